Source: an optimization exercise on an open RTL-to-GDS flow (aim: small area). Production flows keep margins and buffers that such runs may drop. Function was checked by simulation only, so behaviour that the tests miss may differ from the original. Order is by start time. A run may have started before the one above it ended, and the first run may already hold edits. Not every run is shown, and edits may drop behaviour that the tests do not exercise. The flow treats the clock pin as an ideal source, which a real chip does not have. Power is estimated from default activity; no workload was simulated.

==> design.v <==
module gf1
	(
	input MCLK,
	input CLK,  
	input IOW,
	input IOR,
	input CS1,  
	input CS2,  
	input DACK1,  
	input DACK2,  
	input RESET,
	output WAIT,
	output DRQ1,
	output DRQ2,
	output IRQ1,
	output IRQ2,
	output IRQ3,
	input DMA_TC,
	input [15:0] DATA_i,
	output [15:0] DATA_o,
	input IO16,
	input [3:0] ADDRESS,
	output BUSA_LOW,
	output BUSA_HIGH,
	input [7:0] DRAM_DATA_i,
	output [7:0] DRAM_DATA_o,
	output reg DRAM_WE,
	output reg DRAM_RAS,
	output [8:0] DRAM_ADDR,
	output DRAM_CAS0,
	output DRAM_CAS1,
	output DRAM_CAS2,
	output DRAM_CAS3,
	output DAC_DATA,
	output reg DAC_CLK,
	output reg DAC_LR,
	output reg DAC_LR2
	);
	reg clk_sel[0:16];
	reg clk1, clk2, clk3, clk4;
	reg chan_sel_i;
	reg [5:0] chan_cnt[0:1];
	reg chan_cnt_res_l;
	reg chan_c0_l;
	reg [4:0] chan_latch1[0:3];
	reg [4:0] chan_latch2;
	reg [4:0] chan_active_cnt;
	reg [4:0] chan_active_cnt_l;
	reg [4:0] chan_irq;
	reg [4:0] chan_irq_l;
	reg [4:0] chan_cmp_l;
	reg [4:0] chan_cmp_l2;
	reg [4:0] ram_addr_l;
	reg chan_cnt_res;
	reg clk4_chc0;
	reg clk4_chc0n;
	reg voice_ram_update_pipeline;
	reg voice_ram_update;
	reg [4:0] chan_sel;
	reg [15:0] glob_data_bus;
	wire chan_c0 = chan_cnt[1][0];
	wire chan_active_match = chan_cmp_l == chan_active_cnt_l;
	wire chan_irq_match = chan_cmp_l2 == chan_irq_l;
	reg [147:0] voice_ram[0:31];
	reg [147:0] ram_right_bus;
	reg [147:0] ram_left_bus;
	reg [147:0] ram_output_latch;
	reg [147:0] ram_input_latch;
	wire [7:0] wave_params = ram_output_latch[147:140];
	reg [5:0] wave_params_l1[0:2];
	reg [2:0] wave_params_l2[0:2];
	reg wave_roll[0:2];
	reg wave_end_reach;
	wire wave_end_cond = wave_end_reach & (wave_params_l1[2][1] | ~wave_roll[2]);
	wire wave_irq_pend_next = wave_params_l1[2][3] & (wave_params_l1[2][5] | wave_end_reach);
	wire wave_status_next = wave_params_l1[2][0] | (~wave_params_l1[2][0] & (wave_end_cond & ~wave_params_l1[2][1]));
	wire wave_dir_next = wave_params_l1[2][4] ^ (wave_end_cond & (wave_params_l1[2][1] & wave_params_l1[2][2]));
	wire wave_is_stopped = wave_params[1] | wave_params[0];
	reg w1811;
	reg w1856;
	reg w1813;
	reg w1853;
	reg wave_phase1;
	reg wave_phase2;
	reg wave_phase3;
	reg wave_phase4;
	reg wave_of_check_l;
	reg [28:0] wave_mux_lo;
	reg [28:0] wave_mux_hi;
	reg [28:0] wave_inc2;
	reg wave_sel1;  
	reg wave_sel2;  
	reg wave_sel3;  
	wire [28:0] wave_add1 = (wave_sel2 ? wave_inc2 : (wave_sel1 ? wave_mux_lo : wave_mux_hi)) ^ {29{wave_sel3}};
	wire [28:0] wave_add2 = wave_sel1 ? wave_mux_hi : wave_mux_lo;
	wire [29:0] wave_sum = { 1'h0, wave_add1 } + { 1'h0, wave_add2 } + { 29'h0, wave_sel3 };
	reg [28:0] wave_sum_mem;
	reg [28:0] wave_next_l[0:5];
	reg [28:0] wave_addr_l[0:2];
	reg wave_irq_set;
	reg wave_irq_set_l;
	reg wave_irq_clear;
	reg wave_irq_clear_l1;
	reg wave_irq_clear_l2;
	reg wave_irq_clear_l3;
	reg wave_irq_clear_l4;
	reg wave_irq_clear_l5;
	reg wave_irq_set_cond;
	wire [28:0] wave_cur = {
			ram_output_latch[139],
			ram_output_latch[136],
			ram_output_latch[133],
			ram_output_latch[130],
			ram_output_latch[127],
			ram_output_latch[124],
			ram_output_latch[121],
			ram_output_latch[118],
			ram_output_latch[115],
			ram_output_latch[112],
			ram_output_latch[109],
			ram_output_latch[106],
			ram_output_latch[103],
			ram_output_latch[100],
			ram_output_latch[97],
			ram_output_latch[93],
			ram_output_latch[89],
			ram_output_latch[85],
			ram_output_latch[81],
			ram_output_latch[77],
			ram_output_latch[73],
			ram_output_latch[69],
			ram_output_latch[65],
			ram_output_latch[61],
			ram_output_latch[57],
			ram_output_latch[55],
			ram_output_latch[53],
			ram_output_latch[51],
			ram_output_latch[49]
		};
	wire [28:0] wave_start = {
			ram_output_latch[138],
			ram_output_latch[135],
			ram_output_latch[132],
			ram_output_latch[129],
			ram_output_latch[126],
			ram_output_latch[123],
			ram_output_latch[120],
			ram_output_latch[117],
			ram_output_latch[114],
			ram_output_latch[111],
			ram_output_latch[108],
			ram_output_latch[105],
			ram_output_latch[102],
			ram_output_latch[99],
			ram_output_latch[96],
			ram_output_latch[92],
			ram_output_latch[88],
			ram_output_latch[84],
			ram_output_latch[80],
			ram_output_latch[76],
			ram_output_latch[72],
			ram_output_latch[68],
			ram_output_latch[64],
			ram_output_latch[60],
			5'h0
		};
	wire [28:0] wave_end = {
			ram_output_latch[137],
			ram_output_latch[134],
			ram_output_latch[131],
			ram_output_latch[128],
			ram_output_latch[125],
			ram_output_latch[122],
			ram_output_latch[119],
			ram_output_latch[116],
			ram_output_latch[113],
			ram_output_latch[110],
			ram_output_latch[107],
			ram_output_latch[104],
			ram_output_latch[101],
			ram_output_latch[98],
			ram_output_latch[95],
			ram_output_latch[91],
			ram_output_latch[87],
			ram_output_latch[83],
			ram_output_latch[79],
			ram_output_latch[75],
			ram_output_latch[71],
			ram_output_latch[67],
			ram_output_latch[63],
			ram_output_latch[59],
			5'h0
		};
	wire [28:0] wave_inc = {
			14'h0,
			ram_output_latch[94],
			ram_output_latch[90],
			ram_output_latch[86],
			ram_output_latch[82],
			ram_output_latch[78],
			ram_output_latch[74],
			ram_output_latch[70],
			ram_output_latch[66],
			ram_output_latch[62],
			ram_output_latch[58],
			ram_output_latch[56],
			ram_output_latch[54],
			ram_output_latch[52],
			ram_output_latch[50],
			ram_output_latch[48]
		};
	wire [7:0] ramp_params = ram_output_latch[41:34];
	reg [5:0] ramp_params_l1[0:2];
	reg [2:0] ramp_params_l2[0:2];
	reg ramp_end_reach;
	wire ramp_end_cond = ramp_end_reach;
	wire ramp_irq_pend_next = ramp_params_l1[2][3] & (ramp_params_l1[2][5] | ramp_end_reach);
	wire ramp_status_next = ramp_params_l1[2][0] | (~ramp_params_l1[2][0] & (ramp_end_cond & ~ramp_params_l1[2][1]));
	wire ramp_dir_next = ramp_params_l1[2][4] ^ (ramp_end_cond & (ramp_params_l1[2][1] & ramp_params_l1[2][2]));
	wire ramp_is_stopped = ramp_params[1] | ramp_params[0];
	reg w1935;
	reg w1987;
	reg w1989;
	reg w1932;
	reg ramp_phase1;
	reg ramp_phase2;
	reg ramp_phase3;
	reg ramp_phase4;
	reg ramp_of_check_l;
	reg [11:0] ramp_mux_lo;
	reg [11:0] ramp_mux_hi;
	reg ramp_sel1;
	reg ramp_sel2;
	reg ramp_sel3;
	wire [11:0] ramp_add1 = (ramp_sel2 ? 12'h0 : (ramp_sel1 ? ramp_mux_lo : ramp_mux_hi)) ^ {12{ramp_sel3}};
	wire [11:0] ramp_add2 = ramp_sel1 ? ramp_mux_hi : ramp_mux_lo;
	wire [12:0] ramp_sum = { 1'h0, ramp_add1 } + { 1'h0, ramp_add2 } + { 12'h0, ramp_sel3 };
	reg [11:0] ramp_sum_mem;
	reg [11:0] ramp_next_l[0:5];
	reg [11:0] ramp_addr_l[0:2];
	reg [8:0] ramp_cnt[0:1];
	reg [4:0] ramp_ch_l;
	reg w368;
	reg ramp_irq_set;
	reg ramp_irq_set_l;
	reg ramp_irq_clear;
	reg ramp_irq_clear_l1;
	reg ramp_irq_clear_l2;
	reg ramp_irq_clear_l3;
	reg ramp_irq_clear_l4;
	reg ramp_irq_clear_l5;
	reg ramp_irq_set_cond;
	wire [11:0] ramp_cur = {
			ram_output_latch[33],
			ram_output_latch[30],
			ram_output_latch[27],
			ram_output_latch[24],
			ram_output_latch[21],
			ram_output_latch[18],
			ram_output_latch[15],
			ram_output_latch[11],
			ram_output_latch[7],
			ram_output_latch[5],
			ram_output_latch[3],
			ram_output_latch[1]
		};
	wire [11:0] ramp_start = {
			ram_output_latch[32],
			ram_output_latch[29],
			ram_output_latch[26],
			ram_output_latch[23],
			ram_output_latch[20],
			ram_output_latch[17],
			ram_output_latch[14],
			ram_output_latch[10],
			4'h0
		};
	wire [11:0] ramp_end = {
			ram_output_latch[31],
			ram_output_latch[28],
			ram_output_latch[25],
			ram_output_latch[22],
			ram_output_latch[19],
			ram_output_latch[16],
			ram_output_latch[13],
			ram_output_latch[9],
			4'h0
		};
	wire [11:0] ramp_inc = {
			6'h0,
			ram_output_latch[12] & w368,
			ram_output_latch[8] & w368,
			ram_output_latch[6] & w368,
			ram_output_latch[4] & w368,
			ram_output_latch[2] & w368,
			ram_output_latch[0] & w368
		};
	reg voice_irq_read_l;
	reg voice_irq_read_l2;
	reg [15:0] cpu_bus;
	wire rec_dma_chan_width = 0;  
	wire midi_rx_irq = 0;
	wire midi_tx_irq = 0;
	assign DRQ2 = 0;
	assign IRQ3 = 0;
	wire dack_comb = DACK1 | DACK2;
	wire cpu_write = IOW & ~dack_comb;
	wire cpu_read = IOR & ~dack_comb;
	wire cpu_addr_0 = ADDRESS == 4'h0;
	wire cpu_addr_1 = ADDRESS == 4'h1;
	wire cpu_addr_2 = ADDRESS == 4'h2;
	wire cpu_addr_3 = ADDRESS == 4'h3;
	wire cpu_addr_4 = ADDRESS == 4'h4;
	wire cpu_addr_5 = ADDRESS == 4'h5;
	wire cpu_addr_6 = ADDRESS == 4'h6;
	wire cpu_addr_7 = ADDRESS == 4'h7;
	wire cpu_addr_8 = ADDRESS == 4'h8;
	wire cpu_addr_9 = ADDRESS == 4'h9;
	wire cpu_addr_A = ADDRESS == 4'hA;
	wire cpu_addr_C = ADDRESS == 4'hC;
	wire cpu_addr_D = ADDRESS == 4'hD;
	wire cpu_addr_E = ADDRESS == 4'hE;
	wire cpu_input = IOW & (dack_comb |
		(CS1 & (cpu_addr_1 | cpu_addr_2 | cpu_addr_3 | cpu_addr_4 | cpu_addr_5 | cpu_addr_6 | cpu_addr_7
			| cpu_addr_8 | cpu_addr_9 | cpu_addr_A | cpu_addr_C | cpu_addr_D | cpu_addr_E)) |
			(CS2 & (cpu_addr_0 | cpu_addr_1)));
	wire cpu_output = IOR & (dack_comb |
		(CS1 & (cpu_addr_1 | cpu_addr_2 | cpu_addr_3 | cpu_addr_4 | cpu_addr_5 | cpu_addr_6 | cpu_addr_7
			| cpu_addr_8 | cpu_addr_9 | cpu_addr_A | cpu_addr_C | cpu_addr_E)) |
			(CS2 & (cpu_addr_0 | cpu_addr_1)));
	assign DATA_o = cpu_bus;
	reg [7:0] glob_reg;
	reg [7:0] glob_reg_l2;
	reg [15:0] glob_data_read;
	reg [7:0] glob_data_l1;
	reg [15:0] glob_data_l2;
	wire glob_data_exec = cpu_write & CS1 & ((cpu_addr_4 & IO16) | cpu_addr_5);
	reg glob_data_wr1;
	reg glob_data_wr2;
	reg glob_data_rd1;
	reg glob_data_rd2;
	reg glob_data_rd3;
	wire cpu_write_4 = cpu_write & CS1 & cpu_addr_4;
	wire cpu_write_5 = cpu_write & CS1 & cpu_addr_5;
	wire glob_addr_41 = glob_reg_l2[6:0] == 7'h41;
	wire glob_addr_42 = glob_reg_l2[6:0] == 7'h42;
	wire glob_addr_43 = glob_reg_l2[6:0] == 7'h43;
	wire glob_addr_44 = glob_reg_l2[6:0] == 7'h44;
	wire glob_addr_45 = glob_reg_l2[6:0] == 7'h45;
	wire glob_addr_46 = glob_reg_l2[6:0] == 7'h46;
	wire glob_addr_47 = glob_reg_l2[6:0] == 7'h47;
	wire glob_addr_48 = glob_reg_l2[6:0] == 7'h48;
	wire glob_addr_49 = glob_reg_l2[6:0] == 7'h49;
	wire glob_addr_4b = glob_reg_l2[6:0] == 7'h4b;
	wire glob_addr_4c = glob_reg_l2[6:0] == 7'h4c;
	reg [7:0] glob_read_mux;
	reg dram_dma_invert_msb;
	reg dram_dma_data_size;
	reg dram_dma_irq_en_l;
	reg dram_dma_irq_en;
	reg dram_dma_rate1;
	reg dram_dma_rate0;
	reg dram_dma_chan_width;
	reg dram_dma_dir;
	reg dram_dma_en_l;
	reg dram_dma_en;
	reg [19:0] dram_dma_address[0:1];
	reg [19:0] dram_peek_address;
	reg timer_ctrl_b5_l;
	reg timer_ctrl_b5;
	reg timer_ctrl_b4_l;
	reg timer_ctrl_b4;
	reg timer2_irq_en_l;
	reg timer2_irq_en;
	reg timer1_irq_en_l;
	reg timer1_irq_en;
	reg timer_ctrl_b1_l;
	reg timer_ctrl_b1;
	reg timer_ctrl_b0_l;
	reg timer_ctrl_b0;
	reg [7:0] timer1_reg_l;
	reg [7:0] timer1_reg;
	reg [7:0] timer2_reg_l;
	reg [7:0] timer2_reg;
	reg clk_div_reset[0:1];
	reg [3:0] clk_div_cnt[0:1];
	reg clk_div_reset2[0:1];
	reg [6:0] clk_div_cnt2[0:1];
	reg [1:0] clk_div_cnt3[0:1];
	reg clk_div_timer;
	reg clk_div_timer2;
	reg [7:0] timer1_cnt[0:1];
	wire [8:0] timer1_cnt_add = { 1'h0, timer1_cnt[1] } + 9'h1;
	wire timer1_of = timer1_cnt_add[8];
	reg timer1_irq_l;
	reg timer1_irq;
	reg timer1_expire_l;
	reg timer1_expire;
	reg timer1_start_l;
	reg timer1_start;
	reg timer1_mask_l;
	reg timer1_mask;
	reg [7:0] timer2_cnt[0:1];
	wire [8:0] timer2_cnt_add = { 1'h0, timer2_cnt[1] } + 9'h1;
	wire timer2_of = timer2_cnt_add[8];
	reg timer2_irq_l;
	reg timer2_irq;
	reg timer2_expire_l;
	reg timer2_expire;
	reg timer2_start_l;
	reg timer2_start;
	reg timer2_mask_l;
	reg timer2_mask;
	reg timer_irq_res_l;
	reg timer_irq_res;
	reg adlib_io_req_l;
	reg adlib_io_req;
	reg blaster_io_dsp_req_l;
	reg blaster_io_dsp_req;
	reg blaster_io_dsp_reset_req_l;
	reg blaster_io_dsp_reset_req;
	reg voice_write_pending[0:1];
	reg voice_read_pending[0:1];
	wire voice_rw_pending = voice_write_pending[1] | voice_read_pending[1];
	wire cpu_write3 = cpu_write & CS1 & cpu_addr_3;
	reg gf1_irq_enable_l;
	reg gf1_irq_enable;
	reg dac_enable_l;
	reg dac_enable;
	reg reset_reg_not_l;
	reg reset_reg_not;
	wire wave_irq = gf1_irq_enable & wave_irq_set;
	wire ramp_irq = gf1_irq_enable & ramp_irq_set;
	wire reset_reg = ~reset_reg_not;
	reg [7:0] peek_reg;
	reg [7:0] reg_2XA;
	reg [7:0] reg_2XC;
	reg [7:0] reg_2XE;
	reg [7:0] adlib_reg;
	reg [7:0] adlib_data;
	reg adlib_reg_sel_4[0:1];
	reg dram_dma_tc_l;
	reg dram_dma_tc;
	reg dram_dma_irq_pending;
	reg dram_dma_req_wr1;
	reg dram_dma_req_wr2;
	reg dram_dma_req_rd;
	reg cls9_dma_write;
	reg cls9_dma_read;
	reg dram_refresh_slot;
	reg [2:0] dram_dma_clk_cnt[0:1];
	wire dram_dma_rate00 = ~dram_dma_rate0 & ~dram_dma_rate1;
	wire dram_dma_rate01 = ~dram_dma_rate0 & dram_dma_rate1;
	wire dram_dma_rate10 = dram_dma_rate0 & ~dram_dma_rate1;
	wire dram_dma_rate11 = dram_dma_rate0 & dram_dma_rate1;
	wire [3:0] dram_dma_clk_cntc = { dram_dma_clk_cnt[1], ~dram_refresh_slot };
	wire dram_dma_tick = dram_dma_en & (
		(dram_dma_rate00 & 1'h1) |
		(dram_dma_rate01 & dram_dma_clk_cntc[1:0] == 2'h0) |
		(dram_dma_rate10 & dram_dma_clk_cntc[2:0] == 3'h0) |
		(dram_dma_rate11 & dram_dma_clk_cntc[3:0] == 4'h0));
	assign DRQ1 = (~dram_dma_tc & dram_dma_req_wr2) | dram_dma_req_rd;
	reg [15:0] dram_dma_in_data;
	wire [15:0] dram_dma_in_data_sign;
	reg dram_dma_hi_lo_byte_sel[0:1];
	assign dram_dma_in_data_sign = { dram_dma_in_data[15] ^ (dram_dma_chan_width & dram_dma_invert_msb),
		dram_dma_in_data[14:8], 
		dram_dma_in_data[7] ^ (dram_dma_invert_msb &
		(~dram_dma_data_size | (~dram_dma_hi_lo_byte_sel[1] & dram_dma_data_size & ~dram_dma_chan_width))),
		dram_dma_in_data[6:0] };
	reg dram_dma_write_state1;
	reg dram_dma_write_state2;
	wire dram_dma_irq_ack = cpu_read & CS1 & cpu_addr_5 & glob_addr_41;
	reg dram_io_wr_dma_l;
	reg dram_io_wr_dma;
	reg dram_io_rd_dma_l;
	reg dram_io_rd_dma;
	reg dram_io_pp_l;
	reg dram_io_pp;
	wire dram_dma_access = dram_io_wr_dma | dram_io_rd_dma;
	reg [15:0] dram_dma_rd_latch;
	reg dram_dma_read_state1;
	reg dram_dma_read_state2;
	reg dram_dma_read_state3;
	wire dram_cpu_poke = cpu_write & CS1 & cpu_addr_7;
	wire dram_cpu_peek = cpu_read & CS1 & cpu_addr_7;
	wire dram_cpu_pp = dram_cpu_poke | dram_cpu_peek;
	wire dram_pp_enable = dram_io_pp & ~dram_io_wr_dma & (~dram_io_rd_dma | dram_io_wr_dma);
	reg dram_pp_state;
	wire dram_pp_wait = ~reset_reg & (dram_cpu_pp & ~dram_pp_state);
	wire cpu_dram_access = dram_io_pp | dram_io_wr_dma | dram_io_rd_dma;
	wire dram_io_dir = dram_io_wr_dma | (dram_pp_enable & ~dram_cpu_peek);
	wire dram_cpu_access_16 = dram_dma_chan_width & (dram_io_rd_dma | dram_io_wr_dma);
	reg dram_voice_access_16;
	reg dram_access_16;
	reg dram_in_16;
	reg [15:0] dram_bus;
	reg [15:0] dram_in;
	reg dram_subaddr;
	reg dram_hi_sel;
	assign DRAM_DATA_o = ((dram_access_16 & ~dram_subaddr) | ~dram_access_16) ? dram_bus[7:0] : dram_bus[15:8];
	reg dram_addr_cw_sel;
	wire [19:0] dram_cpu_addr = dram_dma_access ? dram_dma_address[1] : dram_peek_address;
	wire [19:0] dram_addr_linear = dram_addr_cw_sel ? dram_cpu_addr : wave_addr_l[2][28:9];
	wire [10:0] dram_addr1 = dram_hi_sel ?
		{ dram_addr_linear[16], dram_addr_linear[15], dram_addr_linear[15], dram_addr_linear[14:7] } :
		{ dram_addr_linear[17], dram_addr_linear[16], dram_addr_linear[7:0], dram_subaddr };
	assign DRAM_ADDR = dram_access_16 ?
		{ dram_addr1[9], dram_addr1[7:0] } :
		{ dram_addr1[10], dram_addr1[8:1] };
	reg dram_cas;
	reg dram_cas_refresh;
	assign DRAM_CAS0 = dram_cas & (dram_addr_linear[19:18] == 2'h0 | dram_cas_refresh);
	assign DRAM_CAS1 = dram_cas & (dram_addr_linear[19:18] == 2'h1 | dram_cas_refresh);
	assign DRAM_CAS2 = dram_cas & (dram_addr_linear[19:18] == 2'h2 | dram_cas_refresh);
	assign DRAM_CAS3 = dram_cas & (dram_addr_linear[19:18] == 2'h3 | dram_cas_refresh);
	reg dram_latch_hi;
	reg dram_latch_lo;
	wire dma_tc_irq = dram_dma_irq_en & dram_dma_tc;  
	reg [4:0] dest_channel;
	reg [4:0] dest_channel_l2;
	reg [5:0] voice_reg_sel;
	wire voice_reg_0 = voice_reg_sel[4:0] == 5'h0;
	wire voice_reg_1 = voice_reg_sel[4:0] == 5'h1;
	wire voice_reg_2 = voice_reg_sel[4:0] == 5'h2;
	wire voice_reg_3 = voice_reg_sel[4:0] == 5'h3;
	wire voice_reg_4 = voice_reg_sel[4:0] == 5'h4;
	wire voice_reg_5 = voice_reg_sel[4:0] == 5'h5;
	wire voice_reg_6 = voice_reg_sel[4:0] == 5'h6;
	wire voice_reg_7 = voice_reg_sel[4:0] == 5'h7;
	wire voice_reg_8 = voice_reg_sel[4:0] == 5'h8;
	wire voice_reg_9 = voice_reg_sel[4:0] == 5'h9;
	wire voice_reg_A = voice_reg_sel[4:0] == 5'ha;
	wire voice_reg_B = voice_reg_sel[4:0] == 5'hb;
	wire voice_reg_C = voice_reg_sel[4:0] == 5'hc;
	wire voice_reg_D = voice_reg_sel[4:0] == 5'hd;
	wire voice_reg_E = voice_reg_sel[3:0] == 4'he;
	wire voice_reg_F = voice_reg_sel[3:0] == 4'hf;
	wire blaster_io_irq = blaster_io_dsp_req | blaster_io_dsp_reset_req | adlib_io_req;
	wire adlib_irq = timer1_expire | timer2_expire;
	wire wait_voice_write = glob_data_exec & glob_data_wr2;
	wire wait_voice_read = (glob_data_rd3 & cpu_read & CS1 & (cpu_addr_4 | cpu_addr_5)) | (glob_data_wr2 & cpu_write3);
	assign WAIT = dram_pp_wait | wait_voice_read | wait_voice_write;
	reg ram_strobe;
	reg ram_wr_strobe;
	reg w1816;
	reg w1822;
	reg w1848;
	reg w1885;
	reg w1823;
	reg w1845;
	reg w192;
	reg w100;
	reg w134;
	reg w1863;
	reg w1982;
	reg w1800;
	reg w1801;
	reg w1944;
	reg w434;
	reg wave_is_stopped_l[0:4];
	reg ramp_is_stopped_l[0:4];
	reg voice_ram_read;
	reg [15:0] mul_val_a_l;
	reg [15:0] mul_val_a;
	reg [8:0] mul_val_b;
	reg [7:0] interp_in;
	reg [8:0] interp_in_mul;
	wire signed [15:0] mul_val_a_s = mul_val_a;
	wire signed [9:0] mul_val_b_s = { 1'h0, mul_val_b };
	reg signed [24:0] mul_result;
	reg [15:0] mul_mem[0:1];
	reg [15:0] mul_interp;
	reg [11:0] atten_l[0:1];
	reg [3:0] pan_l[0:1];
	reg w2048;
	wire [3:0] pan = w2048 ? pan_l[1] : ~pan_l[1];
	reg [8:0] pan_atten;
	wire [12:0] atten1 = { 1'h0, atten_l[1] } + { pan_atten, 4'h0 };
	wire [11:0] atten = ((pan == 4'hf) | atten1[12]) ? 12'h000 : atten1[11:0];
	reg [15:0] val_shifted;
	reg [20:0] accum_l[0:1];
	reg [20:0] accum_add;
	wire [20:0] accum_sum = accum_add + { {5{val_shifted[15]}}, val_shifted }; 
	wire accum_clip1 = ~accum_sum[20] & (accum_sum[19:15] != 5'h0);
	wire accum_clip2 = accum_sum[20] & (accum_sum[19:15] != 5'h1f);
	wire [15:0] accum_clip = accum_clip2 ? 16'h8000 : (accum_clip1 ? 16'h7fff : accum_sum[15:0]);
	reg [15:0] accum_mem;
	reg [15:0] accum_shifter[0:1];
	reg [5:0] dac_counter[0:1];
	reg w2008[0:1];
	reg w2007;
	reg w2003;
	reg w2042;
	reg w2045;
	reg w2043;
	reg w2044;
	reg w2020;
	reg w2029;
	reg w2022;
	reg w2021;
	reg w1999;
	reg w1998;
	reg w2059;
	reg w2031;
	reg w2038;
	reg w2055;
	reg w2040;
	assign DAC_DATA = accum_shifter[1][15];
	assign IRQ1 = dma_tc_irq | ramp_irq | wave_irq;
	assign IRQ2 = blaster_io_irq | timer2_irq | timer1_irq;
	assign BUSA_LOW = cpu_input | cpu_output;
	assign BUSA_HIGH = (cpu_input | cpu_output) & (IO16 | (DACK1 & dram_dma_chan_width) | (DACK2 & rec_dma_chan_width));
	reg w2056;
	reg w33;
	reg w2036;
	reg w2035;
	reg w2415;
	reg w2416;
	reg w1924;
	reg w1923;
	reg w2360;
	reg w2360_l[0:3];
	reg dac_clk1_l[0:1];
	reg dac_clk2_l[0:1];
	reg dac_clk3_l[0:1];
	reg dac_clk4_l[0:1];
	reg w262;
	reg w262_l[0:2];
	always @(posedge MCLK)
	begin
		if (!CLK)
		begin
        clk_sel[1] = clk_sel[0];
        clk_sel[3] = clk_sel[2];
        clk_sel[5] = clk_sel[4];
        clk_sel[7] = clk_sel[6];
        clk_sel[9] = clk_sel[8];
        clk_sel[11] = clk_sel[10];
        clk_sel[13] = clk_sel[12];
        clk_sel[15] = clk_sel[14];
		end
		else
		begin
        clk_sel[2] = clk_sel[1];
        clk_sel[4] = clk_sel[3];
        clk_sel[6] = clk_sel[5];
        clk_sel[8] = clk_sel[7];
        clk_sel[10] = clk_sel[9];
        clk_sel[12] = clk_sel[11];
        clk_sel[14] = clk_sel[13];
        clk_sel[16] = clk_sel[15];
        clk_sel[0] = ~(clk_sel[1] | clk_sel[3] | clk_sel[5] |
            clk_sel[7] | clk_sel[9] | clk_sel[11] | clk_sel[13]);
		end
		if (RESET)
		begin
			clk_sel[0] = 0;
			clk_sel[1] = 0;
			clk_sel[2] = 0;
			clk_sel[3] = 0;
			clk_sel[4] = 0;
			clk_sel[5] = 0;
			clk_sel[6] = 0;
			clk_sel[7] = 0;
			clk_sel[8] = 0;
			clk_sel[9] = 0;
			clk_sel[10] = 0;
			clk_sel[11] = 0;
			clk_sel[12] = 0;
			clk_sel[13] = 0;
			clk_sel[14] = 0;
			clk_sel[15] = 0;
			clk_sel[16] = 0;
		end
		if (clk_sel[13])
			clk1 = 1;
		else if (clk_sel[1])
			clk1 = 0;
		if (clk_sel[1])
			clk2 = 1;
		else if (clk_sel[5])
			clk2 = 0;
		if (clk_sel[5])
			clk3 = 1;
		else if (clk_sel[9])
			clk3 = 0;
		if (clk_sel[9])
			clk4 = 1;
		else if (clk_sel[13])
			clk4 = 0;
		if (RESET)
		begin
			clk1 = 0;
			clk2 = 0;
			clk3 = 0;
			clk4 = 0;
		end
		chan_cnt_res = clk2 & chan_cnt_res_l & chan_c0;
		clk4_chc0 = chan_c0 & clk4;
		clk4_chc0n = ~chan_c0 & clk4;
		if (clk4)
			chan_sel_i <= 1;
		else if (clk2)
			chan_sel_i <= 0;
		if (clk1)
			chan_cnt[0] <= chan_cnt[1] + 6'h1;
		else if (chan_cnt_res)
			chan_cnt[0] <= 0;
		if (clk3)
			chan_cnt[1] <= chan_cnt[0];
		if (clk1)
			chan_c0_l <= chan_c0;
		if (clk3)
		begin
			if (~chan_c0_l)
			begin
				chan_latch1[0] <= chan_cnt[1][5:1];
				chan_latch1[2] <= chan_latch1[1];
				chan_latch2 <= chan_latch1[3];
			end
			else
			begin
				chan_latch1[1] <= chan_latch1[0];
				chan_latch1[3] <= chan_latch1[2];
				chan_latch2 <= chan_cnt[1][5:1];
			end
		end
		if (chan_sel_i)
			chan_sel <= chan_latch2;
		else
			chan_sel <= dest_channel_l2;
		if (clk2)
			chan_active_cnt_l <= chan_active_cnt;
		if (clk4_chc0n)
			chan_cmp_l <= chan_sel;
		if (clk4_chc0)
			chan_cnt_res_l <= chan_active_match | reset_reg;
		if (clk4_chc0)
			chan_cmp_l2 <= chan_cmp_l;
		if (wave_irq_set_cond | ramp_irq_set_cond)
			chan_irq <= chan_cmp_l2;
		if (clk1)
			chan_irq_l <= chan_irq;
		if (RESET)
		begin
			chan_cnt[0] <= 0;
			chan_cnt[1] <= 0;
			chan_cnt_res_l <= 0;
			chan_active_cnt <= 0;
		end
		if (glob_reg_l2[7:6] != 2'h0 | reset_reg | glob_data_wr2)
			glob_data_wr1 <= 0;
		else if (glob_data_exec)
			glob_data_wr1 <= 1;
		if (reset_reg | (clk_sel[9] & voice_rw_pending))
			glob_data_wr2 <= 0;
		else if (~glob_data_exec & glob_data_wr1)
			glob_data_wr2 <= 1;
		if (~glob_data_wr2)
		begin
			dest_channel_l2 <= dest_channel;
			glob_reg_l2 <= glob_reg;
			glob_data_l2[7:0] <= glob_data_l1;
			if (glob_data_exec)
				glob_data_l2[15:8] <= IO16 ? DATA_i[15:8] : DATA_i[7:0];
		end
		w434 = clk3 & voice_read_pending[1] & ~voice_write_pending[1];
		if (glob_reg_l2[7:6] != 2'h2 | reset_reg | glob_data_rd2)
			glob_data_rd1 <= 0;
		else if (cpu_write3)
			glob_data_rd1 <= 1;
		if (reset_reg | w434)
			glob_data_rd2 <= 0;
		else if (~cpu_write3 & glob_data_rd1)
			glob_data_rd2 <= 1;
		if (reset_reg | (~w434 & ~glob_data_rd2))
			glob_data_rd3 <= 0;
		else if (glob_data_rd2)
			glob_data_rd3 <= 1;
		if (clk_sel[14] | reset_reg)
		begin
			voice_write_pending[0] <= 1'h0;
			voice_write_pending[1] <= 1'h0;
			voice_read_pending[0] <= 1'h0;
			voice_read_pending[1] <= 1'h0;
		end
		else if (clk_sel[1])
		begin
			voice_write_pending[1] <= voice_write_pending[0];
			voice_read_pending[1] <= voice_read_pending[0];
		end
		else
		begin
			voice_write_pending[0] <= glob_data_wr2;
			voice_read_pending[0] <= glob_data_rd2;
		end
		ram_strobe = clk_sel[3] | clk_sel[11];
		if (voice_write_pending[1] & clk3)
			ram_wr_strobe = 1'h1;
		else if (clk4)
			ram_wr_strobe = 1'h0;
		if (clk3)
			voice_irq_read_l <= 1'h0;
		if (ram_strobe & clk2 & voice_rw_pending)
		begin
			glob_data_bus <= 16'hffff;  
		end
		else if (ram_wr_strobe)
		begin
			glob_data_bus <= glob_data_bus & ~glob_data_l2;
		end
		else if (w434)
		begin
			if (voice_reg_E)
				glob_data_bus[12:8] <= glob_data_bus[12:8] & chan_active_cnt;
			else if (voice_reg_F)
			begin
				glob_data_bus[15:8] <= glob_data_bus[15:8] & { ~wave_irq_set_l, ~ramp_irq_set_l, 1'h1, chan_irq };
				voice_irq_read_l <= 1'h1;
			end
			else if (voice_reg_0)
				glob_data_bus[15:8] <= glob_data_bus[15:8] & ram_right_bus[147:140];
			else if (voice_reg_1)
			begin
				glob_data_bus[15:1] <= glob_data_bus[15:1] & {
					ram_right_bus[94],
					ram_right_bus[90],
					ram_right_bus[86],
					ram_right_bus[82],
					ram_right_bus[78],
					ram_right_bus[74],
					ram_right_bus[70],
					ram_right_bus[66],
					ram_right_bus[62],
					ram_right_bus[58],
					ram_right_bus[56],
					ram_right_bus[54],
					ram_right_bus[52],
					ram_right_bus[50],
					ram_right_bus[48] };
			end
			else if (voice_reg_2)
			begin
				glob_data_bus[12:0] <= glob_data_bus[12:0] & {
					ram_right_bus[138],
					ram_right_bus[135],
					ram_right_bus[132],
					ram_right_bus[129],
					ram_right_bus[126],
					ram_right_bus[123],
					ram_right_bus[120],
					ram_right_bus[117],
					ram_right_bus[114],
					ram_right_bus[111],
					ram_right_bus[108],
					ram_right_bus[105],
					ram_right_bus[102] };
			end
			else if (voice_reg_3)
			begin
				glob_data_bus[15:5] <= glob_data_bus[15:5] & {
					ram_right_bus[99],
					ram_right_bus[96],
					ram_right_bus[92],
					ram_right_bus[88],
					ram_right_bus[84],
					ram_right_bus[80],
					ram_right_bus[76],
					ram_right_bus[72],
					ram_right_bus[68],
					ram_right_bus[64],
					ram_right_bus[60] };
			end
			else if (voice_reg_4)
			begin
				glob_data_bus[12:0] <= glob_data_bus[12:0] & {
					ram_right_bus[137],
					ram_right_bus[134],
					ram_right_bus[131],
					ram_right_bus[128],
					ram_right_bus[125],
					ram_right_bus[122],
					ram_right_bus[119],
					ram_right_bus[116],
					ram_right_bus[113],
					ram_right_bus[110],
					ram_right_bus[107],
					ram_right_bus[104],
					ram_right_bus[101] };
			end
			else if (voice_reg_5)
			begin
				glob_data_bus[15:5] <= glob_data_bus[15:5] & {
					ram_right_bus[98],
					ram_right_bus[95],
					ram_right_bus[91],
					ram_right_bus[87],
					ram_right_bus[83],
					ram_right_bus[79],
					ram_right_bus[75],
					ram_right_bus[71],
					ram_right_bus[67],
					ram_right_bus[63],
					ram_right_bus[59] };
			end
			else if (voice_reg_6)
			begin
				glob_data_bus[15:8] <= glob_data_bus[15:8] & {
					ram_right_bus[43],
					ram_right_bus[42],
					ram_right_bus[12],
					ram_right_bus[8],
					ram_right_bus[6],
					ram_right_bus[4],
					ram_right_bus[2],
					ram_right_bus[0] };
			end
			else if (voice_reg_7)
			begin
				glob_data_bus[15:8] <= glob_data_bus[15:8] & {
					ram_right_bus[32],
					ram_right_bus[29],
					ram_right_bus[26],
					ram_right_bus[23],
					ram_right_bus[20],
					ram_right_bus[17],
					ram_right_bus[14],
					ram_right_bus[10] };
			end
			else if (voice_reg_8)
			begin
				glob_data_bus[15:8] <= glob_data_bus[15:8] & {
					ram_right_bus[31],
					ram_right_bus[28],
					ram_right_bus[25],
					ram_right_bus[22],
					ram_right_bus[19],
					ram_right_bus[16],
					ram_right_bus[13],
					ram_right_bus[9] };
			end
			else if (voice_reg_9)
			begin
				glob_data_bus[15:4] <= glob_data_bus[15:4] & {
					ram_right_bus[33],
					ram_right_bus[30],
					ram_right_bus[27],
					ram_right_bus[24],
					ram_right_bus[21],
					ram_right_bus[18],
					ram_right_bus[15],
					ram_right_bus[11],
					ram_right_bus[7],
					ram_right_bus[5],
					ram_right_bus[3],
					ram_right_bus[1] };
			end
			else if (voice_reg_A)
			begin
				glob_data_bus[12:0] <= glob_data_bus[12:0] & {
					ram_right_bus[139],
					ram_right_bus[136],
					ram_right_bus[133],
					ram_right_bus[130],
					ram_right_bus[127],
					ram_right_bus[124],
					ram_right_bus[121],
					ram_right_bus[118],
					ram_right_bus[115],
					ram_right_bus[112],
					ram_right_bus[109],
					ram_right_bus[106],
					ram_right_bus[103] };
			end
			else if (voice_reg_B)
			begin
				glob_data_bus <= glob_data_bus & {
					ram_right_bus[100],
					ram_right_bus[97],
					ram_right_bus[93],
					ram_right_bus[89],
					ram_right_bus[85],
					ram_right_bus[81],
					ram_right_bus[77],
					ram_right_bus[73],
					ram_right_bus[69],
					ram_right_bus[65],
					ram_right_bus[61],
					ram_right_bus[57],
					ram_right_bus[55],
					ram_right_bus[53],
					ram_right_bus[51],
					ram_right_bus[49] };
			end
			else if (voice_reg_C)
			begin
				glob_data_bus[11:8] <= glob_data_bus[11:8] & {
					ram_right_bus[47],
					ram_right_bus[46],
					ram_right_bus[45],
					ram_right_bus[44] };
			end
			else if (voice_reg_D)
			begin
				glob_data_bus[15:8] <= glob_data_bus[15:8] & {
					ram_right_bus[41],
					ram_right_bus[40],
					ram_right_bus[39],
					ram_right_bus[38],
					ram_right_bus[37],
					ram_right_bus[36],
					ram_right_bus[35],
					ram_right_bus[34] };
			end
		end
		if (clk_sel[4])
			voice_reg_sel <= glob_reg_l2[5:0];
		voice_ram_update_pipeline = chan_c0 & clk2;
		w1816 = voice_write_pending[1] & clk4;
		voice_ram_update = voice_ram_update_pipeline | w1816;
		w1848 = voice_rw_pending & clk3;
		voice_ram_read = clk1 | w1848;
		if (voice_ram_read)
			ram_addr_l = chan_sel;
		if (voice_ram_read)
			ram_right_bus <= voice_ram[ram_addr_l];
		else if ((clk_sel[4] & ~clk1) | clk_sel[12])
			ram_right_bus <= ~148'h0;
		if (voice_ram_update)
			voice_ram[ram_addr_l] <= ram_left_bus;
		w1823 = voice_rw_pending & clk3;
		w1845 = chan_c0 & clk1;
		w100 = clk4 & voice_write_pending[1];
		if (w100)
		begin
			if (voice_reg_E)
				chan_active_cnt <= ~glob_data_bus[12:8];
			else if (voice_reg_0)
				ram_input_latch[147:140] <= glob_data_bus[15:8];
			else if (voice_reg_1)
			begin
				ram_input_latch[94] <= glob_data_bus[15];
				ram_input_latch[90] <= glob_data_bus[14];
				ram_input_latch[86] <= glob_data_bus[13];
				ram_input_latch[82] <= glob_data_bus[12];
				ram_input_latch[78] <= glob_data_bus[11];
				ram_input_latch[74] <= glob_data_bus[10];
				ram_input_latch[70] <= glob_data_bus[9];
				ram_input_latch[66] <= glob_data_bus[8];
				ram_input_latch[62] <= glob_data_bus[7];
				ram_input_latch[58] <= glob_data_bus[6];
				ram_input_latch[56] <= glob_data_bus[5];
				ram_input_latch[54] <= glob_data_bus[4];
				ram_input_latch[52] <= glob_data_bus[3];
				ram_input_latch[50] <= glob_data_bus[2];
				ram_input_latch[48] <= glob_data_bus[1];
			end
			else if (voice_reg_2)
			begin
				ram_input_latch[138] <= glob_data_bus[12];
				ram_input_latch[135] <= glob_data_bus[11];
				ram_input_latch[132] <= glob_data_bus[10];
				ram_input_latch[129] <= glob_data_bus[9];
				ram_input_latch[126] <= glob_data_bus[8];
				ram_input_latch[123] <= glob_data_bus[7];
				ram_input_latch[120] <= glob_data_bus[6];
				ram_input_latch[117] <= glob_data_bus[5];
				ram_input_latch[114] <= glob_data_bus[4];
				ram_input_latch[111] <= glob_data_bus[3];
				ram_input_latch[108] <= glob_data_bus[2];
				ram_input_latch[105] <= glob_data_bus[1];
				ram_input_latch[102] <= glob_data_bus[0];
			end
			else if (voice_reg_3)
			begin
				ram_input_latch[99] <= glob_data_bus[15];
				ram_input_latch[96] <= glob_data_bus[14];
				ram_input_latch[92] <= glob_data_bus[13];
				ram_input_latch[88] <= glob_data_bus[12];
				ram_input_latch[84] <= glob_data_bus[11];
				ram_input_latch[80] <= glob_data_bus[10];
				ram_input_latch[76] <= glob_data_bus[9];
				ram_input_latch[72] <= glob_data_bus[8];
				ram_input_latch[68] <= glob_data_bus[7];
				ram_input_latch[64] <= glob_data_bus[6];
				ram_input_latch[60] <= glob_data_bus[5];
			end
			else if (voice_reg_4)
			begin
				ram_input_latch[137] <= glob_data_bus[12];
				ram_input_latch[134] <= glob_data_bus[11];
				ram_input_latch[131] <= glob_data_bus[10];
				ram_input_latch[128] <= glob_data_bus[9];
				ram_input_latch[125] <= glob_data_bus[8];
				ram_input_latch[122] <= glob_data_bus[7];
				ram_input_latch[119] <= glob_data_bus[6];
				ram_input_latch[116] <= glob_data_bus[5];
				ram_input_latch[113] <= glob_data_bus[4];
				ram_input_latch[110] <= glob_data_bus[3];
				ram_input_latch[107] <= glob_data_bus[2];
				ram_input_latch[104] <= glob_data_bus[1];
				ram_input_latch[101] <= glob_data_bus[0];
			end
			else if (voice_reg_5)
			begin
				ram_input_latch[98] <= glob_data_bus[15];
				ram_input_latch[95] <= glob_data_bus[14];
				ram_input_latch[91] <= glob_data_bus[13];
				ram_input_latch[87] <= glob_data_bus[12];
				ram_input_latch[83] <= glob_data_bus[11];
				ram_input_latch[79] <= glob_data_bus[10];
				ram_input_latch[75] <= glob_data_bus[9];
				ram_input_latch[71] <= glob_data_bus[8];
				ram_input_latch[67] <= glob_data_bus[7];
				ram_input_latch[63] <= glob_data_bus[6];
				ram_input_latch[59] <= glob_data_bus[5];
			end
			else if (voice_reg_6)
			begin
				ram_input_latch[43] <= glob_data_bus[15];
				ram_input_latch[42] <= glob_data_bus[14];
				ram_input_latch[12] <= glob_data_bus[13];
				ram_input_latch[8] <= glob_data_bus[12];
				ram_input_latch[6] <= glob_data_bus[11];
				ram_input_latch[4] <= glob_data_bus[10];
				ram_input_latch[2] <= glob_data_bus[9];
				ram_input_latch[0] <= glob_data_bus[8];
			end
			else if (voice_reg_7)
			begin
				ram_input_latch[32] <= glob_data_bus[15];
				ram_input_latch[29] <= glob_data_bus[14];
				ram_input_latch[26] <= glob_data_bus[13];
				ram_input_latch[23] <= glob_data_bus[12];
				ram_input_latch[20] <= glob_data_bus[11];
				ram_input_latch[17] <= glob_data_bus[10];
				ram_input_latch[14] <= glob_data_bus[9];
				ram_input_latch[10] <= glob_data_bus[8];
			end
			else if (voice_reg_8)
			begin
				ram_input_latch[31] <= glob_data_bus[15];
				ram_input_latch[28] <= glob_data_bus[14];
				ram_input_latch[25] <= glob_data_bus[13];
				ram_input_latch[22] <= glob_data_bus[12];
				ram_input_latch[19] <= glob_data_bus[11];
				ram_input_latch[16] <= glob_data_bus[10];
				ram_input_latch[13] <= glob_data_bus[9];
				ram_input_latch[9] <= glob_data_bus[8];
			end
			else if (voice_reg_9)
			begin
				ram_input_latch[33] <= glob_data_bus[15];
				ram_input_latch[30] <= glob_data_bus[14];
				ram_input_latch[27] <= glob_data_bus[13];
				ram_input_latch[24] <= glob_data_bus[12];
				ram_input_latch[21] <= glob_data_bus[11];
				ram_input_latch[18] <= glob_data_bus[10];
				ram_input_latch[15] <= glob_data_bus[9];
				ram_input_latch[11] <= glob_data_bus[8];
				ram_input_latch[7] <= glob_data_bus[7];
				ram_input_latch[5] <= glob_data_bus[6];
				ram_input_latch[3] <= glob_data_bus[5];
				ram_input_latch[1] <= glob_data_bus[4];
			end
			else if (voice_reg_A)
			begin
				ram_input_latch[139] <= glob_data_bus[12];
				ram_input_latch[136] <= glob_data_bus[11];
				ram_input_latch[133] <= glob_data_bus[10];
				ram_input_latch[130] <= glob_data_bus[9];
				ram_input_latch[127] <= glob_data_bus[8];
				ram_input_latch[124] <= glob_data_bus[7];
				ram_input_latch[121] <= glob_data_bus[6];
				ram_input_latch[118] <= glob_data_bus[5];
				ram_input_latch[115] <= glob_data_bus[4];
				ram_input_latch[112] <= glob_data_bus[3];
				ram_input_latch[109] <= glob_data_bus[2];
				ram_input_latch[106] <= glob_data_bus[1];
				ram_input_latch[103] <= glob_data_bus[0];
			end
			else if (voice_reg_B)
			begin
				ram_input_latch[100] <= glob_data_bus[15];
				ram_input_latch[97] <= glob_data_bus[14];
				ram_input_latch[93] <= glob_data_bus[13];
				ram_input_latch[89] <= glob_data_bus[12];
				ram_input_latch[85] <= glob_data_bus[11];
				ram_input_latch[81] <= glob_data_bus[10];
				ram_input_latch[77] <= glob_data_bus[9];
				ram_input_latch[73] <= glob_data_bus[8];
				ram_input_latch[69] <= glob_data_bus[7];
				ram_input_latch[65] <= glob_data_bus[6];
				ram_input_latch[61] <= glob_data_bus[5];
				ram_input_latch[57] <= glob_data_bus[4];
				ram_input_latch[55] <= glob_data_bus[3];
				ram_input_latch[53] <= glob_data_bus[2];
				ram_input_latch[51] <= glob_data_bus[1];
				ram_input_latch[49] <= glob_data_bus[0];
			end
			else if (voice_reg_C)
			begin
				ram_input_latch[47] <= glob_data_bus[11];
				ram_input_latch[46] <= glob_data_bus[10];
				ram_input_latch[45] <= glob_data_bus[9];
				ram_input_latch[44] <= glob_data_bus[8];
			end
			else if (voice_reg_D)
			begin
				ram_input_latch[41] <= glob_data_bus[15];
				ram_input_latch[40] <= glob_data_bus[14];
				ram_input_latch[39] <= glob_data_bus[13];
				ram_input_latch[38] <= glob_data_bus[12];
				ram_input_latch[37] <= glob_data_bus[11];
				ram_input_latch[36] <= glob_data_bus[10];
				ram_input_latch[35] <= glob_data_bus[9];
				ram_input_latch[34] <= glob_data_bus[8];
			end
		end
		else if (w1823 | w1845)
		begin
			ram_input_latch <= ~ram_right_bus; 
		end
		w1885 = ~chan_c0 & clk1;
		if (w1885)
			ram_output_latch <= ram_right_bus;
		w134 = chan_c0 & clk2;
		if (clk4)
		begin
			if (chan_c0)
			begin
				wave_is_stopped_l[0] <= wave_is_stopped;
				wave_is_stopped_l[2] <= wave_is_stopped_l[1];
				wave_is_stopped_l[4] <= wave_is_stopped_l[3];
				ramp_is_stopped_l[0] <= ramp_is_stopped;
				ramp_is_stopped_l[2] <= ramp_is_stopped_l[1];
				ramp_is_stopped_l[4] <= ramp_is_stopped_l[3];
			end
			else
			begin
				wave_is_stopped_l[1] <= wave_is_stopped_l[0];
				wave_is_stopped_l[3] <= wave_is_stopped_l[2];
				ramp_is_stopped_l[1] <= ramp_is_stopped_l[0];
				ramp_is_stopped_l[3] <= ramp_is_stopped_l[2];
			end
		end
		w1863 = (chan_c0 & ~wave_is_stopped_l[4]) & clk2;
		w1982 = (chan_c0 & ~ramp_is_stopped_l[4]) & clk2;
		if (w134)
		begin
			ram_left_bus[147] <= wave_params_l2[2][2] & ~wave_irq_clear_l5;
			ram_left_bus[41] <= ramp_params_l2[2][2] & ~ramp_irq_clear_l5;
		end
		if (w1863)
		begin
			ram_left_bus[146] <= wave_params_l2[2][1];
			ram_left_bus[140] <= wave_params_l2[2][0];
			ram_left_bus[139] <= wave_next_l[5][28];
			ram_left_bus[136] <= wave_next_l[5][27];
			ram_left_bus[133] <= wave_next_l[5][26];
			ram_left_bus[130] <= wave_next_l[5][25];
			ram_left_bus[127] <= wave_next_l[5][24];
			ram_left_bus[124] <= wave_next_l[5][23];
			ram_left_bus[121] <= wave_next_l[5][22];
			ram_left_bus[118] <= wave_next_l[5][21];
			ram_left_bus[115] <= wave_next_l[5][20];
			ram_left_bus[112] <= wave_next_l[5][19];
			ram_left_bus[109] <= wave_next_l[5][18];
			ram_left_bus[106] <= wave_next_l[5][17];
			ram_left_bus[103] <= wave_next_l[5][16];
			ram_left_bus[100] <= wave_next_l[5][15];
			ram_left_bus[97] <= wave_next_l[5][14];
			ram_left_bus[93] <= wave_next_l[5][13];
			ram_left_bus[89] <= wave_next_l[5][12];
			ram_left_bus[85] <= wave_next_l[5][11];
			ram_left_bus[81] <= wave_next_l[5][10];
			ram_left_bus[77] <= wave_next_l[5][9];
			ram_left_bus[73] <= wave_next_l[5][8];
			ram_left_bus[69] <= wave_next_l[5][7];
			ram_left_bus[65] <= wave_next_l[5][6];
			ram_left_bus[61] <= wave_next_l[5][5];
			ram_left_bus[57] <= wave_next_l[5][4];
			ram_left_bus[55] <= wave_next_l[5][3];
			ram_left_bus[53] <= wave_next_l[5][2];
			ram_left_bus[51] <= wave_next_l[5][1];
			ram_left_bus[49] <= wave_next_l[5][0];
		end
		if (w1982)
		begin
			ram_left_bus[40] <= ramp_params_l2[2][1];
			ram_left_bus[34] <= ramp_params_l2[2][0];
			ram_left_bus[33] <= ramp_next_l[5][11];
			ram_left_bus[30] <= ramp_next_l[5][10];
			ram_left_bus[27] <= ramp_next_l[5][9];
			ram_left_bus[24] <= ramp_next_l[5][8];
			ram_left_bus[21] <= ramp_next_l[5][7];
			ram_left_bus[18] <= ramp_next_l[5][6];
			ram_left_bus[15] <= ramp_next_l[5][5];
			ram_left_bus[11] <= ramp_next_l[5][4];
			ram_left_bus[7] <= ramp_next_l[5][3];
			ram_left_bus[5] <= ramp_next_l[5][2];
			ram_left_bus[3] <= ramp_next_l[5][1];
			ram_left_bus[1] <= ramp_next_l[5][0];
		end
		w1800 = ram_strobe & w134;
		w1801 = ram_strobe & (w100 | (w134 & ~w1863));
		w1944 = ram_strobe & (w100 | (w134 & ~w1982));
		if (w1800 | w1801)
		begin
			ram_left_bus[145] <= ~ram_input_latch[145];
			ram_left_bus[144] <= ~ram_input_latch[144];
			ram_left_bus[143] <= ~ram_input_latch[143];
			ram_left_bus[142] <= ~ram_input_latch[142];
			ram_left_bus[141] <= ~ram_input_latch[141];
			ram_left_bus[138] <= ~ram_input_latch[138];
			ram_left_bus[137] <= ~ram_input_latch[137];
			ram_left_bus[135] <= ~ram_input_latch[135];
			ram_left_bus[134] <= ~ram_input_latch[134];
			ram_left_bus[132] <= ~ram_input_latch[132];
			ram_left_bus[131] <= ~ram_input_latch[131];
			ram_left_bus[129] <= ~ram_input_latch[129];
			ram_left_bus[128] <= ~ram_input_latch[128];
			ram_left_bus[126] <= ~ram_input_latch[126];
			ram_left_bus[125] <= ~ram_input_latch[125];
			ram_left_bus[123] <= ~ram_input_latch[123];
			ram_left_bus[122] <= ~ram_input_latch[122];
			ram_left_bus[120] <= ~ram_input_latch[120];
			ram_left_bus[119] <= ~ram_input_latch[119];
			ram_left_bus[117] <= ~ram_input_latch[117];
			ram_left_bus[116] <= ~ram_input_latch[116];
			ram_left_bus[114] <= ~ram_input_latch[114];
			ram_left_bus[113] <= ~ram_input_latch[113];
			ram_left_bus[111] <= ~ram_input_latch[111];
			ram_left_bus[110] <= ~ram_input_latch[110];
			ram_left_bus[108] <= ~ram_input_latch[108];
			ram_left_bus[107] <= ~ram_input_latch[107];
			ram_left_bus[105] <= ~ram_input_latch[105];
			ram_left_bus[104] <= ~ram_input_latch[104];
			ram_left_bus[102] <= ~ram_input_latch[102];
			ram_left_bus[101] <= ~ram_input_latch[101];
			ram_left_bus[99] <= ~ram_input_latch[99];
			ram_left_bus[98] <= ~ram_input_latch[98];
			ram_left_bus[96] <= ~ram_input_latch[96];
			ram_left_bus[95] <= ~ram_input_latch[95];
			ram_left_bus[94] <= ~ram_input_latch[94];
			ram_left_bus[92] <= ~ram_input_latch[92];
			ram_left_bus[91] <= ~ram_input_latch[91];
			ram_left_bus[90] <= ~ram_input_latch[90];
			ram_left_bus[88] <= ~ram_input_latch[88];
			ram_left_bus[87] <= ~ram_input_latch[87];
			ram_left_bus[86] <= ~ram_input_latch[86];
			ram_left_bus[84] <= ~ram_input_latch[84];
			ram_left_bus[83] <= ~ram_input_latch[83];
			ram_left_bus[82] <= ~ram_input_latch[82];
			ram_left_bus[80] <= ~ram_input_latch[80];
			ram_left_bus[79] <= ~ram_input_latch[79];
			ram_left_bus[78] <= ~ram_input_latch[78];
			ram_left_bus[76] <= ~ram_input_latch[76];
			ram_left_bus[75] <= ~ram_input_latch[75];
			ram_left_bus[74] <= ~ram_input_latch[74];
			ram_left_bus[72] <= ~ram_input_latch[72];
			ram_left_bus[71] <= ~ram_input_latch[71];
			ram_left_bus[70] <= ~ram_input_latch[70];
			ram_left_bus[68] <= ~ram_input_latch[68];
			ram_left_bus[67] <= ~ram_input_latch[67];
			ram_left_bus[66] <= ~ram_input_latch[66];
			ram_left_bus[64] <= ~ram_input_latch[64];
			ram_left_bus[63] <= ~ram_input_latch[63];
			ram_left_bus[62] <= ~ram_input_latch[62];
			ram_left_bus[60] <= ~ram_input_latch[60];
			ram_left_bus[59] <= ~ram_input_latch[59];
			ram_left_bus[58] <= ~ram_input_latch[58];
			ram_left_bus[56] <= ~ram_input_latch[56];
			ram_left_bus[54] <= ~ram_input_latch[54];
			ram_left_bus[52] <= ~ram_input_latch[52];
			ram_left_bus[50] <= ~ram_input_latch[50];
			ram_left_bus[48] <= ~ram_input_latch[48];
			ram_left_bus[47] <= ~ram_input_latch[47];
			ram_left_bus[46] <= ~ram_input_latch[46];
			ram_left_bus[45] <= ~ram_input_latch[45];
			ram_left_bus[44] <= ~ram_input_latch[44];
			ram_left_bus[43] <= ~ram_input_latch[43];
			ram_left_bus[42] <= ~ram_input_latch[42];
			ram_left_bus[39] <= ~ram_input_latch[39];
			ram_left_bus[38] <= ~ram_input_latch[38];
			ram_left_bus[37] <= ~ram_input_latch[37];
			ram_left_bus[36] <= ~ram_input_latch[36];
			ram_left_bus[35] <= ~ram_input_latch[35];
			ram_left_bus[32] <= ~ram_input_latch[32];
			ram_left_bus[31] <= ~ram_input_latch[31];
			ram_left_bus[29] <= ~ram_input_latch[29];
			ram_left_bus[28] <= ~ram_input_latch[28];
			ram_left_bus[26] <= ~ram_input_latch[26];
			ram_left_bus[25] <= ~ram_input_latch[25];
			ram_left_bus[23] <= ~ram_input_latch[23];
			ram_left_bus[22] <= ~ram_input_latch[22];
			ram_left_bus[20] <= ~ram_input_latch[20];
			ram_left_bus[19] <= ~ram_input_latch[19];
			ram_left_bus[17] <= ~ram_input_latch[17];
			ram_left_bus[16] <= ~ram_input_latch[16];
			ram_left_bus[14] <= ~ram_input_latch[14];
			ram_left_bus[13] <= ~ram_input_latch[13];
			ram_left_bus[12] <= ~ram_input_latch[12];
			ram_left_bus[10] <= ~ram_input_latch[10];
			ram_left_bus[9] <= ~ram_input_latch[9];
			ram_left_bus[8] <= ~ram_input_latch[8];
			ram_left_bus[6] <= ~ram_input_latch[6];
			ram_left_bus[4] <= ~ram_input_latch[4];
			ram_left_bus[2] <= ~ram_input_latch[2];
			ram_left_bus[0] <= ~ram_input_latch[0];
		end
		if (w1801)
		begin
			ram_left_bus[147] <= ~ram_input_latch[147];
			ram_left_bus[146] <= ~ram_input_latch[146];
			ram_left_bus[140] <= ~ram_input_latch[140];
			ram_left_bus[139] <= ~ram_input_latch[139];
			ram_left_bus[136] <= ~ram_input_latch[136];
			ram_left_bus[133] <= ~ram_input_latch[133];
			ram_left_bus[130] <= ~ram_input_latch[130];
			ram_left_bus[127] <= ~ram_input_latch[127];
			ram_left_bus[124] <= ~ram_input_latch[124];
			ram_left_bus[121] <= ~ram_input_latch[121];
			ram_left_bus[118] <= ~ram_input_latch[118];
			ram_left_bus[115] <= ~ram_input_latch[115];
			ram_left_bus[112] <= ~ram_input_latch[112];
			ram_left_bus[109] <= ~ram_input_latch[109];
			ram_left_bus[106] <= ~ram_input_latch[106];
			ram_left_bus[103] <= ~ram_input_latch[103];
			ram_left_bus[100] <= ~ram_input_latch[100];
			ram_left_bus[97] <= ~ram_input_latch[97];
			ram_left_bus[93] <= ~ram_input_latch[93];
			ram_left_bus[89] <= ~ram_input_latch[89];
			ram_left_bus[85] <= ~ram_input_latch[85];
			ram_left_bus[81] <= ~ram_input_latch[81];
			ram_left_bus[77] <= ~ram_input_latch[77];
			ram_left_bus[73] <= ~ram_input_latch[73];
			ram_left_bus[69] <= ~ram_input_latch[69];
			ram_left_bus[65] <= ~ram_input_latch[65];
			ram_left_bus[61] <= ~ram_input_latch[61];
			ram_left_bus[57] <= ~ram_input_latch[57];
			ram_left_bus[55] <= ~ram_input_latch[55];
			ram_left_bus[53] <= ~ram_input_latch[53];
			ram_left_bus[51] <= ~ram_input_latch[51];
			ram_left_bus[49] <= ~ram_input_latch[49];
		end
		if (w1944)
		begin
			ram_left_bus[41] <= ~ram_input_latch[41];
			ram_left_bus[40] <= ~ram_input_latch[40];
			ram_left_bus[34] <= ~ram_input_latch[34];
			ram_left_bus[33] <= ~ram_input_latch[33];
			ram_left_bus[30] <= ~ram_input_latch[30];
			ram_left_bus[27] <= ~ram_input_latch[27];
			ram_left_bus[24] <= ~ram_input_latch[24];
			ram_left_bus[21] <= ~ram_input_latch[21];
			ram_left_bus[18] <= ~ram_input_latch[18];
			ram_left_bus[15] <= ~ram_input_latch[15];
			ram_left_bus[11] <= ~ram_input_latch[11];
			ram_left_bus[7] <= ~ram_input_latch[7];
			ram_left_bus[5] <= ~ram_input_latch[5];
			ram_left_bus[3] <= ~ram_input_latch[3];
			ram_left_bus[1] <= ~ram_input_latch[1];
		end
		if (clk_sel[8] | clk_sel[16])
			ram_left_bus <= 148'h0;
		if (clk3)
		begin
			wave_params_l1[0] <= { wave_params[7], wave_params[6], wave_params[5], wave_params[4], wave_params[3], wave_params[0] };
			wave_roll[0] <= ramp_params[2];
		end
		if (clk1)
		begin
			wave_params_l1[1] <= wave_params_l1[0];
			wave_roll[1] <= wave_roll[0];
		end
		if (clk3)
		begin
			wave_params_l1[2] <= wave_params_l1[1];
			wave_roll[2] <= wave_roll[1];
		end
		if (clk4_chc0)
			wave_params_l2[0] <= { wave_irq_pend_next, wave_dir_next, wave_status_next };
		if (clk3)
			wave_params_l2[1] <= wave_params_l2[0];
		if (clk4_chc0)
			wave_params_l2[2] <= wave_params_l2[1];
		if (clk4)
			w1811 <= chan_c0;
		if (clk2)
			w1856 <= w1811;
		if (clk3)
			w1813 = 1'h1;
		if (clk1)
			w1813 = 1'h0;
		if (clk1)
			w1853 = 1'h1;
		if (clk3)
			w1853 = 1'h0;
		wave_phase1 = w1813 & w1856;
		wave_phase2 = w1813 & ~w1856;
		wave_phase3 = w1853 & w1811;
		wave_phase4 = w1853 & ~w1811;
		if (clk2 | clk4)
		begin
			wave_inc2 <= 29'h0;
			wave_inc2[9] <= wave_phase4;
			wave_sel1 <= 1'h1;
			wave_sel2 <= 1'h0;
			wave_sel3 <= 1'h0;
			if (wave_phase4)
			begin
				wave_sel2 <= 1'h1;
				wave_mux_hi <= wave_cur;
			end
			if (wave_phase2)
			begin
				if (wave_params[6])  
					wave_sel3 <= 1'h1;
				wave_mux_lo <= wave_inc;
				wave_mux_hi <= wave_cur;
			end
			if (wave_phase3)
			begin
				wave_sel3 <= 1'h1;
				if (wave_params[6])  
					wave_mux_lo <= wave_start;
				else
				begin
					wave_sel1 <= 1'h0;
					wave_mux_lo <= wave_end;
				end
				wave_mux_hi <= wave_sum_mem;
			end
			if (wave_phase1)
			begin
				if (~wave_is_stopped)
				begin
					if (wave_end_cond)
					begin
						if (wave_params[3])  
						begin
							if (wave_params[6] ^ wave_params[4])
								wave_mux_lo <= wave_end;
							else
							begin
								wave_mux_lo <= wave_start;
								wave_sel3 <= 1'h1;
							end
							wave_sel1 <= 1'h0;
							wave_mux_hi <= wave_sum_mem;
						end
						else
						begin
							wave_sel2 <= 1'h1;
							wave_mux_hi <= wave_cur;
						end
					end
					else
					begin
						if (wave_params[6])  
							wave_sel3 <= 1'h1;
						wave_mux_lo <= wave_inc;
						wave_mux_hi <= wave_cur;
					end
				end
				else
				begin
					wave_sel2 <= 1'h1;
					wave_mux_hi <= wave_cur;
				end
			end
		end
		if (clk2)
			wave_of_check_l <= chan_c0;
		if (wave_of_check_l & clk3)
			wave_end_reach <= ~wave_sum[29];
		if (clk1 | clk3)
			wave_sum_mem <= wave_sum[28:0];
		if (clk1)
		begin
			wave_next_l[0] <= wave_sum[28:0];
			wave_next_l[2] <= wave_next_l[1];
			wave_next_l[4] <= wave_next_l[3];
		end
		if (clk3)
		begin
			wave_next_l[1] <= wave_next_l[0];
			wave_next_l[3] <= wave_next_l[2];
			wave_next_l[5] <= wave_next_l[4];
		end
		if (clk3)
		begin
			wave_addr_l[0] <= wave_sum[28:0];
			wave_addr_l[2] <= wave_addr_l[1];
		end
		if (clk1 & chan_c0)
			wave_addr_l[1] <= wave_addr_l[0];
		else if (clk2 & ~chan_c0)
			wave_addr_l[1] <= wave_cur;
		if (clk3)
		begin
			ramp_params_l1[0] <= { ramp_params[7], ramp_params[6], ramp_params[5], ramp_params[4], ramp_params[3], ramp_params[0] };
		end
		if (clk1)
		begin
			ramp_params_l1[1] <= ramp_params_l1[0];
		end
		if (clk3)
		begin
			ramp_params_l1[2] <= ramp_params_l1[1];
		end
		if (clk4_chc0)
			ramp_params_l2[0] <= { ramp_irq_pend_next, ramp_dir_next, ramp_status_next };
		if (clk3)
			ramp_params_l2[1] <= ramp_params_l2[0];
		if (clk4_chc0)
			ramp_params_l2[2] <= ramp_params_l2[1];
		if (clk4)
			w1935 <= chan_c0;
		if (clk2)
			w1987 <= w1935;
		if (clk3)
			w1989 = 1'h1;
		if (clk1)
			w1989 = 1'h0;
		if (clk1)
			w1932 = 1'h1;
		if (clk3)
			w1932 = 1'h0;
		ramp_phase1 = w1989 & w1987;
		ramp_phase2 = w1989 & ~w1987;
		ramp_phase3 = w1932 & w1935;
		ramp_phase4 = w1932 & ~w1935;
		if (clk2 | clk4)
		begin
			ramp_sel1 <= 1'h1;
			ramp_sel2 <= 1'h0;
			ramp_sel3 <= 1'h0;
			if (ramp_phase4)
			begin
				ramp_sel2 <= 1'h1;
				ramp_mux_hi <= ramp_cur;
			end
			if (ramp_phase2)
			begin
				if (ramp_params[6])  
					ramp_sel3 <= 1'h1;
				ramp_mux_lo <= ramp_inc;
				ramp_mux_hi <= ramp_cur;
			end
			if (ramp_phase3)
			begin
				ramp_sel3 <= 1'h1;
				if (ramp_params[6])  
					ramp_mux_lo <= ramp_start;
				else
				begin
					ramp_sel1 <= 1'h0;
					ramp_mux_lo <= ramp_end;
				end
				ramp_mux_hi <= ramp_sum_mem;
			end
			if (ramp_phase1)
			begin
				if (~ramp_is_stopped)
				begin
					if (ramp_end_cond)
					begin
						if (ramp_params[3])  
						begin
							if (ramp_params[6] ^ ramp_params[4])
								ramp_mux_lo <= ramp_end;
							else
							begin
								ramp_mux_lo <= ramp_start;
								ramp_sel3 <= 1'h1;
							end
							ramp_sel1 <= 1'h0;
							ramp_mux_hi <= ramp_sum_mem;
						end
						else
						begin
							ramp_sel2 <= 1'h1;
							ramp_mux_hi <= ramp_cur;
						end
					end
					else
					begin
						if (ramp_params[6])  
							ramp_sel3 <= 1'h1;
						ramp_mux_lo <= ramp_inc;
						ramp_mux_hi <= ramp_cur;
					end
				end
				else
				begin
					ramp_sel2 <= 1'h1;
					ramp_mux_hi <= ramp_cur;
				end
			end
		end
		if (clk2)
			ramp_of_check_l <= chan_c0;
		if (ramp_of_check_l & clk3)
			ramp_end_reach <= ~ramp_sum[12];
		if (clk1 | clk3)
			ramp_sum_mem <= ramp_sum[11:0];
		if (clk1)
		begin
			ramp_next_l[0] <= ramp_sum[11:0];
			ramp_next_l[2] <= ramp_next_l[1];
			ramp_next_l[4] <= ramp_next_l[3];
		end
		if (clk3)
		begin
			ramp_next_l[1] <= ramp_next_l[0];
			ramp_next_l[3] <= ramp_next_l[2];
			ramp_next_l[5] <= ramp_next_l[4];
		end
		if (clk3)
		begin
			ramp_addr_l[0] <= ramp_sum[11:0];
			ramp_addr_l[2] <= ramp_addr_l[1];
		end
		if (clk1 & chan_c0)
			ramp_addr_l[1] <= ramp_addr_l[0];
		else if (clk2 & ~chan_c0)
			ramp_addr_l[1] <= ramp_cur;
		if (reset_reg)
		begin
			ramp_cnt[0] <= 9'h0;
			ramp_cnt[1] <= 9'h0;
		end
		else if (~chan_cnt_res)
			ramp_cnt[0] <= ramp_cnt[1] + 9'h1;
		else
			ramp_cnt[1] <= ramp_cnt[0];
		if (w1885)
			ramp_ch_l <= ~chan_sel;
		if (clk3)
		begin
			case ({ram_output_latch[43], ram_output_latch[42]})
				2'h0: w368 <= 1'h1;
				2'h1: w368 <= ramp_ch_l[2:0] == ramp_cnt[1][2:0];
				2'h2: w368 <= ramp_ch_l == ramp_cnt[1][4:0] & ramp_cnt[1][5];
				2'h3: w368 <= ramp_ch_l == ramp_cnt[1][4:0] & ramp_cnt[1][8:5] == 4'hf;
				default: w368 <= 1'h1;
			endcase
		end
		voice_irq_read_l2 = clk4 & voice_irq_read_l;
		wave_irq_set_cond = clk2 & ~chan_c0 & ~wave_irq_clear_l1 & ~wave_irq_set_l & ~ramp_irq_set_l & wave_irq_pend_next;
		if (reset_reg | voice_irq_read_l2)
			wave_irq_set <= 1'h0;
		else if (wave_irq_set_cond)
			wave_irq_set <= 1'h1;
		if (reset_reg | wave_irq_clear_l4)
			wave_irq_clear <= 1'h0;
		else if (voice_irq_read_l2 & wave_irq_set_l)
			wave_irq_clear <= 1'h1;
		if (clk3)
		begin
			wave_irq_set_l <= wave_irq_set;
			wave_irq_clear_l2 <= wave_irq_clear_l1;
			wave_irq_clear_l4 <= wave_irq_clear_l3;
		end
		if (clk4 & chan_c0)
		begin
			wave_irq_clear_l1 <= wave_irq_clear;
			wave_irq_clear_l3 <= wave_irq_clear_l2 & ~wave_irq_set & chan_irq_match;
			wave_irq_clear_l5 <= wave_irq_clear_l4;
		end
		ramp_irq_set_cond = clk2 & ~chan_c0 & ~ramp_irq_clear_l1 & ~wave_irq_set_l & ~ramp_irq_set_l & ramp_irq_pend_next;
		if (reset_reg | voice_irq_read_l2)
			ramp_irq_set <= 1'h0;
		else if (ramp_irq_set_cond)
			ramp_irq_set <= 1'h1;
		if (reset_reg | ramp_irq_clear_l4)
			ramp_irq_clear <= 1'h0;
		else if (voice_irq_read_l2 & ramp_irq_set_l)
			ramp_irq_clear <= 1'h1;
		if (clk3)
		begin
			ramp_irq_set_l <= ramp_irq_set;
			ramp_irq_clear_l2 <= ramp_irq_clear_l1;
			ramp_irq_clear_l4 <= ramp_irq_clear_l3;
		end
		if (clk4 & chan_c0)
		begin
			ramp_irq_clear_l1 <= ramp_irq_clear;
			ramp_irq_clear_l3 <= ramp_irq_clear_l2 & ~ramp_irq_set & chan_irq_match;
			ramp_irq_clear_l5 <= ramp_irq_clear_l4;
		end
		if (cpu_write_5 & glob_addr_41)
		begin
			dram_dma_invert_msb <= glob_data_l2[15];
			dram_dma_data_size <= glob_data_l2[14];
			dram_dma_irq_en_l <= glob_data_l2[13];
			dram_dma_rate1 <= glob_data_l2[12];
			dram_dma_rate0 <= glob_data_l2[11];
			dram_dma_chan_width <= glob_data_l2[10];
			dram_dma_dir <= glob_data_l2[9];
			dram_dma_en_l <= glob_data_l2[8];
		end
		else
		begin
			dram_dma_irq_en <= dram_dma_irq_en_l;
			dram_dma_en <= dram_dma_en_l;
		end
		if (cpu_write_5 & glob_addr_45)
		begin
			timer_ctrl_b5_l <= glob_data_l2[13];
			timer_ctrl_b4_l <= glob_data_l2[12];
			timer2_irq_en_l <= glob_data_l2[11];
			timer1_irq_en_l <= glob_data_l2[10];
			timer_ctrl_b1_l <= glob_data_l2[9];
			timer_ctrl_b0_l <= glob_data_l2[8];
		end
		else
		begin
			timer_ctrl_b5 <= timer_ctrl_b5_l;
			timer_ctrl_b4 <= timer_ctrl_b4_l;
			timer2_irq_en <= timer2_irq_en_l;
			timer1_irq_en <= timer1_irq_en_l;
			timer_ctrl_b1 <= timer_ctrl_b1_l;
			timer_ctrl_b0 <= timer_ctrl_b0_l;
		end
		if (cpu_write_5 & glob_addr_46)
		begin
			timer1_reg_l <= glob_data_l2[15:8];
		end
		else
		begin
			timer1_reg <= timer1_reg_l;
		end
		if (cpu_write_5 & glob_addr_47)
		begin
			timer2_reg_l <= glob_data_l2[15:8];
		end
		else
		begin
			timer2_reg <= timer2_reg_l;
		end
		if (cpu_write_5 & glob_addr_4c)
		begin
			gf1_irq_enable_l <= glob_data_l2[10];
			dac_enable_l <= glob_data_l2[9];
			reset_reg_not_l <= glob_data_l2[8];
		end
		else
		begin
			gf1_irq_enable <= gf1_irq_enable_l;
			dac_enable <= dac_enable_l;
			reset_reg_not <= reset_reg_not_l;
		end
		if (reset_reg)
		begin
			dram_dma_invert_msb <= 1'h0;
			dram_dma_data_size <= 1'h0;
			dram_dma_irq_en_l <= 1'h0;
			dram_dma_irq_en <= 1'h0;
			dram_dma_rate1 <= 1'h0;
			dram_dma_rate0 <= 1'h0;
			dram_dma_chan_width <= 1'h0;
			dram_dma_dir <= 1'h0;
			timer_ctrl_b5_l <= 1'h0;
			timer_ctrl_b5 <= 1'h0;
			timer_ctrl_b4_l <= 1'h0;
			timer_ctrl_b4 <= 1'h0;
			timer2_irq_en_l <= 1'h0;
			timer2_irq_en <= 1'h0;
			timer1_irq_en_l <= 1'h0;
			timer1_irq_en <= 1'h0;
			timer_ctrl_b1_l <= 1'h0;
			timer_ctrl_b1 <= 1'h0;
			timer_ctrl_b0_l <= 1'h0;
			timer_ctrl_b0 <= 1'h0;
			gf1_irq_enable_l <= 1'h0;
			gf1_irq_enable <= 1'h0;
			dac_enable_l <= 1'h0;
			dac_enable <= 1'h0;
		end
		if (reset_reg | (dram_dma_tc & (dram_dma_dir | cls9_dma_write)))
		begin
			dram_dma_en_l <= 1'h0;
			dram_dma_en <= 1'h0;
		end
		if (RESET)
		begin
			reset_reg_not_l <= 1'h0;
			reset_reg_not <= 1'h0;
		end
		if (((cpu_write_4 & IO16) | cpu_write_5) & glob_addr_43)
			dram_peek_address[15:0] <= glob_data_l2;
		if (cpu_write_5 & glob_addr_44)
			dram_peek_address[19:16] <= glob_data_l2[11:8];
		if (glob_addr_41)
		begin
			glob_read_mux = { 
				dram_dma_invert_msb,
				dram_dma_irq_pending,
				dram_dma_irq_en_l,
				dram_dma_rate1,
				dram_dma_rate0,
				dram_dma_chan_width,
				dram_dma_dir,
				dram_dma_en_l
				};
		end
		else if (glob_addr_45)
		begin
			glob_read_mux = { 
				2'h0,
				timer_ctrl_b5,
				timer_ctrl_b4,
				timer2_irq_en,
				timer1_irq_en,
				timer_ctrl_b1,
				timer_ctrl_b0
				};
		end
		else if (glob_addr_49)
		begin
			glob_read_mux = 8'h0;  
		end
		else if (glob_addr_4c)
		begin
			glob_read_mux = { 
				5'h0,
				gf1_irq_enable,
				dac_enable,
				reset_reg_not
				};
		end
		if (w434)
			glob_data_read <= glob_data_bus;
		if (cpu_input)
			cpu_bus <= DATA_i;
		if (cpu_read)
		begin
			if (CS1)  
			begin
				if (cpu_addr_1)  
					cpu_bus[7:0] <= 8'h0;  
				if (glob_reg_l2[7:6] == 2'h2)  
				begin
					if (cpu_addr_4 | cpu_addr_5)
						cpu_bus[15:8] <= glob_data_read[15:8];
					if (cpu_addr_5 & ~IO16)
						cpu_bus[7:0] <= glob_data_read[15:8];
					if (cpu_addr_4 | (cpu_addr_5 & IO16))
						cpu_bus[7:0] <= glob_data_read[7:0];
				end
				if (glob_reg_l2[6] & (cpu_addr_4 | cpu_addr_5))
					cpu_bus <= glob_read_mux;
				if (cpu_addr_6)  
					cpu_bus[7:0] <= { dma_tc_irq, ramp_irq, wave_irq, blaster_io_irq, timer2_irq, timer1_irq, midi_rx_irq, midi_tx_irq };
				if (cpu_addr_7)  
					cpu_bus[7:0] <= peek_reg;
				if (cpu_addr_8)  
				begin
					if (~timer_ctrl_b0)
						cpu_bus[7:0] <= { adlib_irq, timer1_expire, timer2_expire, blaster_io_dsp_req, blaster_io_dsp_reset_req, timer1_irq, timer2_irq, adlib_io_req };
					else
						cpu_bus[7:0] <= reg_2XA;
				end
				if (cpu_addr_9)  
					cpu_bus[7:0] <= adlib_data;
				if (cpu_addr_A)  
					cpu_bus[7:0] <= adlib_reg;
				if (cpu_addr_C)  
					cpu_bus[7:0] <= reg_2XC;
				if (cpu_addr_E)  
					cpu_bus[7:0] <= reg_2XE;
			end
			if (CS2)  
			begin
				if (cpu_addr_0)
					cpu_bus[7:0] <= 8'h0;  
				if (cpu_addr_1)
					cpu_bus[7:0] <= 8'h0;  
			end
		end
		if (cpu_write)
		begin
			if (CS1)
			begin
				if (cpu_addr_2)
					dest_channel <= DATA_i[4:0];
				if (cpu_addr_3)
					glob_reg <= DATA_i[7:0];
				if (cpu_addr_4 | (cpu_addr_5 & IO16))
					glob_data_l1 <= DATA_i[7:0];
				if (cpu_addr_A)
					reg_2XA <= DATA_i[7:0];
				if (cpu_addr_C | cpu_addr_D)
					reg_2XC <= DATA_i[7:0];
				if (cpu_addr_E)
					reg_2XE <= DATA_i[7:0];
			end
			if (CS2)
			begin
			end
		end
		if (cpu_write & CS1 & cpu_addr_8)
		begin
			adlib_reg <= DATA_i[7:0];
			adlib_reg_sel_4[0] <= DATA_i[7:0] == 8'h4;
		end
		else
			adlib_reg_sel_4[1] <= adlib_reg_sel_4[0];
		if (cpu_write & CS1 & cpu_addr_9 & (~adlib_reg_sel_4[1] | timer_ctrl_b0))
		begin
			adlib_data <= DATA_i[7:0];
			adlib_io_req_l <= timer_ctrl_b1;
		end
		else
			adlib_io_req <= adlib_io_req_l;
		if ((cpu_read & CS1 & cpu_addr_9) | reset_reg)
		begin
			adlib_io_req_l <= 1'h0;
			adlib_io_req <= 1'h0;
		end
		if (cpu_write & CS1 & cpu_addr_9 & adlib_reg_sel_4[1] & ~timer_ctrl_b0)
		begin
			timer_irq_res_l <= DATA_i[7];
			timer1_mask_l <= DATA_i[7] ? timer1_mask : DATA_i[6];
			timer2_mask_l <= DATA_i[7] ? timer2_mask : DATA_i[5];
			timer2_start_l <= DATA_i[7] ? timer2_start : DATA_i[1];
			timer1_start_l <= DATA_i[7] ? timer1_start : DATA_i[0];
		end
		else
		begin
			timer_irq_res <= timer_irq_res_l;
			timer1_mask <= timer1_mask_l;
			timer2_mask <= timer2_mask_l;
			timer2_start <= timer2_start_l;
			timer1_start <= timer1_start_l;
		end
		if (reset_reg)
		begin
			timer1_mask_l <= 1'h0;
			timer1_mask <= 1'h0;
			timer2_mask_l <= 1'h0;
			timer2_mask <= 1'h0;
			timer2_start_l <= 1'h0;
			timer2_start <= 1'h0;
			timer1_start_l <= 1'h0;
			timer1_start <= 1'h0;
		end
		if (~adlib_irq)
		begin
			timer_irq_res_l <= 1'h0;
			timer_irq_res <= 1'h0;
		end
		if (cpu_read & CS1 & cpu_addr_C)
			blaster_io_dsp_req_l <= timer_ctrl_b5;
		else
			blaster_io_dsp_req <= blaster_io_dsp_req_l;
		if (cpu_read & CS1 & cpu_addr_6)
			blaster_io_dsp_reset_req_l <= timer_ctrl_b5;
		else
			blaster_io_dsp_reset_req <= blaster_io_dsp_reset_req_l;
		if (reset_reg | ~timer_ctrl_b5)
		begin
			blaster_io_dsp_req_l <= 1'h0;
			blaster_io_dsp_req <= 1'h0;
			blaster_io_dsp_reset_req_l <= 1'h0;
			blaster_io_dsp_reset_req <= 1'h0;
		end
		if (~CLK)
		begin
			clk_div_cnt[0] = clk_div_cnt[1] + 4'h1;
			clk_div_reset[1] = clk_div_reset[0];
		end
		else
		begin
			clk_div_cnt[1] = clk_div_cnt[0];
			clk_div_reset[0] = clk_div_cnt[1][3] & clk_div_cnt[1][1];
		end
		if (RESET | clk_div_reset[1])
		begin
			clk_div_cnt[0] = 4'h0;
			clk_div_cnt[1] = 4'h0;
		end
		if (RESET)
		begin
			clk_div_reset[0] = 1'h0;
			clk_div_reset[1] = 1'h0;
		end
		if (~clk_div_cnt[1][2])
		begin
			clk_div_cnt2[0] = clk_div_cnt2[1] + 7'h1;
			clk_div_reset2[1] = clk_div_reset2[0];
		end
		else
		begin
			clk_div_cnt2[1] = clk_div_cnt2[0];
			clk_div_reset2[0] = clk_div_cnt2[1][6] & clk_div_cnt2[1][3] & clk_div_cnt2[1][2] & clk_div_cnt2[1][1];
		end
		if (reset_reg | clk_div_reset2[1])
		begin
			clk_div_cnt2[0] = 7'h0;
			clk_div_cnt2[1] = 7'h0;
		end
		if (reset_reg)
		begin
			clk_div_reset2[0] = 1'h0;
			clk_div_reset2[1] = 1'h0;
		end
		clk_div_timer = ~((~clk_div_cnt2[1][6] & clk_div_cnt[1][2]) | (~clk_div_cnt2[1][6] & ~timer_ctrl_b4) | (clk_div_cnt[1][2] & timer_ctrl_b4));
		if (~clk_div_timer)
			clk_div_cnt3[0] = clk_div_cnt3[1] + 2'h1;
		else
			clk_div_cnt3[1] = clk_div_cnt3[0];
		if (reset_reg)
		begin
			clk_div_cnt3[0] = 1'h0;
			clk_div_cnt3[1] = 1'h0;
		end
		clk_div_timer2 = clk_div_cnt3[1][1];
		if (~clk_div_timer)
		begin
			if (timer1_start & ~timer1_of)
				timer1_cnt[0] <= timer1_cnt_add[7:0];
			else
				timer1_cnt[0] <= timer1_reg;
			timer1_irq_l <= timer1_irq | (timer1_start & timer1_of);
			timer1_expire_l <= timer1_expire | (~timer1_mask & timer1_start & timer1_of);
		end
		else
		begin
			timer1_cnt[1] <= timer1_cnt[0];
			timer1_irq <= timer1_irq_l;
			timer1_expire <= timer1_expire_l;
		end
		if (~timer1_irq_en)
		begin
			timer1_irq_l <= 1'h0;
			timer1_irq <= 1'h0;
		end
		if (~clk_div_timer2)
		begin
			if (timer2_start & ~timer2_of)
				timer2_cnt[0] <= timer2_cnt_add[7:0];
			else
				timer2_cnt[0] <= timer2_reg;
			timer2_irq_l <= timer2_irq | (timer2_start & timer2_of);
			timer2_expire_l <= timer2_expire | (~timer2_mask & timer2_start & timer2_of);
		end
		else
		begin
			timer2_cnt[1] <= timer2_cnt[0];
			timer2_irq <= timer2_irq_l;
			timer2_expire <= timer2_expire_l;
		end
		if (~timer2_irq_en)
		begin
			timer2_irq_l <= 1'h0;
			timer2_irq <= 1'h0;
		end
		if (reset_reg | timer_irq_res)
		begin
			timer1_expire_l <= 1'h0;
			timer1_expire <= 1'h0;
			timer2_expire_l <= 1'h0;
			timer2_expire <= 1'h0;
		end
		if (clk_sel[1] & chan_c0)
			dram_refresh_slot = 1'h1;
		else if (clk_sel[9])
			dram_refresh_slot = 1'h0;
		if ((IOR | IOW) & DACK1 & dram_dma_en)
			dram_dma_tc_l <= DMA_TC;
		else
			dram_dma_tc <= dram_dma_tc_l;
		if (reset_reg | dram_dma_irq_ack)
		begin
			dram_dma_tc_l <= 1'h0;
			dram_dma_tc <= 1'h0;
		end
		if (dram_dma_tc)
			dram_dma_irq_pending <= 1'h1;
		else if (~dram_dma_tc & ~dram_dma_irq_ack)
			dram_dma_irq_pending <= 1'h0;
		cls9_dma_write = clk_sel[9] & ~dram_dma_dir & dram_dma_access;
		cls9_dma_read = clk_sel[9] & dram_dma_dir & dram_dma_access;
		if (cls9_dma_read)
			dram_dma_req_rd <= 1'h1;
		else if (DACK1 | ~dram_dma_en)
			dram_dma_req_rd <= 1'h0;
		if (~dram_dma_en | cls9_dma_write)
			dram_dma_req_wr1 <= 1'h1;
		else if (dram_dma_req_wr2)
			dram_dma_req_wr1 <= 1'h0;
		if (dram_dma_tick & ~dram_dma_dir & dram_dma_req_wr1)
			dram_dma_req_wr2 <= 1'h1;
		else if (DACK1 | ~dram_dma_en)
			dram_dma_req_wr2 <= 1'h0;
		if (dram_refresh_slot)
			dram_dma_clk_cnt[0] <= dram_dma_clk_cnt[1] + 3'h1;
		else
			dram_dma_clk_cnt[1] <= dram_dma_clk_cnt[0];
		if (reset_reg)
		begin
			dram_dma_clk_cnt[0] <= 0;
			dram_dma_clk_cnt[1] <= 0;
		end
		if (DACK1 & IOW)
			dram_dma_in_data <= DATA_i;
		if (~dram_dma_write_state1)
			dram_dma_hi_lo_byte_sel[0] <= ~dram_dma_hi_lo_byte_sel[1];
		else
			dram_dma_hi_lo_byte_sel[1] <= dram_dma_hi_lo_byte_sel[0];
		if (~dram_dma_en)
		begin
			dram_dma_hi_lo_byte_sel[0] <= 1'h0;
			dram_dma_hi_lo_byte_sel[1] <= 1'h0;
		end
		if (IOW & DACK1)
			dram_dma_write_state1 <= 1'h1;
		else if (dram_dma_dir | ~dram_dma_en | dram_dma_write_state2)
			dram_dma_write_state1 <= 1'h0;
		if (dram_dma_write_state1 & ~IOW)
			dram_dma_write_state2 <= 1'h1;
		else if (cls9_dma_write | ~dram_dma_en)
			dram_dma_write_state2 <= 1'h0;
		if (IOR & DACK1 & dram_dma_en & dram_dma_dir)
			cpu_bus <= dram_dma_rd_latch;
		if (IOR & DACK1)
			dram_dma_read_state1 <= 1'h1;
		else if (~dram_dma_en | dram_dma_read_state2)
			dram_dma_read_state1 <= 1'h0;
		if (dram_dma_en | (IOR & ~dram_dma_read_state1))
			dram_dma_read_state2 <= 1'h1;
		else if (cls9_dma_read)
			dram_dma_read_state2 <= 1'h0;
		if (dram_dma_read_state2 & dram_dma_dir & dram_dma_tick)
			dram_dma_read_state3 <= 1'h1;
		else if (cls9_dma_read | ~dram_dma_en)
			dram_dma_read_state3 <= 1'h0;
		if (((cpu_write_4 & IO16) | cpu_write_5) & glob_addr_42)
		begin
			dram_dma_address[0] <= { glob_data_l2, 4'h0 };
			dram_dma_address[1] <= { glob_data_l2, 4'h0 };
		end
		else if (cls9_dma_read | dram_dma_write_state2)
			dram_dma_address[0] <= dram_dma_address[1] + 20'h1;
		else
			dram_dma_address[1] <= dram_dma_address[0];
		if (~clk_sel[1])
			dram_io_wr_dma_l = dram_dma_write_state2;
		else
			dram_io_wr_dma = dram_io_wr_dma_l;
		if (~clk_sel[1])
			dram_io_rd_dma_l = dram_dma_read_state3;
		else
			dram_io_rd_dma = dram_io_rd_dma_l;
		if (~clk_sel[1])
			dram_io_pp_l = dram_cpu_pp;
		else
			dram_io_pp = dram_io_pp_l;
		if (dram_refresh_slot | clk_sel[14] | reset_reg)
		begin
			dram_io_wr_dma_l = 1'h0;
			dram_io_wr_dma = 1'h0;
			dram_io_rd_dma_l = 1'h0;
			dram_io_rd_dma = 1'h0;
			dram_io_pp_l = 1'h0;
			dram_io_pp = 1'h0;
		end
		if (reset_reg | ~dram_cpu_pp)
			dram_pp_state <= 1'h0;
		else if (clk_sel[9] & dram_pp_enable)
			dram_pp_state <= 1'h1;
		if (dram_cpu_pp & ~dram_pp_state)
			peek_reg <= dram_bus[7:0];
		if (clk3)
			dram_voice_access_16 <= wave_params[2];
		if (dram_cpu_access_16 & clk_sel[1])
			dram_access_16 <= 1'h1;
		if (~dram_cpu_access_16 & clk_sel[1])
			dram_access_16 <= 1'h0;
		if (dram_voice_access_16 & clk_sel[9])
			dram_access_16 <= 1'h1;
		if (~dram_voice_access_16 & clk_sel[9])
			dram_access_16 <= 1'h0;
		if (clk_sel[2] | clk_sel[10])
			dram_in_16 <= dram_access_16;
		if (clk_sel[2] & dram_io_dir)
			DRAM_WE <= 1'h1;
		if (clk_sel[9])
			DRAM_WE <= 1'h0;
		if (clk_sel[6] | clk_sel[14])
			dram_subaddr <= 1'h1;
		if (clk_sel[9] | clk_sel[1])
			dram_subaddr <= 1'h0;
		if (clk_sel[1])
			dram_addr_cw_sel <= 1'h1;
		else if (clk_sel[9])
			dram_addr_cw_sel <= 1'h0;
		if (clk_sel[8] & clk_sel[9])
			dram_hi_sel <= 1'h1;
		if (clk_sel[11])
			dram_hi_sel <= 1'h0;
		if (clk_sel[16] & clk_sel[1])
			dram_hi_sel <= 1'h1;
		if (clk_sel[3])
			dram_hi_sel <= 1'h0;
		if (~dram_io_dir)
		begin
			dram_bus[15:8] <= dram_in[15:8];
			if (dram_in_16)
				dram_bus[7:0] <= dram_in[7:0];
			else
				dram_bus[7:0] <= dram_in[15:8];
		end
		if (dram_io_dir & dram_pp_enable & dram_cpu_poke)
			dram_bus[7:0] <= cpu_bus[7:0];
		if (dram_io_dir & dram_dma_access & ~dram_dma_dir)
			dram_bus <= dram_dma_in_data_sign;
		if (dram_dma_read_state3)
			dram_dma_rd_latch <= dram_bus;
		if (clk_sel[10])
			DRAM_RAS <= 1'h1;
		if (clk_sel[16])
			DRAM_RAS <= 1'h0;
		if (clk_sel[2] & cpu_dram_access)
			DRAM_RAS <= 1'h1;
		if (clk_sel[5] & dram_refresh_slot)
			DRAM_RAS <= 1'h1;
		if (clk_sel[7] & clk_sel[8])
			DRAM_RAS <= 1'h0;
		if (clk_sel[11] & clk_sel[12])
			dram_cas <= 1'h1;
		if (clk_sel[13] & clk_sel[14] & dram_voice_access_16)
			dram_cas <= 1'h0;
		else if (clk_sel[15])
			dram_cas <= 1'h1;
		if (clk_sel[1])
			dram_cas <= 1'h0;
		if (clk_sel[4] & (cpu_dram_access | dram_refresh_slot))
			dram_cas <= 1'h1;
		if (clk_sel[5] & clk_sel[6] & dram_cpu_access_16)
			dram_cas <= 1'h0;
		else if (clk_sel[7])
			dram_cas <= 1'h1;
		if (clk_sel[9])
			dram_cas <= 1'h0;
		if (clk_sel[2] & chan_c0)
			dram_cas_refresh <= 1'h1;
		if (clk_sel[9])
			dram_cas_refresh <= 1'h0;
		if (clk_sel[1] | clk_sel[9])
			dram_latch_hi <= 1'h1;
		if (clk_sel[6] | clk_sel[14])
			dram_latch_hi <= 1'h0;
		if (clk_sel[6] | clk_sel[14])
			dram_latch_lo <= 1'h1;
		if (clk_sel[4] | clk_sel[12])
			dram_latch_lo <= 1'h0;
		if (dram_latch_hi)
			dram_in[15:8] <= DRAM_DATA_i;
		if (dram_latch_lo)
			dram_in[7:0] <= DRAM_DATA_i;
		if (~dram_in_16)
			dram_in[7:0] <= 8'h0;
		if (clk1)
			mul_val_a_l <= dram_in;
		if (clk3)
			mul_val_a <= mul_val_a_l;
		else if (clk1)
			mul_val_a <= mul_interp;
		w2056 = clk2 & chan_c0_l;
		w33 = ~chan_c0_l & clk2;
		w2036 = chan_c0 & clk1;
		w2035 = ~chan_c0 & clk1;
		w2415 = ~chan_c0_l & clk4;
		w2416 = chan_c0_l & clk4;
		w1924 = chan_c0_l & clk3;
		w1923 = ~chan_c0_l & clk3;
		if (w1924)
		begin
			atten_l[0] <= ramp_cur;
			pan_l[0] <= ram_output_latch[47:44];
		end
		if (w1923)
		begin
			atten_l[1] <= atten_l[0];
			pan_l[1] <= pan_l[0];
		end
		if (w33)
			interp_in <= wave_cur[8:1];
		if (w2036)
			interp_in_mul <= 9'h100 - { 1'h0, interp_in };
		if (w2035)
			interp_in_mul <= { 1'h0, interp_in };
		if (clk3)
			mul_val_b <= interp_in_mul;
		else if (clk1)
			mul_val_b <= { 1'h1, atten[7:0] };
		mul_result <= mul_val_a_s * mul_val_b_s;
		if (w2415)
			mul_mem[0] <= mul_result[23:8];
		if (w2416)
			mul_mem[1] <= mul_result[23:8];
		if (w2036)
			mul_interp <= mul_mem[0] + mul_mem[1];
		if (w2415)
			w2048 <= 1'h1;
		else if (w2416)
			w2048 <= 1'h0;
		case (pan)
			4'h0: pan_atten = 9'h000;
			4'h1: pan_atten = 9'h1fe;
			4'h2: pan_atten = 9'h1fc;
			4'h3: pan_atten = 9'h1fa;
			4'h4: pan_atten = 9'h1f8;
			4'h5: pan_atten = 9'h1f7;
			4'h6: pan_atten = 9'h1f4;
			4'h7: pan_atten = 9'h1f2;
			4'h8: pan_atten = 9'h1f0;
			4'h9: pan_atten = 9'h1eb;
			4'ha: pan_atten = 9'h1e7;
			4'hb: pan_atten = 9'h1e2;
			4'hc: pan_atten = 9'h1da;
			4'hd: pan_atten = 9'h1d2;
			4'he: pan_atten = 9'h1c0;
			default: pan_atten = 9'h0;
		endcase
		if (clk2)
		begin
			val_shifted <= {{15{mul_result[24]}}, mul_result[24:9]} >> (~atten[11:8]);
		end
		if (w2416)
			accum_l[0] <= accum_sum;
		if (w2415)
			accum_l[1] <= accum_sum;
		if (w33)
			w2360 <= 1'h0;
		else if (chan_cnt_res)
			w2360 <= 1'h1;
		if (w2416)
		begin
			w2360_l[0] <= w2360;
			w2360_l[2] <= w2360_l[1];
		end
		else if (w2056)
		begin
			w2360_l[1] <= w2360_l[0];
			w2360_l[3] <= w2360_l[2];
		end
		if (w2360_l[3])
			accum_add <= 21'h0;
		else if (w2056)
			accum_add <= accum_l[0];
		else if (w33)
			accum_add <= accum_l[1];
		if (w2360_l[1] & w2415)
			accum_mem <= accum_clip;
		if (CLK)
		begin
			dac_clk1_l[0] = clk1;
			dac_clk2_l[0] = clk2;
			dac_clk3_l[0] = clk3;
			dac_clk4_l[0] = clk4;
		end
		else
		begin
			dac_clk1_l[1] = dac_clk1_l[0];
			dac_clk2_l[1] = dac_clk2_l[0];
			dac_clk3_l[1] = dac_clk3_l[0];
			dac_clk4_l[1] = dac_clk4_l[0];
		end
		w2003 = (clk1 & dac_clk1_l[1])
			| (clk2 & dac_clk2_l[1])
			| (clk3 & dac_clk3_l[1])
			| (clk4 & dac_clk4_l[1]);
		if (clk1)
			w262 = 1'h1;
		else if (chan_cnt_res)
			w262 = 1'h0;
		if (clk3)
		begin
			w262_l[0] <= w262;
			w262_l[2] <= w262_l[1];
		end
		if (clk1)
			w262_l[1] <= w262_l[0];
		if (~w2003)
		begin
			dac_counter[0] = dac_counter[1] + 6'h1;
			w2008[0] = dac_counter[1][5] & dac_counter[1][4] & dac_counter[1][2];
		end
		else
		begin
			dac_counter[1] = dac_counter[0];
			w2008[1] = w2008[0];
		end
		if (~dac_enable | w2008[1])
			w2007 = 1'h1;
		else if (~w262_l[2])
			w2007 = 1'h0;
		if (w2007)
		begin
			dac_counter[0] = 0;
			dac_counter[1] = 0;
		end
		w2042 = ~(dac_counter[1][1] & dac_counter[1][2]);
		w2045 = ~(~dac_counter[1][0] & ~dac_counter[1][1]);
		w2043 = ~(w2042 & dac_counter[1][5] & ~dac_counter[1][4] & ~dac_counter[1][3]);
		w2044 = ~(w2045 & dac_counter[1][4] & dac_counter[1][3] & dac_counter[1][2]);
		w2020 = ~(w2043 & w2044);
		w2029 = ~(~dac_counter[1][3] & dac_counter[1][2] & ~dac_counter[1][1] & dac_counter[1][0]);
		w2022 = ~(~dac_counter[1][4] & ~dac_counter[1][5]);
		w2021 = ~w2022;
		w1999 = ~(w2029 | w2022);
		w1998 = ~(w2020 | w1999);
		w2059 = ~(~dac_counter[1][5] & ~(dac_counter[1][4] & dac_counter[1][3] & dac_counter[1][2]));
		w2031 = ~(~dac_counter[1][3] | ~dac_counter[1][2] | ~dac_counter[1][1]);
		w2038 = ~(~w2003 & (w1999 | w2022 | w2031));
		w2055 = ~(~dac_counter[1][5] | dac_counter[1][4] | ~dac_counter[1][3] | ~dac_counter[1][0]);
		w2040 = ~(dac_counter[1][5] | ~dac_counter[1][4] | dac_counter[1][3] | ~dac_counter[1][0]);
		if (w2038)
			accum_shifter[0] <= w1998 ? { accum_shifter[1][14:0], 1'h0 } : (w2059 ? accum_mem : accum_clip);
		else
			accum_shifter[1] <= accum_shifter[0];
		DAC_CLK <= w2003;
		if (w2021 & ~w2003)
			DAC_LR <= 1'h1;
		if (~dac_enable | (w2020 & ~w2003))
			DAC_LR <= 1'h0;
		if ((w2020 | w2021) & ~w2003)
			DAC_LR2 <= 1'h1;
		if (~dac_enable | ((w2055 | w2040) & ~w2003))
			DAC_LR2 <= 1'h0;
	end
endmodule
==> run.sh <==
#!/bin/bash
# synth_recipe.tcl (not shown) runs the flow's synth.tcl, then flattens the netlist and writes it again
# the make line also repeats each setting of config.mk as NAME=value (left out here)
make -C /OpenROAD-flow-scripts/flow DESIGN_CONFIG=/design/flow/config.mk WORK_HOME=/design/flow/orfs CLKGATE_MAP_FILE= SYNTH_SCRIPT=/design/flow/synth_recipe.tcl finish
==> config.mk <==
export PLATFORM = sky130hd
export DESIGN_NAME = gf1
export DESIGN_NICKNAME = gf1
export VERILOG_FILES = /design/flow/design.v
export SDC_FILE = /design/flow/constraint.sdc
export NUM_CORES = 8
export LEC_CHECK = 0
export CAP_MARGIN = 20
export CORE_MARGIN = 2
export CORE_UTILIZATION = 45
export SLEW_MARGIN = 20
export SYNTH_MEMORY_MAX_BITS = 16384
==> constraint.sdc <==
create_clock -name core_clock -period 15.0 [get_ports {MCLK}]
set_input_delay 3.0000 -clock core_clock [delete_from_list [all_inputs] [get_ports {MCLK}]]
set_output_delay 3.0000 -clock core_clock [all_outputs]
set_load 0.01 [all_outputs]
==> notes.md, run 1 <==
Worst setup path:
- Walking the worst path, the cells encountered are clkdlybuf4s50_1 -> nor2_1 -> nand3_1 -> nor4_4 -> o21ai_0 -> o211ai_1 -> clkdlybuf4s50_1.
- The arrival time at the worst endpoint is 6.87 ns.
- The cell type with the highest occurrence count on the critical path is sky130_fd_sc_hd__clkdlybuf4s50_1.
- STA classifies the critical path startpoint as an input pin.
- The critical path in this run is classified as input pin to output pin.
- The critical-path cell with the highest stage delay is sky130_fd_sc_hd__nor4_4.
- The largest fanout on the critical path is 12.
- The data required time of the critical path is 12.00 ns.
- Counting both buffers and inverters, the worst setup path holds a total of 2.
- STA classifies the critical path endpoint as an output pin.
- The critical path's top delay family is simple AND/OR/NAND/NOR gates.
- The critical path's largest stage delay is 0.93 ns.

Global routing:
- The number of antenna violations at the first check in global routing is 41.
- The global-route wire length before repair is 1130 mm.
- The final global-route overflow total is 0.
- The aggregate global-route resource usage is 25.5%.
- The via count of the first global-routing pass is 151441.
- The largest net degree at the start of global routing is 168.

Run:
- The total of max-cap violations is 0.

Finish:
- With fillers left out, the area of the finished cells amounts to 304000 um2.
- The area added between synthesis and finish is 12.3%.
- At the end of the flow the core is filled with cells to 50.8%.
- The flip-flop count of the largest register after layout is 4736.
- The largest register by flop count is voice_ram.
- The total number of nets in the final design is 18136.
- The combined flip-flop and latch cell area is 199000 um2.
- In the final layout, the registers with the most flip-flops are voice_ram (4736), wave_next_l (174).
- The count of cells in the finished layout, fillers not included, comes to 26426.
- The multi-input combinational cells in the finished layout cover a total of 67200 um2.
- Cells with a size suffix above 1 make up 13.0% of the layout.
- The filler cell count is 49348.

Place:
- The congestion estimate from routability-driven global placement came to 0.893.
- The count of input and output buffers is 87.
- The half-perimeter wire length after detailed placement is 438 mm.
- Timing analysis after detailed placement gives a worst setup slack of 4.37 ns.
- Counting tap cells, the placed design contains a total of 25151 instances.
- Once placement finished, the instance area stood at 282000 um2.

Yosys:
- The library cell occupying the most area in the post-synthesis netlist is sky130_fd_sc_hd__edfxtp_1.
- The cell area after technology mapping is 271000 um2.
- The post-synthesis average cell area is 15.3 um2.
- The top cell type by area accounts for 70.0% of the synthesized area.
- The share of synthesized registers carrying an async set or reset is 0%.
- Yosys attributes the largest share of cell area to sky130_fd_sc_hd__edfxtp_1 (70%), sky130_fd_sc_hd__mux4_2 (4.5%), sky130_fd_sc_hd__nand2_1 (4.0%), sky130_fd_sc_hd__dfxtp_1 (3.6%), sky130_fd_sc_hd__mux2i_1 (2.5%).
- Synthesis handed over a netlist of 17678 instances.
- The prevailing post-synth register cell is sky130_fd_sc_hd__edfxtp_1.
- The synthesized design contains 6307 enable-type register cells.
- For this run, the register share of the synthesized area comes to 73.6%.
- In this run, synthesis produced a sequential element count of 6790.
- The netlist uses 105 different library cells.
- The Yosys step of the flow raised 42 warnings.

Timing:
- The shortest clock period the worst path allows after layout is 9.87 ns.
- Headroom to the max-slew limit came out at 13.5%.
- Timing would allow up to 101 MHz.
- For the final database, setup skew stands at 0.0707 ns.
- The worst path meets setup with 5.13 ns of slack.
- Setup violations remaining at the end of the flow were counted as 0.
- Setup repair after global routing left no endpoint under its margin.
- After layout, the worst path uses 65.8% of the clock period.
- The count of endpoints failing hold in the final timing report is 0.
- The transition time at the pin with the least slew margin is 1.30 ns.
- The tightest hold path in the finished design has a slack of 0.373 ns.
- The sum of negative setup slack is 0 ns.
- The max-slew violation count was 0.

Route:
- The number of vias per cell is 6.04.
- The count of TritonRoute iterations in the first routing pass is 8.
- The routed wire length per instance is 30.1 um.
- The detailed-route DRC error count is 0.
- The number of violations reported at the end of detailed-routing iteration 0 is 22023.
- The number of antenna-violating nets in the routed design is 0.
- The routed layout has 159605 vias.
- For this block, the routed nets add up to 796 mm of wire.

Clock network:
- Clock tree synthesis inserted a total of 673 buffers.
- The number of setup buffers added after CTS is 0.
- The CTS tree is built.
- The tree built by TritonCTS fans out to 6790 sinks.
- The H-tree was split into 6 levels.
- For this design, the CTS-stage hold fixing added 0 buffers.
- Clock tree synthesis selected as its root buffer the cell sky130_fd_sc_hd__clkbuf_16.
- The clock latency on the worst-skew pair is 1.16 ns.
- The clock-pin slew on the worst setup and hold paths is 0.06 ns.
- In this run the deepest clock path goes through 4 buffers.
- Once the clock tree was built, the resizer swapped 0 gates to a different size.

Floorplan:
- The die is 779 um tall.
- The floorplan step defined a die boundary enclosing 607000 um2.
- The effective utilization at floorplan is 45.2%.
- In this run the standard cell core region covers 598000 um2.
- The overall die width is 779 um.
- The I/O pin total is 90.
- After floorplanning, the core was divided into 284 placement rows.

Status:
- The run finished with no timing, DRC or antenna violations.

Hold path:
- The kind of path behind the tightest hold check is register to register.

Pwr:
- Total power for the finished layout comes to 42.0 mW.
- VDD sags by at most 0.144 mV.
- Power spread over the standard cell area amounts to 138 nW/um2.
- The static leakage is 94.3 nW.
[cell families after synthesis]
logic type                 count (synthesis)  share of synthesized area [%]
buffers and inverters                   1276                           1.88
and+or+nand+nor                         5335                           8.61
AOI/OAI and AO/OA                       2374                           5.82
DFF                                     6790                           73.6
xor gates and xnor gates                 215                          0.696
muxes                                   1414                           7.81
adders and majority gates                273                           1.60
other                                      1                        0.00139
[placed cells by master (no fill, tap or decap), types with 226 or more instances in the layout]
cell                        instances
sky130_fd_sc_hd__mux2i_1          672
sky130_fd_sc_hd__a211oi_1         226
sky130_fd_sc_hd__a22oi_1          247
sky130_fd_sc_hd__dfxtp_1          403
sky130_fd_sc_hd__buf_4            364
sky130_fd_sc_hd__clkbuf_16        681
sky130_fd_sc_hd__edfxtp_1        6307
sky130_fd_sc_hd__nand3_1          970
sky130_fd_sc_hd__inv_1            233
sky130_fd_sc_hd__and3_1           254
sky130_fd_sc_hd__o21ai_0          335
sky130_fd_sc_hd__a21oi_1          715
sky130_fd_sc_hd__mux4_2           536
sky130_fd_sc_hd__nand2_1         2840
sky130_fd_sc_hd__nor2_1           691
[worst register-to-register path, cell delays in order, from the launching register on]
cell                      delay [ns]
sky130_fd_sc_hd__dfxtp_1        0.61
sky130_fd_sc_hd__nor2_1         0.26
sky130_fd_sc_hd__o32ai_4        0.16
sky130_fd_sc_hd__buf_4          0.53
sky130_fd_sc_hd__buf_12         0.64
sky130_fd_sc_hd__mux2i_4        0.59
sky130_fd_sc_hd__buf_4          0.58
sky130_fd_sc_hd__buf_12         0.52
sky130_fd_sc_hd__nand2_1        0.67
sky130_fd_sc_hd__nor2_4         0.87
sky130_fd_sc_hd__buf_4          0.75
sky130_fd_sc_hd__buf_4          0.84
[layer usage]
layer  GRT usage, %  up-vias  wire [um]
li1               -    67650          -
met1           36.2    82453     321000
met2           40.5     8073     371000
met3           4.69     1415      77700
met4           7.67       14      26300
met5              0        -        104
[layout make-up]
type / count / share of cell area (%)
Clock inverter: 362 / 1.24
Antenna cell: 24 / 0.0198
Clock buffer: 883 / 6.00
Sequential cell: 6790 / 65.5
Multi-Input combinational cell: 9613 / 22.1
Timing Repair Buffer: 499 / 1.49
Inverter: 247 / 0.320
Tap cell: 8008 / 3.30
[worst paths after layout]
| path | slack [ns] | start | end | depth (start not counted) |
|---|---|---|---|---|
| hold reg to reg | 0.37 | w262_l[0] | w262_l[1] | 0 |
| setup / recovery | 5.13 | DACK1 | WAIT | 7 |
| hold / removal | 0.37 | w262_l[0] | w262_l[1] | 0 |
| setup reg to reg | 7.50 | voice_write_pending[1] | voice_ram[0][130] | 11 |
[where the power goes]
group | internal, mW | leakage (nW) | total [mW] | switching, mW
logic | 1.45 | 32.6 | 4.30 | 2.86
clock network | 9.51 | 10.7 | 16.9 | 7.36
registers | 20.7 | 51.0 | 20.9 | 0.173
total | 31.6 | 94.3 | 42.0 | 10.4
[synth_stat cells, drive strengths merged, types with 23 or more instances]
master	number
o2111ai	62
buf	293
o21a	46
xor2	104
and2	132
edfxtp	6307
a211oi	227
a21o	37
or4	76
mux2i	678
dfxtp	483
a21boi	56
ha	150
nor3	69
fa	123
nor2	748
o22ai	53
a31oi	76
mux4	536
xnor2	111
nand3	971
a22oi	248
mux2	200
a221oi	29
clkbuf	736
and3	254
a21oi	725
nand2b	44
nand2	2848
a311oi	223
o211ai	50
o21bai	23
inv	246
o21ai	345
nand4	24
nor2b	65
==> inputs of run 2 (changes only) <==
--- a/design.v
+++ b/design.v
@@ -61,11 +61,27 @@
 	wire chan_c0 = chan_cnt[1][0];
 	wire chan_active_match = chan_cmp_l == chan_active_cnt_l;
 	wire chan_irq_match = chan_cmp_l2 == chan_irq_l;
-	reg [147:0] voice_ram[0:31];
-	reg [147:0] ram_right_bus;
-	reg [147:0] ram_left_bus;
+	reg [1:0] vr_rot;
 	reg [147:0] ram_output_latch;
-	reg [147:0] ram_input_latch;
+	reg vr_ones;             
+	reg [4:0] vr_raddr;      
+	reg [4:0] vr_waddr;      
+	reg vr_pend;             
+	reg vr_host;             
+	reg [1:0] cl147, clW, cl41, clR, clU;
+	reg [1:0] pc147, pcW, pc41, pcR, pcU;
+	reg vr_phost;
+	reg [4735:0] vr_ring;    
+	reg [4:0] vr_ca;
+	reg vr_slot;
+	reg vr_commit;
+	integer vr_i;
+	wire [1:0] vr_rpos = vr_raddr[1:0] + vr_rot;
+	wire [147:0] vr_ring_rd = vr_ring[{vr_raddr[4:2], vr_rpos} * 148 +: 148];
+	wire [147:0] vr_we;
+	wire [147:0] vr_wd;
+	wire vr_byp = vr_pend & (vr_waddr == vr_raddr);
+	wire [147:0] ram_right_bus = vr_ones ? {148{1'b1}} : vr_byp ? ((vr_ring_rd & ~vr_we) | (vr_wd & vr_we)) : vr_ring_rd;
 	wire [7:0] wave_params = ram_output_latch[147:140];
 	reg [5:0] wave_params_l1[0:2];
 	reg [2:0] wave_params_l2[0:2];
@@ -1023,12 +1039,6 @@
 		voice_ram_read = clk1 | w1848;
 		if (voice_ram_read)
 			ram_addr_l = chan_sel;
-		if (voice_ram_read)
-			ram_right_bus <= voice_ram[ram_addr_l];
-		else if ((clk_sel[4] & ~clk1) | clk_sel[12])
-			ram_right_bus <= ~148'h0;
-		if (voice_ram_update)
-			voice_ram[ram_addr_l] <= ram_left_bus;
 		w1823 = voice_rw_pending & clk3;
 		w1845 = chan_c0 & clk1;
 		w100 = clk4 & voice_write_pending[1];
@@ -1036,191 +1046,6 @@
 		begin
 			if (voice_reg_E)
 				chan_active_cnt <= ~glob_data_bus[12:8];
-			else if (voice_reg_0)
-				ram_input_latch[147:140] <= glob_data_bus[15:8];
-			else if (voice_reg_1)
-			begin
-				ram_input_latch[94] <= glob_data_bus[15];
-				ram_input_latch[90] <= glob_data_bus[14];
-				ram_input_latch[86] <= glob_data_bus[13];
-				ram_input_latch[82] <= glob_data_bus[12];
-				ram_input_latch[78] <= glob_data_bus[11];
-				ram_input_latch[74] <= glob_data_bus[10];
-				ram_input_latch[70] <= glob_data_bus[9];
-				ram_input_latch[66] <= glob_data_bus[8];
-				ram_input_latch[62] <= glob_data_bus[7];
-				ram_input_latch[58] <= glob_data_bus[6];
-				ram_input_latch[56] <= glob_data_bus[5];
-				ram_input_latch[54] <= glob_data_bus[4];
-				ram_input_latch[52] <= glob_data_bus[3];
-				ram_input_latch[50] <= glob_data_bus[2];
-				ram_input_latch[48] <= glob_data_bus[1];
-			end
-			else if (voice_reg_2)
-			begin
-				ram_input_latch[138] <= glob_data_bus[12];
-				ram_input_latch[135] <= glob_data_bus[11];
-				ram_input_latch[132] <= glob_data_bus[10];
-				ram_input_latch[129] <= glob_data_bus[9];
-				ram_input_latch[126] <= glob_data_bus[8];
-				ram_input_latch[123] <= glob_data_bus[7];
-				ram_input_latch[120] <= glob_data_bus[6];
-				ram_input_latch[117] <= glob_data_bus[5];
-				ram_input_latch[114] <= glob_data_bus[4];
-				ram_input_latch[111] <= glob_data_bus[3];
-				ram_input_latch[108] <= glob_data_bus[2];
-				ram_input_latch[105] <= glob_data_bus[1];
-				ram_input_latch[102] <= glob_data_bus[0];
-			end
-			else if (voice_reg_3)
-			begin
-				ram_input_latch[99] <= glob_data_bus[15];
-				ram_input_latch[96] <= glob_data_bus[14];
-				ram_input_latch[92] <= glob_data_bus[13];
-				ram_input_latch[88] <= glob_data_bus[12];
-				ram_input_latch[84] <= glob_data_bus[11];
-				ram_input_latch[80] <= glob_data_bus[10];
-				ram_input_latch[76] <= glob_data_bus[9];
-				ram_input_latch[72] <= glob_data_bus[8];
-				ram_input_latch[68] <= glob_data_bus[7];
-				ram_input_latch[64] <= glob_data_bus[6];
-				ram_input_latch[60] <= glob_data_bus[5];
-			end
-			else if (voice_reg_4)
-			begin
-				ram_input_latch[137] <= glob_data_bus[12];
-				ram_input_latch[134] <= glob_data_bus[11];
-				ram_input_latch[131] <= glob_data_bus[10];
-				ram_input_latch[128] <= glob_data_bus[9];
-				ram_input_latch[125] <= glob_data_bus[8];
-				ram_input_latch[122] <= glob_data_bus[7];
-				ram_input_latch[119] <= glob_data_bus[6];
-				ram_input_latch[116] <= glob_data_bus[5];
-				ram_input_latch[113] <= glob_data_bus[4];
-				ram_input_latch[110] <= glob_data_bus[3];
-				ram_input_latch[107] <= glob_data_bus[2];
-				ram_input_latch[104] <= glob_data_bus[1];
-				ram_input_latch[101] <= glob_data_bus[0];
-			end
-			else if (voice_reg_5)
-			begin
-				ram_input_latch[98] <= glob_data_bus[15];
-				ram_input_latch[95] <= glob_data_bus[14];
-				ram_input_latch[91] <= glob_data_bus[13];
-				ram_input_latch[87] <= glob_data_bus[12];
-				ram_input_latch[83] <= glob_data_bus[11];
-				ram_input_latch[79] <= glob_data_bus[10];
-				ram_input_latch[75] <= glob_data_bus[9];
-				ram_input_latch[71] <= glob_data_bus[8];
-				ram_input_latch[67] <= glob_data_bus[7];
-				ram_input_latch[63] <= glob_data_bus[6];
-				ram_input_latch[59] <= glob_data_bus[5];
-			end
-			else if (voice_reg_6)
-			begin
-				ram_input_latch[43] <= glob_data_bus[15];
-				ram_input_latch[42] <= glob_data_bus[14];
-				ram_input_latch[12] <= glob_data_bus[13];
-				ram_input_latch[8] <= glob_data_bus[12];
-				ram_input_latch[6] <= glob_data_bus[11];
-				ram_input_latch[4] <= glob_data_bus[10];
-				ram_input_latch[2] <= glob_data_bus[9];
-				ram_input_latch[0] <= glob_data_bus[8];
-			end
-			else if (voice_reg_7)
-			begin
-				ram_input_latch[32] <= glob_data_bus[15];
-				ram_input_latch[29] <= glob_data_bus[14];
-				ram_input_latch[26] <= glob_data_bus[13];
-				ram_input_latch[23] <= glob_data_bus[12];
-				ram_input_latch[20] <= glob_data_bus[11];
-				ram_input_latch[17] <= glob_data_bus[10];
-				ram_input_latch[14] <= glob_data_bus[9];
-				ram_input_latch[10] <= glob_data_bus[8];
-			end
-			else if (voice_reg_8)
-			begin
-				ram_input_latch[31] <= glob_data_bus[15];
-				ram_input_latch[28] <= glob_data_bus[14];
-				ram_input_latch[25] <= glob_data_bus[13];
-				ram_input_latch[22] <= glob_data_bus[12];
-				ram_input_latch[19] <= glob_data_bus[11];
-				ram_input_latch[16] <= glob_data_bus[10];
-				ram_input_latch[13] <= glob_data_bus[9];
-				ram_input_latch[9] <= glob_data_bus[8];
-			end
-			else if (voice_reg_9)
-			begin
-				ram_input_latch[33] <= glob_data_bus[15];
-				ram_input_latch[30] <= glob_data_bus[14];
-				ram_input_latch[27] <= glob_data_bus[13];
-				ram_input_latch[24] <= glob_data_bus[12];
-				ram_input_latch[21] <= glob_data_bus[11];
-				ram_input_latch[18] <= glob_data_bus[10];
-				ram_input_latch[15] <= glob_data_bus[9];
-				ram_input_latch[11] <= glob_data_bus[8];
-				ram_input_latch[7] <= glob_data_bus[7];
-				ram_input_latch[5] <= glob_data_bus[6];
-				ram_input_latch[3] <= glob_data_bus[5];
-				ram_input_latch[1] <= glob_data_bus[4];
-			end
-			else if (voice_reg_A)
-			begin
-				ram_input_latch[139] <= glob_data_bus[12];
-				ram_input_latch[136] <= glob_data_bus[11];
-				ram_input_latch[133] <= glob_data_bus[10];
-				ram_input_latch[130] <= glob_data_bus[9];
-				ram_input_latch[127] <= glob_data_bus[8];
-				ram_input_latch[124] <= glob_data_bus[7];
-				ram_input_latch[121] <= glob_data_bus[6];
-				ram_input_latch[118] <= glob_data_bus[5];
-				ram_input_latch[115] <= glob_data_bus[4];
-				ram_input_latch[112] <= glob_data_bus[3];
-				ram_input_latch[109] <= glob_data_bus[2];
-				ram_input_latch[106] <= glob_data_bus[1];
-				ram_input_latch[103] <= glob_data_bus[0];
-			end
-			else if (voice_reg_B)
-			begin
-				ram_input_latch[100] <= glob_data_bus[15];
-				ram_input_latch[97] <= glob_data_bus[14];
-				ram_input_latch[93] <= glob_data_bus[13];
-				ram_input_latch[89] <= glob_data_bus[12];
-				ram_input_latch[85] <= glob_data_bus[11];
-				ram_input_latch[81] <= glob_data_bus[10];
-				ram_input_latch[77] <= glob_data_bus[9];
-				ram_input_latch[73] <= glob_data_bus[8];
-				ram_input_latch[69] <= glob_data_bus[7];
-				ram_input_latch[65] <= glob_data_bus[6];
-				ram_input_latch[61] <= glob_data_bus[5];
-				ram_input_latch[57] <= glob_data_bus[4];
-				ram_input_latch[55] <= glob_data_bus[3];
-				ram_input_latch[53] <= glob_data_bus[2];
-				ram_input_latch[51] <= glob_data_bus[1];
-				ram_input_latch[49] <= glob_data_bus[0];
-			end
-			else if (voice_reg_C)
-			begin
-				ram_input_latch[47] <= glob_data_bus[11];
-				ram_input_latch[46] <= glob_data_bus[10];
-				ram_input_latch[45] <= glob_data_bus[9];
-				ram_input_latch[44] <= glob_data_bus[8];
-			end
-			else if (voice_reg_D)
-			begin
-				ram_input_latch[41] <= glob_data_bus[15];
-				ram_input_latch[40] <= glob_data_bus[14];
-				ram_input_latch[39] <= glob_data_bus[13];
-				ram_input_latch[38] <= glob_data_bus[12];
-				ram_input_latch[37] <= glob_data_bus[11];
-				ram_input_latch[36] <= glob_data_bus[10];
-				ram_input_latch[35] <= glob_data_bus[9];
-				ram_input_latch[34] <= glob_data_bus[8];
-			end
-		end
-		else if (w1823 | w1845)
-		begin
-			ram_input_latch <= ~ram_right_bus; 
 		end
 		w1885 = ~chan_c0 & clk1;
 		if (w1885)
@@ -1247,224 +1072,46 @@
 		end
 		w1863 = (chan_c0 & ~wave_is_stopped_l[4]) & clk2;
 		w1982 = (chan_c0 & ~ramp_is_stopped_l[4]) & clk2;
-		if (w134)
-		begin
-			ram_left_bus[147] <= wave_params_l2[2][2] & ~wave_irq_clear_l5;
-			ram_left_bus[41] <= ramp_params_l2[2][2] & ~ramp_irq_clear_l5;
-		end
-		if (w1863)
-		begin
-			ram_left_bus[146] <= wave_params_l2[2][1];
-			ram_left_bus[140] <= wave_params_l2[2][0];
-			ram_left_bus[139] <= wave_next_l[5][28];
-			ram_left_bus[136] <= wave_next_l[5][27];
-			ram_left_bus[133] <= wave_next_l[5][26];
-			ram_left_bus[130] <= wave_next_l[5][25];
-			ram_left_bus[127] <= wave_next_l[5][24];
-			ram_left_bus[124] <= wave_next_l[5][23];
-			ram_left_bus[121] <= wave_next_l[5][22];
-			ram_left_bus[118] <= wave_next_l[5][21];
-			ram_left_bus[115] <= wave_next_l[5][20];
-			ram_left_bus[112] <= wave_next_l[5][19];
-			ram_left_bus[109] <= wave_next_l[5][18];
-			ram_left_bus[106] <= wave_next_l[5][17];
-			ram_left_bus[103] <= wave_next_l[5][16];
-			ram_left_bus[100] <= wave_next_l[5][15];
-			ram_left_bus[97] <= wave_next_l[5][14];
-			ram_left_bus[93] <= wave_next_l[5][13];
-			ram_left_bus[89] <= wave_next_l[5][12];
-			ram_left_bus[85] <= wave_next_l[5][11];
-			ram_left_bus[81] <= wave_next_l[5][10];
-			ram_left_bus[77] <= wave_next_l[5][9];
-			ram_left_bus[73] <= wave_next_l[5][8];
-			ram_left_bus[69] <= wave_next_l[5][7];
-			ram_left_bus[65] <= wave_next_l[5][6];
-			ram_left_bus[61] <= wave_next_l[5][5];
-			ram_left_bus[57] <= wave_next_l[5][4];
-			ram_left_bus[55] <= wave_next_l[5][3];
-			ram_left_bus[53] <= wave_next_l[5][2];
-			ram_left_bus[51] <= wave_next_l[5][1];
-			ram_left_bus[49] <= wave_next_l[5][0];
-		end
-		if (w1982)
-		begin
-			ram_left_bus[40] <= ramp_params_l2[2][1];
-			ram_left_bus[34] <= ramp_params_l2[2][0];
-			ram_left_bus[33] <= ramp_next_l[5][11];
-			ram_left_bus[30] <= ramp_next_l[5][10];
-			ram_left_bus[27] <= ramp_next_l[5][9];
-			ram_left_bus[24] <= ramp_next_l[5][8];
-			ram_left_bus[21] <= ramp_next_l[5][7];
-			ram_left_bus[18] <= ramp_next_l[5][6];
-			ram_left_bus[15] <= ramp_next_l[5][5];
-			ram_left_bus[11] <= ramp_next_l[5][4];
-			ram_left_bus[7] <= ramp_next_l[5][3];
-			ram_left_bus[5] <= ramp_next_l[5][2];
-			ram_left_bus[3] <= ramp_next_l[5][1];
-			ram_left_bus[1] <= ramp_next_l[5][0];
-		end
 		w1800 = ram_strobe & w134;
 		w1801 = ram_strobe & (w100 | (w134 & ~w1863));
 		w1944 = ram_strobe & (w100 | (w134 & ~w1982));
-		if (w1800 | w1801)
+		if (w134) begin cl147 <= 2'd1; cl41 <= 2'd1; end
+		if (w1863) clW <= 2'd1;
+		if (w1982) clR <= 2'd1;
+		if (w1800 | w1801) clU <= 2'd2;
+		if (w1801) begin cl147 <= 2'd2; clW <= 2'd2; end
+		if (w1944) begin cl41 <= 2'd2; clR <= 2'd2; end
+		if (clk_sel[8] | clk_sel[16]) begin cl147 <= 2'd0; clW <= 2'd0; cl41 <= 2'd0; clR <= 2'd0; clU <= 2'd0; end
+		if (w100) vr_host <= 1'b1;
+		else if (w134) vr_host <= 1'b0;
+		if (voice_ram_read)
 		begin
-			ram_left_bus[145] <= ~ram_input_latch[145];
-			ram_left_bus[144] <= ~ram_input_latch[144];
-			ram_left_bus[143] <= ~ram_input_latch[143];
-			ram_left_bus[142] <= ~ram_input_latch[142];
-			ram_left_bus[141] <= ~ram_input_latch[141];
-			ram_left_bus[138] <= ~ram_input_latch[138];
-			ram_left_bus[137] <= ~ram_input_latch[137];
-			ram_left_bus[135] <= ~ram_input_latch[135];
-			ram_left_bus[134] <= ~ram_input_latch[134];
-			ram_left_bus[132] <= ~ram_input_latch[132];
-			ram_left_bus[131] <= ~ram_input_latch[131];
-			ram_left_bus[129] <= ~ram_input_latch[129];
-			ram_left_bus[128] <= ~ram_input_latch[128];
-			ram_left_bus[126] <= ~ram_input_latch[126];
-			ram_left_bus[125] <= ~ram_input_latch[125];
-			ram_left_bus[123] <= ~ram_input_latch[123];
-			ram_left_bus[122] <= ~ram_input_latch[122];
-			ram_left_bus[120] <= ~ram_input_latch[120];
-			ram_left_bus[119] <= ~ram_input_latch[119];
-			ram_left_bus[117] <= ~ram_input_latch[117];
-			ram_left_bus[116] <= ~ram_input_latch[116];
-			ram_left_bus[114] <= ~ram_input_latch[114];
-			ram_left_bus[113] <= ~ram_input_latch[113];
-			ram_left_bus[111] <= ~ram_input_latch[111];
-			ram_left_bus[110] <= ~ram_input_latch[110];
-			ram_left_bus[108] <= ~ram_input_latch[108];
-			ram_left_bus[107] <= ~ram_input_latch[107];
-			ram_left_bus[105] <= ~ram_input_latch[105];
-			ram_left_bus[104] <= ~ram_input_latch[104];
-			ram_left_bus[102] <= ~ram_input_latch[102];
-			ram_left_bus[101] <= ~ram_input_latch[101];
-			ram_left_bus[99] <= ~ram_input_latch[99];
-			ram_left_bus[98] <= ~ram_input_latch[98];
-			ram_left_bus[96] <= ~ram_input_latch[96];
-			ram_left_bus[95] <= ~ram_input_latch[95];
-			ram_left_bus[94] <= ~ram_input_latch[94];
-			ram_left_bus[92] <= ~ram_input_latch[92];
-			ram_left_bus[91] <= ~ram_input_latch[91];
-			ram_left_bus[90] <= ~ram_input_latch[90];
-			ram_left_bus[88] <= ~ram_input_latch[88];
-			ram_left_bus[87] <= ~ram_input_latch[87];
-			ram_left_bus[86] <= ~ram_input_latch[86];
-			ram_left_bus[84] <= ~ram_input_latch[84];
-			ram_left_bus[83] <= ~ram_input_latch[83];
-			ram_left_bus[82] <= ~ram_input_latch[82];
-			ram_left_bus[80] <= ~ram_input_latch[80];
-			ram_left_bus[79] <= ~ram_input_latch[79];
-			ram_left_bus[78] <= ~ram_input_latch[78];
-			ram_left_bus[76] <= ~ram_input_latch[76];
-			ram_left_bus[75] <= ~ram_input_latch[75];
-			ram_left_bus[74] <= ~ram_input_latch[74];
-			ram_left_bus[72] <= ~ram_input_latch[72];
-			ram_left_bus[71] <= ~ram_input_latch[71];
-			ram_left_bus[70] <= ~ram_input_latch[70];
-			ram_left_bus[68] <= ~ram_input_latch[68];
-			ram_left_bus[67] <= ~ram_input_latch[67];
-			ram_left_bus[66] <= ~ram_input_latch[66];
-			ram_left_bus[64] <= ~ram_input_latch[64];
-			ram_left_bus[63] <= ~ram_input_latch[63];
-			ram_left_bus[62] <= ~ram_input_latch[62];
-			ram_left_bus[60] <= ~ram_input_latch[60];
-			ram_left_bus[59] <= ~ram_input_latch[59];
-			ram_left_bus[58] <= ~ram_input_latch[58];
-			ram_left_bus[56] <= ~ram_input_latch[56];
-			ram_left_bus[54] <= ~ram_input_latch[54];
-			ram_left_bus[52] <= ~ram_input_latch[52];
-			ram_left_bus[50] <= ~ram_input_latch[50];
-			ram_left_bus[48] <= ~ram_input_latch[48];
-			ram_left_bus[47] <= ~ram_input_latch[47];
-			ram_left_bus[46] <= ~ram_input_latch[46];
-			ram_left_bus[45] <= ~ram_input_latch[45];
-			ram_left_bus[44] <= ~ram_input_latch[44];
-			ram_left_bus[43] <= ~ram_input_latch[43];
-			ram_left_bus[42] <= ~ram_input_latch[42];
-			ram_left_bus[39] <= ~ram_input_latch[39];
-			ram_left_bus[38] <= ~ram_input_latch[38];
-			ram_left_bus[37] <= ~ram_input_latch[37];
-			ram_left_bus[36] <= ~ram_input_latch[36];
-			ram_left_bus[35] <= ~ram_input_latch[35];
-			ram_left_bus[32] <= ~ram_input_latch[32];
-			ram_left_bus[31] <= ~ram_input_latch[31];
-			ram_left_bus[29] <= ~ram_input_latch[29];
-			ram_left_bus[28] <= ~ram_input_latch[28];
-			ram_left_bus[26] <= ~ram_input_latch[26];
-			ram_left_bus[25] <= ~ram_input_latch[25];
-			ram_left_bus[23] <= ~ram_input_latch[23];
-			ram_left_bus[22] <= ~ram_input_latch[22];
-			ram_left_bus[20] <= ~ram_input_latch[20];
-			ram_left_bus[19] <= ~ram_input_latch[19];
-			ram_left_bus[17] <= ~ram_input_latch[17];
-			ram_left_bus[16] <= ~ram_input_latch[16];
-			ram_left_bus[14] <= ~ram_input_latch[14];
-			ram_left_bus[13] <= ~ram_input_latch[13];
-			ram_left_bus[12] <= ~ram_input_latch[12];
-			ram_left_bus[10] <= ~ram_input_latch[10];
-			ram_left_bus[9] <= ~ram_input_latch[9];
-			ram_left_bus[8] <= ~ram_input_latch[8];
-			ram_left_bus[6] <= ~ram_input_latch[6];
-			ram_left_bus[4] <= ~ram_input_latch[4];
-			ram_left_bus[2] <= ~ram_input_latch[2];
-			ram_left_bus[0] <= ~ram_input_latch[0];
-		end
-		if (w1801)
-		begin
-			ram_left_bus[147] <= ~ram_input_latch[147];
-			ram_left_bus[146] <= ~ram_input_latch[146];
-			ram_left_bus[140] <= ~ram_input_latch[140];
-			ram_left_bus[139] <= ~ram_input_latch[139];
-			ram_left_bus[136] <= ~ram_input_latch[136];
-			ram_left_bus[133] <= ~ram_input_latch[133];
-			ram_left_bus[130] <= ~ram_input_latch[130];
-			ram_left_bus[127] <= ~ram_input_latch[127];
-			ram_left_bus[124] <= ~ram_input_latch[124];
-			ram_left_bus[121] <= ~ram_input_latch[121];
-			ram_left_bus[118] <= ~ram_input_latch[118];
-			ram_left_bus[115] <= ~ram_input_latch[115];
-			ram_left_bus[112] <= ~ram_input_latch[112];
-			ram_left_bus[109] <= ~ram_input_latch[109];
-			ram_left_bus[106] <= ~ram_input_latch[106];
-			ram_left_bus[103] <= ~ram_input_latch[103];
-			ram_left_bus[100] <= ~ram_input_latch[100];
-			ram_left_bus[97] <= ~ram_input_latch[97];
-			ram_left_bus[93] <= ~ram_input_latch[93];
-			ram_left_bus[89] <= ~ram_input_latch[89];
-			ram_left_bus[85] <= ~ram_input_latch[85];
-			ram_left_bus[81] <= ~ram_input_latch[81];
-			ram_left_bus[77] <= ~ram_input_latch[77];
-			ram_left_bus[73] <= ~ram_input_latch[73];
-			ram_left_bus[69] <= ~ram_input_latch[69];
-			ram_left_bus[65] <= ~ram_input_latch[65];
-			ram_left_bus[61] <= ~ram_input_latch[61];
-			ram_left_bus[57] <= ~ram_input_latch[57];
-			ram_left_bus[55] <= ~ram_input_latch[55];
-			ram_left_bus[53] <= ~ram_input_latch[53];
-			ram_left_bus[51] <= ~ram_input_latch[51];
-			ram_left_bus[49] <= ~ram_input_latch[49];
-		end
-		if (w1944)
-		begin
-			ram_left_bus[41] <= ~ram_input_latch[41];
-			ram_left_bus[40] <= ~ram_input_latch[40];
-			ram_left_bus[34] <= ~ram_input_latch[34];
-			ram_left_bus[33] <= ~ram_input_latch[33];
-			ram_left_bus[30] <= ~ram_input_latch[30];
-			ram_left_bus[27] <= ~ram_input_latch[27];
-			ram_left_bus[24] <= ~ram_input_latch[24];
-			ram_left_bus[21] <= ~ram_input_latch[21];
-			ram_left_bus[18] <= ~ram_input_latch[18];
-			ram_left_bus[15] <= ~ram_input_latch[15];
-			ram_left_bus[11] <= ~ram_input_latch[11];
-			ram_left_bus[7] <= ~ram_input_latch[7];
-			ram_left_bus[5] <= ~ram_input_latch[5];
-			ram_left_bus[3] <= ~ram_input_latch[3];
-			ram_left_bus[1] <= ~ram_input_latch[1];
+			vr_ones <= 1'b0;
+			vr_raddr <= chan_sel;
+		end
+		else if ((clk_sel[4] & ~clk1) | clk_sel[12])
+			vr_ones <= 1'b1;
+		vr_ca = vr_waddr;
+		vr_slot = (vr_ca[1:0] + vr_rot) == 2'd3;
+		vr_commit = vr_pend & ~voice_ram_update & vr_slot;
+		vr_rot <= vr_rot + 2'd1;
+		if (voice_ram_update)
+		begin
+			vr_waddr <= ram_addr_l;
+			pc147 <= cl147; pcW <= clW; pc41 <= cl41; pcR <= clR; pcU <= clU;
+			vr_phost <= vr_host;
+		end
+		vr_pend <= voice_ram_update | (vr_pend & ~vr_commit);
+		for (vr_i = 0; vr_i < 8; vr_i = vr_i + 1)
+		begin
+			vr_ring[(vr_i*4+1)*148 +: 148] <= vr_ring[(vr_i*4+0)*148 +: 148];
+			vr_ring[(vr_i*4+2)*148 +: 148] <= vr_ring[(vr_i*4+1)*148 +: 148];
+			vr_ring[(vr_i*4+3)*148 +: 148] <= vr_ring[(vr_i*4+2)*148 +: 148];
+			if (vr_commit & (vr_ca[4:2] == vr_i))
+				vr_ring[(vr_i*4)*148 +: 148] <= (vr_ring[(vr_i*4+3)*148 +: 148] & ~vr_we) | (vr_wd & vr_we);
+			else
+				vr_ring[(vr_i*4)*148 +: 148] <= vr_ring[(vr_i*4+3)*148 +: 148];
 		end
-		if (clk_sel[8] | clk_sel[16])
-			ram_left_bus <= 148'h0;
 		if (clk3)
 		begin
 			wave_params_l1[0] <= { wave_params[7], wave_params[6], wave_params[5], wave_params[4], wave_params[3], wave_params[0] };
@@ -1588,7 +1235,8 @@
 		begin
 			wave_next_l[1] <= wave_next_l[0];
 			wave_next_l[3] <= wave_next_l[2];
-			wave_next_l[5] <= wave_next_l[4];
+			if (~chan_c0_l)
+				wave_next_l[5] <= wave_next_l[4];
 		end
 		if (clk3)
 		begin
@@ -1717,7 +1365,8 @@
 		begin
 			ramp_next_l[1] <= ramp_next_l[0];
 			ramp_next_l[3] <= ramp_next_l[2];
-			ramp_next_l[5] <= ramp_next_l[4];
+			if (~chan_c0_l)
+				ramp_next_l[5] <= ramp_next_l[4];
 		end
 		if (clk3)
 		begin
@@ -2536,4 +2185,27 @@
 		if (~dac_enable | ((w2055 | w2040) & ~w2003))
 			DAC_LR2 <= 1'h0;
 	end
+	wire [147:0] vr_hd = {~glob_data_bus[15], ~glob_data_bus[14], ~glob_data_bus[13], ~glob_data_bus[12], ~glob_data_bus[11], ~glob_data_bus[10], ~glob_data_bus[9], ~glob_data_bus[8], ~glob_data_bus[12], ~glob_data_bus[12], ~glob_data_bus[12], ~glob_data_bus[11], ~glob_data_bus[11], ~glob_data_bus[11], ~glob_data_bus[10], ~glob_data_bus[10], ~glob_data_bus[10], ~glob_data_bus[9], ~glob_data_bus[9], ~glob_data_bus[9], ~glob_data_bus[8], ~glob_data_bus[8], ~glob_data_bus[8], ~glob_data_bus[7], ~glob_data_bus[7], ~glob_data_bus[7], ~glob_data_bus[6], ~glob_data_bus[6], ~glob_data_bus[6], ~glob_data_bus[5], ~glob_data_bus[5], ~glob_data_bus[5], ~glob_data_bus[4], ~glob_data_bus[4], ~glob_data_bus[4], ~glob_data_bus[3], ~glob_data_bus[3], ~glob_data_bus[3], ~glob_data_bus[2], ~glob_data_bus[2], ~glob_data_bus[2], ~glob_data_bus[1], ~glob_data_bus[1], ~glob_data_bus[1], ~glob_data_bus[0], ~glob_data_bus[0], ~glob_data_bus[0], ~glob_data_bus[15], ~glob_data_bus[15], ~glob_data_bus[15], ~glob_data_bus[14], ~glob_data_bus[14], ~glob_data_bus[14], ~glob_data_bus[15], ~glob_data_bus[13], ~glob_data_bus[13], ~glob_data_bus[13], ~glob_data_bus[14], ~glob_data_bus[12], ~glob_data_bus[12], ~glob_data_bus[12], ~glob_data_bus[13], ~glob_data_bus[11], ~glob_data_bus[11], ~glob_data_bus[11], ~glob_data_bus[12], ~glob_data_bus[10], ~glob_data_bus[10], ~glob_data_bus[10], ~glob_data_bus[11], ~glob_data_bus[9], ~glob_data_bus[9], ~glob_data_bus[9], ~glob_data_bus[10], ~glob_data_bus[8], ~glob_data_bus[8], ~glob_data_bus[8], ~glob_data_bus[9], ~glob_data_bus[7], ~glob_data_bus[7], ~glob_data_bus[7], ~glob_data_bus[8], ~glob_data_bus[6], ~glob_data_bus[6], ~glob_data_bus[6], ~glob_data_bus[7], ~glob_data_bus[5], ~glob_data_bus[5], ~glob_data_bus[5], ~glob_data_bus[6], ~glob_data_bus[4], ~glob_data_bus[5], ~glob_data_bus[3], ~glob_data_bus[4], ~glob_data_bus[2], ~glob_data_bus[3], ~glob_data_bus[1], ~glob_data_bus[2], ~glob_data_bus[0], ~glob_data_bus[1], ~glob_data_bus[11], ~glob_data_bus[10], ~glob_data_bus[9], ~glob_data_bus[8], ~glob_data_bus[15], ~glob_data_bus[14], ~glob_data_bus[15], ~glob_data_bus[14], ~glob_data_bus[13], ~glob_data_bus[12], ~glob_data_bus[11], ~glob_data_bus[10], ~glob_data_bus[9], ~glob_data_bus[8], ~glob_data_bus[15], ~glob_data_bus[15], ~glob_data_bus[15], ~glob_data_bus[14], ~glob_data_bus[14], ~glob_data_bus[14], ~glob_data_bus[13], ~glob_data_bus[13], ~glob_data_bus[13], ~glob_data_bus[12], ~glob_data_bus[12], ~glob_data_bus[12], ~glob_data_bus[11], ~glob_data_bus[11], ~glob_data_bus[11], ~glob_data_bus[10], ~glob_data_bus[10], ~glob_data_bus[10], ~glob_data_bus[9], ~glob_data_bus[9], ~glob_data_bus[9], ~glob_data_bus[13], ~glob_data_bus[8], ~glob_data_bus[8], ~glob_data_bus[8], ~glob_data_bus[12], ~glob_data_bus[7], ~glob_data_bus[11], ~glob_data_bus[6], ~glob_data_bus[10], ~glob_data_bus[5], ~glob_data_bus[9], ~glob_data_bus[4], ~glob_data_bus[8]};
+	wire [147:0] vr_hf = ~vr_phost | voice_reg_E ? 148'h0 :
+		voice_reg_0 ? 148'hff00000000000000000000000000000000000 :
+		voice_reg_1 ? 148'h0000000000000444444444555000000000000 :
+		voice_reg_2 ? 148'h0049249249240000000000000000000000000 :
+		voice_reg_3 ? 148'h0000000000009111111111000000000000000 :
+		voice_reg_4 ? 148'h0024924924920000000000000000000000000 :
+		voice_reg_5 ? 148'h0000000000004888888888800000000000000 :
+		voice_reg_6 ? 148'h00000000000000000000000000c0000001155 :
+		voice_reg_7 ? 148'h0000000000000000000000000000124924400 :
+		voice_reg_8 ? 148'h0000000000000000000000000000092492200 :
+		voice_reg_9 ? 148'h00000000000000000000000000002492488aa :
+		voice_reg_A ? 148'h0092492492480000000000000000000000000 :
+		voice_reg_B ? 148'h00000000000122222222222aa000000000000 :
+		voice_reg_C ? 148'h0000000000000000000000000f00000000000 :
+		voice_reg_D ? 148'h000000000000000000000000003fc00000000 :
+		148'h0;
+	wire [147:0] vr_nd = {wave_params_l2[2][2] & ~wave_irq_clear_l5, wave_params_l2[2][1], 1'b0, 1'b0, 1'b0, 1'b0, 1'b0, wave_params_l2[2][0], wave_next_l[5][28], 1'b0, 1'b0, wave_next_l[5][27], 1'b0, 1'b0, wave_next_l[5][26], 1'b0, 1'b0, wave_next_l[5][25], 1'b0, 1'b0, wave_next_l[5][24], 1'b0, 1'b0, wave_next_l[5][23], 1'b0, 1'b0, wave_next_l[5][22], 1'b0, 1'b0, wave_next_l[5][21], 1'b0, 1'b0, wave_next_l[5][20], 1'b0, 1'b0, wave_next_l[5][19], 1'b0, 1'b0, wave_next_l[5][18], 1'b0, 1'b0, wave_next_l[5][17], 1'b0, 1'b0, wave_next_l[5][16], 1'b0, 1'b0, wave_next_l[5][15], 1'b0, 1'b0, wave_next_l[5][14], 1'b0, 1'b0, 1'b0, wave_next_l[5][13], 1'b0, 1'b0, 1'b0, wave_next_l[5][12], 1'b0, 1'b0, 1'b0, wave_next_l[5][11], 1'b0, 1'b0, 1'b0, wave_next_l[5][10], 1'b0, 1'b0, 1'b0, wave_next_l[5][9], 1'b0, 1'b0, 1'b0, wave_next_l[5][8], 1'b0, 1'b0, 1'b0, wave_next_l[5][7], 1'b0, 1'b0, 1'b0, wave_next_l[5][6], 1'b0, 1'b0, 1'b0, wave_next_l[5][5], 1'b0, 1'b0, 1'b0, wave_next_l[5][4], 1'b0, wave_next_l[5][3], 1'b0, wave_next_l[5][2], 1'b0, wave_next_l[5][1], 1'b0, wave_next_l[5][0], 1'b0, 1'b0, 1'b0, 1'b0, 1'b0, 1'b0, 1'b0, ramp_params_l2[2][2] & ~ramp_irq_clear_l5, ramp_params_l2[2][1], 1'b0, 1'b0, 1'b0, 1'b0, 1'b0, ramp_params_l2[2][0], ramp_next_l[5][11], 1'b0, 1'b0, ramp_next_l[5][10], 1'b0, 1'b0, ramp_next_l[5][9], 1'b0, 1'b0, ramp_next_l[5][8], 1'b0, 1'b0, ramp_next_l[5][7], 1'b0, 1'b0, ramp_next_l[5][6], 1'b0, 1'b0, ramp_next_l[5][5], 1'b0, 1'b0, 1'b0, ramp_next_l[5][4], 1'b0, 1'b0, 1'b0, ramp_next_l[5][3], 1'b0, ramp_next_l[5][2], 1'b0, ramp_next_l[5][1], 1'b0, ramp_next_l[5][0], 1'b0};
+	wire [147:0] vr_mz = (pc147 == 2'd0 ? 148'h8000000000000000000000000000000000000 : 148'h0) | (pcW == 2'd0 ? 148'h41924924924922222222222aa000000000000 : 148'h0) | (pc41 == 2'd0 ? 148'h0000000000000000000000000020000000000 : 148'h0) | (pcR == 2'd0 ? 148'h00000000000000000000000000106492488aa : 148'h0) | (pcU == 2'd0 ? 148'h3e6db6db6db6ddddddddddd55fcf9b6db7755 : 148'h0);
+	wire [147:0] vr_mn = (pc147 == 2'd1 ? 148'h8000000000000000000000000000000000000 : 148'h0) | (pcW == 2'd1 ? 148'h41924924924922222222222aa000000000000 : 148'h0) | (pc41 == 2'd1 ? 148'h0000000000000000000000000020000000000 : 148'h0) | (pcR == 2'd1 ? 148'h00000000000000000000000000106492488aa : 148'h0) | (pcU == 2'd1 ? 148'h3e6db6db6db6ddddddddddd55fcf9b6db7755 : 148'h0);
+	wire [147:0] vr_mo = (pc147 == 2'd2 ? 148'h8000000000000000000000000000000000000 : 148'h0) | (pcW == 2'd2 ? 148'h41924924924922222222222aa000000000000 : 148'h0) | (pc41 == 2'd2 ? 148'h0000000000000000000000000020000000000 : 148'h0) | (pcR == 2'd2 ? 148'h00000000000000000000000000106492488aa : 148'h0) | (pcU == 2'd2 ? 148'h3e6db6db6db6ddddddddddd55fcf9b6db7755 : 148'h0);
+	assign vr_we = vr_mz | vr_mn | (vr_mo & vr_hf);
+	assign vr_wd = (vr_mn & vr_nd) | (vr_mo & vr_hf & vr_hd);
 endmodule
==> run 2 against run 1 <==
Compared with the run above:
- final cell count down 6.8%
- first-iteration DRC count shrank 22%
- worst setup slack improved by 0.64 ns
- core utilization grew 0.28 points
- flip-flop and latch count is 410 lower
- synthesized cell count shrank 0.84%
- combinational power is 42% lower
- register-to-register slack improved by 0.41 ns
- critical path depth is the same
- power is 13% lower
- via count is 9.2% lower
- largest power group unchanged
==> notes.md, run 2 <==
Worst setup path:
- For this run, the slowest stage of the critical path takes 0.61 ns.
- STA classifies the critical path startpoint as an input pin.
- The cell type with the highest occurrence count on the critical path is sky130_fd_sc_hd__clkdlybuf4s50_1.
- By startpoint and endpoint, the worst setup path is classified as input pin to output pin.
- The critical path's top delay family is buffers and inverters.
- The critical-path cell with the highest stage delay is sky130_fd_sc_hd__a211oi_1.
- The element type at the critical path end is an output pin.
- Counting both buffers and inverters, the worst setup path holds a total of 2.
- Data arrives at the worst endpoint at 6.22 ns.
- Along the worst path, the maximum fanout reaches 12.
- The signal on the critical path passes through clkdlybuf4s50_1 -> nor2_1 -> nand3_1 -> a211oi_1 -> nand2_1 -> o211ai_1 -> clkdlybuf4s50_1.
- The data required time of the critical path is 12.00 ns.

Route:
- In this run the remaining antenna-violating nets after routing total 0.
- The via count is 144857.
- The first detailed-routing pass ran for 9 iterations.
- The routed wire length per instance is 27.8 um.
- The wire length reported by the detailed router is 685 mm.
- After detailed routing, the number of remaining DRC violations is 0.
- The number of vias per cell is 5.88.
- The number of violations reported at the end of detailed-routing iteration 0 is 17071.

Clock network:
- The CTS buffer count is 633.
- The sink count of the clock tree is 6380.
- Clock tree synthesis selected as its root buffer the cell sky130_fd_sc_hd__clkbuf_16.
- The number of instances resized during post-cts repair is 0.
- The clock-pin slew on the worst setup and hold paths is 0.06 ns.
- The number of setup buffers added after CTS is 0.
- The quantity of hold-fixing buffers added after cts is 0.
- The longest clock path from root to sink contains 4 buffers.
- The H-tree was split into 6 levels.
- Clock latency on the worst-skew pair, taken at its later pin, is 1.13 ns.
- The CTS tree is built.

Finish:
- The ratio of cells with drive above 1 in the final layout is 15.2%.
- The filler cell count is 42034.
- In the layout the commonest cells are sky130_fd_sc_hd__dfxtp_1 (5074), sky130_fd_sc_hd__nand2_1 (2745), sky130_fd_sc_hd__edfxtp_1 (1295).
- The most common cell after layout, fill and taps aside is sky130_fd_sc_hd__dfxtp_1.
- The register with the most flip-flops in the final layout is vr_ring.
- Relative to the synthesized area, the layout overhead comes to 13.3%.
- The largest registers in the layout are vr_ring (4736), wave_next_l (174), ram_output_latch (148).
- The final cell utilization of the core is 51.1%.
- In the final design database the tool counted 17900 nets.
- The flip-flop count of the largest register after layout is 4736.

Global routing:
- Global routing used 26.7% of the available tracks across all layers.
- Summed over all layers, the global routing overflow is 0.
- The first global-routing pass estimated 987 mm of wire.
- The via count of the first global-routing pass was 139396.
- The number of antenna violations at the first check in global routing came to 56.
- Entering global routing, the biggest net connects 156 pins.

Status:
- The run finished with no timing, DRC or antenna violations.

Timing:
- The shortest clock period the worst path allows after layout is 9.22 ns.
- Timing would allow up to 108 MHz.
- The worst max-slew margin expressed relative to the limit is 11.2%.
- Setup violations remaining at the end of the flow were counted as 0.
- The final critical-path share of the clock period is 61.5%.
- On the final layout, the worst clock skew is 0.0974 ns.
- The count of endpoints failing hold in the final timing report is 0.
- The max-slew violation count was 0.
- Setup repair after global routing left no endpoint under its margin.
- The sum of negative setup slack is 0 ns.
- The transition time at the pin with the least slew margin is 1.33 ns.

Floorplan:
- The total area inside the core boundary comes to 493000 um2.
- In this run the count of I/O pins placed on the die edge is 90.
- The effective utilization at floorplan is 45.1%.
- Row generation in the floorplan step produced 258 rows.
- The overall die width is 707 um.
- The die covers 499000 um2.
- The vertical die dimension is 707 um.

Pwr:
- In this run the power density over the cells is 146 nW/um2.
- The static leakage is 91.6 nW.
- The design draws 36.8 mW.
- The maximum vdd drop is 0.119 mV.

Yosys:
- The post-synthesis cell type count is 110.
- For this run, the register share of the synthesized area comes to 63.3%.
- The register bit count reported by yosys is 6380.
- The synthesized design devotes to its leading area cell type 45.8% of total area.
- For this run, asynchronously set or reset flops after synthesis account for 0%.
- Summed over all instances, the cell type with the most area after synthesis is sky130_fd_sc_hd__dfxtp_1.
- A synthesized cell averages 12.7 um2.
- The commonest cells after synthesis are sky130_fd_sc_hd__dfxtp_1 (5085), sky130_fd_sc_hd__nand2_1 (2748), sky130_fd_sc_hd__edfxtp_1 (1295).
- The cell with the most instances after synthesis is sky130_fd_sc_hd__dfxtp_1.
- In this run the cell area of the synthesized design comes to 222000 um2.
- Sorting the synthesized cells by area gives the leading types as sky130_fd_sc_hd__dfxtp_1 (46%), sky130_fd_sc_hd__edfxtp_1 (18%), sky130_fd_sc_hd__mux4_2 (10%), sky130_fd_sc_hd__nand2_1 (4.6%), sky130_fd_sc_hd__o21ai_0 (2.5%).
- During synthesis, Yosys emitted a total of 42 warnings.
- Yosys mapped a number of flops with a built-in enable equal to 1295.
- Among all flip-flop cells after synthesis, the most frequent one is sky130_fd_sc_hd__dfxtp_1.
- The cell count after synthesis came out at 17530.

Place:
- The last weighted congestion value of the routability-driven placer is 0.986.
- During placement, the flow inserted port buffers numbering 87.
- The half-perimeter wire length after detailed placement is 445 mm.

Hold path:
- The worst hold path belongs to the class register to register.

Run:
- The total of max-cap violations is 0.
==> run 2: logic make-up after synthesis <==
kind of cell	count (synthesis)	share of synthesized area (%)
compound gates	3025	8.96
fa+ha+maj	275	1.96
other cells	1	0.00169
simple gates	4632	8.92
mux	1672	13.3
xor+xnor	226	0.905
flops	6380	63.3
buf+inv	1319	2.65
==> run 2: path summary, 6_finish.rpt <==
check	endpoint	depth (start not counted)	slack, ns	startpoint
min reg2reg	vr_ring[432]	0	0.28	vr_ring[284]
min	vr_ring[432]	0	0.28	vr_ring[284]
max	WAIT	7	5.78	DACK1
max reg2reg	glob_data_bus[11]	18	7.91	vr_raddr[4]
==> run 2: cell type report <==
cell class / instances / area (um2) / share of cell area [%]
antenna: 34 / 85.1 / 0.0338
clock buffer: 929 / 18500 / 7.36
timing repair buffer: 483 / 4080 / 1.62
multi-input combinational: 9832 / 76100 / 30.2
sequential: 6380 / 141000 / 55.9
tap: 6500 / 8130 / 3.23
clock inverter: 225 / 3020 / 1.20
inverter: 256 / 1010 / 0.400
==> run 2: metal layers <==
layer | vias to the layer above | global-route usage [%] | part of all wire [%]
met2 | 6984 | 40.3 | 44
met3 | 1602 | 5.87 | 9.5
li1 | 63525 | - | -
met5 | - | 0 | 0.023
met4 | 24 | 12.3 | 5.3
met1 | 72722 | 36.7 | 41
==> run 2: where the power goes <==
| part | total [mW] | switching, mW | internal [mW] |
|---|---|---|---|
| registers | 18.0 | 0.198 | 17.8 |
| logic | 2.48 | 1.52 | 0.966 |
| clock network | 16.2 | 6.91 | 9.34 |
| total | 36.8 | 8.63 | 28.1 |
==> run 2: per-stage QoR <==
stage	setup slack, ns	cells	hold WS (ns)	area, um2
floorplan	3.44	17531	0.323	222000
global placement	5.78	23443	0.327	230000
detailed placement	5.60	23447	0.330	230000
CTS	5.90	24601	0.290	251000
global route	5.66	24608	0.300	252000
finish	5.78	24639	0.276	252000
==> inputs of run 3 (changes only) <==
--- a/design.v
+++ b/design.v
@@ -38,6 +38,7 @@
 	);
 	reg clk_sel[0:16];
 	reg clk1, clk2, clk3, clk4;
+	reg clk1_q, clk4_q;
 	reg chan_sel_i;
 	reg [5:0] chan_cnt[0:1];
 	reg chan_cnt_res_l;
@@ -61,27 +62,54 @@
 	wire chan_c0 = chan_cnt[1][0];
 	wire chan_active_match = chan_cmp_l == chan_active_cnt_l;
 	wire chan_irq_match = chan_cmp_l2 == chan_irq_l;
-	reg [1:0] vr_rot;
+	reg [2:0] vr_rot;
 	reg [147:0] ram_output_latch;
 	reg vr_ones;             
 	reg [4:0] vr_raddr;      
-	reg [4:0] vr_waddr;      
-	reg vr_pend;             
 	reg vr_host;             
 	reg [1:0] cl147, clW, cl41, clR, clU;
+	reg [4:0] vr_waddr;
 	reg [1:0] pc147, pcW, pc41, pcR, pcU;
 	reg vr_phost;
-	reg [4735:0] vr_ring;    
-	reg [4:0] vr_ca;
+	reg [4:0] vr_psel;
+	reg [15:0] vr_pbus;
+	reg [5:0] vr_pnew;
+	reg vr_win;              
+	reg vr_pend;             
+	reg vr_rdy;
 	reg vr_slot;
 	reg vr_commit;
 	integer vr_i;
-	wire [1:0] vr_rpos = vr_raddr[1:0] + vr_rot;
-	wire [147:0] vr_ring_rd = vr_ring[{vr_raddr[4:2], vr_rpos} * 148 +: 148];
+	reg [4735:0] vr_ring;    
+	reg [31:0] vr_oh;        
+	reg [4:0] vr_raddr_n;
+	reg [147:0] vr_ring_rd;
+	integer vr_j;
+	always @*
+	begin
+		vr_ring_rd = 148'h0;
+		for (vr_j = 0; vr_j < 32; vr_j = vr_j + 1)
+			vr_ring_rd = vr_ring_rd | (vr_ring[vr_j*148 +: 148] & {148{vr_oh[vr_j]}});
+	end
 	wire [147:0] vr_we;
 	wire [147:0] vr_wd;
-	wire vr_byp = vr_pend & (vr_waddr == vr_raddr);
+	wire vr_byp = (vr_pend | vr_win) & (vr_waddr == vr_raddr);
 	wire [147:0] ram_right_bus = vr_ones ? {148{1'b1}} : vr_byp ? ((vr_ring_rd & ~vr_we) | (vr_wd & vr_we)) : vr_ring_rd;
+	wire pv_reg_0 = vr_psel[4:0] == 5'h0;
+	wire pv_reg_1 = vr_psel[4:0] == 5'h1;
+	wire pv_reg_2 = vr_psel[4:0] == 5'h2;
+	wire pv_reg_3 = vr_psel[4:0] == 5'h3;
+	wire pv_reg_4 = vr_psel[4:0] == 5'h4;
+	wire pv_reg_5 = vr_psel[4:0] == 5'h5;
+	wire pv_reg_6 = vr_psel[4:0] == 5'h6;
+	wire pv_reg_7 = vr_psel[4:0] == 5'h7;
+	wire pv_reg_8 = vr_psel[4:0] == 5'h8;
+	wire pv_reg_9 = vr_psel[4:0] == 5'h9;
+	wire pv_reg_A = vr_psel[4:0] == 5'ha;
+	wire pv_reg_B = vr_psel[4:0] == 5'hb;
+	wire pv_reg_C = vr_psel[4:0] == 5'hc;
+	wire pv_reg_D = vr_psel[4:0] == 5'hd;
+	wire pv_reg_E = vr_psel[3:0] == 4'he;
 	wire [7:0] wave_params = ram_output_latch[147:140];
 	reg [5:0] wave_params_l1[0:2];
 	reg [2:0] wave_params_l2[0:2];
@@ -111,8 +139,8 @@
 	wire [28:0] wave_add2 = wave_sel1 ? wave_mux_hi : wave_mux_lo;
 	wire [29:0] wave_sum = { 1'h0, wave_add1 } + { 1'h0, wave_add2 } + { 29'h0, wave_sel3 };
 	reg [28:0] wave_sum_mem;
-	reg [28:0] wave_next_l[0:5];
-	reg [28:0] wave_addr_l[0:2];
+	reg [28:0] wave_next_l[0:3];
+	reg [28:0] wave_addr_l[1:2];
 	reg wave_irq_set;
 	reg wave_irq_set_l;
 	reg wave_irq_clear;
@@ -252,8 +280,7 @@
 	wire [11:0] ramp_add2 = ramp_sel1 ? ramp_mux_hi : ramp_mux_lo;
 	wire [12:0] ramp_sum = { 1'h0, ramp_add1 } + { 1'h0, ramp_add2 } + { 12'h0, ramp_sel3 };
 	reg [11:0] ramp_sum_mem;
-	reg [11:0] ramp_next_l[0:5];
-	reg [11:0] ramp_addr_l[0:2];
+	reg [11:0] ramp_next_l[0:3];
 	reg [8:0] ramp_cnt[0:1];
 	reg [4:0] ramp_ch_l;
 	reg w368;
@@ -689,6 +716,8 @@
 			clk_sel[15] = 0;
 			clk_sel[16] = 0;
 		end
+		clk1_q = clk1;
+		clk4_q = clk4;
 		if (clk_sel[13])
 			clk1 = 1;
 		else if (clk_sel[1])
@@ -1084,6 +1113,8 @@
 		if (clk_sel[8] | clk_sel[16]) begin cl147 <= 2'd0; clW <= 2'd0; cl41 <= 2'd0; clR <= 2'd0; clU <= 2'd0; end
 		if (w100) vr_host <= 1'b1;
 		else if (w134) vr_host <= 1'b0;
+		vr_raddr_n = voice_ram_read ? chan_sel : vr_raddr;
+		vr_oh <= 32'd1 << {vr_raddr_n[4:3], vr_raddr_n[2:0] + vr_rot + 3'd1};
 		if (voice_ram_read)
 		begin
 			vr_ones <= 1'b0;
@@ -1091,26 +1122,29 @@
 		end
 		else if ((clk_sel[4] & ~clk1) | clk_sel[12])
 			vr_ones <= 1'b1;
-		vr_ca = vr_waddr;
-		vr_slot = (vr_ca[1:0] + vr_rot) == 2'd3;
-		vr_commit = vr_pend & ~voice_ram_update & vr_slot;
-		vr_rot <= vr_rot + 2'd1;
-		if (voice_ram_update)
+		vr_rdy = vr_pend | (vr_win & ~voice_ram_update);
+		vr_slot = (vr_waddr[2:0] + vr_rot) == 3'd7;
+		vr_commit = vr_rdy & vr_slot;
+		vr_rot <= vr_rot + 3'd1;
+		vr_win <= voice_ram_update;
+		vr_pend <= vr_rdy & ~vr_commit;
+		if (voice_ram_update & (~vr_rdy | vr_commit))
 		begin
 			vr_waddr <= ram_addr_l;
 			pc147 <= cl147; pcW <= clW; pc41 <= cl41; pcR <= clR; pcU <= clU;
 			vr_phost <= vr_host;
-		end
-		vr_pend <= voice_ram_update | (vr_pend & ~vr_commit);
-		for (vr_i = 0; vr_i < 8; vr_i = vr_i + 1)
-		begin
-			vr_ring[(vr_i*4+1)*148 +: 148] <= vr_ring[(vr_i*4+0)*148 +: 148];
-			vr_ring[(vr_i*4+2)*148 +: 148] <= vr_ring[(vr_i*4+1)*148 +: 148];
-			vr_ring[(vr_i*4+3)*148 +: 148] <= vr_ring[(vr_i*4+2)*148 +: 148];
-			if (vr_commit & (vr_ca[4:2] == vr_i))
-				vr_ring[(vr_i*4)*148 +: 148] <= (vr_ring[(vr_i*4+3)*148 +: 148] & ~vr_we) | (vr_wd & vr_we);
+			vr_psel <= voice_reg_sel[4:0];
+			vr_pbus <= glob_data_bus;
+			vr_pnew <= { wave_params_l2[2][2] & ~wave_irq_clear_l5, wave_params_l2[2][1], wave_params_l2[2][0],
+				ramp_params_l2[2][2] & ~ramp_irq_clear_l5, ramp_params_l2[2][1], ramp_params_l2[2][0] };
+		end
+		for (vr_i = 0; vr_i < 4; vr_i = vr_i + 1)
+		begin
+			vr_ring[(vr_i*8+1)*148 +: 148*7] <= vr_ring[(vr_i*8+0)*148 +: 148*7];
+			if (vr_commit & (vr_waddr[4:3] == vr_i))
+				vr_ring[(vr_i*8)*148 +: 148] <= (vr_ring[(vr_i*8+7)*148 +: 148] & ~vr_we) | (vr_wd & vr_we);
 			else
-				vr_ring[(vr_i*4)*148 +: 148] <= vr_ring[(vr_i*4+3)*148 +: 148];
+				vr_ring[(vr_i*8)*148 +: 148] <= vr_ring[(vr_i*8+7)*148 +: 148];
 		end
 		if (clk3)
 		begin
@@ -1226,25 +1260,17 @@
 		if (clk1 | clk3)
 			wave_sum_mem <= wave_sum[28:0];
 		if (clk1)
-		begin
 			wave_next_l[0] <= wave_sum[28:0];
-			wave_next_l[2] <= wave_next_l[1];
-			wave_next_l[4] <= wave_next_l[3];
-		end
-		if (clk3)
+		if (clk1 & ~clk1_q)
 		begin
 			wave_next_l[1] <= wave_next_l[0];
+			wave_next_l[2] <= wave_next_l[1];
 			wave_next_l[3] <= wave_next_l[2];
-			if (~chan_c0_l)
-				wave_next_l[5] <= wave_next_l[4];
 		end
 		if (clk3)
-		begin
-			wave_addr_l[0] <= wave_sum[28:0];
 			wave_addr_l[2] <= wave_addr_l[1];
-		end
-		if (clk1 & chan_c0)
-			wave_addr_l[1] <= wave_addr_l[0];
+		if (clk4 & ~clk4_q & chan_c0)
+			wave_addr_l[1] <= wave_sum[28:0];
 		else if (clk2 & ~chan_c0)
 			wave_addr_l[1] <= wave_cur;
 		if (clk3)
@@ -1356,27 +1382,13 @@
 		if (clk1 | clk3)
 			ramp_sum_mem <= ramp_sum[11:0];
 		if (clk1)
-		begin
 			ramp_next_l[0] <= ramp_sum[11:0];
-			ramp_next_l[2] <= ramp_next_l[1];
-			ramp_next_l[4] <= ramp_next_l[3];
-		end
-		if (clk3)
+		if (clk1 & ~clk1_q)
 		begin
 			ramp_next_l[1] <= ramp_next_l[0];
+			ramp_next_l[2] <= ramp_next_l[1];
 			ramp_next_l[3] <= ramp_next_l[2];
-			if (~chan_c0_l)
-				ramp_next_l[5] <= ramp_next_l[4];
-		end
-		if (clk3)
-		begin
-			ramp_addr_l[0] <= ramp_sum[11:0];
-			ramp_addr_l[2] <= ramp_addr_l[1];
 		end
-		if (clk1 & chan_c0)
-			ramp_addr_l[1] <= ramp_addr_l[0];
-		else if (clk2 & ~chan_c0)
-			ramp_addr_l[1] <= ramp_cur;
 		if (reset_reg)
 		begin
 			ramp_cnt[0] <= 9'h0;
@@ -2185,24 +2197,24 @@
 		if (~dac_enable | ((w2055 | w2040) & ~w2003))
 			DAC_LR2 <= 1'h0;
 	end
-	wire [147:0] vr_hd = {~glob_data_bus[15], ~glob_data_bus[14], ~glob_data_bus[13], ~glob_data_bus[12], ~glob_data_bus[11], ~glob_data_bus[10], ~glob_data_bus[9], ~glob_data_bus[8], ~glob_data_bus[12], ~glob_data_bus[12], ~glob_data_bus[12], ~glob_data_bus[11], ~glob_data_bus[11], ~glob_data_bus[11], ~glob_data_bus[10], ~glob_data_bus[10], ~glob_data_bus[10], ~glob_data_bus[9], ~glob_data_bus[9], ~glob_data_bus[9], ~glob_data_bus[8], ~glob_data_bus[8], ~glob_data_bus[8], ~glob_data_bus[7], ~glob_data_bus[7], ~glob_data_bus[7], ~glob_data_bus[6], ~glob_data_bus[6], ~glob_data_bus[6], ~glob_data_bus[5], ~glob_data_bus[5], ~glob_data_bus[5], ~glob_data_bus[4], ~glob_data_bus[4], ~glob_data_bus[4], ~glob_data_bus[3], ~glob_data_bus[3], ~glob_data_bus[3], ~glob_data_bus[2], ~glob_data_bus[2], ~glob_data_bus[2], ~glob_data_bus[1], ~glob_data_bus[1], ~glob_data_bus[1], ~glob_data_bus[0], ~glob_data_bus[0], ~glob_data_bus[0], ~glob_data_bus[15], ~glob_data_bus[15], ~glob_data_bus[15], ~glob_data_bus[14], ~glob_data_bus[14], ~glob_data_bus[14], ~glob_data_bus[15], ~glob_data_bus[13], ~glob_data_bus[13], ~glob_data_bus[13], ~glob_data_bus[14], ~glob_data_bus[12], ~glob_data_bus[12], ~glob_data_bus[12], ~glob_data_bus[13], ~glob_data_bus[11], ~glob_data_bus[11], ~glob_data_bus[11], ~glob_data_bus[12], ~glob_data_bus[10], ~glob_data_bus[10], ~glob_data_bus[10], ~glob_data_bus[11], ~glob_data_bus[9], ~glob_data_bus[9], ~glob_data_bus[9], ~glob_data_bus[10], ~glob_data_bus[8], ~glob_data_bus[8], ~glob_data_bus[8], ~glob_data_bus[9], ~glob_data_bus[7], ~glob_data_bus[7], ~glob_data_bus[7], ~glob_data_bus[8], ~glob_data_bus[6], ~glob_data_bus[6], ~glob_data_bus[6], ~glob_data_bus[7], ~glob_data_bus[5], ~glob_data_bus[5], ~glob_data_bus[5], ~glob_data_bus[6], ~glob_data_bus[4], ~glob_data_bus[5], ~glob_data_bus[3], ~glob_data_bus[4], ~glob_data_bus[2], ~glob_data_bus[3], ~glob_data_bus[1], ~glob_data_bus[2], ~glob_data_bus[0], ~glob_data_bus[1], ~glob_data_bus[11], ~glob_data_bus[10], ~glob_data_bus[9], ~glob_data_bus[8], ~glob_data_bus[15], ~glob_data_bus[14], ~glob_data_bus[15], ~glob_data_bus[14], ~glob_data_bus[13], ~glob_data_bus[12], ~glob_data_bus[11], ~glob_data_bus[10], ~glob_data_bus[9], ~glob_data_bus[8], ~glob_data_bus[15], ~glob_data_bus[15], ~glob_data_bus[15], ~glob_data_bus[14], ~glob_data_bus[14], ~glob_data_bus[14], ~glob_data_bus[13], ~glob_data_bus[13], ~glob_data_bus[13], ~glob_data_bus[12], ~glob_data_bus[12], ~glob_data_bus[12], ~glob_data_bus[11], ~glob_data_bus[11], ~glob_data_bus[11], ~glob_data_bus[10], ~glob_data_bus[10], ~glob_data_bus[10], ~glob_data_bus[9], ~glob_data_bus[9], ~glob_data_bus[9], ~glob_data_bus[13], ~glob_data_bus[8], ~glob_data_bus[8], ~glob_data_bus[8], ~glob_data_bus[12], ~glob_data_bus[7], ~glob_data_bus[11], ~glob_data_bus[6], ~glob_data_bus[10], ~glob_data_bus[5], ~glob_data_bus[9], ~glob_data_bus[4], ~glob_data_bus[8]};
-	wire [147:0] vr_hf = ~vr_phost | voice_reg_E ? 148'h0 :
-		voice_reg_0 ? 148'hff00000000000000000000000000000000000 :
-		voice_reg_1 ? 148'h0000000000000444444444555000000000000 :
-		voice_reg_2 ? 148'h0049249249240000000000000000000000000 :
-		voice_reg_3 ? 148'h0000000000009111111111000000000000000 :
-		voice_reg_4 ? 148'h0024924924920000000000000000000000000 :
-		voice_reg_5 ? 148'h0000000000004888888888800000000000000 :
-		voice_reg_6 ? 148'h00000000000000000000000000c0000001155 :
-		voice_reg_7 ? 148'h0000000000000000000000000000124924400 :
-		voice_reg_8 ? 148'h0000000000000000000000000000092492200 :
-		voice_reg_9 ? 148'h00000000000000000000000000002492488aa :
-		voice_reg_A ? 148'h0092492492480000000000000000000000000 :
-		voice_reg_B ? 148'h00000000000122222222222aa000000000000 :
-		voice_reg_C ? 148'h0000000000000000000000000f00000000000 :
-		voice_reg_D ? 148'h000000000000000000000000003fc00000000 :
+	wire [147:0] vr_hd = {~vr_pbus[15], ~vr_pbus[14], ~vr_pbus[13], ~vr_pbus[12], ~vr_pbus[11], ~vr_pbus[10], ~vr_pbus[9], ~vr_pbus[8], ~vr_pbus[12], ~vr_pbus[12], ~vr_pbus[12], ~vr_pbus[11], ~vr_pbus[11], ~vr_pbus[11], ~vr_pbus[10], ~vr_pbus[10], ~vr_pbus[10], ~vr_pbus[9], ~vr_pbus[9], ~vr_pbus[9], ~vr_pbus[8], ~vr_pbus[8], ~vr_pbus[8], ~vr_pbus[7], ~vr_pbus[7], ~vr_pbus[7], ~vr_pbus[6], ~vr_pbus[6], ~vr_pbus[6], ~vr_pbus[5], ~vr_pbus[5], ~vr_pbus[5], ~vr_pbus[4], ~vr_pbus[4], ~vr_pbus[4], ~vr_pbus[3], ~vr_pbus[3], ~vr_pbus[3], ~vr_pbus[2], ~vr_pbus[2], ~vr_pbus[2], ~vr_pbus[1], ~vr_pbus[1], ~vr_pbus[1], ~vr_pbus[0], ~vr_pbus[0], ~vr_pbus[0], ~vr_pbus[15], ~vr_pbus[15], ~vr_pbus[15], ~vr_pbus[14], ~vr_pbus[14], ~vr_pbus[14], ~vr_pbus[15], ~vr_pbus[13], ~vr_pbus[13], ~vr_pbus[13], ~vr_pbus[14], ~vr_pbus[12], ~vr_pbus[12], ~vr_pbus[12], ~vr_pbus[13], ~vr_pbus[11], ~vr_pbus[11], ~vr_pbus[11], ~vr_pbus[12], ~vr_pbus[10], ~vr_pbus[10], ~vr_pbus[10], ~vr_pbus[11], ~vr_pbus[9], ~vr_pbus[9], ~vr_pbus[9], ~vr_pbus[10], ~vr_pbus[8], ~vr_pbus[8], ~vr_pbus[8], ~vr_pbus[9], ~vr_pbus[7], ~vr_pbus[7], ~vr_pbus[7], ~vr_pbus[8], ~vr_pbus[6], ~vr_pbus[6], ~vr_pbus[6], ~vr_pbus[7], ~vr_pbus[5], ~vr_pbus[5], ~vr_pbus[5], ~vr_pbus[6], ~vr_pbus[4], ~vr_pbus[5], ~vr_pbus[3], ~vr_pbus[4], ~vr_pbus[2], ~vr_pbus[3], ~vr_pbus[1], ~vr_pbus[2], ~vr_pbus[0], ~vr_pbus[1], ~vr_pbus[11], ~vr_pbus[10], ~vr_pbus[9], ~vr_pbus[8], ~vr_pbus[15], ~vr_pbus[14], ~vr_pbus[15], ~vr_pbus[14], ~vr_pbus[13], ~vr_pbus[12], ~vr_pbus[11], ~vr_pbus[10], ~vr_pbus[9], ~vr_pbus[8], ~vr_pbus[15], ~vr_pbus[15], ~vr_pbus[15], ~vr_pbus[14], ~vr_pbus[14], ~vr_pbus[14], ~vr_pbus[13], ~vr_pbus[13], ~vr_pbus[13], ~vr_pbus[12], ~vr_pbus[12], ~vr_pbus[12], ~vr_pbus[11], ~vr_pbus[11], ~vr_pbus[11], ~vr_pbus[10], ~vr_pbus[10], ~vr_pbus[10], ~vr_pbus[9], ~vr_pbus[9], ~vr_pbus[9], ~vr_pbus[13], ~vr_pbus[8], ~vr_pbus[8], ~vr_pbus[8], ~vr_pbus[12], ~vr_pbus[7], ~vr_pbus[11], ~vr_pbus[6], ~vr_pbus[10], ~vr_pbus[5], ~vr_pbus[9], ~vr_pbus[4], ~vr_pbus[8]};
+	wire [147:0] vr_hf = ~vr_phost | pv_reg_E ? 148'h0 :
+		pv_reg_0 ? 148'hff00000000000000000000000000000000000 :
+		pv_reg_1 ? 148'h0000000000000444444444555000000000000 :
+		pv_reg_2 ? 148'h0049249249240000000000000000000000000 :
+		pv_reg_3 ? 148'h0000000000009111111111000000000000000 :
+		pv_reg_4 ? 148'h0024924924920000000000000000000000000 :
+		pv_reg_5 ? 148'h0000000000004888888888800000000000000 :
+		pv_reg_6 ? 148'h00000000000000000000000000c0000001155 :
+		pv_reg_7 ? 148'h0000000000000000000000000000124924400 :
+		pv_reg_8 ? 148'h0000000000000000000000000000092492200 :
+		pv_reg_9 ? 148'h00000000000000000000000000002492488aa :
+		pv_reg_A ? 148'h0092492492480000000000000000000000000 :
+		pv_reg_B ? 148'h00000000000122222222222aa000000000000 :
+		pv_reg_C ? 148'h0000000000000000000000000f00000000000 :
+		pv_reg_D ? 148'h000000000000000000000000003fc00000000 :
 		148'h0;
-	wire [147:0] vr_nd = {wave_params_l2[2][2] & ~wave_irq_clear_l5, wave_params_l2[2][1], 1'b0, 1'b0, 1'b0, 1'b0, 1'b0, wave_params_l2[2][0], wave_next_l[5][28], 1'b0, 1'b0, wave_next_l[5][27], 1'b0, 1'b0, wave_next_l[5][26], 1'b0, 1'b0, wave_next_l[5][25], 1'b0, 1'b0, wave_next_l[5][24], 1'b0, 1'b0, wave_next_l[5][23], 1'b0, 1'b0, wave_next_l[5][22], 1'b0, 1'b0, wave_next_l[5][21], 1'b0, 1'b0, wave_next_l[5][20], 1'b0, 1'b0, wave_next_l[5][19], 1'b0, 1'b0, wave_next_l[5][18], 1'b0, 1'b0, wave_next_l[5][17], 1'b0, 1'b0, wave_next_l[5][16], 1'b0, 1'b0, wave_next_l[5][15], 1'b0, 1'b0, wave_next_l[5][14], 1'b0, 1'b0, 1'b0, wave_next_l[5][13], 1'b0, 1'b0, 1'b0, wave_next_l[5][12], 1'b0, 1'b0, 1'b0, wave_next_l[5][11], 1'b0, 1'b0, 1'b0, wave_next_l[5][10], 1'b0, 1'b0, 1'b0, wave_next_l[5][9], 1'b0, 1'b0, 1'b0, wave_next_l[5][8], 1'b0, 1'b0, 1'b0, wave_next_l[5][7], 1'b0, 1'b0, 1'b0, wave_next_l[5][6], 1'b0, 1'b0, 1'b0, wave_next_l[5][5], 1'b0, 1'b0, 1'b0, wave_next_l[5][4], 1'b0, wave_next_l[5][3], 1'b0, wave_next_l[5][2], 1'b0, wave_next_l[5][1], 1'b0, wave_next_l[5][0], 1'b0, 1'b0, 1'b0, 1'b0, 1'b0, 1'b0, 1'b0, ramp_params_l2[2][2] & ~ramp_irq_clear_l5, ramp_params_l2[2][1], 1'b0, 1'b0, 1'b0, 1'b0, 1'b0, ramp_params_l2[2][0], ramp_next_l[5][11], 1'b0, 1'b0, ramp_next_l[5][10], 1'b0, 1'b0, ramp_next_l[5][9], 1'b0, 1'b0, ramp_next_l[5][8], 1'b0, 1'b0, ramp_next_l[5][7], 1'b0, 1'b0, ramp_next_l[5][6], 1'b0, 1'b0, ramp_next_l[5][5], 1'b0, 1'b0, 1'b0, ramp_next_l[5][4], 1'b0, 1'b0, 1'b0, ramp_next_l[5][3], 1'b0, ramp_next_l[5][2], 1'b0, ramp_next_l[5][1], 1'b0, ramp_next_l[5][0], 1'b0};
+	wire [147:0] vr_nd = {vr_pnew[5], vr_pnew[4], 1'b0, 1'b0, 1'b0, 1'b0, 1'b0, vr_pnew[3], wave_next_l[3][28], 1'b0, 1'b0, wave_next_l[3][27], 1'b0, 1'b0, wave_next_l[3][26], 1'b0, 1'b0, wave_next_l[3][25], 1'b0, 1'b0, wave_next_l[3][24], 1'b0, 1'b0, wave_next_l[3][23], 1'b0, 1'b0, wave_next_l[3][22], 1'b0, 1'b0, wave_next_l[3][21], 1'b0, 1'b0, wave_next_l[3][20], 1'b0, 1'b0, wave_next_l[3][19], 1'b0, 1'b0, wave_next_l[3][18], 1'b0, 1'b0, wave_next_l[3][17], 1'b0, 1'b0, wave_next_l[3][16], 1'b0, 1'b0, wave_next_l[3][15], 1'b0, 1'b0, wave_next_l[3][14], 1'b0, 1'b0, 1'b0, wave_next_l[3][13], 1'b0, 1'b0, 1'b0, wave_next_l[3][12], 1'b0, 1'b0, 1'b0, wave_next_l[3][11], 1'b0, 1'b0, 1'b0, wave_next_l[3][10], 1'b0, 1'b0, 1'b0, wave_next_l[3][9], 1'b0, 1'b0, 1'b0, wave_next_l[3][8], 1'b0, 1'b0, 1'b0, wave_next_l[3][7], 1'b0, 1'b0, 1'b0, wave_next_l[3][6], 1'b0, 1'b0, 1'b0, wave_next_l[3][5], 1'b0, 1'b0, 1'b0, wave_next_l[3][4], 1'b0, wave_next_l[3][3], 1'b0, wave_next_l[3][2], 1'b0, wave_next_l[3][1], 1'b0, wave_next_l[3][0], 1'b0, 1'b0, 1'b0, 1'b0, 1'b0, 1'b0, 1'b0, vr_pnew[2], vr_pnew[1], 1'b0, 1'b0, 1'b0, 1'b0, 1'b0, vr_pnew[0], ramp_next_l[3][11], 1'b0, 1'b0, ramp_next_l[3][10], 1'b0, 1'b0, ramp_next_l[3][9], 1'b0, 1'b0, ramp_next_l[3][8], 1'b0, 1'b0, ramp_next_l[3][7], 1'b0, 1'b0, ramp_next_l[3][6], 1'b0, 1'b0, ramp_next_l[3][5], 1'b0, 1'b0, 1'b0, ramp_next_l[3][4], 1'b0, 1'b0, 1'b0, ramp_next_l[3][3], 1'b0, ramp_next_l[3][2], 1'b0, ramp_next_l[3][1], 1'b0, ramp_next_l[3][0], 1'b0};
 	wire [147:0] vr_mz = (pc147 == 2'd0 ? 148'h8000000000000000000000000000000000000 : 148'h0) | (pcW == 2'd0 ? 148'h41924924924922222222222aa000000000000 : 148'h0) | (pc41 == 2'd0 ? 148'h0000000000000000000000000020000000000 : 148'h0) | (pcR == 2'd0 ? 148'h00000000000000000000000000106492488aa : 148'h0) | (pcU == 2'd0 ? 148'h3e6db6db6db6ddddddddddd55fcf9b6db7755 : 148'h0);
 	wire [147:0] vr_mn = (pc147 == 2'd1 ? 148'h8000000000000000000000000000000000000 : 148'h0) | (pcW == 2'd1 ? 148'h41924924924922222222222aa000000000000 : 148'h0) | (pc41 == 2'd1 ? 148'h0000000000000000000000000020000000000 : 148'h0) | (pcR == 2'd1 ? 148'h00000000000000000000000000106492488aa : 148'h0) | (pcU == 2'd1 ? 148'h3e6db6db6db6ddddddddddd55fcf9b6db7755 : 148'h0);
 	wire [147:0] vr_mo = (pc147 == 2'd2 ? 148'h8000000000000000000000000000000000000 : 148'h0) | (pcW == 2'd2 ? 148'h41924924924922222222222aa000000000000 : 148'h0) | (pc41 == 2'd2 ? 148'h0000000000000000000000000020000000000 : 148'h0) | (pcR == 2'd2 ? 148'h00000000000000000000000000106492488aa : 148'h0) | (pcU == 2'd2 ? 148'h3e6db6db6db6ddddddddddd55fcf9b6db7755 : 148'h0);
--- a/config.mk
+++ b/config.mk
@@ -8,5 +8,7 @@
 export CAP_MARGIN = 20
 export CORE_MARGIN = 2
 export CORE_UTILIZATION = 45
+export CTS_CLUSTER_DIAMETER = 100
+export CTS_CLUSTER_SIZE = 24
 export SLEW_MARGIN = 20
 export SYNTH_MEMORY_MAX_BITS = 16384
==> run 3 against run 2 <==
Compared with the run above:
- worst hold slack improved by 0.047 ns
- critical path depth grew 1
- worst setup slack worse by 0.43 ns
- die area is 8.7% lower
- fmax is 4.4% lower
- flip-flop and latch count is 41 lower
- critical endpoint unchanged
- largest cell class unchanged
==> notes.md, run 3 <==
Worst setup path:
- The combined buffer and inverter count along the critical path is 2.
- The element type at the critical path end is an output pin.
- The setup path with the least slack is of type input pin to output pin.
- The largest individual stage delay along the critical path comes from the cell sky130_fd_sc_hd__clkdlybuf4s50_1.
- STA classifies the critical path startpoint as an input pin.
- Along the worst path, the maximum fanout reaches 12.
- Grouping stages by cell kind, the critical path spends the most delay in simple AND/OR/NAND/NOR gates.
- Tracing the worst setup path back leads to its startpoint at ADDRESS[2].
- For the worst setup path, the data arrival time is 6.65 ns.
- The critical path's largest stage delay is 0.73 ns.
- The critical path goes through clkdlybuf4s50_1 -> nor2b_1 -> and2_1 -> nand2_1 -> a21oi_1 -> nor2b_1 -> a221o_1 -> clkdlybuf4s50_1.
- The startpoint identified for the worst register-to-register timing path is mul_val_b[1].
- The data required time of the critical path is 12.00 ns.

Clock network:
- The clock latency on the worst-skew pair is 1.05 ns.
- The number of setup buffers added after CTS is 0.
- In this run the number of H-tree levels came out at 5.
- The number of hold buffers added after CTS was 0.
- The number of gates resized after CTS was 0.
- The cell chosen for the clock root is sky130_fd_sc_hd__clkbuf_16.
- Buffers inserted during clock tree synthesis total 307.
- The clock net in this run drives a total of 6339 sinks.
- In this run the deepest clock path goes through 4 buffers.
- Clock-pin slew was measured on the worst setup and hold paths at 0.10 ns.
- The CTS tree is built.

Global routing:
- For met2 alone, demand over resource in global routing was 45.8%.
- Global routing used 41.0% of the available met1 tracks.
- The final global-route overflow total is 0.
- The largest net degree at the start of global routing is 80.
- The aggregate global-route resource usage is 29.6%.
- For this run, global-route usage on met3 was measured as 5.36%.
- The via count of the first global-routing pass is 131499.
- The global-route wire length before repair is 979 mm.
- The most utilized layer in the global route result is met2.
- The number of antenna violations at the first check in global routing came to 41.

Route:
- After detailed routing, the total wire length is 698 mm.
- The detail route stage leaves a number of antenna-violating nets equal to 0.
- The first detailed-routing pass took 8 iterations.
- In the final routed layout, each cell accounts on average for 31.8 um.
- The routed layout has 137744 vias.
- Using the TritonRoute via totals, the vias-per-cell ratio works out to 6.27.
- The number of violations reported at the end of detailed-routing iteration 0 is 18453.
- After detailed routing, the number of remaining DRC violations is 0.

Hold path:
- The startpoint identified for the worst hold timing path is vr_ring[4581].
- The path class of the tightest hold or removal check is register to register.

Finish:
- Compared with the post-synthesis result, the final layout area differs by 8.10%.
- The total number of nets in the final design is 16219.
- In the layout the commonest cells are sky130_fd_sc_hd__dfxtp_1 (5090), sky130_fd_sc_hd__a22oi_1 (1506), sky130_fd_sc_hd__nand2_1 (1243).
- The final cell utilization of the core is 48.8%.
- The filler cell count is 39393.
- In the final layout, the multi-input gates occupy 59100 um2.
- The most common cell after layout, fill and taps aside is sky130_fd_sc_hd__dfxtp_1.
- The largest registers in the layout are vr_ring (4736), ram_output_latch (148), wave_next_l (116).
- The post-route netlist has 6.48% of its cells at a drive strength greater than 1.
- The post-layout instance count excluding filler cells is 21983.
- The largest register by flop count is vr_ring.
- Across the whole layout, storage elements account for 139000 um2.
- Summing all non-filler instances in the final layout gives an area of 219000 um2.
- The flip-flop count of the largest register after layout is 4736.

Status:
- The run finished with no timing, DRC or antenna violations.

Floorplan:
- The core region is 449000 um2.
- The effective utilization at floorplan is 45.2%.
- The overall die width is 675 um.
- The floorplan step defined a die boundary enclosing 456000 um2.
- The vertical die dimension is 675 um.
- After floorplanning, the core was divided into 246 placement rows.
- The I/O pin total is 90.

Place:
- The placement-stage worst setup slack is 5.36 ns.
- The half-perimeter wire length after detailed placement is 430 mm.
- After detailed placement, the total cell area comes to 210000 um2.
- The number of placed instances, taps included, is 21544.
- The count of buffers added on input and output ports is 87.
- The last weighted congestion value of the routability-driven placer is 0.974.

Timing:
- Setup slack on the critical path of the routed design comes to 5.35 ns.
- The sum of negative setup slack is 0 ns.
- Setup violations remaining at the end of the flow were counted as 0.
- Setup repair after global routing left no endpoint under its margin.
- Final hold analysis gives a worst-case slack of 0.324 ns.
- The worst max-slew margin expressed relative to the limit is 13.8%.
- Static timing analysis puts the maximum clock frequency at 104 MHz.
- The max-slew violation count is 0.
- Subtracting the final worst setup slack from the clock period gives 9.65 ns.
- The count of endpoints failing hold in the final timing report is 0.
- For the final database, setup skew stands at 0.0705 ns.
- Dividing the final minimum period by the clock period gives 64.3%.
- At the pin with the least slew margin, the transition time is 1.28 ns.

Yosys:
- The number of warnings issued by yosys is 41.
- The library cell occupying the most area in the post-synthesis netlist is sky130_fd_sc_hd__dfxtp_1.
- The post-synthesis cell type count is 112.
- Among all flip-flop cells after synthesis, the most frequent one is sky130_fd_sc_hd__dfxtp_1.
- The fraction of synthesized cell area taken by the top area cell type is 50.6%.
- The register area share after synthesis is 68.6%.
- After synthesis, the mean cell area works out to 12.6 um2.
- The cell with the most instances after synthesis is sky130_fd_sc_hd__dfxtp_1.
- After synthesis the cells add up to 203000 um2.
- The cell count after synthesis is 16147.
- The number of synthesized flops with an enable pin is 1215.
- Ranked by total cell area, the synthesized netlist is headed by sky130_fd_sc_hd__dfxtp_1 (51%), sky130_fd_sc_hd__edfxtp_1 (18%), sky130_fd_sc_hd__a22oi_1 (5.6%), sky130_fd_sc_hd__a22o_1 (2.9%), sky130_fd_sc_hd__nand2_1 (2.3%).
- After synthesis, the most frequently instantiated cells are sky130_fd_sc_hd__dfxtp_1 (5124), sky130_fd_sc_hd__a22oi_1 (1506), sky130_fd_sc_hd__nand2_1 (1252).
- The share of synthesized registers carrying an async set or reset is 0%.
- After synthesis the netlist holds a flip-flop and latch count of 6339.

Pwr:
- For this design the static power due to leakage is 79.3 nW.
- The maximum vdd drop is 0.0991 mV.
- The total power per unit cell area is 136 nW/um2.
- The overall power consumption is 29.8 mW.

Run:
- Across the run, the number of max-cap violations was 0.
## run 3: kinds of logic (layout without fill, tap and decap cells)
| logic type | count (synthesis) | after routing | share of synthesized area [%] |
|---|---|---|---|
| fa+ha+maj | 278 | 278 | 2.18 |
| other cells | 1 | 21 | 0.00185 |
| compound gates | 4545 | 4545 | 16.5 |
| flops | 6339 | 6339 | 68.6 |
| simple gates | 3099 | 3099 | 7.20 |
| xor+xnor | 226 | 226 | 0.977 |
| mux | 416 | 416 | 2.21 |
| buf+inv | 1243 | 1107 | 2.38 |
## run 3: layer usage
metal	wire, um	up-vias
met1	288000	69451
met2	308000	7669
met4	32700	14
li1	-	59145
met3	70100	1465
met5	97	-
## run 3: power breakdown
group          switching [mW]  leakage [nW]  internal (mW)
Sequential              0.253          52.6           17.6
Combinational            1.70          22.6          0.886
Clock                    5.46          4.16           3.88
## run 3: final timing paths
path / to / slack [ns] / cells past startpoint
worst max-delay path: WAIT / 5.35 / 8
worst min register to register: vr_ring[4729] / 0.32 / 0
worst min-delay path: vr_ring[4729] / 0.32 / 0
worst max register to register: mul_result[24] / 8.59 / 20
## run 3: final cells by class
class / instances / share of cell area, %
Sequential cell: 6339 / 63.5
Multi-Input combinational cell: 8566 / 27.0
Clock buffer: 387 / 3.69
Tap cell: 5952 / 3.40
Timing Repair Buffer: 424 / 1.73
Inverter: 264 / 0.459
Clock inverter: 32 / 0.219
Antenna cell: 19 / 0.0217
## run 3: worst register-to-register path: stages, from the launching register on
cell                       delay, ns
sky130_fd_sc_hd__edfxtp_1       0.85
sky130_fd_sc_hd__nand2_1        0.18
sky130_fd_sc_hd__fa_1           0.56
sky130_fd_sc_hd__inv_1          0.05
sky130_fd_sc_hd__fa_1           0.50
sky130_fd_sc_hd__inv_1          0.06
sky130_fd_sc_hd__fa_1           0.54
sky130_fd_sc_hd__inv_1          0.06
sky130_fd_sc_hd__fa_1           0.50
sky130_fd_sc_hd__fa_1           0.42
sky130_fd_sc_hd__ha_1           0.35
sky130_fd_sc_hd__a21o_1         0.19
sky130_fd_sc_hd__a21o_1         0.18
sky130_fd_sc_hd__o21ai_0        0.22
sky130_fd_sc_hd__o211ai_1       0.21
sky130_fd_sc_hd__a21o_1         0.25
sky130_fd_sc_hd__a21oi_1        0.29
sky130_fd_sc_hd__o21ai_1        0.18
sky130_fd_sc_hd__a211o_1        0.33
sky130_fd_sc_hd__a31o_2         0.27
sky130_fd_sc_hd__xnor2_1        0.12
==> inputs of run 4 (changes only) <==
==> flow/run.sh (new file) <==
#!/bin/bash
# Own layout flow: the standard synthesis, its combinational logic re-mapped
# for area (registers untouched), then the standard layout with its own
# clock tree settings. Each tool's output goes to a log file here.
set -euo pipefail
HERE=$(pwd)
RES=$HERE/orfs/results/$FLOW_PLATFORM/gf1/base
LIB=$FLOW_HOME/platforms/$FLOW_PLATFORM/lib/sky130_fd_sc_hd__tt_025C_1v80.lib
CFG=$FLOW_HOME/platforms/$FLOW_PLATFORM/config.mk

# 1. standard synthesis
bash standard.sh "$RES/1_2_yosys.v" > "$HERE/log_1_synth.txt" 2>&1
cp "$RES/1_2_yosys.v" "$HERE/synth_standard.v"

# 2. re-map the combinational logic
SEQ=$(grep -oE 'sky130_fd_sc_hd__[a-z0-9_]+' "$RES/1_2_yosys.v" | sort -u | grep -E '__(e|s|se)?df|__dl' | tr '\n' ' ')
DU=$(sed -n '/DONT_USE_CELLS += /,/^#/p' "$CFG" | grep -oE 'sky130_fd_sc_hd__[a-z0-9_]+' | sed 's/^/-dont_use /' | tr '\n' ' ')
sed -e "s#{LIB}#$LIB#g" -e "s#{NETLIST}#$RES/1_2_yosys.v#g" -e "s#{TOP}#$FLOW_TOP#g" \
    -e "s#{SEQ}#$SEQ#g" -e "s#{DONTUSE}#$DU#g" -e "s#{ABCSCRIPT}#$HERE/flow/area.abc#g" \
    flow/remap.ys > "$HERE/remap_run.ys"
yosys -l "$HERE/log_2_remap.txt" -q "$HERE/remap_run.ys" > /dev/null 2>&1

# 3. the rest of the standard layout, with the clock tree settings below
CTS="-sink_clustering_enable -repair_clock_nets -dont_use_dummy_load -sink_clustering_size ${CTS_SIZE:-24} -sink_clustering_max_diameter ${CTS_DIAM:-100}"
bash standard.sh "CTS_ARGS=$CTS" finish > "$HERE/log_3_layout.txt" 2>&1
==> flow/area.abc (new file) <==
&get -n
&st
&dc2
&dch -f
&nf -R 1000
&st
&dc2
&dch -f
&nf -R 1000
&put
==> flow/remap.ys (new file) <==
# Re-maps the combinational logic of the standard synthesis netlist for area.
# The flip-flops (dfxtp/edfxtp and any other sequential cell) are kept as they are.
read_liberty -ignore_miss_func {LIB}
read_verilog {NETLIST}
hierarchy -top {TOP}
blackbox {SEQ}
flatten
opt_clean
abc -liberty {LIB} {DONTUSE} -script {ABCSCRIPT}
opt_clean -purge
hilomap -singleton -hicell sky130_fd_sc_hd__conb_1 HI -locell sky130_fd_sc_hd__conb_1 LO
insbuf -buf sky130_fd_sc_hd__buf_4 A X
splitnets
opt_clean -purge
stat -liberty {LIB}
write_verilog -noattr -noexpr -nohex -nodec {NETLIST}
==> standard.sh (new file) <==
#!/bin/bash
# synth_recipe.tcl (not shown) runs the flow's synth.tcl, then flattens the netlist and writes it again
# the make line also repeats each setting of config.mk as NAME=value (left out here)
make -C /OpenROAD-flow-scripts/flow DESIGN_CONFIG=/design/flow/config.mk WORK_HOME=/design/flow/orfs CLKGATE_MAP_FILE= SYNTH_SCRIPT=/design/flow/synth_recipe.tcl "${@:-finish}"
--- a/config.mk
+++ b/config.mk
@@ -8,7 +8,5 @@
 export CAP_MARGIN = 20
 export CORE_MARGIN = 2
 export CORE_UTILIZATION = 45
-export CTS_CLUSTER_DIAMETER = 100
-export CTS_CLUSTER_SIZE = 24
 export SLEW_MARGIN = 20
 export SYNTH_MEMORY_MAX_BITS = 16384
removed: run.sh
==> run 4 against run 3 <==
Compared with the run above:
- area after synthesis is 5.2% lower
- synthesized cell count is 9.1% lower
- final cell count is 4.0% lower
- core utilization is 0.97 points higher
- die area is 5.2% lower
- non-clock buffer count is 46 higher
- power is 1.9% lower
- clock power is 5.1% lower
- register-to-register slack worse by 1.4 ns
- first-iteration DRC count is 11% higher
- count of clock-buffer cells in the layout is 82 lower
- sequential power hardly changed
- largest power group unchanged
- highest routed layer unchanged
==> notes.md, run 4 <==
Run:
- Max-cap violations in this run came to 0.

Global routing:
- Entering global routing, the biggest net connects 155 pins.
- The met3 demand-to-capacity share in global routing is 5.98%.
- The via count of the first global-routing pass is 127336.
- In the global route stage, overall resource usage came out at 30.0%.
- The met1 routing resource usage after global routing is 41.1%.
- The final global-route overflow total is 0.
- The met2 demand-to-capacity share in global routing is 46.2%.
- met2 is the most crowded layer.
- The first global-routing pass estimated 948 mm of wire.
- The number of antenna violations at the first check in global routing came to 39.

Route:
- The number of vias per cell is 6.29.
- In this run, the number of DRC markers left after iteration 0 of detailed routing was 20472.
- The detailed-route DRC error count is 0.
- The via count is 132765.
- The routed wire length per instance is 31.9 um.
- The count of TritonRoute iterations in the first routing pass is 15.
- In this run the remaining antenna-violating nets after routing total 0.
- The wire length reported by the detailed router is 673 mm.

Timing:
- Setup violations remaining at the end of the flow were counted as 0.
- The highest clock frequency the design can meet is 103 MHz.
- Dividing the final minimum period by the clock period gives 64.7%.
- The transition time at the pin with the least slew margin is 1.37 ns.
- The max-slew violation count came to 0.
- The final worst-path setup slack is 5.30 ns.
- The sum of negative setup slack is 0 ns.
- The worst clock skew is 0.103 ns.
- Setup repair after global routing left no endpoint under its margin.
- The count of endpoints failing hold in the final timing report is 0.
- The clock period could shrink to 9.70 ns.
- The worst max-slew margin expressed relative to the limit is 8.37%.

Clock network:
- The CTS tree is built.
- TritonCTS created 305 clock buffers.
- The quantity of hold-fixing buffers added after cts is 0.
- For the worst-skew pair, the clock arrives at the later sink with an insertion delay of 1.03 ns.
- Once the clock tree was built, the setup fixing pass inserted 0 buffers.
- The clock net in this run drives a total of 6339 sinks.
- The largest buffer count on any clock path is 4.
- The level count of the clock H-tree is 5.
- The cell sitting at the root of the clock tree is a sky130_fd_sc_hd__clkbuf_16.
- The number of instances resized during post-cts repair is 0.
- The clock-pin slew on the worst setup and hold paths is 0.10 ns.

Floorplan:
- The die covers 432000 um2.
- After floorplanning, the core was divided into 239 placement rows.
- Pin placement for this block handled 90 I/O pins.
- Measured along the x axis, the die boundary spans 657 um.
- The vertical die dimension is 657 um.
- The region available for standard cell placement spans 424000 um2.
- The effective utilization at floorplan is 45.3%.

Finish:
- Leaving out fill and tap cells, the most frequent cell in the layout is sky130_fd_sc_hd__dfxtp_1.
- The filler cell count is 36946.
- The largest registers in the layout are vr_ring (4736), ram_output_latch (148), wave_next_l (116).
- The flip-flop count of the largest register after layout is 4736.
- The post-route netlist has 5.20% of its cells at a drive strength greater than 1.
- In the layout the commonest cells are sky130_fd_sc_hd__dfxtp_1 (5091), sky130_fd_sc_hd__nand2_1 (1642), sky130_fd_sc_hd__edfxtp_1 (1215).
- The register with the most flip-flops in the final layout is vr_ring.
- The area added between synthesis and finish is 9.99%.
- The post-route cell area is 211000 um2.
- For this run, the post-layout net count is 15474.
- Excluding fillers, the count of instances in the completed layout stands at 21112.

Place:
- Summing all placed instances gives a cell area of 204000 um2.
- The cell count after placement is 20788.
- The half-perimeter wire length after detailed placement is 427 mm.
- Input and output buffers added on the ports amount to 87.
- The placement-stage worst setup slack is 4.47 ns.
- The congestion estimate from routability-driven global placement came to 0.936.

Yosys:
- The cell count after synthesis came out at 14675.
- The Yosys step of the flow raised 41 warnings.
- The post-synthesis average cell area is 13.1 um2.
- The cell area that synthesis handed to floorplanning was 192000 um2.

Worst setup path:
- The worst setup path is captured at an output pin.
- The largest fanout on the critical path is 11.
- In this run the critical register-to-register path is launched from wave_sel1.
- At the worst endpoint, the required time is 12.00 ns.
- The setup path with the least slack is of type input pin to output pin.
- The depth of the worst register-to-register path is 28.
- The worst setup path is launched from an input pin.
- The reg-to-reg critical path endpoint is wave_addr_l[1][28].
- For flop-to-flop paths, the worst setup slack is 7.18 ns.
- The arrival time at the worst endpoint is 6.70 ns.

Hold path:
- For hold timing, the worst endpoint is vr_ring[2651].
- The worst hold path begins at vr_ring[2503].
- The kind of path behind the tightest hold check is register to register.
- The count of cells along the worst hold path is 0.

Status:
- The run finished with no timing, DRC or antenna violations.

Pwr:
- The maximum vdd drop is 0.113 mV.
- Power spread over the standard cell area amounts to 138 nW/um2.
- In this run the static leakage power is 75.4 nW.
run 4: routing by layer:
| metal | wire (um) | part of all wire (%) | vias to the layer above |
|---|---|---|---|
| met5 | 105 | 0.016 | - |
| met2 | 293000 | 44 | 7844 |
| met3 | 73100 | 11 | 1494 |
| met4 | 34600 | 5.1 | 18 |
| li1 | - | - | 57520 |
| met1 | 272000 | 40 | 65889 |
run 4: final cells by class:
type | instances | area (um2) | area share (%)
sequential | 6339 | 139000 | 65.9
multi-input combinational | 8148 | 52700 | 24.9
clock buffer | 305 | 7630 | 3.61
tap | 5663 | 7090 | 3.35
timing repair buffer | 470 | 4010 | 1.90
inverter | 171 | 649 | 0.307
antenna | 16 | 40.0 | 0.0189
run 4: worst max-delay path by stage:
stage,start,to,slack [ns],depth (start not counted)
after global placement,CLK,accum_shifter[0][11],4.75,17
after floorplan,CLK,ramp_next_l[1][0],2.58,3
after detailed placement,CLK,accum_shifter[0][12],4.47,17
final,ADDRESS[3],WAIT,5.30,9
after CTS,ADDRESS[3],WAIT,5.36,9
after global routing,CLK,accum_shifter[0][2],4.75,17
run 4: critical path: stages:
cell	delay, ns
sky130_fd_sc_hd__clkdlybuf4s50_1	0.69
sky130_fd_sc_hd__nor2b_1	0.37
sky130_fd_sc_hd__nand2_1	0.23
sky130_fd_sc_hd__nor2_1	0.44
sky130_fd_sc_hd__o21ai_0	0.24
sky130_fd_sc_hd__nor2_1	0.62
sky130_fd_sc_hd__a32oi_1	0.12
sky130_fd_sc_hd__nand2_1	0.32
sky130_fd_sc_hd__clkdlybuf4s50_1	0.66
run 4: stage by stage:
| stage | power [mW] | hold slack (ns) | utilization, % |
|---|---|---|---|
| 6_report | 29.2 | 0.267 | 49.8 |
| 5_1_grt | 30.0 | 0.283 | 49.8 |
| 4_1_cts | 29.2 | 0.272 | 49.8 |
| 3_5_place_dp | 20.7 | 0.335 | 48.0 |
| 3_3_place_gp | 20.7 | 0.332 | 48.0 |
| 2_1_floorplan | 19.7 | 0.330 | - |
run 4: power by group:
group	leakage [nW]	internal [mW]	total (mW)	switching (mW)
Combinational	19.2	0.857	2.54	1.68
Sequential	52.5	17.6	17.8	0.247
Clock	3.76	3.65	8.86	5.21
==> inputs of run 5 (changes only) <==
--- a/design.v
+++ b/design.v
@@ -40,10 +40,12 @@
 	reg clk1, clk2, clk3, clk4;
 	reg clk1_q, clk4_q;
 	reg chan_sel_i;
-	reg [5:0] chan_cnt[0:1];
+	reg [5:0] chan_cnt[1:1];
+	reg chan_cnt_inc, chan_cnt_zero;   
 	reg chan_cnt_res_l;
 	reg chan_c0_l;
 	reg [4:0] chan_latch1[0:3];
+	reg chan_f1_seen;         
 	reg [4:0] chan_latch2;
 	reg [4:0] chan_active_cnt;
 	reg [4:0] chan_active_cnt_l;
@@ -71,8 +73,6 @@
 	reg [4:0] vr_waddr;
 	reg [1:0] pc147, pcW, pc41, pcR, pcU;
 	reg vr_phost;
-	reg [4:0] vr_psel;
-	reg [15:0] vr_pbus;
 	reg [5:0] vr_pnew;
 	reg vr_win;              
 	reg vr_pend;             
@@ -95,25 +95,26 @@
 	wire [147:0] vr_wd;
 	wire vr_byp = (vr_pend | vr_win) & (vr_waddr == vr_raddr);
 	wire [147:0] ram_right_bus = vr_ones ? {148{1'b1}} : vr_byp ? ((vr_ring_rd & ~vr_we) | (vr_wd & vr_we)) : vr_ring_rd;
-	wire pv_reg_0 = vr_psel[4:0] == 5'h0;
-	wire pv_reg_1 = vr_psel[4:0] == 5'h1;
-	wire pv_reg_2 = vr_psel[4:0] == 5'h2;
-	wire pv_reg_3 = vr_psel[4:0] == 5'h3;
-	wire pv_reg_4 = vr_psel[4:0] == 5'h4;
-	wire pv_reg_5 = vr_psel[4:0] == 5'h5;
-	wire pv_reg_6 = vr_psel[4:0] == 5'h6;
-	wire pv_reg_7 = vr_psel[4:0] == 5'h7;
-	wire pv_reg_8 = vr_psel[4:0] == 5'h8;
-	wire pv_reg_9 = vr_psel[4:0] == 5'h9;
-	wire pv_reg_A = vr_psel[4:0] == 5'ha;
-	wire pv_reg_B = vr_psel[4:0] == 5'hb;
-	wire pv_reg_C = vr_psel[4:0] == 5'hc;
-	wire pv_reg_D = vr_psel[4:0] == 5'hd;
-	wire pv_reg_E = vr_psel[3:0] == 4'he;
+	wire pv_reg_0 = voice_reg_sel[4:0] == 5'h0;
+	wire pv_reg_1 = voice_reg_sel[4:0] == 5'h1;
+	wire pv_reg_2 = voice_reg_sel[4:0] == 5'h2;
+	wire pv_reg_3 = voice_reg_sel[4:0] == 5'h3;
+	wire pv_reg_4 = voice_reg_sel[4:0] == 5'h4;
+	wire pv_reg_5 = voice_reg_sel[4:0] == 5'h5;
+	wire pv_reg_6 = voice_reg_sel[4:0] == 5'h6;
+	wire pv_reg_7 = voice_reg_sel[4:0] == 5'h7;
+	wire pv_reg_8 = voice_reg_sel[4:0] == 5'h8;
+	wire pv_reg_9 = voice_reg_sel[4:0] == 5'h9;
+	wire pv_reg_A = voice_reg_sel[4:0] == 5'ha;
+	wire pv_reg_B = voice_reg_sel[4:0] == 5'hb;
+	wire pv_reg_C = voice_reg_sel[4:0] == 5'hc;
+	wire pv_reg_D = voice_reg_sel[4:0] == 5'hd;
+	wire pv_reg_E = voice_reg_sel[3:0] == 4'he;
 	wire [7:0] wave_params = ram_output_latch[147:140];
 	reg [5:0] wave_params_l1[0:2];
 	reg [2:0] wave_params_l2[0:2];
 	reg wave_roll[0:2];
+	reg clk1_seen;            
 	reg wave_end_reach;
 	wire wave_end_cond = wave_end_reach & (wave_params_l1[2][1] | ~wave_roll[2]);
 	wire wave_irq_pend_next = wave_params_l1[2][3] & (wave_params_l1[2][5] | wave_end_reach);
@@ -281,7 +282,8 @@
 	wire [12:0] ramp_sum = { 1'h0, ramp_add1 } + { 1'h0, ramp_add2 } + { 12'h0, ramp_sel3 };
 	reg [11:0] ramp_sum_mem;
 	reg [11:0] ramp_next_l[0:3];
-	reg [8:0] ramp_cnt[0:1];
+	reg [8:0] ramp_cnt[1:1];
+	reg ramp_cnt_inc;         
 	reg [4:0] ramp_ch_l;
 	reg w368;
 	reg ramp_irq_set;
@@ -407,7 +409,8 @@
 	reg dram_dma_dir;
 	reg dram_dma_en_l;
 	reg dram_dma_en;
-	reg [19:0] dram_dma_address[0:1];
+	reg [19:0] dram_dma_address[1:1];
+	reg dram_dma_addr_inc;    
 	reg [19:0] dram_peek_address;
 	reg timer_ctrl_b5_l;
 	reg timer_ctrl_b5;
@@ -426,10 +429,13 @@
 	reg [7:0] timer2_reg_l;
 	reg [7:0] timer2_reg;
 	reg clk_div_reset[0:1];
-	reg [3:0] clk_div_cnt[0:1];
+	reg [3:0] clk_div_cnt[1:1];
+	reg clk_div_inc;
 	reg clk_div_reset2[0:1];
-	reg [6:0] clk_div_cnt2[0:1];
-	reg [1:0] clk_div_cnt3[0:1];
+	reg [6:0] clk_div_cnt2[1:1];
+	reg clk_div_inc2;
+	reg [1:0] clk_div_cnt3[1:1];
+	reg clk_div_inc3;
 	reg clk_div_timer;
 	reg clk_div_timer2;
 	reg [7:0] timer1_cnt[0:1];
@@ -491,7 +497,8 @@
 	reg cls9_dma_write;
 	reg cls9_dma_read;
 	reg dram_refresh_slot;
-	reg [2:0] dram_dma_clk_cnt[0:1];
+	reg [2:0] dram_dma_clk_cnt[1:1];
+	reg dram_dma_clk_inc;
 	wire dram_dma_rate00 = ~dram_dma_rate0 & ~dram_dma_rate1;
 	wire dram_dma_rate01 = ~dram_dma_rate0 & dram_dma_rate1;
 	wire dram_dma_rate10 = dram_dma_rate0 & ~dram_dma_rate1;
@@ -630,7 +637,8 @@
 	wire [15:0] accum_clip = accum_clip2 ? 16'h8000 : (accum_clip1 ? 16'h7fff : accum_sum[15:0]);
 	reg [15:0] accum_mem;
 	reg [15:0] accum_shifter[0:1];
-	reg [5:0] dac_counter[0:1];
+	reg [5:0] dac_counter[1:1];
+	reg dac_counter_inc;
 	reg w2008[0:1];
 	reg w2007;
 	reg w2003;
@@ -749,11 +757,21 @@
 		else if (clk2)
 			chan_sel_i <= 0;
 		if (clk1)
-			chan_cnt[0] <= chan_cnt[1] + 6'h1;
+		begin
+			chan_cnt_inc <= 1'b1;
+			chan_cnt_zero <= 1'b0;
+		end
 		else if (chan_cnt_res)
-			chan_cnt[0] <= 0;
+		begin
+			chan_cnt_inc <= 1'b0;
+			chan_cnt_zero <= 1'b1;
+		end
 		if (clk3)
-			chan_cnt[1] <= chan_cnt[0];
+		begin
+			chan_cnt[1] <= chan_cnt_zero ? 6'h0 : chan_cnt[1] + {5'h0, chan_cnt_inc};
+			chan_cnt_inc <= 1'b0;
+			chan_cnt_zero <= 1'b0;
+		end
 		if (clk1)
 			chan_c0_l <= chan_c0;
 		if (clk3)
@@ -761,14 +779,17 @@
 			if (~chan_c0_l)
 			begin
 				chan_latch1[0] <= chan_cnt[1][5:1];
-				chan_latch1[2] <= chan_latch1[1];
-				chan_latch2 <= chan_latch1[3];
+				if (chan_f1_seen)
+				begin
+					chan_latch1[2] <= chan_latch1[0];
+					chan_latch2 <= chan_latch1[2];
+				end
+				chan_f1_seen <= 1'b0;
 			end
 			else
 			begin
-				chan_latch1[1] <= chan_latch1[0];
-				chan_latch1[3] <= chan_latch1[2];
 				chan_latch2 <= chan_cnt[1][5:1];
+				chan_f1_seen <= 1'b1;
 			end
 		end
 		if (chan_sel_i)
@@ -789,7 +810,8 @@
 			chan_irq_l <= chan_irq;
 		if (RESET)
 		begin
-			chan_cnt[0] <= 0;
+			chan_cnt_inc <= 1'b0;
+			chan_cnt_zero <= 1'b0;
 			chan_cnt[1] <= 0;
 			chan_cnt_res_l <= 0;
 			chan_active_cnt <= 0;
@@ -847,7 +869,7 @@
 			ram_wr_strobe = 1'h0;
 		if (clk3)
 			voice_irq_read_l <= 1'h0;
-		if (ram_strobe & clk2 & voice_rw_pending)
+		if (clk_sel[4] & clk2 & voice_rw_pending)
 		begin
 			glob_data_bus <= 16'hffff;  
 		end
@@ -1085,18 +1107,14 @@
 			if (chan_c0)
 			begin
 				wave_is_stopped_l[0] <= wave_is_stopped;
-				wave_is_stopped_l[2] <= wave_is_stopped_l[1];
-				wave_is_stopped_l[4] <= wave_is_stopped_l[3];
 				ramp_is_stopped_l[0] <= ramp_is_stopped;
-				ramp_is_stopped_l[2] <= ramp_is_stopped_l[1];
-				ramp_is_stopped_l[4] <= ramp_is_stopped_l[3];
-			end
-			else
-			begin
-				wave_is_stopped_l[1] <= wave_is_stopped_l[0];
-				wave_is_stopped_l[3] <= wave_is_stopped_l[2];
-				ramp_is_stopped_l[1] <= ramp_is_stopped_l[0];
-				ramp_is_stopped_l[3] <= ramp_is_stopped_l[2];
+				if (~clk4_q)
+				begin
+					wave_is_stopped_l[2] <= wave_is_stopped_l[0];
+					wave_is_stopped_l[4] <= wave_is_stopped_l[2];
+					ramp_is_stopped_l[2] <= ramp_is_stopped_l[0];
+					ramp_is_stopped_l[4] <= ramp_is_stopped_l[2];
+				end
 			end
 		end
 		w1863 = (chan_c0 & ~wave_is_stopped_l[4]) & clk2;
@@ -1133,8 +1151,6 @@
 			vr_waddr <= ram_addr_l;
 			pc147 <= cl147; pcW <= clW; pc41 <= cl41; pcR <= clR; pcU <= clU;
 			vr_phost <= vr_host;
-			vr_psel <= voice_reg_sel[4:0];
-			vr_pbus <= glob_data_bus;
 			vr_pnew <= { wave_params_l2[2][2] & ~wave_irq_clear_l5, wave_params_l2[2][1], wave_params_l2[2][0],
 				ramp_params_l2[2][2] & ~ramp_irq_clear_l5, ramp_params_l2[2][1], ramp_params_l2[2][0] };
 		end
@@ -1150,23 +1166,27 @@
 		begin
 			wave_params_l1[0] <= { wave_params[7], wave_params[6], wave_params[5], wave_params[4], wave_params[3], wave_params[0] };
 			wave_roll[0] <= ramp_params[2];
+			ramp_params_l1[0] <= { ramp_params[7], ramp_params[6], ramp_params[5], ramp_params[4], ramp_params[3], ramp_params[0] };
+			if (clk1_seen)
+			begin
+				wave_params_l1[2] <= wave_params_l1[0];
+				wave_roll[2] <= wave_roll[0];
+				ramp_params_l1[2] <= ramp_params_l1[0];
+			end
+			clk1_seen <= 1'b0;
 		end
 		if (clk1)
-		begin
-			wave_params_l1[1] <= wave_params_l1[0];
-			wave_roll[1] <= wave_roll[0];
-		end
-		if (clk3)
-		begin
-			wave_params_l1[2] <= wave_params_l1[1];
-			wave_roll[2] <= wave_roll[1];
-		end
+			clk1_seen <= 1'b1;
 		if (clk4_chc0)
+		begin
 			wave_params_l2[0] <= { wave_irq_pend_next, wave_dir_next, wave_status_next };
-		if (clk3)
-			wave_params_l2[1] <= wave_params_l2[0];
-		if (clk4_chc0)
-			wave_params_l2[2] <= wave_params_l2[1];
+			ramp_params_l2[0] <= { ramp_irq_pend_next, ramp_dir_next, ramp_status_next };
+			if (~clk4_q)
+			begin
+				wave_params_l2[2] <= wave_params_l2[0];
+				ramp_params_l2[2] <= ramp_params_l2[0];
+			end
+		end
 		if (clk4)
 			w1811 <= chan_c0;
 		if (clk2)
@@ -1273,24 +1293,6 @@
 			wave_addr_l[1] <= wave_sum[28:0];
 		else if (clk2 & ~chan_c0)
 			wave_addr_l[1] <= wave_cur;
-		if (clk3)
-		begin
-			ramp_params_l1[0] <= { ramp_params[7], ramp_params[6], ramp_params[5], ramp_params[4], ramp_params[3], ramp_params[0] };
-		end
-		if (clk1)
-		begin
-			ramp_params_l1[1] <= ramp_params_l1[0];
-		end
-		if (clk3)
-		begin
-			ramp_params_l1[2] <= ramp_params_l1[1];
-		end
-		if (clk4_chc0)
-			ramp_params_l2[0] <= { ramp_irq_pend_next, ramp_dir_next, ramp_status_next };
-		if (clk3)
-			ramp_params_l2[1] <= ramp_params_l2[0];
-		if (clk4_chc0)
-			ramp_params_l2[2] <= ramp_params_l2[1];
 		if (clk4)
 			w1935 <= chan_c0;
 		if (clk2)
@@ -1391,13 +1393,16 @@
 		end
 		if (reset_reg)
 		begin
-			ramp_cnt[0] <= 9'h0;
 			ramp_cnt[1] <= 9'h0;
+			ramp_cnt_inc <= 1'b0;
 		end
 		else if (~chan_cnt_res)
-			ramp_cnt[0] <= ramp_cnt[1] + 9'h1;
+			ramp_cnt_inc <= 1'b1;
 		else
-			ramp_cnt[1] <= ramp_cnt[0];
+		begin
+			ramp_cnt[1] <= ramp_cnt[1] + {8'h0, ramp_cnt_inc};
+			ramp_cnt_inc <= 1'b0;
+		end
 		if (w1885)
 			ramp_ch_l <= ~chan_sel;
 		if (clk3)
@@ -1732,17 +1737,18 @@
 		end
 		if (~CLK)
 		begin
-			clk_div_cnt[0] = clk_div_cnt[1] + 4'h1;
+			clk_div_inc = 1'b1;
 			clk_div_reset[1] = clk_div_reset[0];
 		end
 		else
 		begin
-			clk_div_cnt[1] = clk_div_cnt[0];
+			clk_div_cnt[1] = clk_div_cnt[1] + {3'h0, clk_div_inc};
+			clk_div_inc = 1'b0;
 			clk_div_reset[0] = clk_div_cnt[1][3] & clk_div_cnt[1][1];
 		end
 		if (RESET | clk_div_reset[1])
 		begin
-			clk_div_cnt[0] = 4'h0;
+			clk_div_inc = 1'b0;
 			clk_div_cnt[1] = 4'h0;
 		end
 		if (RESET)
@@ -1752,17 +1758,18 @@
 		end
 		if (~clk_div_cnt[1][2])
 		begin
-			clk_div_cnt2[0] = clk_div_cnt2[1] + 7'h1;
+			clk_div_inc2 = 1'b1;
 			clk_div_reset2[1] = clk_div_reset2[0];
 		end
 		else
 		begin
-			clk_div_cnt2[1] = clk_div_cnt2[0];
+			clk_div_cnt2[1] = clk_div_cnt2[1] + {6'h0, clk_div_inc2};
+			clk_div_inc2 = 1'b0;
 			clk_div_reset2[0] = clk_div_cnt2[1][6] & clk_div_cnt2[1][3] & clk_div_cnt2[1][2] & clk_div_cnt2[1][1];
 		end
 		if (reset_reg | clk_div_reset2[1])
 		begin
-			clk_div_cnt2[0] = 7'h0;
+			clk_div_inc2 = 1'b0;
 			clk_div_cnt2[1] = 7'h0;
 		end
 		if (reset_reg)
@@ -1772,12 +1779,15 @@
 		end
 		clk_div_timer = ~((~clk_div_cnt2[1][6] & clk_div_cnt[1][2]) | (~clk_div_cnt2[1][6] & ~timer_ctrl_b4) | (clk_div_cnt[1][2] & timer_ctrl_b4));
 		if (~clk_div_timer)
-			clk_div_cnt3[0] = clk_div_cnt3[1] + 2'h1;
+			clk_div_inc3 = 1'b1;
 		else
-			clk_div_cnt3[1] = clk_div_cnt3[0];
+		begin
+			clk_div_cnt3[1] = clk_div_cnt3[1] + {1'h0, clk_div_inc3};
+			clk_div_inc3 = 1'b0;
+		end
 		if (reset_reg)
 		begin
-			clk_div_cnt3[0] = 1'h0;
+			clk_div_inc3 = 1'b0;
 			clk_div_cnt3[1] = 1'h0;
 		end
 		clk_div_timer2 = clk_div_cnt3[1][1];
@@ -1860,12 +1870,15 @@
 		else if (DACK1 | ~dram_dma_en)
 			dram_dma_req_wr2 <= 1'h0;
 		if (dram_refresh_slot)
-			dram_dma_clk_cnt[0] <= dram_dma_clk_cnt[1] + 3'h1;
+			dram_dma_clk_inc <= 1'b1;
 		else
-			dram_dma_clk_cnt[1] <= dram_dma_clk_cnt[0];
+		begin
+			dram_dma_clk_cnt[1] <= dram_dma_clk_cnt[1] + {2'h0, dram_dma_clk_inc};
+			dram_dma_clk_inc <= 1'b0;
+		end
 		if (reset_reg)
 		begin
-			dram_dma_clk_cnt[0] <= 0;
+			dram_dma_clk_inc <= 1'b0;
 			dram_dma_clk_cnt[1] <= 0;
 		end
 		if (DACK1 & IOW)
@@ -1903,13 +1916,16 @@
 			dram_dma_read_state3 <= 1'h0;
 		if (((cpu_write_4 & IO16) | cpu_write_5) & glob_addr_42)
 		begin
-			dram_dma_address[0] <= { glob_data_l2, 4'h0 };
 			dram_dma_address[1] <= { glob_data_l2, 4'h0 };
+			dram_dma_addr_inc <= 1'b0;
 		end
 		else if (cls9_dma_read | dram_dma_write_state2)
-			dram_dma_address[0] <= dram_dma_address[1] + 20'h1;
+			dram_dma_addr_inc <= 1'b1;
 		else
-			dram_dma_address[1] <= dram_dma_address[0];
+		begin
+			dram_dma_address[1] <= dram_dma_address[1] + {19'h0, dram_dma_addr_inc};
+			dram_dma_addr_inc <= 1'b0;
+		end
 		if (~clk_sel[1])
 			dram_io_wr_dma_l = dram_dma_write_state2;
 		else
@@ -2151,12 +2167,13 @@
 			w262_l[1] <= w262_l[0];
 		if (~w2003)
 		begin
-			dac_counter[0] = dac_counter[1] + 6'h1;
+			dac_counter_inc = 1'b1;
 			w2008[0] = dac_counter[1][5] & dac_counter[1][4] & dac_counter[1][2];
 		end
 		else
 		begin
-			dac_counter[1] = dac_counter[0];
+			dac_counter[1] = dac_counter[1] + {5'h0, dac_counter_inc};
+			dac_counter_inc = 1'b0;
 			w2008[1] = w2008[0];
 		end
 		if (~dac_enable | w2008[1])
@@ -2165,7 +2182,7 @@
 			w2007 = 1'h0;
 		if (w2007)
 		begin
-			dac_counter[0] = 0;
+			dac_counter_inc = 1'b0;
 			dac_counter[1] = 0;
 		end
 		w2042 = ~(dac_counter[1][1] & dac_counter[1][2]);
@@ -2197,7 +2214,7 @@
 		if (~dac_enable | ((w2055 | w2040) & ~w2003))
 			DAC_LR2 <= 1'h0;
 	end
-	wire [147:0] vr_hd = {~vr_pbus[15], ~vr_pbus[14], ~vr_pbus[13], ~vr_pbus[12], ~vr_pbus[11], ~vr_pbus[10], ~vr_pbus[9], ~vr_pbus[8], ~vr_pbus[12], ~vr_pbus[12], ~vr_pbus[12], ~vr_pbus[11], ~vr_pbus[11], ~vr_pbus[11], ~vr_pbus[10], ~vr_pbus[10], ~vr_pbus[10], ~vr_pbus[9], ~vr_pbus[9], ~vr_pbus[9], ~vr_pbus[8], ~vr_pbus[8], ~vr_pbus[8], ~vr_pbus[7], ~vr_pbus[7], ~vr_pbus[7], ~vr_pbus[6], ~vr_pbus[6], ~vr_pbus[6], ~vr_pbus[5], ~vr_pbus[5], ~vr_pbus[5], ~vr_pbus[4], ~vr_pbus[4], ~vr_pbus[4], ~vr_pbus[3], ~vr_pbus[3], ~vr_pbus[3], ~vr_pbus[2], ~vr_pbus[2], ~vr_pbus[2], ~vr_pbus[1], ~vr_pbus[1], ~vr_pbus[1], ~vr_pbus[0], ~vr_pbus[0], ~vr_pbus[0], ~vr_pbus[15], ~vr_pbus[15], ~vr_pbus[15], ~vr_pbus[14], ~vr_pbus[14], ~vr_pbus[14], ~vr_pbus[15], ~vr_pbus[13], ~vr_pbus[13], ~vr_pbus[13], ~vr_pbus[14], ~vr_pbus[12], ~vr_pbus[12], ~vr_pbus[12], ~vr_pbus[13], ~vr_pbus[11], ~vr_pbus[11], ~vr_pbus[11], ~vr_pbus[12], ~vr_pbus[10], ~vr_pbus[10], ~vr_pbus[10], ~vr_pbus[11], ~vr_pbus[9], ~vr_pbus[9], ~vr_pbus[9], ~vr_pbus[10], ~vr_pbus[8], ~vr_pbus[8], ~vr_pbus[8], ~vr_pbus[9], ~vr_pbus[7], ~vr_pbus[7], ~vr_pbus[7], ~vr_pbus[8], ~vr_pbus[6], ~vr_pbus[6], ~vr_pbus[6], ~vr_pbus[7], ~vr_pbus[5], ~vr_pbus[5], ~vr_pbus[5], ~vr_pbus[6], ~vr_pbus[4], ~vr_pbus[5], ~vr_pbus[3], ~vr_pbus[4], ~vr_pbus[2], ~vr_pbus[3], ~vr_pbus[1], ~vr_pbus[2], ~vr_pbus[0], ~vr_pbus[1], ~vr_pbus[11], ~vr_pbus[10], ~vr_pbus[9], ~vr_pbus[8], ~vr_pbus[15], ~vr_pbus[14], ~vr_pbus[15], ~vr_pbus[14], ~vr_pbus[13], ~vr_pbus[12], ~vr_pbus[11], ~vr_pbus[10], ~vr_pbus[9], ~vr_pbus[8], ~vr_pbus[15], ~vr_pbus[15], ~vr_pbus[15], ~vr_pbus[14], ~vr_pbus[14], ~vr_pbus[14], ~vr_pbus[13], ~vr_pbus[13], ~vr_pbus[13], ~vr_pbus[12], ~vr_pbus[12], ~vr_pbus[12], ~vr_pbus[11], ~vr_pbus[11], ~vr_pbus[11], ~vr_pbus[10], ~vr_pbus[10], ~vr_pbus[10], ~vr_pbus[9], ~vr_pbus[9], ~vr_pbus[9], ~vr_pbus[13], ~vr_pbus[8], ~vr_pbus[8], ~vr_pbus[8], ~vr_pbus[12], ~vr_pbus[7], ~vr_pbus[11], ~vr_pbus[6], ~vr_pbus[10], ~vr_pbus[5], ~vr_pbus[9], ~vr_pbus[4], ~vr_pbus[8]};
+	wire [147:0] vr_hd = {~glob_data_bus[15], ~glob_data_bus[14], ~glob_data_bus[13], ~glob_data_bus[12], ~glob_data_bus[11], ~glob_data_bus[10], ~glob_data_bus[9], ~glob_data_bus[8], ~glob_data_bus[12], ~glob_data_bus[12], ~glob_data_bus[12], ~glob_data_bus[11], ~glob_data_bus[11], ~glob_data_bus[11], ~glob_data_bus[10], ~glob_data_bus[10], ~glob_data_bus[10], ~glob_data_bus[9], ~glob_data_bus[9], ~glob_data_bus[9], ~glob_data_bus[8], ~glob_data_bus[8], ~glob_data_bus[8], ~glob_data_bus[7], ~glob_data_bus[7], ~glob_data_bus[7], ~glob_data_bus[6], ~glob_data_bus[6], ~glob_data_bus[6], ~glob_data_bus[5], ~glob_data_bus[5], ~glob_data_bus[5], ~glob_data_bus[4], ~glob_data_bus[4], ~glob_data_bus[4], ~glob_data_bus[3], ~glob_data_bus[3], ~glob_data_bus[3], ~glob_data_bus[2], ~glob_data_bus[2], ~glob_data_bus[2], ~glob_data_bus[1], ~glob_data_bus[1], ~glob_data_bus[1], ~glob_data_bus[0], ~glob_data_bus[0], ~glob_data_bus[0], ~glob_data_bus[15], ~glob_data_bus[15], ~glob_data_bus[15], ~glob_data_bus[14], ~glob_data_bus[14], ~glob_data_bus[14], ~glob_data_bus[15], ~glob_data_bus[13], ~glob_data_bus[13], ~glob_data_bus[13], ~glob_data_bus[14], ~glob_data_bus[12], ~glob_data_bus[12], ~glob_data_bus[12], ~glob_data_bus[13], ~glob_data_bus[11], ~glob_data_bus[11], ~glob_data_bus[11], ~glob_data_bus[12], ~glob_data_bus[10], ~glob_data_bus[10], ~glob_data_bus[10], ~glob_data_bus[11], ~glob_data_bus[9], ~glob_data_bus[9], ~glob_data_bus[9], ~glob_data_bus[10], ~glob_data_bus[8], ~glob_data_bus[8], ~glob_data_bus[8], ~glob_data_bus[9], ~glob_data_bus[7], ~glob_data_bus[7], ~glob_data_bus[7], ~glob_data_bus[8], ~glob_data_bus[6], ~glob_data_bus[6], ~glob_data_bus[6], ~glob_data_bus[7], ~glob_data_bus[5], ~glob_data_bus[5], ~glob_data_bus[5], ~glob_data_bus[6], ~glob_data_bus[4], ~glob_data_bus[5], ~glob_data_bus[3], ~glob_data_bus[4], ~glob_data_bus[2], ~glob_data_bus[3], ~glob_data_bus[1], ~glob_data_bus[2], ~glob_data_bus[0], ~glob_data_bus[1], ~glob_data_bus[11], ~glob_data_bus[10], ~glob_data_bus[9], ~glob_data_bus[8], ~glob_data_bus[15], ~glob_data_bus[14], ~glob_data_bus[15], ~glob_data_bus[14], ~glob_data_bus[13], ~glob_data_bus[12], ~glob_data_bus[11], ~glob_data_bus[10], ~glob_data_bus[9], ~glob_data_bus[8], ~glob_data_bus[15], ~glob_data_bus[15], ~glob_data_bus[15], ~glob_data_bus[14], ~glob_data_bus[14], ~glob_data_bus[14], ~glob_data_bus[13], ~glob_data_bus[13], ~glob_data_bus[13], ~glob_data_bus[12], ~glob_data_bus[12], ~glob_data_bus[12], ~glob_data_bus[11], ~glob_data_bus[11], ~glob_data_bus[11], ~glob_data_bus[10], ~glob_data_bus[10], ~glob_data_bus[10], ~glob_data_bus[9], ~glob_data_bus[9], ~glob_data_bus[9], ~glob_data_bus[13], ~glob_data_bus[8], ~glob_data_bus[8], ~glob_data_bus[8], ~glob_data_bus[12], ~glob_data_bus[7], ~glob_data_bus[11], ~glob_data_bus[6], ~glob_data_bus[10], ~glob_data_bus[5], ~glob_data_bus[9], ~glob_data_bus[4], ~glob_data_bus[8]};
 	wire [147:0] vr_hf = ~vr_phost | pv_reg_E ? 148'h0 :
 		pv_reg_0 ? 148'hff00000000000000000000000000000000000 :
 		pv_reg_1 ? 148'h0000000000000444444444555000000000000 :
--- a/flow/run.sh
+++ b/flow/run.sh
@@ -22,4 +22,4 @@
 
 # 3. the rest of the standard layout, with the clock tree settings below
 CTS="-sink_clustering_enable -repair_clock_nets -dont_use_dummy_load -sink_clustering_size ${CTS_SIZE:-24} -sink_clustering_max_diameter ${CTS_DIAM:-100}"
-bash standard.sh "CTS_ARGS=$CTS" finish > "$HERE/log_3_layout.txt" 2>&1
+bash standard.sh "CTS_ARGS=$CTS" "BUFFER_PORTS_ARGS=-buffer_cell sky130_fd_sc_hd__buf_1" finish > "$HERE/log_3_layout.txt" 2>&1
==> flow/area.abc (replaced) <==
&get -n
&st
&dc2
&dch -f
&nf -R 1000
&put
mfs2 -W 4 -M 5000
&get -n
&st
&dch -f
&nf -R 1000
&put
--- a/config.mk
+++ b/config.mk
@@ -7,6 +7,7 @@
 export LEC_CHECK = 0
 export CAP_MARGIN = 20
 export CORE_MARGIN = 2
-export CORE_UTILIZATION = 45
+export CORE_UTILIZATION = 60
+export PLACE_DENSITY = 0.7
 export SLEW_MARGIN = 20
 export SYNTH_MEMORY_MAX_BITS = 16384
==> run 5 against run 4 <==
Compared with the run above:
- still clean on timing, DRC and antenna
- clock power fell by 2.6%
- die area is 26% lower
- core utilization grew 16 points
- worst setup slack better by 0.87 ns
- sequential power hardly changed
- synthesized cell count down 1.1%
- final cell count decreased by 7.9%
- non-clock buffer count down 34
- fmax up 9.9%
- global-route usage is 10 points higher
- via count is 2.3% higher
- critical path depth up 19
- critical endpoint is now accum_shifter[0][10]
- largest power group unchanged
==> notes.md, run 5 <==
Status:
- The flow ran to the end and the layout has no timing, DRC or antenna violations.

Floorplan:
- The die outline area is 318000 um2.
- The effective utilization at floorplan is 60.3%.
- The I/O pin total is 90.
- The overall die width is 564 um.
- After floorplanning, the core was sized to cover 312000 um2.
- After floorplanning, the core was divided into 205 placement rows.
- The vertical die dimension is 564 um.

Place:
- The number of placed instances, taps included, is 19069.
- Detailed placement ended at an HPWL of 418 mm.
- The congestion estimate from routability-driven global placement came to 0.985.
- The count of input and output buffers is 87.
- Summing all placed instances gives a cell area of 197000 um2.
- The placement-stage worst setup slack is 6.04 ns.

Timing:
- Setup repair after global routing left no endpoint under its margin.
- The final critical-path share of the clock period is 58.8%.
- Setup total negative slack on the finished layout was measured at 0 ns.
- Across all setup checks in the final design, the least slack found is 6.17 ns.
- Setup violations remaining at the end of the flow were counted as 0.
- The max-slew violation count was 0.
- The shortest clock period the worst path allows after layout is 8.83 ns.
- The transition time at the pin with the least slew margin is 1.29 ns.
- Measured against its own limit, the worst slew margin works out to 13.5%.
- The count of endpoints failing hold in the final timing report is 0.
- On the final layout, the worst clock skew is 0.119 ns.
- The highest clock frequency the design can meet is 113 MHz.

Run:
- The total of max-cap violations is 0.

Worst setup path:
- For the worst flop-to-flop path, the logic depth is 28.
- Among the stages of the critical path, the cell type that occurs most often is sky130_fd_sc_hd__maj3_1.
- For this run, the slowest stage of the critical path takes 0.54 ns.
- Along the worst path, the maximum fanout reaches 16.
- STA classifies the critical path endpoint as a register.
- The reg-to-reg critical path endpoint is accum_shifter[0][10].
- The arrival time at the worst endpoint is 9.45 ns.
- For the worst setup path, the data required time is 15.62 ns.
- On the critical path, the stage with the largest delay is an instance of sky130_fd_sc_hd__o21a_1.
- The worst setup path is launched from a register.
- The flop-to-flop setup slack is 6.17 ns.
- The critical path's top delay family is compound AO/OA/AOI/OAI gates.
- The combined buffer and inverter count along the critical path is 0.
- In this run the number of cells on the critical path is 28.
- The worst setup path is of the register to register kind.
- The launch instance of the worst register-to-register path is val_shifted[0].

Route:
- The detailed-route DRC error count is 0.
- Dividing the detail-routed wire length by the instance count gives 34.0 um.
- The routed design has 661 mm of wire.
- Summing over every cut layer, the via total after detailed routing is 135861.
- The number of vias per cell is 6.99.
- The number of violations reported at the end of detailed-routing iteration 0 is 25058.
- The number of antenna-violating nets in the routed design is 0.
- The count of TritonRoute iterations in the first routing pass is 15.

Hold path:
- The kind of path behind the tightest hold check is register to register.
- For hold timing, the worst endpoint is vr_ring[3332].
- Counting instances, the worst hold path has a depth of 0.
- The worst min-delay path startpoint is vr_ring[3184].

Global routing:
- The number of antenna violations at the first check in global routing is 54.
- Global routing finished with a remaining overflow of 0.
- The global-route wire length before repair is 931 mm.
- The met3 demand-to-capacity share in global routing is 12.0%.
- The largest net degree at the start of global routing is 90.
- The met1 routing resource usage after global routing is 53.3%.
- The most utilized layer in the global route result is met2.
- The aggregate global-route resource usage is 40.4%.
- The via count of the first global-routing pass is 131158.
- In the global route stage, met2 resource usage came out at 59.2%.

Yosys:
- Yosys printed 41 warnings.
- After synthesis, the mean cell area works out to 12.9 um2.
- In the synthesized netlist, the number of instances is 14516.
- The cell area after technology mapping is 188000 um2.

Clock network:
- The number of instances resized during post-cts repair is 0.
- The number of hold buffers added after CTS was 0.
- The sink count of the clock tree is 6239.
- TritonCTS created 299 clock buffers.
- The largest buffer count on any clock path is 4.
- The level count of the clock H-tree is 5.
- Once the clock tree was built, the setup fixing pass inserted 0 buffers.
- CTS placed an instance of sky130_fd_sc_hd__clkbuf_16 at the clock tree root.
- Clock-pin slew was measured on the worst setup and hold paths at 0.09 ns.
- The CTS tree is built.
- The clock reaches the later pin of the worst-skew pair after 0.99 ns.

Finish:
- The register with the most flip-flops in the layout has 4736 of them.
- The total number of nets in the final design is 15275.
- Excluding fillers, the count of instances in the completed layout stands at 19445.
- In the final layout, the registers with the most flip-flops are vr_ring (4736), ram_output_latch (148), wave_next_l (116).
- The post-route cell area is 204000 um2.
- Ranked by flip-flop count, first place goes to vr_ring.
- The area growth from synthesis to layout is 8.73%.
- The ratio of cells with drive above 1 in the final layout is 4.84%.
- In the layout the commonest cells are sky130_fd_sc_hd__dfxtp_1 (5059), sky130_fd_sc_hd__nand2_1 (1675), sky130_fd_sc_hd__edfxtp_1 (1146).
- The most common cell after layout, fill and taps aside is sky130_fd_sc_hd__dfxtp_1.

Pwr:
- The total power per unit cell area is 149 nW/um2.
- In this run the static leakage power is 73.0 nW.
- The worst-case IR drop observed on VDD is 0.124 mV.
## run 5: cell types whose count changed in the layout (fill, tap and decap cells not counted), sizes merged, moves of 75 or more
cell	change
o21ai	+242
a22o	-384
nand3	-83
clkdlybuf4s50	-87
nor3	+105
a222oi	+138
a221oi	-75
## run 5: how the worst max path moves through the flow
stage / from / endpoint / slack, ns
CTS: val_shifted[1] / accum_shifter[0][2] / 6.23
global placement: RESET / accum_shifter[0][15] / 6.07
global route: val_shifted[0] / accum_shifter[0][2] / 5.51
detailed placement: RESET / accum_shifter[0][15] / 6.04
finish: val_shifted[0] / accum_shifter[0][10] / 6.17
floorplan: RESET / ramp_next_l[1][0] / 2.75
## run 5: final cells by class
class / instances / area (um2)
timing repair buffer: 436 / 3340
inverter: 138 / 527
sequential: 6239 / 136000
multi-input combinational: 8122 / 51200
tap: 4140 / 5180
clock buffer: 299 / 7480
antenna: 71 / 178
fill: 23329 / 108000
## run 5: worst register-to-register path: cells and delay by family, from the launching register on
family,cells,cell delay [ns]
XOR/XNOR,2,0.73
adder cells (fa/ha/maj),6,2.55
AND/OR/NAND/NOR,5,1.51
flip-flops,1,0.41
AO/OA/AOI/OAI,15,3.31
## run 5: stage by stage
step                      total power, mW  utilization (%)  hold WS (ns)
after CTS                            30.2             65.4         0.309
after floorplan                      20.0                -         0.326
after global routing                 31.1             65.5         0.314
after global placement               21.9             63.0         0.332
final                                30.5             65.5         0.308
after detailed placement             22.0             63.0         0.332
## run 5: where the power goes
part / total, mW / switching [mW] / internal (mW)
logic: 3.91 / 2.90 / 1.01
clock network: 8.63 / 5.05 / 3.58
registers: 17.9 / 0.457 / 17.5
total: 30.5 / 8.40 / 22.1
## run 5: layer usage
| metal | part of all wire (%) | vias to the layer above |
|---|---|---|
| met5 | 0.061 | - |
| met4 | 6.6 | 40 |
| met3 | 14 | 2370 |
| met2 | 42 | 10669 |
| met1 | 37 | 66106 |
| li1 | - | 56676 |
==> inputs of run 6 (changes only) <==
--- a/flow/run.sh
+++ b/flow/run.sh
@@ -21,5 +21,5 @@
 yosys -l "$HERE/log_2_remap.txt" -q "$HERE/remap_run.ys" > /dev/null 2>&1
 
 # 3. the rest of the standard layout, with the clock tree settings below
-CTS="-sink_clustering_enable -repair_clock_nets -dont_use_dummy_load -sink_clustering_size ${CTS_SIZE:-24} -sink_clustering_max_diameter ${CTS_DIAM:-100}"
+CTS="-sink_clustering_enable -repair_clock_nets -dont_use_dummy_load -sink_clustering_size ${CTS_SIZE:-26} -sink_clustering_max_diameter ${CTS_DIAM:-80}"
 bash standard.sh "CTS_ARGS=$CTS" "BUFFER_PORTS_ARGS=-buffer_cell sky130_fd_sc_hd__buf_1" finish > "$HERE/log_3_layout.txt" 2>&1
--- a/flow/area.abc
+++ b/flow/area.abc
@@ -10,3 +10,9 @@
 &dch -f
 &nf -R 1000
 &put
+mfs2 -W 4 -M 5000
+&get -n
+&st
+&dch -f
+&nf -R 1000
+&put
==> run 6 against run 5 <==
Compared with the run above:
- critical path type unchanged
- critical endpoint is now accum_shifter[0][4]
- power grew 0.34%
- combinational power grew 5.4%
- synthesized cell count shrank 0.76%
- still clean on timing, DRC and antenna
- first-iteration DRC count grew 2.5%
- register-to-register slack is essentially flat
==> notes.md, run 6 <==
Finish:
- The flip-flop count of the largest register after layout is 4736.
- The library cell used most frequently in the layout, excluding fill and tap cells, is sky130_fd_sc_hd__dfxtp_1.
- Ranked by flip-flop count, first place goes to vr_ring.
- Compared with the post-synthesis result, the final layout area differs by 8.57%.
- In the layout the commonest cells are sky130_fd_sc_hd__dfxtp_1 (5059), sky130_fd_sc_hd__nand2_1 (1551), sky130_fd_sc_hd__edfxtp_1 (1146).
- The total number of nets in the final design is 15162.
- Fill cells in the final layout number 23087.
- The ratio of cells with drive above 1 in the final layout is 4.95%.
- In the final layout, the registers with the most flip-flops are vr_ring (4736), ram_output_latch (148), wave_next_l (116).

Floorplan:
- Measured along the x axis, the die boundary spans 563 um.
- The I/O pin total is 90.
- The effective utilization at floorplan is 60.2%.
- The floorplan step defined a die boundary enclosing 317000 um2.
- After floorplanning, the core was divided into 205 placement rows.
- In this run the standard cell core region covers 311000 um2.
- The vertical die dimension is 563 um.

Route:
- The count of TritonRoute iterations in the first routing pass is 13.
- The wire length reported by the detailed router is 662 mm.
- For this block, the initial DRC count from the detailed router was 25680.
- Dividing the detail-routed wire length by the instance count gives 34.3 um.
- The via count is 135034.
- The number of antenna-violating nets in the routed design is 0.
- The detailed-route DRC error count is 0.
- The number of vias per cell is 7.00.

Worst setup path:
- Counting stages on the worst path, the most repeated cell is sky130_fd_sc_hd__maj3_1.
- The critical path's top delay family is adder cells.
- The critical path startpoint category is a register.
- The critical-path cell with the highest stage delay is sky130_fd_sc_hd__and2_1.
- The category of the most critical setup path is register to register.
- The critical path's largest stage delay is 0.81 ns.
- Data arrives at the worst endpoint at 9.46 ns.
- The largest fanout on the critical path is 28.
- The element type at the critical path end is a register.
- The combined buffer and inverter count along the critical path is 0.
- For the worst setup path, the data required time is 15.63 ns.

Clock network:
- Once the clock tree was built, the setup fixing pass inserted 0 buffers.
- The clock drives 6239 sinks.
- Counting along the longest clock path gives a buffer depth of 4.
- The quantity of hold-fixing buffers added after cts is 0.
- TritonCTS built the clock tree.
- The number of instances resized during post-cts repair is 0.
- Clock tree synthesis inserted a total of 287 buffers.
- In this run the clock root is driven by a sky130_fd_sc_hd__clkbuf_16.
- CTS built an H-tree with a depth of 5.
- The clock latency on the worst-skew pair is 0.96 ns.
- The clock-pin slew on the worst setup and hold paths is 0.10 ns.

Place:
- At the end of routability-driven placement, the weighted congestion stood at 1.01.
- Input and output buffers added on the ports amount to 87.
- Detailed placement finished with a half-perimeter wire length of 416 mm.
- The placement-stage worst setup slack is 5.09 ns.

Timing:
- Measured against its own limit, the worst slew margin works out to 9.54%.
- The final critical-path share of the clock period is 58.9%.
- Final hold analysis gives a worst-case slack of 0.291 ns.
- Setup repair after global routing left no endpoint under its margin.
- The transition time at the pin with the least slew margin is 1.34 ns.
- Counting I/O delays and the setup requirement, the final critical path takes 8.83 ns.
- The count of endpoints failing hold in the final timing report was 0.
- The max-slew violation count is 0.
- Setup violations remaining at the end of the flow were counted as 0.
- After layout, the worst setup slack is 6.17 ns.
- For the final database, setup skew stands at 0.109 ns.
- The highest clock frequency the design can meet is 113 MHz.
- For the final routed database, the setup TNS stands at 0 ns.

Yosys:
- The cell count after synthesis is 14406.
- The post-synthesis average cell area is 13.0 um2.
- During synthesis, Yosys emitted a total of 41 warnings.
- In this run the cell area of the synthesized design comes to 188000 um2.

Pwr:
- IR analysis of the VDD net gives a maximum drop of 0.115 mV.
- The static leakage is 72.7 nW.
- For this design the ratio of total power to cell area is 150 nW/um2.

Status:
- The flow ran to the end and the layout has no timing, DRC or antenna violations.

Global routing:
- The via count of the first global-routing pass is 130182.
- The global-route wire length before repair is 933 mm.
- Entering global routing, the biggest net connects 79 pins.
- After global routing the overflow that remains totals 0.
- The aggregate global-route resource usage is 40.6%.
- The number of antenna violations at the first check in global routing is 48.

Run:
- Max-cap violations in this run came to 0.

Hold path:
- The tightest min-delay check is of the register to register type.
## run 6: path summary, 6_finish.rpt
| check | slack (ns) | depth (start not counted) | endpoint | from |
|---|---|---|---|---|
| worst max-delay path | 6.17 | 29 | accum_shifter[0][4] | val_shifted[0] |
| worst min-delay path | 0.29 | 0 | vr_ring[4283] | vr_ring[4135] |
| worst max register to register | 6.17 | 29 | accum_shifter[0][4] | val_shifted[0] |
| worst min register to register | 0.29 | 0 | vr_ring[4283] | vr_ring[4135] |
## run 6: per-stage QoR
step	utilization (%)	total power [mW]	cells	area (um2)
6_report	65.4	30.6	19302	204000
5_1_grt	65.4	31.2	19262	204000
4_1_cts	65.3	30.3	19257	203000
2_1_floorplan	-	20.2	14407	188000
3_3_place_gp	63.0	22.2	18969	196000
3_5_place_dp	63.0	22.2	18970	196000
## run 6: area by class of cell
type / count / area, um2 / share of cell area [%]
timing repair buffer: 445 / 3310 / 1.63
antenna: 41 / 103 / 0.0504
tap: 4140 / 5180 / 2.54
multi-input combinational: 8012 / 50800 / 25.0
clock buffer: 287 / 7180 / 3.53
sequential: 6239 / 136000 / 67.0
inverter: 138 / 520 / 0.256
## run 6: metal layers
| metal | up-vias | part of all wire, % | global-route usage [%] | routed length [um] |
|---|---|---|---|---|
| li1 | 56429 | - | - | - |
| met1 | 65981 | 37 | 53.6 | 242000 |
| met2 | 10469 | 43 | 60.7 | 284000 |
| met3 | 2131 | 14 | 10.7 | 90500 |
| met4 | 24 | 6.7 | 22.9 | 44200 |
| met5 | - | 0.027 | 0 | 176 |
## run 6: power by group
part	internal, mW	switching, mW	leakage (nW)
Clock	3.45	5.03	3.54
Combinational	1.06	3.05	17.5
Sequential	17.5	0.483	51.6
## run 6: worst reg2reg max path: cells and delay by family, from the launching register on
family                     cells  cell delay (ns)
AOI/OAI and AO/OA             14             2.72
xor gates and xnor gates       2             0.52
adders and majority gates      7             2.85
DFF                            1             0.42
muxes                          1             0.27
and+or+nand+nor                5             1.77
==> inputs of run 7 (changes only) <==
--- a/design.v
+++ b/design.v
@@ -75,6 +75,11 @@
 	reg vr_phost;
 	reg [5:0] vr_pnew;
 	reg vr_win;              
+	reg vr_lost;             
+	reg vr_xfer;
+	reg [4:0] vr_waddr2;
+	reg [1:0] qc147, qcW, qc41, qcR, qcU;
+	reg vr_qhost;
 	reg vr_pend;             
 	reg vr_rdy;
 	reg vr_slot;
@@ -1145,7 +1150,8 @@
 		vr_commit = vr_rdy & vr_slot;
 		vr_rot <= vr_rot + 3'd1;
 		vr_win <= voice_ram_update;
-		vr_pend <= vr_rdy & ~vr_commit;
+		vr_xfer = vr_lost & ~voice_ram_update & (~vr_rdy | vr_commit);
+		vr_pend <= (vr_rdy & ~vr_commit) | vr_xfer;
 		if (voice_ram_update & (~vr_rdy | vr_commit))
 		begin
 			vr_waddr <= ram_addr_l;
@@ -1153,6 +1159,23 @@
 			vr_phost <= vr_host;
 			vr_pnew <= { wave_params_l2[2][2] & ~wave_irq_clear_l5, wave_params_l2[2][1], wave_params_l2[2][0],
 				ramp_params_l2[2][2] & ~ramp_irq_clear_l5, ramp_params_l2[2][1], ramp_params_l2[2][0] };
+			vr_lost <= 1'b0;
+		end
+		else if (voice_ram_update)
+		begin
+			vr_waddr2 <= ram_addr_l;
+			qc147 <= cl147; qcW <= clW; qc41 <= cl41; qcR <= clR; qcU <= clU;
+			vr_qhost <= vr_host;
+			vr_lost <= 1'b1;
+		end
+		else if (vr_xfer)
+		begin
+			vr_waddr <= vr_waddr2;
+			pc147 <= qc147; pcW <= qcW; pc41 <= qc41; pcR <= qcR; pcU <= qcU;
+			vr_phost <= vr_qhost;
+			vr_pnew <= { wave_params_l2[2][2] & ~wave_irq_clear_l5, wave_params_l2[2][1], wave_params_l2[2][0],
+				ramp_params_l2[2][2] & ~ramp_irq_clear_l5, ramp_params_l2[2][1], ramp_params_l2[2][0] };
+			vr_lost <= 1'b0;
 		end
 		for (vr_i = 0; vr_i < 4; vr_i = vr_i + 1)
 		begin
==> run 7 against run 6 <==
Compared with the run above:
- still clean on timing, DRC and antenna
- power fell by 1.5%
- core utilization rose by 0.086 points
- first-iteration DRC count rose by 0.19%
- synthesized cell count barely moved
- clock power fell by 0.5%
- worst setup slack got worse by 0.27 ns
- fmax fell by 2.9%
- worst hold slack improved by 0.017 ns
- wire length fell by 2.3%
- critical endpoint is now vr_ring[3646]
- highest routed layer unchanged
==> notes.md, run 7 <==
Timing:
- The worst clock skew is 0.0847 ns.
- The worst max-slew margin expressed relative to the limit is 9.09%.
- The transition time at the pin with the least slew margin is 1.35 ns.
- The worst path in the final design needs a cycle of 9.10 ns, including I/O delays and setup.
- Setup repair after global routing left no endpoint under its margin.
- The final critical path takes up 60.7% of the cycle.
- The number of setup violations in the final report is 0.
- Static timing analysis puts the maximum clock frequency at 110 MHz.
- The max-slew violation count came to 0.
- The sum of negative setup slack is 0 ns.
- The count of endpoints failing hold in the final timing report is 0.

Clock network:
- TritonCTS built the clock tree.
- The largest buffer count on any clock path is 4.
- The cell chosen for the clock root is sky130_fd_sc_hd__clkbuf_16.
- Once the clock tree was built, the setup fixing pass inserted 0 buffers.
- After clock tree synthesis, the clock-pin slew on the worst setup and hold paths is 0.10 ns.
- The sink count of the clock tree is 6255.
- The level count of the clock H-tree is 5.
- The CTS buffer count is 284.
- The number of instances resized during post-cts repair is 0.
- For this design, the CTS-stage hold fixing added 0 buffers.
- The clock latency on the worst-skew pair is 0.98 ns.

Global routing:
- The via count of the first global-routing pass was 131556.
- Across every metal layer, demand over resource in global routing totals 39.5%.
- Entering global routing, the biggest net connects 69 pins.
- The global-route wire length before repair is 919 mm.
- For met1 alone, demand over resource in global routing was 53.5%.
- The met3 demand-to-capacity share in global routing is 10.1%.
- The number of antenna violations at the first check in global routing is 31.
- The most utilized layer in the global route result is met2.
- The met2 demand-to-capacity share in global routing is 59.2%.
- The total overflow left after global routing is 0.

Worst setup path:
- The element type at the critical path end is a register.
- The critical path startpoint category is an input pin.
- Data arrives at the worst endpoint at 9.95 ns.
- In this run the critical register-to-register path is launched from wave_sel1.
- The flop-to-flop setup slack is 6.03 ns.
- The largest fanout on the critical path is 25.
- The depth of the worst register-to-register path is 32.
- The endpoint identified for the worst register-to-register timing path is wave_addr_l[1][28].
- For the worst setup path, the data required time is 15.85 ns.
- The critical path is of the input pin to register type.

Run:
- The tool flagged a number of max-cap violations equal to 0.

Hold path:
- The worst hold path was traced through 0 stages.
- The worst min-delay path startpoint is vr_ring[3230].
- The kind of path behind the tightest hold check is register to register.
- The worst hold path terminates at vr_ring[3378].

Finish:
- In the layout the commonest cells are sky130_fd_sc_hd__dfxtp_1 (5061), sky130_fd_sc_hd__nand2_1 (1503), sky130_fd_sc_hd__edfxtp_1 (1161).
- In the final layout, the registers with the most flip-flops are vr_ring (4736), ram_output_latch (148), wave_next_l (116).
- The ratio of cells with drive above 1 in the final layout is 4.85%.
- The register with the most flip-flops in the layout has 4736 of them.
- The area added between synthesis and finish is 8.49%.
- The library cell used most frequently in the layout, excluding fill and tap cells, is sky130_fd_sc_hd__dfxtp_1.
- The largest register by flop count is vr_ring.
- At the end of the flow, the number of nets in the layout was 15176.

Pwr:
- The share of total power dissipated in combinational logic is 12.4%.
- The maximum vdd drop is 0.112 mV.
- For this design the total switching power over the nets is 8.03 mW.
- In this run, flip-flops and latches consume 59.6% of the power.
- The overall power consumption is 30.1 mW.
- The total power per unit cell area is 147 nW/um2.
- The portion of total power attributed to the clock network is 28.0%.
- For this design the static power due to leakage is 72.9 nW.
- The switching part of the total is 26.7%.
- The internal power of the cells totals 22.1 mW.

Route:
- The via count is 134665.
- The detailed-route DRC error count is 0.
- For this block, the routed nets add up to 646 mm of wire.
- The number of vias per cell is 6.98.
- The routed wire length per instance is 33.5 um.
- The detail route stage leaves a number of antenna-violating nets equal to 0.
- The number of violations reported at the end of detailed-routing iteration 0 is 25730.
- The count of TritonRoute iterations in the first routing pass is 12.

Status:
- The run finished with no timing, DRC or antenna violations.

Place:
- Once detailed placement completed, the half-perimeter wirelength came to 405 mm.
- The last weighted congestion value of the routability-driven placer is 0.980.
- Input and output buffers added on the ports amount to 87.

Yosys:
- The cell area after technology mapping is 188000 um2.
- The cell count after synthesis is 14420.
- The post-synthesis average cell area is 13.1 um2.
- During synthesis, Yosys emitted a total of 41 warnings.

Floorplan:
- Measured along the y axis, the die boundary spans 564 um.
- Pin placement for this block handled 90 I/O pins.
- For this configuration, the core starts out at a cell density of 60.4%.
- The region available for standard cell placement spans 312000 um2.
- The floorplan step defined a die boundary enclosing 318000 um2.
- The number of standard-cell rows in the floorplan is 205.
- The overall die width is 564 um.
-- run 7: routing by layer --
metal	share of wire (%)	routed length, um	vias to the layer above
li1	-	-	56460
met1	37	241000	65725
met2	43	276000	10262
met3	14	90700	2196
met4	6.0	38800	22
met5	0.022	140	-
-- run 7: how the worst max path moves through the flow --
| stage | start | to | slack, ns | cells after the start |
|---|---|---|---|---|
| 6_report | RESET | vr_ring[3646] | 5.90 | 17 |
| 5_1_grt | wave_sel1 | wave_addr_l[1][28] | 5.45 | 32 |
| 4_1_cts | wave_sel1 | wave_addr_l[1][28] | 6.15 | 32 |
| 3_5_place_dp | RESET | vr_ring[3642] | 5.29 | 17 |
| 3_3_place_gp | RESET | vr_ring[3642] | 5.53 | 17 |
| 2_1_floorplan | RESET | ramp_next_l[1][0] | 2.75 | 1 |
-- run 7: layout make-up --
type	instances	area, um2
inverter	155	589
tap	4140	5180
multi-input combinational	7993	50900
clock buffer	284	7110
antenna	23	57.6
fill	23230	108000
sequential	6255	137000
timing repair buffer	448	3410
-- run 7: worst max-delay path: stages --
cell,delay (ns)
sky130_fd_sc_hd__buf_1,0.09
sky130_fd_sc_hd__buf_4,0.31
sky130_fd_sc_hd__clkinv_1,0.54
sky130_fd_sc_hd__a21oi_1,0.32
sky130_fd_sc_hd__or2_0,0.52
sky130_fd_sc_hd__and2_0,0.51
sky130_fd_sc_hd__clkinv_1,0.50
sky130_fd_sc_hd__and2_0,0.39
sky130_fd_sc_hd__nor2_1,0.45
sky130_fd_sc_hd__a21o_1,0.27
sky130_fd_sc_hd__nand2b_1,0.26
sky130_fd_sc_hd__clkinv_1,0.14
sky130_fd_sc_hd__and3_2,0.58
sky130_fd_sc_hd__buf_4,0.51
sky130_fd_sc_hd__buf_4,0.33
sky130_fd_sc_hd__nand2_1,0.68
sky130_fd_sc_hd__a22o_1,0.48
-- run 7: stage by stage --
stage / cells / hold WS, ns / utilization, % / setup WS, ns / cell area, um2
6_report: 19298 / 0.309 / 65.5 / 5.90 / 204000
5_1_grt: 19278 / 0.315 / 65.5 / 5.45 / 204000
4_1_cts: 19272 / 0.309 / 65.4 / 6.15 / 204000
3_5_place_dp: 18988 / 0.334 / 63.1 / 5.29 / 197000
3_3_place_gp: 18986 / 0.331 / 63.1 / 5.53 / 197000
2_1_floorplan: 14421 / 0.326 / - / 2.75 / 188000
-- run 7: power by group through the flow --
stage          logic, mW  registers (mW)  clock network, mW
6_report            3.73            17.9               8.43
5_1_grt             3.90            18.0               8.96
4_1_cts             3.60            17.9               8.40
3_5_place_dp        3.56            18.3                  0
3_3_place_gp        3.52            18.3                  0
2_1_floorplan       1.95            18.3                  0
==> inputs of run 8 (changes only) <==
--- a/design.v
+++ b/design.v
@@ -624,6 +624,26 @@
 	wire signed [15:0] mul_val_a_s = mul_val_a;
 	wire signed [9:0] mul_val_b_s = { 1'h0, mul_val_b };
 	reg signed [24:0] mul_result;
+	reg [24:0] mul_booth;
+	reg [2:0] mb_g;
+	reg mb_one, mb_two, mb_neg;
+	reg [16:0] mb_p;
+	integer mb_i;
+	wire [10:0] mb_b = {1'b0, mul_val_b, 1'b0};
+	always @*
+	begin
+		mul_booth = 25'h0;
+		for (mb_i = 0; mb_i < 5; mb_i = mb_i + 1)
+		begin
+			mb_g = mb_b[2*mb_i +: 3];
+			mb_one = mb_g[0] ^ mb_g[1];
+			mb_two = (mb_g == 3'b011) | (mb_g == 3'b100);
+			mb_neg = mb_g[2] & ~(mb_g[1] & mb_g[0]);
+			mb_p = (mb_one ? {mul_val_a[15], mul_val_a} : (mb_two ? {mul_val_a, 1'b0} : 17'h0)) ^ {17{mb_neg}};
+			mul_booth = mul_booth + ({~mb_p[16], mb_p} << (2*mb_i)) + ({24'h0, mb_neg} << (2*mb_i));
+		end
+		mul_booth = mul_booth - 25'h0aa0000;
+	end
 	reg [15:0] mul_mem[0:1];
 	reg [15:0] mul_interp;
 	reg [11:0] atten_l[0:1];
@@ -2100,7 +2120,7 @@
 			mul_val_b <= interp_in_mul;
 		else if (clk1)
 			mul_val_b <= { 1'h1, atten[7:0] };
-		mul_result <= mul_val_a_s * mul_val_b_s;
+		mul_result <= mul_booth;
 		if (w2415)
 			mul_mem[0] <= mul_result[23:8];
 		if (w2416)
--- a/flow/run.sh
+++ b/flow/run.sh
@@ -21,5 +21,5 @@
 yosys -l "$HERE/log_2_remap.txt" -q "$HERE/remap_run.ys" > /dev/null 2>&1
 
 # 3. the rest of the standard layout, with the clock tree settings below
-CTS="-sink_clustering_enable -repair_clock_nets -dont_use_dummy_load -sink_clustering_size ${CTS_SIZE:-26} -sink_clustering_max_diameter ${CTS_DIAM:-80}"
+CTS="-sink_clustering_enable -repair_clock_nets -dont_use_dummy_load -sink_clustering_size ${CTS_SIZE:-28} -sink_clustering_max_diameter ${CTS_DIAM:-100}"
 bash standard.sh "CTS_ARGS=$CTS" "BUFFER_PORTS_ARGS=-buffer_cell sky130_fd_sc_hd__buf_1" finish > "$HERE/log_3_layout.txt" 2>&1
==> run 8 against run 7 <==
Compared with the run above:
- combinational power decreased by about 40%
- via count is 0.51% lower
- still clean
- synthesized cell count down 1.6%
- clock power down 3.6%
- core utilization is 0.31 points lower
- sequential power is essentially flat
- largest cell class unchanged
- fmax grew 2.5%
- count of clock-buffer cells in the layout is 21 lower
==> notes.md, run 8 <==
Hold path:
- The count of cells along the worst hold path is 0.
- The path class of the tightest hold or removal check is register to register.

Worst setup path:
- The arrival time at the worst endpoint is 9.56 ns.
- In this run the worst path has a maximum fanout of 86.
- The worst setup path is captured at a register.
- By startpoint and endpoint, the worst setup path is classified as register to register.
- The flop-to-flop setup slack is 6.12 ns.
- On the worst path, the slowest cell contributes a delay of 0.72 ns.
- The largest individual stage delay along the critical path comes from the cell sky130_fd_sc_hd__buf_4.
- The depth of the worst register-to-register path is 40.
- Data on the critical path is required at its endpoint by 15.68 ns.
- The cell type with the highest occurrence count on the critical path is sky130_fd_sc_hd__a21oi_1.
- The critical path startpoint category is a register.

Route:
- The via count is 133977.
- In the detailed route, the total length drawn on met3 is 90.4 mm.
- The number of violations reported at the end of detailed-routing iteration 0 is 24997.
- The highest layer used for signal routing is met5.
- The routed design has 665 mm of wire.
- The detailed-route DRC error count is 0.
- The count of nets left with antenna violations once routing finished came out at 0.
- The count of TritonRoute iterations in the first routing pass is 11.
- The routed length on met1 is 243 mm.
- The met2 routed wirelength is 283 mm.
- The number of vias per cell is 7.02.
- The routed wire length per instance is 34.8 um.

Floorplan:
- The floorplan has 205 rows.
- The effective utilization at floorplan is 60.2%.
- The overall die width is 563 um.
- The core box area is 311000 um2.
- During I/O placement, the number of pins put on the boundary was 90.
- The floorplan step set the die height to 563 um.
- The floorplan step defined a die boundary enclosing 316000 um2.

Clock network:
- The number of instances resized during post-cts repair is 0.
- The CTS buffer count is 263.
- The clock-pin slew on the worst setup and hold paths is 0.12 ns.
- The cell chosen for the clock root is sky130_fd_sc_hd__clkbuf_16.
- TritonCTS built the clock tree.
- Clock tree synthesis found a total of 6255 sinks.
- The largest buffer count on any clock path is 4.
- Buffers inserted to repair hold after CTS numbered 0.
- The level count of the clock H-tree is 5.
- The clock reaches the later pin of the worst-skew pair after 0.96 ns.
- The number of setup buffers added after CTS is 0.

Yosys:
- Synthesis produced 14196 cells.
- The number of warnings issued by yosys is 41.
- In this run the mean area of a mapped cell was 13.2 um2.
- The cell area after technology mapping is 187000 um2.

Timing:
- The max-slew violation count is 0.
- The final critical-path share of the clock period is 59.2%.
- The worst max-slew margin expressed relative to the limit is 7.05%.
- Clock skew on the completed layout was measured at 0.0890 ns.
- The count of endpoints failing hold in the final timing report came to 0.
- The transition time at the pin with the least slew margin is 1.38 ns.
- Setup repair after global routing left no endpoint under its margin.
- Setup violations remaining at the end of the flow were counted as 0.
- The highest clock frequency the design can meet is 113 MHz.
- Setup total negative slack on the finished layout was measured at 0 ns.
- The shortest clock period the worst path allows after layout is 8.88 ns.

Global routing:
- The largest net degree at the start of global routing is 87.
- The global-route wire length before repair is 936 mm.
- The via count of the first global-routing pass was 130474.
- The number of antenna violations at the first check in global routing is 42.
- Global routing finished with a remaining overflow of 0.
- Global routing used 40.8% of the available tracks.

Status:
- The flow ran to the end and the layout has no timing, DRC or antenna violations.

Pwr:
- The maximum vdd drop is 0.103 mV.
- The total power per unit cell area is 138 nW/um2.
- In this run the static leakage power is 72.7 nW.

Place:
- The count of input and output buffers is 87.
- The congestion estimate from routability-driven global placement came to 1.05.
- The cell count after placement is 18785.
- The half-perimeter wire length after detailed placement is 428 mm.

Finish:
- The final cell utilization of the core is 65.2%.
- The total number of nets in the final design is 14950.
- In the layout the commonest cells are sky130_fd_sc_hd__dfxtp_1 (5060), sky130_fd_sc_hd__nand2_1 (1303), sky130_fd_sc_hd__edfxtp_1 (1161).
- The ratio of cells with drive above 1 in the final layout is 4.94%.
- The finished layout holds 19076 standard cells, fillers aside.
- The register with the most flip-flops in the layout has 4736 of them.
- Compared with the post-synthesis result, the final layout area differs by 8.32%.
- The largest register by flop count is vr_ring.
- The filler cell count is 22972.
- The most common cell after layout, fill and taps aside is sky130_fd_sc_hd__dfxtp_1.
- The largest registers in the layout are vr_ring (4736), ram_output_latch (148), wave_next_l (116).

Run:
- The total of max-cap violations is 0.
## run 8: layout make-up
class,count,area (um2),area share (%)
Multi-Input combinational cell,7751,49800,24.6
Antenna cell,27,67.6,0.0333
Timing Repair Buffer,467,3500,1.73
Tap cell,4140,5180,2.56
Inverter,173,656,0.323
Clock buffer,263,6580,3.25
Sequential cell,6255,137000,67.6
## run 8: path summary, 6_finish.rpt
check                    start                 end
setup / recovery     wave_sel1  wave_addr_l[1][28]
hold reg to reg   vr_ring[754]        vr_ring[902]
hold / removal    vr_ring[754]        vr_ring[902]
setup reg to reg     wave_sel1  wave_addr_l[1][28]
## run 8: critical path: cells and delay by family, from the launching register on
family	cells	cell delay [ns]
compound gates	19	3.40
simple gates	11	1.18
xor+xnor	1	0.17
mux	1	0.32
buf+inv	2	0.78
flops	1	0.34
fa+ha+maj	6	2.43
## run 8: layer usage
layer | track usage, % | up-vias
li1 | - | 55858
met1 | 54.3 | 65712
met2 | 60.6 | 10135
met3 | 10.0 | 2238
met4 | 24.6 | 34
met5 | 0 | -
## run 8: power by group
| part | switching, mW | leakage [nW] | internal [mW] |
|---|---|---|---|
| sequential | 0.231 | 51.9 | 17.4 |
| clock | 4.96 | 3.24 | 3.18 |
| combinational | 1.46 | 17.6 | 0.778 |
| total | 6.65 | 72.7 | 21.3 |
## run 8: per-stage QoR
stage                     hold slack (ns)  setup slack (ns)  total power, mW  cell area, um2
after global routing                0.278              5.36             28.7          203000
final                               0.287              6.12             28.0          203000
after CTS                           0.287              6.24             27.9          203000
after floorplan                     0.326              2.70             19.4          187000
after global placement              0.331              6.23             20.1          196000
after detailed placement            0.334              6.14             20.1          196000
==> inputs of run 9 (changes only) <==
--- a/flow/run.sh
+++ b/flow/run.sh
@@ -21,5 +21,5 @@
 yosys -l "$HERE/log_2_remap.txt" -q "$HERE/remap_run.ys" > /dev/null 2>&1
 
 # 3. the rest of the standard layout, with the clock tree settings below
-CTS="-sink_clustering_enable -repair_clock_nets -dont_use_dummy_load -sink_clustering_size ${CTS_SIZE:-28} -sink_clustering_max_diameter ${CTS_DIAM:-100}"
+CTS="-sink_clustering_enable -repair_clock_nets -dont_use_dummy_load -sink_clustering_size ${CTS_SIZE:-26} -sink_clustering_max_diameter ${CTS_DIAM:-80}"
 bash standard.sh "CTS_ARGS=$CTS" "BUFFER_PORTS_ARGS=-buffer_cell sky130_fd_sc_hd__buf_1" finish > "$HERE/log_3_layout.txt" 2>&1
==> run 9 against run 8 <==
Compared with the run above:
- still clean
- synthesized cell count is the same
- final cell count grew 0.13%
- clock skew grew 0.043 ns
- clock power grew 3.9%
- critical path depth is the same
- first-iteration DRC count shrank 0.18%
- wire length is essentially flat
- flip-flop and latch count is the same
- combinational power is essentially flat
- die area is the same
- count of clock-buffer cells in the layout grew 22
- critical path type unchanged
- largest power group unchanged
==> notes.md, run 9 <==
Yosys:
- The cell area after technology mapping is 187000 um2.
- The average instance in the mapped netlist occupies 13.2 um2.
- The number of warnings issued by yosys is 41.
- The cell count after synthesis is 14196.

Clock network:
- The clock reaches the later pin of the worst-skew pair after 0.99 ns.
- The root buffer cell chosen for the clock tree is sky130_fd_sc_hd__clkbuf_16.
- The level count of the clock H-tree is 5.
- After clock tree synthesis, the clock-pin slew on the worst setup and hold paths is 0.10 ns.
- The number of setup buffers added after CTS is 0.
- The number of instances resized during post-cts repair is 0.
- The tree built by TritonCTS fans out to 6255 sinks.
- TritonCTS built the clock tree.
- Buffers inserted to repair hold after CTS numbered 0.
- TritonCTS created 285 clock buffers.
- The largest buffer count on any clock path is 4.

Worst setup path:
- The category of the most critical setup path is register to register.
- The element type at the critical path end is a register.
- The worst setup path is launched from a register.
- The cell type with the highest occurrence count on the critical path is sky130_fd_sc_hd__a21oi_1.
- Along the worst path, the maximum fanout reaches 86.
- In this design, the stage delay of the slowest critical-path cell is 0.72 ns.
- For the worst setup path, the data required time is 15.67 ns.
- For flop-to-flop paths, the worst setup slack is 6.05 ns.
- The slowest stage of the critical path is the sky130_fd_sc_hd__buf_4 cell.
- At the worst endpoint, the arrival time is 9.62 ns.

Timing:
- For the final routed database, the setup TNS stands at 0 ns.
- Setup slack closes at 6.05 ns.
- For this run, the top clock speed supported by timing is 112 MHz.
- Dividing the final minimum period by the clock period gives 59.7%.
- Setup repair after global routing left no endpoint under its margin.
- The number of setup violations in the final report is 0.
- Headroom to the max-slew limit came out at 13.9%.
- The max-slew violation count is 0.
- The count of endpoints failing hold in the final timing report came to 0.
- The worst hold slack is 0.306 ns.
- The transition time at the pin with the least slew margin is 1.28 ns.
- The shortest clock period the worst path allows after layout is 8.95 ns.
- The worst clock skew is 0.132 ns.

Hold path:
- The min-delay analysis places its worst path in the category register to register.

Global routing:
- Global routing used 40.8% of the available tracks across all layers.
- The number of antenna violations at the first check in global routing was 49.
- The largest net degree at the start of global routing is 87.
- The via count of the first global-routing pass is 130900.
- The global-route wire length before repair is 938 mm.
- After global routing the overflow that remains totals 0.

Route:
- In the routed layout, each cell is associated on average with a via count of 7.03.
- For this block, the initial DRC count from the detailed router was 24953.
- The count of nets left with antenna violations once routing finished came out at 0.
- The sum of met3 wire segment lengths after detailed routing is 90.1 mm.
- After detailed routing, the met2 layer carries 283 mm of wire.
- The routed layout has 134245 vias.
- The highest layer touched by signal routing is met5.
- After detailed routing, the number of remaining DRC violations is 0.
- After detailed routing, the average wire length per cell comes to 34.8 um.
- The final layout contains routed wiring with a total length of 665 mm.
- The count of TritonRoute iterations in the first routing pass is 12.
- For this block, wires on met1 add up to 242 mm.

Place:
- The placement-stage worst setup slack is 6.14 ns.
- The congestion estimate from routability-driven global placement came to 1.05.
- After legalization and detailed placement, the total HPWL measured 428 mm.
- Summing all placed instances gives a cell area of 196000 um2.
- The count of input and output buffers is 87.
- Including well taps, the total number of placed cells is 18785.

Pwr:
- The design draws 28.3 mW.
- The total power per unit cell area is 139 nW/um2.
- For this design the static power due to leakage is 73.0 nW.
- The maximum vdd drop is 0.115 mV.

Finish:
- Cells with a size suffix above 1 make up 5.08% of the layout.
- Measured on the finished design, the core utilization comes to 65.3%.
- Once layout is complete, the cells apart from fillers number 19101.
- The top cell types in the final layout, fill and taps aside, are sky130_fd_sc_hd__dfxtp_1 (5060), sky130_fd_sc_hd__nand2_1 (1303), sky130_fd_sc_hd__edfxtp_1 (1161).
- The largest register by flop count is vr_ring.
- The filler cell count is 22915.
- With fillers left out, the area of the finished cells amounts to 203000 um2.
- The net count of the finished layout is 14972.
- The flip-flop count of the largest register after layout is 4736.
- The most common cell after layout, fill and taps aside is sky130_fd_sc_hd__dfxtp_1.
- The largest registers in the layout are vr_ring (4736), ram_output_latch (148), wave_next_l (116).
- The area added between synthesis and finish is 8.62%.

Run:
- The total of max-cap violations is 0.

Floorplan:
- The core box area is 311000 um2.
- The I/O pin total is 90.
- From bottom edge to top edge, the die measures 563 um.
- The number of standard-cell rows in the floorplan is 205.
- The overall die width is 563 um.
- The floorplan step defined a die boundary enclosing 316000 um2.
- For this configuration, the core starts out at a cell density of 60.2%.

Status:
- The run finished with no timing, DRC or antenna violations.
[run 9: worst max-delay path, delay by kind of cell (launching register included)]
kind	cells	cell delay (ns)
xor+xnor	2	0.35
compound gates	16	2.86
simple gates	12	1.23
buf+inv	2	0.79
flops	1	0.33
fa+ha+maj	6	2.45
mux	2	0.60
[run 9: report_power, final]
group,internal [mW],switching [mW]
Clock,3.42,5.02
Combinational,0.778,1.46
Sequential,17.4,0.232
Total,21.6,6.71
[run 9: area by class of cell]
| cell class | instances | area [um2] | area share (%) |
|---|---|---|---|
| sequential | 6255 | 137000 | 67.4 |
| multi-input combinational | 7751 | 49800 | 24.5 |
| clock buffer | 285 | 7130 | 3.51 |
| tap | 4140 | 5180 | 2.55 |
| timing repair buffer | 467 | 3500 | 1.72 |
| inverter | 173 | 656 | 0.323 |
| antenna | 30 | 75.1 | 0.0369 |
[run 9: path summary, 6_finish.rpt]
check,startpoint,endpoint,cells past startpoint
hold reg to reg,vr_ring[371],vr_ring[519],0
hold / removal,vr_ring[371],vr_ring[519],0
setup / recovery,wave_sel1,wave_addr_l[1][28],40
setup reg to reg,wave_sel1,wave_addr_l[1][28],40
[run 9: layer usage]
metal | vias up | track usage, %
met2 | 10282 | 60.6
met4 | 36 | 25.6
li1 | 55907 | -
met3 | 2314 | 10.2
met1 | 65706 | 53.9
met5 | - | 0
==> inputs of run 10 (changes only) <==
--- a/flow/run.sh
+++ b/flow/run.sh
@@ -21,5 +21,5 @@
 yosys -l "$HERE/log_2_remap.txt" -q "$HERE/remap_run.ys" > /dev/null 2>&1
 
 # 3. the rest of the standard layout, with the clock tree settings below
-CTS="-sink_clustering_enable -repair_clock_nets -dont_use_dummy_load -sink_clustering_size ${CTS_SIZE:-26} -sink_clustering_max_diameter ${CTS_DIAM:-80}"
+CTS="-sink_clustering_enable -repair_clock_nets -dont_use_dummy_load -sink_clustering_size ${CTS_SIZE:-28} -sink_clustering_max_diameter ${CTS_DIAM:-100}"
 bash standard.sh "CTS_ARGS=$CTS" "BUFFER_PORTS_ARGS=-buffer_cell sky130_fd_sc_hd__buf_1" finish > "$HERE/log_3_layout.txt" 2>&1
--- a/flow/area.abc
+++ b/flow/area.abc
@@ -16,3 +16,9 @@
 &dch -f
 &nf -R 1000
 &put
+mfs2 -W 4 -M 5000
+&get -n
+&st
+&dch -f
+&nf -R 1000
+&put
--- a/config.mk
+++ b/config.mk
@@ -7,7 +7,7 @@
 export LEC_CHECK = 0
 export CAP_MARGIN = 20
 export CORE_MARGIN = 2
-export CORE_UTILIZATION = 60
-export PLACE_DENSITY = 0.7
+export CORE_UTILIZATION = 65
+export PLACE_DENSITY = 0.75
 export SLEW_MARGIN = 20
 export SYNTH_MEMORY_MAX_BITS = 16384
==> run 10 against run 9 <==
Compared with the run above:
- core utilization increased by 5.3 points
- count of clock-buffer cells in the layout shrank 23
- critical endpoint unchanged
- flip-flop and latch count is the same
- global-route usage grew 2.6 points
- wire length is 1.8% lower
- clock power fell by 4.1%
- critical path type unchanged
- fmax down 11%
- first-iteration DRC count up 5.1%
- clock skew fell by 0.034 ns
==> notes.md, run 10 <==
Timing:
- The highest clock frequency the design can meet is 99.7 MHz.
- The max-slew violation count is 0.
- The final critical-path share of the clock period is 66.8%.
- The worst max-slew margin expressed relative to the limit is 16.5%.
- Setup violations remaining at the end of the flow were counted as 0.
- For the pin with the worst max-slew slack, the measured transition is 1.24 ns.
- The shortest clock period the worst path allows after layout is 10.03 ns.
- The count of endpoints failing hold in the final timing report was 0.
- The sum of negative setup slack is 0 ns.
- The worst clock skew is 0.0982 ns.
- Setup repair after global routing left no endpoint under its margin.

Route:
- The detailed-route DRC error count is 0.
- The count of nets left with antenna violations once routing finished came out at 0.
- The routed layout has 134943 vias.
- The number of vias per cell is 7.21.
- The routed wire length per instance is 34.8 um.
- The count of TritonRoute iterations in the first routing pass is 15.
- The final layout contains routed wiring with a total length of 653 mm.
- The number of violations reported at the end of detailed-routing iteration 0 is 26225.

Global routing:
- In the global route stage, met2 resource usage came out at 63.8%.
- The first global-routing pass estimated 924 mm of wire.
- The global routing stage identified its most utilized layer as met2.
- For met3 alone, demand over resource in global routing was 11.8%.
- Entering global routing, the biggest net connects 72 pins.
- For this run, global-route usage on met1 was measured as 58.3%.
- Across every metal layer, demand over resource in global routing totals 43.5%.
- The via count of the first global-routing pass is 130253.
- The number of antenna violations at the first check in global routing was 52.
- The final global-route overflow total is 0.

Floorplan:
- The die covers 292000 um2.
- The overall die width is 540 um.
- The vertical die dimension is 540 um.
- The number of standard-cell rows in the floorplan is 196.
- The effective utilization at floorplan is 65.5%.
- For this design the top-level I/O count stands at 90.
- The core box area is 286000 um2.

Hold path:
- The worst min-delay path startpoint is vr_ring[3930].
- The kind of path behind the tightest hold check is register to register.

Pwr:
- For this design the ratio of total power to cell area is 140 nW/um2.
- Summing internal, switching and leakage power gives 28.3 mW.
- For this design the static power due to leakage is 72.1 nW.
- The maximum vdd drop is 0.116 mV.

Worst setup path:
- The combined buffer and inverter count along the critical path is 1.
- The critical path in this run is classified as register to register.
- The launch point of the critical path is wave_sel1.
- The data required time of the critical path is 15.67 ns.
- The launch instance of the worst register-to-register path is wave_sel1.
- STA classifies the critical path startpoint as a register.
- STA classifies the critical path endpoint as a register.
- The cell type with the highest occurrence count on the critical path is sky130_fd_sc_hd__a21oi_1.
- The arrival time at the worst endpoint is 10.70 ns.
- Broken down by cell family, the worst path's largest delay share belongs to compound AO/OA/AOI/OAI gates.
- In this design, the stage delay of the slowest critical-path cell is 0.75 ns.
- The largest fanout on the critical path is 71.
- For this design, the slowest cell found on the critical path is sky130_fd_sc_hd__buf_4.

Clock network:
- The largest buffer count on any clock path is 4.
- The CTS buffer count is 262.
- The quantity of hold-fixing buffers added after cts is 0.
- The tree is rooted in a sky130_fd_sc_hd__clkbuf_16.
- The number of setup buffers added after CTS is 0.
- CTS saw 6255 sinks.
- The level count of the clock H-tree is 5.
- The clock reaches the later pin of the worst-skew pair after 0.97 ns.
- TritonCTS built the clock tree.
- The clock-pin slew on the worst setup and hold paths is 0.11 ns.
- The number of instances resized during post-cts repair is 0.

Finish:
- Counting the fill cells in the layout gives 19769.
- The most common cell after layout, fill and taps aside is sky130_fd_sc_hd__dfxtp_1.
- Ranked by flip-flop count, first place goes to vr_ring.
- The area added between synthesis and finish is 7.96%.
- After routing the design area is 202000 um2.
- The total number of nets in the final design is 14959.
- The ratio of cells with drive above 1 in the final layout is 4.84%.
- The flip-flop count of the largest register after layout is 4736.
- The largest registers in the layout are vr_ring (4736), ram_output_latch (148), wave_next_l (116).
- The combined flip-flop and latch cell area is 137000 um2.
- Leaving out fill and tap cells, the most frequent cells in the layout are sky130_fd_sc_hd__dfxtp_1 (5058), sky130_fd_sc_hd__nand2_1 (1348), sky130_fd_sc_hd__edfxtp_1 (1161).
- The area of the multi-input gates is 49600 um2.
- Measured on the finished design, the core utilization comes to 70.7%.

Run:
- The tool flagged a number of max-cap violations equal to 0.

Yosys:
- In the synthesized netlist, the number of instances is 14222.
- The mapped netlist covers 187000 um2.
- The Yosys step of the flow raised 41 warnings.
- In this run the mean area of a mapped cell was 13.1 um2.

Place:
- The congestion estimate from routability-driven global placement came to 1.01.
- After legalization and detailed placement, the total HPWL measured 408 mm.
- After detailed placement, the total cell area comes to 195000 um2.
- During placement, the flow inserted port buffers numbering 87.

Status:
- The run finished with no timing, DRC or antenna violations.
-- run 10: worst paths after layout --
kind	endpoint	slack (ns)	cells past startpoint
min	vr_ring[4078]	0.30	0
max reg2reg	wave_addr_l[1][28]	4.97	40
min reg2reg	vr_ring[4078]	0.30	0
max	wave_addr_l[1][28]	4.97	40
-- run 10: routing by layer --
layer  vias to the layer above  share of wire [%]  wire (um)
li1                      55844                  -          -
met1                     65201                 36     233000
met2                     11287                 42     276000
met3                      2585                 15      98000
met4                        26                7.0      45400
met5                         -              0.039        255
-- run 10: where the power goes --
group | switching (mW) | total [mW] | internal, mW
sequential | 0.276 | 17.6 | 17.3
combinational | 1.73 | 2.61 | 0.879
clock | 4.94 | 8.10 | 3.16
total | 6.94 | 28.3 | 21.4
-- run 10: per-stage QoR --
| stage | instances | hold WS [ns] | setup WS (ns) |
|---|---|---|---|
| after floorplan | 14223 | 0.326 | 2.70 |
| after global placement | 18414 | 0.332 | 5.08 |
| after detailed placement | 18415 | 0.334 | 5.16 |
| after CTS | 18677 | 0.306 | 5.11 |
| after global routing | 18689 | 0.315 | 4.28 |
| final | 18728 | 0.303 | 4.97 |
-- run 10: final cells by class --
class,instances,share of cell area [%]
tap,3762,2.33
timing repair buffer,451,1.62
clock buffer,262,3.25
antenna,48,0.0595
multi-input combinational,7765,24.6
inverter,185,0.345
sequential,6255,67.8
==> inputs of run 11 (changes only) <==
--- a/flow/run.sh
+++ b/flow/run.sh
@@ -7,6 +7,7 @@
 RES=$HERE/orfs/results/$FLOW_PLATFORM/gf1/base
 LIB=$FLOW_HOME/platforms/$FLOW_PLATFORM/lib/sky130_fd_sc_hd__tt_025C_1v80.lib
 CFG=$FLOW_HOME/platforms/$FLOW_PLATFORM/config.mk
+PORTS="BUFFER_PORTS_ARGS=-buffer_cell sky130_fd_sc_hd__buf_1"
 
 # 1. standard synthesis
 bash standard.sh "$RES/1_2_yosys.v" > "$HERE/log_1_synth.txt" 2>&1
@@ -20,6 +21,22 @@
     flow/remap.ys > "$HERE/remap_run.ys"
 yosys -l "$HERE/log_2_remap.txt" -q "$HERE/remap_run.ys" > /dev/null 2>&1
 
-# 3. the rest of the standard layout, with the clock tree settings below
-CTS="-sink_clustering_enable -repair_clock_nets -dont_use_dummy_load -sink_clustering_size ${CTS_SIZE:-28} -sink_clustering_max_diameter ${CTS_DIAM:-100}"
-bash standard.sh "CTS_ARGS=$CTS" "BUFFER_PORTS_ARGS=-buffer_cell sky130_fd_sc_hd__buf_1" finish > "$HERE/log_3_layout.txt" 2>&1
+BASE_CTS="-sink_clustering_enable -repair_clock_nets -dont_use_dummy_load"
+CHOSEN=""
+i=0
+for cfg in "32 100" "30 100 -clustering_exponent 2" "30 90" "29 100" "28 100" "26 80"; do
+  i=$((i+1))
+  set -- $cfg
+  ARGS="$BASE_CTS -sink_clustering_size $1 -sink_clustering_max_diameter $2 ${*:3}"
+  rm -f "$RES/4_1_cts.odb" "$RES/4_cts.odb" "$RES/4_cts.sdc"
+  bash standard.sh "CTS_ARGS=$ARGS" "$PORTS" cts > "$HERE/log_3_cts_try$i.txt" 2>&1
+  ODB="$RES/4_1_cts.odb" SDC="$RES/4_cts.sdc" openroad -no_init -exit flow/clkslew.tcl > "$HERE/log_3_slew_try$i.txt" 2>&1 || true
+  S=$(awk '/^CLKSLEW/{print $2}' "$HERE/log_3_slew_try$i.txt")
+  CHOSEN="$ARGS"
+  echo "try $i: $ARGS: slew $S" >> "$HERE/log_3_cts_chosen.txt"
+  if awk -v s="$S" 'BEGIN{exit !(s != "" && s <= 0.112)}'; then break; fi
+done
+echo "chosen: $CHOSEN" >> "$HERE/log_3_cts_chosen.txt"
+
+# 4. the rest of the standard layout
+bash standard.sh "CTS_ARGS=$CHOSEN" "$PORTS" finish > "$HERE/log_4_layout.txt" 2>&1
==> flow/clkslew.tcl (new file) <==
# Largest flip-flop clock-pin slew after clock tree synthesis, with placement parasitics.
set plat $::env(FLOW_HOME)/platforms/$::env(FLOW_PLATFORM)
read_lef $plat/lef/sky130_fd_sc_hd.tlef
read_lef $plat/lef/sky130_fd_sc_hd_merged.lef
read_liberty $plat/lib/sky130_fd_sc_hd__tt_025C_1v80.lib
read_db $::env(ODB)
read_sdc $::env(SDC)
source $plat/setRC.tcl
estimate_parasitics -placement
set mx 0
foreach p [get_pins -hierarchical */CLK] {
  set s [get_property $p slew_max]
  if {$s > $mx} { set mx $s }
}
puts "CLKSLEW $mx"
==> run 11 against run 10 <==
Compared with the run above:
- still clean on timing, DRC and antenna
- clock power barely moved
- via count stayed put
- register-to-register slack barely moved
- highest routed layer unchanged
==> notes.md, run 11 <==
Timing:
- The transition time at the pin with the least slew margin is 1.24 ns.
- The worst hold slack is 0.303 ns.
- The max-slew violation count came to 0.
- Summed over all failing endpoints, the final setup total negative slack is 0 ns.
- Setup violations remaining at the end of the flow were counted as 0.
- The highest clock frequency the design can meet is 99.7 MHz.
- The worst clock skew is 0.0982 ns.
- The worst path in the final design needs a cycle of 10.03 ns, including I/O delays and setup.
- The worst max-slew margin expressed relative to the limit is 16.5%.
- The count of endpoints failing hold in the final timing report is 0.
- Setup repair after global routing left no endpoint under its margin.
- The final critical-path share of the clock period is 66.8%.

Clock network:
- Once the clock tree was built, the resizer swapped 0 gates to a different size.
- The quantity of hold-fixing buffers added after cts is 0.
- TritonCTS built the clock tree.
- The CTS buffer count is 262.
- The sink count of the clock tree is 6255.
- The largest buffer count on any clock path is 4.
- The clock-pin slew on the worst setup and hold paths is 0.11 ns.
- For the worst-skew pair, the clock arrives at the later sink with an insertion delay of 0.97 ns.
- The H-tree generated during clock tree synthesis spans 5 levels.
- The cell chosen for the clock root is sky130_fd_sc_hd__clkbuf_16.
- Once the clock tree was built, the setup fixing pass inserted 0 buffers.

Global routing:
- The via count of the first global-routing pass came to 130253.
- The number of antenna violations at the first check in global routing came to 52.
- After global routing the overflow that remains totals 0.
- The global-route wire length before repair is 924 mm.
- The aggregate global-route resource usage is 43.5%.
- The largest net degree at the start of global routing is 72.

Route:
- The detailed-route DRC error count is 0.
- The routed wire length per instance is 34.8 um.
- The number of vias per cell is 7.21.
- The number of antenna-violating nets in the routed design is 0.
- The count of TritonRoute iterations in the first routing pass is 15.
- The number of violations reported at the end of detailed-routing iteration 0 is 26225.
- Summed over all layers, the routed wires come to 653 mm.
- The via count is 134943.

Pwr:
- The total net switching power is 6.94 mW.
- Combinational logic is responsible for 9.2% of the overall power.
- The maximum vdd drop is 0.116 mV.
- The share of total power dissipated in sequential elements is 62.2%.
- For this design the ratio of total power to cell area is 140 nW/um2.
- The internal power summed over all cells is 21.4 mW.
- In this run, the clock network consumes 28.6% of the power.
- The switching part of the total is 24.5%.
- Summed over all cells, the static leakage comes to 72.1 nW.

Yosys:
- The post-synthesis average cell area is 13.1 um2.
- The cell area after technology mapping is 187000 um2.
- The number of warnings issued by yosys is 41.
- Synthesis handed over a netlist of 14222 instances.

Place:
- The half-perimeter wire length after detailed placement is 408 mm.
- The last weighted congestion value of the routability-driven placer is 1.01.
- In this run the tool buffered the top-level ports with 87 buffer cells.
- The cell count after placement is 18415.
- Once placement finished, the instance area stood at 195000 um2.

Finish:
- The combined flip-flop and latch cell area is 137000 um2.
- The most common cell after layout, fill and taps aside is sky130_fd_sc_hd__dfxtp_1.
- The area added between synthesis and finish is 7.96%.
- The filler cell count is 19769.
- The library cells used most frequently in the layout, excluding fill and tap cells, are sky130_fd_sc_hd__dfxtp_1 (5058), sky130_fd_sc_hd__nand2_1 (1348), sky130_fd_sc_hd__edfxtp_1 (1161).
- The finished layout holds 18728 standard cells, fillers aside.
- The area of the multi-input gates is 49600 um2.
- The finished cells cover 202000 um2.
- The flip-flop count of the largest register after layout is 4736.
- The largest registers in the layout are vr_ring (4736), ram_output_latch (148), wave_next_l (116).
- Of the cells placed in the final design, the portion with a size suffix greater than 1 is 4.84%.
- The total number of nets in the final design is 14959.
- The largest register by flop count is vr_ring.

Worst setup path:
- The largest fanout on the critical path is 71.
- Broken down by cell family, the worst path's largest delay share belongs to compound AO/OA/AOI/OAI gates.
- The slowest stage of the critical path belongs to the cell sky130_fd_sc_hd__buf_4.
- The critical path's largest stage delay is 0.75 ns.
- The critical path startpoint category is a register.
- The arrival time at the worst endpoint is 10.70 ns.
- STA classifies the critical path endpoint as a register.
- The data required time of the critical path is 15.67 ns.
- The cell type with the highest occurrence count on the critical path is sky130_fd_sc_hd__a21oi_1.
- Counting both buffers and inverters, the worst setup path holds a total of 1.
- The category of the most critical setup path is register to register.

Floorplan:
- The overall die width is 540 um.
- The core region is 286000 um2.
- The effective utilization at floorplan is 65.5%.
- The die covers 292000 um2.
- The vertical die dimension is 540 um.
- The initialized floorplan defines 196 standard-cell rows.
- For this design the top-level I/O count stands at 90.

Hold path:
- The kind of path behind the tightest hold check is register to register.

Run:
- Max-cap violations in this run came to 0.

Status:
- The run finished with no timing, DRC or antenna violations.
-- run 11: final cells by class --
| cell class | instances | area share, % |
|---|---|---|
| timing repair buffer | 451 | 1.62 |
| clock buffer | 262 | 3.25 |
| antenna | 48 | 0.0595 |
| inverter | 185 | 0.345 |
| multi-input combinational | 7765 | 24.6 |
| tap | 3762 | 2.33 |
| sequential | 6255 | 67.8 |
-- run 11: per-layer routing --
metal | up-vias | track usage, % | routed length, um
li1 | 55844 | - | -
met1 | 65201 | 58.3 | 233000
met2 | 11287 | 63.8 | 276000
met3 | 2585 | 11.8 | 98000
met4 | 26 | 25.1 | 45400
met5 | - | 0 | 255
-- run 11: worst register-to-register path, delay by kind of cell (launching register included) --
kind | cells | cell delay (ns)
AOI/OAI and AO/OA | 27 | 5.13
adders and majority gates | 5 | 2.05
buffers and inverters | 1 | 0.75
DFF | 1 | 0.74
xor gates and xnor gates | 2 | 0.38
and+or+nand+nor | 4 | 0.38
muxes | 1 | 0.31
-- run 11: path summary, 6_finish.rpt --
check                                          end     startpoint  slack, ns  cells after the start
worst max-delay path            wave_addr_l[1][28]      wave_sel1       4.97                     40
worst min-delay path                 vr_ring[4078]  vr_ring[3930]       0.30                      0
worst max register to register  wave_addr_l[1][28]      wave_sel1       4.97                     40
worst min register to register       vr_ring[4078]  vr_ring[3930]       0.30                      0
-- run 11: power groups by stage --
| stage | clock network, mW | logic, mW | registers (mW) |
|---|---|---|---|
| 2_1_floorplan | 0 | 1.57 | 18.0 |
| 3_3_place_gp | 0 | 2.50 | 18.0 |
| 3_5_place_dp | 0 | 2.51 | 18.0 |
| 4_1_cts | 8.06 | 2.54 | 17.6 |
| 5_1_grt | 8.61 | 2.77 | 17.6 |
| 6_report | 8.10 | 2.61 | 17.6 |
-- run 11: stage by stage --
stage	power, mW	util, %	setup WS (ns)
after floorplan	19.5	-	2.70
after global placement	20.5	68.3	5.08
after detailed placement	20.5	68.3	5.16
after CTS	28.2	70.6	5.11
after global routing	29.0	70.6	4.28
final	28.3	70.7	4.97
==> inputs of run 12 (changes only) <==
--- a/design.v
+++ b/design.v
@@ -145,7 +145,13 @@
 	wire [28:0] wave_add2 = wave_sel1 ? wave_mux_hi : wave_mux_lo;
 	wire [29:0] wave_sum = { 1'h0, wave_add1 } + { 1'h0, wave_add2 } + { 29'h0, wave_sel3 };
 	reg [28:0] wave_sum_mem;
-	reg [28:0] wave_next_l[0:3];
+	reg [28:0] wave_next_l[0:2];    
+	reg [2:0] vn_perm;              
+	reg [1:0] vn_ws;                
+	reg [1:0] vn_ws_n;
+	reg [2:0] vn_perm_n;
+	reg [5:0] vn_nmo;               
+	reg [5:0] vn_nmo_n;
 	reg [28:0] wave_addr_l[1:2];
 	reg wave_irq_set;
 	reg wave_irq_set_l;
@@ -286,7 +292,7 @@
 	wire [11:0] ramp_add2 = ramp_sel1 ? ramp_mux_hi : ramp_mux_lo;
 	wire [12:0] ramp_sum = { 1'h0, ramp_add1 } + { 1'h0, ramp_add2 } + { 12'h0, ramp_sel3 };
 	reg [11:0] ramp_sum_mem;
-	reg [11:0] ramp_next_l[0:3];
+	reg [11:0] ramp_next_l[0:2];
 	reg [8:0] ramp_cnt[1:1];
 	reg ramp_cnt_inc;         
 	reg [4:0] ramp_ch_l;
@@ -1322,13 +1328,37 @@
 			wave_end_reach <= ~wave_sum[29];
 		if (clk1 | clk3)
 			wave_sum_mem <= wave_sum[28:0];
-		if (clk1)
-			wave_next_l[0] <= wave_sum[28:0];
+		vn_ws_n = vn_ws;
 		if (clk1 & ~clk1_q)
 		begin
-			wave_next_l[1] <= wave_next_l[0];
-			wave_next_l[2] <= wave_next_l[1];
-			wave_next_l[3] <= wave_next_l[2];
+			if (chan_c0)
+			begin
+				vn_ws_n = vn_nmo[3:2];
+				vn_nmo_n = {vn_nmo[3:2], vn_nmo[5:4], vn_nmo[1:0]};
+			end
+			else
+			begin
+				vn_ws_n = vn_nmo[1:0];
+				vn_nmo_n = {vn_nmo[1:0], vn_nmo[5:4], vn_nmo[3:2]};
+			end
+			case (vn_nmo_n)
+				6'b00_01_10: vn_perm_n = 3'd0;
+				6'b00_10_01: vn_perm_n = 3'd1;
+				6'b01_00_10: vn_perm_n = 3'd2;
+				6'b01_10_00: vn_perm_n = 3'd3;
+				6'b10_00_01: vn_perm_n = 3'd4;
+				default:     vn_perm_n = 3'd5;
+			endcase
+			vn_perm <= vn_perm_n;
+			vn_ws <= vn_ws_n;
+		end
+		if (clk1)
+		begin
+			case (vn_ws_n)
+				2'd0: begin wave_next_l[0] <= wave_sum[28:0]; ramp_next_l[0] <= ramp_sum[11:0]; end
+				2'd1: begin wave_next_l[1] <= wave_sum[28:0]; ramp_next_l[1] <= ramp_sum[11:0]; end
+				default: begin wave_next_l[2] <= wave_sum[28:0]; ramp_next_l[2] <= ramp_sum[11:0]; end
+			endcase
 		end
 		if (clk3)
 			wave_addr_l[2] <= wave_addr_l[1];
@@ -1426,14 +1456,6 @@
 			ramp_end_reach <= ~ramp_sum[12];
 		if (clk1 | clk3)
 			ramp_sum_mem <= ramp_sum[11:0];
-		if (clk1)
-			ramp_next_l[0] <= ramp_sum[11:0];
-		if (clk1 & ~clk1_q)
-		begin
-			ramp_next_l[1] <= ramp_next_l[0];
-			ramp_next_l[2] <= ramp_next_l[1];
-			ramp_next_l[3] <= ramp_next_l[2];
-		end
 		if (reset_reg)
 		begin
 			ramp_cnt[1] <= 9'h0;
@@ -2257,6 +2279,21 @@
 		if (~dac_enable | ((w2055 | w2040) & ~w2003))
 			DAC_LR2 <= 1'h0;
 	end
+	always @*
+	begin
+		case (vn_perm)
+			3'd0: vn_nmo = 6'b00_01_10;
+			3'd1: vn_nmo = 6'b00_10_01;
+			3'd2: vn_nmo = 6'b01_00_10;
+			3'd3: vn_nmo = 6'b01_10_00;
+			3'd4: vn_nmo = 6'b10_00_01;
+			3'd5: vn_nmo = 6'b10_01_00;
+			3'd6: vn_nmo = 6'b00_01_10;
+			default: vn_nmo = 6'b00_10_01;
+		endcase
+	end
+	wire [28:0] wave_next_o = vn_nmo[1:0] == 2'd0 ? wave_next_l[0] : vn_nmo[1:0] == 2'd1 ? wave_next_l[1] : wave_next_l[2];
+	wire [11:0] ramp_next_o = vn_nmo[1:0] == 2'd0 ? ramp_next_l[0] : vn_nmo[1:0] == 2'd1 ? ramp_next_l[1] : ramp_next_l[2];
 	wire [147:0] vr_hd = {~glob_data_bus[15], ~glob_data_bus[14], ~glob_data_bus[13], ~glob_data_bus[12], ~glob_data_bus[11], ~glob_data_bus[10], ~glob_data_bus[9], ~glob_data_bus[8], ~glob_data_bus[12], ~glob_data_bus[12], ~glob_data_bus[12], ~glob_data_bus[11], ~glob_data_bus[11], ~glob_data_bus[11], ~glob_data_bus[10], ~glob_data_bus[10], ~glob_data_bus[10], ~glob_data_bus[9], ~glob_data_bus[9], ~glob_data_bus[9], ~glob_data_bus[8], ~glob_data_bus[8], ~glob_data_bus[8], ~glob_data_bus[7], ~glob_data_bus[7], ~glob_data_bus[7], ~glob_data_bus[6], ~glob_data_bus[6], ~glob_data_bus[6], ~glob_data_bus[5], ~glob_data_bus[5], ~glob_data_bus[5], ~glob_data_bus[4], ~glob_data_bus[4], ~glob_data_bus[4], ~glob_data_bus[3], ~glob_data_bus[3], ~glob_data_bus[3], ~glob_data_bus[2], ~glob_data_bus[2], ~glob_data_bus[2], ~glob_data_bus[1], ~glob_data_bus[1], ~glob_data_bus[1], ~glob_data_bus[0], ~glob_data_bus[0], ~glob_data_bus[0], ~glob_data_bus[15], ~glob_data_bus[15], ~glob_data_bus[15], ~glob_data_bus[14], ~glob_data_bus[14], ~glob_data_bus[14], ~glob_data_bus[15], ~glob_data_bus[13], ~glob_data_bus[13], ~glob_data_bus[13], ~glob_data_bus[14], ~glob_data_bus[12], ~glob_data_bus[12], ~glob_data_bus[12], ~glob_data_bus[13], ~glob_data_bus[11], ~glob_data_bus[11], ~glob_data_bus[11], ~glob_data_bus[12], ~glob_data_bus[10], ~glob_data_bus[10], ~glob_data_bus[10], ~glob_data_bus[11], ~glob_data_bus[9], ~glob_data_bus[9], ~glob_data_bus[9], ~glob_data_bus[10], ~glob_data_bus[8], ~glob_data_bus[8], ~glob_data_bus[8], ~glob_data_bus[9], ~glob_data_bus[7], ~glob_data_bus[7], ~glob_data_bus[7], ~glob_data_bus[8], ~glob_data_bus[6], ~glob_data_bus[6], ~glob_data_bus[6], ~glob_data_bus[7], ~glob_data_bus[5], ~glob_data_bus[5], ~glob_data_bus[5], ~glob_data_bus[6], ~glob_data_bus[4], ~glob_data_bus[5], ~glob_data_bus[3], ~glob_data_bus[4], ~glob_data_bus[2], ~glob_data_bus[3], ~glob_data_bus[1], ~glob_data_bus[2], ~glob_data_bus[0], ~glob_data_bus[1], ~glob_data_bus[11], ~glob_data_bus[10], ~glob_data_bus[9], ~glob_data_bus[8], ~glob_data_bus[15], ~glob_data_bus[14], ~glob_data_bus[15], ~glob_data_bus[14], ~glob_data_bus[13], ~glob_data_bus[12], ~glob_data_bus[11], ~glob_data_bus[10], ~glob_data_bus[9], ~glob_data_bus[8], ~glob_data_bus[15], ~glob_data_bus[15], ~glob_data_bus[15], ~glob_data_bus[14], ~glob_data_bus[14], ~glob_data_bus[14], ~glob_data_bus[13], ~glob_data_bus[13], ~glob_data_bus[13], ~glob_data_bus[12], ~glob_data_bus[12], ~glob_data_bus[12], ~glob_data_bus[11], ~glob_data_bus[11], ~glob_data_bus[11], ~glob_data_bus[10], ~glob_data_bus[10], ~glob_data_bus[10], ~glob_data_bus[9], ~glob_data_bus[9], ~glob_data_bus[9], ~glob_data_bus[13], ~glob_data_bus[8], ~glob_data_bus[8], ~glob_data_bus[8], ~glob_data_bus[12], ~glob_data_bus[7], ~glob_data_bus[11], ~glob_data_bus[6], ~glob_data_bus[10], ~glob_data_bus[5], ~glob_data_bus[9], ~glob_data_bus[4], ~glob_data_bus[8]};
 	wire [147:0] vr_hf = ~vr_phost | pv_reg_E ? 148'h0 :
 		pv_reg_0 ? 148'hff00000000000000000000000000000000000 :
@@ -2274,7 +2311,7 @@
 		pv_reg_C ? 148'h0000000000000000000000000f00000000000 :
 		pv_reg_D ? 148'h000000000000000000000000003fc00000000 :
 		148'h0;
-	wire [147:0] vr_nd = {vr_pnew[5], vr_pnew[4], 1'b0, 1'b0, 1'b0, 1'b0, 1'b0, vr_pnew[3], wave_next_l[3][28], 1'b0, 1'b0, wave_next_l[3][27], 1'b0, 1'b0, wave_next_l[3][26], 1'b0, 1'b0, wave_next_l[3][25], 1'b0, 1'b0, wave_next_l[3][24], 1'b0, 1'b0, wave_next_l[3][23], 1'b0, 1'b0, wave_next_l[3][22], 1'b0, 1'b0, wave_next_l[3][21], 1'b0, 1'b0, wave_next_l[3][20], 1'b0, 1'b0, wave_next_l[3][19], 1'b0, 1'b0, wave_next_l[3][18], 1'b0, 1'b0, wave_next_l[3][17], 1'b0, 1'b0, wave_next_l[3][16], 1'b0, 1'b0, wave_next_l[3][15], 1'b0, 1'b0, wave_next_l[3][14], 1'b0, 1'b0, 1'b0, wave_next_l[3][13], 1'b0, 1'b0, 1'b0, wave_next_l[3][12], 1'b0, 1'b0, 1'b0, wave_next_l[3][11], 1'b0, 1'b0, 1'b0, wave_next_l[3][10], 1'b0, 1'b0, 1'b0, wave_next_l[3][9], 1'b0, 1'b0, 1'b0, wave_next_l[3][8], 1'b0, 1'b0, 1'b0, wave_next_l[3][7], 1'b0, 1'b0, 1'b0, wave_next_l[3][6], 1'b0, 1'b0, 1'b0, wave_next_l[3][5], 1'b0, 1'b0, 1'b0, wave_next_l[3][4], 1'b0, wave_next_l[3][3], 1'b0, wave_next_l[3][2], 1'b0, wave_next_l[3][1], 1'b0, wave_next_l[3][0], 1'b0, 1'b0, 1'b0, 1'b0, 1'b0, 1'b0, 1'b0, vr_pnew[2], vr_pnew[1], 1'b0, 1'b0, 1'b0, 1'b0, 1'b0, vr_pnew[0], ramp_next_l[3][11], 1'b0, 1'b0, ramp_next_l[3][10], 1'b0, 1'b0, ramp_next_l[3][9], 1'b0, 1'b0, ramp_next_l[3][8], 1'b0, 1'b0, ramp_next_l[3][7], 1'b0, 1'b0, ramp_next_l[3][6], 1'b0, 1'b0, ramp_next_l[3][5], 1'b0, 1'b0, 1'b0, ramp_next_l[3][4], 1'b0, 1'b0, 1'b0, ramp_next_l[3][3], 1'b0, ramp_next_l[3][2], 1'b0, ramp_next_l[3][1], 1'b0, ramp_next_l[3][0], 1'b0};
+	wire [147:0] vr_nd = {vr_pnew[5], vr_pnew[4], 1'b0, 1'b0, 1'b0, 1'b0, 1'b0, vr_pnew[3], wave_next_o[28], 1'b0, 1'b0, wave_next_o[27], 1'b0, 1'b0, wave_next_o[26], 1'b0, 1'b0, wave_next_o[25], 1'b0, 1'b0, wave_next_o[24], 1'b0, 1'b0, wave_next_o[23], 1'b0, 1'b0, wave_next_o[22], 1'b0, 1'b0, wave_next_o[21], 1'b0, 1'b0, wave_next_o[20], 1'b0, 1'b0, wave_next_o[19], 1'b0, 1'b0, wave_next_o[18], 1'b0, 1'b0, wave_next_o[17], 1'b0, 1'b0, wave_next_o[16], 1'b0, 1'b0, wave_next_o[15], 1'b0, 1'b0, wave_next_o[14], 1'b0, 1'b0, 1'b0, wave_next_o[13], 1'b0, 1'b0, 1'b0, wave_next_o[12], 1'b0, 1'b0, 1'b0, wave_next_o[11], 1'b0, 1'b0, 1'b0, wave_next_o[10], 1'b0, 1'b0, 1'b0, wave_next_o[9], 1'b0, 1'b0, 1'b0, wave_next_o[8], 1'b0, 1'b0, 1'b0, wave_next_o[7], 1'b0, 1'b0, 1'b0, wave_next_o[6], 1'b0, 1'b0, 1'b0, wave_next_o[5], 1'b0, 1'b0, 1'b0, wave_next_o[4], 1'b0, wave_next_o[3], 1'b0, wave_next_o[2], 1'b0, wave_next_o[1], 1'b0, wave_next_o[0], 1'b0, 1'b0, 1'b0, 1'b0, 1'b0, 1'b0, 1'b0, vr_pnew[2], vr_pnew[1], 1'b0, 1'b0, 1'b0, 1'b0, 1'b0, vr_pnew[0], ramp_next_o[11], 1'b0, 1'b0, ramp_next_o[10], 1'b0, 1'b0, ramp_next_o[9], 1'b0, 1'b0, ramp_next_o[8], 1'b0, 1'b0, ramp_next_o[7], 1'b0, 1'b0, ramp_next_o[6], 1'b0, 1'b0, ramp_next_o[5], 1'b0, 1'b0, 1'b0, ramp_next_o[4], 1'b0, 1'b0, 1'b0, ramp_next_o[3], 1'b0, ramp_next_o[2], 1'b0, ramp_next_o[1], 1'b0, ramp_next_o[0], 1'b0};
 	wire [147:0] vr_mz = (pc147 == 2'd0 ? 148'h8000000000000000000000000000000000000 : 148'h0) | (pcW == 2'd0 ? 148'h41924924924922222222222aa000000000000 : 148'h0) | (pc41 == 2'd0 ? 148'h0000000000000000000000000020000000000 : 148'h0) | (pcR == 2'd0 ? 148'h00000000000000000000000000106492488aa : 148'h0) | (pcU == 2'd0 ? 148'h3e6db6db6db6ddddddddddd55fcf9b6db7755 : 148'h0);
 	wire [147:0] vr_mn = (pc147 == 2'd1 ? 148'h8000000000000000000000000000000000000 : 148'h0) | (pcW == 2'd1 ? 148'h41924924924922222222222aa000000000000 : 148'h0) | (pc41 == 2'd1 ? 148'h0000000000000000000000000020000000000 : 148'h0) | (pcR == 2'd1 ? 148'h00000000000000000000000000106492488aa : 148'h0) | (pcU == 2'd1 ? 148'h3e6db6db6db6ddddddddddd55fcf9b6db7755 : 148'h0);
 	wire [147:0] vr_mo = (pc147 == 2'd2 ? 148'h8000000000000000000000000000000000000 : 148'h0) | (pcW == 2'd2 ? 148'h41924924924922222222222aa000000000000 : 148'h0) | (pc41 == 2'd2 ? 148'h0000000000000000000000000020000000000 : 148'h0) | (pcR == 2'd2 ? 148'h00000000000000000000000000106492488aa : 148'h0) | (pcU == 2'd2 ? 148'h3e6db6db6db6ddddddddddd55fcf9b6db7755 : 148'h0);
==> run 12 against run 11 <==
Compared with the run above:
- largest cell class unchanged
- clock power is 3.2% higher
- highest routed layer unchanged
- area after synthesis fell by 0.14%
- power decreased by 2.1%
- combinational power down 26%
- die area is 0.14% lower
- still clean on timing, DRC and antenna
- critical endpoint unchanged
==> notes.md, run 12 <==
Status:
- The flow ran to the end and the layout has no timing, DRC or antenna violations.

Timing:
- The max-slew violation count is 0.
- Setup repair after global routing left no endpoint under its margin.
- For the final routed database, the setup TNS stands at 0 ns.
- For this run, the top clock speed supported by timing is 110 MHz.
- The worst path uses 60.5% of the clock period.
- The worst max-slew margin expressed relative to the limit is 15.5%.
- The shortest clock period the worst path allows after layout is 9.07 ns.
- Across the routed clock network, the largest skew measured is 0.111 ns.
- At the pin with the least slew margin, the transition time is 1.25 ns.
- The count of endpoints failing hold in the final timing report is 0.
- Setup violations remaining at the end of the flow were counted as 0.

Yosys:
- The post-synthesis average cell area is 13.0 um2.
- The cell area after technology mapping is 187000 um2.
- For this run, the number of Yosys warnings is 41.
- Synthesis produced a netlist whose cell count is 14329.

Clock network:
- TritonCTS built the clock tree.
- The largest buffer count on any clock path is 4.
- The clock latency on the worst-skew pair is 1.00 ns.
- The quantity of hold-fixing buffers added after cts is 0.
- The number of setup buffers added after CTS is 0.
- The sink count of the clock tree is 6219.
- The CTS buffer count is 283.
- The clock-pin slew on the worst setup and hold paths is 0.11 ns.
- Clock tree synthesis selected as its root buffer the cell sky130_fd_sc_hd__clkbuf_16.
- The level count of the clock H-tree is 5.
- Post-CTS repair changed the size of 0 cells.

Pwr:
- Summed over all cells, the static leakage comes to 71.9 nW.
- IR analysis of the VDD net gives a maximum drop of 0.121 mV.
- Power comes to 27.7 mW.
- Dividing total power by cell area gives a power density of 137 nW/um2.

Hold path:
- The tightest min-delay check is of the register to register type.
- In this run the most critical hold path is launched from vr_ring[3279].

Worst setup path:
- At the worst endpoint, the required time is 15.71 ns.
- The combined buffer and inverter count along the critical path is 2.
- The launch point of the critical path is wave_sel1.
- The launch instance of the worst register-to-register path is wave_sel1.
- The critical path's largest stage delay is 0.73 ns.
- The critical path startpoint category is a register.
- The critical-path cell with the highest stage delay is sky130_fd_sc_hd__buf_4.
- The category of the most critical setup path is register to register.
- In this design, the largest share of critical-path delay is due to compound AO/OA/AOI/OAI gates.
- The largest fanout on the critical path is 87.
- By instance count, the cell type seen most on the critical path is sky130_fd_sc_hd__nor2_1.
- The element type at the critical path end is a register.
- Data on the critical path arrives at its endpoint at 9.78 ns.

Global routing:
- For this run the aggregate overflow at the end of global routing stands at 0.
- Entering global routing, the biggest net connects 92 pins.
- The number of antenna violations at the first check in global routing is 42.
- Global routing used 42.2% of the available tracks across all layers.
- The via count of the first global-routing pass is 132456.
- The global-route wire length before repair is 907 mm.

Floorplan:
- The number of standard-cell rows in the floorplan is 196.
- The vertical die dimension is 540 um.
- Pin placement for this block handled 90 I/O pins.
- The core region is 285000 um2.
- The die outline area is 292000 um2.
- The overall die width is 540 um.
- The effective utilization at floorplan is 65.4%.

Place:
- The half-perimeter wire length after detailed placement is 397 mm.
- The area of placed instances is 195000 um2.
- Routability-driven placement finished with a final weighted congestion of 1.00.
- Port buffering added 87 buffers.

Finish:
- In the final layout, the registers with the most flip-flops are vr_ring (4736), ram_output_latch (148), wave_next_l (87).
- Compared with the post-synthesis result, the final layout area differs by 8.25%.
- The final layout contains 15076 nets.
- The post-route netlist has 4.90% of its cells at a drive strength greater than 1.
- The layout has 19598 filler cells.
- With fillers left out, the area of the finished cells amounts to 202000 um2.
- The flip-flop count of the largest register after layout is 4736.
- The largest register by flop count is vr_ring.
- The most common cell after layout, fill and taps aside is sky130_fd_sc_hd__dfxtp_1.
- Leaving out fill and tap cells, the most frequent cells in the layout are sky130_fd_sc_hd__dfxtp_1 (5062), sky130_fd_sc_hd__nand2_1 (1254), sky130_fd_sc_hd__a222oi_1 (1164).

Route:
- The detailed router placed 135356 vias in this run.
- After detailed routing, the total wire length is 634 mm.
- The number of violations reported at the end of detailed-routing iteration 0 is 25911.
- The count of nets left with antenna violations once routing finished came out at 0.
- The number of vias per cell is 7.19.
- In the routed design, unresolved DRC markers number 0.
- In the final routed layout, each cell accounts on average for 33.7 um.
- The first detailed-routing pass ran for 14 iterations.

Run:
- The total of max-cap violations is 0.
run 12: final cells by class:
type | instances | area (um2) | share of cell area, %
clock buffers | 283 | 7080 | 3.50
inverters | 168 | 641 | 0.317
well taps | 3762 | 4710 | 2.33
multi-input cells | 7925 | 50500 | 25.0
diodes | 31 | 77.6 | 0.0384
flip-flops and latches | 6219 | 136000 | 67.2
repair buffers | 440 | 3250 | 1.61
run 12: metrics by stage:
step | hold WS [ns] | setup slack, ns | cells | utilization, %
final | 0.303 | 5.93 | 18828 | 70.8
after global routing | 0.313 | 5.24 | 18799 | 70.8
after floorplan | 0.327 | 4.61 | 14330 | -
after CTS | 0.309 | 6.08 | 18796 | 70.8
after global placement | 0.331 | 5.96 | 18510 | 68.3
after detailed placement | 0.335 | 5.75 | 18513 | 68.3
run 12: worst paths after layout:
path,end,slack (ns),cells past startpoint
worst max-delay path,wave_addr_l[1][28],5.93,41
worst min-delay path,vr_ring[3427],0.30,0
worst max register to register,wave_addr_l[1][28],5.93,41
worst min register to register,vr_ring[3427],0.30,0
run 12: report_power, final:
part           internal (mW)  total [mW]  leakage [nW]  switching, mW
combinational          0.701        1.93          17.0           1.23
clock                   3.40        8.36          3.49           4.96
sequential              17.2        17.4          51.4          0.191
run 12: layer usage:
layer / wire (um) / global-route usage [%]
met4: 46600 / 25.3
met3: 94300 / 11.7
met1: 224000 / 55.6
met5: 231 / 0
met2: 269000 / 62.5
==> inputs of run 13 (changes only) <==
--- a/flow/run.sh
+++ b/flow/run.sh
@@ -34,7 +34,7 @@
   S=$(awk '/^CLKSLEW/{print $2}' "$HERE/log_3_slew_try$i.txt")
   CHOSEN="$ARGS"
   echo "try $i: $ARGS: slew $S" >> "$HERE/log_3_cts_chosen.txt"
-  if awk -v s="$S" 'BEGIN{exit !(s != "" && s <= 0.112)}'; then break; fi
+  if awk -v s="$S" 'BEGIN{exit !(s != "" && s <= 0.1135)}'; then break; fi
 done
 echo "chosen: $CHOSEN" >> "$HERE/log_3_cts_chosen.txt"
 
==> run 13 against run 12 <==
Compared with the run above:
- critical path type unchanged
- still clean on timing, DRC and antenna
- worst setup slack worse by 0.070 ns
- first-iteration DRC count hardly changed
- via count is 0.36% lower
- worst hold slack worse by 0.025 ns
==> notes.md, run 13 <==
Timing:
- The shortest clock period the worst path allows after layout is 9.14 ns.
- The count of endpoints failing hold in the final timing report is 0.
- Between clock sinks in the finished design, the worst skew comes to 0.117 ns.
- The number of setup violations in the final report is 0.
- In this run the tightest slew margin relative to its limit is 8.61%.
- In the final timing run, aggregate negative setup slack is 0 ns.
- The max-slew violation count is 0.
- The highest clock frequency the design can meet is 109 MHz.
- Setup repair after global routing left no endpoint under its margin.
- The transition time at the pin with the least slew margin is 1.36 ns.
- The final critical-path share of the clock period is 60.9%.

Finish:
- The most common cell after layout, fill and taps aside is sky130_fd_sc_hd__dfxtp_1.
- Counting flops per register, the top entry is vr_ring.
- The largest registers in the layout are vr_ring (4736), ram_output_latch (148), wave_next_l (87).
- Of the cells placed in the final design, the portion with a size suffix greater than 1 is 4.74%.
- The library cells used most frequently in the layout, excluding fill and tap cells, are sky130_fd_sc_hd__dfxtp_1 (5062), sky130_fd_sc_hd__nand2_1 (1254), sky130_fd_sc_hd__a222oi_1 (1164).
- The total number of nets in the final design is 15055.
- The finished cells cover 202000 um2.
- Relative to the synthesized area, the layout overhead comes to 7.95%.
- The flip-flop count of the largest register after layout is 4736.
- The final cell utilization of the core is 70.6%.

Clock network:
- The sink count of the clock tree is 6219.
- The tree is rooted in a sky130_fd_sc_hd__clkbuf_16.
- At the later pin of the worst-skew pair, clock insertion delay measures 1.00 ns.
- The number of setup buffers added after CTS is 0.
- Post-CTS repair changed the size of 0 cells.
- The clock-pin slew on the worst setup and hold paths is 0.11 ns.
- The level count of the clock H-tree is 5.
- The CTS buffer count is 262.
- The CTS tree is built.
- Buffers inserted to repair hold after CTS numbered 0.
- The largest buffer count on any clock path is 4.

Worst setup path:
- The arrival time at the worst endpoint is 9.86 ns.
- The worst register-to-register path has a setup slack of 5.86 ns.
- The reg-to-reg critical path endpoint is wave_addr_l[1][28].
- The critical path contains buffers and inverters numbering 2 combined.
- The cell type with the highest occurrence count on the critical path is sky130_fd_sc_hd__nor2_1.
- The largest fanout on the critical path is 87.
- The kind of cell with the highest combined delay along the critical path is compound AO/OA/AOI/OAI gates.
- Data on the critical path is required at its endpoint by 15.73 ns.
- The depth of the worst register-to-register path is 41.
- STA classifies the critical path startpoint as a register.
- The critical-path cell with the highest stage delay is sky130_fd_sc_hd__buf_4.
- The critical path's largest stage delay is 0.74 ns.
- The category of the most critical setup path is register to register.
- The element type at the critical path end is a register.
- The worst register-to-register path begins at wave_sel1.
- The critical path depth in cells is 41.

Global routing:
- The first global-routing pass estimated 904 mm of wire.
- The final global-route overflow total is 0.
- The via count of the first global-routing pass is 132146.
- The number of antenna violations at the first check in global routing was 50.
- The largest net degree at the start of global routing is 92.
- Global routing used 42.2% of the available tracks.

Status:
- The flow ran to the end and the layout has no timing, DRC or antenna violations.

Floorplan:
- The core box area is 285000 um2.
- After floorplanning, the core was divided into 196 placement rows.
- The die outline area is 292000 um2.
- The vertical die dimension is 540 um.
- In this run the count of I/O pins placed on the die edge is 90.
- The effective utilization at floorplan is 65.4%.
- The die is 540 um wide.

Pwr:
- The static leakage is 71.6 nW.
- The completed layout was analyzed and its total power is 27.4 mW.
- The maximum vdd drop is 0.129 mV.
- In this run the power density over the cells is 136 nW/um2.

Hold path:
- The worst min-delay path startpoint is vr_ring[4426].
- For hold timing, the worst endpoint is vr_ring[4574].
- The count of cells along the worst hold path is 0.
- The tightest min-delay check is of the register to register type.

Yosys:
- The number of warnings issued by yosys is 41.
- The post-synthesis average cell area is 13.0 um2.
- The cell count after synthesis is 14329.
- The cell area after technology mapping is 187000 um2.

Place:
- Detailed placement finished with a half-perimeter wire length of 397 mm.
- Port buffering added 87 buffers.
- The placed instances occupy a cell area of 195000 um2.
- Routability-driven placement finished with a final weighted congestion of 1.00.

Route:
- The number of antenna-violating nets in the routed design is 0.
- The via count is 134864.
- The number of violations reported at the end of detailed-routing iteration 0 is 25903.
- The first detailed-routing pass took 13 iterations.
- The wire length reported by the detailed router is 633 mm.
- The detailed-route DRC error count is 0.
- The routed wire length per instance is 33.7 um.
- The number of vias per cell is 7.17.

Run:
- The total of max-cap violations is 0.
-- run 13: worst reg2reg max path: cells and delay by family, from the launching register on --
family	cells	cell delay [ns]
AOI/OAI and AO/OA	14	2.97
buffers and inverters	2	0.84
and+or+nand+nor	18	2.50
muxes	1	0.34
adders and majority gates	6	1.96
DFF	1	0.33
-- run 13: routing by layer --
| metal | up-vias | wire (um) | track usage [%] |
|---|---|---|---|
| li1 | 56289 | - | - |
| met4 | 30 | 46400 | 25.6 |
| met2 | 11124 | 268000 | 62.1 |
| met3 | 2460 | 95600 | 11.8 |
| met5 | - | 320 | 0 |
| met1 | 64961 | 223000 | 55.5 |
-- run 13: worst max-delay path by stage --
stage              start                   end  slack (ns)
2_1_floorplan        CLK   accum_shifter[0][0]        4.61
3_3_place_gp       RESET  accum_shifter[0][11]        5.96
3_5_place_dp       RESET  accum_shifter[0][12]        5.75
4_1_cts        wave_sel1    wave_addr_l[1][28]        6.06
5_1_grt        wave_sel1    wave_addr_l[1][28]        5.23
6_report       wave_sel1    wave_addr_l[1][28]        5.86
-- run 13: cell type report --
| cell class | instances | area [um2] |
|---|---|---|
| Antenna cell | 28 | 70.1 |
| Tap cell | 3762 | 4710 |
| Timing Repair Buffer | 440 | 3250 |
| Clock buffer | 262 | 6560 |
| Multi-Input combinational cell | 7925 | 50500 |
| Inverter | 168 | 641 |
| Sequential cell | 6219 | 136000 |
| Fill cell | 19643 | 83900 |
-- run 13: metrics by stage --
stage / setup WS, ns / hold WS (ns) / std cells
2_1_floorplan: 4.61 / 0.327 / 14330
3_3_place_gp: 5.96 / 0.331 / 18510
3_5_place_dp: 5.75 / 0.335 / 18513
4_1_cts: 6.06 / 0.280 / 18775
5_1_grt: 5.23 / 0.271 / 18780
6_report: 5.86 / 0.278 / 18804
-- run 13: power breakdown --
group | internal, mW | switching [mW]
sequential | 17.2 | 0.191
clock | 3.16 | 4.91
combinational | 0.701 | 1.23

[static timing again, ports no longer ideal]
How much do the figures lean on ideal ports? The routed layouts below were timed once more, with nothing changed but the port constraints. Step 1: set_driving_cell puts a clkbuf_16 on MCLK and a buf_2 on each other input, an assumption about the parent block. Step 2 also shifts input and output timing later by t, the mid clock arrival at the registers, as if the neighbouring blocks saw the same clock. a / b / c = ideal / step 1 / step 2; a / b = the first two.
run | t (ns) | slack for setup (ns) | worst setup path at the end | worst register clock-pin slew, ns | pins driven straight from the clock port
run 1 | 1.254 | 5.135 / 5.111 / 4.247 | input to register | 0.07 / 0.07 | 1
run 2 | 1.198 | 5.779 / 5.751 / 5.300 | input to register | 0.07 / 0.07 | 1
run 3 | 1.113 | 5.353 / 5.307 / 5.307 | input to output | 0.11 / 0.11 | 1
run 4 | 1.069 | 5.300 / 5.186 / 4.371 | input to register | 0.10 / 0.10 | 1
run 5 | 1.038 | 6.173 / 6.173 / 5.780 | input to register | 0.10 / 0.10 | 1
run 6 | 1.017 | 6.168 / 6.168 / 5.247 | input to register | 0.11 / 0.11 | 1
run 7 | 1.024 | 5.902 / 5.979 / 4.955 | input to register | 0.11 / 0.11 | 1
run 8 | 1.034 | 6.121 / 6.121 / 5.733 | input to register | 0.12 / 0.12 | 1
run 9 | 1.046 | 6.050 / 6.050 / 5.793 | input to register | 0.11 / 0.11 | 1
run 10 | 1.034 | 4.973 / 4.973 / 4.973 | register to register | 0.12 / 0.12 | 1
run 11 | 1.034 | 4.973 / 4.973 / 4.973 | register to register | 0.12 / 0.12 | 1
run 12 | 1.038 | 5.932 / 5.932 / 5.657 | input to register | 0.11 / 0.11 | 1
run 13 | 1.034 | 5.862 / 5.862 / 5.691 | input to register | 0.12 / 0.12 | 1
After both steps setup and hold are still met in every run listed. For run 7, which loses most, drivers alone change the setup slack by +0.077 ns; drivers and shift together by -0.947 ns.
